Background: an optimization exercise with open tools, aiming at small area, a short achievable clock period and few clock cycles. Do not read the settings as production practice. At most, simulation tests tie the RTL to the original design; equivalence was not proved. Order is by start time. A run may have started before the one above it ended, and the first run may already hold edits. The series may have gaps, and a smaller design here may also do less where the tests do not look. Function not checked in runs 3, 4, 10, 11, 18, 20, 25 and 28: the RTL went through the layout flow alone. Power and IR drop assume default switching activity.

**config.mk**
```make
export PLATFORM = sky130hd
export DESIGN_NAME = rsa_encrypt
export DESIGN_NICKNAME = rsa_encrypt
export VERILOG_FILES = /design/flow/design.v
export SDC_FILE = /design/flow/constraint.sdc
export NUM_CORES = 4
export LEC_CHECK = 0
export CAP_MARGIN = 20
export CORE_MARGIN = 2
export CORE_UTILIZATION = 40
export SLEW_MARGIN = 20
```
**run.sh**
```bash
#!/bin/bash
# synth_recipe.tcl (not shown) runs the flow's synth.tcl, then flattens the netlist and writes it again
# the make line also repeats each setting of config.mk as NAME=value (left out here)
make -C /OpenROAD-flow-scripts/flow DESIGN_CONFIG=/design/flow/config.mk WORK_HOME=/design/flow/orfs CLKGATE_MAP_FILE= SYNTH_SCRIPT=/design/flow/synth_recipe.tcl finish
```
**constraint.sdc**
```tcl
create_clock -name core_clock -period 7.0 [get_ports {clk}]
set_input_delay 1.4000 -clock core_clock [delete_from_list [all_inputs] [get_ports {clk}]]
set_output_delay 1.4000 -clock core_clock [all_outputs]
set_load 0.01 [all_outputs]
```
**design.v**
```verilog
module controller
(
  input wire clk                   ,
  input wire rst                   ,
  input wire [2:0] input_data_type ,
  input wire is_multiplication_done,
  input wire is_mod_done           ,
  output reg initialize            ,
  output reg en_multiply           ,
  output reg en_modulo             ,
  output reg update_e              ,
  output reg update_n              ,
  output reg done                  ,
  output wire ready
);
    localparam [2:0] WAITING=3'd0, INITIALIZE=3'd1, MULTIPLY=3'd2, MODULO=3'd3, DONE=3'd4, UPDATE_N_STATE=3'd5, UPDATE_E_STATE=3'd6;
    localparam [1:0] NONE=2'd0, INPUT_DATA_READY=2'd1, N_READY=2'd2, E_READY=2'd3;
    reg [2:0] current_state;
    reg [2:0] next_state;
    always @(posedge clk) begin
        if (rst)
            current_state <= WAITING;
        else
		    current_state <= next_state;
    end
    assign ready = (current_state == WAITING);
    always @(*) begin
        initialize = 0;
        en_multiply = 0;
        en_modulo = 0;
        update_e = 0;
        update_n = 0;
        done = 0;
        next_state = WAITING;
        case(current_state)
            WAITING: begin
                if (input_data_type == NONE) 
                    next_state = WAITING;
                else if(input_data_type == INPUT_DATA_READY)
                    next_state = INITIALIZE;
                else if (input_data_type == N_READY)
                    next_state = UPDATE_N_STATE;
                else if(input_data_type == E_READY)
                    next_state = UPDATE_E_STATE;
            end
            INITIALIZE: begin
                initialize = 1;
                next_state = MULTIPLY;
            end
            MULTIPLY: begin
                if (is_multiplication_done) 
                    next_state = DONE;
                else begin
                    en_multiply = 1;
                    next_state = MODULO;
                end
            end
            MODULO: begin
                if (is_mod_done)
                    next_state = MULTIPLY;
                else begin
                    en_modulo = 1;
                    next_state = MODULO;
                end
            end
            DONE: begin
                done = 1;
                next_state = WAITING;
            end
            UPDATE_N_STATE: begin
                update_n = 1;
                next_state = WAITING;
            end
            UPDATE_E_STATE: begin
                update_e = 1;
                next_state = WAITING;
            end
        endcase
    end
endmodule
module datapath
(
  input wire [12:0] data            ,
  input wire clk                   ,
  input wire rst                   ,
  input wire initialize            ,
  input wire en_multiply           ,
  input wire en_modulo             ,
  input wire update_e              ,
  input wire update_n              ,
  input wire done                  ,
  output wire is_multiplication_done,
  output wire is_mod_done           ,
  output reg [15:0] output_data
);
    reg [31:0] n;
    reg [31:0] e;
    reg [7:0] frozen_data;
    reg [31:0] arithmetic_temp;
    reg [31:0] iterations_left;
    always @(posedge clk) 
    begin
        if (initialize) begin
            frozen_data <= data[7:0];
            arithmetic_temp <= {24'b0, data[7:0]};
            iterations_left <= e;
        end
        if (en_multiply) begin
            arithmetic_temp <= arithmetic_temp * frozen_data;
            iterations_left <= iterations_left - 1;
        end
        if (en_modulo) begin
            if (arithmetic_temp >= n)
                arithmetic_temp <= arithmetic_temp - n;
        end
        if (done) 
            output_data <= arithmetic_temp[15:0];
        if (rst) begin
            e <= 32'd17;
            n <= 32'd3233;
        end else begin
            if (update_e)
                e <= {19'd0, data};
            if (update_n)
                n <= {19'd0, data};
        end
    end
    assign is_multiplication_done = (iterations_left == 1);
    assign is_mod_done = (n > arithmetic_temp);
endmodule
module rsa_encrypt
(
  input wire clk,
  input wire rst,
  input wire [12:0] data,
  input wire [2:0] input_data_type,
  output wire [15:0] output_data,
  output wire ready
);
    wire is_multiplication_done;
    wire is_mod_done;
    wire initialize;
    wire en_multiply;
    wire en_modulo;
    wire update_e;
    wire update_n;
    wire done;
    controller controller_inst(
      .clk(clk),
      .rst(rst),
      .input_data_type(input_data_type),
      .is_multiplication_done(is_multiplication_done),
      .is_mod_done(is_mod_done),
      .initialize(initialize),
      .en_multiply(en_multiply),
      .en_modulo(en_modulo),
      .update_e(update_e),
      .update_n(update_n),
      .done(done),
      .ready(ready)
    );
    datapath datapath_inst(
      .data(data),
      .clk(clk),
      .rst(rst),
      .initialize(initialize),
      .en_multiply(en_multiply),
      .en_modulo(en_modulo),
      .update_e(update_e),
      .update_n(update_n),
      .done(done),
      .is_multiplication_done(is_multiplication_done),
      .is_mod_done(is_mod_done),
      .output_data(output_data)
    );
endmodule
```
==> results of run 1 <==
flip-flops by register name, indices dropped and copies added (netlist names):
| register | flops |
|---|---|
| datapath_inst.n | 13 |
| datapath_inst.e | 13 |
| datapath_inst.output_data | 16 |
| datapath_inst.iterations_left | 32 |
| controller_inst.current_state | 3 |
| datapath_inst.arithmetic_temp | 32 |
| datapath_inst.frozen_data | 8 |
per-layer routing:
layer	GRT usage [%]	up-vias	part of all wire, %
met2	33.9	200	48
met1	27.5	4820	48
li1	-	4567	-
met5	0	-	0
met4	3.32	0	0.46
met3	2.20	11	3.9
cell families (layout without fill, tap and decap cells):
logic type / after synthesis / count (layout) / synth area share (%)
xor gates and xnor gates: 69 / 69 / 4.82
AOI/OAI and AO/OA: 231 / 231 / 12.2
and+or+nand+nor: 536 / 536 / 22.3
muxes: 1 / 1 / 0.0799
buffers and inverters: 221 / 230 / 6.89
DFF: 117 / 117 / 23.2
adders and majority gates: 212 / 212 / 30.6
worst min-delay path, delay by kind of cell (launching register included):
| kind | cells | cell delay [ns] |
|---|---|---|
| flops | 1 | 0.31 |
| simple gates | 1 | 0.05 |
| compound gates | 1 | 0.05 |
path summary, 6_finish.rpt:
kind / endpoint / slack (ns) / start / depth (start not counted)
hold / removal: datapath_inst.n[2]$_SDFFE_PP0N_ / 0.46 / datapath_inst.n[2]$_SDFFE_PP0N_ / 2
setup reg to reg: datapath_inst.arithmetic_temp[30]$_DFF_P_ / 1.25 / datapath_inst.frozen_data[3]$_DFFE_PP_ / 15
setup / recovery: datapath_inst.arithmetic_temp[30]$_DFF_P_ / 1.25 / datapath_inst.frozen_data[3]$_DFFE_PP_ / 15
hold reg to reg: datapath_inst.n[2]$_SDFFE_PP0N_ / 0.46 / datapath_inst.n[2]$_SDFFE_PP0N_ / 2
final cells by class:
cell class / instances / area (sq um) / area share, %
multi-input combinational: 1049 / 8780 / 63.8
sequential: 117 / 2900 / 21.1
inverter: 158 / 593 / 4.31
tap: 396 / 495 / 3.60
clock buffer: 17 / 425 / 3.09
timing repair buffer: 40 / 385 / 2.80
clock inverter: 15 / 176 / 1.28
Yosys cell counts (28+ instances only):
cell / number / area (sq um)
edfxtp_1: 56 / 1680
fa_1: 157 / 3140
nor3_1: 28 / 140
ha_1: 55 / 688
inv_1: 157 / 589
clkbuf_1: 49 / 184
nor2_1: 80 / 300
dfxtp_1: 61 / 1220
and2_1: 178 / 1110
o21ai_0: 50 / 250
xnor2_1: 55 / 482
nand2_1: 155 / 582
a21oi_1: 69 / 345
stage by stage:
stage / hold slack [ns] / std cells / instance area (sq um) / setup slack, ns / util [%]
3_5_place_dp: 0.453 / 1760 / 13200 / 1.34 / 42.8
4_1_cts: 0.462 / 1792 / 13800 / 1.27 / 44.7
6_report: 0.457 / 1792 / 13800 / 1.25 / 44.7
3_3_place_gp: 0.441 / 1760 / 13200 / 1.36 / 42.8
2_1_floorplan: 0.422 / 1387 / 12500 / 2.01 / -
5_1_grt: 0.476 / 1792 / 13800 / 0.909 / 44.7
==> summary.md, run 1 <==
| Metric | Value |
|---|---|
| Antenna Cells | `0` |
| Starting Density | `40.8%` |
| Layout cells sized above 1 | `4.30%` |
| Root Buffer | `clkbuf_16` |
| CP cell instances | `and2_1 > fa_1 > fa_1 > fa_1 > inv_1 > fa_1 > inv_1 > ha_1 > nand4_1 > or3_1 > o21ai_1 > a311oi_1 > nor3_1 > o221ai_1 > a211o_1` |
| Core box area | `30700 sq um` |
| H-tree Lvls | `4` |
| DR vias | `approximately 9600` |
| Startpoint Class | `flip-flop` |
| Fmax | `0.174 GHz` |
| GPL Wtd Cong | `slightly above 0.8` |
| Initial antenna violation count | `0` |
| Final setup vio count | `0` |
| Distinct cells, synth | `69` |
| Cts repair resizes | `0` |
| Die height | `181 um` |
| Clk_skew | `between 0.02 and 0.03 ns` |
| CP Capture Type | `flip-flop` |
| Iter 0 DRT Violations | `546` |
| Pin count of the biggest net entering global routing | `44` |
| Routed len/inst | `about 17 um` |
| Antenna-violating nets left | `0` |
| Post-synth EDFFs | `56` |
| Vias in the first global route | `between 10000 and 15000` |
| Total grt overflow | `0` |
| Die Area | `32800 sq um` |
| Worst-Margin Slew | `1.09 ns` |
| Slowest stage delay, CP | `around 1.0 ns` |
| Avg Cell Area, Syn | `9.04 sq um` |
| Num rows | `64` |
| Filler cell count | `3043` |
| Min-delay worst type | `reg -> reg` |
| Final Cycle Share | `82.1%` |
| Min cycle time layout | `5.75 ns` |
| Final Max Tran Viols | `0` |
| Final hold violations | `0` |
| WL final | `30800 um` |
| Crit path max-delay family | `adder cells` |
| Max Cap Viol | `0` |
| Die width | `181 um` |
| Most common cell after layout, fill and taps aside | `and2_1` |
| Most frequent cells in the layout | `and2_1 (178), inv_1 (157), fa_1 (157), nand2_1 (155), nor2_1 (80)` |
| RSZ-0062 raised after global routing | `false` |
| CTS Hold Bufs | `0` |
| Hpwl dp | `22500 um` |
| Worst-path fanout max | `29` |
| Clk sinks | `between 100 and 150` |
| Post-synth top flop | `dfxtp_1` |
| Crit path arrival time | `roughly 6.1 ns` |
| First-pass GRT wire length | `about 52000 um` |
| Cell Area, Synth | `~13000 sq um` |
| Crit path top cell by count | `fa_1` |
| First drt pass iteration count | `5` |
| Slowest CP cell | `edfxtp_1` |
| Relative slew slack | `~27%` |
| I/O Pins | `35` |
| Async S/R FF share, synth | `0%` |
| GRT Total Usage | `around a fifth` |
| CP required | `7.30 ns` |
| Status | `complete, no violations` |
| Max clock buf depth | `2` |
| Via/cell ratio | `5.36` |
| Area Overhead vs Synth | `9.75%` |
| Synth Instances | `1387` |
| Post CTS Setup Buffer Count | `0` |
| # DRC | `0` |
| Synth Register Bits | `around 120` |
| Final nets | `1613` |
| Skew-Pair Late Insertion Delay | `roughly 0.43 ns` |
| Reg clk slew, reported paths | `0.06 ns` |
| CTS tree | `built` |
| Setup TNS | `0 ns` |
| WP buf/inv | `2` |
| IO Port Bufs | `34` |
| Crit path kind | `reg -> reg` |
| Sequential fraction of the synthesis area | `a little under a quarter` |
| YS warnings | `2` |
| CTS buffer count | `17` |
Testbench counts, summed over its fixed seeds: cycles 13,466,695.
Power of run 1 is left out: the tool's default activity adds up to more than one toggle a clock period on the data nets, which glitch-free logic cannot reach.
==> run 2, diff against run 1 <==
==> design.v (replaced) <==
module rsa_encrypt
(
  input wire clk,
  input wire rst,
  input wire [12:0] data,
  input wire [2:0] input_data_type,
  output wire [15:0] output_data,
  output wire ready
);
    reg [12:0] n;
    reg [12:0] e;
    reg [7:0]  m;
    reg [12:0] acc;
    reg [12:0] p;
    reg [3:0]  idx;
    reg [3:0]  eidx;
    reg        op_mul;
    reg        busy;
    reg        start;
    assign ready = ~busy;
    assign output_data = {3'b000, acc};
    function [3:0] msb13(input [12:0] w);
        integer i;
        begin
            msb13 = 4'd0;
            for (i = 1; i < 13; i = i + 1)
                if (w[i]) msb13 = i[3:0];
        end
    endfunction
    wire [3:0] msbn = msb13(n);
    wire [3:0] msbe = msb13(e);
    wire [3:0] msbm = msb13({5'b00000, m});
    wire [12:0] w   = op_mul ? {5'b00000, m} : acc;
    wire        bit_ = w[idx];
    wire [14:0] s   = {1'b0, p, 1'b0} + (bit_ ? {2'b00, acc} : 15'd0);
    wire [15:0] d1  = {1'b0, s} - {3'b000, n};
    wire [15:0] d2  = {1'b0, s} - {2'b00, n, 1'b0};
    wire [12:0] pn  = ~d2[15] ? d2[12:0] : (~d1[15] ? d1[12:0] : s[12:0]);
    wire accept = ready & (input_data_type == 3'd1);
    wire last   = (idx == 4'd0);
    wire next_mul = ~op_mul & e[eidx];
    always @(posedge clk) begin
        if (rst) begin
            n     <= 13'd3233;
            e     <= 13'd17;
            busy  <= 1'b0;
            start <= 1'b0;
        end else if (~busy) begin
            if (input_data_type == 3'd2) n <= data;
            if (input_data_type == 3'd3) e <= data;
            if (accept) begin
                busy  <= 1'b1;
                start <= 1'b1;
            end
        end else if (start) begin
            start <= 1'b0;
            if (msbe == 4'd0)
                busy <= 1'b0;
        end else if (last & ~next_mul & (eidx == 4'd0)) begin
            busy <= 1'b0;
        end
    end
    always @(posedge clk) begin
        if (~busy) begin
            if (accept) begin
                m   <= data[7:0];
                acc <= {5'b00000, data[7:0]};
            end
        end else if (start) begin
            if (msbe == 4'd0) begin
            end else if ({5'b00000, m} >= n) begin
                acc    <= 13'd1;
                p      <= 13'd0;
                idx    <= msbm;
                op_mul <= 1'b1;
                eidx   <= msbe;
            end else begin
                p      <= (msbn != 4'd0 && acc[msbn]) ? acc : 13'd0;
                idx    <= (msbn != 4'd0) ? msbn - 4'd1 : 4'd0;
                op_mul <= 1'b0;
                eidx   <= msbe - 4'd1;
            end
        end else if (~last) begin
            p   <= pn;
            idx <= idx - 4'd1;
        end else begin
            acc <= pn;
            if (next_mul) begin
                p      <= (msbm != 4'd0) ? pn : 13'd0;
                idx    <= (msbm != 4'd0) ? msbm - 4'd1 : 4'd0;
                op_mul <= 1'b1;
            end else begin
                p      <= (msbn != 4'd0 && pn[msbn]) ? pn : 13'd0;
                idx    <= (msbn != 4'd0) ? msbn - 4'd1 : 4'd0;
                op_mul <= 1'b0;
                eidx   <= eidx - 4'd1;
            end
        end
    end
endmodule
==> summary.md, run 2 <==
| Metric | Value |
|---|---|
| Min-Delay Endpoint | `e[0]$_SDFFE_PP1P_` |
| Post-route setup slack | `approximately 0.47 ns` |
| Antenna-violating nets left | `0` |
| Crit path arrival time | `6.62 ns` |
| Commonest cells in the netlist | `nor2_1 (81), nand2_1 (77), a21oi_1 (72)` |
| R2R cell count | `22` |
| GPL Wtd Cong | `0.936` |
| Power, Total | `2.09 mW` |
| Vias in the first global route | `5952` |
| Clk sinks | `between 70 and 80` |
| H-tree Lvls | `3` |
| Hold_sp | `e[0]$_SDFFE_PP1P_` |
| First drt pass iteration count | `5` |
| Startpoint Class | `flip-flop` |
| Final Cycle Share | `93.2%` |
| Most common cell after layout, fill and taps aside | `nor2_1` |
| Clk_skew | `0.00702 ns` |
| Crit path kind | `reg -> reg` |
| CTS buffer count | `9` |
| Synth Register Bits | `a little over 70` |
| Die Area | `17700 sq um` |
| DR vias | `about 6200` |
| Slowest CP cell | `mux4_2` |
| Filler cell count | `1582` |
| Status | `complete, no violations` |
| CTS tree | `built` |
| Distinct cells, synth | `84` |
| Post-route cell area | `7620 sq um` |
| # DRC | `0` |
| Root Buffer | `clkbuf_16` |
| Core box area | `~16000 sq um` |
| Die width | `133 um` |
| Final hold violations | `0` |
| Synth Instances | `774` |
| Final nets | `between 800 and 900` |
| Worst reg2reg endpoint | `p[9]$_DFFE_PP_` |
| Final Max Tran Viols | `0` |
| Synth area leaders | `edfxtp_1 (19%), ha_1 (9.8%), dfxtp_1 (8.4%)` |
| Pin count of the biggest net entering global routing | `29` |
| Antenna Cells | `0` |
| Top-area cell type share of the netlist area | `19.4%` |
| Worst R2R Start | `op_mul$_DFFE_PP_` |
| Max clock buf depth | `2` |
| P_leak | `between 2 and 3 nW` |
| Post-synth top flop | `edfxtp_1` |
| VDD IR max | `0.117 mV` |
| Leading area contributor after synthesis | `edfxtp_1` |
| Hold Crit Depth | `2` |
| IO Port Bufs | `31` |
| CP cell instances | `mux4_2 > mux4_2 > mux2i_4 > nor2b_1 > ha_1 > fa_1 > a211oi_2 > nor3_2 > o21a_1 > nor2_1 > xnor2_1 > ha_1 > nand4_1 > nor2_1 > a211o_1 > o41ai_4 > buf_4 > nand2_4 > a311o_1 > o211ai_2 > nor2_1 > a31o_1` |
| CP required | `7.09 ns` |
| RSZ-0062 raised after global routing | `false` |
| Post-synth EDFFs | `43` |
| Starting Density | `between 40% and 50%` |
| Finished Core Util | `between 40% and 50%` |
| Via/cell ratio | `5.95` |
| I/O Pins | `35` |
| Iter 0 DRT Violations | `534` |
| Worst-path fanout max | `15` |
| First-pass GRT wire length | `33000 um` |
| Worst slack at placement | `-0.000371 ns` |
| CP Capture Type | `flip-flop` |
| Reg clk slew, reported paths | `around 0.05 ns` |
| Initial antenna violation count | `0` |
| Total grt overflow | `0` |
| Num rows | `47` |
| Most frequent cells in the layout | `nor2_1 (81), nand2_1 (77), a21oi_1 (71), ha_1 (52), inv_1 (47)` |
| Min cycle time layout | `6.53 ns` |
| GRT Total Usage | `24.0%` |
| Cell Area, Synth | `6650 sq um` |
| Die height | `133 um` |
| YS warnings | `1` |
| Async S/R FF share, synth | `0%` |
| WL final | `21100 um` |
| Worst-Margin Slew | `1.01 ns` |
| Area after DPL | `between 7000 and 8000 sq um` |
| Routed len/inst | `20.3 um` |
| Internal reg-to-reg setup slack | `~0.47 ns` |
| P per Cell Area | `274 nW/um^2` |
| Sequential fraction of the synthesis area | `27.8%` |
| Slowest stage delay, CP | `0.53 ns` |
| Hpwl dp | `16800 um` |
| Final setup vio count | `0` |
| Skew-Pair Late Insertion Delay | `about 0.35 ns` |
| Fmax | `0.153 GHz` |
| Max Cap Viol | `0` |
| Most common cell in the netlist | `nor2_1` |
| Relative slew slack | `about a third` |
| Avg Cell Area, Syn | `8.59 sq um` |
| Min-delay worst type | `reg -> reg` |
| Crit path top cell by count | `nor2_1` |
| Area Overhead vs Synth | `14.6%` |
| Layout cells sized above 1 | `12.5%` |
run 2: changes by cell type after synthesis, sizes merged, moves of 14 or more:
cell,previous run,this run
o2bb2ai,0,16
dfxtp,61,28
xnor2,55,20
fa,157,3
mux2i,1,15
and2,178,2
clkbuf,49,15
inv,158,48
o21ai,54,26
nand2,156,79
run 2: where the power goes:
group | total (mW) | internal (mW) | switching (mW)
registers | 0.511 | 0.490 | 0.0209
logic | 1.11 | 0.436 | 0.675
clock network | 0.466 | 0.292 | 0.174
total | 2.09 | 1.22 | 0.869
run 2: worst max-delay path by stage:
stage	startpoint	end	slack, ns	cells past startpoint
4_1_cts	op_mul$_DFFE_PP_	p[0]$_DFFE_PP_	0.01	21
6_report	op_mul$_DFFE_PP_	p[9]$_DFFE_PP_	0.47	22
3_5_place_dp	op_mul$_DFFE_PP_	p[5]$_DFFE_PP_	-0.0004	21
2_1_floorplan	idx[0]$_DFFE_PP_	p[8]$_DFFE_PP_	0.83	25
3_3_place_gp	op_mul$_DFFE_PP_	p[0]$_DFFE_PP_	0.21	22
5_1_grt	op_mul$_DFFE_PP_	p[2]$_DFFE_PP_	0.07	23
run 2: layout make-up:
class | instances | area, sq um | area share [%]
Multi-Input combinational cell | 623 | 4500 | 59.0
Timing Repair Buffer | 57 | 505 | 6.63
Sequential cell | 71 | 1850 | 24.3
Clock buffer | 14 | 297 | 3.89
Tap cell | 220 | 275 | 3.61
Clock inverter | 2 | 10.0 | 0.131
Inverter | 49 | 184 | 2.41
run 2: what timing repair did:
action / 4_1_cts / 5_1_grt
cloned: 0 / 0
buffers inserted: 0 / 4
hold buffers: 0 / 0
resized for setup: 1 / 10
endpoints found under the setup margin: 5 / 18
pin swaps: 0 / 1
run 2: critical path: cells and delay by family, from the launching register on:
kind / cells / cell delay [ns]
buffers and inverters: 1 / 0.18
muxes: 3 / 1.28
and+or+nand+nor: 7 / 0.81
AOI/OAI and AO/OA: 7 / 2.21
xor gates and xnor gates: 1 / 0.25
adders and majority gates: 3 / 1.07
DFF: 1 / 0.48
run 2: per-layer routing:
layer	track usage, %	wire length, um	up-vias
li1	-	-	2930
met2	41.3	10300	212
met4	9.50	665	0
met3	3.52	995	36
met5	0	0	-
met1	30.4	9080	2989
run 2: through the flow:
stage	hold WS (ns)	cells	TNS [ns]
floorplan	0.433	776	0
global placement	0.452	1016	0
global route	0.510	1036	0
detailed placement	0.461	1016	-0.000371
finish	0.474	1036	0
CTS	0.473	1032	0
run 2: logic make-up (layout without fill, tap and decap cells):
family / after synthesis / count (layout) / synth area share (%)
buffers and inverters: 82 / 122 / 5.61
other: 1 / 3 / 0.0564
muxes: 34 / 34 / 7.17
xor gates and xnor gates: 30 / 30 / 3.95
adders and majority gates: 55 / 55 / 10.7
AOI/OAI and AO/OA: 223 / 223 / 24.8
DFF: 71 / 71 / 27.8
and+or+nand+nor: 278 / 278 / 19.9
Testbench counts for the RTL of run 2, summed over its fixed seeds: cycles 41,850.
==> run 3, diff against run 2 <==
--- a/design.v
+++ b/design.v
@@ -16,2 +16,3 @@
     reg [3:0]  eidx;
+    reg        wbit;
     reg        op_mul;
@@ -19,2 +20,3 @@
     reg        start;
+    reg        prep;
     assign ready = ~busy;
@@ -32,8 +34,20 @@
     wire [3:0] msbm = msb13({5'b00000, m});
-    wire [12:0] w   = op_mul ? {5'b00000, m} : acc;
-    wire        bit_ = w[idx];
-    wire [14:0] s   = {1'b0, p, 1'b0} + (bit_ ? {2'b00, acc} : 15'd0);
-    wire [15:0] d1  = {1'b0, s} - {3'b000, n};
-    wire [15:0] d2  = {1'b0, s} - {2'b00, n, 1'b0};
-    wire [12:0] pn  = ~d2[15] ? d2[12:0] : (~d1[15] ? d1[12:0] : s[12:0]);
+    wire [3:0] msbn1 = msbn - 4'd1;
+    wire [3:0] msbm1 = msbm - 4'd1;
+    wire       n_gt1 = (msbn != 4'd0);
+    wire       m_gt1 = (msbm != 4'd0);
+    wire [15:0] a2  = {2'b00, p, 1'b0};
+    wire [15:0] ba  = wbit ? {3'b000, acc} : 16'd0;
+    wire [15:0] nn1 = ~{3'b000, n};
+    wire [15:0] nn2 = ~{2'b00, n, 1'b0};
+    wire [15:0] x1  = a2 ^ ba ^ nn1;
+    wire [15:0] c1  = (a2 & ba) | (a2 & nn1) | (ba & nn1);
+    wire [15:0] x2  = a2 ^ ba ^ nn2;
+    wire [15:0] c2  = (a2 & ba) | (a2 & nn2) | (ba & nn2);
+    wire [15:0] s   = a2 + ba;
+    wire [15:0] d1  = x1 + {c1[14:0], 1'b1};
+    wire [15:0] d2  = x2 + {c2[14:0], 1'b1};
+    wire        ge2 = ~d2[15];
+    wire        ge1 = ~d1[15];
+    wire [12:0] pn  = ge2 ? d2[12:0] : (ge1 ? d1[12:0] : s[12:0]);
     wire accept = ready & (input_data_type == 3'd1);
@@ -41,2 +55,4 @@
     wire next_mul = ~op_mul & e[eidx];
+    wire [3:0]  idx1 = idx - 4'd1;
+    wire [12:0] w    = op_mul ? {5'b00000, m} : acc;
     always @(posedge clk) begin
@@ -58,3 +74,3 @@
                 busy <= 1'b0;
-        end else if (last & ~next_mul & (eidx == 4'd0)) begin
+        end else if (~prep & last & ~next_mul & (eidx == 4'd0)) begin
             busy <= 1'b0;
@@ -69,2 +85,3 @@
         end else if (start) begin
+            prep <= 1'b0;
             if (msbe == 4'd0) begin
@@ -74,2 +91,3 @@
                 idx    <= msbm;
+                wbit   <= m[msbm];
                 op_mul <= 1'b1;
@@ -77,4 +95,5 @@
             end else begin
-                p      <= (msbn != 4'd0 && acc[msbn]) ? acc : 13'd0;
-                idx    <= (msbn != 4'd0) ? msbn - 4'd1 : 4'd0;
+                p      <= (n_gt1 && acc[msbn]) ? acc : 13'd0;
+                idx    <= n_gt1 ? msbn1 : 4'd0;
+                wbit   <= n_gt1 ? acc[msbn1] : acc[0];
                 op_mul <= 1'b0;
@@ -82,5 +101,11 @@
             end
+        end else if (prep) begin
+            prep <= 1'b0;
+            p    <= (n_gt1 && acc[msbn]) ? acc : 13'd0;
+            idx  <= n_gt1 ? msbn1 : 4'd0;
+            wbit <= n_gt1 ? acc[msbn1] : acc[0];
         end else if (~last) begin
-            p   <= pn;
-            idx <= idx - 4'd1;
+            p    <= pn;
+            idx  <= idx1;
+            wbit <= w[idx1];
         end else begin
@@ -88,8 +113,8 @@
             if (next_mul) begin
-                p      <= (msbm != 4'd0) ? pn : 13'd0;
-                idx    <= (msbm != 4'd0) ? msbm - 4'd1 : 4'd0;
+                p      <= m_gt1 ? pn : 13'd0;
+                idx    <= m_gt1 ? msbm1 : 4'd0;
+                wbit   <= m_gt1 ? m[msbm1] : m[0];
                 op_mul <= 1'b1;
             end else begin
-                p      <= (msbn != 4'd0 && pn[msbn]) ? pn : 13'd0;
-                idx    <= (msbn != 4'd0) ? msbn - 4'd1 : 4'd0;
+                prep   <= 1'b1;
                 op_mul <= 1'b0;
==> summary.md, run 3 <==
| Metric | Value |
|---|---|
| Clk_skew | `0.00642 ns` |
| Most frequent cells in the layout | `nand2_1 (82), inv_1 (72), nor2_1 (66), a21oi_1 (59), ha_1 (54)` |
| Antenna-violating nets left | `0` |
| P_leak | `3.13 nW` |
| Die height | `136 um` |
| VDD IR max | `0.144 mV` |
| Skew-Pair Late Insertion Delay | `0.34 ns` |
| Hold Crit Depth | `2` |
| YS warnings | `1` |
| Leading area contributor after synthesis | `edfxtp_1` |
| Core box area | `17200 sq um` |
| Final setup vio count | `0` |
| DR vias | `around 6100` |
| Setup TNS | `0 ns` |
| Sequential fraction of the synthesis area | `27.3%` |
| Antenna Cells | `0` |
| Min cycle time layout | `4.30 ns` |
| Routed len/inst | `19.0 um` |
| Total grt overflow | `0` |
| Most common cell after layout, fill and taps aside | `nand2_1` |
| Distinct cells, synth | `78` |
| Startpoint Class | `flip-flop` |
| Die Area | `between 15000 and 20000 sq um` |
| Max Cap Viol | `0` |
| Synth Instances | `roughly 800` |
| Synth Register Bits | `73` |
| First drt pass iteration count | `5` |
| First-pass GRT wire length | `32600 um` |
| Initial antenna violation count | `0` |
| P per Cell Area | `between 150 and 200 nW/um^2` |
| Worst-path fanout max | `15` |
| Pin count of the biggest net entering global routing | `29` |
| Die width | `136 um` |
| Crit path arrival time | `4.38 ns` |
| Cell Area, Synth | `7010 sq um` |
| Post-synth top flop | `edfxtp_1` |
| WL final | `roughly 20000 um` |
| CP required | `7.09 ns` |
| Crit path kind | `reg -> reg` |
| # DRC | `0` |
| Post-synth EDFFs | `45` |
| Hpwl dp | `15900 um` |
| Final nets | `919` |
| Async S/R FF share, synth | `0%` |
| Worst Setup SP | `wbit$_DFFE_PP_` |
| CTS buffer count | `9` |
| Synth area leaders | `edfxtp_1 (19%), ha_1 (9.6%), dfxtp_1 (8.0%)` |
| Worst-Margin Slew | `0.947 ns` |
| H-tree Lvls | `3` |
| Iter 0 DRT Violations | `448` |
| Reg clk slew, reported paths | `~0.060 ns` |
| CP Capture Type | `flip-flop` |
| Root Buffer | `clkbuf_16` |
| Relative slew slack | `36.0%` |
| Top-area cell type share of the netlist area | `19.3%` |
| Final hold violations | `0` |
| Area Overhead vs Synth | `12.2%` |
| Status | `complete, no violations` |
| Clk sinks | `73` |
| I/O Pins | `35` |
| Vias in the first global route | `5957` |
| CTS tree | `built` |
| Finished Core Util | `45.7%` |
| Commonest cells in the netlist | `nand2_1 (82), inv_1 (72), nor2_1 (66)` |
| Post CTS Setup Buffer Count | `0` |
| Worst R2R Start | `wbit$_DFFE_PP_` |
| Layout cells sized above 1 | `about 6.4%` |
| Min-delay worst type | `reg -> reg` |
| Internal reg-to-reg setup slack | `2.70 ns` |
| Worst reg2reg endpoint | `p[11]$_DFFE_PP_` |
| Via/cell ratio | `5.80` |
| IO Port Bufs | `31` |
| Most common cell in the netlist | `nand2_1` |
| Post-route cell area | `7870 sq um` |
| R2R cell count | `12` |
| Cts repair resizes | `0` |
| Max clock buf depth | `2` |
| Final Max Tran Viols | `0` |
| Starting Density | `40.7%` |
| Fmax | `0.233 GHz` |
| RSZ-0062 raised after global routing | `false` |
| Num rows | `48` |
| Final Cycle Share | `between 60% and 70%` |
| Filler cell count | `1684` |
| Avg Cell Area, Syn | `8.79 sq um` |
| Area after DPL | `7540 sq um` |
| CTS Hold Bufs | `0` |
| Critical path capture point | `p[11]$_DFFE_PP_` |
| GPL Wtd Cong | `0.889` |
| GRT Total Usage | `22.8%` |
run 3: changes by cell type after synthesis, moves of 10 or more:
cell,previous run,this run
inv_1,47,72
fa_1,3,25
and2_1,1,17
nor2_1,81,66
o21ai_1,0,14
a21oi_1,72,59
o2bb2ai_1,15,4
nor3_1,29,19
run 3: power breakdown:
part	total (mW)	leakage, nW	switching (mW)	internal (mW)
Combinational	0.493	2.33	0.281	0.212
Clock	0.510	0.158	0.194	0.316
Sequential	0.509	0.644	0.0289	0.481
run 3: cell families after synthesis:
logic type | synth area share (%)
buf+inv | 5.67
simple gates | 17.4
flops | 27.3
other cells | 0.0535
fa+ha+maj | 16.8
xor+xnor | 4.37
mux | 7.30
compound gates | 21.2
run 3: metal layers:
metal  global-route usage (%)  wire length (um)  up-vias
li1                         -                 -     2957
met1                     32.3              9590     2928
met2                     35.8              8940      183
met3                     3.80               983       33
met4                     6.48               511        0
met5                        0                 0        -
run 3: worst max-delay path, stage by stage (launching register included):
cell and delay (ns):
edfxtp_1 0.65, and2_1 0.23, inv_1 0.10, fa_1 0.50, inv_1 0.04, ha_1 0.32
nor2b_1 0.15, a221oi_1 0.55, o21ai_1 0.23, o211ai_1 0.29, a31oi_2 0.32, a221o_1 0.40
a32o_1 0.26
run 3: layout make-up:
cell class	instances	area, sq um	share of cell area (%)
timing repair buffer	35	335	4.26
clock inverter	7	101	1.29
tap	225	282	3.58
multi-input combinational	627	4730	60.1
inverter	76	288	3.66
clock buffer	9	225	2.86
sequential	73	1910	24.3
run 3: worst min path at each step:
stage                                  from           endpoint  slack [ns]
after floorplan           e[0]$_SDFFE_PP1P_  e[0]$_SDFFE_PP1P_        0.43
after global placement    e[0]$_SDFFE_PP1P_  e[0]$_SDFFE_PP1P_        0.46
after detailed placement  e[0]$_SDFFE_PP1P_  e[0]$_SDFFE_PP1P_        0.47
after CTS                 e[0]$_SDFFE_PP1P_  e[0]$_SDFFE_PP1P_        0.48
after global routing      e[0]$_SDFFE_PP1P_  e[0]$_SDFFE_PP1P_        0.51
final                     e[0]$_SDFFE_PP1P_  e[0]$_SDFFE_PP1P_        0.47
run 3: per-stage QoR:
step / setup slack, ns / hold WS [ns] / instances / power, mW
floorplan: 3.45 / 0.433 / 800 / 0.875
global placement: 2.75 / 0.464 / 1036 / 1.00
detailed placement: 2.65 / 0.468 / 1036 / 1.00
CTS: 2.63 / 0.479 / 1052 / 1.51
global route: 2.47 / 0.505 / 1052 / 1.60
finish: 2.70 / 0.471 / 1052 / 1.51
==> run 4, diff against run 3 <==
--- a/config.mk
+++ b/config.mk
@@ -10,2 +10,3 @@
 export CORE_UTILIZATION = 40
+export SETUP_SLACK_MARGIN = 3.6
 export SLEW_MARGIN = 20
==> summary.md, run 4 <==
| Metric | Value |
|---|---|
| Most common cell after layout, fill and taps aside | `nand2_1` |
| Dpl cells | `1036` |
| Post-synth EDFFs | `45` |
| Die Area | `18600 sq um` |
| Crit path kind | `reg -> reg` |
| Combinational Power Share | `between 40% and 50%` |
| Leading area contributor after synthesis | `edfxtp_1` |
| Die height | `136 um` |
| Iter 0 DRT Violations | `483` |
| Pin count of the biggest net entering global routing | `29` |
| Root Buffer | `clkbuf_16` |
| Commonest cells in the netlist | `nand2_1 (82), inv_1 (72), nor2_1 (66)` |
| Num rows | `48` |
| Distinct cells, synth | `78` |
| Total grt overflow | `0` |
| # DRC | `0` |
| Most frequent cells in the layout | `nand2_1 (75), inv_1 (64), nor2_1 (64), a21oi_1 (54), edfxtp_1 (45)` |
| R2R cell count | `13` |
| First drt pass iteration count | `5` |
| Min-Delay Endpoint | `e[1]$_SDFFE_PP0P_` |
| Non-filler instance count after layout | `1096` |
| Async S/R FF share, synth | `0%` |
| Internal cell power | `1.07 mW` |
| Switching Share | `34.6%` |
| Synth Instances | `about 800` |
| CP cell instances | `buf_6 > buf_6 > and2_4 > fa_2 > ha_1 > nor2_2 > o21ai_2 > a221o_1 > o41a_1 > a31oi_1 > xnor2_1 > a2bb2oi_2 > o2bb2ai_1` |
| Clk_skew | `0.0101 ns` |
| Initial antenna violation count | `0` |
| Min-delay worst type | `reg -> reg` |
| Slowest CP cell | `fa_2` |
| CTS buffer count | `9` |
| Final Max Tran Viols | `0` |
| Crit path arrival time | `3.55 ns` |
| Avg Cell Area, Syn | `~8.8 sq um` |
| Fmax | `0.288 GHz` |
| Clk sinks | `73` |
| Cell Area, Synth | `7010 sq um` |
| WL final | `21400 um` |
| Relative slew slack | `around 36%` |
| Routed len/inst | `19.6 um` |
| Worst R2R Start | `wbit$_DFFE_PP_` |
| Reg clk slew, reported paths | `0.06 ns` |
| Hold_sp | `e[1]$_SDFFE_PP0P_` |
| Finished Core Util | `50.7%` |
| Worst-Margin Slew | `between 0.9 and 1 ns` |
| Slowest stage delay, CP | `~0.46 ns` |
| Hpwl dp | `15700 um` |
| Core box area | `about 17000 sq um` |
| CTS tree | `built` |
| Crit path top cell by count | `buf_6` |
| Filler cell count | `1593` |
| Final Cycle Share | `49.5%` |
| Max Cap Viol | `0` |
| Hold Crit Depth | `2` |
| Synth area leaders | `edfxtp_1 (19%), ha_1 (9.6%), dfxtp_1 (8.0%)` |
| Starting Density | `40.7%` |
| Min cycle time layout | `3.47 ns` |
| Worst reg2reg endpoint | `p[12]$_DFFE_PP_` |
| VDD IR max | `0.131 mV` |
| H-tree Lvls | `3` |
| Skew-Pair Late Insertion Delay | `0.35 ns` |
| Via/cell ratio | `5.73` |
| I/O Pins | `35` |
| DR vias | `around 6300` |
| Startpoint Class | `flip-flop` |
| Final nets | `between 900 and 1000` |
| GRT Total Usage | `23.8%` |
| Top-area cell type share of the netlist area | `19.3%` |
| Sequential fraction of the synthesis area | `27.3%` |
| CP Capture Type | `flip-flop` |
| Layout cells sized above 1 | `between 10% and 20%` |
| Max clock buf depth | `2` |
| Status | `complete, no violations` |
| Flop pwr share | `a little under a third` |
| Vias in the first global route | `6064` |
| Worst slack at placement | `2.91 ns` |
| Post-route setup slack | `3.53 ns` |
| Synth Register Bits | `73` |
| First-pass GRT wire length | `33800 um` |
| Clock power share | `28.2%` |
| Most common cell in the netlist | `nand2_1` |
| Switching Power | `~570 uW` |
| Antenna-violating nets left | `0` |
| GPL Wtd Cong | `0.905` |
| Setup TNS | `0 ns` |
| Post-synth top flop | `edfxtp_1` |
| Final setup vio count | `0` |
| Die width | `about 140 um` |
| P per Cell Area | `about 190 nW/um^2` |
| YS warnings | `1` |
| RSZ-0062 raised after global routing | `true` |
| Worst-path fanout max | `6` |
| Antenna Cells | `0` |
| Internal reg-to-reg setup slack | `about 3.5 ns` |
| CP required | `7.08 ns` |
| Area Overhead vs Synth | `24.5%` |
| Power, Total | `about 1.6 mW` |
| IO Port Bufs | `31` |
| Final hold violations | `0` |
| P_leak | `roughly 3.4 nW` |
## run 4: kinds of logic (layout without fill, tap and decap cells)
kind of cell    count (synthesis)  in the layout  share of synthesized area (%)
flops                          73             73                           27.3
other cells                     1              3                         0.0535
xor+xnor                       35             35                           4.37
simple gates                  257            257                           17.4
buf+inv                       100            170                           5.67
compound gates                218            219                           21.2
fa+ha+maj                      79             79                           16.8
mux                            35             35                           7.30
## run 4: cell type report
class	count	area [sq um]	area share, %
clock buffer	10	229	2.62
clock inverter	6	66.3	0.760
tap	225	282	3.22
inverter	76	293	3.35
sequential	73	1910	21.9
timing repair buffer	78	704	8.07
multi-input combinational	628	5250	60.1
## run 4: what timing repair did
item                                    in CTS  in global routing
gates resized for setup                     51                 66
hold endpoints to repair                     0                  0
hold buffers                                 0                  0
endpoints found under the setup margin      27                 26
gates cloned                                 1                  1
setup buffers                               24                 17
pin swaps                                   25                 54
## run 4: routing by layer
layer  routed length [um]  GRT usage (%)
met1                 9990           34.3
met2                 9780           37.3
met3                 1320           3.21
met4                  330           6.54
met5                    0              0
## run 4: worst max-delay path by stage
stage	startpoint	end	slack (ns)	cells past startpoint
global placement	wbit$_DFFE_PP_	acc[4]$_DFFE_PP_	2.59	13
global route	wbit$_DFFE_PP_	p[3]$_DFFE_PP_	3.42	14
floorplan	wbit$_DFFE_PP_	p[11]$_DFFE_PP_	3.61	14
detailed placement	wbit$_DFFE_PP_	p[2]$_DFFE_PP_	2.91	13
CTS	wbit$_DFFE_PP_	p[12]$_DFFE_PP_	3.50	15
finish	wbit$_DFFE_PP_	p[12]$_DFFE_PP_	3.53	13
## run 4: metrics by stage
| step | hold slack (ns) | instance area, sq um |
|---|---|---|
| 4_1_cts | 0.474 | 8280 |
| 3_5_place_dp | 0.465 | 7550 |
| 5_1_grt | 0.506 | 8730 |
| 3_3_place_gp | 0.461 | 7540 |
| 2_1_floorplan | 0.433 | 7030 |
| 6_report | 0.474 | 8730 |
## run 4: power by group through the flow
stage,logic (mW),clock network [mW],registers (mW)
after floorplan,0.371,0,0.505
after global placement,0.483,0,0.518
after detailed placement,0.485,0,0.518
after CTS,0.566,0.468,0.507
after global routing,0.733,0.485,0.510
final,0.671,0.464,0.508
## run 4: critical path: cells and delay by family, from the launching register on
kind / cells / cell delay (ns)
AOI/OAI and AO/OA: 6 / 1.38
adders and majority gates: 2 / 0.71
DFF: 1 / 0.38
and+or+nand+nor: 2 / 0.34
buffers and inverters: 2 / 0.28
xor gates and xnor gates: 1 / 0.12
==> run 5, diff against run 4 <==
--- a/design.v
+++ b/design.v
@@ -19,4 +19,4 @@
     reg        busy;
-    reg        start;
-    reg        prep;
+    reg        start;    
+    reg        prep;     
     assign ready = ~busy;
@@ -31,9 +31,9 @@
     endfunction
-    wire [3:0] msbn = msb13(n);
-    wire [3:0] msbe = msb13(e);
-    wire [3:0] msbm = msb13({5'b00000, m});
-    wire [3:0] msbn1 = msbn - 4'd1;
+    wire [3:0] msbe  = msb13(e);
+    wire [3:0] msbm  = msb13({5'b00000, m});
+    wire [3:0] msba  = msb13(acc);
     wire [3:0] msbm1 = msbm - 4'd1;
-    wire       n_gt1 = (msbn != 4'd0);
+    wire [3:0] msba1 = msba - 4'd1;
     wire       m_gt1 = (msbm != 4'd0);
+    wire       a_gt1 = (msba != 4'd0);
     wire [15:0] a2  = {2'b00, p, 1'b0};
@@ -52,4 +52,4 @@
     wire [12:0] pn  = ge2 ? d2[12:0] : (ge1 ? d1[12:0] : s[12:0]);
-    wire accept = ready & (input_data_type == 3'd1);
-    wire last   = (idx == 4'd0);
+    wire accept   = ready & (input_data_type == 3'd1);
+    wire last     = (idx == 4'd0);
     wire next_mul = ~op_mul & e[eidx];
@@ -57,2 +57,5 @@
     wire [12:0] w    = op_mul ? {5'b00000, m} : acc;
+    wire e_one    = (msbe == 4'd0);
+    wire reduce   = ({5'b00000, m} >= n);
+    wire sq_setup = prep | (start & ~e_one & ~reduce);
     always @(posedge clk) begin
@@ -63,2 +66,3 @@
             start <= 1'b0;
+            prep  <= 1'b0;
         end else if (~busy) begin
@@ -72,6 +76,11 @@
             start <= 1'b0;
-            if (msbe == 4'd0)
+            if (e_one)
                 busy <= 1'b0;
-        end else if (~prep & last & ~next_mul & (eidx == 4'd0)) begin
-            busy <= 1'b0;
+        end else if (prep) begin
+            prep <= 1'b0;
+        end else if (last) begin
+            if (~next_mul & (eidx == 4'd0))
+                busy <= 1'b0;
+            else if (~next_mul)
+                prep <= 1'b1;
         end
@@ -84,6 +93,11 @@
             end
+        end else if (sq_setup) begin
+            p      <= a_gt1 ? acc : 13'd0;
+            idx    <= a_gt1 ? msba1 : 4'd0;
+            wbit   <= a_gt1 ? acc[msba1] : acc[0];
+            op_mul <= 1'b0;
+            if (start)
+                eidx <= msbe - 4'd1;
         end else if (start) begin
-            prep <= 1'b0;
-            if (msbe == 4'd0) begin
-            end else if ({5'b00000, m} >= n) begin
+            if (~e_one) begin
                 acc    <= 13'd1;
@@ -94,14 +108,3 @@
                 eidx   <= msbe;
-            end else begin
-                p      <= (n_gt1 && acc[msbn]) ? acc : 13'd0;
-                idx    <= n_gt1 ? msbn1 : 4'd0;
-                wbit   <= n_gt1 ? acc[msbn1] : acc[0];
-                op_mul <= 1'b0;
-                eidx   <= msbe - 4'd1;
             end
-        end else if (prep) begin
-            prep <= 1'b0;
-            p    <= (n_gt1 && acc[msbn]) ? acc : 13'd0;
-            idx  <= n_gt1 ? msbn1 : 4'd0;
-            wbit <= n_gt1 ? acc[msbn1] : acc[0];
         end else if (~last) begin
@@ -118,3 +121,2 @@
             end else begin
-                prep   <= 1'b1;
                 op_mul <= 1'b0;
--- a/config.mk
+++ b/config.mk
@@ -10,3 +10,3 @@
 export CORE_UTILIZATION = 40
-export SETUP_SLACK_MARGIN = 3.6
+export SETUP_SLACK_MARGIN = 4.2
 export SLEW_MARGIN = 20
==> summary.md, run 5 <==
| Metric | Value |
|---|---|
| First drt pass iteration count | `5` |
| Clk sinks | `73` |
| Starting Density | `40.8%` |
| P per Cell Area | `198 nW/um^2` |
| Leading area contributor after synthesis | `edfxtp_1` |
| Avg Cell Area, Syn | `~8.9 sq um` |
| WL final | `22800 um` |
| Setup TNS | `0 ns` |
| Crit path arrival time | `3.51 ns` |
| Post-synth EDFFs | `44` |
| Hpwl dp | `15600 um` |
| Non-filler instance count after layout | `1092` |
| CTS buffer count | `9` |
| Max clock buf depth | `2` |
| Via/cell ratio | `6.01` |
| H-tree Lvls | `3` |
| YS warnings | `1` |
| Area after DPL | `around 7300 sq um` |
| Iter 0 DRT Violations | `560` |
| Most frequent cells in the layout | `nand2_1 (77), buf_4 (64), inv_1 (54), nor2_1 (52), a21oi_1 (46)` |
| IO Port Bufs | `31` |
| VDD IR max | `0.130 mV` |
| Final nets | `966` |
| CP required | `7.09 ns` |
| Total grt overflow | `0` |
| Crit path kind | `reg -> reg` |
| Hold Crit Depth | `2` |
| Synth Instances | `762` |
| GRT Total Usage | `approximately a quarter` |
| I/O Pins | `35` |
| Area Overhead vs Synth | `35.3%` |
| Startpoint Class | `flip-flop` |
| Post-route cell area | `9150 sq um` |
| Die Area | `between 15000 and 20000 sq um` |
| Post-synth top flop | `edfxtp_1` |
| Die width | `about 130 um` |
| Async S/R FF share, synth | `0%` |
| Most common cell in the netlist | `nand2_1` |
| Synth area leaders | `edfxtp_1 (20%), ha_1 (10%), dfxtp_1 (8.6%)` |
| Num rows | `47` |
| CTS tree | `built` |
| CP Capture Type | `flip-flop` |
| Worst-Margin Slew | `1.08 ns` |
| Root Buffer | `clkbuf_16` |
| CTS Hold Bufs | `0` |
| Skew-Pair Late Insertion Delay | `around 0.34 ns` |
| Most common cell after layout, fill and taps aside | `nand2_1` |
| Distinct cells, synth | `76` |
| Worst-path fanout max | `6` |
| Final Cycle Share | `48.8%` |
| Initial antenna violation count | `0` |
| Cell Area, Synth | `approximately 6800 sq um` |
| Min-delay worst type | `reg -> reg` |
| Die height | `134 um` |
| Sequential fraction of the synthesis area | `28.1%` |
| Relative slew slack | `27.7%` |
| Synth Register Bits | `73` |
| # DRC | `0` |
| Final setup vio count | `0` |
| GPL Wtd Cong | `0.927` |
| First-pass GRT wire length | `34000 um` |
| Final Max Tran Viols | `0` |
| Min cycle time layout | `3.42 ns` |
| Reg clk slew, reported paths | `0.06 ns` |
| Pin count of the biggest net entering global routing | `30` |
| Layout cells sized above 1 | `27.5%` |
| RSZ-0062 raised after global routing | `true` |
| DR vias | `6558` |
| R2R cell count | `14` |
| Commonest cells in the netlist | `nand2_1 (83), a21oi_1 (58), nor2_1 (58)` |
| Top-area cell type share of the netlist area | `19.5%` |
| Clk_skew | `0.00922 ns` |
| Fmax | `0.292 GHz` |
| Antenna Cells | `0` |
| P_leak | `3.57 nW` |
| Core box area | `16600 sq um` |
| Status | `complete, no violations` |
| Antenna-violating nets left | `0` |
| Routed len/inst | `20.9 um` |
| Dpl cells | `~990` |
| Vias in the first global route | `6133` |
| Max Cap Viol | `0` |
| Final hold violations | `0` |
run 5: layout make-up:
cell class / instances / area [sq um]
Fill cell: 1468 / 7430
Tap cell: 220 / 275
Timing Repair Buffer: 124 / 1160
Multi-Input combinational cell: 602 / 5270
Sequential cell: 73 / 1910
Clock inverter: 3 / 43.8
Inverter: 57 / 219
Clock buffer: 13 / 282
run 5: power breakdown:
part / internal (mW) / total, mW / switching (mW)
Combinational: 0.362 / 0.798 / 0.436
Sequential: 0.486 / 0.510 / 0.0233
Clock: 0.318 / 0.501 / 0.184
run 5: worst paths after layout:
kind	startpoint	to	slack [ns]
worst max register to register	wbit$_DFFE_PP_	acc[1]$_DFFE_PP_	3.58
worst min-delay path	n[3]$_SDFFE_PP0P_	n[3]$_SDFFE_PP0P_	0.46
worst max-delay path	wbit$_DFFE_PP_	acc[1]$_DFFE_PP_	3.58
worst min register to register	n[3]$_SDFFE_PP0P_	n[3]$_SDFFE_PP0P_	0.46
run 5: cells by family after synthesis:
| kind of cell | synth area share (%) |
|---|---|
| mux | 5.68 |
| fa+ha+maj | 18.0 |
| other cells | 0.0554 |
| compound gates | 21.2 |
| simple gates | 17.6 |
| xor+xnor | 4.01 |
| flops | 28.1 |
| buf+inv | 5.29 |
run 5: through the flow:
stage / hold slack (ns) / power, mW / setup slack, ns / utilization (%)
after CTS: 0.455 / 1.69 / 3.57 / 51.1
final: 0.457 / 1.81 / 3.58 / 55.2
after global placement: 0.444 / 1.06 / 3.14 / 44.2
after detailed placement: 0.447 / 1.07 / 3.00 / 44.2
after floorplan: 0.436 / 0.923 / 3.74 / -
after global routing: 0.480 / 1.89 / 3.47 / 55.2
run 5: metal layers:
| metal | global-route usage (%) | share of wire (%) | up-vias |
|---|---|---|---|
| met5 | 0 | 0 | - |
| met1 | 32.5 | 40 | 3194 |
| met2 | 41.8 | 49 | 296 |
| met4 | 7.37 | 3.5 | 0 |
| met3 | 3.33 | 7.1 | 69 |
| li1 | - | - | 2999 |
run 5: timing repair:
action                     CTS  global route
buffers inserted            63            24
setup endpoints to repair   95            68
cloned                       1             3
gates resized for setup    101            98
pin swaps                   34            43
run 5: critical path, stage by stage, from the launching register on:
cell and delay (ns):
edfxtp_1 0.42, buf_4 0.19, and2_4 0.15, fa_1 0.52, ha_4 0.22, a21o_1 0.18
a21oi_4 0.18, inv_1 0.11, o311ai_4 0.37, buf_6 0.17, o21ai_4 0.11, buf_6 0.14
buf_6 0.10, a32oi_1 0.18, o21ai_1 0.10
Testbench counts for the RTL of run 5, summed over its fixed seeds: cycles 37,587.
==> run 6, diff against run 5 <==
--- a/config.mk
+++ b/config.mk
@@ -10,3 +10,3 @@
 export CORE_UTILIZATION = 40
-export SETUP_SLACK_MARGIN = 4.2
+export SETUP_SLACK_MARGIN = 3.6
 export SLEW_MARGIN = 20
==> summary.md, run 6 <==
| Metric | Value |
|---|---|
| Total grt overflow | `0` |
| R2R cell count | `14` |
| Fmax | `0.294 GHz` |
| Layout cells sized above 1 | `15.0%` |
| Largest family of logic cells by synthesized area | `compound AO/OA/AOI/OAI gates` |
| Post-synthesis xor/xnor area fraction | `4.01%` |
| Worst-Margin Slew | `1.10 ns` |
| Worst R2R Start | `wbit$_DFFE_PP_` |
| CTS Hold Bufs | `0` |
| Final hold violations | `0` |
| Hold_sp | `n[6]$_SDFFE_PP0P_` |
| Iter 0 DRT Violations | `796` |
| Starting Density | `about two fifths` |
| Status | `complete, no violations` |
| VDD IR max | `0.124 mV` |
| Internal reg-to-reg setup slack | `3.60 ns` |
| Post-route setup slack | `3.60 ns` |
| # DRC | `0` |
| Hold Crit Depth | `2` |
| Area Overhead vs Synth | `19.4%` |
| Post-route cell area | `8080 sq um` |
| Hpwl dp | `15700 um` |
| Final nets | `905` |
| Core box area | `16600 sq um` |
| Post-synth top flop | `edfxtp_1` |
| WL final | `21200 um` |
| I/O Pins | `35` |
| Synthesized-area fraction occupied by adder cells | `18.0%` |
| H-tree Lvls | `3` |
| YS warnings | `1` |
| Skew-Pair Late Insertion Delay | `0.34 ns` |
| Die Area | `between 15000 and 20000 sq um` |
| Antenna-violating nets left | `0` |
| Mux cell area share after synthesis | `about 5.7%` |
| Setup TNS | `0 ns` |
| Non-filler instance count after layout | `approximately 1000` |
| P per Cell Area | `~200 nW/um^2` |
| Post-synthesis simple-gate area fraction | `17.6%` |
| Clk sinks | `73` |
| Min cycle time layout | `around 3.4 ns` |
| Worst-path fanout max | `7` |
| Die width | `around 130 um` |
| Leading area contributor after synthesis | `edfxtp_1` |
| Most common cell after layout, fill and taps aside | `nand2_1` |
| Clk_skew | `0.00868 ns` |
| Root Buffer | `clkbuf_16` |
| Distinct cells, synth | `76` |
| Final setup vio count | `0` |
| Async S/R FF share, synth | `0%` |
| Pin count of the biggest net entering global routing | `32` |
| Most common cell in the netlist | `nand2_1` |
| Worst slack at placement | `3.07 ns` |
| Relative slew slack | `roughly a quarter` |
| Commonest cells in the netlist | `nand2_1 (83), a21oi_1 (58), nor2_1 (58)` |
| Antenna Cells | `0` |
| Crit path kind | `reg -> reg` |
| Initial antenna violation count | `0` |
| Final Cycle Share | `about half` |
| First drt pass iteration count | `5` |
| Vias in the first global route | `between 5000 and 6000` |
| Synth Instances | `762` |
| Min-Delay Endpoint | `n[6]$_SDFFE_PP0P_` |
| P_leak | `3.11 nW` |
| Sequential fraction of the synthesis area | `between 20% and 30%` |
| Die height | `134 um` |
| Via/cell ratio | `6.01` |
| GPL Wtd Cong | `0.925` |
| Max Cap Viol | `0` |
| Startpoint Class | `flip-flop` |
| DR vias | `around 6200` |
| Reg clk slew, reported paths | `~0.06 ns` |
| Min-delay worst type | `reg -> reg` |
| Post-synth EDFFs | `44` |
| CP required | `roughly 7.1 ns` |
| CTS tree | `built` |
| Routed len/inst | `roughly 20 um` |
| IO Port Bufs | `31` |
| Dpl cells | `988` |
| Synth Register Bits | `73` |
| Top-area cell type share of the netlist area | `19.5%` |
| Num rows | `47` |
| Final Max Tran Viols | `0` |
| RSZ-0062 raised after global routing | `true` |
| Area after DPL | `7280 sq um` |
| Avg Cell Area, Syn | `8.88 sq um` |
| CTS buffer count | `9` |
| Complex-gate fraction of the synthesized area | `21.2%` |
| GRT Total Usage | `23.1%` |
| Max clock buf depth | `2` |
| Crit path arrival time | `3.48 ns` |
| Synth area leaders | `edfxtp_1 (20%), ha_1 (10%), dfxtp_1 (8.6%)` |
| CP Capture Type | `flip-flop` |
| Power, Total | `approximately 1.6 mW` |
| Cell Area, Synth | `6770 sq um` |
| First-pass GRT wire length | `31900 um` |
| Most frequent cells in the layout | `nand2_1 (80), nor2_1 (57), inv_1 (56), a21oi_1 (53)` |
| Worst reg2reg endpoint | `p[9]$_DFFE_PP_` |
-- run 6: changes by cell type in the layout (fill, tap and decap cells not counted), sizes merged --
cell / change
buf: -59
clkdlybuf4s50: +13
dlygate4sd2: -12
clkinv: +4
clkbuf: -3
and2: +1
bufinv: -1
clkinvlp: -1
dlymetal6s2s: -1
inv: -1
o21ai: -1
-- run 6: metal layers --
layer	up-vias	wire length, um	GRT usage, %
met5	-	0	0
met3	66	1380	4.76
met4	0	959	10.5
li1	2872	-	-
met2	270	9970	37.5
met1	2988	8910	29.9
-- run 6: how the worst max path moves through the flow --
stage                         startpoint               end  slack, ns  cells past startpoint
after global routing      wbit$_DFFE_PP_    p[9]$_DFFE_PP_       3.46                     12
after floorplan           wbit$_DFFE_PP_  acc[5]$_DFFE_PP_       3.64                     12
final                     wbit$_DFFE_PP_    p[9]$_DFFE_PP_       3.60                     14
after detailed placement  wbit$_DFFE_PP_  acc[5]$_DFFE_PP_       3.07                     11
after global placement    wbit$_DFFE_PP_  acc[5]$_DFFE_PP_       3.20                     11
after CTS                 wbit$_DFFE_PP_  acc[5]$_DFFE_PP_       3.59                     13
-- run 6: final cells by class --
| type | instances | area, sq um |
|---|---|---|
| Fill cell | 1568 | 8510 |
| Sequential cell | 73 | 1900 |
| Tap cell | 220 | 275 |
| Multi-Input combinational cell | 602 | 4840 |
| Timing Repair Buffer | 63 | 583 |
| Clock buffer | 12 | 246 |
| Inverter | 57 | 214 |
| Clock inverter | 4 | 18.8 |
-- run 6: metrics by stage --
step | hold slack (ns) | utilization [%]
2_1_floorplan | 0.436 | -
3_3_place_gp | 0.444 | 43.9
3_5_place_dp | 0.452 | 43.9
4_1_cts | 0.460 | 47.0
5_1_grt | 0.483 | 48.7
6_report | 0.462 | 48.7
-- run 6: critical path, cell delays in order (launching register included) --
cell       delay [ns]
edfxtp_1         0.40
buf_6            0.15
and2_4           0.16
fa_1             0.53
ha_4             0.31
o21ai_1          0.06
o21bai_2         0.21
o2111ai_2        0.18
a21oi_2          0.25
o31ai_4          0.07
buf_6            0.15
and2_4           0.19
buf_6            0.12
a211oi_4         0.27
o21ai_2          0.09
-- run 6: cells by family after synthesis --
family / count (synthesis)
adders and majority gates: 81
AOI/OAI and AO/OA: 213
muxes: 22
other: 1
xor gates and xnor gates: 31
buffers and inverters: 90
and+or+nand+nor: 251
DFF: 73
-- run 6: power by group --
part / total (mW) / leakage [nW] / internal [mW] / switching (mW)
logic: 0.659 / 2.33 / 0.285 / 0.374
registers: 0.513 / 0.640 / 0.486 / 0.0261
clock network: 0.423 / 0.134 / 0.247 / 0.176
total: 1.59 / 3.11 / 1.02 / 0.576
-- run 6: timing repair --
item | 4_1_cts | 5_1_grt
gates resized for setup | 27 | 52
setup endpoints to repair | 26 | 41
cloned | 1 | 1
buffers inserted | 18 | 7
pin swaps | 8 | 25
endpoints found under the hold margin | 0 | 0
==> run 7, diff against run 6 <==
--- a/config.mk
+++ b/config.mk
@@ -9,3 +9,3 @@
 export CORE_MARGIN = 2
-export CORE_UTILIZATION = 40
+export CORE_UTILIZATION = 65
 export SETUP_SLACK_MARGIN = 3.6
==> summary.md, run 7 <==
| Metric | Value |
|---|---|
| Status | `complete, no violations` |
| Final Max Tran Viols | `0` |
| Total grt overflow | `0` |
| Most common cell in the netlist | `nand2_1` |
| Vias in the first global route | `6124` |
| GPL Wtd Cong | `0.910` |
| Avg Cell Area, Syn | `between 8 and 9 sq um` |
| Async S/R FF share, synth | `0%` |
| Leading area contributor after synthesis | `edfxtp_1` |
| Fmax | `0.290 GHz` |
| Internal cell power | `~940 uW` |
| Skew-Pair Late Insertion Delay | `0.36 ns` |
| RSZ-0062 raised after global routing | `true` |
| Clock power share | `21.7%` |
| Power, Total | `1.51 mW` |
| Reg clk slew, reported paths | `0.09 ns` |
| Hpwl dp | `14700 um` |
| Commonest cells in the netlist | `nand2_1 (83), a21oi_1 (58), nor2_1 (58)` |
| Starting Density | `66.1%` |
| Worst-Margin Slew | `1.06 ns` |
| Routed metal-1 wire length | `8090 um` |
| Area after DPL | `7170 sq um` |
| Startpoint Class | `flip-flop` |
| Crit path arrival time | `3.54 ns` |
| Cell Area, Synth | `6770 sq um` |
| Highest metal used | `met4` |
| Max clock buf depth | `2` |
| Switching Power | `~570 uW` |
| Antenna Cells | `0` |
| P per Cell Area | `188 nW/um^2` |
| VDD IR max | `0.140 mV` |
| First-pass GRT wire length | `~32000 um` |
| # DRC | `0` |
| Synth area leaders | `edfxtp_1 (20%), ha_1 (10%), dfxtp_1 (8.6%)` |
| CTS buffer count | `9` |
| Setup TNS | `0 ns` |
| WL final | `approximately 20000 um` |
| Slowest stage delay, CP | `0.57 ns` |
| CP required | `7.09 ns` |
| Min cycle time layout | `3.45 ns` |
| First drt pass iteration count | `5` |
| Flop pwr share | `33.8%` |
| Area Overhead vs Synth | `18.6%` |
| Synth Register Bits | `73` |
| GRT Total Usage | `36.7%` |
| Post-route cell area | `8020 sq um` |
| Final setup vio count | `0` |
| Final hold violations | `0` |
| Distinct cells, synth | `76` |
| Initial antenna violation count | `0` |
| Met2 WL | `approximately 9600 um` |
| Top-area cell type share of the netlist area | `19.5%` |
| H-tree Lvls | `3` |
| WP buf/inv | `1` |
| Layout cells sized above 1 | `between 10% and 20%` |
| CTS Hold Bufs | `0` |
| Antenna-violating nets left | `0` |
| Final Cycle Share | `49.3%` |
| Slowest CP cell | `fa_2` |
| Post-synth top flop | `edfxtp_1` |
| CP Capture Type | `flip-flop` |
| Crit path top cell by count | `and2_4` |
| Num rows | `37` |
| Sequential fraction of the synthesis area | `about 28%` |
| Met3 WL | `2000 um` |
| Crit path kind | `reg -> reg` |
| Min-delay worst type | `reg -> reg` |
| Clk_skew | `0.0162 ns` |
| Die width | `106 um` |
| CTS tree | `built` |
| Crit path max-delay family | `compound AO/OA/AOI/OAI gates` |
| Synth Instances | `around 760` |
| Relative slew slack | `between 20% and 30%` |
| Final nets | `918` |
| Routed len/inst | `21.2 um` |
| CP cell instances | `buf_6 > and2_4 > fa_2 > ha_4 > a211oi_2 > o21bai_2 > o2111ai_4 > a21oi_4 > o31ai_4 > and2_4 > mux2i_4 > o221ai_2` |
| Via/cell ratio | `6.71` |
| Most common cell after layout, fill and taps aside | `nand2_1` |
| Finished Core Util | `78.4%` |
| Post-synth EDFFs | `44` |
| P_leak | `3.12 nW` |
| IO Port Bufs | `31` |
| YS warnings | `1` |
| Combinational Power Share | `44.5%` |
| Root Buffer | `clkbuf_8` |
| Worst-path fanout max | `6` |
| DR vias | `6440` |
| Core box area | `10200 sq um` |
| Filler cell count | `696` |
| Hold slack | `between 0.4 and 0.5 ns` |
| Clk sinks | `73` |
| Max Cap Viol | `0` |
| Die height | `106 um` |
| Most frequent cells in the layout | `nand2_1 (80), nor2_1 (58), inv_1 (56), a21oi_1 (50)` |
| Pin count of the biggest net entering global routing | `30` |
| Die Area | `11200 sq um` |
| I/O Pins | `35` |
| Switching Share | `37.6%` |
| Iter 0 DRT Violations | `approximately 670` |
==> run 7: cell count changes in the layout (fill, tap and decap cells not counted), moves of 3 or more <==
cell / before / now
a21oi_1: 53 / 50
buf_4: 24 / 36
clkbuf_16: 9 / 0
clkbuf_8: 1 / 9
clkinvlp_4: 0 / 3
o21ai_1: 13 / 17
==> run 7: layout make-up <==
cell class / instances / area [sq um] / area share (%)
clock buffer: 10 / 128 / 1.59
sequential: 73 / 1900 / 23.7
inverter: 57 / 218 / 2.71
multi-input combinational: 601 / 4850 / 60.5
timing repair buffer: 77 / 696 / 8.67
clock inverter: 6 / 58.8 / 0.733
tap: 136 / 170 / 2.12
==> run 7: kinds of logic after synthesis <==
kind of cell | share of synthesized area (%)
XOR/XNOR | 4.01
multiplexers | 5.68
AND/OR/NAND/NOR | 17.6
AO/OA/AOI/OAI | 21.2
adder cells (fa/ha/maj) | 18.0
other | 0.0554
buffers and inverters | 5.29
flip-flops | 28.1
==> run 7: through the flow <==
stage	worst slack, ns	instances
floorplan	3.64	764
global placement	3.22	904
detailed placement	3.11	904
CTS	3.56	945
global route	3.46	960
finish	3.55	960
==> run 7: routing by layer <==
layer | global-route usage [%] | up-vias
met5 | 0 | -
met1 | 49.0 | 3052
met3 | 7.60 | 73
met2 | 60.8 | 414
met4 | 10.6 | 0
li1 | - | 2901
==> run 7: path summary, 6_finish.rpt <==
check                           cells after the start  slack [ns]                end         startpoint
worst max register to register                     12        3.55   acc[5]$_DFFE_PP_     wbit$_DFFE_PP_
worst min-delay path                                2        0.46  n[2]$_SDFFE_PP0P_  n[2]$_SDFFE_PP0P_
worst min register to register                      2        0.46  n[2]$_SDFFE_PP0P_  n[2]$_SDFFE_PP0P_
worst max-delay path                               12        3.55   acc[5]$_DFFE_PP_     wbit$_DFFE_PP_
==> run 7: timing repair <==
item / CTS / global route
resized for setup: 24 / 68
gates cloned: 1 / 0
pin swaps: 17 / 42
setup endpoints to repair: 27 / 29
setup buffers: 24 / 15
==> run 7: power groups by stage <==
stage               logic, mW  registers, mW  clock network, mW
detailed placement      0.530          0.523                  0
global route            0.727          0.513              0.346
global placement        0.514          0.522                  0
finish                  0.673          0.510              0.329
floorplan               0.401          0.511                  0
CTS                     0.582          0.510              0.326
==> run 7: worst reg2reg max path: stages, from the launching register on <==
cell and delay (ns):
edfxtp_1 0.42, buf_6 0.16, and2_4 0.15, fa_2 0.57
ha_4 0.21, a211oi_2 0.25, o21bai_2 0.16, o2111ai_4 0.25
a21oi_4 0.10, o31ai_4 0.28, and2_4 0.27, mux2i_4 0.26
o221ai_2 0.11
==> run 8, diff against run 7 <==
--- a/config.mk
+++ b/config.mk
@@ -9,3 +9,4 @@
 export CORE_MARGIN = 2
-export CORE_UTILIZATION = 65
+export CORE_UTILIZATION = 40
+export CTS_BUF_LIST = sky130_fd_sc_hd__clkbuf_4 sky130_fd_sc_hd__clkbuf_8
 export SETUP_SLACK_MARGIN = 3.6
==> summary.md, run 8 <==
| Metric | Value |
|---|---|
| Status | `complete, no violations` |
| Top-area cell type share of the netlist area | `19.5%` |
| Initial antenna violation count | `0` |
| Max Cap Viol | `0` |
| Most common cell after layout, fill and taps aside | `nand2_1` |
| Crit path kind | `reg -> reg` |
| Max clock buf depth | `2` |
| Slowest stage delay, CP | `between 0.5 and 0.6 ns` |
| Mux cell area share after synthesis | `5.68%` |
| Distinct cells, synth | `76` |
| IO Port Bufs | `31` |
| Worst-path fanout max | `7` |
| CTS buffer count | `9` |
| Async S/R FF share, synth | `0%` |
| Complex-gate fraction of the synthesized area | `21.2%` |
| Post-synthesis simple-gate area fraction | `between 10% and 20%` |
| P_leak | `approximately 3 nW` |
| Core box area | `approximately 17000 sq um` |
| H-tree Lvls | `3` |
| YS warnings | `1` |
| Commonest cells in the netlist | `nand2_1 (83), a21oi_1 (58), nor2_1 (58)` |
| Crit path arrival time | `3.53 ns` |
| Pin count of the biggest net entering global routing | `32` |
| Post-synth top flop | `edfxtp_1` |
| Antenna-violating nets left | `0` |
| Final Max Tran Viols | `0` |
| Num rows | `47` |
| GRT Total Usage | `between 20% and 30%` |
| Clk sinks | `73` |
| Multi-input logic area | `between 4000 and 5000 sq um` |
| Hpwl dp | `15700 um` |
| Sequential fraction of the synthesis area | `28.1%` |
| Most frequent cells in the layout | `nand2_1 (80), nor2_1 (58), inv_1 (56), a21oi_1 (53)` |
| Cell Area, Synth | `about 6800 sq um` |
| Setup TNS | `0 ns` |
| Layout cells sized above 1 | `between 15 and 20%` |
| Largest family of logic cells by synthesized area | `compound AO/OA/AOI/OAI gates` |
| Die Area | `18000 sq um` |
| Relative slew slack | `between 20% and 30%` |
| I/O Pins | `35` |
| Final setup vio count | `0` |
| CP required | `roughly 7 ns` |
| WL final | `around 21000 um` |
| Antenna Cells | `0` |
| RSZ-0062 raised after global routing | `true` |
| Avg Cell Area, Syn | `roughly 8.9 sq um` |
| Final hold violations | `0` |
| CP cell instances | `buf_6 > and2_4 > fa_2 > ha_4 > a211oi_2 > o21bai_2 > o2111ai_2 > a21oi_2 > o31ai_4 > buf_6 > and2_4 > mux2i_2 > o221ai_1` |
| VDD IR max | `0.0787 mV` |
| Synth area leaders | `edfxtp_1 (20%), ha_1 (10%), dfxtp_1 (8.6%)` |
| # DRC | `0` |
| P per Cell Area | `185 nW/um^2` |
| Post-route cell area | `8000 sq um` |
| Clk_skew | `0.0146 ns` |
| Post-synthesis xor/xnor area fraction | `under 10%` |
| Filler cell count | `1586` |
| GPL Wtd Cong | `0.925` |
| Final Cycle Share | `49.0%` |
| Min-delay worst type | `reg -> reg` |
| Most common cell in the netlist | `nand2_1` |
| Synth Register Bits | `73` |
| CP Capture Type | `flip-flop` |
| DR vias | `around 6200` |
| Skew-Pair Late Insertion Delay | `0.37 ns` |
| Root Buffer | `clkbuf_8` |
| WP buf/inv | `2` |
| Final nets | `906` |
| Crit path max-delay family | `compound AO/OA/AOI/OAI gates` |
| CTS tree | `built` |
| Iter 0 DRT Violations | `679` |
| Area Overhead vs Synth | `18.2%` |
| Starting Density | `40.8%` |
| Post-synth EDFFs | `44` |
| Worst-Margin Slew | `1.14 ns` |
| Fmax | `0.291 GHz` |
| Synth Instances | `762` |
| First drt pass iteration count | `5` |
| Leading area contributor after synthesis | `edfxtp_1` |
| Area after DPL | `~7300 sq um` |
| Min cycle time layout | `3.43 ns` |
| First-pass GRT wire length | `31900 um` |
| Slowest CP cell | `fa_2` |
| Via/cell ratio | `5.99` |
| Die height | `134 um` |
| Register area | `1900 sq um` |
| Routed len/inst | `20.4 um` |
| Total grt overflow | `0` |
| Vias in the first global route | `5826` |
| Die width | `134 um` |
| Synthesized-area fraction occupied by adder cells | `between 10% and 20%` |
| Reg clk slew, reported paths | `0.08 ns` |
| Startpoint Class | `flip-flop` |
run 8: report_power, final:
| part | leakage [nW] | total (mW) | switching (mW) | internal, mW |
|---|---|---|---|---|
| Combinational | 2.34 | 0.660 | 0.374 | 0.286 |
| Sequential | 0.640 | 0.512 | 0.0259 | 0.486 |
| Clock | 0.0944 | 0.305 | 0.162 | 0.143 |
run 8: cell type report:
class                      count  area share, %
multi-input combinational    601           60.4
sequential                    73           23.8
timing repair buffer          65           7.53
tap                          220           3.44
inverter                      57           2.68
clock buffer                  12           1.91
clock inverter                 4          0.235
run 8: timing repair:
action / in CTS / in global routing
setup endpoints to repair: 26 / 41
pin swaps: 8 / 25
cloned: 1 / 0
buffers inserted: 19 / 8
gates resized for setup: 28 / 49
hold buffers: 0 / 0
run 8: path summary, 6_finish.rpt:
check | startpoint | to | slack (ns) | cells past startpoint
worst max register to register | wbit$_DFFE_PP_ | acc[5]$_DFFE_PP_ | 3.57 | 13
worst min-delay path | n[3]$_SDFFE_PP0P_ | n[3]$_SDFFE_PP0P_ | 0.47 | 2
worst min register to register | n[3]$_SDFFE_PP0P_ | n[3]$_SDFFE_PP0P_ | 0.47 | 2
worst max-delay path | wbit$_DFFE_PP_ | acc[5]$_DFFE_PP_ | 3.57 | 13
run 8: worst reg2reg max path, stage by stage (launching register included):
cell	delay [ns]
edfxtp_1	0.40
buf_6	0.15
and2_4	0.15
fa_2	0.57
ha_4	0.21
a211oi_2	0.24
o21bai_2	0.12
o2111ai_2	0.25
a21oi_2	0.11
o31ai_4	0.18
buf_6	0.17
and2_4	0.23
mux2i_2	0.26
o221ai_1	0.13
run 8: through the flow:
stage | utilization (%) | hold slack [ns] | power [mW] | std cells | setup WS [ns]
6_report | 48.2 | 0.468 | 1.48 | 1032 | 3.57
5_1_grt | 48.2 | 0.487 | 1.55 | 1032 | 3.48
4_1_cts | 46.5 | 0.463 | 1.41 | 1024 | 3.61
3_5_place_dp | 43.9 | 0.452 | 1.07 | 988 | 3.07
3_3_place_gp | 43.9 | 0.444 | 1.05 | 988 | 3.20
2_1_floorplan | - | 0.436 | 0.912 | 764 | 3.64
run 8: metal layers:
layer / global-route usage [%] / vias to the layer above / share of wire, %
met5: 0 / - / 0
met4: 10.2 / 0 / 4.3
met3: 5.29 / 61 / 7.4
met2: 37.4 / 291 / 47
met1: 30.0 / 2957 / 41
li1: - / 2877 / -
run 8: cell families after synthesis:
group,count (synthesis)
DFF,73
and+or+nand+nor,251
other,1
xor gates and xnor gates,31
muxes,22
AOI/OAI and AO/OA,213
buffers and inverters,90
adders and majority gates,81
==> run 9, diff against run 8 <==
--- a/config.mk
+++ b/config.mk
@@ -10,4 +10,3 @@
 export CORE_UTILIZATION = 40
-export CTS_BUF_LIST = sky130_fd_sc_hd__clkbuf_4 sky130_fd_sc_hd__clkbuf_8
-export SETUP_SLACK_MARGIN = 3.6
+export SETUP_SLACK_MARGIN = 3.85
 export SLEW_MARGIN = 20
==> summary.md, run 9 <==
| Metric | Value |
|---|---|
| Crit path kind | `reg -> reg` |
| Synth Register Bits | `73` |
| Area Overhead vs Synth | `23.5%` |
| Slowest stage delay, CP | `0.56 ns` |
| IO Port Bufs | `31` |
| Final Max Tran Viols | `0` |
| WL final | `21400 um` |
| # DRC | `0` |
| RSZ-0062 raised after global routing | `true` |
| Synth Instances | `about 760` |
| Distinct cells, synth | `76` |
| Hpwl dp | `15700 um` |
| Most frequent cells in the layout | `nand2_1 (79), nor2_1 (58), inv_1 (56), a21oi_1 (50), buf_4 (45)` |
| Core box area | `16600 sq um` |
| Setup TNS | `0 ns` |
| Final Cycle Share | `49.1%` |
| H-tree Lvls | `3` |
| Dpl cells | `989` |
| Pin count of the biggest net entering global routing | `30` |
| Avg Cell Area, Syn | `between 8 and 9 sq um` |
| Worst-path fanout max | `5` |
| Power, Total | `around 1.7 mW` |
| GR met1 Demand/Resource | `31.6%` |
| Most common cell after layout, fill and taps aside | `nand2_1` |
| WP buf/inv | `2` |
| Clk_skew | `0.00534 ns` |
| Leading area contributor after synthesis | `edfxtp_1` |
| Clk sinks | `73` |
| Total grt overflow | `0` |
| CP Capture Type | `flip-flop` |
| P per Cell Area | `198 nW/um^2` |
| Crit path max-delay family | `compound AO/OA/AOI/OAI gates` |
| GRT Total Usage | `a little under a quarter` |
| VDD IR max | `0.101 mV` |
| Most common cell in the netlist | `nand2_1` |
| Crit path top cell by count | `and2_4` |
| Antenna-violating nets left | `0` |
| Max Cap Viol | `0` |
| Final hold violations | `0` |
| First drt pass iteration count | `5` |
| Via/cell ratio | `5.99` |
| Root Buffer | `clkbuf_16` |
| Max clock buf depth | `2` |
| Routed len/inst | `20.3 um` |
| Async S/R FF share, synth | `0%` |
| CP required | `7.07 ns` |
| I/O Pins | `35` |
| Fmax | `0.291 GHz` |
| CP cell instances | `buf_4 > and2_4 > fa_2 > ha_4 > a211oi_2 > o21bai_2 > o2111ai_4 > a21oi_4 > o31ai_4 > buf_6 > and2_4 > mux2i_4 > o221ai_1` |
| Sequential fraction of the synthesis area | `28.1%` |
| CTS Hold Bufs | `0` |
| P_leak | `around 3.2 nW` |
| Synth area leaders | `edfxtp_1 (20%), ha_1 (10%), dfxtp_1 (8.6%)` |
| Min-delay worst type | `reg -> reg` |
| DR vias | `6307` |
| Vias in the first global route | `6126` |
| GR Util met2 | `40.0%` |
| Antenna Cells | `0` |
| Die Area | `18000 sq um` |
| Commonest cells in the netlist | `nand2_1 (83), a21oi_1 (58), nor2_1 (58)` |
| Startpoint Class | `flip-flop` |
| GRT met3 Usage | `3.59%` |
| Cell Area, Synth | `between 6000 and 7000 sq um` |
| First-pass GRT wire length | `33400 um` |
| CTS buffer count | `9` |
| Final nets | `just over 900` |
| Post-synth EDFFs | `44` |
| Iter 0 DRT Violations | `753` |
| Crit path arrival time | `3.51 ns` |
| Worst-Margin Slew | `0.940 ns` |
| Relative slew slack | `37.1%` |
| Initial antenna violation count | `0` |
| Post-synth top flop | `edfxtp_1` |
| Non-filler instance count after layout | `1053` |
| Top-area cell type share of the netlist area | `approximately 20%` |
| Status | `complete, no violations` |
| GR peak layer | `met2` |
| Min cycle time layout | `3.44 ns` |
| Starting Density | `around two fifths` |
| Final setup vio count | `0` |
| Layout cells sized above 1 | `19.1%` |
| YS warnings | `1` |
| Num rows | `47` |
| Die width | `134 um` |
| CTS tree | `built` |
| Slowest CP cell | `fa_2` |
| GPL Wtd Cong | `0.919` |
| Skew-Pair Late Insertion Delay | `between 0.3 and 0.4 ns` |
| Die height | `134 um` |
| Reg clk slew, reported paths | `0.06 ns` |
==> run 9: where the power goes <==
| group | switching [mW] | internal (mW) | total [mW] | leakage [nW] |
|---|---|---|---|---|
| Combinational | 0.391 | 0.311 | 0.702 | 2.46 |
| Sequential | 0.0260 | 0.487 | 0.513 | 0.641 |
| Clock | 0.167 | 0.270 | 0.437 | 0.137 |
==> run 9: stage by stage <==
stage	util, %	hold slack [ns]	worst slack, ns	instance area (sq um)
6_report	50.4	0.455	3.56	8360
5_1_grt	50.4	0.469	3.46	8360
4_1_cts	48.6	0.457	3.58	8060
3_5_place_dp	44.1	0.449	3.11	7320
3_3_place_gp	44.1	0.444	3.21	7320
2_1_floorplan	-	0.436	3.74	6800
==> run 9: cells by family (layout without fill, tap and decap cells) <==
| family | after synthesis | count (layout) | share of synthesized area [%] |
|---|---|---|---|
| and+or+nand+nor | 251 | 251 | 17.6 |
| DFF | 73 | 73 | 28.1 |
| muxes | 22 | 22 | 5.68 |
| other | 1 | 3 | 0.0554 |
| buffers and inverters | 90 | 159 | 5.29 |
| adders and majority gates | 81 | 81 | 18.0 |
| AOI/OAI and AO/OA | 213 | 213 | 21.2 |
| xor gates and xnor gates | 31 | 31 | 4.01 |
==> run 9: path summary, 6_finish.rpt <==
check                          from                 to  slack [ns]  depth (start not counted)
setup reg to reg     wbit$_DFFE_PP_   acc[5]$_DFFE_PP_        3.56                         13
hold reg to reg   n[1]$_SDFFE_PP0P_  n[1]$_SDFFE_PP0P_        0.45                          2
hold / removal    n[1]$_SDFFE_PP0P_  n[1]$_SDFFE_PP0P_        0.45                          2
setup / recovery     wbit$_DFFE_PP_   acc[5]$_DFFE_PP_        3.56                         13
==> run 9: cell type report <==
| type | count | area (sq um) |
|---|---|---|
| clock buffers | 16 | 282 |
| fillers | 1553 | 8230 |
| inverters | 57 | 215 |
| well taps | 220 | 275 |
| multi-input cells | 601 | 4920 |
| flip-flops and latches | 73 | 1900 |
| repair buffers | 86 | 758 |
==> run 9: worst register-to-register path: cells and delay by family, from the launching register on <==
kind | cells | cell delay [ns]
AOI/OAI and AO/OA | 6 | 1.03
adders and majority gates | 2 | 0.77
DFF | 1 | 0.44
and+or+nand+nor | 2 | 0.36
buffers and inverters | 2 | 0.33
muxes | 1 | 0.25
==> run 9: routing by layer <==
metal	wire, um	share of wire, %
met5	0	0
met4	847	4.0
met3	1500	7.0
met2	10200	48
met1	8840	41
==> run 9: what timing repair did <==
| item | CTS | global route |
|---|---|---|
| endpoints found under the setup margin | 30 | 47 |
| pin swaps | 19 | 33 |
| gates resized for setup | 53 | 46 |
| cloned | 3 | 1 |
| setup buffers | 32 | 12 |
==> run 10, diff against run 9 <==
--- a/design.v
+++ b/design.v
@@ -31,2 +31,10 @@
     endfunction
+    function below13(input [12:0] w);
+        integer i;
+        begin
+            below13 = w[0];
+            for (i = 1; i < 13; i = i + 1)
+                if (w[i]) below13 = w[i-1];
+        end
+    endfunction
     wire [3:0] msbe  = msb13(e);
@@ -34,6 +42,6 @@
     wire [3:0] msba  = msb13(acc);
-    wire [3:0] msbm1 = msbm - 4'd1;
-    wire [3:0] msba1 = msba - 4'd1;
+    wire [3:0] msbd  = msb13({5'b00000, data[7:0]});
     wire       m_gt1 = (msbm != 4'd0);
     wire       a_gt1 = (msba != 4'd0);
+    wire       d_gt1 = (msbd != 4'd0);
     wire [15:0] a2  = {2'b00, p, 1'b0};
@@ -53,2 +61,3 @@
     wire accept   = ready & (input_data_type == 3'd1);
+    wire e_one    = (msbe == 4'd0);
     wire last     = (idx == 4'd0);
@@ -57,5 +66,4 @@
     wire [12:0] w    = op_mul ? {5'b00000, m} : acc;
-    wire e_one    = (msbe == 4'd0);
-    wire reduce   = ({5'b00000, m} >= n);
-    wire sq_setup = prep | (start & ~e_one & ~reduce);
+    wire reduce   = start & ({5'b00000, m} >= n);
+    wire finish   = ~reduce & ~prep & last & ~next_mul & (eidx == 4'd0);
     always @(posedge clk) begin
@@ -70,3 +78,3 @@
             if (input_data_type == 3'd3) e <= data;
-            if (accept) begin
+            if (accept & ~e_one) begin
                 busy  <= 1'b1;
@@ -74,13 +82,7 @@
             end
-        end else if (start) begin
+        end else begin
             start <= 1'b0;
-            if (e_one)
+            prep  <= ~reduce & ~prep & last & ~next_mul & (eidx != 4'd0);
+            if (finish)
                 busy <= 1'b0;
-        end else if (prep) begin
-            prep <= 1'b0;
-        end else if (last) begin
-            if (~next_mul & (eidx == 4'd0))
-                busy <= 1'b0;
-            else if (~next_mul)
-                prep <= 1'b1;
         end
@@ -93,33 +95,41 @@
             end
-        end else if (sq_setup) begin
-            p      <= a_gt1 ? acc : 13'd0;
-            idx    <= a_gt1 ? msba1 : 4'd0;
-            wbit   <= a_gt1 ? acc[msba1] : acc[0];
+        end else if (reduce) begin
+            acc <= 13'd1;
+        end else if (~prep & last) begin
+            acc <= pn;
+        end
+    end
+    always @(posedge clk) begin
+        if (~busy) begin
             op_mul <= 1'b0;
-            if (start)
-                eidx <= msbe - 4'd1;
-        end else if (start) begin
-            if (~e_one) begin
-                acc    <= 13'd1;
-                p      <= 13'd0;
-                idx    <= msbm;
-                wbit   <= m[msbm];
-                op_mul <= 1'b1;
-                eidx   <= msbe;
-            end
-        end else if (~last) begin
-            p    <= pn;
-            idx  <= idx1;
-            wbit <= w[idx1];
-        end else begin
-            acc <= pn;
-            if (next_mul) begin
-                p      <= m_gt1 ? pn : 13'd0;
-                idx    <= m_gt1 ? msbm1 : 4'd0;
-                wbit   <= m_gt1 ? m[msbm1] : m[0];
-                op_mul <= 1'b1;
-            end else begin
-                op_mul <= 1'b0;
-                eidx   <= eidx - 4'd1;
-            end
+            eidx   <= msbe - 4'd1;
+        end else if (reduce) begin
+            op_mul <= 1'b1;
+            eidx   <= msbe;
+        end else if (~prep & last) begin
+            op_mul <= next_mul;
+            if (~next_mul)
+                eidx <= eidx - 4'd1;
+        end
+    end
+    always @(posedge clk) begin
+        p    <= pn;
+        idx  <= idx1;
+        wbit <= w[idx1];
+        if (~busy) begin
+            p    <= d_gt1 ? {5'b00000, data[7:0]} : 13'd0;
+            idx  <= d_gt1 ? msbd - 4'd1 : 4'd0;
+            wbit <= below13({5'b00000, data[7:0]});
+        end else if (reduce) begin
+            p    <= 13'd0;
+            idx  <= msbm;
+            wbit <= 1'b1;
+        end else if (prep) begin
+            p    <= a_gt1 ? acc : 13'd0;
+            idx  <= a_gt1 ? msba - 4'd1 : 4'd0;
+            wbit <= below13(acc);
+        end else if (last & next_mul) begin
+            p    <= m_gt1 ? pn : 13'd0;
+            idx  <= m_gt1 ? msbm - 4'd1 : 4'd0;
+            wbit <= m_gt1 ? m[msbm - 4'd1] : m[0];
         end
--- a/config.mk
+++ b/config.mk
@@ -10,3 +10,4 @@
 export CORE_UTILIZATION = 40
-export SETUP_SLACK_MARGIN = 3.85
+export CTS_BUF_LIST = sky130_fd_sc_hd__clkbuf_4 sky130_fd_sc_hd__clkbuf_8
+export SETUP_SLACK_MARGIN = 3.6
 export SLEW_MARGIN = 20
==> summary.md, run 10 <==
| Metric | Value |
|---|---|
| CP required | `7.21 ns` |
| Hold_sp | `n[9]$_SDFFE_PP0P_` |
| GRT Total Usage | `between 20% and 30%` |
| Hpwl dp | `15600 um` |
| Relative slew slack | `roughly 55%` |
| Sequential fraction of the synthesis area | `25.0%` |
| Crit path arrival time | `3.65 ns` |
| Min-delay worst type | `reg -> reg` |
| Clk_skew | `0.0121 ns` |
| Post-synth EDFFs | `25` |
| YS warnings | `1` |
| CTS tree | `built` |
| Antenna Cells | `0` |
| Non-filler instance count after layout | `1083` |
| GPL Wtd Cong | `roughly 0.89` |
| CP cell instances | `buf_6 > and2_4 > fa_1 > ha_4 > nand2b_4 > o21ai_4 > a41oi_2 > o211ai_2 > o221ai_4 > and2_4 > or3_4 > a311oi_2` |
| Final Cycle Share | `49.2%` |
| Post-synth top flop | `dfxtp_1` |
| Finished Core Util | `between 40% and 50%` |
| P per Cell Area | `292 nW/um^2` |
| Final hold violations | `0` |
| Final nets | `953` |
| Hold slack | `0.458 ns` |
| Final Max Tran Viols | `0` |
| Worst R2R Start | `wbit$_DFF_P_` |
| DR vias | `between 6000 and 7000` |
| Reg clk slew, reported paths | `0.09 ns` |
| Most frequent cells in the layout | `nand2_1 (80), inv_1 (61), nor2_1 (60), a21oi_1 (56), dfxtp_1 (46)` |
| IO Port Bufs | `31` |
| Worst-path fanout max | `6` |
| Slowest CP cell | `fa_1` |
| Max Cap Viol | `0` |
| Crit path max-delay family | `compound AO/OA/AOI/OAI gates` |
| Core box area | `16600 sq um` |
| Area Overhead vs Synth | `21.4%` |
| Iter 0 DRT Violations | `672` |
| Worst-Margin Slew | `0.666 ns` |
| Crit path kind | `reg -> reg` |
| Routed len/inst | `20.3 um` |
| Antenna-violating nets left | `0` |
| WP buf/inv | `1` |
| Pin count of the biggest net entering global routing | `30` |
| Skew-Pair Late Insertion Delay | `0.37 ns` |
| Fmax | `0.290 GHz` |
| Internal reg-to-reg setup slack | `roughly 3.6 ns` |
| Synth Instances | `801` |
| Die width | `around 130 um` |
| Commonest cells in the netlist | `nand2_1 (81), nor2_1 (62), a21oi_1 (61), inv_1 (61), ha_1 (54)` |
| H-tree Lvls | `3` |
| Starting Density | `41.2%` |
| Most common cell after layout, fill and taps aside | `nand2_1` |
| P_leak | `3.30 nW` |
| Distinct cells, synth | `84` |
| WL final | `22000 um` |
| CTS Hold Bufs | `0` |
| Synth area leaders | `dfxtp_1 (14%), edfxtp_1 (11%), ha_1 (9.9%)` |
| I/O Pins | `35` |
| # DRC | `0` |
| Setup TNS | `0 ns` |
| Avg Cell Area, Syn | `8.56 sq um` |
| Die height | `135 um` |
| Dpl cells | `approximately 1000` |
| Crit path top cell by count | `and2_4` |
| First-pass GRT wire length | `around 33000 um` |
| CP Capture Type | `flip-flop` |
| Worst slack at placement | `2.53 ns` |
| Status | `complete, no violations` |
| Leading area contributor after synthesis | `dfxtp_1` |
| Startpoint Class | `flip-flop` |
| Top-area cell type share of the netlist area | `14.0%` |
| First drt pass iteration count | `5` |
| Root Buffer | `clkbuf_8` |
| VDD IR max | `about 0.11 mV` |
| Slowest stage delay, CP | `around 0.49 ns` |
| Vias in the first global route | `5873` |
| Synth Register Bits | `73` |
| Via/cell ratio | `5.92` |
| Die Area | `18200 sq um` |
| Layout cells sized above 1 | `17.7%` |
| Async S/R FF share, synth | `0%` |
| Num rows | `47` |
| Clk sinks | `73` |
| Initial antenna violation count | `0` |
| Most common cell in the netlist | `nand2_1` |
| Cell Area, Synth | `6850 sq um` |
| Worst Setup SP | `wbit$_DFF_P_` |
| Total grt overflow | `0` |
| Max clock buf depth | `2` |
| CTS buffer count | `9` |
| Final setup vio count | `0` |
| RSZ-0062 raised after global routing | `true` |
| Post-route setup slack | `3.55 ns` |
| Min cycle time layout | `3.45 ns` |
==> run 10: worst paths after layout <==
| kind | cells after the start | endpoint |
|---|---|---|
| worst min-delay path | 2 | n[9]$_SDFFE_PP0P_ |
| worst min register to register | 2 | n[9]$_SDFFE_PP0P_ |
| worst max register to register | 12 | acc[2]$_DFFE_PP_ |
| worst max-delay path | 12 | acc[2]$_DFFE_PP_ |
==> run 10: routing by layer <==
metal | routed length (um) | share of wire, % | GRT usage [%]
met5 | 0 | 0 | 0
met4 | 672 | 3.1 | 8.71
met3 | 1430 | 6.5 | 4.88
met2 | 9570 | 44 | 35.4
met1 | 10300 | 47 | 34.2
==> run 10: layout make-up <==
class	instances	area, sq um
Fill cell	1590	8320
Sequential cell	73	1720
Inverter	63	236
Timing Repair Buffer	79	698
Clock buffer	9	124
Tap cell	220	275
Clock inverter	7	103
Multi-Input combinational cell	632	5170
==> run 10: report_power, final <==
group | internal [mW] | total, mW | switching (mW)
clock | 0.205 | 0.389 | 0.184
combinational | 0.690 | 1.51 | 0.818
sequential | 0.477 | 0.529 | 0.0514
total | 1.37 | 2.43 | 1.05
==> run 10: worst reg2reg max path, delay by kind of cell, from the launching register on <==
family | cells | cell delay [ns]
AOI/OAI and AO/OA | 5 | 1.06
buffers and inverters | 1 | 0.14
adders and majority gates | 2 | 0.84
and+or+nand+nor | 4 | 0.87
DFF | 1 | 0.37
==> run 10: kinds of logic (layout without fill, tap and decap cells) <==
logic type / count (synthesis) / count (layout) / share of synthesized area (%)
AO/OA/AOI/OAI: 233 / 234 / 23.4
AND/OR/NAND/NOR: 255 / 256 / 18.0
multiplexers: 24 / 24 / 5.71
XOR/XNOR: 37 / 37 / 4.73
adder cells (fa/ha/maj): 78 / 78 / 16.7
buffers and inverters: 100 / 158 / 6.43
other: 1 / 3 / 0.0547
flip-flops: 73 / 73 / 25.0
==> run 10: per-stage QoR <==
stage / power (mW) / cell area (sq um)
after floorplan: 1.39 / 6890
after global placement: 1.64 / 7270
after detailed placement: 1.64 / 7270
after CTS: 2.19 / 7880
after global routing: 2.57 / 8320
final: 2.43 / 8320
==> run 10: repair_timing <==
action / CTS / global route
buffers inserted: 24 / 22
gates resized for setup: 31 / 53
endpoints found under the setup margin: 27 / 27
pin swaps: 19 / 21
cloned: 1 / 1
==> run 11, diff against run 10 <==
--- a/config.mk
+++ b/config.mk
@@ -11,3 +11,3 @@
 export CTS_BUF_LIST = sky130_fd_sc_hd__clkbuf_4 sky130_fd_sc_hd__clkbuf_8
-export SETUP_SLACK_MARGIN = 3.6
+export SETUP_SLACK_MARGIN = 3.3
 export SLEW_MARGIN = 20
==> summary.md, run 11 <==
| Metric | Value |
|---|---|
| RSZ-0062 raised after global routing | `true` |
| First drt pass iteration count | `5` |
| GPL Wtd Cong | `approximately 0.9` |
| Cell Area, Synth | `6850 sq um` |
| Total grt overflow | `0` |
| Post-synth top flop | `dfxtp_1` |
| Min cycle time layout | `3.62 ns` |
| WP buf/inv | `0` |
| Final nets | `~930` |
| Reg clk slew, reported paths | `0.08 ns` |
| Vias in the first global route | `5635` |
| Max Cap Viol | `0` |
| Die height | `135 um` |
| Async S/R FF share, synth | `0%` |
| Most common cell in the netlist | `nand2_1` |
| Die Area | `18200 sq um` |
| WL final | `21000 um` |
| Status | `complete, no violations` |
| Pin count of the biggest net entering global routing | `30` |
| VDD IR max | `0.137 mV` |
| Setup TNS | `0 ns` |
| Largest family of logic cells by synthesized area | `compound AO/OA/AOI/OAI gates` |
| Root Buffer | `clkbuf_8` |
| Worst slack at placement | `between 2 and 3 ns` |
| Min-delay worst type | `reg -> reg` |
| CP required | `7.10 ns` |
| Post-synthesis xor/xnor area fraction | `4.73%` |
| Distinct cells, synth | `84` |
| Num rows | `47` |
| Post-synthesis simple-gate area fraction | `18.0%` |
| Startpoint Class | `flip-flop` |
| Synth area leaders | `dfxtp_1 (14%), edfxtp_1 (11%), ha_1 (9.9%)` |
| Synth Register Bits | `73` |
| Fmax | `0.276 GHz` |
| Dpl cells | `1019` |
| Worst-Margin Slew | `0.879 ns` |
| CTS Hold Bufs | `0` |
| Most frequent cells in the layout | `nand2_1 (80), inv_1 (61), a21oi_1 (61), nor2_1 (61), ha_1 (54)` |
| Mux cell area share after synthesis | `5.71%` |
| CP Capture Type | `flip-flop` |
| Die width | `135 um` |
| Most common cell after layout, fill and taps aside | `nand2_1` |
| Routed len/inst | `19.8 um` |
| Relative slew slack | `41.4%` |
| Clk_skew | `0.0128 ns` |
| Commonest cells in the netlist | `nand2_1 (81), nor2_1 (62), a21oi_1 (61), inv_1 (61), ha_1 (54)` |
| Final Cycle Share | `51.7%` |
| Top-area cell type share of the netlist area | `14.0%` |
| Antenna Cells | `0` |
| Skew-Pair Late Insertion Delay | `0.37 ns` |
| Initial antenna violation count | `0` |
| Slowest CP cell | `fa_1` |
| I/O Pins | `35` |
| Core box area | `16600 sq um` |
| Layout cells sized above 1 | `10.7%` |
| Synth Instances | `801` |
| H-tree Lvls | `3` |
| Finished Core Util | `a little under half` |
| Area Overhead vs Synth | `13.8%` |
| Final setup vio count | `0` |
| Max clock buf depth | `2` |
| Via/cell ratio | `approximately 6` |
| DR vias | `just over 6000` |
| First-pass GRT wire length | `32500 um` |
| P_leak | `~3.1 nW` |
| CTS tree | `built` |
| Hpwl dp | `15400 um` |
| Final hold violations | `0` |
| YS warnings | `1` |
| Final Max Tran Viols | `0` |
| CTS buffer count | `9` |
| Worst-path fanout max | `9` |
| Non-filler instance count after layout | `1063` |
| Avg Cell Area, Syn | `8.56 sq um` |
| Post-route setup slack | `3.38 ns` |
| # DRC | `0` |
| Synthesized-area fraction occupied by adder cells | `16.7%` |
| Sequential fraction of the synthesis area | `25.0%` |
| GRT Total Usage | `23.2%` |
| Complex-gate fraction of the synthesized area | `23.4%` |
| Post-synth EDFFs | `25` |
| P per Cell Area | `278 nW/um^2` |
| Clk sinks | `73` |
| Antenna-violating nets left | `0` |
| IO Port Bufs | `31` |
| Iter 0 DRT Violations | `about 560` |
| CP cell instances | `and2_2 > fa_1 > ha_1 > o21ai_0 > o21ai_1 > a31oi_4 > o31ai_4 > a31o_4 > mux2_2 > a21oi_1 > o31ai_1` |
| Crit path arrival time | `3.72 ns` |
| Crit path max-delay family | `compound AO/OA/AOI/OAI gates` |
| Leading area contributor after synthesis | `dfxtp_1` |
| Filler cell count | `1616` |
| Crit path kind | `reg -> reg` |
| Slowest stage delay, CP | `0.45 ns` |
| Starting Density | `41.2%` |
## run 11: worst register-to-register path: stages, from the launching register on
cell and delay [ns]:
edfxtp_1 0.43, and2_2 0.26, fa_1 0.45, ha_1 0.36, o21ai_0 0.13, o21ai_1 0.25
a31oi_4 0.17, o31ai_4 0.31, a31o_4 0.29, mux2_2 0.37, a21oi_1 0.26, o31ai_1 0.09
## run 11: worst paths after layout
check,start,end,slack (ns),depth (start not counted)
max reg2reg,acc[2]$_DFFE_PP_,acc[6]$_DFFE_PP_,3.38,11
min,n[8]$_SDFFE_PP0P_,n[8]$_SDFFE_PP0P_,0.46,2
min reg2reg,n[8]$_SDFFE_PP0P_,n[8]$_SDFFE_PP0P_,0.46,2
max,acc[2]$_DFFE_PP_,acc[6]$_DFFE_PP_,3.38,11
## run 11: final cells by class
| class | instances | area, sq um | share of cell area [%] |
|---|---|---|---|
| clock buffers | 12 | 153 | 1.96 |
| repair buffers | 60 | 523 | 6.71 |
| well taps | 220 | 275 | 3.53 |
| multi-input cells | 631 | 4820 | 61.8 |
| inverters | 63 | 236 | 3.03 |
| flip-flops and latches | 73 | 1720 | 22.0 |
| clock inverters | 4 | 76.3 | 0.979 |
## run 11: where the power goes
| part | total (mW) | internal, mW | switching, mW |
|---|---|---|---|
| clock | 0.395 | 0.220 | 0.175 |
| combinational | 1.24 | 0.535 | 0.708 |
| sequential | 0.530 | 0.477 | 0.0526 |
## run 11: cell families (layout without fill, tap and decap cells)
family,after synthesis,in the layout
AOI/OAI and AO/OA,233,233
xor gates and xnor gates,37,37
adders and majority gates,78,78
buffers and inverters,100,139
DFF,73,73
muxes,24,24
other,1,3
and+or+nand+nor,255,256
## run 11: repair_timing
item	4_1_cts	5_1_grt
gates resized for setup	11	8
setup endpoints to repair	26	26
buffers inserted	7	20
cloned	0	1
pin swaps	0	5
## run 11: metrics by stage
step           hold slack [ns]  cell area [sq um]  power (mW)
2_1_floorplan            0.433               6860        1.39
3_3_place_gp             0.445               7260        1.63
3_5_place_dp             0.450               7260        1.63
4_1_cts                  0.461               7590        2.06
5_1_grt                  0.484               7800        2.31
6_report                 0.462               7800        2.17
## run 11: per-layer routing
| metal | up-vias | track usage, % | part of all wire [%] |
|---|---|---|---|
| met2 | 207 | 36.6 | 45 |
| li1 | 2994 | - | - |
| met3 | 30 | 3.00 | 5.6 |
| met4 | 0 | 4.50 | 1.5 |
| met5 | - | 0 | 0 |
| met1 | 2968 | 34.3 | 48 |
==> run 12, diff against run 11 <==
==> design.v: back to that of run 5 <==
--- a/config.mk
+++ b/config.mk
@@ -8,2 +8,4 @@
 export CAP_MARGIN = 20
+export CELL_PAD_IN_SITES_DETAIL_PLACEMENT = 0
+export CELL_PAD_IN_SITES_GLOBAL_PLACEMENT = 0
 export CORE_MARGIN = 2
@@ -11,3 +13,4 @@
 export CTS_BUF_LIST = sky130_fd_sc_hd__clkbuf_4 sky130_fd_sc_hd__clkbuf_8
-export SETUP_SLACK_MARGIN = 3.3
+export PLACE_DENSITY = 0.85
+export SETUP_SLACK_MARGIN = 3.6
 export SLEW_MARGIN = 20
==> summary.md, run 12 <==
| Metric | Value |
|---|---|
| Root Buffer | `clkbuf_8` |
| Avg Cell Area, Syn | `8.88 sq um` |
| Worst reg2reg endpoint | `p[9]$_DFFE_PP_` |
| Area Overhead vs Synth | `20.2%` |
| P per Cell Area | `194 nW/um^2` |
| Final hold violations | `0` |
| Most common cell in the netlist | `nand2_1` |
| Min cycle time layout | `3.54 ns` |
| Layout cells sized above 1 | `16.0%` |
| Post-synth top flop | `edfxtp_1` |
| Clk sinks | `73` |
| Final nets | `917` |
| Core box area | `16600 sq um` |
| Final Max Tran Viols | `0` |
| Cell Area, Synth | `6770 sq um` |
| Top-area cell type share of the netlist area | `19.5%` |
| Initial antenna violation count | `0` |
| Clk_skew | `0.00783 ns` |
| Max Cap Viol | `0` |
| CTS buffer count | `9` |
| Vias in the first global route | `6152` |
| CTS tree | `built` |
| Worst-path fanout max | `5` |
| Starting Density | `between 40% and 50%` |
| DR vias | `6486` |
| Synth area leaders | `edfxtp_1 (20%), ha_1 (10%), dfxtp_1 (8.6%)` |
| H-tree Lvls | `3` |
| Startpoint Class | `flip-flop` |
| Leading area contributor after synthesis | `edfxtp_1` |
| First drt pass iteration count | `6` |
| Num rows | `47` |
| GPL Wtd Cong | `0.912` |
| CP Capture Type | `flip-flop` |
| Die Area | `18000 sq um` |
| Final Cycle Share | `50.5%` |
| Post-synth EDFFs | `44` |
| RSZ-0062 raised after global routing | `true` |
| Antenna Cells | `0` |
| Most frequent cells in the layout | `nand2_1 (79), nor2_1 (58), inv_1 (56), a21oi_1 (53), ha_1 (45)` |
| Critical path capture point | `p[9]$_DFFE_PP_` |
| Internal reg-to-reg setup slack | `3.46 ns` |
| First-pass GRT wire length | `31500 um` |
| CP required | `7.10 ns` |
| YS warnings | `1` |
| Synth Register Bits | `73` |
| Status | `complete, no violations` |
| GRT Total Usage | `22.1%` |
| VDD IR max | `0.0961 mV` |
| Fmax | `roughly 0.28 GHz` |
| Most common cell after layout, fill and taps aside | `nand2_1` |
| Crit path top cell by count | `buf_4` |
| Pin count of the biggest net entering global routing | `30` |
| Crit path arrival time | `~3.6 ns` |
| Total grt overflow | `0` |
| # DRC | `0` |
| Slowest CP cell | `a2111oi_2` |
| Setup TNS | `0 ns` |
| Crit path kind | `reg -> reg` |
| Finished Core Util | `49.0%` |
| Max clock buf depth | `2` |
| Die height | `134 um` |
| Commonest cells in the netlist | `nand2_1 (83), a21oi_1 (58), nor2_1 (58)` |
| I/O Pins | `35` |
| Slowest stage delay, CP | `0.47 ns` |
| Hpwl dp | `roughly 14000 um` |
| Min-delay worst type | `reg -> reg` |
| CP cell instances | `buf_4 > and2_1 > fa_1 > ha_1 > a21o_1 > a41o_4 > buf_4 > a2111oi_2 > nor3_1 > xor2_1 > o21ai_0 > o21ai_1` |
| Distinct cells, synth | `76` |
| CTS Hold Bufs | `0` |
| IO Port Bufs | `31` |
| WL final | `between 20000 and 25000 um` |
| Sequential fraction of the synthesis area | `between 20% and 30%` |
| R2R cell count | `12` |
| P_leak | `3.14 nW` |
| Skew-Pair Late Insertion Delay | `0.36 ns` |
| Via/cell ratio | `between 6 and 7` |
| Iter 0 DRT Violations | `943` |
| Final setup vio count | `0` |
| Hold_sp | `n[3]$_SDFFE_PP0P_` |
| Worst R2R Start | `wbit$_DFFE_PP_` |
| Relative slew slack | `between 20% and 30%` |
| Dpl cells | `990` |
| Worst-Margin Slew | `1.10 ns` |
| Async S/R FF share, synth | `0%` |
| Worst Setup SP | `wbit$_DFFE_PP_` |
| Routed len/inst | `19.7 um` |
| Antenna-violating nets left | `0` |
| Reg clk slew, reported paths | `0.08 ns` |
| Non-filler instance count after layout | `1043` |
| Synth Instances | `about 760` |
| Die width | `134 um` |
run 12: changes by cell type in the layout (fill, tap and decap cells not counted), moves of 9 or more:
cell / previous run / this run
buf_6: 0 / 9
dfxtp_1: 47 / 29
edfxtp_1: 25 / 44
ha_1: 54 / 45
nand3_1: 16 / 27
o31ai_1: 10 / 1
run 12: what timing repair did:
action | CTS | global route
buffers inserted | 22 | 14
gates cloned | 1 | 0
pin swaps | 18 | 20
resized for setup | 46 | 38
endpoints found under the hold margin | 0 | 0
setup endpoints to repair | 26 | 27
run 12: where the power goes:
group / switching [mW] / internal [mW]
sequential: 0.0266 / 0.486
clock: 0.173 / 0.207
combinational: 0.385 / 0.299
run 12: area by class of cell:
cell class	count	area (sq um)
clock inverters	6	87.6
repair buffers	76	682
clock buffers	10	131
well taps	220	275
flip-flops and latches	73	1900
multi-input cells	601	4840
inverters	57	214
fillers	1446	8450
run 12: cell families after synthesis:
logic type | synth area share, %
adder cells (fa/ha/maj) | 18.0
AO/OA/AOI/OAI | 21.2
flip-flops | 28.1
buffers and inverters | 5.29
multiplexers | 5.68
XOR/XNOR | 4.01
other | 0.0554
AND/OR/NAND/NOR | 17.6
run 12: worst min-delay path by stage:
stage                             end  depth (start not counted)
detailed placement  n[3]$_SDFFE_PP0P_                          2
global route        n[3]$_SDFFE_PP0P_                          2
finish              n[3]$_SDFFE_PP0P_                          2
floorplan           e[0]$_SDFFE_PP1P_                          2
CTS                 n[3]$_SDFFE_PP0P_                          2
global placement    n[6]$_SDFFE_PP0P_                          2
run 12: metrics by stage:
step | setup WS [ns] | power, mW | area [sq um] | hold slack (ns)
final | 3.46 | 1.58 | 8130 | 0.458
after global routing | 3.23 | 1.64 | 8130 | 0.490
after CTS | 3.53 | 1.48 | 7860 | 0.459
after global placement | 3.23 | 1.04 | 7290 | 0.444
after detailed placement | 3.10 | 1.05 | 7290 | 0.448
after floorplan | 3.64 | 0.912 | 6770 | 0.436
run 12: worst max-delay path, delay by kind of cell (launching register included):
kind,cells,cell delay [ns]
xor+xnor,1,0.18
fa+ha+maj,2,0.82
buf+inv,2,0.35
compound gates,5,1.19
flops,1,0.45
simple gates,2,0.30
run 12: routing by layer:
metal	vias to the layer above	share of wire, %	wire length, um	track usage (%)
met5	-	0	0	0
met4	0	5.6	1150	10.9
met3	98	10	2120	4.27
met2	439	46	9430	35.3
met1	3049	38	7820	28.6
li1	2900	-	-	-
Testbench counts for the RTL of run 12, summed over its fixed seeds: cycles 37,587.
==> run 13, diff against run 12 <==
==> config.mk (replaced) <==
export PLATFORM = sky130hd
export DESIGN_NAME = rsa_encrypt
export DESIGN_NICKNAME = rsa_encrypt
export VERILOG_FILES = /design/flow/design.v
export SDC_FILE = /design/flow/constraint.sdc
export NUM_CORES = 4
export LEC_CHECK = 0
export CAP_MARGIN = 5
export CORE_MARGIN = 2
export CORE_UTILIZATION = 40
export CTS_BUF_LIST = sky130_fd_sc_hd__clkbuf_4 sky130_fd_sc_hd__clkbuf_8
export SETUP_SLACK_MARGIN = 3.6
export SLEW_MARGIN = 5
export TNS_END_PERCENT = 100
==> summary.md, run 13 <==
| Metric | Value |
|---|---|
| Synth Register Bits | `73` |
| Die Area | `between 15000 and 20000 sq um` |
| Final Max Tran Viols | `0` |
| Setup TNS | `0 ns` |
| CTS buffer count | `9` |
| Total grt overflow | `0` |
| RSZ-0062 raised after global routing | `true` |
| Fmax | `just under 0.3 GHz` |
| Hpwl dp | `15700 um` |
| Non-filler instance count after layout | `1032` |
| Filler cell count | `~1600` |
| Slowest CP cell | `fa_2` |
| CP Capture Type | `flip-flop` |
| # DRC | `0` |
| P per Cell Area | `185 nW/um^2` |
| Hold slack | `approximately 0.47 ns` |
| Crit path kind | `reg -> reg` |
| Die height | `134 um` |
| Max clock buf depth | `2` |
| Core box area | `16600 sq um` |
| Final Cycle Share | `48.9%` |
| Min cycle time layout | `3.43 ns` |
| Relative slew slack | `21.0%` |
| Hold Crit Depth | `2` |
| Slowest stage delay, CP | `0.57 ns` |
| Post-synth top flop | `edfxtp_1` |
| IO Port Bufs | `31` |
| Clk_skew | `0.0154 ns` |
| Internal reg-to-reg setup slack | `3.57 ns` |
| Commonest cells in the netlist | `nand2_1 (83), a21oi_1 (58), nor2_1 (58)` |
| First drt pass iteration count | `5` |
| Final hold violations | `0` |
| Starting Density | `between 40% and 50%` |
| GRT Total Usage | `23.2%` |
| Synth area leaders | `edfxtp_1 (20%), ha_1 (10%), dfxtp_1 (8.6%)` |
| Most frequent cells in the layout | `nand2_1 (80), nor2_1 (58), inv_1 (56), a21oi_1 (53)` |
| P_leak | `3.08 nW` |
| CP cell instances | `buf_6 > and2_4 > fa_2 > ha_4 > a211oi_2 > o21bai_2 > o2111ai_2 > a21oi_2 > o31ai_4 > buf_6 > and2_4 > mux2i_2 > o221ai_1` |
| Routed len/inst | `20.4 um` |
| Post-synth EDFFs | `44` |
| Most common cell in the netlist | `nand2_1` |
| Clk sinks | `73` |
| R2R cell count | `13` |
| CTS Hold Bufs | `0` |
| Cell Area, Synth | `6770 sq um` |
| Min-delay worst type | `reg -> reg` |
| Avg Cell Area, Syn | `8.88 sq um` |
| Worst-path fanout max | `7` |
| Antenna-violating nets left | `0` |
| Hold_sp | `n[4]$_SDFFE_PP0P_` |
| Post-route setup slack | `3.57 ns` |
| First-pass GRT wire length | `31900 um` |
| VDD IR max | `between 0.07 and 0.08 mV` |
| Initial antenna violation count | `0` |
| GPL Wtd Cong | `0.925` |
| Distinct cells, synth | `76` |
| CP required | `7.10 ns` |
| Synth Instances | `762` |
| Sequential fraction of the synthesis area | `28.1%` |
| Pin count of the biggest net entering global routing | `32` |
| Post-route cell area | `7990 sq um` |
| Register area | `1900 sq um` |
| H-tree Lvls | `3` |
| WL final | `21000 um` |
| Layout cells sized above 1 | `between 10% and 20%` |
| Worst R2R Start | `wbit$_DFFE_PP_` |
| Area after DPL | `7280 sq um` |
| Final nets | `906` |
| Leading area contributor after synthesis | `edfxtp_1` |
| YS warnings | `1` |
| Crit path arrival time | `3.53 ns` |
| Multi-input logic area | `4820 sq um` |
| Most common cell after layout, fill and taps aside | `nand2_1` |
| Worst-Margin Slew | `1.18 ns` |
| CTS tree | `built` |
| Max Cap Viol | `0` |
| Root Buffer | `clkbuf_8` |
| Area Overhead vs Synth | `18.1%` |
| Min-Delay Endpoint | `n[4]$_SDFFE_PP0P_` |
| DR vias | `between 6000 and 7000` |
| Async S/R FF share, synth | `0%` |
| Die width | `134 um` |
| Num rows | `47` |
| Via/cell ratio | `6.01` |
| Final setup vio count | `0` |
| Worst reg2reg endpoint | `acc[5]$_DFFE_PP_` |
| Worst slack at placement | `3.07 ns` |
| Antenna Cells | `0` |
| Top-area cell type share of the netlist area | `19.5%` |
| Iter 0 DRT Violations | `about 670` |
| Status | `complete, no violations` |
| I/O Pins | `35` |
| Skew-Pair Late Insertion Delay | `0.37 ns` |
| Startpoint Class | `flip-flop` |
| Reg clk slew, reported paths | `~0.080 ns` |
| Vias in the first global route | `5826` |
| Dpl cells | `988` |
-- run 13: cells by family (layout without fill, tap and decap cells) --
logic type               after synthesis  count (layout)  synth area share (%)
AND/OR/NAND/NOR                      251             251                  17.6
AO/OA/AOI/OAI                        213             213                  21.2
buffers and inverters                 90             138                  5.29
adder cells (fa/ha/maj)               81              81                  18.0
flip-flops                            73              73                  28.1
XOR/XNOR                              31              31                  4.01
multiplexers                          22              22                  5.68
other                                  1               3                0.0554
-- run 13: what timing repair did --
item / 4_1_cts / 5_1_grt
resized for setup: 28 / 49
endpoints found under the setup margin: 26 / 41
cloned: 1 / 0
buffers inserted: 19 / 8
pin swaps: 8 / 25
-- run 13: worst max path at each step --
| stage | startpoint | endpoint | slack (ns) | cells after the start |
|---|---|---|---|---|
| final | wbit$_DFFE_PP_ | acc[5]$_DFFE_PP_ | 3.57 | 13 |
| after global routing | wbit$_DFFE_PP_ | p[11]$_DFFE_PP_ | 3.48 | 13 |
| after CTS | wbit$_DFFE_PP_ | p[4]$_DFFE_PP_ | 3.61 | 14 |
| after detailed placement | wbit$_DFFE_PP_ | acc[5]$_DFFE_PP_ | 3.07 | 11 |
| after global placement | wbit$_DFFE_PP_ | acc[5]$_DFFE_PP_ | 3.20 | 11 |
| after floorplan | wbit$_DFFE_PP_ | acc[5]$_DFFE_PP_ | 3.64 | 12 |
-- run 13: power by group --
part	total (mW)	switching (mW)	leakage (nW)	internal, mW
combinational	0.659	0.374	2.34	0.286
clock	0.303	0.160	0.0944	0.143
sequential	0.512	0.0260	0.640	0.486
total	1.47	0.560	3.08	0.915
-- run 13: through the flow --
step | total power, mW | utilization, %
3_3_place_gp | 1.05 | 43.9
5_1_grt | 1.55 | 48.2
4_1_cts | 1.41 | 46.5
6_report | 1.47 | 48.2
3_5_place_dp | 1.07 | 43.9
2_1_floorplan | 0.912 | -
-- run 13: layer usage --
| metal | part of all wire [%] | GRT usage [%] | wire length [um] | vias up |
|---|---|---|---|---|
| li1 | - | - | - | 2877 |
| met1 | 42 | 30.0 | 8880 | 3003 |
| met2 | 47 | 37.4 | 9900 | 261 |
| met3 | 6.5 | 5.29 | 1360 | 60 |
| met4 | 4.2 | 10.2 | 884 | 0 |
| met5 | 0 | 0 | 0 | - |
-- run 13: final cells by class --
cell class	instances	area share (%)
clock buffer	12	1.91
clock inverter	4	0.235
inverter	57	2.68
multi-input combinational	601	60.4
sequential	73	23.8
tap	220	3.45
timing repair buffer	65	7.53
-- run 13: worst max-delay path: cells and delay by family, from the launching register on --
family,cells,cell delay (ns)
AO/OA/AOI/OAI,6,1.03
buffers and inverters,2,0.32
flip-flops,1,0.40
adder cells (fa/ha/maj),2,0.78
AND/OR/NAND/NOR,2,0.37
multiplexers,1,0.26
==> run 14, diff against run 13 <==
==> design.v (replaced) <==
module rsa_encrypt
(
  input wire clk,
  input wire rst,
  input wire [12:0] data,
  input wire [2:0] input_data_type,
  output wire [15:0] output_data,
  output wire ready
);
    reg [12:0] n;
    reg [12:0] e;
    reg [7:0]  m;
    reg [12:0] acc;
    reg [12:0] p;
    reg [3:0]  idx;
    reg [3:0]  eidx;
    reg        wbit;
    reg        op_mul;
    reg        busy;
    reg        start;    
    reg        prep;     
    assign ready = ~busy;
    assign output_data = {3'b000, acc};
    function [3:0] msb13(input [12:0] w);
        integer i;
        begin
            msb13 = 4'd0;
            for (i = 1; i < 13; i = i + 1)
                if (w[i]) msb13 = i[3:0];
        end
    endfunction
    function below13(input [12:0] w);
        integer i;
        begin
            below13 = w[0];
            for (i = 1; i < 13; i = i + 1)
                if (w[i]) below13 = w[i-1];
        end
    endfunction
    wire [3:0] msbe  = msb13(e);
    wire [3:0] msbm  = msb13({5'b00000, m});
    wire [3:0] msba  = msb13(acc);
    wire [3:0] msbd  = msb13({5'b00000, data[7:0]});
    wire       m_gt1 = (msbm != 4'd0);
    wire       a_gt1 = (msba != 4'd0);
    wire       d_gt1 = (msbd != 4'd0);
    wire [15:0] a2  = {2'b00, p, 1'b0};
    wire [15:0] ba  = wbit ? {3'b000, acc} : 16'd0;
    wire [15:0] nn1 = ~{3'b000, n};
    wire [15:0] nn2 = ~{2'b00, n, 1'b0};
    wire [15:0] x1  = a2 ^ ba ^ nn1;
    wire [15:0] c1  = (a2 & ba) | (a2 & nn1) | (ba & nn1);
    wire [15:0] x2  = a2 ^ ba ^ nn2;
    wire [15:0] c2  = (a2 & ba) | (a2 & nn2) | (ba & nn2);
    wire [15:0] s   = a2 + ba;
    wire [15:0] d1  = x1 + {c1[14:0], 1'b1};
    wire [15:0] d2  = x2 + {c2[14:0], 1'b1};
    wire        ge2 = ~d2[15];
    wire        ge1 = ~d1[15];
    wire [12:0] pn  = ge2 ? d2[12:0] : (ge1 ? d1[12:0] : s[12:0]);
    wire accept   = ready & (input_data_type == 3'd1);
    wire e_one    = (msbe == 4'd0);
    wire last     = (idx == 4'd0);
    wire next_mul = ~op_mul & e[eidx] & m_gt1;
    wire [3:0]  idx1 = idx - 4'd1;
    wire [12:0] w    = op_mul ? {5'b00000, m} : acc;
    wire reduce   = start & ({5'b00000, m} >= n);
    wire finish   = ~reduce & ~prep & last & ~next_mul & (eidx == 4'd0);
    always @(posedge clk) begin
        if (rst) begin
            n     <= 13'd3233;
            e     <= 13'd17;
            busy  <= 1'b0;
            start <= 1'b0;
            prep  <= 1'b0;
        end else if (~busy) begin
            if (input_data_type == 3'd2) n <= data;
            if (input_data_type == 3'd3) e <= data;
            if (accept & ~e_one) begin
                busy  <= 1'b1;
                start <= 1'b1;
            end
        end else begin
            start <= 1'b0;
            prep  <= ~reduce & ~prep & last & ~next_mul & (eidx != 4'd0);
            if (finish)
                busy <= 1'b0;
        end
    end
    always @(posedge clk) begin
        if (~busy) begin
            if (accept) begin
                m   <= data[7:0];
                acc <= {5'b00000, data[7:0]};
            end
        end else if (reduce) begin
            acc <= 13'd1;
        end else if (~prep & last) begin
            acc <= pn;
        end
    end
    always @(posedge clk) begin
        if (~busy) begin
            op_mul <= 1'b0;
            eidx   <= msbe - 4'd1;
        end else if (reduce) begin
            op_mul <= 1'b1;
            eidx   <= msbe;
        end else if (~prep & last) begin
            op_mul <= next_mul;
            if (~next_mul)
                eidx <= eidx - 4'd1;
        end
    end
    always @(posedge clk) begin
        p    <= pn;
        idx  <= idx1;
        wbit <= w[idx1];
        if (~busy) begin
            p    <= d_gt1 ? {5'b00000, data[7:0]} : 13'd0;
            idx  <= d_gt1 ? msbd - 4'd1 : 4'd0;
            wbit <= below13({5'b00000, data[7:0]});
        end else if (reduce) begin
            p    <= 13'd0;
            idx  <= msbm;
            wbit <= 1'b1;
        end else if (prep) begin
            p    <= a_gt1 ? acc : 13'd0;
            idx  <= a_gt1 ? msba - 4'd1 : 4'd0;
            wbit <= below13(acc);
        end else if (last & next_mul) begin
            p    <= pn;
            idx  <= msbm - 4'd1;
            wbit <= below13({5'b00000, m});
        end
    end
endmodule
--- a/config.mk
+++ b/config.mk
@@ -7,8 +7,6 @@
 export LEC_CHECK = 0
-export CAP_MARGIN = 5
+export CAP_MARGIN = 20
 export CORE_MARGIN = 2
 export CORE_UTILIZATION = 40
-export CTS_BUF_LIST = sky130_fd_sc_hd__clkbuf_4 sky130_fd_sc_hd__clkbuf_8
 export SETUP_SLACK_MARGIN = 3.6
-export SLEW_MARGIN = 5
-export TNS_END_PERCENT = 100
+export SLEW_MARGIN = 20
==> summary.md, run 14 <==
| Metric | Value |
|---|---|
| Post-synth EDFFs | `25` |
| Post-route setup slack | `3.63 ns` |
| Final Max Tran Viols | `0` |
| P per Cell Area | `approximately 260 nW/um^2` |
| Die width | `132 um` |
| Final Cycle Share | `48.1%` |
| Core box area | `16000 sq um` |
| CTS Hold Bufs | `0` |
| Synth Register Bits | `73` |
| Most common cell after layout, fill and taps aside | `nand2_1` |
| IO Port Bufs | `31` |
| WL final | `around 21000 um` |
| Vias in the first global route | `5716` |
| Routed len/inst | `20.1 um` |
| Layout cells sized above 1 | `a little under an eighth` |
| Post-synth top flop | `dfxtp_1` |
| Initial antenna violation count | `0` |
| Leading area contributor after synthesis | `dfxtp_1` |
| Relative slew slack | `39.2%` |
| Hpwl dp | `15700 um` |
| Antenna-violating nets left | `0` |
| Fmax | `around 0.3 GHz` |
| Skew-Pair Late Insertion Delay | `0.35 ns` |
| Synth area leaders | `dfxtp_1 (15%), edfxtp_1 (11%), ha_1 (10%)` |
| Final setup vio count | `0` |
| Most frequent cells in the layout | `nand2_1 (85), inv_1 (74), a21oi_1 (62), nor2_1 (59), ha_1 (53)` |
| Final hold violations | `0` |
| Min-delay worst type | `reg -> reg` |
| Commonest cells in the netlist | `nand2_1 (87), inv_1 (74), a21oi_1 (66)` |
| Dpl cells | `between 1000 and 1500` |
| Root Buffer | `clkbuf_16` |
| Total grt overflow | `0` |
| First-pass GRT wire length | `31600 um` |
| Synth Instances | `786` |
| Status | `complete, no violations` |
| Min cycle time layout | `3.37 ns` |
| RSZ-0062 raised after global routing | `true` |
| # DRC | `0` |
| Avg Cell Area, Syn | `8.40 sq um` |
| Startpoint Class | `flip-flop` |
| Distinct cells, synth | `76` |
| Crit path arrival time | `3.47 ns` |
| Pin count of the biggest net entering global routing | `30` |
| Worst-path fanout max | `9` |
| I/O Pins | `35` |
| Top-area cell type share of the netlist area | `14.6%` |
| Async S/R FF share, synth | `0%` |
| Final nets | `slightly above 900` |
| Max clock buf depth | `2` |
| Crit path kind | `reg -> reg` |
| Clk_skew | `0.00892 ns` |
| Iter 0 DRT Violations | `518` |
| CP Capture Type | `flip-flop` |
| Clk sinks | `73` |
| Reg clk slew, reported paths | `about 0.060 ns` |
| DR vias | `6141` |
| Setup TNS | `0 ns` |
| Max Cap Viol | `0` |
| Worst slack at placement | `between 3 and 4 ns` |
| Via/cell ratio | `5.91` |
| Starting Density | `41.3%` |
| Most common cell in the netlist | `nand2_1` |
| Die Area | `between 15000 and 20000 sq um` |
| Antenna Cells | `0` |
| Sequential fraction of the synthesis area | `25.9%` |
| YS warnings | `1` |
| Num rows | `46` |
| P_leak | `3.12 nW` |
| CTS tree | `built` |
| Worst-Margin Slew | `0.911 ns` |
| Area Overhead vs Synth | `16.5%` |
| VDD IR max | `0.154 mV` |
| GPL Wtd Cong | `0.915` |
| H-tree Lvls | `3` |
| CTS buffer count | `9` |
| Cell Area, Synth | `6600 sq um` |
| First drt pass iteration count | `5` |
| GRT Total Usage | `23.0%` |
| Die height | `132 um` |
| Non-filler instance count after layout | `between 1000 and 1500` |
| CP required | `roughly 7.1 ns` |
==> run 14: changes by cell type in the layout (fill, tap and decap cells not counted), moves of 8 or more <==
cell,change
clkbuf_16,+9
edfxtp_1,-19
ha_1,+9
mux4_2,-8
dfxtp_1,+18
inv_1,+18
clkbuf_8,-10
a21oi_1,+9
nand3_1,-14
==> run 14: path summary, 6_finish.rpt <==
kind                startpoint  cells after the start  slack, ns                    end
max           acc[5]$_DFFE_PP_                     11       3.63  acc[12]$_SDFFCE_PP0P_
min reg2reg  n[2]$_SDFFE_PP0P_                      2       0.46      n[2]$_SDFFE_PP0P_
min          n[2]$_SDFFE_PP0P_                      2       0.46      n[2]$_SDFFE_PP0P_
max reg2reg   acc[5]$_DFFE_PP_                     11       3.63  acc[12]$_SDFFCE_PP0P_
==> run 14: cell type report <==
type	count	area, sq um
clock buffer	10	229
clock inverter	6	42.5
fill	1559	8310
inverter	74	278
multi-input combinational	609	4700
sequential	73	1720
tap	216	270
timing repair buffer	51	459
==> run 14: critical path, stage by stage (launching register included) <==
cell	delay, ns
edfxtp_1	0.41
and2_1	0.23
fa_1	0.44
ha_1	0.35
a21o_1	0.20
a21o_1	0.20
a31o_2	0.27
o21ai_4	0.25
a21o_4	0.25
buf_4	0.13
o211ai_1	0.15
and3_1	0.23
==> run 14: cell families (layout without fill, tap and decap cells) <==
kind of cell,Yosys count,count (layout),synth area share (%)
adder cells (fa/ha/maj),82,82,18.6
flip-flops,73,73,25.9
buffers and inverters,107,141,6.48
AND/OR/NAND/NOR,243,243,17.2
AO/OA/AOI/OAI,232,233,23.2
multiplexers,18,18,4.49
XOR/XNOR,30,30,3.98
other,1,3,0.0568
==> run 14: stage by stage <==
step | cell area [sq um] | utilization [%] | hold WS (ns) | power, mW
4_1_cts | 7460 | 46.6 | 0.461 | 1.88
3_5_place_dp | 7060 | 44.1 | 0.452 | 1.42
2_1_floorplan | 6610 | - | 0.433 | 1.19
5_1_grt | 7690 | 48.1 | 0.487 | 2.12
3_3_place_gp | 7060 | 44.1 | 0.445 | 1.41
6_report | 7690 | 48.1 | 0.458 | 2.00
==> run 14: report_power, final <==
part	total [mW]	switching (mW)	internal, mW
Clock	0.430	0.189	0.241
Sequential	0.517	0.0426	0.475
Combinational	1.06	0.606	0.452
Total	2.00	0.837	1.17
==> run 14: what timing repair did <==
item                       CTS  global route
gates resized for setup     13            41
setup endpoints to repair   27            39
pin swaps                    0             9
buffers inserted            11             4
cloned                       0             3
==> run 14: per-layer routing <==
layer / part of all wire (%) / GRT usage (%)
met2: 45 / 36.3
met4: 2.8 / 6.57
met5: 0 / 0
met1: 45 / 31.9
met3: 7.4 / 4.90
Testbench counts for the RTL of run 14, summed over its fixed seeds: cycles 37,062.
==> run 15, diff against run 14 <==
--- a/config.mk
+++ b/config.mk
@@ -10,2 +10,3 @@
 export CORE_UTILIZATION = 40
+export CTS_BUF_LIST = sky130_fd_sc_hd__clkbuf_4 sky130_fd_sc_hd__clkbuf_8
 export SETUP_SLACK_MARGIN = 3.6
==> summary.md, run 15 <==
| Metric | Value |
|---|---|
| P_leak | `3.08 nW` |
| Min cycle time layout | `around 3.4 ns` |
| Filler cell count | `1571` |
| Min-Delay Endpoint | `n[2]$_SDFFE_PP0P_` |
| Sequential fraction of the synthesis area | `about 26%` |
| Distinct cells, synth | `76` |
| Synth Instances | `786` |
| Final nets | `roughly 920` |
| Total grt overflow | `0` |
| Top-area cell type share of the netlist area | `approximately 15%` |
| CP required | `7.11 ns` |
| Num rows | `46` |
| First drt pass iteration count | `5` |
| Root Buffer | `clkbuf_8` |
| Crit path kind | `reg -> reg` |
| P per Cell Area | `247 nW/um^2` |
| Skew-Pair Late Insertion Delay | `around 0.37 ns` |
| Relative slew slack | `39.7%` |
| Worst reg2reg endpoint | `acc[10]$_SDFFCE_PP0P_` |
| Cell Area, Synth | `about 6600 sq um` |
| Final Cycle Share | `between 40% and 50%` |
| Fmax | `0.298 GHz` |
| Post-synth top flop | `dfxtp_1` |
| GRT Total Usage | `22.9%` |
| Max clock buf depth | `2` |
| Synth area leaders | `dfxtp_1 (15%), edfxtp_1 (11%), ha_1 (10%)` |
| RSZ-0062 raised after global routing | `true` |
| Hold Crit Depth | `2` |
| Antenna Cells | `0` |
| First-pass GRT wire length | `31500 um` |
| Synth Register Bits | `73` |
| Commonest cells in the netlist | `nand2_1 (87), inv_1 (74), a21oi_1 (66)` |
| Post-synth EDFFs | `25` |
| YS warnings | `1` |
| GPL Wtd Cong | `0.915` |
| CTS Hold Bufs | `0` |
| Final hold violations | `0` |
| Antenna-violating nets left | `0` |
| Clk_skew | `roughly 0.013 ns` |
| Status | `complete, no violations` |
| Hpwl dp | `15700 um` |
| Setup TNS | `0 ns` |
| Vias in the first global route | `5705` |
| CTS tree | `built` |
| Async S/R FF share, synth | `0%` |
| Routed len/inst | `20.0 um` |
| Leading area contributor after synthesis | `dfxtp_1` |
| Die width | `132 um` |
| Initial antenna violation count | `0` |
| Worst-path fanout max | `6` |
| WL final | `about 21000 um` |
| Non-filler instance count after layout | `around 1000` |
| VDD IR max | `0.113 mV` |
| Final Max Tran Viols | `0` |
| Clk sinks | `between 70 and 80` |
| Worst R2R Start | `acc[1]$_DFFE_PP_` |
| Min-delay worst type | `reg -> reg` |
| I/O Pins | `35` |
| Most common cell in the netlist | `nand2_1` |
| DR vias | `6108` |
| Most frequent cells in the layout | `nand2_1 (85), inv_1 (74), a21oi_1 (63), nor2_1 (59), ha_1 (54)` |
| Reg clk slew, reported paths | `0.09 ns` |
| Most common cell after layout, fill and taps aside | `nand2_1` |
| Area Overhead vs Synth | `14.8%` |
| Internal reg-to-reg setup slack | `3.65 ns` |
| Final setup vio count | `0` |
| # DRC | `0` |
| Crit path arrival time | `3.46 ns` |
| Max Cap Viol | `0` |
| Startpoint Class | `flip-flop` |
| Core box area | `16000 sq um` |
| Pin count of the biggest net entering global routing | `30` |
| Dpl cells | `between 1000 and 1500` |
| Avg Cell Area, Syn | `8.40 sq um` |
| Via/cell ratio | `5.87` |
| Starting Density | `41.3%` |
| IO Port Bufs | `31` |
| CTS buffer count | `9` |
| Hold_sp | `n[2]$_SDFFE_PP0P_` |
| CP Capture Type | `flip-flop` |
| Worst-Margin Slew | `roughly 0.9 ns` |
| Die Area | `between 15000 and 20000 sq um` |
| Die height | `132 um` |
| Iter 0 DRT Violations | `518` |
| Layout cells sized above 1 | `11.7%` |
| H-tree Lvls | `3` |
| R2R cell count | `12` |
## run 15: cell counts after synthesis
No cell type changed its count.
## run 15: cells by family after synthesis
| family | synth area share (%) |
|---|---|
| xor+xnor | 3.98 |
| mux | 4.49 |
| other cells | 0.0568 |
| fa+ha+maj | 18.6 |
| compound gates | 23.2 |
| flops | 25.9 |
| simple gates | 17.2 |
| buf+inv | 6.48 |
## run 15: where the power goes
part | leakage, nW | switching (mW) | internal, mW
Sequential | 0.629 | 0.0425 | 0.474
Combinational | 2.36 | 0.603 | 0.444
Clock | 0.0896 | 0.173 | 0.134
Total | 3.08 | 0.818 | 1.05
## run 15: area by class of cell
type                       count  area, sq um  area share, %
multi-input combinational    609         4680           61.7
sequential                    73         1720           22.6
timing repair buffer          52          467           6.16
inverter                      74          278           3.66
tap                          216          270           3.56
clock buffer                  10          131           1.73
clock inverter                 6         42.5          0.561
## run 15: worst max path at each step
stage | cells after the start | to | startpoint | slack, ns
final | 12 | acc[10]$_SDFFCE_PP0P_ | acc[1]$_DFFE_PP_ | 3.65
after global routing | 11 | acc[7]$_DFFE_PP_ | acc[8]$_SDFFCE_PP0P_ | 3.51
after CTS | 11 | acc[12]$_SDFFCE_PP0P_ | acc[1]$_DFFE_PP_ | 3.60
after detailed placement | 11 | acc[6]$_DFFE_PP_ | wbit$_DFF_P_ | 3.15
after global placement | 8 | idx[3]$_DFF_P_ | data[2] | 3.21
after floorplan | 14 | acc[10]$_SDFFCE_PP0P_ | acc[6]$_DFFE_PP_ | 3.66
## run 15: through the flow
| step | power [mW] | hold slack (ns) | setup WS [ns] | util, % | area (sq um) |
|---|---|---|---|---|---|
| final | 1.87 | 0.461 | 3.65 | 47.4 | 7580 |
| after global routing | 1.98 | 0.491 | 3.51 | 47.4 | 7580 |
| after CTS | 1.76 | 0.464 | 3.60 | 46.0 | 7360 |
| after detailed placement | 1.42 | 0.452 | 3.15 | 44.1 | 7060 |
| after global placement | 1.41 | 0.445 | 3.21 | 44.1 | 7060 |
| after floorplan | 1.19 | 0.433 | 3.66 | - | 6610 |
## run 15: worst max-delay path, stage by stage, from the launching register on
cell      delay [ns]
edfxtp_1        0.40
and2_2          0.25
fa_1            0.48
ha_1            0.34
a211oi_2        0.09
o211ai_1        0.34
a31oi_2         0.18
o21ai_2         0.26
buf_6           0.20
nor2_1          0.06
a311o_1         0.30
o21ai_1         0.12
nor2_1          0.07
## run 15: routing by layer
| layer | vias up | GRT usage, % | part of all wire [%] |
|---|---|---|---|
| li1 | 2884 | - | - |
| met5 | - | 0 | 0 |
| met4 | 0 | 7.59 | 3.0 |
| met3 | 38 | 4.52 | 6.6 |
| met1 | 2961 | 31.7 | 46 |
| met2 | 225 | 36.1 | 45 |
## run 15: timing repair
action,in CTS,in global routing
gates cloned,0,3
resized for setup,15,36
buffers inserted,10,6
pin swaps,0,13
endpoints found under the setup margin,27,38
==> run 16, diff against run 15 <==
--- a/config.mk
+++ b/config.mk
@@ -11,3 +11,3 @@
 export CTS_BUF_LIST = sky130_fd_sc_hd__clkbuf_4 sky130_fd_sc_hd__clkbuf_8
-export SETUP_SLACK_MARGIN = 3.6
+export SETUP_SLACK_MARGIN = 3.8
 export SLEW_MARGIN = 20
==> summary.md, run 16 <==
| Metric | Value |
|---|---|
| Skew-Pair Late Insertion Delay | `0.37 ns` |
| Final Max Tran Viols | `0` |
| Hold slack | `0.470 ns` |
| Post-route cell area | `roughly 8300 sq um` |
| Iter 0 DRT Violations | `608` |
| Commonest cells in the netlist | `nand2_1 (87), inv_1 (74), a21oi_1 (66)` |
| Vias in the first global route | `6165` |
| GPL Wtd Cong | `0.946` |
| Crit path kind | `reg -> reg` |
| Area after DPL | `between 7000 and 8000 sq um` |
| Slowest CP cell | `fa_1` |
| Leading area contributor after synthesis | `dfxtp_1` |
| Routed len/inst | `20.8 um` |
| Multi-input logic area | `5110 sq um` |
| CP cell instances | `buf_6 > and2_4 > fa_1 > ha_4 > nor2b_4 > o31a_1 > o211a_1 > o2111a_1 > a311oi_2 > o211ai_1 > and3_1` |
| Die width | `around 130 um` |
| Pin count of the biggest net entering global routing | `30` |
| Area Overhead vs Synth | `26.2%` |
| Core box area | `16000 sq um` |
| IO Port Bufs | `31` |
| Post-synth top flop | `dfxtp_1` |
| DR vias | `~6400` |
| Distinct cells, synth | `76` |
| Via/cell ratio | `6.00` |
| First drt pass iteration count | `5` |
| Most frequent cells in the layout | `nand2_1 (80), inv_1 (74), nor2_1 (58), a21oi_1 (54), dfxtp_1 (46)` |
| GRT Total Usage | `24.8%` |
| Clk sinks | `73` |
| Antenna-violating nets left | `0` |
| Slowest stage delay, CP | `0.53 ns` |
| RSZ-0062 raised after global routing | `true` |
| CP Capture Type | `flip-flop` |
| Reg clk slew, reported paths | `0.09 ns` |
| Post-route setup slack | `around 3.7 ns` |
| Cell Area, Synth | `6600 sq um` |
| Sequential fraction of the synthesis area | `between 20 and 30%` |
| Async S/R FF share, synth | `0%` |
| Top-area cell type share of the netlist area | `14.6%` |
| VDD IR max | `0.100 mV` |
| Min cycle time layout | `3.32 ns` |
| WP buf/inv | `1` |
| YS warnings | `1` |
| Relative slew slack | `35.1%` |
| Crit path max-delay family | `compound AO/OA/AOI/OAI gates` |
| Die height | `132 um` |
| Status | `complete, no violations` |
| H-tree Lvls | `3` |
| CTS Hold Bufs | `0` |
| Synth Instances | `786` |
| Synth Register Bits | `73` |
| Die Area | `about 18000 sq um` |
| Worst slack at placement | `3.02 ns` |
| CTS tree | `built` |
| CP required | `7.13 ns` |
| Initial antenna violation count | `0` |
| Max clock buf depth | `2` |
| Worst-Margin Slew | `0.973 ns` |
| Antenna Cells | `0` |
| P per Cell Area | `265 nW/um^2` |
| Crit path arrival time | `approximately 3.5 ns` |
| Total grt overflow | `0` |
| P_leak | `3.35 nW` |
| WL final | `22400 um` |
| Final setup vio count | `0` |
| Most common cell after layout, fill and taps aside | `nand2_1` |
| Num rows | `46` |
| Register area | `between 1500 and 2000 sq um` |
| Synth area leaders | `dfxtp_1 (15%), edfxtp_1 (11%), ha_1 (10%)` |
| Fmax | `0.302 GHz` |
| Filler cell count | `1480` |
| Setup TNS | `0 ns` |
| Avg Cell Area, Syn | `8.40 sq um` |
| Worst-path fanout max | `7` |
| Min-delay worst type | `reg -> reg` |
| Max Cap Viol | `0` |
| CTS buffer count | `9` |
| Final hold violations | `0` |
| Post-synth EDFFs | `25` |
| Hpwl dp | `15800 um` |
| # DRC | `0` |
| Root Buffer | `clkbuf_8` |
| Starting Density | `41.3%` |
| Clk_skew | `0.0171 ns` |
| First-pass GRT wire length | `around 34000 um` |
| Final nets | `953` |
| Final Cycle Share | `47.4%` |
| Most common cell in the netlist | `nand2_1` |
| Startpoint Class | `flip-flop` |
| Layout cells sized above 1 | `between 20% and 30%` |
| I/O Pins | `35` |
## run 16: routing by layer
layer	track usage [%]	vias to the layer above	wire length, um
li1	-	2955	-
met1	34.7	3128	9700
met2	39.0	309	10300
met3	4.52	54	1680
met4	7.95	0	669
met5	0	-	0
## run 16: layout make-up
cell class              count  area share (%)
repair buffers             84            9.31
inverters                  74            3.33
flip-flops and latches     73            20.6
clock buffers              10            1.65
multi-input cells         611            61.4
clock inverters             6           0.480
well taps                 216            3.24
## run 16: kinds of logic after synthesis
logic type,share of synthesized area [%]
simple gates,17.2
compound gates,23.2
buf+inv,6.48
fa+ha+maj,18.6
flops,25.9
xor+xnor,3.98
mux,4.49
other cells,0.0568
## run 16: stage by stage
step | cells | power [mW] | util (%)
detailed placement | 1005 | 1.43 | 44.3
floorplan | 788 | 1.20 | -
global route | 1074 | 2.32 | 52.1
global placement | 1005 | 1.41 | 44.3
CTS | 1057 | 1.98 | 49.3
finish | 1074 | 2.21 | 52.1
## run 16: final timing paths
| path | depth (start not counted) | slack [ns] | from | endpoint |
|---|---|---|---|---|
| setup reg to reg | 11 | 3.68 | wbit$_DFF_P_ | acc[12]$_SDFFCE_PP0P_ |
| hold reg to reg | 2 | 0.47 | n[1]$_SDFFE_PP0P_ | n[1]$_SDFFE_PP0P_ |
| hold / removal | 2 | 0.47 | n[1]$_SDFFE_PP0P_ | n[1]$_SDFFE_PP0P_ |
| setup / recovery | 11 | 3.68 | wbit$_DFF_P_ | acc[12]$_SDFFCE_PP0P_ |
## run 16: worst register-to-register path, delay by kind of cell, from the launching register on
kind	cells	cell delay, ns
adders and majority gates	2	0.75
DFF	1	0.38
buffers and inverters	1	0.15
and+or+nand+nor	3	0.48
AOI/OAI and AO/OA	5	1.33
## run 16: repair_timing
item | CTS | global route
buffers inserted | 33 | 17
pin swaps | 28 | 31
resized for setup | 75 | 65
hold endpoints to repair | 0 | 0
endpoints found under the setup margin | 40 | 26
gates cloned | 3 | 0
## run 16: report_power, final
group | switching [mW] | leakage [nW] | internal, mW
clock network | 0.183 | 0.0973 | 0.140
logic | 0.749 | 2.63 | 0.618
registers | 0.0453 | 0.629 | 0.474
total | 0.977 | 3.35 | 1.23
==> run 17, diff against run 16 <==
--- a/config.mk
+++ b/config.mk
@@ -11,3 +11,3 @@
 export CTS_BUF_LIST = sky130_fd_sc_hd__clkbuf_4 sky130_fd_sc_hd__clkbuf_8
-export SETUP_SLACK_MARGIN = 3.8
+export SETUP_SLACK_MARGIN = 3.4
 export SLEW_MARGIN = 20
==> summary.md, run 17 <==
| Metric | Value |
|---|---|
| Status | `complete, no violations` |
| Complex-gate fraction of the synthesized area | `23.2%` |
| Crit path arrival time | `3.73 ns` |
| Post-synthesis simple-gate area fraction | `17.2%` |
| DR vias | `6029` |
| Post-synthesis xor/xnor area fraction | `approximately 4%` |
| Worst-Margin Slew | `0.932 ns` |
| Sequential fraction of the synthesis area | `between 20% and 30%` |
| Routed len/inst | `between 15 and 20 um` |
| Hpwl dp | `~16000 um` |
| Crit path kind | `reg -> reg` |
| Num rows | `46` |
| CP Capture Type | `flip-flop` |
| Synth Instances | `786` |
| WL final | `20100 um` |
| Pin count of the biggest net entering global routing | `30` |
| Synth Register Bits | `73` |
| Post-synth top flop | `dfxtp_1` |
| Cell Area, Synth | `6600 sq um` |
| Reg clk slew, reported paths | `about 0.090 ns` |
| Total grt overflow | `0` |
| Most common cell in the netlist | `nand2_1` |
| Mux cell area share after synthesis | `4.49%` |
| GPL Wtd Cong | `~0.9` |
| Die height | `132 um` |
| Relative slew slack | `37.8%` |
| Die Area | `17500 sq um` |
| Worst-path fanout max | `13` |
| Max clock buf depth | `2` |
| Slowest CP cell | `fa_1` |
| Largest family of logic cells by synthesized area | `compound AO/OA/AOI/OAI gates` |
| Initial antenna violation count | `0` |
| Area Overhead vs Synth | `12.1%` |
| First drt pass iteration count | `6` |
| Worst slack at placement | `3.15 ns` |
| Leading area contributor after synthesis | `dfxtp_1` |
| Core box area | `roughly 16000 sq um` |
| VDD IR max | `0.114 mV` |
| YS warnings | `1` |
| Iter 0 DRT Violations | `between 500 and 600` |
| Antenna-violating nets left | `0` |
| Avg Cell Area, Syn | `8.40 sq um` |
| Slowest stage delay, CP | `0.50 ns` |
| I/O Pins | `35` |
| Final setup vio count | `0` |
| Commonest cells in the netlist | `nand2_1 (87), inv_1 (74), a21oi_1 (66)` |
| Final Max Tran Viols | `0` |
| Crit path top cell by count | `o21ai_1` |
| Filler cell count | `1585` |
| Final Cycle Share | `just under 50%` |
| First-pass GRT wire length | `31200 um` |
| P_leak | `3.02 nW` |
| Most common cell after layout, fill and taps aside | `nand2_1` |
| Post-route setup slack | `between 3 and 4 ns` |
| Finished Core Util | `between 40% and 50%` |
| CP required | `about 7.3 ns` |
| RSZ-0062 raised after global routing | `false` |
| Setup TNS | `0 ns` |
| Synth area leaders | `dfxtp_1 (15%), edfxtp_1 (11%), ha_1 (10%)` |
| Async S/R FF share, synth | `0%` |
| IO Port Bufs | `31` |
| Post-synth EDFFs | `25` |
| Via/cell ratio | `5.83` |
| Final nets | `~910` |
| Distinct cells, synth | `76` |
| Min-delay worst type | `reg -> reg` |
| CTS tree | `built` |
| Max Cap Viol | `0` |
| Skew-Pair Late Insertion Delay | `0.37 ns` |
| # DRC | `0` |
| Most frequent cells in the layout | `nand2_1 (86), inv_1 (74), a21oi_1 (64), nor2_1 (60), ha_1 (55)` |
| H-tree Lvls | `3` |
| Fmax | `0.289 GHz` |
| Root Buffer | `clkbuf_8` |
| Die width | `132 um` |
| P per Cell Area | `between 200 and 250 nW/um^2` |
| Antenna Cells | `0` |
| GRT Total Usage | `22.8%` |
| Vias in the first global route | `roughly 5600` |
| Top-area cell type share of the netlist area | `around 15%` |
| Layout cells sized above 1 | `8.44%` |
| Clk sinks | `between 70 and 80` |
| CTS buffer count | `9` |
| Starting Density | `41.3%` |
| Min cycle time layout | `roughly 3.5 ns` |
| CP cell instances | `and2_1 > fa_1 > ha_1 > nand2_1 > o21ai_1 > a31o_2 > o21ai_2 > a21oi_2 > mux2i_1 > o21ai_1 > a22o_1` |
| Final hold violations | `0` |
| Synthesized-area fraction occupied by adder cells | `18.6%` |
| Clk_skew | `0.0156 ns` |
| Startpoint Class | `flip-flop` |
-- run 17: critical path: cells and delay by family, from the launching register on --
family	cells	cell delay, ns
AO/OA/AOI/OAI	6	1.42
adder cells (fa/ha/maj)	2	0.84
flip-flops	1	0.45
AND/OR/NAND/NOR	2	0.33
multiplexers	1	0.31
-- run 17: layout make-up --
type                    count  area, sq um  share of cell area (%)
flip-flops and latches     73         1710                    23.1
clock buffers              10          131                    1.78
well taps                 216          270                    3.65
multi-input cells         608         4540                    61.3
clock inverters             6         42.5                   0.575
inverters                  74          278                    3.75
repair buffers             47          429                    5.80
-- run 17: where the power goes --
part           switching [mW]  internal, mW
registers              0.0437         0.474
clock network           0.175         0.134
logic                   0.551         0.397
-- run 17: worst paths after layout --
check	slack, ns	endpoint	startpoint	cells after the start
setup / recovery	3.54	p[1]$_DFF_P_	wbit$_DFF_P_	11
hold / removal	0.46	n[2]$_SDFFE_PP0P_	n[2]$_SDFFE_PP0P_	2
setup reg to reg	3.54	p[1]$_DFF_P_	wbit$_DFF_P_	11
hold reg to reg	0.46	n[2]$_SDFFE_PP0P_	n[2]$_SDFFE_PP0P_	2
-- run 17: cell families (layout without fill, tap and decap cells) --
family	count (synthesis)	count (layout)
simple gates	243	243
compound gates	232	232
buf+inv	107	137
fa+ha+maj	82	82
flops	73	73
xor+xnor	30	30
mux	18	18
other cells	1	3
-- run 17: per-stage QoR --
step           instance area [sq um]  instances  hold WS (ns)  total power, mW
2_1_floorplan                   6610        788         0.433             1.19
3_3_place_gp                    7060       1005         0.445             1.41
3_5_place_dp                    7060       1005         0.452             1.42
4_1_cts                         7270       1024         0.464             1.74
5_1_grt                         7400       1034         0.491             1.89
6_report                        7400       1034         0.462             1.77
-- run 17: metal layers --
metal / routed length [um] / GRT usage (%) / up-vias
met2: 9040 / 35.5 / 252
met5: 0 / 0 / -
met4: 524 / 6.93 / 0
li1: - / - / 2865
met3: 1430 / 4.37 / 36
met1: 9110 / 32.1 / 2876
-- run 17: repair_timing --
action / 4_1_cts / 5_1_grt
setup buffers: 3 / 10
hold buffers: 0 / 0
cloned: 0 / 0
pin swaps: 0 / 1
endpoints found under the setup margin: 21 / 26
resized for setup: 4 / 16
==> run 18, diff against run 17 <==
--- a/design.v
+++ b/design.v
@@ -114,4 +114,11 @@
     end
+    wire        p_step  = busy & ~reduce & ~prep;
+    wire [12:0] p_other = ~busy ? (d_gt1 ? {5'b00000, data[7:0]} : 13'd0)
+                        : (prep & a_gt1) ? acc : 13'd0;
+    wire [12:0] pc0 = p_step ? s[12:0]  : p_other;
+    wire [12:0] pc1 = p_step ? d1[12:0] : p_other;
+    wire [12:0] pc2 = p_step ? d2[12:0] : p_other;
+    wire [12:0] p_next = ge2 ? pc2 : (ge1 ? pc1 : pc0);
+    always @(posedge clk) p <= p_next;
     always @(posedge clk) begin
-        p    <= pn;
         idx  <= idx1;
@@ -119,3 +126,2 @@
         if (~busy) begin
-            p    <= d_gt1 ? {5'b00000, data[7:0]} : 13'd0;
             idx  <= d_gt1 ? msbd - 4'd1 : 4'd0;
@@ -123,3 +129,2 @@
         end else if (reduce) begin
-            p    <= 13'd0;
             idx  <= msbm;
@@ -127,3 +132,2 @@
         end else if (prep) begin
-            p    <= a_gt1 ? acc : 13'd0;
             idx  <= a_gt1 ? msba - 4'd1 : 4'd0;
@@ -131,3 +135,2 @@
         end else if (last & next_mul) begin
-            p    <= pn;
             idx  <= msbm - 4'd1;
--- a/config.mk
+++ b/config.mk
@@ -11,3 +11,3 @@
 export CTS_BUF_LIST = sky130_fd_sc_hd__clkbuf_4 sky130_fd_sc_hd__clkbuf_8
-export SETUP_SLACK_MARGIN = 3.4
+export SETUP_SLACK_MARGIN = 3.6
 export SLEW_MARGIN = 20
==> summary.md, run 18 <==
| Metric | Value |
|---|---|
| Final hold violations | `0` |
| Top-area cell type share of the netlist area | `14.8%` |
| CTS tree | `built` |
| YS warnings | `1` |
| I/O Pins | `35` |
| Non-filler instance count after layout | `1025` |
| CP Capture Type | `flip-flop` |
| Relative slew slack | `40.3%` |
| Cell Area, Synth | `6480 sq um` |
| Synth Instances | `761` |
| First-pass GRT wire length | `29600 um` |
| P_leak | `3.07 nW` |
| Async S/R FF share, synth | `0%` |
| Vias in the first global route | `5672` |
| Crit path arrival time | `around 3.6 ns` |
| Die height | `131 um` |
| Status | `complete, no violations` |
| Leading area contributor after synthesis | `dfxtp_1` |
| Dpl cells | `978` |
| CP cell instances | `and2_4 > fa_1 > ha_2 > or3_1 > o22a_2 > a2111oi_4 > a21oi_2 > a31oi_4 > o21ai_0 > o22ai_1 > nor2_1` |
| Worst-path fanout max | `7` |
| Antenna Cells | `0` |
| WL final | `18700 um` |
| First drt pass iteration count | `5` |
| Pin count of the biggest net entering global routing | `30` |
| Initial antenna violation count | `0` |
| Final nets | `approximately 900` |
| Total grt overflow | `0` |
| Num rows | `46` |
| Min-delay worst type | `reg -> reg` |
| Slowest CP cell | `fa_1` |
| VDD IR max | `0.107 mV` |
| Clk_skew | `between 0.01 and 0.015 ns` |
| CP required | `roughly 7.1 ns` |
| Sequential fraction of the synthesis area | `26.4%` |
| Final setup vio count | `0` |
| RSZ-0062 raised after global routing | `true` |
| Final Max Tran Viols | `0` |
| Via/cell ratio | `5.73` |
| Routed len/inst | `about 18 um` |
| Post-route cell area | `7570 sq um` |
| Core box area | `15800 sq um` |
| CTS buffer count | `9` |
| Max Cap Viol | `0` |
| P per Cell Area | `249 nW/um^2` |
| Root Buffer | `clkbuf_8` |
| Hpwl dp | `around 14000 um` |
| Iter 0 DRT Violations | `~380` |
| Most common cell in the netlist | `nand2_1` |
| Antenna-violating nets left | `0` |
| Post-synth EDFFs | `25` |
| Clk sinks | `73` |
| Area Overhead vs Synth | `16.9%` |
| Die Area | `17200 sq um` |
| Die width | `131 um` |
| Finished Core Util | `47.8%` |
| H-tree Lvls | `3` |
| Fmax | `0.288 GHz` |
| Distinct cells, synth | `between 60 and 70` |
| Max clock buf depth | `2` |
| Most common cell after layout, fill and taps aside | `nand2_1` |
| GRT Total Usage | `21.2%` |
| Final Cycle Share | `49.6%` |
| Power, Total | `1.89 mW` |
| Slowest stage delay, CP | `0.48 ns` |
| Area after DPL | `a little under 7000 sq um` |
| Reg clk slew, reported paths | `~0.090 ns` |
| Most frequent cells in the layout | `nand2_1 (83), nor2_1 (62), a21oi_1 (62), inv_1 (53), ha_1 (48)` |
| Setup TNS | `0 ns` |
| # DRC | `0` |
| Post-synth top flop | `dfxtp_1` |
| Startpoint Class | `flip-flop` |
| Commonest cells in the netlist | `nand2_1 (84), a21oi_1 (66), nor2_1 (64)` |
| Avg Cell Area, Syn | `between 8 and 9 sq um` |
| DR vias | `approximately 5900` |
| Starting Density | `40.9%` |
| Skew-Pair Late Insertion Delay | `0.36 ns` |
| Synth Register Bits | `73` |
| Synth area leaders | `dfxtp_1 (15%), edfxtp_1 (12%), ha_1 (10%)` |
| Min cycle time layout | `around 3.5 ns` |
| Worst-Margin Slew | `0.892 ns` |
| Layout cells sized above 1 | `12.5%` |
| Crit path kind | `reg -> reg` |
| GPL Wtd Cong | `0.908` |
| IO Port Bufs | `31` |
==> run 18: cell types whose count changed in the layout (fill, tap and decap cells not counted), sizes merged, moves of 6 or more <==
| cell | delta |
|---|---|
| inv | -22 |
| buf | +15 |
| o211ai | -7 |
| mux2i | +6 |
==> run 18: where the power goes <==
| group | leakage [nW] | switching [mW] | total, mW | internal (mW) |
|---|---|---|---|---|
| Sequential | 0.628 | 0.0405 | 0.514 | 0.473 |
| Clock | 0.127 | 0.166 | 0.417 | 0.251 |
| Combinational | 2.32 | 0.531 | 0.959 | 0.427 |
| Total | 3.07 | 0.738 | 1.89 | 1.15 |
==> run 18: worst paths after layout <==
check                     endpoint  cells past startpoint  slack (ns)         startpoint
min reg2reg      n[2]$_SDFFE_PP0P_                      2        0.46  n[2]$_SDFFE_PP0P_
min              n[2]$_SDFFE_PP0P_                      2        0.46  n[2]$_SDFFE_PP0P_
max reg2reg  acc[11]$_SDFFCE_PP0P_                     11        3.53   acc[1]$_DFFE_PP_
max          acc[11]$_SDFFCE_PP0P_                     11        3.53   acc[1]$_DFFE_PP_
==> run 18: layout make-up <==
class                           instances  area, sq um
Clock buffer                           11          145
Clock inverter                          5          104
Fill cell                            1502         8250
Inverter                               54          203
Multi-Input combinational cell        603         4580
Sequential cell                        73         1720
Tap cell                              216          270
Timing Repair Buffer                   63          559
==> run 18: per-stage QoR <==
step / hold slack, ns / setup WS, ns
global placement: 0.445 / 3.25
finish: 0.460 / 3.53
floorplan: 0.436 / 3.59
CTS: 0.459 / 3.57
global route: 0.472 / 3.45
detailed placement: 0.447 / 3.17
==> run 18: what timing repair did <==
item	CTS	global route
buffers inserted	16	15
setup endpoints to repair	40	24
hold buffers	0	0
hold endpoints to repair	0	0
gates resized for setup	14	21
pin swaps	9	10
==> run 18: worst max-delay path, delay by kind of cell (launching register included) <==
family,cells,cell delay (ns)
AO/OA/AOI/OAI,6,1.46
flip-flops,1,0.44
AND/OR/NAND/NOR,3,0.62
adder cells (fa/ha/maj),2,0.68
==> run 18: cells by family (layout without fill, tap and decap cells) <==
group                      Yosys count  after routing  share of synthesized area [%]
DFF                                 73             73                           26.4
xor gates and xnor gates            36             36                           4.87
adders and majority gates           80             80                           18.6
and+or+nand+nor                    254            254                           18.3
AOI/OAI and AO/OA                  207            207                           20.8
muxes                               23             23                           5.51
buffers and inverters               87            133                           5.45
other                                1              3                         0.0579
==> run 18: metal layers <==
metal / track usage [%] / vias to the layer above / routed length, um
met4: 8.64 / 0 / 561
met2: 34.2 / 236 / 8620
li1: - / 2799 / -
met5: 0 / - / 0
met3: 3.32 / 47 / 1120
met1: 28.5 / 2787 / 8410
==> run 19, diff against run 18 <==
--- a/design.v
+++ b/design.v
@@ -114,11 +114,4 @@
     end
-    wire        p_step  = busy & ~reduce & ~prep;
-    wire [12:0] p_other = ~busy ? (d_gt1 ? {5'b00000, data[7:0]} : 13'd0)
-                        : (prep & a_gt1) ? acc : 13'd0;
-    wire [12:0] pc0 = p_step ? s[12:0]  : p_other;
-    wire [12:0] pc1 = p_step ? d1[12:0] : p_other;
-    wire [12:0] pc2 = p_step ? d2[12:0] : p_other;
-    wire [12:0] p_next = ge2 ? pc2 : (ge1 ? pc1 : pc0);
-    always @(posedge clk) p <= p_next;
     always @(posedge clk) begin
+        p    <= pn;
         idx  <= idx1;
@@ -126,2 +119,3 @@
         if (~busy) begin
+            p    <= d_gt1 ? {5'b00000, data[7:0]} : 13'd0;
             idx  <= d_gt1 ? msbd - 4'd1 : 4'd0;
@@ -129,2 +123,3 @@
         end else if (reduce) begin
+            p    <= 13'd0;
             idx  <= msbm;
@@ -132,2 +127,3 @@
         end else if (prep) begin
+            p    <= a_gt1 ? acc : 13'd0;
             idx  <= a_gt1 ? msba - 4'd1 : 4'd0;
@@ -135,2 +131,3 @@
         end else if (last & next_mul) begin
+            p    <= pn;
             idx  <= msbm - 4'd1;
==> flow/run.sh (new file) <==
#!/bin/bash
# Standard layout, with the port buffers made of buf_1 cells instead of the
# automatically chosen delay buffers. The whole make output goes to
# standard_make.log; ORFS's own per-step logs are under orfs/logs/.
set -euo pipefail
bash standard.sh "BUFFER_PORTS_ARGS=-buffer_cell sky130_fd_sc_hd__buf_1" finish > standard_make.log 2>&1
==> standard.sh (new file) <==
#!/bin/bash
# synth_recipe.tcl (not shown) runs the flow's synth.tcl, then flattens the netlist and writes it again
# the make line also repeats each setting of config.mk as NAME=value (left out here)
make -C /OpenROAD-flow-scripts/flow DESIGN_CONFIG=/design/flow/config.mk WORK_HOME=/design/flow/orfs CLKGATE_MAP_FILE= SYNTH_SCRIPT=/design/flow/synth_recipe.tcl "${@:-finish}"
removed: run.sh
==> summary.md, run 19 <==
| Metric | Value |
|---|---|
| Commonest cells in the netlist | `nand2_1 (87), inv_1 (74), a21oi_1 (66)` |
| Area Overhead vs Synth | `12.3%` |
| P_leak | `3.00 nW` |
| Non-filler instance count after layout | `1042` |
| # DRC | `0` |
| Routed len/inst | `19.4 um` |
| Area after DPL | `6880 sq um` |
| Antenna-violating nets left | `0` |
| Root Buffer | `clkbuf_8` |
| Leading area contributor after synthesis | `dfxtp_1` |
| Multi-input logic area | `around 4700 sq um` |
| Internal cell power | `1.04 mW` |
| Post-route cell area | `7410 sq um` |
| P per Cell Area | `249 nW/um^2` |
| First-pass GRT wire length | `approximately 31000 um` |
| CP cell instances | `and2_2 > fa_2 > ha_4 > nor2b_2 > o31a_1 > o211a_1 > o2111a_1 > a311oi_2 > o211ai_1 > and3_1` |
| Post-synth EDFFs | `25` |
| RSZ-0062 raised after global routing | `true` |
| Filler cell count | `between 1500 and 2000` |
| Switching Power | `between 800 and 900 uW` |
| YS warnings | `1` |
| Synth area leaders | `dfxtp_1 (15%), edfxtp_1 (11%), ha_1 (10%)` |
| Flop pwr share | `27.9%` |
| CTS buffer count | `9` |
| Skew-Pair Late Insertion Delay | `0.37 ns` |
| Via/cell ratio | `5.80` |
| Cell Area, Synth | `6600 sq um` |
| Sequential fraction of the synthesis area | `25.9%` |
| Relative slew slack | `about 47%` |
| Clock power share | `17.1%` |
| Antenna Cells | `0` |
| Synth Register Bits | `73` |
| Most common cell after layout, fill and taps aside | `nand2_1` |
| Final hold violations | `0` |
| Crit path kind | `reg -> reg` |
| Fmax | `0.298 GHz` |
| Most frequent cells in the layout | `nand2_1 (85), inv_1 (74), a21oi_1 (62), nor2_1 (60), ha_1 (52)` |
| Die width | `132 um` |
| Final nets | `921` |
| Combinational Power Share | `between 50% and 60%` |
| Min cycle time layout | `3.36 ns` |
| Final Max Tran Viols | `0` |
| Worst reg2reg endpoint | `acc[12]$_SDFFCE_PP0P_` |
| Critical path capture point | `acc[12]$_SDFFCE_PP0P_` |
| Setup TNS | `0 ns` |
| H-tree Lvls | `3` |
| CTS tree | `built` |
| Hpwl dp | `15000 um` |
| Final Cycle Share | `48.0%` |
| Min-delay worst type | `reg -> reg` |
| Die height | `132 um` |
| Internal reg-to-reg setup slack | `3.64 ns` |
| Most common cell in the netlist | `nand2_1` |
| Clk_skew | `0.0140 ns` |
| Worst R2R Start | `acc[2]$_DFFE_PP_` |
| Register area | `1720 sq um` |
| GPL Wtd Cong | `0.920` |
| Worst Setup SP | `acc[2]$_DFFE_PP_` |
| Distinct cells, synth | `76` |
| WL final | `20300 um` |
| Pin count of the biggest net entering global routing | `30` |
| I/O Pins | `35` |
| First drt pass iteration count | `5` |
| Slowest CP cell | `fa_2` |
| Synth Instances | `~800` |
| Async S/R FF share, synth | `0%` |
| DR vias | `6044` |
| Reg clk slew, reported paths | `0.09 ns` |
| Hold Crit Depth | `2` |
| Crit path arrival time | `3.48 ns` |
| Vias in the first global route | `between 5000 and 6000` |
| Slowest stage delay, CP | `0.58 ns` |
| Worst-path fanout max | `4` |
| Starting Density | `41.3%` |
| Total grt overflow | `0` |
| VDD IR max | `between 0.1 and 0.15 mV` |
| Layout cells sized above 1 | `12.0%` |
| Final setup vio count | `0` |
| Die Area | `17500 sq um` |
| Switching Share | `43.7%` |
| Num rows | `46` |
| Post-synth top flop | `dfxtp_1` |
| Startpoint Class | `flip-flop` |
| Iter 0 DRT Violations | `564` |
| CP required | `just over 7 ns` |
| Clk sinks | `73` |
| Status | `complete, no violations` |
| Core box area | `16000 sq um` |
| Dpl cells | `1007` |
| R2R cell count | `10` |
| Max clock buf depth | `2` |
| Max Cap Viol | `0` |
| CP Capture Type | `flip-flop` |
| Avg Cell Area, Syn | `8.40 sq um` |
| Finished Core Util | `roughly 46%` |
| GRT Total Usage | `22.6%` |
| Top-area cell type share of the netlist area | `14.6%` |
| Initial antenna violation count | `0` |
| Worst-Margin Slew | `roughly 0.78 ns` |
| IO Port Bufs | `31` |
-- run 19: critical path, delay by kind of cell (launching register included) --
kind / cells / cell delay (ns)
AOI/OAI and AO/OA: 5 / 1.29
adders and majority gates: 2 / 0.80
and+or+nand+nor: 3 / 0.62
DFF: 1 / 0.40
-- run 19: cells by family (layout without fill, tap and decap cells) --
kind of cell	count (synthesis)	in the layout	share of synthesized area [%]
flip-flops	73	73	25.9
AND/OR/NAND/NOR	243	243	17.2
buffers and inverters	107	144	6.48
adder cells (fa/ha/maj)	82	82	18.6
multiplexers	18	18	4.49
AO/OA/AOI/OAI	232	233	23.2
other	1	3	0.0568
XOR/XNOR	30	30	3.98
-- run 19: power groups by stage --
stage          registers, mW  clock network, mW  logic [mW]
3_3_place_gp           0.530                  0       0.867
3_5_place_dp           0.530                  0       0.870
2_1_floorplan          0.510                  0       0.678
5_1_grt                0.521              0.333        1.11
4_1_cts                0.516              0.320       0.901
6_report               0.516              0.316        1.02
-- run 19: area by class of cell --
class                      count  area share, %
sequential                    73           23.2
tap                          216           3.65
clock inverter                 7          0.709
clock buffer                   9           1.67
multi-input combinational    609           63.1
timing repair buffer          54           3.92
inverter                      74           3.75
-- run 19: repair_timing --
item | CTS | global route
hold buffers | 0 | 0
gates resized for setup | 10 | 41
gates cloned | 0 | 2
setup endpoints to repair | 26 | 40
setup buffers | 10 | 7
pin swaps | 0 | 8
-- run 19: how the worst min path moves through the flow --
| stage | startpoint | endpoint |
|---|---|---|
| 5_1_grt | e[1]$_SDFFE_PP0P_ | e[1]$_SDFFE_PP0P_ |
| 4_1_cts | n[2]$_SDFFE_PP0P_ | n[2]$_SDFFE_PP0P_ |
| 6_report | n[2]$_SDFFE_PP0P_ | n[2]$_SDFFE_PP0P_ |
| 3_5_place_dp | n[1]$_SDFFE_PP0P_ | n[1]$_SDFFE_PP0P_ |
| 2_1_floorplan | e[0]$_SDFFE_PP1P_ | e[0]$_SDFFE_PP1P_ |
| 3_3_place_gp | n[2]$_SDFFE_PP0P_ | n[2]$_SDFFE_PP0P_ |
-- run 19: through the flow --
| stage | setup slack [ns] | hold slack (ns) | power (mW) |
|---|---|---|---|
| 2_1_floorplan | 3.66 | 0.433 | 1.19 |
| 3_3_place_gp | 3.21 | 0.444 | 1.40 |
| 3_5_place_dp | 3.15 | 0.456 | 1.40 |
| 4_1_cts | 3.58 | 0.470 | 1.74 |
| 5_1_grt | 3.55 | 0.491 | 1.97 |
| 6_report | 3.64 | 0.468 | 1.85 |
-- run 19: per-layer routing --
metal	routed length (um)	global-route usage [%]	part of all wire (%)	vias up
li1	-	-	-	2879
met3	1430	4.60	7.1	41
met1	9490	33.3	47	2877
met2	8850	33.3	44	247
met5	0	0	0	-
met4	481	7.11	2.4	0
Testbench counts for the RTL of run 19, summed over its fixed seeds: cycles 37,062.
==> run 20, diff against run 19 <==
--- a/design.v
+++ b/design.v
@@ -89,13 +89,13 @@
     end
+    wire        a_step  = busy & ~reduce & ~prep & last;
+    wire        a_load  = a_step | (~busy & accept) | (busy & reduce);
+    wire [12:0] a_other = ~busy ? {5'b00000, data[7:0]} : 13'd1;
+    wire [12:0] ac0 = a_step ? s[12:0]  : a_other;
+    wire [12:0] ac1 = a_step ? d1[12:0] : a_other;
+    wire [12:0] ac2 = a_step ? d2[12:0] : a_other;
     always @(posedge clk) begin
-        if (~busy) begin
-            if (accept) begin
-                m   <= data[7:0];
-                acc <= {5'b00000, data[7:0]};
-            end
-        end else if (reduce) begin
-            acc <= 13'd1;
-        end else if (~prep & last) begin
-            acc <= pn;
-        end
+        if (~busy & accept)
+            m <= data[7:0];
+        if (a_load)
+            acc <= ge2 ? ac2 : (ge1 ? ac1 : ac0);
     end
@@ -114,4 +114,11 @@
     end
+    wire        p_step  = busy & ~reduce & ~prep;
+    wire [12:0] p_other = ~busy ? (d_gt1 ? {5'b00000, data[7:0]} : 13'd0)
+                        : (prep & a_gt1) ? acc : 13'd0;
+    wire [12:0] pc0 = p_step ? s[12:0]  : p_other;
+    wire [12:0] pc1 = p_step ? d1[12:0] : p_other;
+    wire [12:0] pc2 = p_step ? d2[12:0] : p_other;
+    wire [12:0] p_next = ge2 ? pc2 : (ge1 ? pc1 : pc0);
+    always @(posedge clk) p <= p_next;
     always @(posedge clk) begin
-        p    <= pn;
         idx  <= idx1;
@@ -119,3 +126,2 @@
         if (~busy) begin
-            p    <= d_gt1 ? {5'b00000, data[7:0]} : 13'd0;
             idx  <= d_gt1 ? msbd - 4'd1 : 4'd0;
@@ -123,3 +129,2 @@
         end else if (reduce) begin
-            p    <= 13'd0;
             idx  <= msbm;
@@ -127,3 +132,2 @@
         end else if (prep) begin
-            p    <= a_gt1 ? acc : 13'd0;
             idx  <= a_gt1 ? msba - 4'd1 : 4'd0;
@@ -131,3 +135,2 @@
         end else if (last & next_mul) begin
-            p    <= pn;
             idx  <= msbm - 4'd1;
==> summary.md, run 20 <==
| Metric | Value |
|---|---|
| Status | `complete, no violations` |
| Fmax | `0.293 GHz` |
| Largest family of logic cells by synthesized area | `compound AO/OA/AOI/OAI gates` |
| Most frequent cells in the layout | `inv_1 (90), nand2_1 (78), a21oi_1 (65), nor2_1 (64), dfxtp_1 (46)` |
| CP cell instances | `inv_1 > fa_2 > ha_4 > a211oi_4 > o21ai_2 > a2111o_1 > a31oi_4 > buf_12 > nor2_1 > a211oi_2 > a21oi_1 > a221o_1` |
| Final Max Tran Viols | `0` |
| First-pass GRT wire length | `31700 um` |
| Min cycle time layout | `3.41 ns` |
| Post-synth EDFFs | `25` |
| Num rows | `47` |
| CTS buffer count | `9` |
| Post-synth top flop | `dfxtp_1` |
| Finished Core Util | `47.9%` |
| CP required | `7.25 ns` |
| Hold Crit Depth | `2` |
| P_leak | `3.25 nW` |
| IO Port Bufs | `31` |
| Total grt overflow | `0` |
| Avg Cell Area, Syn | `between 8 and 9 sq um` |
| Top-area cell type share of the netlist area | `14.5%` |
| Cell Area, Synth | `roughly 6600 sq um` |
| Hpwl dp | `14500 um` |
| WP buf/inv | `2` |
| Final nets | `952` |
| Starting Density | `about 40%` |
| Internal reg-to-reg setup slack | `about 3.6 ns` |
| CP Capture Type | `flip-flop` |
| Post-synthesis xor/xnor area fraction | `4.49%` |
| CTS Hold Bufs | `0` |
| RSZ-0062 raised after global routing | `true` |
| Startpoint Class | `flip-flop` |
| Flop pwr share | `approximately a quarter` |
| Pin count of the biggest net entering global routing | `30` |
| R2R cell count | `12` |
| Dpl cells | `just over 1000` |
| Switching Share | `41.4%` |
| I/O Pins | `35` |
| # DRC | `0` |
| Final setup vio count | `0` |
| Relative slew slack | `35.9%` |
| Iter 0 DRT Violations | `421` |
| Async S/R FF share, synth | `0%` |
| Post-synthesis simple-gate area fraction | `17.6%` |
| Die width | `133 um` |
| Initial antenna violation count | `0` |
| Crit path arrival time | `around 3.7 ns` |
| GRT Total Usage | `between 20% and 30%` |
| Worst-Margin Slew | `0.962 ns` |
| P per Cell Area | `around 250 nW/um^2` |
| Clock power share | `18.3%` |
| Antenna Cells | `0` |
| Core box area | `roughly 16000 sq um` |
| Most common cell in the netlist | `inv_1` |
| Max Cap Viol | `0` |
| Slowest stage delay, CP | `approximately 0.63 ns` |
| Combinational Power Share | `55.6%` |
| Leading area contributor after synthesis | `dfxtp_1` |
| Sequential fraction of the synthesis area | `25.8%` |
| Vias in the first global route | `5992` |
| DR vias | `6102` |
| Worst-path fanout max | `7` |
| Synthesized-area fraction occupied by adder cells | `18.2%` |
| Area Overhead vs Synth | `18.6%` |
| Crit path kind | `reg -> reg` |
| Final Cycle Share | `around half` |
| Die height | `133 um` |
| CTS tree | `built` |
| Reg clk slew, reported paths | `0.08 ns` |
| Root Buffer | `clkbuf_8` |
| Final hold violations | `0` |
| Layout cells sized above 1 | `16.2%` |
| Switching Power | `810 uW` |
| Antenna-violating nets left | `0` |
| Internal cell power | `1.14 mW` |
| Min-delay worst type | `reg -> reg` |
| Worst R2R Start | `n[1]$_SDFFE_PP0P_` |
| Most common cell after layout, fill and taps aside | `inv_1` |
| Crit path max-delay family | `compound AO/OA/AOI/OAI gates` |
| Mux cell area share after synthesis | `5.43%` |
| H-tree Lvls | `3` |
| Commonest cells in the netlist | `inv_1 (90), nand2_1 (84), a21oi_1 (70)` |
| Worst reg2reg endpoint | `p[1]$_DFF_P_` |
| Synth area leaders | `dfxtp_1 (14%), edfxtp_1 (11%), ha_1 (10%)` |
| Min-Delay Endpoint | `n[6]$_SDFFE_PP0P_` |
| Skew-Pair Late Insertion Delay | `0.36 ns` |
| Non-filler instance count after layout | `1079` |
| Routed len/inst | `18.8 um` |
| Clk_skew | `0.00999 ns` |
| Hold_sp | `n[6]$_SDFFE_PP0P_` |
| Setup TNS | `0 ns` |
| Distinct cells, synth | `71` |
| YS warnings | `1` |
| WL final | `20300 um` |
| Complex-gate fraction of the synthesized area | `21.2%` |
| Die Area | `between 15000 and 20000 sq um` |
| VDD IR max | `0.134 mV` |
| GPL Wtd Cong | `0.859` |
| First drt pass iteration count | `5` |
| Synth Register Bits | `73` |
| Via/cell ratio | `between 5 and 6` |
| Slowest CP cell | `fa_2` |
| Clk sinks | `73` |
| Max clock buf depth | `2` |
| Synth Instances | `about 800` |
## run 20: cells by family (layout without fill, tap and decap cells)
logic type	after synthesis	in the layout
fa+ha+maj	80	80
buf+inv	120	180
xor+xnor	34	34
mux	23	23
simple gates	252	252
compound gates	210	214
other cells	1	3
flops	73	73
## run 20: worst register-to-register path, delay by kind of cell, from the launching register on
family | cells | cell delay, ns
adders and majority gates | 2 | 0.85
DFF | 1 | 0.38
buffers and inverters | 2 | 0.32
AOI/OAI and AO/OA | 7 | 1.68
and+or+nand+nor | 1 | 0.06
## run 20: worst max-delay path by stage
| stage | depth (start not counted) | end | start | slack [ns] |
|---|---|---|---|---|
| after detailed placement | 12 | acc[9]$_DFFE_PP_ | wbit$_DFF_P_ | 2.85 |
| final | 12 | p[1]$_DFF_P_ | n[1]$_SDFFE_PP0P_ | 3.59 |
| after CTS | 13 | p[6]$_DFF_P_ | wbit$_DFF_P_ | 3.59 |
| after global placement | 10 | acc[3]$_DFFE_PP_ | wbit$_DFF_P_ | 2.87 |
| after floorplan | 12 | acc[9]$_DFFE_PP_ | acc[8]$_DFFE_PP_ | 3.65 |
| after global routing | 17 | p[5]$_DFF_P_ | acc[1]$_DFFE_PP_ | 3.47 |
## run 20: power by group through the flow
stage,combinational [mW],clock (mW),sequential (mW)
2_1_floorplan,0.638,0,0.503
3_3_place_gp,0.798,0,0.525
3_5_place_dp,0.796,0,0.525
4_1_cts,0.948,0.366,0.510
5_1_grt,1.18,0.382,0.516
6_report,1.09,0.357,0.511
## run 20: cell type report
cell class	instances	area [sq um]
flip-flops and latches	73	1720
repair buffers	74	485
fillers	1578	8540
clock inverters	2	35.0
multi-input cells	606	4840
inverters	90	338
clock buffers	14	180
well taps	220	275
## run 20: metrics by stage
stage	worst slack, ns	hold WS [ns]	instance area (sq um)	power, mW
floorplan	3.65	0.436	6640	1.14
global placement	2.87	0.449	6930	1.32
detailed placement	2.85	0.452	6930	1.32
CTS	3.59	0.462	7600	1.82
global route	3.47	0.476	7870	2.07
finish	3.59	0.462	7870	1.95
## run 20: routing by layer
layer / track usage, % / routed length, um / up-vias
li1: - / - / 2936
met1: 30.8 / 8980 / 2909
met2: 37.6 / 9660 / 213
met3: 3.03 / 1080 / 44
met4: 8.42 / 559 / 0
met5: 0 / 0 / -
## run 20: what timing repair did
action / 4_1_cts / 5_1_grt
setup endpoints to repair: 39 / 39
gates resized for setup: 47 / 37
gates cloned: 3 / 1
pin swaps: 14 / 15
buffers inserted: 29 / 10
==> run 21, diff against run 20 <==
--- a/design.v
+++ b/design.v
@@ -89,13 +89,13 @@
     end
-    wire        a_step  = busy & ~reduce & ~prep & last;
-    wire        a_load  = a_step | (~busy & accept) | (busy & reduce);
-    wire [12:0] a_other = ~busy ? {5'b00000, data[7:0]} : 13'd1;
-    wire [12:0] ac0 = a_step ? s[12:0]  : a_other;
-    wire [12:0] ac1 = a_step ? d1[12:0] : a_other;
-    wire [12:0] ac2 = a_step ? d2[12:0] : a_other;
     always @(posedge clk) begin
-        if (~busy & accept)
-            m <= data[7:0];
-        if (a_load)
-            acc <= ge2 ? ac2 : (ge1 ? ac1 : ac0);
+        if (~busy) begin
+            if (accept) begin
+                m   <= data[7:0];
+                acc <= {5'b00000, data[7:0]};
+            end
+        end else if (reduce) begin
+            acc <= 13'd1;
+        end else if (~prep & last) begin
+            acc <= pn;
+        end
     end
@@ -114,11 +114,4 @@
     end
-    wire        p_step  = busy & ~reduce & ~prep;
-    wire [12:0] p_other = ~busy ? (d_gt1 ? {5'b00000, data[7:0]} : 13'd0)
-                        : (prep & a_gt1) ? acc : 13'd0;
-    wire [12:0] pc0 = p_step ? s[12:0]  : p_other;
-    wire [12:0] pc1 = p_step ? d1[12:0] : p_other;
-    wire [12:0] pc2 = p_step ? d2[12:0] : p_other;
-    wire [12:0] p_next = ge2 ? pc2 : (ge1 ? pc1 : pc0);
-    always @(posedge clk) p <= p_next;
     always @(posedge clk) begin
+        p    <= pn;
         idx  <= idx1;
@@ -126,2 +119,3 @@
         if (~busy) begin
+            p    <= d_gt1 ? {5'b00000, data[7:0]} : 13'd0;
             idx  <= d_gt1 ? msbd - 4'd1 : 4'd0;
@@ -129,2 +123,3 @@
         end else if (reduce) begin
+            p    <= 13'd0;
             idx  <= msbm;
@@ -132,2 +127,3 @@
         end else if (prep) begin
+            p    <= a_gt1 ? acc : 13'd0;
             idx  <= a_gt1 ? msba - 4'd1 : 4'd0;
@@ -135,2 +131,3 @@
         end else if (last & next_mul) begin
+            p    <= pn;
             idx  <= msbm - 4'd1;
--- a/config.mk
+++ b/config.mk
@@ -11,2 +11,4 @@
 export CTS_BUF_LIST = sky130_fd_sc_hd__clkbuf_4 sky130_fd_sc_hd__clkbuf_8
+export CTS_CLUSTER_DIAMETER = 100
+export CTS_CLUSTER_SIZE = 30
 export SETUP_SLACK_MARGIN = 3.6
==> summary.md, run 21 <==
| Metric | Value |
|---|---|
| Slowest stage delay, CP | `0.58 ns` |
| Area after DPL | `6880 sq um` |
| CP required | `between 7 and 8 ns` |
| P per Cell Area | `249 nW/um^2` |
| Finished Core Util | `46.3%` |
| Die width | `132 um` |
| CTS Hold Bufs | `0` |
| H-tree Lvls | `3` |
| Dpl cells | `1007` |
| GPL Wtd Cong | `0.920` |
| Hold slack | `0.468 ns` |
| Starting Density | `41.3%` |
| Combinational Power Share | `55.0%` |
| Crit path arrival time | `about 3.5 ns` |
| Crit path max-delay family | `compound AO/OA/AOI/OAI gates` |
| Top-area cell type share of the netlist area | `14.6%` |
| Antenna-violating nets left | `0` |
| Skew-Pair Late Insertion Delay | `0.37 ns` |
| Synth Register Bits | `73` |
| Layout cells sized above 1 | `12.0%` |
| Worst-path fanout max | `4` |
| Distinct cells, synth | `76` |
| WL final | `20300 um` |
| Clk sinks | `73` |
| CP cell instances | `and2_2 > fa_2 > ha_4 > nor2b_2 > o31a_1 > o211a_1 > o2111a_1 > a311oi_2 > o211ai_1 > and3_1` |
| Flop pwr share | `27.9%` |
| Final setup vio count | `0` |
| Min-delay worst type | `reg -> reg` |
| Reg clk slew, reported paths | `0.09 ns` |
| Num rows | `46` |
| Total grt overflow | `0` |
| Core box area | `around 16000 sq um` |
| Crit path kind | `reg -> reg` |
| Filler cell count | `1628` |
| Antenna Cells | `0` |
| Commonest cells in the netlist | `nand2_1 (87), inv_1 (74), a21oi_1 (66)` |
| Max Cap Viol | `0` |
| Final nets | `just over 900` |
| IO Port Bufs | `31` |
| CTS buffer count | `9` |
| Post-route cell area | `approximately 7400 sq um` |
| Multi-input logic area | `4680 sq um` |
| Status | `complete, no violations` |
| First drt pass iteration count | `5` |
| Max clock buf depth | `2` |
| Hpwl dp | `15000 um` |
| Internal cell power | `1.04 mW` |
| Clock power share | `17.1%` |
| First-pass GRT wire length | `31000 um` |
| GRT Total Usage | `22.6%` |
| CTS tree | `built` |
| Root Buffer | `clkbuf_8` |
| Slowest CP cell | `fa_2` |
| Leading area contributor after synthesis | `dfxtp_1` |
| Die Area | `17500 sq um` |
| Min cycle time layout | `3.36 ns` |
| # DRC | `0` |
| Sequential fraction of the synthesis area | `25.9%` |
| Clk_skew | `0.0140 ns` |
| Post-synth EDFFs | `25` |
| Switching Share | `43.7%` |
| Non-filler instance count after layout | `1042` |
| Cell Area, Synth | `between 6000 and 7000 sq um` |
| Iter 0 DRT Violations | `564` |
| Final hold violations | `0` |
| Worst-Margin Slew | `0.784 ns` |
| Area Overhead vs Synth | `12.3%` |
| Avg Cell Area, Syn | `8.40 sq um` |
| Via/cell ratio | `between 5 and 6` |
| VDD IR max | `0.120 mV` |
| WP buf/inv | `0` |
| Die height | `132 um` |
| Most common cell in the netlist | `nand2_1` |
| RSZ-0062 raised after global routing | `true` |
| Synth Instances | `786` |
| Post-synth top flop | `dfxtp_1` |
| DR vias | `6044` |
| I/O Pins | `35` |
| Vias in the first global route | `5634` |
| Async S/R FF share, synth | `0%` |
| Routed len/inst | `19.4 um` |
| Fmax | `0.298 GHz` |
| CP Capture Type | `flip-flop` |
| Initial antenna violation count | `0` |
| Most common cell after layout, fill and taps aside | `nand2_1` |
| Final Cycle Share | `48.0%` |
| Most frequent cells in the layout | `nand2_1 (85), inv_1 (74), a21oi_1 (62), nor2_1 (60), ha_1 (52)` |
| Final Max Tran Viols | `0` |
| Switching Power | `just over 800 uW` |
| YS warnings | `1` |
| Setup TNS | `0 ns` |
| Synth area leaders | `dfxtp_1 (15%), edfxtp_1 (11%), ha_1 (10%)` |
| Startpoint Class | `flip-flop` |
| P_leak | `roughly 3.0 nW` |
| Register area | `1720 sq um` |
| Relative slew slack | `47.2%` |
| Pin count of the biggest net entering global routing | `30` |
run 21: cell types whose count changed after synthesis, sizes merged, moves of 5 or more:
cell | before | now
inv | 90 | 74
o21ai | 31 | 45
o211ai | 1 | 9
a21o | 16 | 11
a221o | 6 | 1
a32oi | 0 | 5
nand3 | 15 | 10
nor2 | 67 | 62
nor3 | 28 | 23
o2111ai | 5 | 0
run 21: logic make-up (layout without fill, tap and decap cells):
| group | Yosys count | count (layout) | synth area share [%] |
|---|---|---|---|
| compound gates | 232 | 233 | 23.2 |
| fa+ha+maj | 82 | 82 | 18.6 |
| buf+inv | 107 | 144 | 6.48 |
| xor+xnor | 30 | 30 | 3.98 |
| mux | 18 | 18 | 4.49 |
| simple gates | 243 | 243 | 17.2 |
| flops | 73 | 73 | 25.9 |
| other cells | 1 | 3 | 0.0568 |
run 21: worst paths after layout:
kind / start / to / slack (ns) / cells past startpoint
worst max-delay path: acc[2]$_DFFE_PP_ / acc[12]$_SDFFCE_PP0P_ / 3.64 / 10
worst min-delay path: n[2]$_SDFFE_PP0P_ / n[2]$_SDFFE_PP0P_ / 0.47 / 2
worst max register to register: acc[2]$_DFFE_PP_ / acc[12]$_SDFFCE_PP0P_ / 3.64 / 10
worst min register to register: n[2]$_SDFFE_PP0P_ / n[2]$_SDFFE_PP0P_ / 0.47 / 2
run 21: cell type report:
| cell class | count | area share, % |
|---|---|---|
| Clock buffer | 9 | 1.67 |
| Clock inverter | 7 | 0.709 |
| Inverter | 74 | 3.75 |
| Multi-Input combinational cell | 609 | 63.1 |
| Sequential cell | 73 | 23.2 |
| Tap cell | 216 | 3.65 |
| Timing Repair Buffer | 54 | 3.92 |
run 21: timing repair:
item                                    CTS  global route
gates cloned                              0             2
endpoints found under the setup margin   26            40
resized for setup                        10            41
buffers inserted                         10             7
pin swaps                                 0             8
run 21: power groups by stage:
stage | logic, mW | clock network (mW) | registers (mW)
after floorplan | 0.678 | 0 | 0.510
final | 1.02 | 0.316 | 0.516
after detailed placement | 0.870 | 0 | 0.530
after global routing | 1.11 | 0.333 | 0.521
after CTS | 0.901 | 0.320 | 0.516
after global placement | 0.867 | 0 | 0.530
run 21: through the flow:
stage | power (mW) | worst slack [ns]
after CTS | 1.74 | 3.58
after detailed placement | 1.40 | 3.15
after floorplan | 1.19 | 3.66
after global routing | 1.97 | 3.55
final | 1.85 | 3.64
after global placement | 1.40 | 3.21
run 21: worst register-to-register path, cell delays in order (launching register included):
cell and delay, ns:
edfxtp_1 0.40, and2_2 0.25, fa_2 0.58, ha_4 0.22, nor2b_2 0.15, o31a_1 0.34
o211a_1 0.27, o2111a_1 0.26, a311oi_2 0.22, o211ai_1 0.20, and3_1 0.22
run 21: per-layer routing:
layer	global-route usage (%)	routed length, um	vias to the layer above
li1	-	-	2879
met1	33.3	9490	2877
met2	33.3	8850	247
met3	4.60	1430	41
met4	7.11	481	0
met5	0	0	-
Testbench counts for the RTL of run 21, summed over its fixed seeds: cycles 37,062.
==> run 22, diff against run 21 <==
--- a/config.mk
+++ b/config.mk
@@ -11,5 +11,3 @@
 export CTS_BUF_LIST = sky130_fd_sc_hd__clkbuf_4 sky130_fd_sc_hd__clkbuf_8
-export CTS_CLUSTER_DIAMETER = 100
-export CTS_CLUSTER_SIZE = 30
-export SETUP_SLACK_MARGIN = 3.6
+export SETUP_SLACK_MARGIN = 3.7
 export SLEW_MARGIN = 20
==> summary.md, run 22 <==
| Metric | Value |
|---|---|
| Status | `complete, no violations` |
| Non-filler instance count after layout | `1056` |
| Most common cell after layout, fill and taps aside | `nand2_1` |
| Post-synth EDFFs | `25` |
| Cell Area, Synth | `6600 sq um` |
| Max Cap Viol | `0` |
| Root Buffer | `clkbuf_8` |
| Final Max Tran Viols | `0` |
| Pin count of the biggest net entering global routing | `30` |
| YS warnings | `1` |
| Min cycle time layout | `3.33 ns` |
| IO Port Bufs | `31` |
| Sequential fraction of the synthesis area | `25.9%` |
| Relative slew slack | `a little under half` |
| Skew-Pair Late Insertion Delay | `0.39 ns` |
| GRT Total Usage | `around a quarter` |
| Area Overhead vs Synth | `16.5%` |
| Area after DPL | `6890 sq um` |
| VDD IR max | `0.113 mV` |
| Clk sinks | `73` |
| Vias in the first global route | `5706` |
| CP Capture Type | `flip-flop` |
| CP cell instances | `and2_4 > fa_1 > ha_4 > nor2b_2 > o31a_1 > o211a_1 > o2111a_1 > a311oi_2 > o211ai_1 > and3_1` |
| Synth Instances | `786` |
| Worst-Margin Slew | `0.803 ns` |
| P_leak | `3.10 nW` |
| Min-delay worst type | `reg -> reg` |
| RSZ-0062 raised after global routing | `true` |
| Worst slack at placement | `2.91 ns` |
| Synth Register Bits | `73` |
| Most common cell in the netlist | `nand2_1` |
| Final setup vio count | `0` |
| Clk_skew | `0.0126 ns` |
| H-tree Lvls | `3` |
| WP buf/inv | `0` |
| Commonest cells in the netlist | `nand2_1 (87), inv_1 (74), a21oi_1 (66)` |
| Leading area contributor after synthesis | `dfxtp_1` |
| Fmax | `0.301 GHz` |
| Top-area cell type share of the netlist area | `14.6%` |
| Routed len/inst | `20.3 um` |
| Layout cells sized above 1 | `14.8%` |
| Crit path arrival time | `3.47 ns` |
| # DRC | `0` |
| Avg Cell Area, Syn | `~8.4 sq um` |
| Die width | `around 130 um` |
| Startpoint Class | `flip-flop` |
| Die Area | `17500 sq um` |
| First-pass GRT wire length | `32700 um` |
| Final nets | `between 900 and 1000` |
| Crit path max-delay family | `compound AO/OA/AOI/OAI gates` |
| Crit path kind | `reg -> reg` |
| Final Cycle Share | `47.5%` |
| Reg clk slew, reported paths | `0.09 ns` |
| Post-route setup slack | `approximately 3.7 ns` |
| Filler cell count | `1610` |
| Num rows | `46` |
| Iter 0 DRT Violations | `575` |
| GPL Wtd Cong | `0.926` |
| Final hold violations | `0` |
| Slowest CP cell | `fa_1` |
| Antenna-violating nets left | `0` |
| Initial antenna violation count | `0` |
| Hpwl dp | `15100 um` |
| CTS buffer count | `9` |
| Multi-input logic area | `a little under 5000 sq um` |
| Register area | `1720 sq um` |
| Most frequent cells in the layout | `nand2_1 (85), inv_1 (74), a21oi_1 (62), nor2_1 (61), ha_1 (48)` |
| Power, Total | `2.00 mW` |
| Synth area leaders | `dfxtp_1 (15%), edfxtp_1 (11%), ha_1 (10%)` |
| Max clock buf depth | `2` |
| Via/cell ratio | `5.86` |
| Dpl cells | `1007` |
| CTS tree | `built` |
| Setup TNS | `0 ns` |
| Post-synth top flop | `dfxtp_1` |
| I/O Pins | `35` |
| Core box area | `16000 sq um` |
| Die height | `132 um` |
| Async S/R FF share, synth | `0%` |
| Starting Density | `about two fifths` |
| DR vias | `6192` |
| Slowest stage delay, CP | `0.57 ns` |
| WL final | `21400 um` |
| Total grt overflow | `0` |
| Antenna Cells | `0` |
| Post-route cell area | `between 7000 and 8000 sq um` |
| Worst-path fanout max | `4` |
| P per Cell Area | `260 nW/um^2` |
| CP required | `7.14 ns` |
| Distinct cells, synth | `76` |
| First drt pass iteration count | `5` |
[run 22: worst paths after layout]
kind / from / end / slack, ns / cells past startpoint
setup / recovery: acc[2]$_DFFE_PP_ / acc[12]$_SDFFCE_PP0P_ / 3.67 / 10
hold / removal: n[1]$_SDFFE_PP0P_ / n[1]$_SDFFE_PP0P_ / 0.46 / 2
setup reg to reg: acc[2]$_DFFE_PP_ / acc[12]$_SDFFCE_PP0P_ / 3.67 / 10
hold reg to reg: n[1]$_SDFFE_PP0P_ / n[1]$_SDFFE_PP0P_ / 0.46 / 2
[run 22: report_power, final]
group          total (mW)  internal, mW  leakage (nW)  switching [mW]
clock               0.361         0.171         0.105           0.190
sequential          0.515         0.474         0.630          0.0412
combinational        1.12         0.491          2.37           0.634
total                2.00          1.14          3.10           0.866
[run 22: final cells by class]
type | count | area share (%)
multi-input combinational | 611 | 62.7
inverter | 74 | 3.61
tap | 216 | 3.51
timing repair buffer | 66 | 5.19
sequential | 73 | 22.4
clock buffer | 10 | 1.71
clock inverter | 6 | 0.878
[run 22: cell families (layout without fill, tap and decap cells)]
kind of cell    count (synthesis)  after routing  share of synthesized area (%)
other cells                     1              3                         0.0568
fa+ha+maj                      82             82                           18.6
buf+inv                       107            156                           6.48
flops                          73             73                           25.9
mux                            18             18                           4.49
simple gates                  243            243                           17.2
xor+xnor                       30             30                           3.98
compound gates                232            235                           23.2
[run 22: worst register-to-register path: cells and delay by family, from the launching register on]
| kind | cells | cell delay (ns) |
|---|---|---|
| adder cells (fa/ha/maj) | 2 | 0.80 |
| AND/OR/NAND/NOR | 3 | 0.57 |
| flip-flops | 1 | 0.43 |
| AO/OA/AOI/OAI | 5 | 1.27 |
[run 22: timing repair]
action / CTS / global route
buffers inserted: 18 / 12
cloned: 3 / 0
pin swaps: 11 / 17
resized for setup: 30 / 48
endpoints found under the setup margin: 27 / 41
hold buffers: 0 / 0
[run 22: metal layers]
metal  share of wire, %  global-route usage [%]
met5                  0                       0
met4                1.8                    6.63
met3                6.2                    4.33
met2                 45                    37.0
met1                 46                    34.5
[run 22: through the flow]
stage	hold slack [ns]	utilization [%]
floorplan	0.433	-
global placement	0.443	43.0
detailed placement	0.450	43.0
CTS	0.463	46.2
global route	0.492	48.1
finish	0.463	48.1
==> run 23, diff against run 22 <==
--- a/config.mk
+++ b/config.mk
@@ -11,3 +11,3 @@
 export CTS_BUF_LIST = sky130_fd_sc_hd__clkbuf_4 sky130_fd_sc_hd__clkbuf_8
-export SETUP_SLACK_MARGIN = 3.7
+export SETUP_SLACK_MARGIN = 3.5
 export SLEW_MARGIN = 20
==> summary.md, run 23 <==
| Metric | Value |
|---|---|
| Final Cycle Share | `48.6%` |
| Final hold violations | `0` |
| Met2 WL | `around 8600 um` |
| Avg Cell Area, Syn | `8.40 sq um` |
| Clk_skew | `0.0122 ns` |
| YS warnings | `1` |
| Post-synth top flop | `dfxtp_1` |
| VDD IR max | `0.122 mV` |
| WL final | `20000 um` |
| Most common cell after layout, fill and taps aside | `nand2_1` |
| Die width | `~130 um` |
| Relative slew slack | `between 40% and 50%` |
| Startpoint Class | `flip-flop` |
| GPL Wtd Cong | `just over 0.9` |
| Clk sinks | `73` |
| R2R cell count | `11` |
| Worst slack at placement | `3.15 ns` |
| # DRC | `0` |
| Reg clk slew, reported paths | `about 0.090 ns` |
| Hpwl dp | `15000 um` |
| Pin count of the biggest net entering global routing | `30` |
| Filler cell count | `~1700` |
| Min cycle time layout | `3.40 ns` |
| Skew-Pair Late Insertion Delay | `0.37 ns` |
| First drt pass iteration count | `5` |
| Vias in the first global route | `5546` |
| Multi-input logic area | `4570 sq um` |
| Internal reg-to-reg setup slack | `3.60 ns` |
| RSZ-0062 raised after global routing | `true` |
| Max clock buf depth | `2` |
| Worst Setup SP | `acc[1]$_DFFE_PP_` |
| Post-synth EDFFs | `25` |
| CP cell instances | `and2_1 > fa_1 > ha_1 > a211oi_2 > o211ai_1 > a31oi_2 > o21ai_2 > buf_2 > o211ai_1 > nand3_1 > a21oi_1` |
| CP Capture Type | `flip-flop` |
| Met3 WL | `1470 um` |
| Leading area contributor after synthesis | `dfxtp_1` |
| Layout cells sized above 1 | `about a tenth` |
| Worst-Margin Slew | `about 0.8 ns` |
| GRT Total Usage | `22.5%` |
| Synth Register Bits | `73` |
| Die height | `132 um` |
| H-tree Lvls | `3` |
| Most common cell in the netlist | `nand2_1` |
| Crit path kind | `reg -> reg` |
| Max Cap Viol | `0` |
| Slowest stage delay, CP | `0.47 ns` |
| Min-Delay Endpoint | `n[1]$_SDFFE_PP0P_` |
| WP buf/inv | `1` |
| Most frequent cells in the layout | `nand2_1 (86), inv_1 (74), a21oi_1 (64), nor2_1 (61), ha_1 (55)` |
| Fmax | `0.294 GHz` |
| Crit path top cell by count | `o211ai_1` |
| Antenna Cells | `0` |
| Initial antenna violation count | `0` |
| Worst-path fanout max | `11` |
| Highest metal used | `met4` |
| Starting Density | `41.3%` |
| Post-route setup slack | `3.60 ns` |
| Worst reg2reg endpoint | `p[12]$_SDFF_PP0_` |
| Distinct cells, synth | `between 70 and 80` |
| Final Max Tran Viols | `0` |
| Hold_sp | `n[1]$_SDFFE_PP0P_` |
| Synth area leaders | `dfxtp_1 (15%), edfxtp_1 (11%), ha_1 (10%)` |
| First-pass GRT wire length | `30800 um` |
| I/O Pins | `35` |
| CTS tree | `built` |
| Commonest cells in the netlist | `nand2_1 (87), inv_1 (74), a21oi_1 (66)` |
| Routed metal-1 wire length | `roughly 9400 um` |
| Crit path max-delay family | `compound AO/OA/AOI/OAI gates` |
| Area Overhead vs Synth | `10.5%` |
| CTS Hold Bufs | `0` |
| Top-area cell type share of the netlist area | `approximately 15%` |
| Die Area | `17500 sq um` |
| CTS buffer count | `9` |
| Final nets | `920` |
| Via/cell ratio | `5.72` |
| Antenna-violating nets left | `0` |
| Root Buffer | `clkbuf_8` |
| Crit path arrival time | `3.67 ns` |
| Num rows | `46` |
| CP required | `between 7 and 8 ns` |
| P_leak | `2.97 nW` |
| Cell Area, Synth | `around 6600 sq um` |
| P per Cell Area | `245 nW/um^2` |
| DR vias | `5950` |
| Routed len/inst | `19.2 um` |
| Sequential fraction of the synthesis area | `around a quarter` |
| Slowest CP cell | `fa_1` |
| Iter 0 DRT Violations | `464` |
| Status | `complete, no violations` |
| Setup TNS | `0 ns` |
| Total grt overflow | `0` |
| Register area | `1720 sq um` |
| Worst R2R Start | `acc[1]$_DFFE_PP_` |
| IO Port Bufs | `31` |
| Async S/R FF share, synth | `0%` |
| Final setup vio count | `0` |
| Min-delay worst type | `reg -> reg` |
| Core box area | `16000 sq um` |
| Non-filler instance count after layout | `about 1000` |
| Synth Instances | `786` |
| Hold Crit Depth | `2` |
| Dpl cells | `1007` |
==> run 23: changes by cell type in the layout (fill, tap and decap cells not counted), sizes merged <==
cell    previous run  this run
clkbuf            10         9
bufinv             1         0
o21ai             47        45
buf               66        53
inv               76        78
==> run 23: power by group <==
| part | total, mW | switching (mW) | internal [mW] |
|---|---|---|---|
| clock | 0.314 | 0.182 | 0.132 |
| sequential | 0.517 | 0.0423 | 0.474 |
| combinational | 0.960 | 0.559 | 0.401 |
| total | 1.79 | 0.783 | 1.01 |
==> run 23: cell families after synthesis <==
group                      after synthesis  share of synthesized area (%)
adders and majority gates               82                           18.6
AOI/OAI and AO/OA                      232                           23.2
buffers and inverters                  107                           6.48
and+or+nand+nor                        243                           17.2
xor gates and xnor gates                30                           3.98
muxes                                   18                           4.49
DFF                                     73                           25.9
other                                    1                         0.0568
==> run 23: tightest hold or removal path, cell delays in order (launching register included) <==
cell,delay (ns)
dfxtp_1,0.32
nand2_1,0.05
a21oi_1,0.05
==> run 23: what timing repair did <==
item / 4_1_cts / 5_1_grt
buffers inserted: 6 / 10
endpoints found under the setup margin: 25 / 39
pin swaps: 0 / 3
gates cloned: 0 / 2
resized for setup: 7 / 20
==> run 23: worst max path at each step <==
stage,end,depth (start not counted)
floorplan,acc[10]$_SDFFCE_PP0P_,14
global placement,acc[6]$_DFFE_PP_,11
detailed placement,acc[6]$_DFFE_PP_,11
CTS,acc[6]$_DFFE_PP_,11
global route,p[9]$_SDFF_PP0_,11
finish,p[12]$_SDFF_PP0_,11
==> run 23: metal layers <==
metal,GRT usage [%],up-vias
met5,0,-
met4,6.93,0
met3,4.18,38
met2,32.8,238
met1,33.7,2794
li1,-,2880
==> run 23: layout make-up <==
cell class	count	share of cell area [%]
multi-input cells	609	62.6
flip-flops and latches	73	23.6
repair buffers	53	3.88
inverters	74	3.81
well taps	216	3.70
clock buffers	9	1.70
clock inverters	7	0.720
==> run 23: stage by stage <==
step                      area [sq um]  utilization [%]  hold slack [ns]  total power, mW
after floorplan                   6610                -            0.433             1.19
after detailed placement          6880             43.0            0.456             1.40
after global routing              7290             45.6            0.491             1.92
after global placement            6880             43.0            0.444             1.40
after CTS                         7130             44.6            0.470             1.73
final                             7290             45.6            0.467             1.79
==> run 24, diff against run 23 <==
--- a/config.mk
+++ b/config.mk
@@ -11,3 +11,4 @@
 export CTS_BUF_LIST = sky130_fd_sc_hd__clkbuf_4 sky130_fd_sc_hd__clkbuf_8
-export SETUP_SLACK_MARGIN = 3.5
+export PLACE_DENSITY = 0.5
+export SETUP_SLACK_MARGIN = 3.6
 export SLEW_MARGIN = 20
==> summary.md, run 24 <==
| Metric | Value |
|---|---|
| CP Capture Type | `flip-flop` |
| Num rows | `46` |
| Synth Register Bits | `between 70 and 80` |
| CP cell instances | `buf_6 > and2_4 > fa_1 > ha_4 > nor2b_4 > o31a_1 > o211a_4 > o2111a_1 > a311oi_2 > o211ai_1 > and3_1` |
| Startpoint Class | `flip-flop` |
| Max clock buf depth | `2` |
| VDD IR max | `roughly 0.12 mV` |
| CP required | `7.12 ns` |
| Most frequent cells in the layout | `nand2_1 (84), inv_1 (73), a21oi_1 (61), nor2_1 (59), ha_1 (48)` |
| Async S/R FF share, synth | `0%` |
| CTS buffer count | `9` |
| Root Buffer | `clkbuf_8` |
| RSZ-0062 raised after global routing | `true` |
| Iter 0 DRT Violations | `roughly 550` |
| Core box area | `between 15000 and 20000 sq um` |
| Most common cell in the netlist | `nand2_1` |
| Leading area contributor after synthesis | `dfxtp_1` |
| Setup TNS | `0 ns` |
| Worst R2R Start | `wbit$_DFF_P_` |
| First-pass GRT wire length | `between 30000 and 40000 um` |
| Slowest stage delay, CP | `0.59 ns` |
| Most common cell after layout, fill and taps aside | `nand2_1` |
| Filler cell count | `1674` |
| Antenna-violating nets left | `0` |
| Slowest CP cell | `fa_1` |
| First drt pass iteration count | `5` |
| Final hold violations | `0` |
| WP buf/inv | `1` |
| Commonest cells in the netlist | `nand2_1 (87), inv_1 (74), a21oi_1 (66)` |
| CTS tree | `built` |
| IO Port Bufs | `31` |
| Starting Density | `41.3%` |
| Fmax | `0.298 GHz` |
| Crit path kind | `reg -> reg` |
| Register area | `1720 sq um` |
| Sequential fraction of the synthesis area | `between 20 and 30%` |
| Relative slew slack | `41.0%` |
| # DRC | `0` |
| GRT Total Usage | `about a quarter` |
| Die height | `132 um` |
| Worst-Margin Slew | `between 0.8 and 0.9 ns` |
| Initial antenna violation count | `0` |
| Cell Area, Synth | `roughly 6600 sq um` |
| WL final | `about 22000 um` |
| Final Max Tran Viols | `0` |
| Antenna Cells | `0` |
| Die width | `132 um` |
| Synth area leaders | `dfxtp_1 (15%), edfxtp_1 (11%), ha_1 (10%)` |
| Worst-path fanout max | `5` |
| Area Overhead vs Synth | `16.4%` |
| Crit path max-delay family | `compound AO/OA/AOI/OAI gates` |
| Skew-Pair Late Insertion Delay | `between 0.3 and 0.4 ns` |
| Total grt overflow | `0` |
| DR vias | `6058` |
| GPL Wtd Cong | `about 0.9` |
| Multi-input logic area | `4830 sq um` |
| Avg Cell Area, Syn | `8.40 sq um` |
| Post-synth EDFFs | `25` |
| Final Cycle Share | `between 40 and 50%` |
| Min-delay worst type | `reg -> reg` |
| Post-synth top flop | `dfxtp_1` |
| Clk sinks | `73` |
| Synth Instances | `786` |
| Min cycle time layout | `around 3.4 ns` |
| H-tree Lvls | `3` |
| Pin count of the biggest net entering global routing | `24` |
| I/O Pins | `35` |
| Top-area cell type share of the netlist area | `14.6%` |
| CTS Hold Bufs | `0` |
| Hpwl dp | `16300 um` |
| Routed len/inst | `20.8 um` |
| Worst Setup SP | `wbit$_DFF_P_` |
| Final nets | `932` |
| P per Cell Area | `261 nW/um^2` |
| Dpl cells | `approximately 1000` |
| Status | `complete, no violations` |
| Reg clk slew, reported paths | `0.08 ns` |
| Crit path arrival time | `between 3 and 4 ns` |
| P_leak | `3.08 nW` |
| Final setup vio count | `0` |
| Clk_skew | `0.0102 ns` |
| Distinct cells, synth | `between 70 and 80` |
| Via/cell ratio | `about 5.8` |
| Non-filler instance count after layout | `1053` |
| YS warnings | `1` |
| Hold_sp | `n[8]$_SDFFE_PP0P_` |
| Layout cells sized above 1 | `15.5%` |
| Die Area | `17500 sq um` |
| Max Cap Viol | `0` |
| Vias in the first global route | `~5700` |
## run 24: cell counts after synthesis
No cell type changed its count.
## run 24: logic make-up after synthesis
logic type                 count (synthesis)  share of synthesized area [%]
adders and majority gates                 82                           18.6
xor gates and xnor gates                  30                           3.98
DFF                                       73                           25.9
other                                      1                         0.0568
muxes                                     18                           4.49
AOI/OAI and AO/OA                        232                           23.2
buffers and inverters                    107                           6.48
and+or+nand+nor                          243                           17.2
## run 24: what timing repair did
action,in CTS,in global routing
resized for setup,18,70
setup endpoints to repair,40,41
gates cloned,1,2
pin swaps,3,20
buffers inserted,12,16
## run 24: final timing paths
path | end | slack, ns | cells after the start
worst max register to register | acc[12]$_SDFFCE_PP0P_ | 3.65 | 11
worst min register to register | n[8]$_SDFFE_PP0P_ | 0.46 | 2
worst min-delay path | n[8]$_SDFFE_PP0P_ | 0.46 | 2
worst max-delay path | acc[12]$_SDFFCE_PP0P_ | 3.65 | 11
## run 24: area by class of cell
| cell class | instances | share of cell area, % |
|---|---|---|
| Inverter | 74 | 3.61 |
| Timing Repair Buffer | 65 | 5.08 |
| Clock buffer | 10 | 1.79 |
| Tap cell | 216 | 3.52 |
| Multi-Input combinational cell | 609 | 62.8 |
| Clock inverter | 6 | 0.830 |
| Sequential cell | 73 | 22.4 |
## run 24: per-stage QoR
step	util (%)	total power, mW	hold WS (ns)	setup WS [ns]	area [sq um]
after floorplan	-	1.19	0.433	3.66	6610
after global placement	43.0	1.41	0.444	3.03	6880
after detailed placement	43.0	1.41	0.459	3.09	6880
after CTS	45.2	1.80	0.471	3.59	7230
after global routing	48.0	2.14	0.500	3.55	7690
final	48.0	2.01	0.464	3.65	7690
## run 24: metal layers
metal,GRT usage (%),vias up,share of wire (%)
met5,0,-,0
met2,35.7,226,43
li1,-,2903,-
met1,37.1,2911,49
met4,3.88,0,1.2
met3,3.91,18,7.6
## run 24: tightest hold or removal path, delay by kind of cell, from the launching register on
kind            cells  cell delay [ns]
simple gates        1             0.05
flops               1             0.32
compound gates      1             0.05
## run 24: power breakdown
| group | internal [mW] | switching (mW) |
|---|---|---|
| logic | 0.502 | 0.638 |
| registers | 0.474 | 0.0465 |
| clock network | 0.176 | 0.172 |
| total | 1.15 | 0.857 |
==> run 25, diff against run 24 <==
--- a/design.v
+++ b/design.v
@@ -42,6 +42,4 @@
     wire [3:0] msba  = msb13(acc);
-    wire [3:0] msbd  = msb13({5'b00000, data[7:0]});
     wire       m_gt1 = (msbm != 4'd0);
     wire       a_gt1 = (msba != 4'd0);
-    wire       d_gt1 = (msbd != 4'd0);
     wire [15:0] a2  = {2'b00, p, 1'b0};
@@ -67,3 +65,3 @@
     wire reduce   = start & ({5'b00000, m} >= n);
-    wire finish   = ~reduce & ~prep & last & ~next_mul & (eidx == 4'd0);
+    wire finish   = ~start & ~prep & last & ~next_mul & (eidx == 4'd0);
     always @(posedge clk) begin
@@ -84,3 +82,3 @@
             start <= 1'b0;
-            prep  <= ~reduce & ~prep & last & ~next_mul & (eidx != 4'd0);
+            prep  <= ~start & ~prep & last & ~next_mul & (eidx != 4'd0);
             if (finish)
@@ -97,3 +95,3 @@
             acc <= 13'd1;
-        end else if (~prep & last) begin
+        end else if (~start & ~prep & last) begin
             acc <= pn;
@@ -108,3 +106,3 @@
             eidx   <= msbe;
-        end else if (~prep & last) begin
+        end else if (~start & ~prep & last) begin
             op_mul <= next_mul;
@@ -118,7 +116,3 @@
         wbit <= w[idx1];
-        if (~busy) begin
-            p    <= d_gt1 ? {5'b00000, data[7:0]} : 13'd0;
-            idx  <= d_gt1 ? msbd - 4'd1 : 4'd0;
-            wbit <= below13({5'b00000, data[7:0]});
-        end else if (reduce) begin
+        if (reduce) begin
             p    <= 13'd0;
@@ -126,3 +120,3 @@
             wbit <= 1'b1;
-        end else if (prep) begin
+        end else if (prep | start) begin
             p    <= a_gt1 ? acc : 13'd0;
--- a/config.mk
+++ b/config.mk
@@ -11,3 +11,2 @@
 export CTS_BUF_LIST = sky130_fd_sc_hd__clkbuf_4 sky130_fd_sc_hd__clkbuf_8
-export PLACE_DENSITY = 0.5
 export SETUP_SLACK_MARGIN = 3.6
==> summary.md, run 25 <==
| Metric | Value |
|---|---|
| Antenna Cells | `0` |
| First-pass GRT wire length | `30600 um` |
| Final Cycle Share | `50.1%` |
| Most common cell in the netlist | `nand2_1` |
| Starting Density | `just over 40%` |
| Synth area leaders | `dfxtp_1 (15%), edfxtp_1 (12%), ha_1 (10%)` |
| Setup TNS | `0 ns` |
| Sequential fraction of the synthesis area | `26.7%` |
| Post-synth top flop | `dfxtp_1` |
| Antenna-violating nets left | `0` |
| CTS Hold Bufs | `0` |
| Status | `complete, no violations` |
| Most frequent cells in the layout | `nand2_1 (77), inv_1 (69), nor2_1 (62), a21oi_1 (61), dfxtp_1 (46)` |
| CP Capture Type | `flip-flop` |
| Post-synth EDFFs | `25` |
| Synth Register Bits | `73` |
| DR vias | `5791` |
| Cell Area, Synth | `6410 sq um` |
| Async S/R FF share, synth | `0%` |
| CP required | `7.22 ns` |
| Root Buffer | `clkbuf_8` |
| Clk_skew | `between 0.008 and 0.009 ns` |
| Worst Setup SP | `acc[1]$_DFFE_PP_` |
| Core box area | `15800 sq um` |
| Commonest cells in the netlist | `nand2_1 (79), inv_1 (71), a21oi_1 (66)` |
| Die height | `approximately 130 um` |
| WL final | `19200 um` |
| R2R cell count | `13` |
| Final Max Tran Viols | `0` |
| Avg Cell Area, Syn | `8.59 sq um` |
| Most common cell after layout, fill and taps aside | `nand2_1` |
| Relative slew slack | `52.5%` |
| CTS buffer count | `9` |
| Min-delay worst type | `reg -> reg` |
| I/O Pins | `35` |
| Num rows | `46` |
| Worst R2R Start | `acc[1]$_DFFE_PP_` |
| Leading area contributor after synthesis | `dfxtp_1` |
| CTS tree | `built` |
| Die width | `131 um` |
| GRT Total Usage | `23.4%` |
| Fmax | `between 0.2 and 0.3 GHz` |
| Startpoint Class | `flip-flop` |
| Vias in the first global route | `5832` |
| Die Area | `between 15000 and 20000 sq um` |
| Hold_sp | `n[9]$_SDFFE_PP0P_` |
| Iter 0 DRT Violations | `391` |
| Hpwl dp | `14500 um` |
| Total grt overflow | `0` |
| First drt pass iteration count | `5` |
| Clk sinks | `73` |
| YS warnings | `1` |
| Final nets | `895` |
| Hold slack | `0.488 ns` |
| RSZ-0062 raised after global routing | `true` |
| Pin count of the biggest net entering global routing | `30` |
| Via/cell ratio | `5.67` |
| Crit path arrival time | `~3.7 ns` |
| Distinct cells, synth | `67` |
| Skew-Pair Late Insertion Delay | `0.37 ns` |
| Hold Crit Depth | `2` |
| IO Port Bufs | `31` |
| Reg clk slew, reported paths | `0.08 ns` |
| Layout cells sized above 1 | `16.4%` |
| Initial antenna violation count | `0` |
| H-tree Lvls | `3` |
| Area Overhead vs Synth | `18.3%` |
| Min cycle time layout | `3.51 ns` |
| GPL Wtd Cong | `about 0.9` |
| Crit path kind | `reg -> reg` |
| Top-area cell type share of the netlist area | `15.0%` |
| Final setup vio count | `0` |
| Worst-path fanout max | `6` |
| Worst-Margin Slew | `0.706 ns` |
| Max Cap Viol | `0` |
| Final hold violations | `0` |
| Max clock buf depth | `2` |
| # DRC | `0` |
| Finished Core Util | `48.1%` |
| Routed len/inst | `18.8 um` |
| Synth Instances | `roughly 750` |
[run 25: cell types whose count changed in the layout (fill, tap and decap cells not counted), sizes merged, moves of 5 or more]
cell | previous run | this run
inv | 77 | 71
nand2 | 87 | 79
nand2b | 4 | 9
nor2b | 11 | 6
nor3 | 23 | 13
[run 25: area by class of cell]
class / count / area (sq um)
Clock buffer: 11 / 145
Clock inverter: 5 / 55.1
Fill cell: 1532 / 8180
Inverter: 71 / 267
Multi-Input combinational cell: 578 / 4690
Sequential cell: 73 / 1720
Tap cell: 216 / 270
Timing Repair Buffer: 67 / 444
[run 25: worst paths after layout]
path	end	slack, ns
worst max-delay path	acc[1]$_DFFE_PP_	3.49
worst min-delay path	n[9]$_SDFFE_PP0P_	0.49
worst max register to register	acc[1]$_DFFE_PP_	3.49
worst min register to register	n[9]$_SDFFE_PP0P_	0.49
[run 25: kinds of logic after synthesis]
kind of cell             share of synthesized area, %
adder cells (fa/ha/maj)                          17.9
multiplexers                                     5.77
other                                          0.0585
XOR/XNOR                                         5.19
AO/OA/AOI/OAI                                    22.3
flip-flops                                       26.7
AND/OR/NAND/NOR                                  15.8
buffers and inverters                            6.28
[run 25: metal layers]
metal / track usage [%] / part of all wire (%) / vias to the layer above
met2: 40.3 / 49 / 163
met1: 29.3 / 44 / 2809
met3: 3.83 / 4.4 / 53
li1: - / - / 2766
met5: 0 / 0 / -
met4: 9.57 / 3.0 / 0
[run 25: critical path: stages, from the launching register on]
cell	delay, ns
edfxtp_1	0.42
and2_4	0.20
fa_1	0.50
ha_2	0.22
or3_4	0.38
o221a_4	0.23
a21o_1	0.22
a31o_4	0.28
a41oi_4	0.21
buf_12	0.15
buf_16	0.11
o211ai_1	0.12
o21a_1	0.17
o2bb2ai_1	0.13
[run 25: metrics by stage]
| stage | worst slack (ns) | area [sq um] | instances |
|---|---|---|---|
| 3_5_place_dp | 2.88 | 6700 | 970 |
| 2_1_floorplan | 3.61 | 6430 | 749 |
| 3_3_place_gp | 3.00 | 6700 | 970 |
| 6_report | 3.49 | 7590 | 1021 |
| 5_1_grt | 3.36 | 7590 | 1021 |
| 4_1_cts | 3.55 | 7290 | 1009 |
[run 25: what timing repair did]
| action | 4_1_cts | 5_1_grt |
|---|---|---|
| endpoints found under the setup margin | 26 | 40 |
| resized for setup | 40 | 42 |
| pin swaps | 8 | 14 |
| gates cloned | 3 | 0 |
| buffers inserted | 20 | 12 |
Power of run 25 is not shown: the default activity estimate is doubtful for this run.
==> run 26, diff against run 25 <==
--- a/design.v
+++ b/design.v
@@ -42,4 +42,6 @@
     wire [3:0] msba  = msb13(acc);
+    wire [3:0] msbd  = msb13({5'b00000, data[7:0]});
     wire       m_gt1 = (msbm != 4'd0);
     wire       a_gt1 = (msba != 4'd0);
+    wire       d_gt1 = (msbd != 4'd0);
     wire [15:0] a2  = {2'b00, p, 1'b0};
@@ -65,3 +67,3 @@
     wire reduce   = start & ({5'b00000, m} >= n);
-    wire finish   = ~start & ~prep & last & ~next_mul & (eidx == 4'd0);
+    wire finish   = ~reduce & ~prep & last & ~next_mul & (eidx == 4'd0);
     always @(posedge clk) begin
@@ -82,3 +84,3 @@
             start <= 1'b0;
-            prep  <= ~start & ~prep & last & ~next_mul & (eidx != 4'd0);
+            prep  <= ~reduce & ~prep & last & ~next_mul & (eidx != 4'd0);
             if (finish)
@@ -95,3 +97,3 @@
             acc <= 13'd1;
-        end else if (~start & ~prep & last) begin
+        end else if (~prep & last) begin
             acc <= pn;
@@ -106,3 +108,3 @@
             eidx   <= msbe;
-        end else if (~start & ~prep & last) begin
+        end else if (~prep & last) begin
             op_mul <= next_mul;
@@ -116,3 +118,7 @@
         wbit <= w[idx1];
-        if (reduce) begin
+        if (~busy) begin
+            p    <= d_gt1 ? {5'b00000, data[7:0]} : 13'd0;
+            idx  <= d_gt1 ? msbd - 4'd1 : 4'd0;
+            wbit <= below13({5'b00000, data[7:0]});
+        end else if (reduce) begin
             p    <= 13'd0;
@@ -120,3 +126,3 @@
             wbit <= 1'b1;
-        end else if (prep | start) begin
+        end else if (prep) begin
             p    <= a_gt1 ? acc : 13'd0;
--- a/config.mk
+++ b/config.mk
@@ -9,3 +9,3 @@
 export CORE_MARGIN = 2
-export CORE_UTILIZATION = 40
+export CORE_UTILIZATION = 50
 export CTS_BUF_LIST = sky130_fd_sc_hd__clkbuf_4 sky130_fd_sc_hd__clkbuf_8
==> summary.md, run 26 <==
| Metric | Value |
|---|---|
| Status | `complete, no violations` |
| Most frequent cells in the layout | `nand2_1 (85), inv_1 (73), a21oi_1 (62), nor2_1 (60), ha_1 (51)` |
| R2R cell count | `12` |
| Max Cap Viol | `0` |
| Starting Density | `about 52%` |
| Reg clk slew, reported paths | `~0.08 ns` |
| Final nets | `927` |
| Core box area | `12800 sq um` |
| GPL Wtd Cong | `about 0.95` |
| Leading area contributor after synthesis | `dfxtp_1` |
| First-pass GRT wire length | `30400 um` |
| P_leak | `3.05 nW` |
| Post-synth top flop | `dfxtp_1` |
| RSZ-0062 raised after global routing | `true` |
| Total grt overflow | `0` |
| First drt pass iteration count | `5` |
| GRT Total Usage | `27.6%` |
| Skew-Pair Late Insertion Delay | `0.37 ns` |
| Antenna-violating nets left | `0` |
| Worst-path fanout max | `7` |
| Final Max Tran Viols | `0` |
| Distinct cells, synth | `76` |
| Post-synth EDFFs | `25` |
| Max clock buf depth | `2` |
| H-tree Lvls | `3` |
| Area Overhead vs Synth | `13.4%` |
| Hpwl dp | `14700 um` |
| Vias in the first global route | `slightly below 6000` |
| Initial antenna violation count | `0` |
| CP Capture Type | `flip-flop` |
| Pin count of the biggest net entering global routing | `30` |
| Hold_sp | `n[8]$_SDFFE_PP0P_` |
| Synth Instances | `786` |
| Root Buffer | `clkbuf_8` |
| P per Cell Area | `256 nW/um^2` |
| Layout cells sized above 1 | `12.6%` |
| Highest metal used | `met4` |
| Switching Share | `42.7%` |
| Commonest cells in the netlist | `nand2_1 (87), inv_1 (74), a21oi_1 (66)` |
| Top-area cell type share of the netlist area | `14.6%` |
| CTS buffer count | `9` |
| Startpoint Class | `flip-flop` |
| I/O Pins | `35` |
| CP required | `7.11 ns` |
| Synth area leaders | `dfxtp_1 (15%), edfxtp_1 (11%), ha_1 (10%)` |
| Fmax | `~0.30 GHz` |
| Iter 0 DRT Violations | `560` |
| Crit path kind | `reg -> reg` |
| Final hold violations | `0` |
| Sequential fraction of the synthesis area | `25.9%` |
| Filler cell count | `1210` |
| WL final | `20300 um` |
| Met2 WL | `roughly 9200 um` |
| Flop pwr share | `about 27%` |
| Die height | `119 um` |
| Setup TNS | `0 ns` |
| Worst-Margin Slew | `0.761 ns` |
| Antenna Cells | `0` |
| Internal cell power | `1.10 mW` |
| Clk_skew | `slightly above 0.01 ns` |
| YS warnings | `1` |
| # DRC | `0` |
| Internal reg-to-reg setup slack | `between 3 and 4 ns` |
| Power, Total | `1.91 mW` |
| Num rows | `41` |
| Worst reg2reg endpoint | `acc[3]$_DFFE_PP_` |
| Via/cell ratio | `6.12` |
| Switching Power | `817 uW` |
| VDD IR max | `about 0.15 mV` |
| Most common cell in the netlist | `nand2_1` |
| Avg Cell Area, Syn | `about 8.4 sq um` |
| Routed len/inst | `20.2 um` |
| Final Cycle Share | `47.9%` |
| Routed metal-1 wire length | `slightly below 9000 um` |
| Min-delay worst type | `reg -> reg` |
| Clk sinks | `73` |
| Die width | `~120 um` |
| Relative slew slack | `49.1%` |
| Worst R2R Start | `acc[2]$_DFFE_PP_` |
| Clock power share | `17.6%` |
| CTS tree | `built` |
| Most common cell after layout, fill and taps aside | `nand2_1` |
| Hold Crit Depth | `2` |
| Async S/R FF share, synth | `0%` |
| Min-Delay Endpoint | `n[8]$_SDFFE_PP0P_` |
| Final setup vio count | `0` |
| Cell Area, Synth | `6600 sq um` |
| Min cycle time layout | `3.35 ns` |
| Met3 WL | `1600 um` |
| Crit path arrival time | `3.46 ns` |
| IO Port Bufs | `31` |
| DR vias | `6147` |
| Synth Register Bits | `73` |
| Die Area | `14100 sq um` |
| Combinational Power Share | `55.4%` |
==> run 26: cell types whose count changed after synthesis, moves of 5 or more <==
cell and delta:
nand2_1 +8, mux4_2 -5, nor3_1 +10, o22ai_1 +5, o21ai_0 -14, o21ai_1 +16
nor2b_1 +5, nand2b_1 -5
==> run 26: worst max-delay path, cell delays in order, from the launching register on <==
cell	delay (ns)
edfxtp_1	0.43
and2_4	0.21
fa_1	0.43
ha_1	0.35
a21oi_1	0.16
o21ai_1	0.14
a31o_2	0.36
o21ai_4	0.28
a21o_4	0.22
buf_4	0.13
o311ai_1	0.09
o21ai_1	0.19
o22ai_1	0.11
==> run 26: layout make-up <==
| cell class | count | area [sq um] | area share, % |
|---|---|---|---|
| multi-input combinational | 609 | 4730 | 63.2 |
| sequential | 73 | 1720 | 23.0 |
| timing repair buffer | 60 | 349 | 4.66 |
| inverter | 74 | 278 | 3.71 |
| tap | 172 | 215 | 2.88 |
| clock buffer | 9 | 124 | 1.66 |
| clock inverter | 7 | 68.8 | 0.920 |
==> run 26: timing repair <==
item	4_1_cts	5_1_grt
buffers inserted	10	13
cloned	0	3
pin swaps	2	13
hold buffers	0	0
resized for setup	13	48
endpoints found under the setup margin	26	40
==> run 26: kinds of logic (layout without fill, tap and decap cells) <==
family / after synthesis / in the layout / synth area share [%]
DFF: 73 / 73 / 25.9
buffers and inverters: 107 / 150 / 6.48
and+or+nand+nor: 243 / 243 / 17.2
other: 1 / 3 / 0.0568
adders and majority gates: 82 / 82 / 18.6
xor gates and xnor gates: 30 / 30 / 3.98
AOI/OAI and AO/OA: 232 / 233 / 23.2
muxes: 18 / 18 / 4.49
==> run 26: per-layer routing <==
layer  GRT usage (%)  vias to the layer above
met5               0                        -
met4            10.3                        0
met3            5.89                       40
met2            43.0                      248
met1            37.7                     2958
li1                -                     2901
==> run 26: through the flow <==
stage	instances	hold WS, ns	utilization [%]	setup slack, ns	instance area (sq um)
final	1004	0.463	58.6	3.65	7480
after global routing	1004	0.488	58.6	3.53	7480
after CTS	988	0.464	55.8	3.60	7130
after detailed placement	962	0.452	53.4	3.06	6820
after global placement	962	0.449	53.4	3.10	6820
after floorplan	788	0.433	-	3.66	6610
==> run 26: worst max path at each step <==
stage	slack (ns)	end	startpoint	cells after the start
5_1_grt	3.53	acc[10]$_SDFFCE_PP0P_	wbit$_DFF_P_	13
6_report	3.65	acc[3]$_DFFE_PP_	acc[2]$_DFFE_PP_	12
3_5_place_dp	3.06	acc[6]$_DFFE_PP_	acc[8]$_SDFFCE_PP0P_	11
2_1_floorplan	3.66	acc[10]$_SDFFCE_PP0P_	acc[6]$_DFFE_PP_	14
4_1_cts	3.60	acc[7]$_DFFE_PP_	n[4]$_SDFFE_PP0P_	11
3_3_place_gp	3.10	acc[7]$_DFFE_PP_	acc[8]$_SDFFCE_PP0P_	11
==> run 26: power groups by stage <==
stage	Clock, mW	Sequential [mW]	Combinational (mW)
floorplan	0	0.510	0.678
global placement	0	0.530	0.839
detailed placement	0	0.530	0.856
CTS	0.341	0.517	0.886
global route	0.361	0.520	1.15
finish	0.337	0.516	1.06
Testbench counts for the RTL of run 26, summed over its fixed seeds: cycles 37,062.
==> run 27, diff against run 26 <==
--- a/config.mk
+++ b/config.mk
@@ -9,4 +9,5 @@
 export CORE_MARGIN = 2
-export CORE_UTILIZATION = 50
+export CORE_UTILIZATION = 40
 export CTS_BUF_LIST = sky130_fd_sc_hd__clkbuf_4 sky130_fd_sc_hd__clkbuf_8
+export GPL_TIMING_DRIVEN = 0
 export SETUP_SLACK_MARGIN = 3.6
==> summary.md, run 27 <==
| Metric | Value |
|---|---|
| Pin count of the biggest net entering global routing | `14` |
| Hold slack | `0.471 ns` |
| Slowest CP cell | `fa_2` |
| Most common cell in the netlist | `nand2_1` |
| Relative slew slack | `51.7%` |
| Post-synth EDFFs | `25` |
| VDD IR max | `0.115 mV` |
| CP cell instances | `buf_8 > and2_4 > fa_2 > buf_6 > ha_4 > a211oi_4 > o211ai_1 > a31oi_4 > o21ai_4 > buf_6 > mux2i_1 > mux2i_1 > o21ai_1 > a22o_1` |
| Antenna Cells | `0` |
| Initial antenna violation count | `0` |
| Slowest stage delay, CP | `0.47 ns` |
| Worst-Margin Slew | `0.721 ns` |
| Synth Instances | `just under 800` |
| Antenna-violating nets left | `0` |
| Skew-Pair Late Insertion Delay | `0.37 ns` |
| Iter 0 DRT Violations | `408` |
| Die Area | `17500 sq um` |
| Clk_skew | `0.00792 ns` |
| Finished Core Util | `47.9%` |
| Num rows | `46` |
| Hpwl dp | `15300 um` |
| Synth area leaders | `dfxtp_1 (15%), edfxtp_1 (11%), ha_1 (10%)` |
| Final setup vio count | `0` |
| Combinational Power Share | `57.6%` |
| Cell Area, Synth | `6600 sq um` |
| Clk sinks | `73` |
| Die height | `132 um` |
| Setup TNS | `0 ns` |
| IO Port Bufs | `30` |
| Vias in the first global route | `5682` |
| Distinct cells, synth | `76` |
| Filler cell count | `between 1500 and 2000` |
| Starting Density | `41.3%` |
| Sequential fraction of the synthesis area | `between 20% and 30%` |
| CTS tree | `built` |
| CTS buffer count | `9` |
| Commonest cells in the netlist | `nand2_1 (87), inv_1 (74), a21oi_1 (66)` |
| Layout cells sized above 1 | `13.9%` |
| Startpoint Class | `flip-flop` |
| Avg Cell Area, Syn | `around 8.4 sq um` |
| Internal cell power | `1.09 mW` |
| Clock power share | `between 15 and 20%` |
| RSZ-0062 raised after global routing | `true` |
| GRT Total Usage | `22.8%` |
| Async S/R FF share, synth | `0%` |
| First drt pass iteration count | `5` |
| Via/cell ratio | `~5.6` |
| Final hold violations | `0` |
| CP required | `roughly 7.3 ns` |
| GPL Wtd Cong | `0.936` |
| Crit path kind | `reg -> reg` |
| Root Buffer | `clkbuf_8` |
| Status | `complete, no violations` |
| Die width | `132 um` |
| CTS Hold Bufs | `0` |
| Leading area contributor after synthesis | `dfxtp_1` |
| Power, Total | `between 1.5 and 2 mW` |
| First-pass GRT wire length | `approximately 31000 um` |
| Final Max Tran Viols | `0` |
| Most frequent cells in the layout | `nand2_1 (85), inv_1 (74), a21oi_1 (61), nor2_1 (60), ha_1 (49)` |
| Worst-path fanout max | `5` |
| Routed len/inst | `18.6 um` |
| Crit path max-delay family | `compound AO/OA/AOI/OAI gates` |
| Max Cap Viol | `0` |
| Crit path arrival time | `3.70 ns` |
| Top-area cell type share of the netlist area | `14.6%` |
| Reg clk slew, reported paths | `0.08 ns` |
| P per Cell Area | `250 nW/um^2` |
| Switching Share | `42.8%` |
| Core box area | `16000 sq um` |
| Fmax | `between 0.2 and 0.3 GHz` |
| P_leak | `between 3 and 4 nW` |
| Post-synth top flop | `dfxtp_1` |
| Total grt overflow | `0` |
| Min-delay worst type | `reg -> reg` |
| Min cycle time layout | `roughly 3.4 ns` |
| Max clock buf depth | `2` |
| H-tree Lvls | `3` |
| Area Overhead vs Synth | `16.2%` |
| CP Capture Type | `flip-flop` |
| Most common cell after layout, fill and taps aside | `nand2_1` |
| # DRC | `0` |
| Final Cycle Share | `slightly below 50%` |
| Flop pwr share | `26.7%` |
| Switching Power | `819 uW` |
| Synth Register Bits | `73` |
| WL final | `between 15000 and 20000 um` |
| DR vias | `6027` |
| Final nets | `951` |
| YS warnings | `1` |
| I/O Pins | `35` |
| WP buf/inv | `3` |
-- run 27: power by group through the flow --
stage | logic [mW] | clock network [mW] | registers [mW]
2_1_floorplan | 0.678 | 0 | 0.510
3_5_place_dp | 0.878 | 0 | 0.523
6_report | 1.10 | 0.300 | 0.510
3_3_place_gp | 0.870 | 0 | 0.523
4_1_cts | 0.983 | 0.304 | 0.510
5_1_grt | 1.20 | 0.323 | 0.516
-- run 27: routing by layer --
metal | track usage, % | routed length, um | share of wire, % | vias up
met5 | 0 | 0 | 0 | -
met3 | 3.56 | 1140 | 5.7 | 23
met1 | 33.6 | 9570 | 48 | 2871
met2 | 35.5 | 9000 | 45 | 183
met4 | 4.54 | 231 | 1.2 | 0
li1 | - | - | - | 2950
-- run 27: layout make-up --
class	instances	area, sq um	share of cell area (%)
plain buffers	33	190	2.48
clock buffers	9	124	1.61
clock inverters	6	42.5	0.555
inverters	74	278	3.62
multi-input cells	608	4760	62.1
flip-flops and latches	73	1720	22.4
well taps	216	270	3.52
repair buffers	52	287	3.74
-- run 27: repair_timing --
| action | CTS | global route |
|---|---|---|
| buffers inserted | 13 | 8 |
| pin swaps | 5 | 13 |
| setup endpoints to repair | 30 | 44 |
| cloned | 1 | 0 |
| gates resized for setup | 37 | 52 |
-- run 27: path summary, 6_finish.rpt --
kind,end,cells past startpoint,from,slack [ns]
worst min-delay path,n[2]$_SDFFE_PP0P_,2,n[2]$_SDFFE_PP0P_,0.47
worst max-delay path,p[1]$_DFF_P_,14,wbit$_DFF_P_,3.55
worst max register to register,p[1]$_DFF_P_,14,wbit$_DFF_P_,3.55
worst min register to register,n[2]$_SDFFE_PP0P_,2,n[2]$_SDFFE_PP0P_,0.47
-- run 27: cells by family (layout without fill, tap and decap cells) --
kind of cell | after synthesis | in the layout | share of synthesized area [%]
buffers and inverters | 107 | 174 | 6.48
adders and majority gates | 82 | 82 | 18.6
muxes | 18 | 18 | 4.49
other | 1 | 3 | 0.0568
DFF | 73 | 73 | 25.9
xor gates and xnor gates | 30 | 30 | 3.98
AOI/OAI and AO/OA | 232 | 232 | 23.2
and+or+nand+nor | 243 | 243 | 17.2
-- run 27: tightest hold or removal path: stages (launching register included) --
cell	delay, ns
dfxtp_1	0.32
nand2_1	0.05
a21oi_1	0.06
-- run 27: metrics by stage --
stage | cell area (sq um) | setup slack (ns) | instances
floorplan | 6610 | 3.66 | 788
global placement | 6990 | 2.72 | 1034
detailed placement | 6990 | 2.70 | 1034
CTS | 7420 | 3.52 | 1063
global route | 7670 | 3.48 | 1071
finish | 7670 | 3.55 | 1071
==> run 28, diff against run 27 <==
--- a/design.v
+++ b/design.v
@@ -31,2 +31,23 @@
     endfunction
+    function [3:0] msb13m1(input [12:0] w);
+        integer i;
+        begin
+            msb13m1 = 4'd0;
+            for (i = 2; i < 13; i = i + 1)
+                if (w[i]) msb13m1 = i - 1;
+        end
+    endfunction
+    function ge8(input [7:0] a, input [7:0] b);
+        integer i;
+        reg done;
+        begin
+            ge8 = 1'b1;
+            done = 1'b0;
+            for (i = 7; i >= 0; i = i - 1)
+                if (!done && a[i] != b[i]) begin
+                    ge8 = a[i];
+                    done = 1'b1;
+                end
+        end
+    endfunction
     function below13(input [12:0] w);
@@ -43,2 +64,6 @@
     wire [3:0] msbd  = msb13({5'b00000, data[7:0]});
+    wire [3:0] msbe1 = msb13m1(e);
+    wire [3:0] msbm1 = msb13m1({5'b00000, m});
+    wire [3:0] msba1 = msb13m1(acc);
+    wire [3:0] msbd1 = msb13m1({5'b00000, data[7:0]});
     wire       m_gt1 = (msbm != 4'd0);
@@ -66,3 +91,3 @@
     wire [12:0] w    = op_mul ? {5'b00000, m} : acc;
-    wire reduce   = start & ({5'b00000, m} >= n);
+    wire reduce   = start & (n[12:8] == 5'd0) & ge8(m, n[7:0]);
     wire finish   = ~reduce & ~prep & last & ~next_mul & (eidx == 4'd0);
@@ -104,3 +129,3 @@
             op_mul <= 1'b0;
-            eidx   <= msbe - 4'd1;
+            eidx   <= msbe1;
         end else if (reduce) begin
@@ -120,3 +145,3 @@
             p    <= d_gt1 ? {5'b00000, data[7:0]} : 13'd0;
-            idx  <= d_gt1 ? msbd - 4'd1 : 4'd0;
+            idx  <= msbd1;
             wbit <= below13({5'b00000, data[7:0]});
@@ -128,3 +153,3 @@
             p    <= a_gt1 ? acc : 13'd0;
-            idx  <= a_gt1 ? msba - 4'd1 : 4'd0;
+            idx  <= msba1;
             wbit <= below13(acc);
@@ -132,3 +157,3 @@
             p    <= pn;
-            idx  <= msbm - 4'd1;
+            idx  <= msbm1;
             wbit <= below13({5'b00000, m});
--- a/config.mk
+++ b/config.mk
@@ -11,3 +11,2 @@
 export CTS_BUF_LIST = sky130_fd_sc_hd__clkbuf_4 sky130_fd_sc_hd__clkbuf_8
-export GPL_TIMING_DRIVEN = 0
 export SETUP_SLACK_MARGIN = 3.6
==> summary.md, run 28 <==
| Metric | Value |
|---|---|
| First drt pass iteration count | `7` |
| First-pass GRT wire length | `31400 um` |
| Post-synth EDFFs | `25` |
| Layout cells sized above 1 | `13.4%` |
| Via/cell ratio | `5.80` |
| Starting Density | `40.5%` |
| Top-area cell type share of the netlist area | `14.4%` |
| Dpl cells | `1019` |
| Skew-Pair Late Insertion Delay | `around 0.36 ns` |
| # DRC | `0` |
| GR Util met2 | `34.3%` |
| CP Capture Type | `flip-flop` |
| Die height | `133 um` |
| Min cycle time layout | `3.31 ns` |
| Status | `complete, no violations` |
| Commonest cells in the netlist | `nand2_1 (88), a21oi_1 (63), nor2_1 (63)` |
| Clk sinks | `73` |
| Min-delay worst type | `reg -> reg` |
| RSZ-0062 raised after global routing | `true` |
| GPL Wtd Cong | `0.885` |
| Hpwl dp | `15100 um` |
| I/O Pins | `35` |
| Synth Instances | `801` |
| Root Buffer | `clkbuf_8` |
| Internal cell power | `approximately 1.7 mW` |
| Async S/R FF share, synth | `0%` |
| P_leak | `2.96 nW` |
| CP required | `a little over 7 ns` |
| Sequential fraction of the synthesis area | `25.7%` |
| Crit path arrival time | `3.57 ns` |
| Switching Share | `47.8%` |
| Total grt overflow | `0` |
| Flop pwr share | `roughly 18%` |
| Clock power share | `11.5%` |
| Core box area | `around 16000 sq um` |
| Cell Area, Synth | `about 6700 sq um` |
| Routed len/inst | `19.1 um` |
| YS warnings | `1` |
| GRT met3 Usage | `about 4.3%` |
| Clk_skew | `approximately 0.014 ns` |
| Combinational Power Share | `70.4%` |
| Worst-path fanout max | `7` |
| Startpoint Class | `flip-flop` |
| Final nets | `918` |
| Synth Register Bits | `73` |
| Most common cell after layout, fill and taps aside | `nand2_1` |
| Vias in the first global route | `between 5000 and 6000` |
| GR met1 Demand/Resource | `32.9%` |
| Fmax | `0.302 GHz` |
| Power, Total | `3.31 mW` |
| Antenna Cells | `0` |
| Reg clk slew, reported paths | `0.09 ns` |
| Most frequent cells in the layout | `nand2_1 (86), nor2_1 (62), a21oi_1 (61), inv_1 (58), dfxtp_1 (45)` |
| P per Cell Area | `441 nW/um^2` |
| Post-synthesis xor/xnor area fraction | `5.38%` |
| VDD IR max | `0.179 mV` |
| Switching Power | `1.58 mW` |
| Non-filler instance count after layout | `1061` |
| Final hold violations | `0` |
| CTS tree | `built` |
| Final Max Tran Viols | `0` |
| DR vias | `6159` |
| Die width | `133 um` |
| Post-synthesis simple-gate area fraction | `21.4%` |
| Final Cycle Share | `47.3%` |
| Distinct cells, synth | `80` |
| Synth area leaders | `dfxtp_1 (14%), edfxtp_1 (11%), ha_1 (7.7%)` |
| H-tree Lvls | `3` |
| Die Area | `17700 sq um` |
| Crit path kind | `reg -> reg` |
| Iter 0 DRT Violations | `566` |
| CTS buffer count | `9` |
| IO Port Bufs | `31` |
| Initial antenna violation count | `0` |
| Final setup vio count | `0` |
| Worst-Margin Slew | `0.661 ns` |
| Max clock buf depth | `2` |
| Antenna-violating nets left | `0` |
| Avg Cell Area, Syn | `8.33 sq um` |
| Mux cell area share after synthesis | `~3.9%` |
| Setup TNS | `0 ns` |
| Num rows | `47` |
| Area Overhead vs Synth | `12.4%` |
| Pin count of the biggest net entering global routing | `30` |
| Complex-gate fraction of the synthesized area | `21.6%` |
| Most common cell in the netlist | `nand2_1` |
| CTS Hold Bufs | `0` |
| GRT Total Usage | `22.7%` |
| GR peak layer | `met2` |
| Leading area contributor after synthesis | `dfxtp_1` |
| Relative slew slack | `between 50 and 60%` |
| Synthesized-area fraction occupied by adder cells | `14.7%` |
| Max Cap Viol | `0` |
| Hold slack | `0.480 ns` |
| WL final | `~20000 um` |
| Filler cell count | `between 1500 and 2000` |
| Post-synth top flop | `dfxtp_1` |
| Largest family of logic cells by synthesized area | `compound AO/OA/AOI/OAI gates` |
-- run 28: cell types whose count changed in the layout (fill, tap and decap cells not counted), sizes merged, moves of 8 or more --
cell / change
a31oi: +8
clkbuf: -19
ha: -14
inv: -15
nand2b: +12
nand3: +10
o21ai: -8
xnor2: +8
-- run 28: logic make-up after synthesis --
kind of cell | after synthesis
AND/OR/NAND/NOR | 289
other | 1
adder cells (fa/ha/maj) | 65
AO/OA/AOI/OAI | 217
multiplexers | 14
flip-flops | 73
buffers and inverters | 101
XOR/XNOR | 41
-- run 28: layout make-up --
type / count / area [sq um] / share of cell area (%)
tap: 220 / 275 / 3.67
clock inverter: 7 / 100 / 1.34
sequential: 73 / 1720 / 22.9
clock buffer: 9 / 124 / 1.65
multi-input combinational: 631 / 4710 / 62.8
timing repair buffer: 61 / 345 / 4.61
inverter: 60 / 225 / 3.00
-- run 28: path summary, 6_finish.rpt --
| kind | cells after the start | start | end | slack (ns) |
|---|---|---|---|---|
| worst max register to register | 12 | wbit$_DFF_P_ | p[0]$_DFF_P_ | 3.69 |
| worst max-delay path | 12 | wbit$_DFF_P_ | p[0]$_DFF_P_ | 3.69 |
| worst min-delay path | 2 | e[0]$_SDFFE_PP1P_ | e[0]$_SDFFE_PP1P_ | 0.48 |
| worst min register to register | 2 | e[0]$_SDFFE_PP1P_ | e[0]$_SDFFE_PP1P_ | 0.48 |
-- run 28: per-stage QoR --
stage | instance area, sq um | worst slack, ns | utilization [%]
2_1_floorplan | 6680 | 3.66 | -
3_3_place_gp | 6870 | 2.68 | 41.7
3_5_place_dp | 6870 | 2.66 | 41.7
4_1_cts | 7240 | 3.64 | 44.0
5_1_grt | 7500 | 3.56 | 45.5
6_report | 7500 | 3.69 | 45.5
-- run 28: worst max-delay path, stage by stage (launching register included) --
cell and delay (ns):
dfxtp_4 0.41, buf_6 0.15, and2_4 0.16, fa_1 0.45, ha_1 0.33, nand2b_1 0.16, o21ai_2 0.21, a31oi_4 0.17
o2111ai_4 0.34, nand2_2 0.19, a21oi_1 0.18, a31oi_1 0.08, a311o_1 0.37
-- run 28: timing repair --
item                       4_1_cts  5_1_grt
setup endpoints to repair       26       24
gates resized for setup         18       39
pin swaps                        0       11
setup buffers                   12       12
cloned                           0        2
-- run 28: per-layer routing --
layer | part of all wire, % | routed length, um
met2 | 44 | 8910
met5 | 0 | 0
met1 | 47 | 9400
met3 | 6.6 | 1330
met4 | 2.8 | 567
-- run 28: power by group through the flow --
stage               Combinational [mW]  Clock [mW]  Sequential (mW)
floorplan                         1.58           0            0.573
global placement                  1.96           0            0.625
detailed placement                1.96           0            0.626
CTS                               2.07       0.386            0.604
global route                      2.57       0.400            0.611
finish                            2.33       0.381            0.599
==> run 29, diff against run 28 <==
--- a/design.v
+++ b/design.v
@@ -31,23 +31,2 @@
     endfunction
-    function [3:0] msb13m1(input [12:0] w);
-        integer i;
-        begin
-            msb13m1 = 4'd0;
-            for (i = 2; i < 13; i = i + 1)
-                if (w[i]) msb13m1 = i - 1;
-        end
-    endfunction
-    function ge8(input [7:0] a, input [7:0] b);
-        integer i;
-        reg done;
-        begin
-            ge8 = 1'b1;
-            done = 1'b0;
-            for (i = 7; i >= 0; i = i - 1)
-                if (!done && a[i] != b[i]) begin
-                    ge8 = a[i];
-                    done = 1'b1;
-                end
-        end
-    endfunction
     function below13(input [12:0] w);
@@ -64,6 +43,2 @@
     wire [3:0] msbd  = msb13({5'b00000, data[7:0]});
-    wire [3:0] msbe1 = msb13m1(e);
-    wire [3:0] msbm1 = msb13m1({5'b00000, m});
-    wire [3:0] msba1 = msb13m1(acc);
-    wire [3:0] msbd1 = msb13m1({5'b00000, data[7:0]});
     wire       m_gt1 = (msbm != 4'd0);
@@ -91,3 +66,3 @@
     wire [12:0] w    = op_mul ? {5'b00000, m} : acc;
-    wire reduce   = start & (n[12:8] == 5'd0) & ge8(m, n[7:0]);
+    wire reduce   = start & ({5'b00000, m} >= n);
     wire finish   = ~reduce & ~prep & last & ~next_mul & (eidx == 4'd0);
@@ -129,3 +104,3 @@
             op_mul <= 1'b0;
-            eidx   <= msbe1;
+            eidx   <= msbe - 4'd1;
         end else if (reduce) begin
@@ -145,3 +120,3 @@
             p    <= d_gt1 ? {5'b00000, data[7:0]} : 13'd0;
-            idx  <= msbd1;
+            idx  <= d_gt1 ? msbd - 4'd1 : 4'd0;
             wbit <= below13({5'b00000, data[7:0]});
@@ -153,3 +128,3 @@
             p    <= a_gt1 ? acc : 13'd0;
-            idx  <= msba1;
+            idx  <= a_gt1 ? msba - 4'd1 : 4'd0;
             wbit <= below13(acc);
@@ -157,3 +132,3 @@
             p    <= pn;
-            idx  <= msbm1;
+            idx  <= msbm - 4'd1;
             wbit <= below13({5'b00000, m});
--- a/config.mk
+++ b/config.mk
@@ -11,3 +11,3 @@
 export CTS_BUF_LIST = sky130_fd_sc_hd__clkbuf_4 sky130_fd_sc_hd__clkbuf_8
-export SETUP_SLACK_MARGIN = 3.6
+export SETUP_SLACK_MARGIN = 3.65
 export SLEW_MARGIN = 20
==> summary.md, run 29 <==
| Metric | Value |
|---|---|
| Routed len/inst | `a little under 20 um` |
| Most frequent cells in the layout | `nand2_1 (85), inv_1 (73), a21oi_1 (61), nor2_1 (58), ha_1 (47)` |
| Worst R2R Start | `acc[2]$_DFFE_PP_` |
| Filler cell count | `around 1600` |
| Most common cell in the netlist | `nand2_1` |
| P_leak | `3.04 nW` |
| Layout cells sized above 1 | `14.7%` |
| Max Cap Viol | `0` |
| Leading area contributor after synthesis | `dfxtp_1` |
| CTS buffer count | `9` |
| Worst Setup SP | `acc[2]$_DFFE_PP_` |
| Final setup vio count | `0` |
| Die Area | `17500 sq um` |
| Area Overhead vs Synth | `14.4%` |
| Antenna Cells | `0` |
| Crit path kind | `reg -> reg` |
| Clk_skew | `between 0.01 and 0.015 ns` |
| Via/cell ratio | `5.77` |
| Total grt overflow | `0` |
| Reg clk slew, reported paths | `roughly 0.09 ns` |
| GRT Total Usage | `between 20% and 30%` |
| Relative slew slack | `48.4%` |
| IO Port Bufs | `31` |
| WL final | `20500 um` |
| Die width | `132 um` |
| P per Cell Area | `about 250 nW/um^2` |
| Post-route cell area | `7550 sq um` |
| Hold_sp | `n[1]$_SDFFE_PP0P_` |
| Commonest cells in the netlist | `nand2_1 (87), inv_1 (74), a21oi_1 (66)` |
| CP cell instances | `and2_4 > fa_2 > ha_4 > nor2b_4 > o31a_1 > o211a_1 > o2111a_1 > a311oi_2 > o211ai_1 > and3_1` |
| Crit path arrival time | `3.44 ns` |
| Min-delay worst type | `reg -> reg` |
| Die height | `between 100 and 150 um` |
| Non-filler instance count after layout | `~1000` |
| Num rows | `46` |
| Setup TNS | `0 ns` |
| Avg Cell Area, Syn | `8.40 sq um` |
| YS warnings | `1` |
| CTS tree | `built` |
| Synth Instances | `786` |
| First-pass GRT wire length | `31100 um` |
| Synth area leaders | `dfxtp_1 (15%), edfxtp_1 (11%), ha_1 (10%)` |
| Area after DPL | `6880 sq um` |
| I/O Pins | `35` |
| DR vias | `~6000` |
| Worst-Margin Slew | `0.766 ns` |
| Vias in the first global route | `5637` |
| VDD IR max | `around 0.12 mV` |
| Final Max Tran Viols | `0` |
| Hold slack | `between 0.4 and 0.5 ns` |
| # DRC | `0` |
| Distinct cells, synth | `76` |
| Min cycle time layout | `approximately 3.3 ns` |
| Pin count of the biggest net entering global routing | `30` |
| Starting Density | `41.3%` |
| Startpoint Class | `flip-flop` |
| Post-synth top flop | `dfxtp_1` |
| GPL Wtd Cong | `a little over 0.9` |
| Sequential fraction of the synthesis area | `25.9%` |
| Async S/R FF share, synth | `0%` |
| H-tree Lvls | `3` |
| First drt pass iteration count | `6` |
| Core box area | `16000 sq um` |
| Slowest stage delay, CP | `roughly 0.57 ns` |
| Initial antenna violation count | `0` |
| Most common cell after layout, fill and taps aside | `nand2_1` |
| Top-area cell type share of the netlist area | `between 10% and 20%` |
| Root Buffer | `clkbuf_8` |
| Fmax | `0.302 GHz` |
| Final hold violations | `0` |
| RSZ-0062 raised after global routing | `true` |
| Internal reg-to-reg setup slack | `3.68 ns` |
| Dpl cells | `1007` |
| Antenna-violating nets left | `0` |
| Worst-path fanout max | `4` |
| Final nets | `between 900 and 1000` |
| Synth Register Bits | `73` |
| Cell Area, Synth | `between 6000 and 7000 sq um` |
| Clk sinks | `73` |
| Slowest CP cell | `fa_2` |
| Iter 0 DRT Violations | `586` |
| Post-synth EDFFs | `25` |
| Final Cycle Share | `47.4%` |
| Max clock buf depth | `2` |
| Hpwl dp | `around 15000 um` |
| CTS Hold Bufs | `0` |
| CP Capture Type | `flip-flop` |
| Skew-Pair Late Insertion Delay | `0.37 ns` |
| Status | `complete, no violations` |
| CP required | `7.12 ns` |
[run 29: cell count changes in the layout (fill, tap and decap cells not counted), sizes merged, moves of 8 or more]
cell	change
a31oi	-8
ha	+14
nand3	-10
xnor2	-8
inv	+16
o21ai	+8
nand2b	-12
[run 29: worst max-delay path, delay by kind of cell (launching register included)]
kind	cells	cell delay [ns]
and+or+nand+nor	3	0.55
AOI/OAI and AO/OA	5	1.32
DFF	1	0.41
adders and majority gates	2	0.79
[run 29: power breakdown]
part,leakage (nW),total (mW),switching [mW],internal (mW)
sequential,0.630,0.516,0.0420,0.474
clock,0.0924,0.314,0.181,0.132
combinational,2.31,1.07,0.604,0.469
[run 29: worst paths after layout]
kind,endpoint,cells past startpoint
hold / removal,n[1]$_SDFFE_PP0P_,2
setup reg to reg,acc[12]$_SDFFCE_PP0P_,10
hold reg to reg,n[1]$_SDFFE_PP0P_,2
setup / recovery,acc[12]$_SDFFCE_PP0P_,10
[run 29: metal layers]
layer,wire (um),GRT usage [%]
met1,9630,33.3
met2,8840,33.5
met3,1510,4.56
met4,484,6.99
met5,0,0
[run 29: per-stage QoR]
stage / worst slack, ns / total power [mW] / util, %
after floorplan: 3.66 / 1.19 / -
after global placement: 3.21 / 1.40 / 43.0
after detailed placement: 3.15 / 1.40 / 43.0
after CTS: 3.65 / 1.75 / 45.1
after global routing: 3.63 / 2.02 / 47.2
final: 3.68 / 1.90 / 47.2
[run 29: area by class of cell]
class / count / area (sq um) / share of cell area [%]
clock buffer: 9 / 124 / 1.64
tap: 216 / 270 / 3.58
sequential: 73 / 1720 / 22.8
clock inverter: 7 / 52.6 / 0.696
multi-input combinational: 609 / 4780 / 63.2
inverter: 74 / 278 / 3.68
timing repair buffer: 59 / 334 / 4.42
[run 29: cells by family after synthesis]
kind of cell / count (synthesis) / share of synthesized area (%)
compound gates: 232 / 23.2
xor+xnor: 30 / 3.98
fa+ha+maj: 82 / 18.6
buf+inv: 107 / 6.48
flops: 73 / 25.9
mux: 18 / 4.49
other cells: 1 / 0.0568
simple gates: 243 / 17.2
[run 29: what timing repair did]
item / in CTS / in global routing
setup buffers: 11 / 10
gates cloned: 0 / 3
endpoints found under the setup margin: 26 / 40
pin swaps: 2 / 18
gates resized for setup: 18 / 60
Testbench counts for the RTL of run 29, summed over its fixed seeds: cycles 37,062.
==> run 30, diff against run 29 <==
--- a/config.mk
+++ b/config.mk
@@ -11,3 +11,4 @@
 export CTS_BUF_LIST = sky130_fd_sc_hd__clkbuf_4 sky130_fd_sc_hd__clkbuf_8
-export SETUP_SLACK_MARGIN = 3.65
+export SETUP_SLACK_MARGIN = 3.6
 export SLEW_MARGIN = 20
+export TNS_END_PERCENT = 30
==> summary.md, run 30 <==
| Metric | Value |
|---|---|
| Status | `complete, no violations` |
| P per Cell Area | `249 nW/um^2` |
| Post-route cell area | `7330 sq um` |
| Initial antenna violation count | `0` |
| Most common cell after layout, fill and taps aside | `nand2_1` |
| Setup TNS | `0 ns` |
| CTS buffer count | `9` |
| Leading area contributor after synthesis | `dfxtp_1` |
| Die height | `132 um` |
| VDD IR max | `0.120 mV` |
| Post-synth EDFFs | `25` |
| IO Port Bufs | `31` |
| Top-area cell type share of the netlist area | `roughly 15%` |
| Core box area | `16000 sq um` |
| Max clock buf depth | `2` |
| Worst-path fanout max | `4` |
| Most common cell in the netlist | `nand2_1` |
| Dpl cells | `1007` |
| H-tree Lvls | `3` |
| Layout cells sized above 1 | `10.3%` |
| Slowest CP cell | `fa_1` |
| Final Max Tran Viols | `0` |
| Post-synthesis xor/xnor area fraction | `3.98%` |
| Die Area | `between 15000 and 20000 sq um` |
| Min-delay worst type | `reg -> reg` |
| Crit path arrival time | `3.51 ns` |
| Post-synthesis simple-gate area fraction | `17.2%` |
| Relative slew slack | `47.3%` |
| Reg clk slew, reported paths | `approximately 0.09 ns` |
| Synth area leaders | `dfxtp_1 (15%), edfxtp_1 (11%), ha_1 (10%)` |
| GPL Wtd Cong | `0.920` |
| Complex-gate fraction of the synthesized area | `23.2%` |
| Min cycle time layout | `3.38 ns` |
| Synth Instances | `~800` |
| Cell Area, Synth | `approximately 6600 sq um` |
| Post-synth top flop | `dfxtp_1` |
| Num rows | `46` |
| DR vias | `5989` |
| Starting Density | `41.3%` |
| Distinct cells, synth | `76` |
| Max Cap Viol | `0` |
| Routed len/inst | `19.3 um` |
| Final setup vio count | `0` |
| Die width | `132 um` |
| Hold slack | `0.467 ns` |
| Clk sinks | `73` |
| Final Cycle Share | `48.3%` |
| CTS tree | `built` |
| Final hold violations | `0` |
| I/O Pins | `35` |
| Post-route setup slack | `~3.6 ns` |
| Skew-Pair Late Insertion Delay | `0.38 ns` |
| RSZ-0062 raised after global routing | `true` |
| Hpwl dp | `15000 um` |
| First-pass GRT wire length | `between 30000 and 40000 um` |
| Area after DPL | `6880 sq um` |
| Slowest stage delay, CP | `0.47 ns` |
| CP cell instances | `and2_2 > fa_1 > ha_1 > nor2b_1 > o31a_1 > o211a_1 > o2111a_1 > a311oi_2 > o211ai_1 > and3_1` |
| Synth Register Bits | `73` |
| Clk_skew | `0.0134 ns` |
| Commonest cells in the netlist | `nand2_1 (87), inv_1 (74), a21oi_1 (66)` |
| YS warnings | `1` |
| Avg Cell Area, Syn | `8.40 sq um` |
| Crit path kind | `reg -> reg` |
| Synthesized-area fraction occupied by adder cells | `18.6%` |
| WL final | `20100 um` |
| Total grt overflow | `0` |
| Sequential fraction of the synthesis area | `25.9%` |
| Area Overhead vs Synth | `11.1%` |
| # DRC | `0` |
| Async S/R FF share, synth | `0%` |
| Pin count of the biggest net entering global routing | `30` |
| Fmax | `approximately 0.30 GHz` |
| Vias in the first global route | `roughly 5600` |
| Via/cell ratio | `between 5 and 6` |
| Worst-Margin Slew | `between 0.7 and 0.8 ns` |
| Mux cell area share after synthesis | `4.49%` |
| Antenna Cells | `0` |
| Startpoint Class | `flip-flop` |
| CP required | `7.13 ns` |
| Filler cell count | `between 1500 and 2000` |
| Root Buffer | `clkbuf_8` |
| Most frequent cells in the layout | `nand2_1 (86), inv_1 (74), a21oi_1 (64), nor2_1 (60), ha_1 (55)` |
| P_leak | `2.98 nW` |
| Iter 0 DRT Violations | `546` |
| Non-filler instance count after layout | `~1000` |
| Largest family of logic cells by synthesized area | `compound AO/OA/AOI/OAI gates` |
| GRT Total Usage | `22.6%` |
| CTS Hold Bufs | `0` |
| Final nets | `919` |
| CP Capture Type | `flip-flop` |
| First drt pass iteration count | `5` |
| Worst slack at placement | `3.15 ns` |
| Antenna-violating nets left | `0` |
run 30: cell counts after synthesis:
Identical to the previous run, type by type.
run 30: layout make-up:
class,instances,area [sq um],area share [%]
multi-input cells,609,4610,62.9
flip-flops and latches,73,1720,23.4
inverters,74,278,3.79
repair buffers,52,275,3.75
well taps,216,270,3.69
clock buffers,9,124,1.69
clock inverters,7,52.6,0.717
run 30: where the power goes:
| part | total [mW] | internal (mW) | switching (mW) |
|---|---|---|---|
| Clock | 0.315 | 0.132 | 0.183 |
| Sequential | 0.516 | 0.474 | 0.0418 |
| Combinational | 0.990 | 0.418 | 0.573 |
| Total | 1.82 | 1.02 | 0.798 |
run 30: layer usage:
metal	share of wire [%]	wire [um]	GRT usage [%]	up-vias
met5	0	0	0	-
met4	2.3	458	7.11	0
met3	7.1	1440	4.60	43
met2	44	8780	33.3	247
met1	47	9440	33.3	2823
li1	-	-	-	2876
run 30: critical path: cells and delay by family (launching register included):
kind	cells	cell delay [ns]
AO/OA/AOI/OAI	5	1.29
adder cells (fa/ha/maj)	2	0.82
AND/OR/NAND/NOR	3	0.63
flip-flops	1	0.40
run 30: final timing paths:
| kind | endpoint | cells after the start | from | slack, ns |
|---|---|---|---|---|
| max | acc[12]$_SDFFCE_PP0P_ | 10 | acc[2]$_DFFE_PP_ | 3.62 |
| min | n[2]$_SDFFE_PP0P_ | 2 | n[2]$_SDFFE_PP0P_ | 0.47 |
| max reg2reg | acc[12]$_SDFFCE_PP0P_ | 10 | acc[2]$_DFFE_PP_ | 3.62 |
| min reg2reg | n[2]$_SDFFE_PP0P_ | 2 | n[2]$_SDFFE_PP0P_ | 0.47 |
run 30: timing repair:
item                                    4_1_cts  5_1_grt
gates resized for setup                      10       26
gates cloned                                  0        2
endpoints found under the setup margin       26       40
pin swaps                                     0        7
setup buffers                                10        5
run 30: cell families after synthesis:
kind of cell	Yosys count
AOI/OAI and AO/OA	232
xor gates and xnor gates	30
adders and majority gates	82
buffers and inverters	107
DFF	73
muxes	18
other	1
and+or+nand+nor	243
run 30: per-stage QoR:
| stage | power [mW] | utilization, % |
|---|---|---|
| 6_report | 1.82 | 45.8 |
| 2_1_floorplan | 1.19 | - |
| 3_5_place_dp | 1.40 | 43.0 |
| 3_3_place_gp | 1.40 | 43.0 |
| 5_1_grt | 1.94 | 45.8 |
| 4_1_cts | 1.74 | 44.8 |
==> run 31, diff against run 30 <==
--- a/config.mk
+++ b/config.mk
@@ -11,4 +11,4 @@
 export CTS_BUF_LIST = sky130_fd_sc_hd__clkbuf_4 sky130_fd_sc_hd__clkbuf_8
-export SETUP_SLACK_MARGIN = 3.6
+export SETUP_SLACK_MARGIN = 3.8
 export SLEW_MARGIN = 20
-export TNS_END_PERCENT = 30
+export TNS_END_PERCENT = 5
==> summary.md, run 31 <==
| Metric | Value |
|---|---|
| Switching Share | `between 40% and 50%` |
| CTS buffer count | `9` |
| Cell Area, Synth | `6600 sq um` |
| Initial antenna violation count | `0` |
| CP required | `roughly 7 ns` |
| Final setup vio count | `0` |
| Clk sinks | `73` |
| Top-area cell type share of the netlist area | `14.6%` |
| Worst-path fanout max | `7` |
| Most common cell in the netlist | `nand2_1` |
| GPL Wtd Cong | `0.894` |
| Async S/R FF share, synth | `0%` |
| Die height | `132 um` |
| Total grt overflow | `0` |
| Fmax | `about 0.29 GHz` |
| # DRC | `0` |
| Num rows | `46` |
| Via/cell ratio | `5.74` |
| P_leak | `3.07 nW` |
| Commonest cells in the netlist | `nand2_1 (87), inv_1 (74), a21oi_1 (66)` |
| Hold slack | `0.460 ns` |
| Synth area leaders | `dfxtp_1 (15%), edfxtp_1 (11%), ha_1 (10%)` |
| CP Capture Type | `flip-flop` |
| Antenna Cells | `0` |
| I/O Pins | `35` |
| Vias in the first global route | `5615` |
| Die Area | `17500 sq um` |
| Worst R2R Start | `wbit$_DFF_P_` |
| Startpoint Class | `flip-flop` |
| Combinational Power Share | `53.7%` |
| Max Cap Viol | `0` |
| Distinct cells, synth | `76` |
| Worst-Margin Slew | `0.829 ns` |
| Status | `complete, no violations` |
| Leading area contributor after synthesis | `dfxtp_1` |
| WL final | `around 20000 um` |
| Min-delay worst type | `reg -> reg` |
| Antenna-violating nets left | `0` |
| GRT Total Usage | `~23%` |
| Synth Instances | `786` |
| Root Buffer | `clkbuf_8` |
| Crit path arrival time | `3.56 ns` |
| Switching Power | `about 800 uW` |
| Power, Total | `1.95 mW` |
| Area Overhead vs Synth | `14.7%` |
| Register area | `1720 sq um` |
| Final Max Tran Viols | `0` |
| Routed len/inst | `19.1 um` |
| Worst reg2reg endpoint | `acc[9]$_SDFFCE_PP0P_` |
| Layout cells sized above 1 | `12.4%` |
| Post-synth EDFFs | `25` |
| Most common cell after layout, fill and taps aside | `nand2_1` |
| Final hold violations | `0` |
| Reg clk slew, reported paths | `0.08 ns` |
| Clock power share | `19.8%` |
| Hpwl dp | `14500 um` |
| P per Cell Area | `between 200 and 300 nW/um^2` |
| Final Cycle Share | `49.2%` |
| Post-synth top flop | `dfxtp_1` |
| Relative slew slack | `44.1%` |
| Internal cell power | `1.15 mW` |
| Min cycle time layout | `approximately 3.4 ns` |
| Starting Density | `41.3%` |
| Avg Cell Area, Syn | `8.40 sq um` |
| Most frequent cells in the layout | `nand2_1 (86), inv_1 (74), a21oi_1 (63), nor2_1 (61), ha_1 (51)` |
| CTS Hold Bufs | `0` |
| Finished Core Util | `47.3%` |
| Die width | `132 um` |
| Post-route setup slack | `around 3.6 ns` |
| Flop pwr share | `26.5%` |
| CTS tree | `built` |
| Skew-Pair Late Insertion Delay | `0.36 ns` |
| H-tree Lvls | `3` |
| Min-Delay Endpoint | `n[1]$_SDFFE_PP0P_` |
| First drt pass iteration count | `5` |
| Max clock buf depth | `2` |
| Worst slack at placement | `2.90 ns` |
| Synth Register Bits | `73` |
| Hold_sp | `n[1]$_SDFFE_PP0P_` |
| Core box area | `approximately 16000 sq um` |
| YS warnings | `1` |
| Clk_skew | `between 0.01 and 0.015 ns` |
| Filler cell count | `around 1600` |
| First-pass GRT wire length | `31700 um` |
| Final nets | `a little over 900` |
| R2R cell count | `13` |
| VDD IR max | `0.130 mV` |
| Multi-input logic area | `4700 sq um` |
| RSZ-0062 raised after global routing | `true` |
| Crit path kind | `reg -> reg` |
| Sequential fraction of the synthesis area | `25.9%` |
| DR vias | `6037` |
| Pin count of the biggest net entering global routing | `30` |
| Setup TNS | `0 ns` |
| Internal reg-to-reg setup slack | `3.55 ns` |
| IO Port Bufs | `31` |
| Iter 0 DRT Violations | `588` |
| Hold Crit Depth | `2` |
| Worst Setup SP | `wbit$_DFF_P_` |
[run 31: cell counts after synthesis]
No cell type changed its count.
[run 31: layout make-up]
cell class	instances	share of cell area, %
timing repair buffer	64	5.01
tap	216	3.57
clock inverter	4	1.02
multi-input combinational	610	62.1
clock buffer	11	1.92
inverter	74	3.67
sequential	73	22.7
[run 31: logic make-up after synthesis]
kind of cell               share of synthesized area [%]
and+or+nand+nor                                     17.2
AOI/OAI and AO/OA                                   23.2
buffers and inverters                               6.48
adders and majority gates                           18.6
DFF                                                 25.9
xor gates and xnor gates                            3.98
muxes                                               4.49
other                                             0.0568
[run 31: critical path, stage by stage, from the launching register on]
cell and delay (ns):
dfxtp_4 0.40, buf_6 0.14, and2_4 0.16, fa_2 0.46, ha_4 0.30, a211oi_4 0.06, o211ai_1 0.45, a31oi_4 0.23
buf_6 0.17, o21ai_4 0.27, buf_6 0.15, mux2i_1 0.18, mux2_4 0.19, nor2_1 0.04
[run 31: worst max path at each step]
stage,cells after the start,end
detailed placement,11,p[4]$_DFF_P_
global route,13,acc[9]$_SDFFCE_PP0P_
finish,13,acc[9]$_SDFFCE_PP0P_
global placement,10,acc[4]$_DFFE_PP_
CTS,13,acc[9]$_SDFFCE_PP0P_
floorplan,12,acc[12]$_SDFFCE_PP0P_
[run 31: repair_timing]
item	4_1_cts	5_1_grt
setup buffers	22	6
pin swaps	16	9
gates resized for setup	47	4
gates cloned	2	0
setup endpoints to repair	40	41
[run 31: metrics by stage]
| step | instance area, sq um | std cells |
|---|---|---|
| finish | 7570 | 1052 |
| CTS | 7490 | 1045 |
| floorplan | 6620 | 788 |
| global placement | 6880 | 1006 |
| global route | 7570 | 1052 |
| detailed placement | 6880 | 1006 |
[run 31: power by group through the flow]
stage	combinational, mW	sequential (mW)	clock, mW
final	1.05	0.516	0.386
after detailed placement	0.855	0.531	0
after CTS	1.01	0.516	0.386
after global routing	1.15	0.522	0.406
after floorplan	0.684	0.510	0
after global placement	0.853	0.531	0
[run 31: per-layer routing]
layer | vias up | global-route usage (%) | part of all wire (%)
met2 | 218 | 35.2 | 44
li1 | 2910 | - | -
met4 | 0 | 3.94 | 1.2
met3 | 18 | 4.18 | 6.9
met5 | - | 0 | 0
met1 | 2891 | 34.3 | 48
==> run 32, diff against run 31 <==
--- a/config.mk
+++ b/config.mk
@@ -11,3 +11,3 @@
 export CTS_BUF_LIST = sky130_fd_sc_hd__clkbuf_4 sky130_fd_sc_hd__clkbuf_8
-export SETUP_SLACK_MARGIN = 3.8
+export SETUP_SLACK_MARGIN = 4.0
 export SLEW_MARGIN = 20
==> summary.md, run 32 <==
| Metric | Value |
|---|---|
| Setup TNS | `0 ns` |
| Worst-path fanout max | `9` |
| Startpoint Class | `flip-flop` |
| CP required | `7.09 ns` |
| Vias in the first global route | `roughly 6000` |
| Pin count of the biggest net entering global routing | `30` |
| Num rows | `46` |
| YS warnings | `1` |
| Final Cycle Share | `47.0%` |
| WL final | `20600 um` |
| Status | `complete, no violations` |
| I/O Pins | `35` |
| Hold slack | `0.457 ns` |
| Leading area contributor after synthesis | `dfxtp_1` |
| Antenna Cells | `0` |
| CTS tree | `built` |
| Hpwl dp | `15100 um` |
| CTS Hold Bufs | `0` |
| Die height | `132 um` |
| GPL Wtd Cong | `0.915` |
| Synthesized-area fraction occupied by adder cells | `18.6%` |
| VDD IR max | `around 0.14 mV` |
| Worst slack at placement | `between 3 and 4 ns` |
| Async S/R FF share, synth | `0%` |
| Finished Core Util | `47.6%` |
| Largest family of logic cells by synthesized area | `compound AO/OA/AOI/OAI gates` |
| First drt pass iteration count | `5` |
| Clk sinks | `73` |
| Slowest stage delay, CP | `roughly 0.48 ns` |
| Layout cells sized above 1 | `13.9%` |
| H-tree Lvls | `3` |
| Commonest cells in the netlist | `nand2_1 (87), inv_1 (74), a21oi_1 (66)` |
| IO Port Bufs | `31` |
| Max clock buf depth | `2` |
| Worst-Margin Slew | `1.06 ns` |
| Core box area | `16000 sq um` |
| Top-area cell type share of the netlist area | `14.6%` |
| Die Area | `~18000 sq um` |
| P per Cell Area | `about 250 nW/um^2` |
| First-pass GRT wire length | `between 30000 and 40000 um` |
| Sequential fraction of the synthesis area | `25.9%` |
| Via/cell ratio | `5.80` |
| Final Max Tran Viols | `0` |
| Post-synth EDFFs | `25` |
| Post-synth top flop | `dfxtp_1` |
| Iter 0 DRT Violations | `519` |
| Relative slew slack | `29.1%` |
| DR vias | `around 6000` |
| Synth Instances | `786` |
| Starting Density | `41.3%` |
| Die width | `132 um` |
| CP Capture Type | `flip-flop` |
| Clk_skew | `0.0105 ns` |
| Synth area leaders | `dfxtp_1 (15%), edfxtp_1 (11%), ha_1 (10%)` |
| Most common cell in the netlist | `nand2_1` |
| Fmax | `~0.3 GHz` |
| Distinct cells, synth | `76` |
| CTS buffer count | `9` |
| RSZ-0062 raised after global routing | `true` |
| GRT Total Usage | `23.2%` |
| P_leak | `around 3 nW` |
| Filler cell count | `approximately 1600` |
| Max Cap Viol | `0` |
| Area Overhead vs Synth | `15.4%` |
| Root Buffer | `clkbuf_8` |
| Crit path kind | `reg -> reg` |
| CP cell instances | `and2_1 > inv_1 > fa_1 > inv_1 > ha_1 > a21oi_2 > o211ai_1 > a31oi_4 > buf_4 > buf_4 > xnor2_1 > a21oi_1 > o31a_1 > nor3_2` |
| Min-delay worst type | `reg -> reg` |
| Crit path arrival time | `~3.4 ns` |
| Final hold violations | `0` |
| Min cycle time layout | `3.29 ns` |
| Complex-gate fraction of the synthesized area | `23.2%` |
| Register area | `1720 sq um` |
| Multi-input logic area | `~4800 sq um` |
| Post-synthesis simple-gate area fraction | `about 17%` |
| # DRC | `0` |
| Cell Area, Synth | `6600 sq um` |
| Post-synthesis xor/xnor area fraction | `3.98%` |
| Post-route setup slack | `around 3.7 ns` |
| Final nets | `a little over 900` |
| Slowest CP cell | `fa_1` |
| Most common cell after layout, fill and taps aside | `nand2_1` |
| Mux cell area share after synthesis | `4.49%` |
| Routed len/inst | `19.5 um` |
| Reg clk slew, reported paths | `0.08 ns` |
| Synth Register Bits | `73` |
| Most frequent cells in the layout | `nand2_1 (84), inv_1 (74), a21oi_1 (62), nor2_1 (61), ha_1 (50)` |
| Avg Cell Area, Syn | `8.40 sq um` |
| Skew-Pair Late Insertion Delay | `0.36 ns` |
| Final setup vio count | `0` |
| Initial antenna violation count | `0` |
| Total grt overflow | `0` |
| Antenna-violating nets left | `0` |
[run 32: changes by cell type in the layout (fill, tap and decap cells not counted), moves of 3 or more]
cell | previous run | this run
o21ai_1 | 15 | 12
buf_6 | 4 | 0
buf_4 | 29 | 35
clkinvlp_4 | 0 | 4
and2_1 | 11 | 7
[run 32: cell type report]
type | count | share of cell area, %
clock inverters | 6 | 0.558
well taps | 216 | 3.55
multi-input cells | 610 | 62.7
inverters | 74 | 3.65
repair buffers | 67 | 5.24
clock buffers | 10 | 1.72
flip-flops and latches | 73 | 22.5
[run 32: path summary, 6_finish.rpt]
path | startpoint | to | slack [ns] | depth (start not counted)
worst max register to register | wbit$_DFF_P_ | acc[11]$_SDFFCE_PP0P_ | 3.71 | 14
worst min register to register | n[2]$_SDFFE_PP0P_ | n[2]$_SDFFE_PP0P_ | 0.46 | 2
worst min-delay path | n[2]$_SDFFE_PP0P_ | n[2]$_SDFFE_PP0P_ | 0.46 | 2
worst max-delay path | wbit$_DFF_P_ | acc[11]$_SDFFCE_PP0P_ | 3.71 | 14
[run 32: what timing repair did]
item                       4_1_cts  5_1_grt
gates resized for setup         19       17
gates cloned                     1        1
setup buffers                   22       10
setup endpoints to repair       46       49
pin swaps                        9        7
[run 32: logic make-up after synthesis]
group                      Yosys count
adders and majority gates           82
DFF                                 73
buffers and inverters              107
and+or+nand+nor                    243
xor gates and xnor gates            30
AOI/OAI and AO/OA                  232
muxes                               18
other                                1
[run 32: critical path, delay by kind of cell, from the launching register on]
kind / cells / cell delay [ns]
AOI/OAI and AO/OA: 5 / 1.05
xor gates and xnor gates: 1 / 0.07
adders and majority gates: 2 / 0.80
buffers and inverters: 4 / 0.42
DFF: 1 / 0.44
and+or+nand+nor: 2 / 0.24
[run 32: per-layer routing]
layer  wire (um)  global-route usage (%)  vias to the layer above  share of wire, %
met5           0                       0                        -                 0
met3        1430                    4.44                       22               6.9
met1        9530                    33.0                     2953                46
met2        9380                    36.5                      235                45
li1            -                       -                     2916                 -
met4         300                    5.14                        0               1.5
[run 32: metrics by stage]
step                      power [mW]  instance area, sq um  std cells
after floorplan                 1.25                  6780        788
after global placement          1.45                  7010       1006
after detailed placement        1.46                  7010       1006
after CTS                       1.85                  7460       1045
after global routing            2.04                  7620       1056
final                           1.91                  7620       1056
[run 32: power breakdown]
part	switching, mW	internal [mW]	total (mW)
registers	0.0427	0.474	0.517
logic	0.610	0.480	1.09
clock network	0.173	0.132	0.306
total	0.826	1.09	1.91
==> run 33, diff against run 32 <==
--- a/config.mk
+++ b/config.mk
@@ -11,3 +11,3 @@
 export CTS_BUF_LIST = sky130_fd_sc_hd__clkbuf_4 sky130_fd_sc_hd__clkbuf_8
-export SETUP_SLACK_MARGIN = 4.0
+export SETUP_SLACK_MARGIN = 3.6
 export SLEW_MARGIN = 20
==> summary.md, run 33 <==
| Metric | Value |
|---|---|
| Status | `complete, no violations` |
| Most common cell after layout, fill and taps aside | `nand2_1` |
| Sequential fraction of the synthesis area | `25.9%` |
| Min-delay worst type | `reg -> reg` |
| Filler cell count | `1642` |
| Most frequent cells in the layout | `nand2_1 (86), inv_1 (74), a21oi_1 (64), nor2_1 (60), ha_1 (55)` |
| Synth Register Bits | `73` |
| GRT Total Usage | `between 20% and 30%` |
| Crit path kind | `reg -> reg` |
| Die Area | `between 15000 and 20000 sq um` |
| Hpwl dp | `15000 um` |
| Max Cap Viol | `0` |
| Internal cell power | `roughly 1.0 mW` |
| Antenna-violating nets left | `0` |
| CTS tree | `built` |
| Cell Area, Synth | `6600 sq um` |
| Post-synth EDFFs | `25` |
| Crit path arrival time | `3.50 ns` |
| Final nets | `920` |
| Worst Setup SP | `acc[2]$_DFFE_PP_` |
| Fmax | `0.296 GHz` |
| VDD IR max | `between 0.1 and 0.15 mV` |
| Area Overhead vs Synth | `11.0%` |
| CP Capture Type | `flip-flop` |
| Top-area cell type share of the netlist area | `between 10 and 15%` |
| Final setup vio count | `0` |
| Clk sinks | `73` |
| Hold_sp | `n[2]$_SDFFE_PP0P_` |
| P_leak | `2.98 nW` |
| DR vias | `~6000` |
| Slowest stage delay, CP | `0.47 ns` |
| Final Cycle Share | `48.2%` |
| Layout cells sized above 1 | `10.2%` |
| CP cell instances | `and2_2 > fa_1 > ha_1 > nor2b_1 > o31a_1 > o211a_1 > o2111a_1 > a311oi_2 > o211ai_1 > and3_1` |
| H-tree Lvls | `3` |
| P per Cell Area | `247 nW/um^2` |
| Combinational Power Share | `~54%` |
| First drt pass iteration count | `5` |
| Most common cell in the netlist | `nand2_1` |
| I/O Pins | `35` |
| Commonest cells in the netlist | `nand2_1 (87), inv_1 (74), a21oi_1 (66)` |
| Num rows | `46` |
| Synth Instances | `786` |
| Async S/R FF share, synth | `0%` |
| Distinct cells, synth | `76` |
| Min cycle time layout | `3.37 ns` |
| Root Buffer | `clkbuf_8` |
| Initial antenna violation count | `0` |
| Worst slack at placement | `3.15 ns` |
| Iter 0 DRT Violations | `520` |
| Slowest CP cell | `fa_1` |
| Clock power share | `17.3%` |
| Non-filler instance count after layout | `approximately 1000` |
| CTS buffer count | `9` |
| Die width | `132 um` |
| Routed len/inst | `19.3 um` |
| Post-route cell area | `7320 sq um` |
| Switching Power | `793 uW` |
| Finished Core Util | `45.8%` |
| Register area | `1720 sq um` |
| Worst-Margin Slew | `around 0.79 ns` |
| Reg clk slew, reported paths | `0.09 ns` |
| GPL Wtd Cong | `~0.92` |
| Starting Density | `roughly two fifths` |
| First-pass GRT wire length | `a little over 30000 um` |
| # DRC | `0` |
| Dpl cells | `1007` |
| WP buf/inv | `0` |
| Switching Share | `43.8%` |
| Max clock buf depth | `2` |
| Startpoint Class | `flip-flop` |
| Leading area contributor after synthesis | `dfxtp_1` |
| Relative slew slack | `a little under half` |
| Final hold violations | `0` |
| Core box area | `16000 sq um` |
| Pin count of the biggest net entering global routing | `30` |
| Post-synth top flop | `dfxtp_1` |
| Clk_skew | `between 0.01 and 0.015 ns` |
| Total grt overflow | `0` |
| IO Port Bufs | `31` |
| Multi-input logic area | `4600 sq um` |
| Via/cell ratio | `5.77` |
| Flop pwr share | `~28%` |
| CP required | `7.12 ns` |
| Die height | `132 um` |
| Worst-path fanout max | `4` |
| WL final | `approximately 20000 um` |
| Worst R2R Start | `acc[2]$_DFFE_PP_` |
| Crit path max-delay family | `compound AO/OA/AOI/OAI gates` |
| Area after DPL | `6880 sq um` |
| Final Max Tran Viols | `0` |
| CTS Hold Bufs | `0` |
| Skew-Pair Late Insertion Delay | `0.37 ns` |
| Vias in the first global route | `about 5600` |
| Setup TNS | `0 ns` |
| Synth area leaders | `dfxtp_1 (15%), edfxtp_1 (11%), ha_1 (10%)` |
| Post-route setup slack | `3.63 ns` |
| RSZ-0062 raised after global routing | `true` |
| Avg Cell Area, Syn | `8.40 sq um` |
| YS warnings | `1` |
| Antenna Cells | `0` |
[run 33: changes by cell type in the layout (fill, tap and decap cells not counted), sizes merged]
cell      before  now
o21ai         47   45
a21o          11   12
inv           75   78
clkbuf        10    9
clkinv         1    3
buf           67   53
clkinvlp       4    0
[run 33: cells by family (layout without fill, tap and decap cells)]
| group | Yosys count | count (layout) | synth area share (%) |
|---|---|---|---|
| compound gates | 232 | 233 | 23.2 |
| xor+xnor | 30 | 30 | 3.98 |
| fa+ha+maj | 82 | 82 | 18.6 |
| buf+inv | 107 | 143 | 6.48 |
| flops | 73 | 73 | 25.9 |
| mux | 18 | 18 | 4.49 |
| other cells | 1 | 3 | 0.0568 |
| simple gates | 243 | 243 | 17.2 |
[run 33: worst register-to-register path, cell delays in order (launching register included)]
cell      delay, ns
edfxtp_1       0.39
and2_2         0.25
fa_1           0.47
ha_1           0.35
nor2b_1        0.16
o31a_1         0.34
o211a_1        0.27
o2111a_1       0.26
a311oi_2       0.22
o211ai_1       0.20
and3_1         0.22
[run 33: per-layer routing]
metal  vias to the layer above  share of wire (%)  GRT usage [%]
met4                         0                2.5           7.47
met3                        40                6.7           4.41
met1                      2849                 48           33.6
li1                       2881                  -              -
met2                       237                 43           32.9
met5                         -                  0              0
[run 33: timing repair]
action                     in CTS  in global routing
pin swaps                       0                  6
setup endpoints to repair      26                 40
buffers inserted                9                  7
cloned                          0                  2
gates resized for setup         9                 24
[run 33: power groups by stage]
| stage | logic [mW] | registers [mW] | clock network, mW |
|---|---|---|---|
| 2_1_floorplan | 0.678 | 0.510 | 0 |
| 3_3_place_gp | 0.867 | 0.530 | 0 |
| 3_5_place_dp | 0.870 | 0.530 | 0 |
| 4_1_cts | 0.900 | 0.516 | 0.320 |
| 5_1_grt | 1.08 | 0.522 | 0.333 |
| 6_report | 0.981 | 0.516 | 0.314 |
[run 33: final timing paths]
kind	to	slack, ns	depth (start not counted)
worst min-delay path	n[2]$_SDFFE_PP0P_	0.47	2
worst min register to register	n[2]$_SDFFE_PP0P_	0.47	2
worst max register to register	acc[12]$_SDFFCE_PP0P_	3.63	10
worst max-delay path	acc[12]$_SDFFCE_PP0P_	3.63	10
[run 33: final cells by class]
type                       instances  area share, %
clock inverter                     7          0.717
timing repair buffer              53           3.86
inverter                          74           3.79
multi-input combinational        609           62.8
sequential                        73           23.5
clock buffer                       9           1.69
tap                              216           3.69
[run 33: stage by stage]
stage | hold WS [ns] | power [mW]
after floorplan | 0.433 | 1.19
after detailed placement | 0.456 | 1.40
after global placement | 0.444 | 1.40
after global routing | 0.491 | 1.94
after CTS | 0.470 | 1.74
final | 0.468 | 1.81
==> run 34, diff against run 33 <==
--- a/config.mk
+++ b/config.mk
@@ -11,3 +11,3 @@
 export CTS_BUF_LIST = sky130_fd_sc_hd__clkbuf_4 sky130_fd_sc_hd__clkbuf_8
-export SETUP_SLACK_MARGIN = 3.6
+export SETUP_SLACK_MARGIN = 3.7
 export SLEW_MARGIN = 20
==> summary.md, run 34 <==
| Metric | Value |
|---|---|
| Routed len/inst | `19.9 um` |
| Die Area | `17500 sq um` |
| Synth area leaders | `dfxtp_1 (15%), edfxtp_1 (11%), ha_1 (10%)` |
| Min cycle time layout | `3.40 ns` |
| I/O Pins | `35` |
| IO Port Bufs | `31` |
| CTS tree | `built` |
| Vias in the first global route | `5670` |
| Crit path kind | `reg -> reg` |
| Num rows | `46` |
| DR vias | `6100` |
| GRT Total Usage | `23.4%` |
| First-pass GRT wire length | `32000 um` |
| Synth Instances | `786` |
| Status | `complete, no violations` |
| Die width | `132 um` |
| Max Cap Viol | `0` |
| Combinational Power Share | `between 50% and 60%` |
| Switching Power | `832 uW` |
| GPL Wtd Cong | `about 0.95` |
| Final nets | `just over 900` |
| Relative slew slack | `45.5%` |
| Worst-path fanout max | `10` |
| Clk sinks | `73` |
| Starting Density | `41.3%` |
| Most common cell after layout, fill and taps aside | `nand2_1` |
| Final hold violations | `0` |
| Cell Area, Synth | `between 6000 and 7000 sq um` |
| Via/cell ratio | `approximately 6` |
| Leading area contributor after synthesis | `dfxtp_1` |
| Switching Share | `42.3%` |
| Most common cell in the netlist | `nand2_1` |
| Pin count of the biggest net entering global routing | `30` |
| Iter 0 DRT Violations | `between 600 and 700` |
| Avg Cell Area, Syn | `8.40 sq um` |
| P_leak | `3.05 nW` |
| Sequential fraction of the synthesis area | `25.9%` |
| Hold slack | `between 0.4 and 0.5 ns` |
| Commonest cells in the netlist | `nand2_1 (87), inv_1 (74), a21oi_1 (66)` |
| Startpoint Class | `flip-flop` |
| Antenna-violating nets left | `0` |
| H-tree Lvls | `3` |
| Clk_skew | `0.0131 ns` |
| Async S/R FF share, synth | `0%` |
| Max clock buf depth | `2` |
| Flop pwr share | `26.2%` |
| First drt pass iteration count | `5` |
| Core box area | `16000 sq um` |
| VDD IR max | `0.148 mV` |
| Min-delay worst type | `reg -> reg` |
| Reg clk slew, reported paths | `0.08 ns` |
| Initial antenna violation count | `0` |
| YS warnings | `1` |
| Worst slack at placement | `2.86 ns` |
| Die height | `132 um` |
| Crit path arrival time | `roughly 3.7 ns` |
| Clock power share | `20.1%` |
| RSZ-0062 raised after global routing | `true` |
| Hpwl dp | `15000 um` |
| # DRC | `0` |
| Most frequent cells in the layout | `nand2_1 (83), inv_1 (74), nor2_1 (61), a21oi_1 (61), ha_1 (51)` |
| Final Max Tran Viols | `0` |
| Layout cells sized above 1 | `13.4%` |
| Fmax | `~0.29 GHz` |
| Internal reg-to-reg setup slack | `3.60 ns` |
| Worst-Margin Slew | `0.815 ns` |
| Distinct cells, synth | `76` |
| Post-synth EDFFs | `25` |
| Final Cycle Share | `48.5%` |
| Post-synth top flop | `dfxtp_1` |
| Top-area cell type share of the netlist area | `between 10 and 15%` |
| P per Cell Area | `260 nW/um^2` |
| Internal cell power | `1.14 mW` |
| CP Capture Type | `flip-flop` |
| Total grt overflow | `0` |
| Synth Register Bits | `between 70 and 80` |
| Post-route setup slack | `about 3.6 ns` |
| WL final | `20800 um` |
| CTS buffer count | `9` |
| Setup TNS | `0 ns` |
| Antenna Cells | `0` |
| Final setup vio count | `0` |
| Skew-Pair Late Insertion Delay | `between 0.3 and 0.4 ns` |
| Root Buffer | `clkbuf_8` |
| CP required | `7.30 ns` |
| Area Overhead vs Synth | `14.7%` |
## run 34: logic make-up (layout without fill, tap and decap cells)
group                      count (synthesis)  after routing  synth area share [%]
DFF                                       73             73                  25.9
other                                      1              3                0.0568
AOI/OAI and AO/OA                        232            235                  23.2
and+or+nand+nor                          243            243                  17.2
buffers and inverters                    107            147                  6.48
adders and majority gates                 82             82                  18.6
xor gates and xnor gates                  30             30                  3.98
muxes                                     18             18                  4.49
## run 34: layer usage
layer  global-route usage [%]  wire length, um  vias up
met4                     6.87              403        0
met2                     35.2             9270      280
met1                     33.3             9420     2898
met5                        0                0        -
li1                         -                -     2895
met3                     5.63             1750       27
## run 34: cell type report
cell class / instances / area, sq um
multi-input combinational: 611 / 4760
sequential: 73 / 1720
clock inverter: 5 / 86.3
inverter: 74 / 278
fill: 1602 / 8430
clock buffer: 11 / 145
timing repair buffer: 57 / 315
tap: 216 / 270
## run 34: power by group through the flow
| stage | clock, mW | sequential (mW) | combinational, mW |
|---|---|---|---|
| final | 0.395 | 0.516 | 1.06 |
| after global routing | 0.413 | 0.521 | 1.15 |
| after floorplan | 0 | 0.510 | 0.680 |
| after detailed placement | 0 | 0.531 | 0.865 |
| after CTS | 0.397 | 0.517 | 0.935 |
| after global placement | 0 | 0.531 | 0.864 |
## run 34: worst paths after layout
kind	start	to	cells past startpoint
worst min-delay path	n[1]$_SDFFE_PP0P_	n[1]$_SDFFE_PP0P_	2
worst min register to register	n[1]$_SDFFE_PP0P_	n[1]$_SDFFE_PP0P_	2
worst max register to register	acc[12]$_SDFFCE_PP0P_	p[1]$_DFF_P_	12
worst max-delay path	acc[12]$_SDFFCE_PP0P_	p[1]$_DFF_P_	12
## run 34: stage by stage
stage | cells | instance area (sq um) | total power, mW | utilization (%)
6_report | 1047 | 7570 | 1.97 | 47.3
5_1_grt | 1047 | 7570 | 2.09 | 47.3
4_1_cts | 1038 | 7300 | 1.85 | 45.6
3_5_place_dp | 1006 | 6880 | 1.40 | 43.0
3_3_place_gp | 1006 | 6880 | 1.40 | 43.0
2_1_floorplan | 788 | 6610 | 1.19 | -
## run 34: critical path, stage by stage, from the launching register on
cell	delay, ns
edfxtp_1	0.59
and2_1	0.25
inv_1	0.09
fa_1	0.49
inv_1	0.05
ha_1	0.45
nand2_1	0.30
o21ai_4	0.28
buf_6	0.17
mux2i_2	0.24
mux2i_1	0.12
o21ai_1	0.14
a22o_1	0.16
## run 34: what timing repair did
item,4_1_cts,5_1_grt
buffers inserted,15,6
resized for setup,17,45
hold buffers,0,0
setup endpoints to repair,40,41
pin swaps,2,13
gates cloned,1,2
==> run 35, diff against run 34 <==
--- a/config.mk
+++ b/config.mk
@@ -11,3 +11,3 @@
 export CTS_BUF_LIST = sky130_fd_sc_hd__clkbuf_4 sky130_fd_sc_hd__clkbuf_8
-export SETUP_SLACK_MARGIN = 3.7
+export SETUP_SLACK_MARGIN = 3.5
 export SLEW_MARGIN = 20
==> summary.md, run 35 <==
| Metric | Value |
|---|---|
| Root Buffer | `clkbuf_8` |
| Vias in the first global route | `5543` |
| CTS tree | `built` |
| Core box area | `16000 sq um` |
| Power, Total | `1.77 mW` |
| Antenna-violating nets left | `0` |
| Pin count of the biggest net entering global routing | `30` |
| # DRC | `0` |
| Final Cycle Share | `48.8%` |
| Fmax | `0.292 GHz` |
| Min cycle time layout | `3.42 ns` |
| Num rows | `between 40 and 50` |
| Setup TNS | `0 ns` |
| Max Cap Viol | `0` |
| RSZ-0062 raised after global routing | `true` |
| Startpoint Class | `flip-flop` |
| Met2 WL | `between 8000 and 9000 um` |
| Initial antenna violation count | `0` |
| Post-route setup slack | `between 3 and 4 ns` |
| Via/cell ratio | `5.77` |
| First-pass GRT wire length | `30800 um` |
| Final hold violations | `0` |
| Starting Density | `between 40% and 50%` |
| Register area | `1720 sq um` |
| IO Port Bufs | `31` |
| Avg Cell Area, Syn | `8.40 sq um` |
| Max clock buf depth | `2` |
| Iter 0 DRT Violations | `roughly 550` |
| Post-synth EDFFs | `25` |
| Skew-Pair Late Insertion Delay | `between 0.3 and 0.4 ns` |
| Total grt overflow | `0` |
| Most frequent cells in the layout | `nand2_1 (86), inv_1 (74), a21oi_1 (63), nor2_1 (61), ha_1 (55)` |
| I/O Pins | `35` |
| VDD IR max | `between 0.1 and 0.15 mV` |
| Met3 WL | `about 1500 um` |
| Clk sinks | `73` |
| P per Cell Area | `about 240 nW/um^2` |
| CTS buffer count | `9` |
| Worst slack at placement | `3.15 ns` |
| Final setup vio count | `0` |
| Post-synth top flop | `dfxtp_1` |
| Die width | `132 um` |
| GPL Wtd Cong | `slightly above 0.9` |
| Async S/R FF share, synth | `0%` |
| Layout cells sized above 1 | `a little under 9%` |
| Commonest cells in the netlist | `nand2_1 (87), inv_1 (74), a21oi_1 (66)` |
| Most common cell in the netlist | `nand2_1` |
| Most common cell after layout, fill and taps aside | `nand2_1` |
| Area after DPL | `6880 sq um` |
| Sequential fraction of the synthesis area | `25.9%` |
| Routed len/inst | `around 19 um` |
| Status | `complete, no violations` |
| YS warnings | `1` |
| Routed metal-1 wire length | `~9400 um` |
| H-tree Lvls | `3` |
| Multi-input logic area | `4550 sq um` |
| Relative slew slack | `43.6%` |
| Synth area leaders | `dfxtp_1 (15%), edfxtp_1 (11%), ha_1 (10%)` |
| Leading area contributor after synthesis | `dfxtp_1` |
| Reg clk slew, reported paths | `0.08 ns` |
| Top-area cell type share of the netlist area | `14.6%` |
| Die height | `~130 um` |
| GRT Total Usage | `22.5%` |
| CP required | `7.12 ns` |
| P_leak | `approximately 3.0 nW` |
| Final Max Tran Viols | `0` |
| First drt pass iteration count | `5` |
| WL final | `20000 um` |
| Synth Register Bits | `between 70 and 80` |
| Final nets | `919` |
| Filler cell count | `1655` |
| DR vias | `around 6000` |
| Distinct cells, synth | `76` |
| Post-route cell area | `7260 sq um` |
| Area Overhead vs Synth | `10.0%` |
| Clk_skew | `0.0117 ns` |
| Internal reg-to-reg setup slack | `roughly 3.6 ns` |
| Crit path arrival time | `between 3 and 4 ns` |
| Highest metal used | `met4` |
| Worst-path fanout max | `4` |
| Antenna Cells | `0` |
| Synth Instances | `just under 800` |
| Worst-Margin Slew | `0.825 ns` |
| Cell Area, Synth | `6600 sq um` |
| Hpwl dp | `15000 um` |
| CTS Hold Bufs | `0` |
| Crit path kind | `reg -> reg` |
| Min-delay worst type | `reg -> reg` |
| CP Capture Type | `flip-flop` |
| Hold slack | `between 0.4 and 0.5 ns` |
| Die Area | `17500 sq um` |
## run 35: cell counts after synthesis
Identical to the previous run, type by type.
## run 35: repair_timing
item / 4_1_cts / 5_1_grt
setup buffers: 5 / 10
endpoints found under the setup margin: 25 / 39
pin swaps: 0 / 3
cloned: 0 / 2
resized for setup: 7 / 13
## run 35: final cells by class
class,instances,share of cell area [%]
clock buffers,9,1.71
clock inverters,7,0.723
inverters,74,3.82
multi-input cells,609,62.6
flip-flops and latches,73,23.6
well taps,216,3.72
repair buffers,52,3.79
## run 35: per-stage QoR
step	std cells	util [%]
6_report	1040	45.4
4_1_cts	1028	44.5
3_5_place_dp	1007	43.0
2_1_floorplan	788	-
3_3_place_gp	1007	43.0
5_1_grt	1040	45.4
## run 35: final timing paths
kind | startpoint | cells after the start | end
min reg2reg | n[2]$_SDFFE_PP0P_ | 2 | n[2]$_SDFFE_PP0P_
min | n[2]$_SDFFE_PP0P_ | 2 | n[2]$_SDFFE_PP0P_
max reg2reg | acc[2]$_DFFE_PP_ | 10 | acc[12]$_SDFFCE_PP0P_
max | acc[2]$_DFFE_PP_ | 10 | acc[12]$_SDFFCE_PP0P_
## run 35: power breakdown
| group | internal [mW] | switching (mW) | leakage [nW] | total [mW] |
|---|---|---|---|---|
| Sequential | 0.474 | 0.0429 | 0.629 | 0.517 |
| Combinational | 0.393 | 0.551 | 2.24 | 0.943 |
| Clock | 0.132 | 0.180 | 0.0924 | 0.312 |
| Total | 0.999 | 0.773 | 2.96 | 1.77 |
## run 35: cells by family after synthesis
kind of cell / Yosys count / share of synthesized area, %
AOI/OAI and AO/OA: 232 / 23.2
and+or+nand+nor: 243 / 17.2
xor gates and xnor gates: 30 / 3.98
buffers and inverters: 107 / 6.48
adders and majority gates: 82 / 18.6
DFF: 73 / 25.9
muxes: 18 / 4.49
other: 1 / 0.0568
## run 35: routing by layer
metal,global-route usage (%),vias to the layer above
met5,0,-
met4,6.93,0
met3,4.18,42
met2,32.8,267
met1,33.6,2815
li1,-,2875
## run 35: critical path, stage by stage, from the launching register on
cell and delay [ns]:
edfxtp_1 0.40, and2_2 0.25, fa_1 0.47, ha_1 0.35
nor2b_1 0.16, o31a_1 0.29, o211a_1 0.29, o2111a_1 0.25
a311oi_1 0.27, o211ai_1 0.22, and3_1 0.23

static timing again, ports no longer ideal:
No port has a modelled driver above. Below, the same layouts with a new extraction and two added sets of constraints.
Step 1, drivers: a clkbuf_16 drives clk and a buf_2 each remaining input, both assumed.
Step 2, shift: input delay + t, output delay - t, t = (earliest + latest rising clock arrival at the registers) / 2. This alone moves slack from input paths to output paths.
Three values: no drivers, after step 1, after step 2; two values: the first two.
run | t, ns | setup WS [ns] | hold WS [ns]
run 1 | 0.465 | 1.250 / 1.250 / 1.250 | 0.457 / 0.457 / 0.457
run 2 | 0.383 | 0.474 / 0.474 / 0.474 | 0.474 / 0.474 / 0.474
run 3 | 0.372 | 2.702 / 2.702 / 2.702 | 0.471 / 0.471 / 0.471
run 4 | 0.381 | 3.533 / 3.533 / 3.511 | 0.474 / 0.474 / 0.474
run 5 | 0.380 | 3.581 / 3.581 / 3.581 | 0.457 / 0.457 / 0.457
run 6 | 0.373 | 3.600 / 3.600 / 3.600 | 0.462 / 0.462 / 0.462
run 7 | 0.388 | 3.550 / 3.550 / 3.550 | 0.461 / 0.461 / 0.461
run 8 | 0.392 | 3.567 / 3.567 / 3.567 | 0.468 / 0.468 / 0.468
run 9 | 0.373 | 3.562 / 3.562 / 3.562 | 0.455 / 0.455 / 0.455
run 10 | 0.400 | 3.553 / 3.553 / 3.298 | 0.458 / 0.458 / 0.458
run 11 | 0.398 | 3.380 / 3.380 / 3.168 | 0.462 / 0.462 / 0.462
run 12 | 0.391 | 3.465 / 3.465 / 3.465 | 0.458 / 0.458 / 0.458
run 13 | 0.392 | 3.574 / 3.574 / 3.533 | 0.469 / 0.469 / 0.469
run 14 | 0.378 | 3.632 / 3.632 / 3.415 | 0.458 / 0.458 / 0.458
run 15 | 0.399 | 3.649 / 3.626 / 3.391 | 0.461 / 0.461 / 0.461
run 16 | 0.403 | 3.685 / 3.685 / 3.514 | 0.470 / 0.470 / 0.470
run 17 | 0.399 | 3.536 / 3.536 / 3.394 | 0.462 / 0.462 / 0.462
run 18 | 0.385 | 3.529 / 3.529 / 3.529 | 0.460 / 0.460 / 0.460
run 19 | 0.403 | 3.640 / 3.640 / 3.537 | 0.468 / 0.468 / 0.468
run 20 | 0.393 | 3.587 / 3.587 / 3.587 | 0.462 / 0.462 / 0.462
run 21 | 0.403 | 3.640 / 3.640 / 3.537 | 0.468 / 0.468 / 0.468
run 22 | 0.419 | 3.673 / 3.673 / 3.396 | 0.463 / 0.463 / 0.463
run 23 | 0.404 | 3.597 / 3.597 / 3.477 | 0.467 / 0.467 / 0.467
run 24 | 0.390 | 3.646 / 3.646 / 3.492 | 0.464 / 0.464 / 0.464
run 25 | 0.396 | 3.490 / 3.490 / 3.490 | 0.488 / 0.488 / 0.488
run 26 | 0.400 | 3.646 / 3.646 / 3.494 | 0.463 / 0.463 / 0.463
run 27 | 0.395 | 3.552 / 3.552 / 3.387 | 0.471 / 0.471 / 0.471
run 28 | 0.388 | 3.687 / 3.687 / 3.687 | 0.480 / 0.480 / 0.480
run 29 | 0.405 | 3.685 / 3.685 / 3.488 | 0.467 / 0.467 / 0.467
run 30 | 0.409 | 3.617 / 3.617 / 3.502 | 0.467 / 0.467 / 0.467
run 31 | 0.390 | 3.554 / 3.554 / 3.463 | 0.460 / 0.460 / 0.460
run 32 | 0.393 | 3.709 / 3.709 / 3.440 | 0.457 / 0.457 / 0.457
run 33 | 0.402 | 3.627 / 3.627 / 3.457 | 0.468 / 0.468 / 0.468
run 34 | 0.394 | 3.604 / 3.604 / 3.377 | 0.455 / 0.455 / 0.455
run 35 | 0.404 | 3.581 / 3.581 / 3.518 | 0.466 / 0.466 / 0.466
After both steps setup and hold are still met in every run listed. For run 22, which loses most, drivers alone change the setup slack by 0.000 ns; drivers and shift together by -0.277 ns.
